This is an optimization exercise on Yosys and OpenROAD, whose aim is small area and a short achievable clock period, not a production implementation. At most, simulation tests tie the RTL to the original design; equivalence was not proved. Order is by start time. A run may have started before the one above it ended, and the first run may already hold edits. Some runs may be left out. An edit can pass the tests and still lose a function that they never use. Function not checked in runs 2, 6, 10, 13, 16, 26 and 27: the RTL went through the layout flow alone. Power is estimated from default activity; no workload was simulated.

===== design/flow/run.sh =====
#!/bin/bash
# synth_recipe.tcl (not shown) runs the flow's synth.tcl, then flattens the netlist and writes it again
# the make line also repeats each setting of config.mk as NAME=value (left out here)
make -C /OpenROAD-flow-scripts/flow DESIGN_CONFIG=/design/flow/config.mk WORK_HOME=/design/flow/orfs CLKGATE_MAP_FILE= SYNTH_SCRIPT=/design/flow/synth_recipe.tcl finish

===== design/flow/config.mk =====
export PLATFORM = sky130hd
export DESIGN_NAME = lcm_32
export DESIGN_NICKNAME = lcm_32
export VERILOG_FILES = /design/flow/design.v
export SDC_FILE = /design/flow/constraint.sdc
export NUM_CORES = 4
export LEC_CHECK = 0
export CAP_MARGIN = 20
export CORE_MARGIN = 2
export CORE_UTILIZATION = 40
export SLEW_MARGIN = 20

===== design/flow/constraint.sdc =====
create_clock -name core_clock -period 10.0 [get_ports {clk}]
set_input_delay 2.0000 -clock core_clock [delete_from_list [all_inputs] [get_ports {clk}]]
set_output_delay 2.0000 -clock core_clock [all_outputs]
set_load 0.01 [all_outputs]

===== design/flow/design.v =====
module comp_64(
    input wire [64-1:0] ina,
    input wire clk,
    input wire rst_n,
    output wire [64-1:0] result,
    output reg ready_n);
    reg [64-1:0] rega;
    reg rst_n_add;
    wire ready_n_add;
    reg [2-1:0] status;
    add_64 add_64(~rega, 64'd1, clk, rst_n_add, result, ready_n_add);
    always @(posedge clk) begin
        if (!rst_n) begin
            rega <= ina;
            rst_n_add <= 0;
            ready_n <= 1;
            status <= 0;
        end else begin
            if (status == 0) begin
                if (!rst_n_add) begin
                    rst_n_add <= 1;
                    status <= 1;
                end
            end else if (status == 1) begin
                if (!ready_n_add) begin
                    status <= 2;
                end
            end else begin
                ready_n <= 0;
            end
        end
    end
endmodule
module add_64(
    input  wire [64-1:0] ina, inb,
    input  wire clk,
    input  wire rst_n,
    output reg [64-1:0] result,
    output reg ready_n);
    reg  [4-1:0] count;
    reg  status;
    reg [64-1:0] rega, regb;
    wire [9-1:0] res;
    reg  [8-1:0] a,b;
    reg carry;
    assign res = a + b + carry;
    always @(posedge clk) begin
        if (!rst_n) begin
            count  <= 0;
            status <= 0;
            result <= 0;
            carry  <= 0;
	        rega   <= ina;
	        regb   <= inb;
            a      <= ina[8-1:0];
            b      <= inb[8-1:0];
            ready_n <= 1;
        end else begin
            if (status >= 1'd1) begin
                ready_n <= 0;
            end else if (status >= 1'd0) begin
                if (count <= 4'd7) begin
                    a <= (rega >> (8*(count+1)));
                    b <= (regb >> (8*(count+1)));
                    carry <= res[9-1];
                    count <= count + 1;
                    case (count)
                        4'd0 : result[8-1:0]   <= res[8-1:0];
                        4'd1 : result[16-1:8]  <= res[8-1:0];
                        4'd2 : result[24-1:16] <= res[8-1:0];
                        4'd3 : result[32-1:24] <= res[8-1:0];
                        4'd4 : result[40-1:32] <= res[8-1:0];
                        4'd5 : result[48-1:40] <= res[8-1:0];
                        4'd6 : result[56-1:48] <= res[8-1:0];
                        4'd7 : begin 
                            result[64-1:56] <= res[8-1:0];
                            status <= status + 1;
                        end
                        default : begin end
                    endcase
                end else begin
                end
            end
        end
    end
endmodule
module sub_64(
    input  wire [64-1:0] ina, inb,
    input  wire clk,
    input  wire rst_n,
    output wire [64-1:0] result,
    output reg ready_n);
    reg  [2-1:0] status;
    reg [64-1:0] rega, regb;
    wire [64-1:0] compb;
    reg rst_n_comp, rst_n_add;
    wire ready_n_comp, ready_n_add;
    comp_64 comp_64(regb, clk, rst_n_comp, compb, ready_n_comp);
    add_64  add_64(rega, compb, clk, rst_n_add, result, ready_n_add);
    always @(posedge clk) begin
        if (!rst_n) begin 
            rst_n_comp <= 0;
            rst_n_add <= 0;
            status <= 0;
	        rega <= ina;
	        regb <= inb;
            ready_n <= 1;
        end else begin
            case (status)
                2'd0 : begin
                    if (!rst_n_comp) begin
                        rst_n_comp <= 1;
                        status <= status + 1;
                    end
                end
                2'd1 : begin
                    if (!ready_n_comp) begin
                        rst_n_add <= 1;
                        status <= status + 1;
                    end 
                end
                2'd2 : begin
                    if (!ready_n_add) begin
                        status <= status + 1;
                    end
                end
		        default : begin
                    ready_n <= 0;
                end
	        endcase
        end
    end
endmodule
module mul_648(
    input wire [64-1:0] ina,
    input wire [8-1:0]  inb,
    input wire clk,
    input wire rst_n,
    output reg [72-1:0] result,
    output reg ready_n);
    reg [64-1:0] rega;
    reg [8-1:0]  regb;
    reg [4-1:0]  count;
    reg [8-1:0]  calca;
    always @(posedge clk) begin
        if (!rst_n) begin
            result <= 0;
            count <= 0;
            rega <= ina;
            regb <= inb;
            ready_n <= 1;
            calca <= ina;
        end else begin
            if (count >= 4'd9) begin
                ready_n <= 0;
            end else begin
                calca <= (ina >> 8*(count+1));
                result <= result + ((calca*regb) << 8*count);
                count  <= count + 1;
            end
        end
    end
endmodule
module mul_328(
    input wire [32-1:0] ina,
    input wire [8-1:0]  inb,
    input wire clk,
    input wire rst_n,
    output reg [40-1:0] result,
    output reg ready_n);
    reg [32-1:0] rega;
    reg [8-1:0]  regb;
    reg [4-1:0]  count;
    reg [8-1:0]  calca;
    always @(posedge clk) begin
        if (!rst_n) begin
            result <= 0;
            count <= 0;
            rega <= ina;
            regb <= inb;
            ready_n <= 1;
            calca <= ina;
        end else begin
            if (count >= 4'd5) begin
                ready_n <= 0;
            end else begin
                calca <= (ina >> 8*(count+1));
                result <= result + ((calca*regb) << 8*count);
                count  <= count + 1;
            end
        end
    end
endmodule
module mul_3232(
    input wire [32-1:0] ina, inb,
    input wire clk,
    input wire rst_n,
    output reg [64-1:0] result,
    output reg ready_n);
    reg [32-1:0] rega, regb;
    reg [8-1:0]  calcb;
    reg [4-1:0]  count;
    wire ready_n_328; 
    reg  finish_328;  
    reg rst_n_328;
    wire [40-1:0] res_328;
    mul_328 mul_328(rega, calcb, clk, rst_n_328, res_328, ready_n_328);
    always @(posedge clk) begin
        if (!rst_n) begin
            result <= 0;
            rega <= ina;
            regb <= inb;
            calcb <= inb;
            ready_n <= 1;
            rst_n_328 <= 0;
            count <= 0;
            finish_328 <= 0;
        end else begin
            if (count >= 4'd4) begin
                ready_n <= 0;
            end else begin
                if (finish_328) begin  
                    result <= result + (res_328 << 8*(count));
                    count <= count + 1;
                    calcb <= (regb >> 8*(count+1));
                    rst_n_328 <= 0;
                    finish_328 <= 0;
                end else begin  
                    rst_n_328 <= 1;
                    if (!ready_n_328 & rst_n_328) begin
                        finish_328 <= 1;
                    end
                end
            end
        end
    end 
endmodule
module mul_6464(
    input wire [64-1:0] ina, inb,
    input wire clk,
    input wire rst_n,
    output reg [128-1:0] result,
    output reg ready_n);
    reg [64-1:0] rega, regb;
    reg [8-1:0]  calcb;
    reg [4-1:0]  count;
    wire ready_n_648; 
    reg  finish_648;  
    reg rst_n_648;
    wire [72-1:0] res_648;
    mul_648 mul_648(rega, calcb, clk, rst_n_648, res_648, ready_n_648);
    always @(posedge clk) begin
        if (!rst_n) begin
            result <= 0;
            rega <= ina;
            regb <= inb;
            calcb <= inb;
            ready_n <= 1;
            rst_n_648 <= 0;
            count <= 0;
            finish_648 <= 0;
        end else begin
            if (count >= 4'd8) begin
                ready_n <= 0;
            end else begin
                if (finish_648) begin  
                    result <= result + (res_648 << 8*(count));
                    count <= count + 1;
                    calcb <= (regb >> 8*(count+1));
                    rst_n_648 <= 0;
                    finish_648 <= 0;
                end else begin  
                    rst_n_648 <= 1;
                    if (!ready_n_648 & rst_n_648) begin
                        finish_648 <= 1;
                    end
                end
            end
        end
    end 
endmodule
module div_binary(
    input wire [64-1:0] a,b,
    input wire clk,
    input wire rst_n,
    output reg [64-1:0] q, r,
    output reg ready_n);
    reg [64-1:0] rega, regb;
    wire [8-1:0] sizea, sizeb;
    reg [2-1:0] status;
    reg rst_n_sizea, rst_n_sizeb, rst_n_sub;
    reg run_module;
    reg [8-1:0] i;
    wire [64-1:0] res_sub;
    wire ready_n_sizea, ready_n_sizeb, ready_n_sub;
    wire [64-1:0] regbshift;
    assign regbshift = regb << (i-sizeb);
    size_64 sizea_64(rega, clk, rst_n_sizea, sizea, ready_n_sizea);
    size_64 sizeb_64(regb, clk, rst_n_sizea, sizeb, ready_n_sizeb);
    sub_64  sub_64(rega, regbshift,clk, rst_n_sub, res_sub, ready_n_sub);
    always @(posedge clk) begin
        if (!rst_n) begin
            rega <= a;
            regb <= b;
            status <= 0;
            run_module <= 0;
            rst_n_sizea <= 0;
            rst_n_sizeb <= 0;
            rst_n_sub <= 0;
            ready_n <= 1;
            q <= 0;
            r <= 0;
            i <= 0;
        end else begin
            if (status == 0) begin
                if (run_module == 0) begin
                    rst_n_sizea <= 1;
                    rst_n_sizeb <= 1;
                    run_module <= 1;
                end else if (!ready_n_sizea & !ready_n_sizeb) begin
                    if (sizea >= sizeb) begin
                        status <= 1;
                        run_module <= 0;
                        i <= sizea;
                    end else begin
                        status <= 2;
                        q <= 0;
                        r <= rega;
                        run_module <= 0;
                    end
                end else begin end
            end else if (status == 1) begin
                if (run_module == 0) begin
                    rst_n_sub <= 1;
                    run_module <= 1;
                    q <= q << 1;
                end else if (!ready_n_sub) begin
                    run_module <= 0;
                    i <= i - 1;
                    if (i <= sizeb) begin
                        status <= 2;
                    end else begin 
                        status <= 1;
                        rst_n_sub <= 0;
                    end
                    if (res_sub[63] == 0) begin
                        rega <= res_sub;
                        q   <= q + 1;
                        r   <= res_sub;
                    end else begin end
                end else begin end
            end else begin
               ready_n <= 0;  
            end
        end
    end
endmodule
module size_64(
    input wire [64-1:0] a,
    input wire clk,
    input wire rst_n,
    output reg [8-1:0] size,  
    output reg ready_n);
    reg [2-1:0] status;
    always @(posedge clk) begin
        if (!rst_n) begin
            size <= 0;
            ready_n <= 1;
        end else begin
            if ((a >> size) != 0) begin 
                size <= size + 1;
            end else begin
                ready_n <= 0;
            end
        end
    end
endmodule
module gcd_32(
    input wire [32-1:0] ina, inb,
    input wire clk,
    input wire rst_n,
    output wire [32-1:0] result,
    output reg ready_n);
    reg [32-1:0] rega, regb, regg;
    reg [2-1:0]  status;
    reg rst_n_mul;
    wire ready_n_mul;
    wire [64-1:0] result_mul;
    assign result = result_mul[32-1:0];
    mul_3232 mul_3232(regb, regg, clk, rst_n_mul, result_mul, ready_n_mul);
    always @(posedge clk) begin
        if (!rst_n) begin
            regg <= 1;
            status <= 2'd0;
            rega   <= ina;
            regb   <= inb;
            ready_n <= 1;
            rst_n_mul <= 0;
        end else begin
            if (status >= 2'd2) begin
                ready_n <= 0;
            end else if (status >= 2'd1) begin
                if (!rst_n_mul) begin 
                    rst_n_mul <= 1;
                end else if (!ready_n_mul & rst_n_mul) begin
                    status <= status + 1;
                end
            end else begin
                if (rega == 32'd0) begin  
                    status <= status + 1;
                end else begin  
                    if (rega[0] == 1'b0 & regb[0] == 1'b0) begin
                        rega <= rega >> 1;
                        regb <= regb >> 1;
                        regg <= regg << 1;
                    end else if (rega[0] == 1'b0 & regb[0] == 1'b1) begin
                        rega <= rega >> 1;
                    end else if (rega[0] == 1'b1 & regb[0] == 1'b0) begin
                        regb <= regb >> 1;
                    end else begin
                        if (rega >= regb) begin
                            rega <= ((rega-regb) >> 1);
                        end else begin
                            regb <= ((regb-rega) >> 1);
                        end
                    end
                end
            end
        end
    end
endmodule 
module gcd_64(
    input wire [64-1:0] ina, inb,
    input wire clk,
    input wire rst_n,
    output wire [64-1:0] result,
    output reg ready_n);
    reg [64-1:0] rega, regb, regg;
    reg [2-1:0]  status;
    reg rst_n_mul;
    wire ready_n_mul;
    wire [128-1:0] result_mul;
    assign result = result_mul[64-1:0];
    mul_6464 mul_6464(regb, regg, clk, rst_n_mul, result_mul, ready_n_mul);
    always @(posedge clk) begin
        if (!rst_n) begin
            regg <= 1;
            status <= 2'd0;
            rega   <= ina;
            regb   <= inb;
            ready_n <= 1;
            rst_n_mul <= 0;
        end else begin
            if (status >= 2'd2) begin
                ready_n <= 0;
            end else if (status >= 2'd1) begin
                if (!rst_n_mul) begin 
                    rst_n_mul <= 1;
                end else if (!ready_n_mul & rst_n_mul) begin
                    status <= status + 1;
                end
            end else begin
                if (rega == 32'd0) begin  
                    status <= status + 1;
                end else begin  
                    if (rega[0] == 1'b0 & regb[0] == 1'b0) begin
                        rega <= rega >> 1;
                        regb <= regb >> 1;
                        regg <= regg << 1;
                    end else if (rega[0] == 1'b0 & regb[0] == 1'b1) begin
                        rega <= rega >> 1;
                    end else if (rega[0] == 1'b1 & regb[0] == 1'b0) begin
                        regb <= regb >> 1;
                    end else begin
                        if (rega >= regb) begin
                            rega <= ((rega-regb) >> 1);
                        end else begin
                            regb <= ((regb-rega) >> 1);
                        end
                    end
                end
            end
        end
    end
endmodule 
module lcm_32(
    input wire [32-1:0] ina, inb,
    input wire clk,
    input wire rst_n,
    output wire [64-1:0] result,
    output reg ready_n);
    reg [32-1:0] rega, regb;
    reg [2-1:0] status;
    reg rst_n_gcd, rst_n_div, rst_n_mul;
    wire [32-1:0] gcd;
    wire [64-1:0] q, r;
    wire ready_n_gcd, ready_n_div, ready_n_mul;
    gcd_32   gcd_32(rega, regb, clk, rst_n_gcd, gcd, ready_n_gcd);
    div_binary div_binary({32'd0, rega}, {32'd0, gcd}, clk, rst_n_div, q, r, ready_n_div);
    mul_3232 mul_3232(q[32-1:0], regb, clk, rst_n_mul, result, ready_n_mul);
    always @(posedge clk) begin
        if (!rst_n) begin
            status <= 0;
            ready_n <= 1;
            rega <= ina;
            regb <= inb;
            rst_n_gcd <= 0;
            rst_n_div <= 0;
            rst_n_mul <= 0;
        end else begin
            case(status)
               2'd0 : begin
                if (!rst_n_gcd) begin
                    rst_n_gcd <= 1;
                end else if (!ready_n_gcd) begin
                    status <= 1;
                end
               end
               2'd1 : begin
                if (!rst_n_div) begin
                    rst_n_div <= 1;
                end else if (!ready_n_div) begin
                    status <= 2;
                end
               end
               2'd2 : begin
                if (!rst_n_mul) begin
                    rst_n_mul <= 1;
                end else if (!ready_n_mul) begin
                    status <= 3;
                end
               end
               default : ready_n <= 0;
            endcase
        end
    end
endmodule 

==> results.toml, run 1 <==
[job]
maxCapViolCount = 0

[timing]
postLayoutSetupSlackWorst_ns = 2.063
tightest_slew_ns = 1.161
slew_violations = 0
finalSetupTns_ns = 0
fin_crit_sh_pct = 79.37
hold_viol_final = 0
setup_violations = 0
rsz0062_at_grt = "false"
min_period_ns = 7.937
slew_headroom_pct = 22.59
fin_worst_skew_ns = 0.05353
fmaxAchievable_mhz = 126.0

[clock_tree]
cts_max_level = 4
cts_tree = "built"
holdBufCountCts = 0
clk_pin_slew_worst_paths_ns = 0.06
post_cts_resized = 0
root_buffer = "clkbuf_16"
clk_latency_ns = 0.82
cts_sinks = 1215
cts_buffer_depth = 3
numCtsBuffers = 136
post_cts_buffers = 0

[setup_path]
cp_slowest_cell = "o41ai_1"
critPathKind = "flip-flop to flip-flop"
worst_path_most_repeated_cell = "fa_1"
slowest_delay_ns = 0.63
cp.required_ns = 10.71
worstPathMaxFanout = 8
start_kind = "flip-flop"
end_kind = "flip-flop"
worstPathArrival_ns = 8.65

[drt]
drt-total-wl_um = 200500
remaining_drc_errors = 0
vias = 54810
drt_iter0_markers = 4808
wl_per_cell_um = 20.68
vias_per_cell = 5.655
ant_nets = 0
drt_first_pass_iters = 8

[floorplanning]
core_um2 = 175500
die-area_um2 = 179500
initial_core_util_pct = 40.14
die_height_um = 423.7
ios = 131
dieWidth_um = 423.7
rows = 154

[yosys]
ys_async_sr_fraction_pct = 0
netlist_area_um2 = 70460
synth_top_area_cell = "edfxtp_1"
syn_area_per_cell_um2 = 9.654
synth.distinct_cells = 95
synth_edf_count = 734
synth_ff_type = "edfxtp_1"
synth_top_cell_area_share_pct = 31.28
seq_area_frac_synth_pct = 44.95
ys_top_cells_by_area = "edfxtp_1, dfxtp_1, ha_1, a21oi_1, nand2_1"
synth_seq_cells = 1215
yosys_warnings = 10
postSynthCellCount = 7298

[placed_design]
place_ws_ns = 2.195
dp_hpwl_um = 145000
port_buffers = 130
finalWeightedCongestion = 0.9416
placed_cells = 9444
placedInstanceArea_um2 = 73840

[grt]
grt_max_degree = 94
antenna_found_initial = 3
grt_pass1_wl_um = 310000
grt_usage_pct = 21.80
grt_pass1_vias = 51707
gr-total-overflow = 0

[finish]
drive_gt1_share_pct = 7.317
fin_nets = 7745
layout_commonest_cell = "nand2_1"
final_cell_mix = "nand2_1, edfxtp_1, nor2_1, a21oi_1, dfxtp_1"
final_cells = 9693
nFillCells = 16567
area_delta_synth_final_pct = 11.50
diodes = 0
design_area_um2 = 78560

[power_and_ir_drop]
vdd.ir_drop.worst_mv = 0.2555
pwr_density_cell_nw_per_um2 = 228.8
leakage_uw = 0.03011

[worst_hold_path]
hp-class = "flip-flop to flip-flop"

[outcome]
status = "no timing/DRC/antenna violations"
metal layers:
metal,GRT usage (%),up-vias,part of all wire (%)
met4,6.595,0,2.7
li1,-,26277,-
met2,34.01,1662,46
met1,31.16,26608,46
met5,0,-,0
met3,3.247,263,5.9
state kept, by name, indices dropped and copies added (netlist names), 55 cells and up:
| register | count |
|---|---|
| div_binary.sub_64.add_64.result | 64 |
| div_binary.sub_64.comp_64.add_64.result | 64 |
| div_binary.sub_64.comp_64.rega | 64 |
| div_binary.sub_64.regb | 64 |
| mul_3232.result | 64 |
| div_binary.rega | 63 |
| div_binary.sub_64.rega | 63 |
| div_binary.sub_64.add_64.regb | 56 |
| div_binary.sub_64.comp_64.add_64.rega | 56 |
| div_binary.sub_64.add_64.rega | 55 |
synthesized netlist by cell type (82+ instances only):
cell,count
nand2_1,782
edfxtp_1,734
nor2_1,727
a21oi_1,684
dfxtp_1,481
inv_1,371
ha_1,355
o21ai_0,334
clkbuf_1,326
mux2i_1,251
and2_1,163
xnor2_1,149
a211oi_1,143
a21o_1,142
nand3_1,142
nor3_1,111
nor2b_1,87
fa_1,82
worst paths after layout:
kind | startpoint | end | slack, ns | cells after the start
setup reg to reg | mul_3232.mul_328.calca[1] | mul_3232.mul_328.result[39] | 2.06 | 28
hold / removal | div_binary.sub_64.regb[55] | div_binary.sub_64.comp_64.rega[55] | 0.40 | 0
hold reg to reg | div_binary.sub_64.regb[55] | div_binary.sub_64.comp_64.rega[55] | 0.40 | 0
setup / recovery | mul_3232.mul_328.calca[1] | mul_3232.mul_328.result[39] | 2.06 | 28
worst max-delay path, delay by kind of cell, from the launching register on:
family / cells / cell delay [ns]
buffers and inverters: 3 / 0.18
AOI/OAI and AO/OA: 12 / 3.05
and+or+nand+nor: 4 / 0.95
muxes: 2 / 0.38
adders and majority gates: 6 / 2.57
xor gates and xnor gates: 1 / 0.25
DFF: 1 / 0.49
where the power goes:
part           leakage, uW  switching [uW]  total, uW  internal, uW
Clock              0.00227            2190       5210          3020
Sequential          0.0120             797       7060          6270
Combinational       0.0158            3560       5700          2150
Total               0.0301            6550      18000         11400
per-stage QoR:
| step | total power [uW] | util (%) | hold slack [ns] |
|---|---|---|---|
| floorplan | 10900 | - | 0.3689 |
| global placement | 12710 | 42.06 | 0.4005 |
| detailed placement | 12760 | 42.07 | 0.4045 |
| CTS | 18040 | 44.75 | 0.4008 |
| global route | 18910 | 44.75 | 0.4160 |
| finish | 17980 | 44.75 | 0.3997 |
kinds of logic (layout without fill, tap and decap cells):
kind of cell,after synthesis,in the layout,share of synthesized area [%]
AOI/OAI and AO/OA,1909,1909,17.19
muxes,398,398,7.066
and+or+nand+nor,2333,2333,15.07
xor gates and xnor gates,221,221,2.747
adders and majority gates,437,437,8.634
buffers and inverters,785,840,4.344
DFF,1215,1215,44.95
cell type report:
| class | count | area [um^2] | share of cell area (%) |
|---|---|---|---|
| Timing Repair Buffer | 213 | 1924 | 2.450 |
| Inverter | 378 | 1435 | 1.827 |
| Clock inverter | 60 | 880.8 | 1.121 |
| Tap cell | 2340 | 2928 | 3.727 |
| Sequential cell | 1215 | 31690 | 40.34 |
| Clock buffer | 189 | 3835 | 4.882 |
| Multi-Input combinational cell | 5298 | 35870 | 45.65 |
==> run 2, diff against run 1 <==
==> design/flow/design.v (replaced) <==
module lcm_32(
    input wire [32-1:0] ina, inb,
    input wire clk,
    input wire rst_n,
    output wire [64-1:0] result,
    output reg ready_n);
    localparam GCD = 2'd0, DIV = 2'd1, MUL = 2'd2, FIN = 2'd3;
    reg [1:0]  ph;
    reg [31:0] u, v;
    reg [5:0]  cnt;
    wire [32:0] duv = {1'b0, u} - {1'b0, v};
    wire [31:0] dvu = v - u;
    wire [32:0] s   = {1'b0, v} + {1'b0, inb};
    assign result = {v, u};
    always @(posedge clk) begin
        if (!rst_n) begin
            ph      <= GCD;
            u       <= ina;
            v       <= inb;
            cnt     <= 6'd0;
            ready_n <= 1'b1;
        end else begin
            case (ph)
            GCD: begin
                if (u == 32'd0) begin
                    u      <= ina;
                    cnt[5] <= 1'b1;
                    ph     <= DIV;
                end else if (!u[0] && !v[0]) begin
                    u   <= u >> 1;
                    v   <= v >> 1;
                    cnt <= cnt + 6'd1;
                end else if (!u[0]) begin
                    u <= u >> 1;
                end else if (!v[0]) begin
                    v <= v >> 1;
                end else if (!duv[32]) begin
                    u <= {1'b0, duv[31:1]};
                end else begin
                    v <= {1'b0, dvu[31:1]};
                end
            end
            DIV: begin
                if (u == 32'd0) begin  
                    v       <= 32'd0;
                    ph      <= FIN;
                    ready_n <= 1'b0;
                end else begin
                    u   <= u[0] ? {1'b1, duv[31:1]} : {1'b0, u[31:1]};
                    cnt <= cnt - 6'd1;
                    if (cnt == 6'd1) begin
                        v   <= 32'd0;
                        cnt <= 6'd32;
                        ph  <= MUL;
                    end
                end
            end
            MUL: begin
                {v, u} <= u[0] ? {s, u[31:1]} : {1'b0, v, u[31:1]};
                cnt    <= cnt - 6'd1;
                if (cnt == 6'd1) begin
                    ph      <= FIN;
                    ready_n <= 1'b0;
                end
            end
            default: ;
            endcase
        end
    end
endmodule
==> results.toml, run 2 <==
[job]
maxCapViolCount = 0

[yosys]
synth.most_common_cell = "a21oi_1"
netlist_area_um2 = 9540
synth_seq_cells = 73
synth_edf_count = 64
synthTopCellsByCount = "a21oi_1, ha_1, o21ai_0"
synth_ff_type = "edfxtp_1"
syn_area_per_cell_um2 = 7.957
ys_async_sr_fraction_pct = 0
yosys_warnings = 1
postSynthCellCount = 1199
synth.distinct_cells = 74
synth_top_area_cell = "edfxtp_1"
seq_area_frac_synth_pct = 22.03
synth_top_cell_area_share_pct = 20.14
ys_top_cells_by_area = "edfxtp_1, ha_1, a21oi_1, xnor2_1, a21o_1"

[setup_path]
end_kind = "flip-flop"
critPathKind = "primary input to flip-flop"
cp_slowest_cell = "o41ai_1"
cp_cell_sequence = "clkdlybuf4s50_1, ha_1, fa_1, a211oi_1, o21ai_0, o31ai_1, o21a_1, o21ai_0, o41ai_1, xor2_1, or3_1, o311ai_1"
cp.required_ns = 10.16
worstPathArrival_ns = 5.33
worstPathMaxFanout = 4
slowest_delay_ns = 0.48
start_kind = "primary input"
worst_path_most_repeated_cell = "o21ai_0"
startpoint = "inb[0]"
r2r_start = "u[17]"

[clock_tree]
cts_sinks = 73
post_cts_resized = 0
cts_tree = "built"
holdBufCountCts = 0
clk_latency_ns = 0.36
cts_buffer_depth = 2
clk_pin_slew_worst_paths_ns = 0.07
post_cts_buffers = 0
numCtsBuffers = 9
cts_max_level = 3
root_buffer = "clkbuf_16"

[finish]
area_delta_synth_final_pct = 18.99
fin_nets = 1457
design_area_um2 = 11350
drive_gt1_share_pct = 3.712
reg_top3 = "u x32, v x32, cnt x6"
final_cell_mix = "clkdlybuf4s50_1, a21oi_1, ha_1, o21ai_0, nor2_1"
layout_commonest_cell = "clkdlybuf4s50_1"
diodes = 0

[floorplanning]
die_height_um = 158.4
die-area_um2 = 25100
rows = 56
ios = 131
dieWidth_um = 158.4
initial_core_util_pct = 40.64
core_um2 = 23470

[outcome]
status = "no timing/DRC/antenna violations"

[timing]
fin_crit_sh_pct = 51.72
fmaxAchievable_mhz = 193.3
rsz0062_at_grt = "false"
setup_violations = 0
tightest_slew_ns = 1.193
hold_viol_final = 0
fin_worst_skew_ns = 0.009716
whs_ns = 0.4436
slew_headroom_pct = 20.18
finalSetupTns_ns = 0
min_period_ns = 5.172
slew_violations = 0

[grt]
antenna_found_initial = 0
grt_pass1_vias = 9172
grt_max_degree = 53
gr-total-overflow = 0
grt_usage_pct = 28.42
grt_pass1_wl_um = 53860

[drt]
dr_wl_met2_um = 16370
wl_per_cell_um = 21.97
ant_nets = 0
top_layer = "met4"
drt_iter0_markers = 903
drt-total-wl_um = 35420
vias = 9705
drt_first_pass_iters = 5
drt-met1-wl_um = 15650
remaining_drc_errors = 0
vias_per_cell = 6.020
wl_met3_um = 2255

[placed_design]
finalWeightedCongestion = 0.9351
placedInstanceArea_um2 = 11080
port_buffers = 130
dp_hpwl_um = 26460

[worst_hold_path]
hp-class = "flip-flop to flip-flop"
min_from = "ready_n"
-- run 2: cell count changes after synthesis, sizes merged, moves of 291 or more --
cell,change
a21oi,-577
dfxtp,-472
inv,-291
nor2,-638
edfxtp,-670
nand2,-698
-- run 2: logic make-up (layout without fill, tap and decap cells) --
group                      Yosys count  count (layout)  synth area share, %
buffers and inverters              145             239                5.862
xor gates and xnor gates            82              82                7.528
muxes                               28              28                2.964
adders and majority gates          103             103                13.74
DFF                                 73              73                22.03
AOI/OAI and AO/OA                  447             447                31.23
and+or+nand+nor                    321             321                16.64
-- run 2: final timing paths --
path / end / slack [ns] / cells past startpoint
worst max-delay path: v[27] / 4.83 / 12
worst min-delay path: ready_n / 0.44 / 2
worst max register to register: u[30] / 5.07 / 11
worst min register to register: ready_n / 0.44 / 2
-- run 2: per-stage QoR --
stage	setup slack [ns]	cells	utilization, %
6_report	4.828	1612	48.36
4_1_cts	4.892	1612	48.36
2_1_floorplan	5.405	1199	-
5_1_grt	4.657	1612	48.36
3_5_place_dp	4.565	1596	47.20
3_3_place_gp	4.596	1596	47.20
-- run 2: worst max-delay path, delay by kind of cell --
kind | cells | cell delay, ns
fa+ha+maj | 2 | 0.68
compound gates | 7 | 1.82
buf+inv | 1 | 0.43
simple gates | 1 | 0.31
xor+xnor | 1 | 0.11
-- run 2: final cells by class --
class                      instances  area [um^2]
fill                            2390        12120
multi-input combinational        981         6892
sequential                        73         2102
timing repair buffer             141         1379
tap                              319        399.1
inverter                          82        307.8
clock buffer                      11        242.7
clock inverter                     5        30.03
-- run 2: layer usage --
metal,vias to the layer above,track usage [%]
li1,4645,-
met5,-,0
met4,0,10.30
met3,53,3.756
met1,4645,37.76
met2,362,47.27
Power of run 2 is not shown: the default activity estimate is doubtful for this run.
==> run 3, diff against run 2 <==
==> design/flow/design.v (replaced) <==
module lcm_32(
    input wire [32-1:0] ina, inb,
    input wire clk,
    input wire rst_n,
    output wire [64-1:0] result,
    output reg ready_n);
    localparam GCD = 2'd0, DIV = 2'd1, MUL = 2'd2;
    reg [1:0]  ph;
    reg [31:0] u, v, w;
    reg [5:0]  cnt;
    wire        mul = (ph == MUL);
    wire        en  = mul ? w[0] : u[0];
    wire        sub = en & ~mul;
    wire [31:0] y   = {32{en}} & (v ^ {32{sub}});
    wire [32:0] a   = {1'b0, u} + {1'b0, y} + {32'd0, sub};
    wire [31:0] ash = {a[32] & mul, a[31:1]};
    assign result = {u, w};
    always @(posedge clk) begin
        if (!rst_n) begin
            ph      <= GCD;
            u       <= ina;
            v       <= inb;
            cnt     <= 6'd0;
            ready_n <= 1'b1;
        end else if (ready_n) begin
            case (ph)
            GCD: begin
                if (u == 32'd0) begin
                    u      <= ina;
                    cnt[5] <= 1'b1;
                    ph     <= DIV;
                end else if (!u[0]) begin
                    u <= ash;
                    if (!v[0]) begin
                        v   <= v >> 1;
                        cnt <= cnt + 6'd1;
                    end
                end else if (!v[0]) begin
                    v <= v >> 1;
                end else if (a[32]) begin  
                    u <= ash;
                end else begin
                    u <= v;
                    v <= u;
                end
            end
            DIV: begin
                u   <= ash;
                w   <= {u[0], w[31:1]};
                cnt <= cnt - 6'd1;
                if (cnt == 6'd1) begin
                    v   <= inb;
                    cnt <= 6'd32;
                    ph  <= MUL;
                end
            end
            default: begin  
                u   <= ash;
                w   <= {a[0], w[31:1]};
                cnt <= cnt - 6'd1;
                if (cnt == 6'd1) ready_n <= 1'b0;
            end
            endcase
        end
    end
endmodule
==> results.toml, run 3 <==
[setup_path]
cp.required_ns = 10.10
start_kind = "flip-flop"
critPathKind = "flip-flop to flip-flop"
end_kind = "flip-flop"
startpoint = "ph[1]"
r2r_start = "ph[1]"
worstPathMaxFanout = 33
worstPathArrival_ns = 5.18
r2r_slack_ns = 4.93

[drt]
drt-total-wl_um = 19600
vias = 6076
drt_first_pass_iters = 6
dr_wl_met2_um = 9302
top_layer = "met4"
drt-met1-wl_um = 8933
remaining_drc_errors = 0
wl_met3_um = 1116
drt_iter0_markers = 460
vias_per_cell = 5.668
ant_nets = 0
wl_per_cell_um = 18.28

[floorplanning]
die_height_um = 135.0
core_um2 = 16700
rows = 47
ios = 131
die-area_um2 = 18220
initial_core_util_pct = 41.09
dieWidth_um = 135.0

[clock_tree]
clk_latency_ns = 0.36
clk_pin_slew_worst_paths_ns = 0.08
post_cts_buffers = 0
post_cts_resized = 0
holdBufCountCts = 0
cts_sinks = 105
cts_buffer_depth = 2
root_buffer = "clkbuf_16"
cts_tree = "built"
numCtsBuffers = 9
cts_max_level = 3

[timing]
slew_headroom_pct = 37.63
fin_worst_skew_ns = 0.01044
hold_viol_final = 0
fmaxAchievable_mhz = 197.2
setup_violations = 0
finalSetupTns_ns = 0
postLayoutSetupSlackWorst_ns = 4.928
min_period_ns = 5.072
tightest_slew_ns = 0.9322
slew_violations = 0
rsz0062_at_grt = "false"
fin_crit_sh_pct = 50.72

[grt]
antenna_found_initial = 0
gr-total-overflow = 0
grt_pass1_vias = 5996
grt_max_degree = 41
grt_pass1_wl_um = 31710
grt_usage_pct = 21.79

[yosys]
postSynthCellCount = 740
syn_area_per_cell_um2 = 9.274
synth.most_common_cell = "nand2_1"
synth_top_cell_area_share_pct = 42.01
ys_top_cells_by_area = "edfxtp_1, o21ai_0, ha_1, nand2_1, a21oi_1"
synth_ff_type = "edfxtp_1"
yosys_warnings = 1
synthTopCellsByCount = "nand2_1, o21ai_0, edfxtp_1"
synth_edf_count = 96
synth.distinct_cells = 61
synth_top_area_cell = "edfxtp_1"
netlist_area_um2 = 6863
synth_seq_cells = 105
seq_area_frac_synth_pct = 44.63
ys_async_sr_fraction_pct = 0

[worst_hold_path]
min_from = "w[1]"
hp-class = "flip-flop to flip-flop"

[finish]
final_cells = 1072
fin_nets = 949
diodes = 0
reg_top3 = "u x32, v x32, w x32"
area_delta_synth_final_pct = 26.38
drive_gt1_share_pct = 5.986
final_cell_mix = "clkdlybuf4s50_1, nand2_1, o21ai_0, edfxtp_1, a21oi_1"
design_area_um2 = 8673
layout_commonest_cell = "clkdlybuf4s50_1"

[placed_design]
dp_hpwl_um = 13990
port_buffers = 130
placedInstanceArea_um2 = 8341
finalWeightedCongestion = 0.8680
place_ws_ns = 4.598
placed_cells = 1055

[outcome]
status = "no timing/DRC/antenna violations"

[power_and_ir_drop]
leakage_uw = 0.003265
vdd.ir_drop.worst_mv = 0.1278
pwr_density_cell_nw_per_um2 = 298.1

[job]
maxCapViolCount = 0
==> run 3: critical path: stages, from the launching register on <==
cell and delay (ns):
dfxtp_1 0.39, inv_1 0.16, o21ai_4 0.66, nor2_1 0.08, a21oi_1 0.19, fa_1 0.22, inv_1 0.06, fa_1 0.42
a211oi_2 0.30, o211ai_2 0.14, nand3_1 0.11, o211ai_2 0.14, a311o_1 0.36, a31o_2 0.31, a21o_1 0.20, a21boi_2 0.55
buf_4 0.38, o21ai_0 0.13
==> run 3: worst paths after layout <==
kind,to,cells after the start
setup / recovery,u[18],17
hold / removal,w[0],0
setup reg to reg,u[18],17
hold reg to reg,w[0],0
==> run 3: kinds of logic after synthesis <==
logic type	count (synthesis)	synth area share [%]
mux	1	0.1459
flops	105	44.63
xor+xnor	27	3.446
compound gates	277	25.07
buf+inv	59	3.701
fa+ha+maj	36	6.782
simple gates	235	16.23
==> run 3: stage by stage <==
stage	utilization (%)	hold WS [ns]	power [uW]
3_3_place_gp	49.94	0.4344	2189
4_1_cts	51.72	0.4530	2583
5_1_grt	51.93	0.4575	2789
3_5_place_dp	49.94	0.4336	2208
6_report	51.93	0.4522	2586
2_1_floorplan	-	0.4733	1760
==> run 3: final cells by class <==
| cell class | count | area [um^2] |
|---|---|---|
| sequential | 105 | 3063 |
| inverter | 15 | 56.30 |
| timing repair buffer | 140 | 1396 |
| multi-input combinational | 576 | 3585 |
| fill | 1535 | 8028 |
| clock buffer | 9 | 225.2 |
| clock inverter | 7 | 72.57 |
| tap | 220 | 275.3 |
==> run 3: power breakdown <==
part	leakage [uW]	switching, uW	internal [uW]
sequential	0.00105	159	642
combinational	0.00207	805	624
clock	0.000146	179	176
==> run 3: per-layer routing <==
layer,track usage (%),vias up
li1,-,2965
met1,30.08,2885
met2,35.05,206
met3,4.054,20
met4,6.424,0
met5,0,-
==> run 4, diff against run 3 <==
==> design/flow/flow/run.sh (new file) <==
#!/bin/bash
# The standard layout (standard.sh: the standard flow's synthesis and ORFS steps, unchanged
# constraints), with ORFS's timing repair asked to leave a larger setup margin
# so that it works the paths below the design's clock period as well.
set -euo pipefail
MARGIN=${MARGIN:-7}
bash standard.sh SETUP_SLACK_MARGIN=$MARGIN TNS_END_PERCENT=100 finish > standard_flow.log 2>&1
==> design/flow/standard.sh (new file) <==
#!/bin/bash
# synth_recipe.tcl (not shown) runs the flow's synth.tcl, then flattens the netlist and writes it again
# the make line also repeats each setting of config.mk as NAME=value (left out here)
make -C /OpenROAD-flow-scripts/flow DESIGN_CONFIG=/design/flow/config.mk WORK_HOME=/design/flow/orfs CLKGATE_MAP_FILE= SYNTH_SCRIPT=/design/flow/synth_recipe.tcl "${@:-finish}"
removed: design/flow/run.sh
==> results.toml, run 4 <==
[clock_tree]
cts_sinks = 105
clk_latency_ns = 0.37
clk_pin_slew_worst_paths_ns = 0.09
cts_max_level = 3
root_buffer = "clkbuf_16"
numCtsBuffers = 9
cts_tree = "built"
cts_buffer_depth = 2

[yosys]
synth_fa_ha_area_share_pct = 6.782
ys_async_sr_fraction_pct = 0
synthTopCellsByCount = "nand2_1, o21ai_0, edfxtp_1"
synth.distinct_cells = 61
synth_top_area_cell = "edfxtp_1"
ys_top_cells_by_area = "edfxtp_1, o21ai_0, ha_1, nand2_1, a21oi_1"
netlist_area_um2 = 6863
synth-xor-area-share_pct = 3.446
syn_area_per_cell_um2 = 9.274
yosys.area_share.simple_pct = 16.23
synth_top_family_by_area = "compound AO/OA/AOI/OAI gates"
postSynthCellCount = 740
synth_compound_area_share_pct = 25.07
synth_ff_type = "edfxtp_1"
synth.most_common_cell = "nand2_1"
seq_area_frac_synth_pct = 44.63
synth_top_cell_area_share_pct = 42.01
yosys_warnings = 1
synth_edf_count = 96
synthMuxAreaShare_pct = 0.1459
synth_seq_cells = 105

[grt]
gr-total-overflow = 0
met3_usage_pct = 4.354
use_met2_pct = 40.05
met1_usage_pct = 33.48
grt_usage_pct = 24.45
grt_max_degree = 41
grt_pass1_vias = 6510
busiest_layer = "met2"
grt_pass1_wl_um = 34620
antenna_found_initial = 0

[power_and_ir_drop]
vdd.ir_drop.worst_mv = 0.1438
pwr_density_cell_nw_per_um2 = 315.5
leakage_uw = 0.004027

[timing]
fmaxAchievable_mhz = 262.3
slew_headroom_pct = 40.91
setup_violations = 0
finalSetupTns_ns = 0
hold_viol_final = 0
min_period_ns = 3.812
fin_worst_skew_ns = 0.01308
slew_violations = 0
fin_crit_sh_pct = 38.12
rsz0062_at_grt = "true"
tightest_slew_ns = 0.8830

[drt]
remaining_drc_errors = 0
vias = 6677
drt-total-wl_um = 22730
drt_first_pass_iters = 7
drt_iter0_markers = 472
ant_nets = 0
vias_per_cell = 5.602
wl_per_cell_um = 19.07

[finish]
final_core_util_pct = 59.04
reg_top3 = "u x32, v x32, w x32"
area_delta_synth_final_pct = 43.66
final_cell_mix = "nand2_1, edfxtp_1, buf_4, o21ai_0, clkdlybuf4s50_1"
layout_commonest_cell = "nand2_1"
diodes = 0
drive_gt1_share_pct = 29.32
fin_nets = 1069

[placed_design]
dp_hpwl_um = 13950
port_buffers = 130
finalWeightedCongestion = 0.8879

[floorplanning]
die-area_um2 = 18220
dieWidth_um = 135.0
ios = 131
die_height_um = 135.0
rows = 47
initial_core_util_pct = 41.09
core_um2 = 16700

[job]
maxCapViolCount = 0

[worst_hold_path]
hp-class = "flip-flop to flip-flop"

[setup_path]
worstPathArrival_ns = 3.93
start_kind = "flip-flop"
critPathKind = "flip-flop to flip-flop"
cp.required_ns = 10.12
worstPathMaxFanout = 7
r2r_slack_ns = 6.19
end_kind = "flip-flop"

[outcome]
status = "no timing/DRC/antenna violations"
==> run 4: critical path, cell delays in order, from the launching register on <==
cell and delay (ns):
dfxtp_2 0.36, inv_4 0.06, nor3b_4 0.31, buf_12 0.16, buf_4 0.15, nand2_1 0.05, o21ai_0 0.08, ha_2 0.34
a21o_1 0.24, a221oi_2 0.29, a21boi_1 0.10, a311o_1 0.37, a31o_4 0.26, a21o_1 0.19, a21boi_4 0.17, buf_12 0.14
buf_6 0.10, buf_12 0.11, o21ai_1 0.05
==> run 4: final timing paths <==
path	cells after the start	to	from
worst max-delay path	18	u[18]	ph[1]
worst max register to register	18	u[18]	ph[1]
worst min register to register	0	w[28]	w[29]
worst min-delay path	0	w[28]	w[29]
==> run 4: per-stage QoR <==
step	area [um^2]	setup WS [ns]	total power [uW]	instances	hold slack, ns
global placement	8382	5.393	2215	1054	0.4340
floorplan	7007	6.278	1797	740	0.4848
detailed placement	8382	5.244	2225	1054	0.4344
global route	9859	6.031	3303	1192	0.4553
finish	9859	6.188	3110	1192	0.4471
CTS	9584	6.158	2914	1172	0.4496
==> run 4: repair_timing <==
item,CTS,global route
setup endpoints to repair,227,83
buffers inserted,96,20
hold buffers,0,0
gates cloned,6,0
resized for setup,338,43
pin swaps,15,29
==> run 4: kinds of logic (layout without fill, tap and decap cells) <==
logic type,Yosys count,count (layout)
AOI/OAI and AO/OA,277,278
muxes,1,1
and+or+nand+nor,235,236
DFF,105,105
adders and majority gates,36,36
buffers and inverters,59,289
xor gates and xnor gates,27,27
==> run 4: area by class of cell <==
type / instances / area, um^2
multi-input cells: 578 / 3844
well taps: 220 / 275.3
clock buffers: 9 / 225.2
fillers: 1464 / 6842
flip-flops and latches: 105 / 3072
inverters: 15 / 61.31
clock inverters: 7 / 70.07
repair buffers: 258 / 2312
==> run 4: routing by layer <==
metal | share of wire (%) | vias to the layer above
met1 | 45 | 3212
met3 | 5.7 | 35
met2 | 47 | 220
met4 | 1.8 | 0
met5 | 0 | -
li1 | - | 3210
==> run 4: where the power goes <==
group | leakage (uW) | internal, uW | switching (uW) | total [uW]
clock | 0.000147 | 177 | 192 | 369
sequential | 0.00105 | 639 | 101 | 741
combinational | 0.00283 | 956 | 1040 | 2000
==> run 5, diff against run 4 <==
==> design/flow/design.v (replaced) <==
module lcm_32(
    input wire [32-1:0] ina, inb,
    input wire clk,
    input wire rst_n,
    output wire [64-1:0] result,
    output reg ready_n);
    reg        gcd_ph, div_ph, mul_ph;    
    reg [31:0] u, v, w;
    reg [5:0]  cnt;
    wire [31:0] y   = mul_ph ? (v & {32{w[0]}}) : (~v & {32{u[0]}});
    wire        cin = ~mul_ph & u[0];
    wire [32:0] a   = {1'b0, u} + {1'b0, y} + {32'd0, cin};
    wire [31:0] ash = {a[32] & mul_ph, a[31:1]};
    assign result = {u, w};
    always @(posedge clk) begin
        if (!rst_n) begin
            gcd_ph  <= 1'b1;
            div_ph  <= 1'b0;
            mul_ph  <= 1'b0;
            u       <= ina;
            v       <= inb;
            cnt     <= 6'd0;
            ready_n <= 1'b1;
        end else if (gcd_ph) begin
            if (u == 32'd0) begin
                u      <= ina;
                cnt[5] <= 1'b1;
                gcd_ph <= 1'b0;
                div_ph <= 1'b1;
            end else if (!u[0]) begin
                u <= ash;
                if (!v[0]) begin
                    v   <= v >> 1;
                    cnt <= cnt + 6'd1;
                end
            end else if (!v[0]) begin
                v <= v >> 1;
            end else if (a[32]) begin  
                u <= ash;
            end else begin
                u <= v;
                v <= u;
            end
        end else if (div_ph) begin
            u   <= ash;
            w   <= {u[0], w[31:1]};
            cnt <= cnt - 6'd1;
            if (cnt == 6'd1) begin
                v      <= inb;
                cnt    <= 6'd32;
                div_ph <= 1'b0;
                mul_ph <= 1'b1;
            end
        end else if (mul_ph) begin
            u   <= ash;
            w   <= {a[0], w[31:1]};
            cnt <= cnt - 6'd1;
            if (cnt == 6'd1) begin
                mul_ph  <= 1'b0;
                ready_n <= 1'b0;
            end
        end
    end
endmodule
==> results.toml, run 5 <==
[placed_design]
finalWeightedCongestion = 0.9123
placed_cells = 1062
dp_hpwl_um = 14030
port_buffers = 130

[yosys]
synth_edf_count = 96
synth.distinct_cells = 56
ys_async_sr_fraction_pct = 0
netlist_area_um2 = 6922
syn_area_per_cell_um2 = 9.266
yosys.area_share.simple_pct = 14.43
synthTopCellsByCount = "edfxtp_1, o21ai_0, nand2_1"
synthMuxAreaShare_pct = 0.3073
synth_compound_area_share_pct = 26.37
postSynthCellCount = 747
synth_top_cell_area_share_pct = 41.65
ys_top_cells_by_area = "edfxtp_1, a22oi_1, ha_1, o21ai_0, a21oi_1"
synth.most_common_cell = "edfxtp_1"
synth_ff_type = "edfxtp_1"
synth_fa_ha_area_share_pct = 6.725
synth_top_area_cell = "edfxtp_1"
synth_top_family_by_area = "compound AO/OA/AOI/OAI gates"
seq_area_frac_synth_pct = 44.54
synth-xor-area-share_pct = 4.049
synth_seq_cells = 106
yosys_warnings = 1

[floorplanning]
ios = 131
rows = 48
initial_core_util_pct = 40.44
dieWidth_um = 135.5
core_um2 = 17120
die-area_um2 = 18370
die_height_um = 135.5

[power_and_ir_drop]
swShare_pct = 45.36
switching_power_uw = 1441
vdd.ir_drop.worst_mv = 0.1407
pwr_density_cell_nw_per_um2 = 317.4
leakage_uw = 0.003942
comb_power_share_pct = 65.3
p_int_uw = 1735
p_seq_share_pct = 23.6
clockPowerShare_pct = 11.1

[clock_tree]
clk_latency_ns = 0.37
cts_sinks = 106
cts_tree = "built"
numCtsBuffers = 9
clk_pin_slew_worst_paths_ns = 0.07
root_buffer = "clkbuf_16"
cts_buffer_depth = 2
cts_max_level = 3
holdBufCountCts = 0

[timing]
setup_violations = 0
min_period_ns = 3.591
hold_viol_final = 0
slew_headroom_pct = 50.66
finalSetupTns_ns = 0
fin_worst_skew_ns = 0.01688
tightest_slew_ns = 0.7390
rsz0062_at_grt = "true"
slew_violations = 0
fin_crit_sh_pct = 35.91
fmaxAchievable_mhz = 278.5

[setup_path]
cp_slowest_cell = "o31a_4"
cpLargestDelayFamily = "compound AO/OA/AOI/OAI gates"
worstPathMaxFanout = 6
worstPathArrival_ns = 3.81
slowest_delay_ns = 0.43
cp_cell_sequence = "bufinv_16, nand2_8, o21ai_2, fa_2, inv_2, fa_2, nand2b_4, a211o_1, a211o_1, o211a_1, nor3_4, nor2_4, o31a_4, buf_12, o21ai_4"
path_buf_inv = 3
start_kind = "flip-flop"
cp.required_ns = 10.22
critPathKind = "flip-flop to flip-flop"
end_kind = "flip-flop"

[grt]
met3_usage_pct = 4.190
busiest_layer = "met2"
gr-total-overflow = 0
grt_pass1_wl_um = 37400
antenna_found_initial = 0
grt_usage_pct = 26.70
use_met2_pct = 43.35
grt_pass1_vias = 6760
grt_max_degree = 35
met1_usage_pct = 35.82

[finish]
multi_input_area_um2 = 4043
drive_gt1_share_pct = 32.04
final_cells = 1208
nFillCells = 1518
reg_top3 = "u x32, v x32, w x32"
area_delta_synth_final_pct = 44.56
final_cell_mix = "buf_4, edfxtp_1, a21oi_1, nor2_1, nand2_1"
final_core_util_pct = 58.46
fin_nets = 1080
diodes = 0
layout_commonest_cell = "buf_4"
regArea_um2 = 3087

[drt]
drt_first_pass_iters = 5
remaining_drc_errors = 0
drt_iter0_markers = 590
vias_per_cell = 5.795
vias = 7000
drt-total-wl_um = 25110
ant_nets = 0
wl_per_cell_um = 20.79

[worst_hold_path]
hp-class = "flip-flop to flip-flop"

[job]
maxCapViolCount = 0

[outcome]
status = "no timing/DRC/antenna violations"
run 5: cell count changes in the layout (fill, tap and decap cells not counted), sizes merged, moves of 18 or more:
| cell | delta |
|---|---|
| a22oi | +23 |
| buf | -18 |
| clkbuf | +19 |
| nand2 | -31 |
| nor2 | +44 |
| nor2b | -32 |
| o21ai | -25 |
run 5: worst register-to-register path: cells and delay by family, from the launching register on:
family,cells,cell delay [ns]
simple gates,4,0.49
fa+ha+maj,2,0.57
flops,1,0.42
compound gates,6,1.51
buf+inv,3,0.44
run 5: final cells by class:
| cell class | instances | area share (%) |
|---|---|---|
| multi-input cells | 585 | 40.40 |
| clock inverters | 6 | 0.5127 |
| clock buffers | 10 | 2.288 |
| flip-flops and latches | 106 | 30.85 |
| inverters | 17 | 0.9379 |
| well taps | 225 | 2.814 |
| repair inverters | 1 | 0.08753 |
| repair buffers | 258 | 22.11 |
run 5: worst paths after layout:
kind | startpoint | to | slack (ns) | cells past startpoint
setup / recovery | v[0] | u[11] | 6.41 | 15
hold / removal | w[24] | w[23] | 0.45 | 0
setup reg to reg | v[0] | u[11] | 6.41 | 15
hold reg to reg | w[24] | w[23] | 0.45 | 0
run 5: repair_timing:
item / CTS / global route
pin swaps: 26 / 27
buffers inserted: 97 / 18
gates cloned: 11 / 4
endpoints found under the setup margin: 225 / 133
gates resized for setup: 293 / 85
run 5: power by group through the flow:
stage	clock network [uW]	logic, uW	registers, uW
final	353	2070	749
after global routing	375	2240	764
after CTS	361	1930	741
after detailed placement	0	1560	804
after global placement	0	1560	806
after floorplan	0	1130	778
run 5: logic make-up after synthesis:
family                     Yosys count
AOI/OAI and AO/OA                  290
and+or+nand+nor                    219
DFF                                106
buffers and inverters               62
adders and majority gates           36
xor gates and xnor gates            32
muxes                                2
run 5: per-stage QoR:
step	power, uW	cell area (um^2)	worst slack (ns)	hold slack [ns]
3_5_place_dp	2363	8419	4.995	0.4334
5_1_grt	3380	10010	6.272	0.4709
4_1_cts	3032	9759	6.477	0.4535
6_report	3176	10010	6.409	0.4521
2_1_floorplan	1904	7092	6.264	0.4666
3_3_place_gp	2363	8419	4.983	0.4391
run 5: routing by layer:
metal  up-vias  wire length (um)
met4         0               934
li1       3293                 -
met3        52              1934
met2       321             11730
met5         -                 0
met1      3334             10510
==> run 6, diff against run 5 <==
--- a/design/flow/design.v
+++ b/design/flow/design.v
@@ -1 +1,166 @@
+module lcm_prefix(input wire [32:0] g, input wire [32:0] p, output wire [32:0] c);
+    wire g0_1 = g[1] | (p[1] & g[0]);
+    wire p0_1 = p[1] & p[0];
+    wire g0_3 = g[3] | (p[3] & g[2]);
+    wire p0_3 = p[3] & p[2];
+    wire g0_5 = g[5] | (p[5] & g[4]);
+    wire p0_5 = p[5] & p[4];
+    wire g0_7 = g[7] | (p[7] & g[6]);
+    wire p0_7 = p[7] & p[6];
+    wire g0_9 = g[9] | (p[9] & g[8]);
+    wire p0_9 = p[9] & p[8];
+    wire g0_11 = g[11] | (p[11] & g[10]);
+    wire p0_11 = p[11] & p[10];
+    wire g0_13 = g[13] | (p[13] & g[12]);
+    wire p0_13 = p[13] & p[12];
+    wire g0_15 = g[15] | (p[15] & g[14]);
+    wire p0_15 = p[15] & p[14];
+    wire g0_17 = g[17] | (p[17] & g[16]);
+    wire p0_17 = p[17] & p[16];
+    wire g0_19 = g[19] | (p[19] & g[18]);
+    wire p0_19 = p[19] & p[18];
+    wire g0_21 = g[21] | (p[21] & g[20]);
+    wire p0_21 = p[21] & p[20];
+    wire g0_23 = g[23] | (p[23] & g[22]);
+    wire p0_23 = p[23] & p[22];
+    wire g0_25 = g[25] | (p[25] & g[24]);
+    wire p0_25 = p[25] & p[24];
+    wire g0_27 = g[27] | (p[27] & g[26]);
+    wire p0_27 = p[27] & p[26];
+    wire g0_29 = g[29] | (p[29] & g[28]);
+    wire p0_29 = p[29] & p[28];
+    wire g0_31 = g[31] | (p[31] & g[30]);
+    wire p0_31 = p[31] & p[30];
+    wire g1_2 = g[2] | (p[2] & g0_1);
+    wire p1_2 = p[2] & p0_1;
+    wire g1_3 = g0_3 | (p0_3 & g0_1);
+    wire p1_3 = p0_3 & p0_1;
+    wire g1_6 = g[6] | (p[6] & g0_5);
+    wire p1_6 = p[6] & p0_5;
+    wire g1_7 = g0_7 | (p0_7 & g0_5);
+    wire p1_7 = p0_7 & p0_5;
+    wire g1_10 = g[10] | (p[10] & g0_9);
+    wire p1_10 = p[10] & p0_9;
+    wire g1_11 = g0_11 | (p0_11 & g0_9);
+    wire p1_11 = p0_11 & p0_9;
+    wire g1_14 = g[14] | (p[14] & g0_13);
+    wire p1_14 = p[14] & p0_13;
+    wire g1_15 = g0_15 | (p0_15 & g0_13);
+    wire p1_15 = p0_15 & p0_13;
+    wire g1_18 = g[18] | (p[18] & g0_17);
+    wire p1_18 = p[18] & p0_17;
+    wire g1_19 = g0_19 | (p0_19 & g0_17);
+    wire p1_19 = p0_19 & p0_17;
+    wire g1_22 = g[22] | (p[22] & g0_21);
+    wire p1_22 = p[22] & p0_21;
+    wire g1_23 = g0_23 | (p0_23 & g0_21);
+    wire p1_23 = p0_23 & p0_21;
+    wire g1_26 = g[26] | (p[26] & g0_25);
+    wire p1_26 = p[26] & p0_25;
+    wire g1_27 = g0_27 | (p0_27 & g0_25);
+    wire p1_27 = p0_27 & p0_25;
+    wire g1_30 = g[30] | (p[30] & g0_29);
+    wire p1_30 = p[30] & p0_29;
+    wire g1_31 = g0_31 | (p0_31 & g0_29);
+    wire p1_31 = p0_31 & p0_29;
+    wire g2_4 = g[4] | (p[4] & g1_3);
+    wire p2_4 = p[4] & p1_3;
+    wire g2_5 = g0_5 | (p0_5 & g1_3);
+    wire p2_5 = p0_5 & p1_3;
+    wire g2_6 = g1_6 | (p1_6 & g1_3);
+    wire p2_6 = p1_6 & p1_3;
+    wire g2_7 = g1_7 | (p1_7 & g1_3);
+    wire p2_7 = p1_7 & p1_3;
+    wire g2_12 = g[12] | (p[12] & g1_11);
+    wire p2_12 = p[12] & p1_11;
+    wire g2_13 = g0_13 | (p0_13 & g1_11);
+    wire p2_13 = p0_13 & p1_11;
+    wire g2_14 = g1_14 | (p1_14 & g1_11);
+    wire p2_14 = p1_14 & p1_11;
+    wire g2_15 = g1_15 | (p1_15 & g1_11);
+    wire p2_15 = p1_15 & p1_11;
+    wire g2_20 = g[20] | (p[20] & g1_19);
+    wire p2_20 = p[20] & p1_19;
+    wire g2_21 = g0_21 | (p0_21 & g1_19);
+    wire p2_21 = p0_21 & p1_19;
+    wire g2_22 = g1_22 | (p1_22 & g1_19);
+    wire p2_22 = p1_22 & p1_19;
+    wire g2_23 = g1_23 | (p1_23 & g1_19);
+    wire p2_23 = p1_23 & p1_19;
+    wire g2_28 = g[28] | (p[28] & g1_27);
+    wire p2_28 = p[28] & p1_27;
+    wire g2_29 = g0_29 | (p0_29 & g1_27);
+    wire p2_29 = p0_29 & p1_27;
+    wire g2_30 = g1_30 | (p1_30 & g1_27);
+    wire p2_30 = p1_30 & p1_27;
+    wire g2_31 = g1_31 | (p1_31 & g1_27);
+    wire p2_31 = p1_31 & p1_27;
+    wire g3_8 = g[8] | (p[8] & g2_7);
+    wire p3_8 = p[8] & p2_7;
+    wire g3_9 = g0_9 | (p0_9 & g2_7);
+    wire p3_9 = p0_9 & p2_7;
+    wire g3_10 = g1_10 | (p1_10 & g2_7);
+    wire p3_10 = p1_10 & p2_7;
+    wire g3_11 = g1_11 | (p1_11 & g2_7);
+    wire p3_11 = p1_11 & p2_7;
+    wire g3_12 = g2_12 | (p2_12 & g2_7);
+    wire p3_12 = p2_12 & p2_7;
+    wire g3_13 = g2_13 | (p2_13 & g2_7);
+    wire p3_13 = p2_13 & p2_7;
+    wire g3_14 = g2_14 | (p2_14 & g2_7);
+    wire p3_14 = p2_14 & p2_7;
+    wire g3_15 = g2_15 | (p2_15 & g2_7);
+    wire p3_15 = p2_15 & p2_7;
+    wire g3_24 = g[24] | (p[24] & g2_23);
+    wire p3_24 = p[24] & p2_23;
+    wire g3_25 = g0_25 | (p0_25 & g2_23);
+    wire p3_25 = p0_25 & p2_23;
+    wire g3_26 = g1_26 | (p1_26 & g2_23);
+    wire p3_26 = p1_26 & p2_23;
+    wire g3_27 = g1_27 | (p1_27 & g2_23);
+    wire p3_27 = p1_27 & p2_23;
+    wire g3_28 = g2_28 | (p2_28 & g2_23);
+    wire p3_28 = p2_28 & p2_23;
+    wire g3_29 = g2_29 | (p2_29 & g2_23);
+    wire p3_29 = p2_29 & p2_23;
+    wire g3_30 = g2_30 | (p2_30 & g2_23);
+    wire p3_30 = p2_30 & p2_23;
+    wire g3_31 = g2_31 | (p2_31 & g2_23);
+    wire p3_31 = p2_31 & p2_23;
+    wire g4_16 = g[16] | (p[16] & g3_15);
+    wire p4_16 = p[16] & p3_15;
+    wire g4_17 = g0_17 | (p0_17 & g3_15);
+    wire p4_17 = p0_17 & p3_15;
+    wire g4_18 = g1_18 | (p1_18 & g3_15);
+    wire p4_18 = p1_18 & p3_15;
+    wire g4_19 = g1_19 | (p1_19 & g3_15);
+    wire p4_19 = p1_19 & p3_15;
+    wire g4_20 = g2_20 | (p2_20 & g3_15);
+    wire p4_20 = p2_20 & p3_15;
+    wire g4_21 = g2_21 | (p2_21 & g3_15);
+    wire p4_21 = p2_21 & p3_15;
+    wire g4_22 = g2_22 | (p2_22 & g3_15);
+    wire p4_22 = p2_22 & p3_15;
+    wire g4_23 = g2_23 | (p2_23 & g3_15);
+    wire p4_23 = p2_23 & p3_15;
+    wire g4_24 = g3_24 | (p3_24 & g3_15);
+    wire p4_24 = p3_24 & p3_15;
+    wire g4_25 = g3_25 | (p3_25 & g3_15);
+    wire p4_25 = p3_25 & p3_15;
+    wire g4_26 = g3_26 | (p3_26 & g3_15);
+    wire p4_26 = p3_26 & p3_15;
+    wire g4_27 = g3_27 | (p3_27 & g3_15);
+    wire p4_27 = p3_27 & p3_15;
+    wire g4_28 = g3_28 | (p3_28 & g3_15);
+    wire p4_28 = p3_28 & p3_15;
+    wire g4_29 = g3_29 | (p3_29 & g3_15);
+    wire p4_29 = p3_29 & p3_15;
+    wire g4_30 = g3_30 | (p3_30 & g3_15);
+    wire p4_30 = p3_30 & p3_15;
+    wire g4_31 = g3_31 | (p3_31 & g3_15);
+    wire p4_31 = p3_31 & p3_15;
+    wire g5_32 = g[32] | (p[32] & g4_31);
+    wire p5_32 = p[32] & p4_31;
+    assign c = {g5_32, g4_31, g4_30, g4_29, g4_28, g4_27, g4_26, g4_25, g4_24, g4_23, g4_22, g4_21, g4_20, g4_19, g4_18, g4_17, g4_16, g3_15, g3_14, g3_13, g3_12, g3_11, g3_10, g3_9, g3_8, g2_7, g2_6, g2_5, g2_4, g1_3, g1_2, g0_1, g[0]};
+endmodule
 module lcm_32(
@@ -11,3 +176,5 @@
     wire        cin = ~mul_ph & u[0];
-    wire [32:0] a   = {1'b0, u} + {1'b0, y} + {32'd0, cin};
+    wire [32:0] c;    
+    lcm_prefix pfx({u & y, cin}, {u ^ y, 1'b0}, c);
+    wire [32:0] a   = {c[32], u ^ y ^ c[31:0]};
     wire [31:0] ash = {a[32] & mul_ph, a[31:1]};
==> results.toml, run 6 <==
[drt]
vias_per_cell = 5.920
wl_per_cell_um = 21.84
vias = 7519
remaining_drc_errors = 0
ant_nets = 0
drt-total-wl_um = 27740
drt_iter0_markers = 697
drt_first_pass_iters = 6

[timing]
hold_viol_final = 0
setup_violations = 0
fin_worst_skew_ns = 0.01014
tightest_slew_ns = 1.083
finalSetupTns_ns = 0
min_period_ns = 4.297
slew_headroom_pct = 27.83
fmaxAchievable_mhz = 232.7
slew_violations = 0
postLayoutSetupSlackWorst_ns = 5.703
rsz0062_at_grt = "true"
fin_crit_sh_pct = 42.97

[clock_tree]
cts_buffer_depth = 2
cts_tree = "built"
clk_latency_ns = 0.37
numCtsBuffers = 9
cts_sinks = 106
holdBufCountCts = 0
cts_max_level = 3
clk_pin_slew_worst_paths_ns = 0.08
root_buffer = "clkbuf_16"

[placed_design]
dp_hpwl_um = 15510
finalWeightedCongestion = 0.8911
placed_cells = 1062
port_buffers = 130
place_ws_ns = 4.431

[floorplanning]
core_um2 = 16700
initial_core_util_pct = 41.17
ios = 131
rows = 47
die_height_um = 135.1
die-area_um2 = 18260
dieWidth_um = 135.1

[yosys]
ys_async_sr_fraction_pct = 0
syn_area_per_cell_um2 = 9.206
synth_top_cell_area_share_pct = 41.92
synth.most_common_cell = "a21oi_1"
synth_seq_cells = 106
synth.distinct_cells = 62
yosys_warnings = 1
synthTopCellsByCount = "a21oi_1, edfxtp_1, o21ai_0"
seq_area_frac_synth_pct = 44.83
netlist_area_um2 = 6877
ys_top_cells_by_area = "edfxtp_1, a21oi_1, o21ai_0, ha_1, nor2_1"
synth_ff_type = "edfxtp_1"
synth_edf_count = 96
synth_top_area_cell = "edfxtp_1"
postSynthCellCount = 747

[setup_path]
cp.required_ns = 10.13
start_kind = "flip-flop"
r2r_start = "w[0]"
worstPathArrival_ns = 4.42
end_kind = "flip-flop"
r2r_end = "u[13]"
reg2reg_depth = 25
worstPathMaxFanout = 7
r2r_slack_ns = 5.70
critPathKind = "flip-flop to flip-flop"
startpoint = "w[0]"

[finish]
reg_top3 = "u x32, v x32, w x32"
layout_commonest_cell = "buf_4"
drive_gt1_share_pct = 36.29
final_cells = 1270
final_cell_mix = "buf_4, edfxtp_1, a21oi_1, buf_6, nor2_1"
fin_nets = 1150
diodes = 0
final_core_util_pct = 65.87
area_delta_synth_final_pct = 59.97
nFillCells = 1327

[grt]
antenna_found_initial = 0
met1_usage_pct = 38.31
grt_max_degree = 53
gr-total-overflow = 0
met3_usage_pct = 5.893
busiest_layer = "met2"
grt_pass1_wl_um = 40630
use_met2_pct = 48.34
grt_pass1_vias = 7201
grt_usage_pct = 29.43

[power_and_ir_drop]
pwr_density_cell_nw_per_um2 = 329.5
vdd.ir_drop.worst_mv = 0.1478
leakage_uw = 0.004436
totalPowerFinal_uw = 3625

[worst_hold_path]
hp-class = "flip-flop to flip-flop"
min_from = "w[28]"
hold_path_depth = 0
hold_path_end = "w[27]"

[outcome]
status = "no timing/DRC/antenna violations"

[job]
maxCapViolCount = 0
[run 6: report_power, final]
part	leakage, uW	internal (uW)	switching, uW
Sequential	0.00104	656	145
Combinational	0.00324	1240	1190
Clock	0.000153	182	205
Total	0.00444	2080	1540
[run 6: how the worst max path moves through the flow]
| stage | to | slack (ns) | cells past startpoint |
|---|---|---|---|
| floorplan | u[9] | 5.85 | 20 |
| global placement | u[22] | 4.71 | 17 |
| detailed placement | u[22] | 4.43 | 17 |
| CTS | u[22] | 5.81 | 19 |
| global route | u[22] | 5.54 | 19 |
| finish | u[13] | 5.70 | 25 |
[run 6: layer usage]
| layer | routed length (um) | vias to the layer above |
|---|---|---|
| met5 | 0 | - |
| met4 | 1124 | 0 |
| met3 | 2289 | 80 |
| met2 | 13080 | 391 |
| met1 | 11250 | 3651 |
| li1 | - | 3397 |
[run 6: logic make-up (layout without fill, tap and decap cells)]
kind of cell | Yosys count | after routing | share of synthesized area [%]
adders and majority gates | 39 | 39 | 7.751
muxes | 3 | 3 | 0.4367
DFF | 106 | 106 | 44.83
and+or+nand+nor | 246 | 251 | 17.27
AOI/OAI and AO/OA | 274 | 274 | 23.84
buffers and inverters | 60 | 358 | 3.457
xor gates and xnor gates | 19 | 19 | 2.420
[run 6: repair_timing]
action | 4_1_cts | 5_1_grt
cloned | 11 | 2
gates resized for setup | 369 | 106
pin swaps | 34 | 57
endpoints found under the setup margin | 225 | 132
buffers inserted | 143 | 36
[run 6: worst max-delay path, stage by stage, from the launching register on]
cell and delay [ns]:
edfxtp_1 0.41, and2_4 0.21, buf_12 0.14, buf_16 0.14
buf_4 0.14, nand2_2 0.06, o21ai_2 0.07, ha_4 0.28
nor2_1 0.05, nor2_2 0.12, a41oi_2 0.15, or3_1 0.37
nand2_2 0.12, a221o_1 0.19, nor2_2 0.06, fa_2 0.45
buf_4 0.16, buf_6 0.10, buf_6 0.10, and3_4 0.16
o21ai_2 0.11, nand3_2 0.11, nand2_1 0.10, o211ai_1 0.11
o221ai_2 0.08, nor2b_1 0.07
[run 6: layout make-up]
cell class | instances | area (um^2) | area share, %
Multi-Input combinational cell | 586 | 4108 | 37.34
Timing Repair Buffer | 325 | 3129 | 28.45
Sequential cell | 106 | 3087 | 28.06
Tap cell | 220 | 275.3 | 2.502
Clock buffer | 9 | 225.2 | 2.047
Clock inverter | 7 | 88.84 | 0.8075
Inverter | 17 | 87.58 | 0.7962
[run 6: stage by stage]
step                hold slack [ns]  instance area [um^2]
CTS                          0.4568                 10420
floorplan                    0.4430                  7136
detailed placement           0.4311                  8472
finish                       0.4564                 11000
global route                 0.4658                 11000
global placement             0.4342                  8472
==> run 7, diff against run 6 <==
==> design/flow/design.v (replaced) <==
module lcm_32(
    input wire [32-1:0] ina, inb,
    input wire clk,
    input wire rst_n,
    output wire [64-1:0] result,
    output reg ready_n);
    reg        gcd_ph, div_ph, mul_ph;    
    reg [31:0] u, v, w;
    reg [5:0]  cnt;
    wire [31:0] y   = mul_ph ? (v & {32{w[0]}}) : (~v & {32{u[0]}});
    wire        cin = ~mul_ph & u[0];
    wire [32:0] a   = {1'b0, u} + {1'b0, y} + {32'd0, cin};
    wire [31:0] ash = {a[32] & mul_ph, a[31:1]};
    assign result = {u, w};
    always @(posedge clk) begin
        if (!rst_n) begin
            gcd_ph  <= 1'b1;
            div_ph  <= 1'b0;
            mul_ph  <= 1'b0;
            u       <= ina;
            v       <= inb;
            cnt     <= 6'd0;
            ready_n <= 1'b1;
        end else if (gcd_ph) begin
            if (u == 32'd0) begin
                u      <= ina;
                cnt[5] <= 1'b1;
                gcd_ph <= 1'b0;
                div_ph <= 1'b1;
            end else if (!u[0]) begin
                u <= ash;
                if (!v[0]) begin
                    v   <= v >> 1;
                    cnt <= cnt + 6'd1;
                end
            end else if (!v[0]) begin
                v <= v >> 1;
            end else if (a[32]) begin  
                u <= ash;
            end else begin
                u <= v;
                v <= u;
            end
        end else if (div_ph) begin
            u   <= ash;
            w   <= {u[0], w[31:1]};
            cnt <= cnt - 6'd1;
            if (cnt == 6'd1) begin
                v      <= inb;
                cnt    <= 6'd32;
                div_ph <= 1'b0;
                mul_ph <= 1'b1;
            end
        end else if (mul_ph) begin
            u   <= ash;
            w   <= {a[0], w[31:1]};
            cnt <= cnt - 6'd1;
            if (cnt == 6'd1) begin
                mul_ph  <= 1'b0;
                ready_n <= 1'b0;
            end
        end
    end
endmodule
==> design/flow/flow/run.sh (replaced) <==
#!/bin/bash
# The standard layout (standard.sh: the standard flow's synthesis and the ORFS steps, with
# the design's constraints unchanged), with two settings changed:
#  - ORFS's timing repair is asked to leave a setup margin, so that it also
#    works the paths that already meet the design's clock period;
#  - the buffer put on every input and output port is buf_1.
# standard.sh's full output goes to standard_flow.log.
set -euo pipefail
MARGIN=${MARGIN:-7}
bash standard.sh \
    SETUP_SLACK_MARGIN=$MARGIN \
    TNS_END_PERCENT=100 \
    "BUFFER_PORTS_ARGS=-buffer_cell sky130_fd_sc_hd__buf_1" \
    finish > standard_flow.log 2>&1
==> results.toml, run 7 <==
[setup_path]
end_kind = "flip-flop"
worstPathMaxFanout = 6
cp.required_ns = 10.20
r2r_end = "u[25]"
r2r_start = "w[0]"
start_kind = "flip-flop"
crit_end = "u[25]"
reg2reg_depth = 16
worstPathArrival_ns = 3.79
critPathKind = "flip-flop to flip-flop"
startpoint = "w[0]"
r2r_slack_ns = 6.41

[yosys]
synth_edf_count = 96
postSynthCellCount = 747
yosys_warnings = 1
ys_top_cells_by_area = "edfxtp_1, a22oi_1, ha_1, o21ai_0, a21oi_1"
synth_fa_ha_area_share_pct = 6.725
netlist_area_um2 = 6922
synth_compound_area_share_pct = 26.37
ys_async_sr_fraction_pct = 0
yosys.area_share.simple_pct = 14.43
synth_ff_type = "edfxtp_1"
seq_area_frac_synth_pct = 44.54
synth_top_cell_area_share_pct = 41.65
syn_area_per_cell_um2 = 9.266
synthTopCellsByCount = "edfxtp_1, o21ai_0, nand2_1"
synth.most_common_cell = "edfxtp_1"
synth_top_area_cell = "edfxtp_1"
synth-xor-area-share_pct = 4.049
synth_seq_cells = 106
synth_top_family_by_area = "compound AO/OA/AOI/OAI gates"
synthMuxAreaShare_pct = 0.3073
synth.distinct_cells = 56

[timing]
rsz0062_at_grt = "true"
hold_viol_final = 0
finalSetupTns_ns = 0
slew_violations = 0
slew_headroom_pct = 52.70
fmaxAchievable_mhz = 278.3
fin_worst_skew_ns = 0.01818
min_period_ns = 3.593
fin_crit_sh_pct = 35.93
tightest_slew_ns = 0.7085
setup_violations = 0
postLayoutSetupSlackWorst_ns = 6.407

[grt]
grt_pass1_vias = 6441
grt_max_degree = 35
grt_pass1_wl_um = 34730
antenna_found_initial = 0
grt_usage_pct = 24.64
gr-total-overflow = 0

[clock_tree]
cts_sinks = 106
cts_tree = "built"
root_buffer = "clkbuf_16"
cts_buffer_depth = 2
cts_max_level = 3
numCtsBuffers = 9
clk_pin_slew_worst_paths_ns = 0.07
clk_latency_ns = 0.37
holdBufCountCts = 0

[finish]
layout_commonest_cell = "buf_1"
fin_nets = 1058
reg_top3 = "u x32, v x32, w x32"
area_delta_synth_final_pct = 35.86
final_core_util_pct = 54.94
diodes = 0
final_cell_mix = "buf_1, edfxtp_1, buf_4, nor2_1"
nFillCells = 1530
final_cells = 1186
drive_gt1_share_pct = 25.70

[drt]
drt_iter0_markers = 534
vias_per_cell = 5.835
drt_first_pass_iters = 5
wl_per_cell_um = 19.46
remaining_drc_errors = 0
vias = 6920
drt-total-wl_um = 23070
ant_nets = 0

[outcome]
status = "no timing/DRC/antenna violations"

[power_and_ir_drop]
leakage_uw = 0.003509
pwr_density_cell_nw_per_um2 = 336.4
vdd.ir_drop.worst_mv = 0.1343

[floorplanning]
ios = 131
die-area_um2 = 18370
dieWidth_um = 135.5
rows = 48
initial_core_util_pct = 40.44
die_height_um = 135.5
core_um2 = 17120

[placed_design]
port_buffers = 130
place_ws_ns = 5.333
finalWeightedCongestion = 0.9177
placed_cells = 1064
dp_hpwl_um = 13980

[worst_hold_path]
hp-class = "flip-flop to flip-flop"

[job]
maxCapViolCount = 0
run 7: cell types whose count changed after synthesis, sizes merged, moves of 5 or more:
cell,change
nand2,+6
a21oi,-25
nor2b,-30
a22oi,+43
clkbuf,+8
buf,-6
nand3,+7
a21o,+5
xor2,+10
run 7: power by group:
part           switching, uW  total, uW  internal, uW
clock                    170        348           178
sequential               135        780           645
combinational           1110       2040           922
total                   1420       3160          1750
run 7: how the worst min path moves through the flow:
| stage | cells after the start | from | to | slack, ns |
|---|---|---|---|---|
| floorplan | 2 | ready_n | ready_n | 0.47 |
| global route | 0 | w[18] | w[17] | 0.47 |
| finish | 0 | w[11] | w[10] | 0.45 |
| global placement | 0 | w[18] | w[17] | 0.44 |
| detailed placement | 0 | w[11] | w[10] | 0.44 |
| CTS | 0 | w[11] | w[10] | 0.45 |
run 7: through the flow:
step	total power [uW]	cell area [um^2]	hold WS, ns
after floorplan	1904	7092	0.4666
after global placement	2267	7620	0.4364
after detailed placement	2263	7620	0.4361
after CTS	2913	8879	0.4519
after global routing	3367	9404	0.4690
final	3163	9404	0.4488
run 7: final cells by class:
type	count	area (um^2)	area share [%]
Timing Repair Buffer	238	1629	17.32
Tap cell	225	281.5	2.994
Multi-Input combinational cell	584	4066	43.24
Clock buffer	13	250.2	2.661
Sequential cell	106	3087	32.82
Clock inverter	3	22.52	0.2395
Inverter	17	67.56	0.7185
run 7: cell families after synthesis:
kind of cell	count (synthesis)
AO/OA/AOI/OAI	290
AND/OR/NAND/NOR	219
flip-flops	106
buffers and inverters	62
adder cells (fa/ha/maj)	36
XOR/XNOR	32
multiplexers	2
run 7: timing repair:
item,CTS,global route
buffers inserted,62,30
setup endpoints to repair,181,146
pin swaps,20,18
resized for setup,79,67
gates cloned,12,2
run 7: critical path: stages, from the launching register on:
cell	delay, ns
edfxtp_1	0.39
and2_4	0.18
buf_12	0.12
nand2_4	0.04
o21ai_2	0.06
fa_2	0.22
inv_2	0.04
fa_2	0.34
nand2b_4	0.15
a211o_1	0.32
a211o_1	0.29
o211a_1	0.26
nor3_4	0.19
nor2_4	0.08
o31a_4	0.42
buf_12	0.18
o31ai_2	0.16
run 7: routing by layer:
layer,global-route usage (%),vias to the layer above,part of all wire [%]
met2,40.57,322,46
met5,0,-,0
met4,8.275,0,3.4
met3,4.938,60,7.3
met1,32.49,3300,43
li1,-,3238,-
==> run 8, diff against run 7 <==
--- a/design/flow/flow/run.sh
+++ b/design/flow/flow/run.sh
@@ -8,3 +8,3 @@
 set -euo pipefail
-MARGIN=${MARGIN:-7}
+MARGIN=${MARGIN:-6.3}
 bash standard.sh \
==> results.toml, run 8 <==
[outcome]
status = "no timing/DRC/antenna violations"

[setup_path]
worstPathMaxFanout = 8
cp.required_ns = 10.21
slowest_delay_ns = 0.42
r2r_slack_ns = 6.28
end_kind = "flip-flop"
cp_slowest_cell = "edfxtp_1"
cpLargestDelayFamily = "compound AO/OA/AOI/OAI gates"
path_buf_inv = 4
cp_cell_sequence = "inv_2, buf_12, nand2_8, o21ai_4, fa_2, inv_2, fa_2, nand2b_4, a211o_1, a211o_1, o211a_1, nor3_4, nor2_4, o31a_4, buf_12, o31ai_2"
critPathKind = "flip-flop to flip-flop"
start_kind = "flip-flop"
worstPathArrival_ns = 3.93

[floorplanning]
die-area_um2 = 18370
ios = 131
core_um2 = 17120
die_height_um = 135.5
rows = 48
initial_core_util_pct = 40.44
dieWidth_um = 135.5

[yosys]
yosys_warnings = 1
seq_area_frac_synth_pct = 44.54
synth_edf_count = 96
synth_top_area_cell = "edfxtp_1"
netlist_area_um2 = 6922
synth_ff_type = "edfxtp_1"
synth_top_cell_area_share_pct = 41.65
ys_top_cells_by_area = "edfxtp_1, a22oi_1, ha_1, o21ai_0, a21oi_1"
postSynthCellCount = 747
synth_seq_cells = 106
syn_area_per_cell_um2 = 9.266
synth.most_common_cell = "edfxtp_1"
synth.distinct_cells = 56
ys_async_sr_fraction_pct = 0
synthTopCellsByCount = "edfxtp_1, o21ai_0, nand2_1"

[clock_tree]
numCtsBuffers = 9
cts_tree = "built"
cts_max_level = 3
clk_latency_ns = 0.37
holdBufCountCts = 0
clk_pin_slew_worst_paths_ns = 0.08
cts_buffer_depth = 2
cts_sinks = 106
root_buffer = "clkbuf_16"

[drt]
ant_nets = 0
vias_per_cell = 5.790
remaining_drc_errors = 0
drt_iter0_markers = 601
drt-total-wl_um = 21890
wl_per_cell_um = 19.74
drt_first_pass_iters = 6
vias = 6421

[worst_hold_path]
hp-class = "flip-flop to flip-flop"

[power_and_ir_drop]
vdd.ir_drop.worst_mv = 0.1331
pwr_density_cell_nw_per_um2 = 329.6
leakage_uw = 0.003051
totalPowerFinal_uw = 2814

[grt]
grt_usage_pct = 23.22
antenna_found_initial = 0
gr-total-overflow = 0
grt_pass1_wl_um = 33060
grt_pass1_vias = 6071
grt_max_degree = 35

[timing]
slew_violations = 0
setup_violations = 0
hold_viol_final = 0
min_period_ns = 3.722
rsz0062_at_grt = "true"
tightest_slew_ns = 0.8537
fin_crit_sh_pct = 37.22
finalSetupTns_ns = 0
fmaxAchievable_mhz = 268.7
slew_headroom_pct = 42.95
fin_worst_skew_ns = 0.009239

[finish]
final_cells = 1109
diodes = 0
area_delta_synth_final_pct = 23.36
layout_commonest_cell = "buf_1"
fin_nets = 981
final_cell_mix = "buf_1, edfxtp_1, nand2_1, a21oi_1, nor2_1"
nFillCells = 1643
drive_gt1_share_pct = 13.35
reg_top3 = "u x32, v x32, w x32"

[placed_design]
dp_hpwl_um = 14270
finalWeightedCongestion = 0.8821
placed_cells = 1066
port_buffers = 130

[job]
maxCapViolCount = 0
[run 8: kinds of logic after synthesis]
logic type               count (synthesis)  synth area share (%)
AO/OA/AOI/OAI                          290                 26.37
XOR/XNOR                                32                 4.049
adder cells (fa/ha/maj)                 36                 6.725
buffers and inverters                   62                 3.579
flip-flops                             106                 44.54
multiplexers                             2                0.3073
AND/OR/NAND/NOR                        219                 14.43
[run 8: stage by stage]
step / setup slack, ns / hold WS, ns / util (%) / instance area, um^2
after CTS: 6.253 / 0.4528 / 47.59 / 8145
after global routing: 6.127 / 0.4646 / 49.88 / 8538
after floorplan: 6.264 / 0.4666 / - / 7036
final: 6.278 / 0.4504 / 49.88 / 8538
after global placement: 5.196 / 0.4364 / 44.52 / 7620
after detailed placement: 5.040 / 0.4363 / 44.52 / 7620
[run 8: cell type report]
cell class / count / area (um^2) / share of cell area [%]
Sequential cell: 106 / 3087 / 36.15
Tap cell: 225 / 281.5 / 3.297
Multi-Input combinational cell: 580 / 3837 / 44.94
Inverter: 17 / 67.56 / 0.7913
Clock buffer: 11 / 232.7 / 2.726
Clock inverter: 5 / 62.56 / 0.7327
Timing Repair Buffer: 165 / 969.7 / 11.36
[run 8: power by group]
group | total [uW] | internal, uW | switching (uW)
registers | 804 | 645 | 159
logic | 1640 | 674 | 964
clock network | 372 | 197 | 175
total | 2810 | 1520 | 1300
[run 8: layer usage]
layer	vias to the layer above	part of all wire [%]	global-route usage, %
li1	3087	-	-
met1	3038	45	33.05
met2	263	45	36.20
met3	33	7.3	4.377
met4	0	1.9	6.481
met5	-	0	0
[run 8: what timing repair did]
action / 4_1_cts / 5_1_grt
resized for setup: 25 / 57
pin swaps: 7 / 30
setup buffers: 9 / 11
setup endpoints to repair: 94 / 61
gates cloned: 3 / 4
[run 8: path summary, 6_finish.rpt]
kind	startpoint	endpoint	depth (start not counted)
setup reg to reg	v[0]	u[25]	16
hold reg to reg	w[10]	w[9]	0
hold / removal	w[10]	w[9]	0
setup / recovery	v[0]	u[25]	16
==> run 9, diff against run 8 <==
--- a/design/flow/design.v
+++ b/design/flow/design.v
@@ -9,5 +9,4 @@
     reg [5:0]  cnt;
-    wire [31:0] y   = mul_ph ? (v & {32{w[0]}}) : (~v & {32{u[0]}});
-    wire        cin = ~mul_ph & u[0];
-    wire [32:0] a   = {1'b0, u} + {1'b0, y} + {32'd0, cin};
+    wire [31:0] y   = mul_ph ? (v & {32{w[0]}}) : ({~v[31:1], 1'b1} & {32{u[0]}});
+    wire [32:0] a   = {1'b0, u} + {1'b0, y};
     wire [31:0] ash = {a[32] & mul_ph, a[31:1]};
--- a/design/flow/flow/run.sh
+++ b/design/flow/flow/run.sh
@@ -8,3 +8,3 @@
 set -euo pipefail
-MARGIN=${MARGIN:-6.3}
+MARGIN=${MARGIN:-6.7}
 bash standard.sh \
==> results.toml, run 9 <==
[yosys]
ys_async_sr_fraction_pct = 0
yosys_warnings = 1
synth_top_cell_area_share_pct = 42.55
netlist_area_um2 = 6775
syn_area_per_cell_um2 = 9.805
synthTopCellsByCount = "edfxtp_1, nor2_1, nand2_1"
seq_area_frac_synth_pct = 45.50
synth_ff_type = "edfxtp_1"
synth.distinct_cells = 59
synth_seq_cells = 106
synth_top_area_cell = "edfxtp_1"
postSynthCellCount = 691
synth_edf_count = 96
synth.most_common_cell = "edfxtp_1"
ys_top_cells_by_area = "edfxtp_1, ha_1, nor2_1, o21ai_0, nand2_1"

[floorplanning]
rows = 47
die-area_um2 = 17990
die_height_um = 134.1
ios = 131
initial_core_util_pct = 40.86
core_um2 = 16580
dieWidth_um = 134.1

[setup_path]
start_kind = "flip-flop"
cp.required_ns = 10.12
worstPathMaxFanout = 28
critPathKind = "flip-flop to flip-flop"
end_kind = "flip-flop"
r2r_start = "w[0]"
startpoint = "w[0]"
worstPathArrival_ns = 3.52

[timing]
finalSetupTns_ns = 0
tightest_slew_ns = 0.8559
fin_worst_skew_ns = 0.01386
fin_crit_sh_pct = 33.97
slew_headroom_pct = 42.86
hold_viol_final = 0
rsz0062_at_grt = "true"
slew_violations = 0
setup_violations = 0
min_period_ns = 3.397
fmaxAchievable_mhz = 294.4

[clock_tree]
cts_max_level = 3
cts_buffer_depth = 2
cts_sinks = 106
cts_tree = "built"
root_buffer = "clkbuf_16"
clk_pin_slew_worst_paths_ns = 0.09
holdBufCountCts = 0
clk_latency_ns = 0.37
numCtsBuffers = 9

[finish]
final_cell_mix = "buf_1, edfxtp_1, nor2_1, nand2_1, buf_4"
design_area_um2 = 9112
layout_commonest_cell = "buf_1"
area_delta_synth_final_pct = 34.50
nFillCells = 1462
diodes = 0
drive_gt1_share_pct = 25.76
fin_nets = 989
reg_top3 = "u x32, v x32, w x32"

[drt]
drt-total-wl_um = 23440
wl_per_cell_um = 21.13
vias_per_cell = 6.028
drt_iter0_markers = 782
ant_nets = 0
remaining_drc_errors = 0
drt_first_pass_iters = 6
vias = 6685

[grt]
gr-total-overflow = 0
antenna_found_initial = 0
grt_pass1_vias = 6566
grt_pass1_wl_um = 35890
grt_max_degree = 37
grt_usage_pct = 25.37

[placed_design]
finalWeightedCongestion = 0.9507
placedInstanceArea_um2 = 7466
port_buffers = 130
dp_hpwl_um = 13600

[power_and_ir_drop]
pwr_density_cell_nw_per_um2 = 329.9
vdd.ir_drop.worst_mv = 0.1349
leakage_uw = 0.003355

[job]
maxCapViolCount = 0

[worst_hold_path]
hp-class = "flip-flop to flip-flop"
min_from = "w[21]"

[outcome]
status = "no timing/DRC/antenna violations"
==> run 9: where the power goes <==
group / switching, uW / leakage, uW / total, uW / internal (uW)
Combinational: 1000 / 0.00215 / 1800 / 803
Clock: 207 / 0.000157 / 392 / 186
Sequential: 172 / 0.00105 / 811 / 639
Total: 1380 / 0.00335 / 3010 / 1630
==> run 9: path summary, 6_finish.rpt <==
| kind | endpoint | slack [ns] | cells past startpoint |
|---|---|---|---|
| setup / recovery | u[8] | 6.60 | 15 |
| hold / removal | w[20] | 0.46 | 0 |
| setup reg to reg | u[8] | 6.60 | 15 |
| hold reg to reg | w[20] | 0.46 | 0 |
==> run 9: logic make-up (layout without fill, tap and decap cells) <==
group	after synthesis	after routing	share of synthesized area (%)
AO/OA/AOI/OAI	238	240	23.97
XOR/XNOR	32	32	4.137
adder cells (fa/ha/maj)	39	39	7.313
buffers and inverters	53	245	3.749
flip-flops	106	106	45.50
multiplexers	5	5	0.8125
AND/OR/NAND/NOR	218	222	14.52
==> run 9: cell type report <==
type | instances | area (um^2) | share of cell area (%)
timing repair buffer | 214 | 1374 | 15.08
clock inverter | 7 | 93.84 | 1.030
tap | 220 | 275.3 | 3.021
clock buffer | 9 | 225.2 | 2.472
sequential | 106 | 3087 | 33.87
inverter | 15 | 56.30 | 0.6179
multi-input combinational | 538 | 4001 | 43.91
==> run 9: metrics by stage <==
| stage | cells | total power, uW | hold WS, ns | utilization (%) | worst slack [ns] |
|---|---|---|---|---|---|
| 6_report | 1109 | 3006 | 0.4566 | 54.95 | 6.603 |
| 5_1_grt | 1109 | 3158 | 0.4769 | 54.95 | 6.435 |
| 4_1_cts | 1096 | 2760 | 0.4581 | 52.61 | 6.683 |
| 3_5_place_dp | 1009 | 2055 | 0.4348 | 45.02 | 5.536 |
| 3_3_place_gp | 1009 | 2027 | 0.4327 | 45.02 | 5.647 |
| 2_1_floorplan | 691 | 1741 | 0.4604 | - | 6.566 |
==> run 9: per-layer routing <==
layer	wire (um)	track usage [%]	vias to the layer above
li1	-	-	3014
met1	9317	32.50	3198
met2	11160	41.97	389
met3	2087	5.971	84
met4	875	9.415	0
met5	0	0	-
==> run 9: worst max-delay path: stages, from the launching register on <==
cell	delay (ns)
edfxtp_1	0.40
and2_4	0.20
buf_12	0.14
buf_16	0.14
buf_8	0.13
nand2_1	0.05
o21ai_1	0.07
ha_2	0.39
nand4_1	0.17
nor4_2	0.36
a31o_1	0.24
a31o_4	0.22
nor4_4	0.06
buf_12	0.18
a22oi_1	0.25
o21ai_2	0.08
==> run 9: what timing repair did <==
action	CTS	global route
pin swaps	24	25
buffers inserted	62	12
cloned	9	1
resized for setup	58	75
hold endpoints to repair	0	0
endpoints found under the setup margin	155	82
==> run 10, diff against run 9 <==
--- a/design/flow/design.v
+++ b/design/flow/design.v
@@ -9,2 +9,3 @@
     reg [5:0]  cnt;
+    reg        rst_q;
     wire [31:0] y   = mul_ph ? (v & {32{w[0]}}) : ({~v[31:1], 1'b1} & {32{u[0]}});
@@ -14,3 +15,10 @@
     always @(posedge clk) begin
-        if (!rst_n) begin
+        rst_q <= rst_n;
+        if (!rst_n || !rst_q)
+            ready_n <= 1'b1;
+        else if (mul_ph && cnt == 6'd1)
+            ready_n <= 1'b0;
+    end
+    always @(posedge clk) begin
+        if (!rst_q) begin
             gcd_ph  <= 1'b1;
@@ -21,3 +29,2 @@
             cnt     <= 6'd0;
-            ready_n <= 1'b1;
         end else if (gcd_ph) begin
@@ -56,6 +63,3 @@
             cnt <= cnt - 6'd1;
-            if (cnt == 6'd1) begin
-                mul_ph  <= 1'b0;
-                ready_n <= 1'b0;
-            end
+            if (cnt == 6'd1) mul_ph <= 1'b0;
         end
==> results.toml, run 10 <==
[drt]
drt_iter0_markers = 557
wl_per_cell_um = 19.49
vias_per_cell = 5.743
vias = 6576
remaining_drc_errors = 0
drt-total-wl_um = 22320
ant_nets = 0
drt_first_pass_iters = 7

[finish]
area_delta_synth_final_pct = 28.25
diodes = 0
nFillCells = 1604
layout_commonest_cell = "buf_1"
fin_nets = 1020
drive_gt1_share_pct = 16.74
final_cell_mix = "buf_1, edfxtp_1, a21oi_1, nand2_1, nor2_1"
reg_top3 = "u x32, v x32, w x32"
design_area_um2 = 9014

[power_and_ir_drop]
swShare_pct = 44.42
switching_power_uw = 1348
p_seq_share_pct = 26.3
vdd.ir_drop.worst_mv = 0.1679
totalPowerFinal_uw = 3035
clockPowerShare_pct = 12.3
leakage_uw = 0.003448
pwr_density_cell_nw_per_um2 = 336.7
comb_power_share_pct = 61.3
p_int_uw = 1687

[clock_tree]
cts_tree = "built"
clk_latency_ns = 0.37
numCtsBuffers = 9
cts_sinks = 107
clk_pin_slew_worst_paths_ns = 0.09
cts_buffer_depth = 2
root_buffer = "clkbuf_16"
holdBufCountCts = 0
cts_max_level = 3

[yosys]
netlist_area_um2 = 7028
synth_seq_cells = 107
seq_area_frac_synth_pct = 44.15
ys_async_sr_fraction_pct = 0
syn_area_per_cell_um2 = 9.484
synth_top_area_cell = "edfxtp_1"
yosys_warnings = 1
ys_top_cells_by_area = "edfxtp_1, a21oi_1, ha_1, a221o_1, o21ai_0"
synthTopCellsByCount = "a21oi_1, edfxtp_1, nand2_1"
synth_edf_count = 96
synth.most_common_cell = "a21oi_1"
synth_top_cell_area_share_pct = 41.02
synth_ff_type = "edfxtp_1"
synth.distinct_cells = 59
postSynthCellCount = 741

[floorplanning]
dieWidth_um = 136.6
core_um2 = 17240
initial_core_util_pct = 40.77
die_height_um = 136.6
die-area_um2 = 18650
ios = 131
rows = 48

[grt]
antenna_found_initial = 0
grt_max_degree = 67
grt_pass1_wl_um = 33920
grt_pass1_vias = 6401
gr-total-overflow = 0
grt_usage_pct = 23.78

[setup_path]
path_buf_inv = 6
worstPathMaxFanout = 13
worst_path_most_repeated_cell = "buf_12"
cpLargestDelayFamily = "compound AO/OA/AOI/OAI gates"
slowest_delay_ns = 0.42
cp_cell_sequence = "and2_4, buf_12, nand2_2, nand2_2, ha_4, inv_2, fa_2, nor2b_4, o211ai_2, a31oi_4, a211o_1, a21boi_4, a31o_4, buf_4, buf_6, nand2_4, a31oi_4, buf_12, buf_12"
r2r_slack_ns = 6.44
start_kind = "flip-flop"
critPathKind = "flip-flop to flip-flop"
cp_slowest_cell = "edfxtp_1"
cp.required_ns = 10.08
r2r_start = "w[0]"
startpoint = "w[0]"
end_kind = "flip-flop"
worstPathArrival_ns = 3.64

[placed_design]
dp_hpwl_um = 13650
placedInstanceArea_um2 = 7742
finalWeightedCongestion = 0.8908
port_buffers = 130
place_ws_ns = 5.450

[timing]
postLayoutSetupSlackWorst_ns = 6.436
slew_violations = 0
setup_violations = 0
fin_worst_skew_ns = 0.01037
finalSetupTns_ns = 0
fmaxAchievable_mhz = 280.6
min_period_ns = 3.564
whs_ns = 0.4574
fin_crit_sh_pct = 35.64
hold_viol_final = 0
slew_headroom_pct = 39.30
rsz0062_at_grt = "true"
tightest_slew_ns = 0.9093

[job]
maxCapViolCount = 0

[worst_hold_path]
min_from = "w[20]"
hp-class = "flip-flop to flip-flop"

[outcome]
status = "no timing/DRC/antenna violations"
[run 10: cell types whose count changed after synthesis, moves of 8 or more]
cell,change
nor2_1,-21
a221o_1,+30
a21oi_1,+60
and3_1,+31
nor2b_1,+28
o21ai_2,-20
a22oi_1,-26
nand4_1,-8
o21ai_1,-10
a31oi_1,+8
a221oi_1,-29
nand2_1,-8
[run 10: kinds of logic after synthesis]
group,count (synthesis),synth area share (%)
buffers and inverters,60,3.614
multiplexers,4,0.6231
XOR/XNOR,27,3.365
adder cells (fa/ha/maj),39,7.050
flip-flops,107,44.15
AO/OA/AOI/OAI,248,22.82
AND/OR/NAND/NOR,256,18.37
[run 10: path summary, 6_finish.rpt]
check,to,cells after the start
worst max-delay path,v[18],19
worst max register to register,v[18],19
worst min register to register,w[19],0
worst min-delay path,w[19],0
[run 10: area by class of cell]
type	instances	area [um^2]	share of cell area [%]
clock buffer	9	225.2	2.499
clock inverter	7	101.3	1.124
inverter	19	71.32	0.7912
multi-input combinational	577	4000	44.38
sequential	107	3107	34.47
tap	225	281.5	3.123
timing repair buffer	201	1227	13.62
[run 10: power groups by stage]
stage | clock network, uW | logic [uW] | registers [uW]
2_1_floorplan | 0 | 1070 | 774
5_1_grt | 399 | 2010 | 815
3_5_place_dp | 0 | 1380 | 811
3_3_place_gp | 0 | 1380 | 812
6_report | 374 | 1860 | 799
4_1_cts | 386 | 1700 | 795
[run 10: per-stage QoR]
step / std cells / utilization, %
global route: 1145 / 52.29
floorplan: 741 / -
detailed placement: 1064 / 44.92
CTS: 1128 / 50.83
finish: 1145 / 52.29
global placement: 1064 / 44.92
[run 10: timing repair]
action / 4_1_cts / 5_1_grt
gates resized for setup: 57 / 27
buffers inserted: 40 / 14
cloned: 8 / 3
setup endpoints to repair: 64 / 64
pin swaps: 53 / 32
[run 10: routing by layer]
layer	share of wire [%]	global-route usage [%]	vias to the layer above
met5	0	0	-
met4	3.6	9.606	0
met3	7.5	5.444	59
met2	46	38.47	256
met1	43	30.79	3122
li1	-	-	3139
==> run 11, diff against run 10 <==
--- a/design/flow/design.v
+++ b/design/flow/design.v
@@ -9,5 +9,5 @@
     reg [5:0]  cnt;
-    reg        rst_q;
-    wire [31:0] y   = mul_ph ? (v & {32{w[0]}}) : ({~v[31:1], 1'b1} & {32{u[0]}});
-    wire [32:0] a   = {1'b0, u} + {1'b0, y};
+    wire [31:0] y   = mul_ph ? (v & {32{w[0]}}) : (~v & {32{u[0]}});
+    wire        cin = ~mul_ph & u[0];
+    wire [32:0] a   = {1'b0, u} + {1'b0, y} + {32'd0, cin};
     wire [31:0] ash = {a[32] & mul_ph, a[31:1]};
@@ -15,10 +15,3 @@
     always @(posedge clk) begin
-        rst_q <= rst_n;
-        if (!rst_n || !rst_q)
-            ready_n <= 1'b1;
-        else if (mul_ph && cnt == 6'd1)
-            ready_n <= 1'b0;
-    end
-    always @(posedge clk) begin
-        if (!rst_q) begin
+        if (!rst_n) begin
             gcd_ph  <= 1'b1;
@@ -29,2 +22,3 @@
             cnt     <= 6'd0;
+            ready_n <= 1'b1;
         end else if (gcd_ph) begin
@@ -63,3 +57,6 @@
             cnt <= cnt - 6'd1;
-            if (cnt == 6'd1) mul_ph <= 1'b0;
+            if (cnt == 6'd1) begin
+                mul_ph  <= 1'b0;
+                ready_n <= 1'b0;
+            end
         end
==> results.toml, run 11 <==
[outcome]
status = "no timing/DRC/antenna violations"

[yosys]
synth_top_area_cell = "edfxtp_1"
synth.distinct_cells = 56
yosys_warnings = 1
netlist_area_um2 = 6922
synth.most_common_cell = "edfxtp_1"
ys_async_sr_fraction_pct = 0
syn_area_per_cell_um2 = 9.266
ys_top_cells_by_area = "edfxtp_1, a22oi_1, ha_1, o21ai_0, a21oi_1"
synthTopCellsByCount = "edfxtp_1, o21ai_0, nand2_1"
synth_ff_type = "edfxtp_1"
synth_edf_count = 96
postSynthCellCount = 747
synth_seq_cells = 106
seq_area_frac_synth_pct = 44.54
synth_top_cell_area_share_pct = 41.65

[clock_tree]
numCtsBuffers = 9
holdBufCountCts = 0
cts_tree = "built"
clk_pin_slew_worst_paths_ns = 0.07
root_buffer = "clkbuf_16"
clk_latency_ns = 0.36
cts_sinks = 106
cts_buffer_depth = 2
cts_max_level = 3

[drt]
drt_iter0_markers = 565
remaining_drc_errors = 0
vias = 6438
drt_first_pass_iters = 5
wl_per_cell_um = 19.45
drt-total-wl_um = 21780
vias_per_cell = 5.748
ant_nets = 0

[floorplanning]
die-area_um2 = 18370
ios = 131
dieWidth_um = 135.5
core_um2 = 17120
die_height_um = 135.5
rows = 48
initial_core_util_pct = 40.44

[timing]
tightest_slew_ns = 0.8073
fmaxAchievable_mhz = 279.2
slew_violations = 0
min_period_ns = 3.582
rsz0062_at_grt = "true"
slew_headroom_pct = 46.05
fin_worst_skew_ns = 0.01258
setup_violations = 0
postLayoutSetupSlackWorst_ns = 6.418
hold_viol_final = 0
finalSetupTns_ns = 0
fin_crit_sh_pct = 35.82

[setup_path]
start_kind = "flip-flop"
worstPathMaxFanout = 29
critPathKind = "flip-flop to flip-flop"
end_kind = "flip-flop"
cp.required_ns = 10.19
worstPathArrival_ns = 3.77
r2r_slack_ns = 6.42

[placed_design]
port_buffers = 130
placed_cells = 1064
place_ws_ns = 5.162
dp_hpwl_um = 14250
finalWeightedCongestion = 0.8522

[grt]
grt_usage_pct = 23.60
gr-total-overflow = 0
grt_pass1_vias = 6060
grt_pass1_wl_um = 33330
grt_max_degree = 35
antenna_found_initial = 0

[finish]
reg_top3 = "u x32, v x32, w x32"
final_core_util_pct = 50.56
final_cells = 1120
fin_nets = 992
drive_gt1_share_pct = 15.20
diodes = 0
layout_commonest_cell = "buf_1"
area_delta_synth_final_pct = 25.02
final_cell_mix = "buf_1, edfxtp_1, nand2_1, a21oi_1, nor2_1"

[power_and_ir_drop]
vdd.ir_drop.worst_mv = 0.1236
switching_power_uw = 1307
p_seq_share_pct = 28.3
clockPowerShare_pct = 12.4
comb_power_share_pct = 59.3
p_int_uw = 1553
pwr_density_cell_nw_per_um2 = 330.5
leakage_uw = 0.003107
totalPowerFinal_uw = 2860
swShare_pct = 45.71

[worst_hold_path]
hp-class = "flip-flop to flip-flop"

[job]
maxCapViolCount = 0
run 11: path summary, 6_finish.rpt:
path | endpoint | depth (start not counted) | start
hold / removal | w[1] | 0 | w[2]
hold reg to reg | w[1] | 0 | w[2]
setup / recovery | u[25] | 16 | mul_ph
setup reg to reg | u[25] | 16 | mul_ph
run 11: cells by family after synthesis:
| group | Yosys count | synth area share, % |
|---|---|---|
| AOI/OAI and AO/OA | 290 | 26.37 |
| muxes | 2 | 0.3073 |
| DFF | 106 | 44.54 |
| and+or+nand+nor | 219 | 14.43 |
| adders and majority gates | 36 | 6.725 |
| buffers and inverters | 62 | 3.579 |
| xor gates and xnor gates | 32 | 4.049 |
run 11: what timing repair did:
action,in CTS,in global routing
setup buffers,22,10
cloned,8,0
setup endpoints to repair,158,73
pin swaps,20,7
resized for setup,59,15
run 11: worst max-delay path, stage by stage (launching register included):
cell and delay [ns]:
dfxtp_4 0.38, and2_4 0.19, buf_12 0.13, nand2_4 0.05
o21ai_2 0.06, fa_2 0.24, inv_2 0.05, fa_2 0.36
nand2b_4 0.15, a211o_1 0.28, a211o_1 0.29, o211a_1 0.27
nor3_4 0.23, nor2_4 0.08, o31a_1 0.28, buf_12 0.19
o31ai_2 0.18
run 11: layer usage:
layer / vias up / wire length [um] / track usage, %
met5: - / 0 / 0
met2: 259 / 9879 / 37.57
met4: 0 / 520 / 7.350
met3: 34 / 1456 / 5.238
li1: 3103 / - / -
met1: 3042 / 9922 / 32.16
run 11: area by class of cell:
type                            instances  area (um^2)
Inverter                               17        67.56
Timing Repair Buffer                  175         1061
Clock inverter                          3        20.02
Tap cell                              225        281.5
Sequential cell                       106         3087
Fill cell                            1642         8463
Clock buffer                           13        270.3
Multi-Input combinational cell        581         3866
run 11: power by group through the flow:
stage	Combinational [uW]	Sequential, uW	Clock [uW]
CTS	1630	804	364
global placement	1460	817	0
finish	1700	809	354
floorplan	1130	778	0
global route	1860	824	379
detailed placement	1470	814	0
run 11: per-stage QoR:
| stage | hold slack, ns | instance area [um^2] |
|---|---|---|
| final | 0.4486 | 8653 |
| after global routing | 0.4598 | 8653 |
| after CTS | 0.4505 | 8518 |
| after detailed placement | 0.4317 | 7640 |
| after global placement | 0.4348 | 7612 |
| after floorplan | 0.4666 | 7081 |
==> run 12, diff against run 11 <==
--- a/design/flow/config.mk
+++ b/design/flow/config.mk
@@ -9,3 +9,4 @@
 export CORE_MARGIN = 2
-export CORE_UTILIZATION = 40
+export CORE_UTILIZATION = 60
+export CTS_BUF_LIST = sky130_fd_sc_hd__clkbuf_8
 export SLEW_MARGIN = 20
==> results.toml, run 12 <==
[finish]
final_cells = 1048
reg_top3 = "u x32, v x32, w x32"
layout_commonest_cell = "buf_1"
diodes = 0
final_cell_mix = "buf_1, edfxtp_1, nand2_1, a21oi_1, nor2_1"
drive_gt1_share_pct = 17.24
regArea_um2 = 3087
multi_input_area_um2 = 3939
area_delta_synth_final_pct = 23.63
fin_nets = 1002
nFillCells = 834
design_area_um2 = 8557

[grt]
grt_pass1_wl_um = 33380
grt_pass1_vias = 6597
antenna_found_initial = 0
grt_max_degree = 36
gr-total-overflow = 0
grt_usage_pct = 33.86

[yosys]
netlist_area_um2 = 6922
synth_ff_type = "edfxtp_1"
synth.most_common_cell = "edfxtp_1"
synth.distinct_cells = 56
synth_edf_count = 96
synth_top_cell_area_share_pct = 41.65
ys_top_cells_by_area = "edfxtp_1, a22oi_1, ha_1, o21ai_0, a21oi_1"
synthTopCellsByCount = "edfxtp_1, o21ai_0, nand2_1"
yosys_warnings = 1
syn_area_per_cell_um2 = 9.266
postSynthCellCount = 747
ys_async_sr_fraction_pct = 0
seq_area_frac_synth_pct = 44.54
synth_seq_cells = 106
synth_top_area_cell = "edfxtp_1"

[clock_tree]
clk_latency_ns = 0.41
clk_pin_slew_worst_paths_ns = 0.11
cts_tree = "built"
cts_max_level = 3
root_buffer = "clkbuf_8"
numCtsBuffers = 9
holdBufCountCts = 0
cts_sinks = 106
cts_buffer_depth = 2

[power_and_ir_drop]
vdd.ir_drop.worst_mv = 0.2288
totalPowerFinal_uw = 2852
p_seq_share_pct = 28.0
p_int_uw = 1504
swShare_pct = 47.28
pwr_density_cell_nw_per_um2 = 333.3
switching_power_uw = 1348
comb_power_share_pct = 62.7
clockPowerShare_pct = 9.3
leakage_uw = 0.003091

[drt]
wl_per_cell_um = 20.91
drt-total-wl_um = 21910
ant_nets = 0
remaining_drc_errors = 0
vias = 6869
drt_iter0_markers = 752
drt_first_pass_iters = 5
vias_per_cell = 6.554

[worst_hold_path]
hold_path_depth = 2
hp-class = "flip-flop to flip-flop"

[floorplanning]
dieWidth_um = 111.4
die_height_um = 111.4
ios = 131
core_um2 = 11320
rows = 39
initial_core_util_pct = 61.14
die-area_um2 = 12410

[timing]
finalSetupTns_ns = 0
hold_viol_final = 0
tightest_slew_ns = 1.013
setup_violations = 0
fmaxAchievable_mhz = 266.8
fin_worst_skew_ns = 0.01118
min_period_ns = 3.748
slew_violations = 0
fin_crit_sh_pct = 37.48
rsz0062_at_grt = "true"
slew_headroom_pct = 32.21

[setup_path]
cp.required_ns = 10.15
end_kind = "flip-flop"
r2r_end = "u[14]"
worstPathMaxFanout = 8
r2r_start = "v[0]"
critPathKind = "flip-flop to flip-flop"
r2r_slack_ns = 6.25
worstPathArrival_ns = 3.90
startpoint = "v[0]"
crit_end = "u[14]"
reg2reg_depth = 16
start_kind = "flip-flop"

[placed_design]
placed_cells = 979
placedInstanceArea_um2 = 7495
dp_hpwl_um = 13190
finalWeightedCongestion = 0.9278
port_buffers = 130

[job]
maxCapViolCount = 0

[outcome]
status = "no timing/DRC/antenna violations"
## run 12: layout make-up
class,instances,area share [%]
tap,143,2.091
clock buffer,9,1.448
inverter,17,0.8335
timing repair inverter,1,0.05849
sequential,106,36.07
clock inverter,7,0.7750
timing repair buffer,183,12.69
multi-input combinational,582,46.03
## run 12: power groups by stage
stage	clock network (uW)	registers, uW	logic [uW]
final	266	798	1790
after global routing	283	809	1930
after CTS	268	782	1650
after detailed placement	0	797	1450
after global placement	0	797	1420
after floorplan	0	778	1130
## run 12: metal layers
metal,track usage (%),vias up,routed length (um)
li1,-,3116,-
met1,43.83,3206,8564
met2,53.21,451,10040
met3,8.165,96,2307
met4,17.78,0,998
met5,0,-,0
## run 12: kinds of logic (layout without fill, tap and decap cells)
group	after synthesis	count (layout)	share of synthesized area [%]
mux	2	2	0.3073
fa+ha+maj	36	36	6.725
flops	106	106	44.54
buf+inv	62	217	3.579
compound gates	290	291	26.37
simple gates	219	221	14.43
xor+xnor	32	32	4.049
## run 12: critical path: stages (launching register included)
cell	delay, ns
edfxtp_1	0.47
clkinvlp_4	0.14
nand2_4	0.07
o21ai_4	0.16
fa_2	0.24
inv_2	0.04
fa_2	0.35
nand2b_4	0.15
a211o_1	0.32
a211o_1	0.32
o211a_1	0.28
nor3_4	0.28
buf_6	0.16
nor3_4	0.06
clkbuf_16	0.18
a22oi_2	0.17
o21ai_1	0.11
## run 12: worst min path at each step
stage                 start      end  slack, ns
global placement      w[18]    w[17]       0.43
CTS                 ready_n  ready_n       0.46
finish              ready_n  ready_n       0.46
global route          w[18]    w[17]       0.47
floorplan           ready_n  ready_n       0.47
detailed placement    w[18]    w[17]       0.43
## run 12: through the flow
stage | hold WS (ns) | setup slack, ns | util (%)
floorplan | 0.4666 | 6.264 | -
global placement | 0.4300 | 4.969 | 66.20
detailed placement | 0.4326 | 4.795 | 66.20
CTS | 0.4557 | 6.476 | 73.15
global route | 0.4678 | 6.146 | 75.59
finish | 0.4580 | 6.252 | 75.59
## run 12: timing repair
action	CTS	global route
buffers inserted	36	9
resized for setup	60	33
endpoints found under the hold margin	0	0
pin swaps	21	35
gates cloned	5	3
setup endpoints to repair	130	95
==> run 13, diff against run 12 <==
==> design/flow/design.v (replaced) <==
module lcm_32(
    input wire [32-1:0] ina, inb,
    input wire clk,
    input wire rst_n,
    output wire [64-1:0] result,
    output reg ready_n);
    reg        gcd_ph, div_ph, mul_ph;    
    reg [31:0] u, v, w;
    reg [5:0]  cnt;
    reg        add_q, sub_q;
    wire [31:0] y   = ({32{add_q}} & v) | ({32{sub_q}} & {~v[31:1], 1'b1});
    wire [32:0] a   = {1'b0, u} + {1'b0, y};
    wire [31:0] ash = {a[32] & mul_ph, a[31:1]};
    assign result = {u, w};
    reg [31:0] u_nx, v_nx, w_nx;
    reg [5:0]  cnt_nx;
    reg        gcd_nx, div_nx, mul_nx, ready_n_nx;
    always @* begin
        u_nx       = u;
        v_nx       = v;
        w_nx       = w;
        cnt_nx     = cnt;
        gcd_nx     = gcd_ph;
        div_nx     = div_ph;
        mul_nx     = mul_ph;
        ready_n_nx = ready_n;
        if (!rst_n) begin
            gcd_nx     = 1'b1;
            div_nx     = 1'b0;
            mul_nx     = 1'b0;
            u_nx       = ina;
            v_nx       = inb;
            cnt_nx     = 6'd0;
            ready_n_nx = 1'b1;
        end else if (gcd_ph) begin
            if (u == 32'd0) begin
                u_nx      = ina;
                cnt_nx[5] = 1'b1;
                gcd_nx    = 1'b0;
                div_nx    = 1'b1;
            end else if (!u[0]) begin
                u_nx = ash;
                if (!v[0]) begin
                    v_nx   = v >> 1;
                    cnt_nx = cnt + 6'd1;
                end
            end else if (!v[0]) begin
                v_nx = v >> 1;
            end else if (a[32]) begin  
                u_nx = ash;
            end else begin
                u_nx = v;
                v_nx = u;
            end
        end else if (div_ph) begin
            u_nx   = ash;
            w_nx   = {u[0], w[31:1]};
            cnt_nx = cnt - 6'd1;
            if (cnt == 6'd1) begin
                v_nx   = inb;
                cnt_nx = 6'd32;
                div_nx = 1'b0;
                mul_nx = 1'b1;
            end
        end else if (mul_ph) begin
            u_nx   = ash;
            w_nx   = {a[0], w[31:1]};
            cnt_nx = cnt - 6'd1;
            if (cnt == 6'd1) begin
                mul_nx     = 1'b0;
                ready_n_nx = 1'b0;
            end
        end
    end
    always @(posedge clk) begin
        u       <= u_nx;
        v       <= v_nx;
        w       <= w_nx;
        cnt     <= cnt_nx;
        gcd_ph  <= gcd_nx;
        div_ph  <= div_nx;
        mul_ph  <= mul_nx;
        ready_n <= ready_n_nx;
        add_q   <= mul_nx & w_nx[0];
        sub_q   <= ~mul_nx & u_nx[0];
    end
endmodule
--- a/design/flow/config.mk
+++ b/design/flow/config.mk
@@ -9,4 +9,3 @@
 export CORE_MARGIN = 2
-export CORE_UTILIZATION = 60
-export CTS_BUF_LIST = sky130_fd_sc_hd__clkbuf_8
+export CORE_UTILIZATION = 40
 export SLEW_MARGIN = 20
==> results.toml, run 13 <==
[worst_hold_path]
hold_path_end = "ready_n"
hp-class = "flip-flop to flip-flop"
min_from = "ready_n"
hold_path_depth = 2

[placed_design]
port_buffers = 130
place_ws_ns = 5.439
dp_hpwl_um = 13950
finalWeightedCongestion = 0.8720

[drt]
drt_first_pass_iters = 6
ant_nets = 0
remaining_drc_errors = 0
vias_per_cell = 5.813
drt-total-wl_um = 23180
drt_iter0_markers = 448
wl_per_cell_um = 20.40
vias = 6603

[clock_tree]
cts_sinks = 108
clk_pin_slew_worst_paths_ns = 0.08
root_buffer = "clkbuf_16"
clk_latency_ns = 0.37
numCtsBuffers = 9
cts_max_level = 3
cts_buffer_depth = 2
cts_tree = "built"

[timing]
hold_viol_final = 0
rsz0062_at_grt = "true"
fmaxAchievable_mhz = 292.5
tightest_slew_ns = 0.8071
fin_worst_skew_ns = 0.01048
slew_violations = 0
fin_crit_sh_pct = 34.19
min_period_ns = 3.419
postLayoutSetupSlackWorst_ns = 6.581
setup_violations = 0
finalSetupTns_ns = 0
slew_headroom_pct = 46.13

[floorplanning]
die_height_um = 140.6
core_um2 = 18150
ios = 131
die-area_um2 = 19760
dieWidth_um = 140.6
initial_core_util_pct = 41.11
rows = 49

[yosys]
synth_seq_cells = 108
synth.most_common_cell = "a21oi_1"
ys_async_sr_fraction_pct = 0
synth_top_cell_area_share_pct = 37.84
synth_top_area_cell = "edfxtp_1"
yosys_warnings = 1
postSynthCellCount = 755
ys_top_cells_by_area = "edfxtp_1, a21oi_1, ha_1, nor2b_1, mux2_2"
netlist_area_um2 = 7460
synth.distinct_cells = 71
synth_edf_count = 94
synth_ff_type = "edfxtp_1"
syn_area_per_cell_um2 = 9.880
synthTopCellsByCount = "a21oi_1, edfxtp_1, nor2b_1"
seq_area_frac_synth_pct = 41.60

[setup_path]
worstPathMaxFanout = 7
end_kind = "flip-flop"
r2r_end = "v[29]"
cp.required_ns = 10.08
critPathKind = "flip-flop to flip-flop"
r2r_slack_ns = 6.58
worstPathArrival_ns = 3.50
start_kind = "flip-flop"
reg2reg_depth = 15
r2r_start = "sub_q"

[finish]
fin_nets = 1004
multi_input_area_um2 = 4478
area_delta_synth_final_pct = 25.51
reg_top3 = "u x32, v x32, w x32"
drive_gt1_share_pct = 17.75
layout_commonest_cell = "buf_1"
diodes = 0
nFillCells = 1661
regArea_um2 = 3112
final_cell_mix = "buf_1, a21oi_1, edfxtp_1, nor2b_1, nor2_1"

[power_and_ir_drop]
pwr_density_cell_nw_per_um2 = 300.9
vdd.ir_drop.worst_mv = 0.1284
leakage_uw = 0.003476

[grt]
gr-total-overflow = 0
grt_max_degree = 40
grt_pass1_vias = 6393
grt_pass1_wl_um = 35420
grt_usage_pct = 22.86
antenna_found_initial = 0

[job]
maxCapViolCount = 0

[outcome]
status = "no timing/DRC/antenna violations"
run 13: changes by cell type in the layout (fill, tap and decap cells not counted), sizes merged, moves of 8 or more:
| cell | delta |
|---|---|
| o21ai | -55 |
| a21o | +13 |
| xor2 | -8 |
| mux2 | +31 |
| nor2 | -15 |
| a21oi | +28 |
| a221o | +33 |
| a22oi | -54 |
| a31oi | -8 |
| and2 | +29 |
| nor2b | +63 |
| nand2 | -48 |
run 13: final cells by class:
cell class / count / share of cell area (%)
multi-input cells: 586 / 47.83
flip-flops and latches: 108 / 33.24
clock inverters: 6 / 0.7484
repair buffers: 183 / 12.12
clock buffers: 10 / 2.446
inverters: 14 / 0.5613
well taps: 229 / 3.060
run 13: repair_timing:
item	CTS	global route
setup buffers	25	15
gates resized for setup	64	32
pin swaps	17	56
hold buffers	0	0
endpoints found under the setup margin	129	63
cloned	7	1
run 13: how the worst max path moves through the flow:
stage	start	to	slack, ns	depth (start not counted)
6_report	sub_q	v[29]	6.58	15
4_1_cts	add_q	u[28]	6.64	13
3_3_place_gp	rst_n	u[31]	5.49	6
2_1_floorplan	v[0]	v[10]	6.64	14
5_1_grt	sub_q	u[28]	6.49	14
3_5_place_dp	rst_n	u[28]	5.44	6
run 13: worst max-delay path, cell delays in order, from the launching register on:
cell and delay, ns:
dfxtp_4 0.39, buf_6 0.13, mux2_4 0.28, ha_4 0.26, a211oi_4 0.22, o211ai_1 0.19, o21ai_1 0.18, o2bb2a_4 0.16
nand3_4 0.08, o31ai_4 0.22, buf_6 0.14, a21boi_4 0.07, o311ai_4 0.31, buf_4 0.17, and2_4 0.17, buf_12 0.14
run 13: report_power, final:
group | total (uW) | internal [uW] | switching [uW] | leakage, uW
Clock | 377 | 198 | 180 | 0.000148
Sequential | 805 | 635 | 169 | 0.00107
Combinational | 1640 | 802 | 834 | 0.00226
Total | 2820 | 1630 | 1180 | 0.00348
run 13: metrics by stage:
| stage | utilization (%) | power (uW) | instances | hold WS (ns) | instance area [um^2] |
|---|---|---|---|---|---|
| floorplan | - | 1725 | 755 | 0.4241 | 7500 |
| detailed placement | 44.48 | 2034 | 1071 | 0.4416 | 8071 |
| CTS | 49.81 | 2654 | 1119 | 0.4516 | 9039 |
| global placement | 44.48 | 2042 | 1071 | 0.4359 | 8071 |
| global route | 51.59 | 2982 | 1136 | 0.4779 | 9363 |
| finish | 51.59 | 2817 | 1136 | 0.4501 | 9363 |
run 13: cells by family after synthesis:
kind of cell | after synthesis | synth area share (%)
mux | 32 | 4.831
simple gates | 249 | 18.42
fa+ha+maj | 36 | 6.139
xor+xnor | 30 | 3.522
flops | 108 | 41.60
buf+inv | 63 | 3.942
compound gates | 237 | 21.55
run 13: metal layers:
layer  up-vias  global-route usage, %  routed length [um]
li1       3126                      -                   -
met1      3203                  31.84               10520
met2       235                  36.58               10840
met3        39                  3.248                1282
met4         0                  8.000                 533
met5         -                      0                   0
==> run 14, diff against run 13 <==
==> design/flow/design.v (replaced) <==
module lcm_32(
    input wire [32-1:0] ina, inb,
    input wire clk,
    input wire rst_n,
    output wire [64-1:0] result,
    output reg ready_n);
    reg        gcd_ph, div_ph, mul_ph;    
    reg [31:0] u, v, w;
    reg [5:0]  cnt;
    wire [31:0] y   = mul_ph ? (v & {32{w[0]}}) : (~v & {32{u[0]}});
    wire        cin = ~mul_ph & u[0];
    wire [32:0] a   = {1'b0, u} + {1'b0, y} + {32'd0, cin};
    wire [31:0] ash = {a[32] & mul_ph, a[31:1]};
    assign result = {u, w};
    always @(posedge clk) begin
        if (!rst_n) begin
            gcd_ph  <= 1'b1;
            div_ph  <= 1'b0;
            mul_ph  <= 1'b0;
            u       <= ina;
            v       <= inb;
            cnt     <= 6'd0;
            ready_n <= 1'b1;
        end else if (gcd_ph) begin
            if (u == 32'd0) begin
                u      <= ina;
                cnt[5] <= 1'b1;
                gcd_ph <= 1'b0;
                div_ph <= 1'b1;
            end else if (!u[0]) begin
                u <= ash;
                if (!v[0]) begin
                    v   <= v >> 1;
                    cnt <= cnt + 6'd1;
                end
            end else if (!v[0]) begin
                v <= v >> 1;
            end else if (a[32]) begin  
                u <= ash;
            end else begin
                u <= v;
                v <= u;
            end
        end else if (div_ph) begin
            u   <= ash;
            w   <= {u[0], w[31:1]};
            cnt <= cnt - 6'd1;
            if (cnt == 6'd1) begin
                v      <= inb;
                cnt    <= 6'd32;
                div_ph <= 1'b0;
                mul_ph <= 1'b1;
            end
        end else if (mul_ph) begin
            u   <= ash;
            w   <= {a[0], w[31:1]};
            cnt <= cnt - 6'd1;
            if (cnt == 6'd1) begin
                mul_ph  <= 1'b0;
                ready_n <= 1'b0;
            end
        end
    end
endmodule
--- a/design/flow/flow/run.sh
+++ b/design/flow/flow/run.sh
@@ -8,3 +8,3 @@
 set -euo pipefail
-MARGIN=${MARGIN:-6.7}
+MARGIN=${MARGIN:-6.5}
 bash standard.sh \
==> results.toml, run 14 <==
[yosys]
seq_area_frac_synth_pct = 44.54
netlist_area_um2 = 6922
ys_async_sr_fraction_pct = 0
ys_top_cells_by_area = "edfxtp_1, a22oi_1, ha_1, o21ai_0, a21oi_1"
synth_top_cell_area_share_pct = 41.65
synth.distinct_cells = 56
syn_area_per_cell_um2 = 9.266
synth_ff_type = "edfxtp_1"
postSynthCellCount = 747
yosys_warnings = 1
synthTopCellsByCount = "edfxtp_1, o21ai_0, nand2_1"
synth.most_common_cell = "edfxtp_1"
synth_edf_count = 96
synth_seq_cells = 106
synth_top_area_cell = "edfxtp_1"

[clock_tree]
clk_pin_slew_worst_paths_ns = 0.07
cts_buffer_depth = 2
holdBufCountCts = 0
clk_latency_ns = 0.36
cts_tree = "built"
cts_max_level = 3
cts_sinks = 106
root_buffer = "clkbuf_16"
numCtsBuffers = 9

[setup_path]
cp.required_ns = 10.12
critPathKind = "flip-flop to flip-flop"
cp_slowest_cell = "edfxtp_1"
cp_cell_sequence = "and2_4, buf_12, nand2_4, o21ai_4, fa_2, buf_4, buf_4, a211oi_1, nor4_1, nor2_1, a211oi_2, a41o_1, a41oi_1, xor2_1, o21ai_2"
slowest_delay_ns = 0.43
worst_path_most_repeated_cell = "buf_4"
worstPathArrival_ns = 3.76
worstPathMaxFanout = 5
end_kind = "flip-flop"
start_kind = "flip-flop"

[drt]
drt_iter0_markers = 564
drt_first_pass_iters = 5
remaining_drc_errors = 0
vias = 6624
vias_per_cell = 5.862
drt-total-wl_um = 23150
wl_per_cell_um = 20.49
ant_nets = 0

[floorplanning]
die-area_um2 = 18370
initial_core_util_pct = 40.44
die_height_um = 135.5
dieWidth_um = 135.5
rows = 48
core_um2 = 17120
ios = 131

[power_and_ir_drop]
leakage_uw = 0.003187
clockPowerShare_pct = 12.6
p_seq_share_pct = 27.0
vdd.ir_drop.worst_mv = 0.1405
comb_power_share_pct = 60.5
swShare_pct = 45.98
pwr_density_cell_nw_per_um2 = 335.0
switching_power_uw = 1372
p_int_uw = 1612

[grt]
grt_max_degree = 35
antenna_found_initial = 0
grt_pass1_vias = 6143
gr-total-overflow = 0
grt_pass1_wl_um = 33780
grt_usage_pct = 24.07

[worst_hold_path]
hp-class = "flip-flop to flip-flop"

[placed_design]
port_buffers = 130
finalWeightedCongestion = 0.9391
placedInstanceArea_um2 = 7614
dp_hpwl_um = 14220

[timing]
fin_worst_skew_ns = 0.009488
slew_headroom_pct = 44.96
min_period_ns = 3.644
rsz0062_at_grt = "true"
slew_violations = 0
finalSetupTns_ns = 0
setup_violations = 0
fin_crit_sh_pct = 36.44
hold_viol_final = 0
tightest_slew_ns = 0.8237
fmaxAchievable_mhz = 274.4

[finish]
area_delta_synth_final_pct = 28.67
final_cell_mix = "buf_1, edfxtp_1, nand2_1, a21oi_1, nor2_1"
layout_commonest_cell = "buf_1"
reg_top3 = "u x32, v x32, w x32"
fin_nets = 1002
design_area_um2 = 8906
drive_gt1_share_pct = 18.67
diodes = 0

[outcome]
status = "no timing/DRC/antenna violations"

[job]
maxCapViolCount = 0
==> run 14: area by class of cell <==
class | count | area [um^2]
Fill cell | 1561 | 8210
Inverter | 17 | 67.56
Sequential cell | 106 | 3087
Clock buffer | 9 | 225.2
Clock inverter | 7 | 76.32
Multi-Input combinational cell | 581 | 3973
Timing Repair Buffer | 185 | 1196
Tap cell | 225 | 281.5
==> run 14: power groups by stage <==
| stage | sequential [uW] | combinational (uW) | clock [uW] |
|---|---|---|---|
| 2_1_floorplan | 778 | 1120 | 0 |
| 3_3_place_gp | 813 | 1460 | 0 |
| 3_5_place_dp | 808 | 1470 | 0 |
| 4_1_cts | 796 | 1620 | 378 |
| 5_1_grt | 818 | 1960 | 393 |
| 6_report | 805 | 1800 | 374 |
==> run 14: path summary, 6_finish.rpt <==
path	startpoint	slack, ns	cells past startpoint	to
worst max register to register	w[0]	6.36	15	u[28]
worst min register to register	w[4]	0.45	0	w[3]
worst min-delay path	w[4]	0.45	0	w[3]
worst max-delay path	w[0]	6.36	15	u[28]
==> run 14: stage by stage <==
step	total power [uW]	hold WS [ns]	utilization, %	std cells	setup WS, ns
final	2983	0.4459	52.03	1130	6.356
after global routing	3175	0.4581	52.03	1130	6.194
after CTS	2799	0.4493	49.85	1112	6.412
after detailed placement	2273	0.4318	44.48	1064	5.430
after global placement	2275	0.4295	44.48	1064	5.473
after floorplan	1902	0.4666	-	747	6.264
==> run 14: kinds of logic (layout without fill, tap and decap cells) <==
group | count (synthesis) | after routing | share of synthesized area [%]
AOI/OAI and AO/OA | 290 | 290 | 26.37
and+or+nand+nor | 219 | 221 | 14.43
DFF | 106 | 106 | 44.54
buffers and inverters | 62 | 218 | 3.579
adders and majority gates | 36 | 36 | 6.725
xor gates and xnor gates | 32 | 32 | 4.049
muxes | 2 | 2 | 0.3073
==> run 14: repair_timing <==
item	in CTS	in global routing
pin swaps	13	35
buffers inserted	24	14
endpoints found under the setup margin	94	94
resized for setup	55	51
hold endpoints to repair	0	0
cloned	8	4
==> run 14: per-layer routing <==
layer	GRT usage [%]	part of all wire, %	up-vias
met5	0	0	-
met2	37.77	46	289
li1	-	-	3130
met3	3.330	6.2	43
met1	33.53	45	3162
met4	9.954	2.6	0
==> run 14: worst max-delay path: cells and delay by family, from the launching register on <==
family                     cells  cell delay [ns]
AOI/OAI and AO/OA              6             1.34
and+or+nand+nor                4             0.62
DFF                            1             0.43
buffers and inverters          3             0.39
adders and majority gates      1             0.39
xor gates and xnor gates       1             0.23
==> run 15, diff against run 14 <==
--- a/design/flow/design.v
+++ b/design/flow/design.v
@@ -9,5 +9,4 @@
     reg [5:0]  cnt;
-    wire [31:0] y   = mul_ph ? (v & {32{w[0]}}) : (~v & {32{u[0]}});
-    wire        cin = ~mul_ph & u[0];
-    wire [32:0] a   = {1'b0, u} + {1'b0, y} + {32'd0, cin};
+    wire [31:0] y   = mul_ph ? (v & {32{w[0]}}) : ({~v[31:1], 1'b1} & {32{u[0]}});
+    wire [32:0] a   = {1'b0, u} + {1'b0, y};
     wire [31:0] ash = {a[32] & mul_ph, a[31:1]};
--- a/design/flow/flow/run.sh
+++ b/design/flow/flow/run.sh
@@ -8,3 +8,3 @@
 set -euo pipefail
-MARGIN=${MARGIN:-6.5}
+MARGIN=${MARGIN:-6.1}
 bash standard.sh \
==> results.toml, run 15 <==
[outcome]
status = "no timing/DRC/antenna violations"

[finish]
final_cell_mix = "buf_1, edfxtp_1, nor2_1, nand2_1, o21ai_0"
area_delta_synth_final_pct = 17.38
design_area_um2 = 7953
reg_top3 = "u x32, v x32, w x32"
drive_gt1_share_pct = 9.436
diodes = 0
layout_commonest_cell = "buf_1"
nFillCells = 1599
fin_nets = 916

[setup_path]
r2r_end = "u[16]"
worstPathArrival_ns = 3.92
cp.required_ns = 10.12
r2r_slack_ns = 6.21
end_kind = "flip-flop"
r2r_start = "w[0]"
path_buf_inv = 3
cpLargestDelayFamily = "buffers and inverters"
slowest_delay_ns = 0.66
cp_cell_sequence = "buf_1, nand2_1, buf_4, nor2_1, a21boi_4, buf_12"
reg2reg_depth = 15
cp_slowest_cell = "buf_1"
critPathKind = "primary input to flip-flop"
worstPathMaxFanout = 36
start_kind = "primary input"

[worst_hold_path]
hold_path_end = "w[14]"
hold_path_depth = 0
min_from = "w[15]"
hp-class = "flip-flop to flip-flop"

[timing]
fin_worst_skew_ns = 0.01897
slew_headroom_pct = 39.02
tightest_slew_ns = 0.9147
setup_violations = 0
fin_crit_sh_pct = 38.00
finalSetupTns_ns = 0
postLayoutSetupSlackWorst_ns = 6.200
min_period_ns = 3.800
fmaxAchievable_mhz = 263.2
hold_viol_final = 0
slew_violations = 0
rsz0062_at_grt = "false"

[yosys]
yosys_warnings = 1
synth_ff_type = "edfxtp_1"
ys_async_sr_fraction_pct = 0
synthTopCellsByCount = "edfxtp_1, nor2_1, nand2_1"
synth_edf_count = 96
synth.most_common_cell = "edfxtp_1"
postSynthCellCount = 691
syn_area_per_cell_um2 = 9.805
synth_seq_cells = 106
synth_top_area_cell = "edfxtp_1"
synth.distinct_cells = 59
synth_top_cell_area_share_pct = 42.55
seq_area_frac_synth_pct = 45.50
netlist_area_um2 = 6775
ys_top_cells_by_area = "edfxtp_1, ha_1, nor2_1, o21ai_0, nand2_1"

[drt]
drt-total-wl_um = 20520
vias = 6095
wl_per_cell_um = 19.81
ant_nets = 0
drt_iter0_markers = 738
vias_per_cell = 5.883
remaining_drc_errors = 0
drt_first_pass_iters = 5

[placed_design]
placedInstanceArea_um2 = 7411
finalWeightedCongestion = 0.9396
port_buffers = 130
place_ws_ns = 5.203
dp_hpwl_um = 13770

[floorplanning]
initial_core_util_pct = 40.86
ios = 131
core_um2 = 16580
die_height_um = 134.1
die-area_um2 = 17990
rows = 47
dieWidth_um = 134.1

[clock_tree]
cts_max_level = 3
clk_pin_slew_worst_paths_ns = 0.09
root_buffer = "clkbuf_16"
cts_sinks = 106
numCtsBuffers = 9
clk_latency_ns = 0.37
cts_tree = "built"
cts_buffer_depth = 2

[grt]
antenna_found_initial = 0
grt_pass1_vias = 5900
grt_max_degree = 37
gr-total-overflow = 0
grt_pass1_wl_um = 31600
grt_usage_pct = 22.10

[power_and_ir_drop]
leakage_uw = 0.002887
vdd.ir_drop.worst_mv = 0.1213
pwr_density_cell_nw_per_um2 = 316.3
totalPowerFinal_uw = 2516

[job]
maxCapViolCount = 0
-- run 15: per-stage QoR --
stage	hold slack [ns]	util (%)	std cells
global route	0.4709	47.96	1036
finish	0.4610	47.96	1036
CTS	0.4632	47.34	1031
floorplan	0.4604	-	691
global placement	0.4343	44.67	1009
detailed placement	0.4337	44.69	1009
-- run 15: where the power goes --
part	internal (uW)	switching, uW
clock network	185	206
logic	517	812
registers	639	158
-- run 15: area by class of cell --
type / count / area [um^2] / share of cell area (%)
clock buffers: 9 / 225.2 / 2.832
well taps: 220 / 275.3 / 3.461
inverters: 15 / 56.30 / 0.7080
flip-flops and latches: 106 / 3087 / 38.81
multi-input cells: 535 / 3547 / 44.60
clock inverters: 7 / 98.84 / 1.243
repair buffers: 144 / 663.1 / 8.339
-- run 15: worst max path at each step --
stage / slack, ns / from / depth (start not counted) / to
global route: 6.02 / w[0] / 15 / u[25]
CTS: 6.11 / rst_n / 3 / w[11]
global placement: 5.32 / u[0] / 13 / u[30]
detailed placement: 5.20 / u[0] / 13 / u[24]
finish: 6.20 / rst_n / 6 / u[24]
floorplan: 6.10 / rst_n / 4 / u[10]
-- run 15: per-layer routing --
layer	vias to the layer above	track usage, %	wire length (um)
li1	2853	-	-
met2	255	37.66	10100
met5	-	0	0
met1	2962	29.49	8895
met4	0	6.199	342
met3	25	3.175	1178
-- run 15: kinds of logic after synthesis --
family | share of synthesized area [%]
AOI/OAI and AO/OA | 23.97
and+or+nand+nor | 14.52
DFF | 45.50
buffers and inverters | 3.749
adders and majority gates | 7.313
xor gates and xnor gates | 4.137
muxes | 0.8125
-- run 15: repair_timing --
item                                    CTS  global route
endpoints found under the hold margin     0             0
endpoints found under the setup margin   94           123
setup buffers                             4             3
pin swaps                                 4             4
gates cloned                              2             2
hold buffers                              0             0
resized for setup                        12            10
-- run 15: worst reg2reg max path: stages (launching register included) --
cell and delay [ns]:
edfxtp_1 0.43, and2_4 0.18, buf_4 0.19, nand2_1 0.08
o21ai_0 0.08, ha_1 0.36, a21oi_1 0.30, o21ai_0 0.18
a21oi_1 0.19, o21ai_1 0.08, a31o_1 0.22, a31o_4 0.28
a21o_1 0.23, a31oi_4 0.34, bufbuf_16 0.35, o21ai_2 0.06
==> run 16, diff against run 15 <==
--- a/design/flow/design.v
+++ b/design/flow/design.v
@@ -10,3 +10,6 @@
     wire [31:0] y   = mul_ph ? (v & {32{w[0]}}) : ({~v[31:1], 1'b1} & {32{u[0]}});
-    wire [32:0] a   = {1'b0, u} + {1'b0, y};
+    wire [16:0] alo  = {1'b0, u[15:0]} + {1'b0, y[15:0]};
+    wire [16:0] ahi0 = {1'b0, u[31:16]} + {1'b0, y[31:16]};
+    wire [16:0] ahi1 = {1'b0, u[31:16]} + {1'b0, y[31:16]} + 17'd1;
+    wire [32:0] a    = {alo[16] ? ahi1 : ahi0, alo[15:0]};
     wire [31:0] ash = {a[32] & mul_ph, a[31:1]};
--- a/design/flow/flow/run.sh
+++ b/design/flow/flow/run.sh
@@ -8,3 +8,3 @@
 set -euo pipefail
-MARGIN=${MARGIN:-6.1}
+MARGIN=${MARGIN:-6.4}
 bash standard.sh \
==> results.toml, run 16 <==
[outcome]
status = "no timing/DRC/antenna violations"

[finish]
fin_nets = 1018
layout_commonest_cell = "buf_1"
reg_top3 = "u x32, v x32, w x32"
final_cell_mix = "buf_1, nand2_1, edfxtp_1, nor2_1, buf_4"
drive_gt1_share_pct = 18.97
final_core_util_pct = 52.77
nFillCells = 1638
diodes = 0
area_delta_synth_final_pct = 28.22

[yosys]
ys_async_sr_fraction_pct = 0
synth_seq_cells = 106
yosys_warnings = 1
synth_ff_type = "edfxtp_1"
synthTopCellsByCount = "nand2_1, edfxtp_1, nor2_1"
synth_top_cell_area_share_pct = 40.22
synth.most_common_cell = "nand2_1"
postSynthCellCount = 739
seq_area_frac_synth_pct = 43.01
ys_top_cells_by_area = "edfxtp_1, ha_1, nand2_1, nor2_1, a221oi_1"
synth.distinct_cells = 77
syn_area_per_cell_um2 = 9.700
synth_top_area_cell = "edfxtp_1"
netlist_area_um2 = 7168
synth_edf_count = 96

[power_and_ir_drop]
totalPowerFinal_uw = 3322
pwr_density_cell_nw_per_um2 = 361.4
vdd.ir_drop.worst_mv = 0.2505
leakage_uw = 0.003344

[clock_tree]
numCtsBuffers = 9
root_buffer = "clkbuf_16"
clk_pin_slew_worst_paths_ns = 0.08
cts_tree = "built"
cts_buffer_depth = 2
cts_max_level = 3
clk_latency_ns = 0.36
cts_sinks = 106

[timing]
finalSetupTns_ns = 0
slew_headroom_pct = 48.67
slew_violations = 0
rsz0062_at_grt = "true"
tightest_slew_ns = 0.7672
setup_violations = 0
fin_crit_sh_pct = 40.97
fmaxAchievable_mhz = 244.1
fin_worst_skew_ns = 0.01240
postLayoutSetupSlackWorst_ns = 5.903
min_period_ns = 4.097
hold_viol_final = 0

[setup_path]
end_kind = "flip-flop"
start_kind = "flip-flop"
worstPathMaxFanout = 7
critPathKind = "flip-flop to flip-flop"
cp.required_ns = 10.11
worstPathArrival_ns = 4.21

[drt]
vias_per_cell = 5.823
drt-total-wl_um = 22910
drt_first_pass_iters = 5
remaining_drc_errors = 0
drt_iter0_markers = 629
wl_per_cell_um = 20.06
ant_nets = 0
vias = 6650

[floorplanning]
rows = 48
ios = 131
initial_core_util_pct = 41.16
die_height_um = 137.9
die-area_um2 = 19010
core_um2 = 17420
dieWidth_um = 137.9

[worst_hold_path]
hp-class = "flip-flop to flip-flop"

[placed_design]
port_buffers = 130
finalWeightedCongestion = 0.8609
place_ws_ns = 4.525
dp_hpwl_um = 14880

[grt]
grt_usage_pct = 24.34
antenna_found_initial = 0
gr-total-overflow = 0
grt_pass1_wl_um = 35110
grt_max_degree = 35
grt_pass1_vias = 6270

[job]
maxCapViolCount = 0
==> run 16: changes by cell type after synthesis, sizes merged, moves of 7 or more <==
cell    change
nand2      +28
a21oi      -13
xnor2       +8
o21a        +7
nor2       +16
a221o      +14
a22oi      -27
o21ai      -36
o221ai     +12
and2       +16
==> run 16: worst paths after layout <==
check                           from    end  slack [ns]  depth (start not counted)
worst max-delay path            u[0]  u[30]        5.90                         17
worst min-delay path            w[1]   w[0]        0.43                          0
worst max register to register  u[0]  u[30]        5.90                         17
worst min register to register  w[1]   w[0]        0.43                          0
==> run 16: per-stage QoR <==
step	cell area [um^2]	hold slack, ns	instances
after floorplan	7361	0.4843	739
after global placement	7991	0.4298	1066
after detailed placement	7991	0.4318	1066
after CTS	9012	0.4347	1133
after global routing	9191	0.4457	1142
final	9191	0.4321	1142
==> run 16: layout make-up <==
| type | instances | area, um^2 | share of cell area (%) |
|---|---|---|---|
| Clock buffer | 9 | 225.2 | 2.450 |
| Inverter | 18 | 67.56 | 0.7351 |
| Timing Repair Buffer | 195 | 1134 | 12.33 |
| Clock inverter | 7 | 76.32 | 0.8304 |
| Multi-Input combinational cell | 582 | 4320 | 47.01 |
| Tap cell | 225 | 281.5 | 3.063 |
| Sequential cell | 106 | 3087 | 33.58 |
==> run 16: layer usage <==
layer / track usage, % / part of all wire (%) / routed length [um]
met3: 3.984 / 7.2 / 1647
met4: 7.086 / 1.9 / 430
met5: 0 / 0 / 0
met1: 34.81 / 45 / 10200
met2: 38.04 / 46 / 10630
==> run 16: power by group <==
group          internal [uW]  switching (uW)
registers                641             166
logic                    975            1170
clock network            180             187
total                   1790            1530
==> run 16: kinds of logic after synthesis <==
group,Yosys count,synth area share [%]
muxes,7,1.239
and+or+nand+nor,285,17.91
xor gates and xnor gates,46,6.092
AOI/OAI and AO/OA,200,21.36
DFF,106,43.01
adders and majority gates,40,7.192
buffers and inverters,55,3.194
==> run 16: repair_timing <==
item	CTS	global route
buffers inserted	45	9
pin swaps	38	26
gates cloned	6	0
hold buffers	0	0
setup endpoints to repair	127	63
resized for setup	61	22
==> run 16: worst max-delay path: stages, from the launching register on <==
cell	delay [ns]
edfxtp_1	0.52
nand2b_4	0.15
buf_4	0.16
o21ai_2	0.15
ha_1	0.29
a21o_1	0.20
a21oi_2	0.18
nand3_2	0.12
a221oi_4	0.23
buf_6	0.18
a21oi_4	0.08
a31oi_4	0.26
xnor2_2	0.17
and4_4	0.33
xnor2_4	0.21
o21ai_4	0.12
buf_6	0.18
a221o_1	0.31
==> run 17, diff against run 16 <==
--- a/design/flow/design.v
+++ b/design/flow/design.v
@@ -10,6 +10,3 @@
     wire [31:0] y   = mul_ph ? (v & {32{w[0]}}) : ({~v[31:1], 1'b1} & {32{u[0]}});
-    wire [16:0] alo  = {1'b0, u[15:0]} + {1'b0, y[15:0]};
-    wire [16:0] ahi0 = {1'b0, u[31:16]} + {1'b0, y[31:16]};
-    wire [16:0] ahi1 = {1'b0, u[31:16]} + {1'b0, y[31:16]} + 17'd1;
-    wire [32:0] a    = {alo[16] ? ahi1 : ahi0, alo[15:0]};
+    wire [32:0] a   = {1'b0, u} + {1'b0, y};
     wire [31:0] ash = {a[32] & mul_ph, a[31:1]};
==> results.toml, run 17 <==
[outcome]
status = "no timing/DRC/antenna violations"

[finish]
layout_commonest_cell = "buf_1"
final_core_util_pct = 49.62
drive_gt1_share_pct = 13.65
area_delta_synth_final_pct = 21.46
final_cell_mix = "buf_1, edfxtp_1, nor2_1, nand2_1, o21ai_0"
design_area_um2 = 8229
diodes = 0
reg_top3 = "u x32, v x32, w x32"
fin_nets = 935

[drt]
remaining_drc_errors = 0
wl_per_cell_um = 19.88
vias = 6111
vias_per_cell = 5.792
ant_nets = 0
drt_first_pass_iters = 6
drt-total-wl_um = 20970
drt_iter0_markers = 596

[job]
maxCapViolCount = 0

[grt]
grt_max_degree = 37
grt_usage_pct = 22.46
gr-total-overflow = 0
grt_pass1_wl_um = 32020
antenna_found_initial = 0
grt_pass1_vias = 5886

[floorplanning]
ios = 131
core_um2 = 16580
rows = 47
initial_core_util_pct = 40.86
dieWidth_um = 134.1
die-area_um2 = 17990
die_height_um = 134.1

[clock_tree]
numCtsBuffers = 9
holdBufCountCts = 0
cts_buffer_depth = 2
cts_max_level = 3
cts_tree = "built"
root_buffer = "clkbuf_16"
clk_pin_slew_worst_paths_ns = 0.08
cts_sinks = 106
clk_latency_ns = 0.37

[setup_path]
cp_cell_sequence = "buf_12, nand2b_2, o21ai_2, ha_1, a21oi_1, nand2_1, a211oi_2, nand3_2, a31o_1, a31o_4, a21o_1, a31oi_4, buf_12, buf_12, o21ai_0"
cp.required_ns = 10.11
worstPathMaxFanout = 11
critPathKind = "flip-flop to flip-flop"
cp_slowest_cell = "dfxtp_4"
worst_path_most_repeated_cell = "buf_12"
path_buf_inv = 3
start_kind = "flip-flop"
worstPathArrival_ns = 3.63
end_kind = "flip-flop"
cpLargestDelayFamily = "compound AO/OA/AOI/OAI gates"
slowest_delay_ns = 0.36

[placed_design]
finalWeightedCongestion = 0.8985
dp_hpwl_um = 13600
placedInstanceArea_um2 = 7432
port_buffers = 130

[power_and_ir_drop]
pwr_density_cell_nw_per_um2 = 317.3
totalPowerFinal_uw = 2611
vdd.ir_drop.worst_mv = 0.1242
leakage_uw = 0.002998

[yosys]
yosys_warnings = 1
synth.most_common_cell = "edfxtp_1"
ys_async_sr_fraction_pct = 0
synthTopCellsByCount = "edfxtp_1, nor2_1, nand2_1"
postSynthCellCount = 691
synth_top_cell_area_share_pct = 42.55
synth_edf_count = 96
synth_seq_cells = 106
synth_ff_type = "edfxtp_1"
ys_top_cells_by_area = "edfxtp_1, ha_1, nor2_1, o21ai_0, nand2_1"
synth.distinct_cells = 59
netlist_area_um2 = 6775
syn_area_per_cell_um2 = 9.805
seq_area_frac_synth_pct = 45.50
synth_top_area_cell = "edfxtp_1"

[timing]
setup_violations = 0
fin_worst_skew_ns = 0.008603
min_period_ns = 3.519
hold_viol_final = 0
fin_crit_sh_pct = 35.19
fmaxAchievable_mhz = 284.2
slew_violations = 0
slew_headroom_pct = 46.10
rsz0062_at_grt = "true"
tightest_slew_ns = 0.8077
finalSetupTns_ns = 0

[worst_hold_path]
hp-class = "flip-flop to flip-flop"
==> run 17: cell types whose count changed after synthesis, sizes merged, moves of 14 or more <==
| cell | previous run | this run |
|---|---|---|
| and2 | 20 | 4 |
| a221o | 14 | 0 |
| o21ai | 52 | 88 |
| nand2 | 104 | 76 |
| a22oi | 1 | 28 |
| nor2 | 96 | 80 |
==> run 17: timing repair <==
item,4_1_cts,5_1_grt
gates resized for setup,22,27
endpoints found under the setup margin,126,60
cloned,4,2
pin swaps,7,16
buffers inserted,10,14
==> run 17: through the flow <==
| stage | instances | hold slack, ns | worst slack [ns] |
|---|---|---|---|
| floorplan | 691 | 0.4604 | 6.415 |
| global placement | 1008 | 0.4339 | 5.072 |
| detailed placement | 1009 | 0.4315 | 5.245 |
| CTS | 1039 | 0.4492 | 6.412 |
| global route | 1055 | 0.4679 | 6.348 |
| finish | 1055 | 0.4480 | 6.481 |
==> run 17: logic make-up after synthesis <==
family	Yosys count	synth area share, %
AOI/OAI and AO/OA	238	23.97
and+or+nand+nor	218	14.52
adders and majority gates	39	7.313
buffers and inverters	53	3.749
xor gates and xnor gates	32	4.137
muxes	5	0.8125
DFF	106	45.50
==> run 17: path summary, 6_finish.rpt <==
kind	end	startpoint	slack, ns	depth (start not counted)
max	u[5]	mul_ph	6.48	15
min	w[27]	w[28]	0.45	0
max reg2reg	u[5]	mul_ph	6.48	15
min reg2reg	w[27]	w[28]	0.45	0
==> run 17: layout make-up <==
cell class | instances | area (um^2)
clock buffer | 9 | 225.2
sequential | 106 | 3087
inverter | 15 | 56.30
multi-input combinational | 536 | 3643
fill | 1556 | 8354
clock inverter | 7 | 70.07
tap | 220 | 275.3
timing repair buffer | 162 | 872.1
==> run 17: power by group <==
group | leakage, uW | switching (uW) | internal (uW) | total [uW]
Combinational | 0.00180 | 858 | 593 | 1450
Clock | 0.000147 | 188 | 177 | 365
Sequential | 0.00105 | 157 | 639 | 795
Total | 0.00300 | 1200 | 1410 | 2610
==> run 17: routing by layer <==
metal  part of all wire [%]  wire length, um  track usage, %
met5                      0                0               0
met1                     43             8941           29.93
met3                    7.0             1478           4.384
met2                     49            10180           37.83
met4                    1.8              378           5.497
==> run 18, diff against run 17 <==
--- a/design/flow/config.mk
+++ b/design/flow/config.mk
@@ -9,3 +9,3 @@
 export CORE_MARGIN = 2
-export CORE_UTILIZATION = 40
+export CORE_UTILIZATION = 55
 export SLEW_MARGIN = 20
==> results.toml, run 18 <==
[floorplanning]
rows = 40
core_um2 = 12010
die-area_um2 = 13220
initial_core_util_pct = 56.41
dieWidth_um = 115.0
die_height_um = 115.0
ios = 131

[placed_design]
finalWeightedCongestion = 0.8860
port_buffers = 130
dp_hpwl_um = 12730
place_ws_ns = 5.295

[job]
maxCapViolCount = 0

[setup_path]
end_kind = "flip-flop"
critPathKind = "flip-flop to flip-flop"
worstPathArrival_ns = 3.75
start_kind = "flip-flop"
cp.required_ns = 10.12
worstPathMaxFanout = 6

[finish]
final_cell_mix = "buf_1, edfxtp_1, nor2_1, nand2_1, o21ai_0"
diodes = 0
fin_nets = 951
reg_top3 = "u x32, v x32, w x32"
drive_gt1_share_pct = 16.10
layout_commonest_cell = "buf_1"
area_delta_synth_final_pct = 22.36
final_core_util_pct = 69.02

[yosys]
synth_seq_cells = 106
synth_edf_count = 96
seq_area_frac_synth_pct = 45.50
ys_async_sr_fraction_pct = 0
synth_top_area_cell = "edfxtp_1"
netlist_area_um2 = 6775
synth.distinct_cells = 59
synth_fa_ha_area_share_pct = 7.313
synthTopCellsByCount = "edfxtp_1, nor2_1, nand2_1"
ys_top_cells_by_area = "edfxtp_1, ha_1, nor2_1, o21ai_0, nand2_1"
synthMuxAreaShare_pct = 0.8126
yosys.area_share.simple_pct = 14.52
postSynthCellCount = 691
synth_top_cell_area_share_pct = 42.55
syn_area_per_cell_um2 = 9.805
yosys_warnings = 1
synth-xor-area-share_pct = 4.137
synth_compound_area_share_pct = 23.97
synth_ff_type = "edfxtp_1"
synth_top_family_by_area = "compound AO/OA/AOI/OAI gates"
synth.most_common_cell = "edfxtp_1"

[clock_tree]
root_buffer = "clkbuf_16"
clk_latency_ns = 0.37
holdBufCountCts = 0
numCtsBuffers = 9
cts_sinks = 106
cts_max_level = 3
cts_buffer_depth = 2
cts_tree = "built"
clk_pin_slew_worst_paths_ns = 0.08

[timing]
fin_crit_sh_pct = 36.35
postLayoutSetupSlackWorst_ns = 6.365
slew_violations = 0
rsz0062_at_grt = "false"
whs_ns = 0.4527
tightest_slew_ns = 0.8312
setup_violations = 0
fmaxAchievable_mhz = 275.1
hold_viol_final = 0
fin_worst_skew_ns = 0.01342
slew_headroom_pct = 44.47
min_period_ns = 3.635
finalSetupTns_ns = 0

[power_and_ir_drop]
vdd.ir_drop.worst_mv = 0.1750
pwr_density_cell_nw_per_um2 = 327.4
leakage_uw = 0.003082

[drt]
drt_iter0_markers = 612
wl_per_cell_um = 21.05
drt-total-wl_um = 21010
vias = 6403
ant_nets = 0
remaining_drc_errors = 0
vias_per_cell = 6.416
drt_first_pass_iters = 5

[grt]
grt_max_degree = 37
grt_pass1_vias = 5806
antenna_found_initial = 0
grt_pass1_wl_um = 30040
gr-total-overflow = 0
grt_usage_pct = 29.34

[outcome]
status = "no timing/DRC/antenna violations"

[worst_hold_path]
hp-class = "flip-flop to flip-flop"
run 18: worst max-delay path, stage by stage (launching register included):
cell,delay [ns]
edfxtp_1,0.51
and2_4,0.25
buf_6,0.13
nand2_1,0.06
o21ai_0,0.11
ha_1,0.43
a21oi_1,0.10
o21ai_0,0.31
nand2b_1,0.15
o21ai_1,0.09
a41oi_2,0.31
a221oi_2,0.13
o41ai_1,0.51
xnor2_1,0.21
o21ai_2,0.07
run 18: power breakdown:
group	total (uW)	switching, uW	internal, uW	leakage [uW]
clock network	381	197	185	0.000156
registers	800	162	639	0.00105
logic	1530	890	643	0.00188
run 18: area by class of cell:
cell class	count	area [um^2]
clock buffers	9	225.2
inverters	15	56.30
multi-input cells	538	3701
flip-flops and latches	106	3087
clock inverters	7	96.34
fillers	963	3721
repair buffers	176	940.9
well taps	147	183.9
run 18: cell families after synthesis:
group                    Yosys count
adder cells (fa/ha/maj)           39
XOR/XNOR                          32
AND/OR/NAND/NOR                  218
buffers and inverters             53
flip-flops                       106
AO/OA/AOI/OAI                    238
multiplexers                       5
run 18: stage by stage:
step / total power (uW) / cell area (um^2) / instances
after floorplan: 1706 / 6798 / 691
after global placement: 1988 / 7318 / 936
after detailed placement: 2016 / 7346 / 937
after CTS: 2431 / 7806 / 965
after global routing: 2864 / 8290 / 998
final: 2715 / 8290 / 998
run 18: repair_timing:
item,4_1_cts,5_1_grt
setup endpoints to repair,94,61
setup buffers,9,27
gates cloned,3,6
gates resized for setup,10,52
pin swaps,4,29
run 18: worst paths after layout:
path         startpoint  endpoint  slack (ns)  cells after the start
min               w[26]     w[25]        0.45                      0
min reg2reg       w[26]     w[25]        0.45                      0
max                w[0]     u[24]        6.36                     14
max reg2reg        w[0]     u[24]        6.36                     14
run 18: routing by layer:
| layer | track usage, % | share of wire [%] |
|---|---|---|
| met3 | 7.644 | 11 |
| met2 | 46.04 | 47 |
| met4 | 8.032 | 2.4 |
| met5 | 0 | 0 |
| met1 | 40.63 | 40 |
==> run 19, diff against run 18 <==
--- a/design/flow/flow/run.sh
+++ b/design/flow/flow/run.sh
@@ -8,3 +8,3 @@
 set -euo pipefail
-MARGIN=${MARGIN:-6.4}
+MARGIN=${MARGIN:-6.55}
 bash standard.sh \
--- a/design/flow/config.mk
+++ b/design/flow/config.mk
@@ -9,3 +9,3 @@
 export CORE_MARGIN = 2
-export CORE_UTILIZATION = 55
+export CORE_UTILIZATION = 40
 export SLEW_MARGIN = 20
==> results.toml, run 19 <==
[outcome]
status = "no timing/DRC/antenna violations"

[yosys]
synth_top_cell_area_share_pct = 42.55
postSynthCellCount = 691
synth-xor-area-share_pct = 4.137
netlist_area_um2 = 6775
synth_fa_ha_area_share_pct = 7.313
yosys_warnings = 1
ys_async_sr_fraction_pct = 0
synth.most_common_cell = "edfxtp_1"
syn_area_per_cell_um2 = 9.805
synth.distinct_cells = 59
synth_top_family_by_area = "compound AO/OA/AOI/OAI gates"
ys_top_cells_by_area = "edfxtp_1, ha_1, nor2_1, o21ai_0, nand2_1"
synthTopCellsByCount = "edfxtp_1, nor2_1, nand2_1"
synth_compound_area_share_pct = 23.97
synth_ff_type = "edfxtp_1"
synthMuxAreaShare_pct = 0.8126
synth_edf_count = 96
yosys.area_share.simple_pct = 14.52
synth_seq_cells = 106
seq_area_frac_synth_pct = 45.50
synth_top_area_cell = "edfxtp_1"

[power_and_ir_drop]
pwr_density_cell_nw_per_um2 = 324.3
leakage_uw = 0.003166
vdd.ir_drop.worst_mv = 0.1321
totalPowerFinal_uw = 2775

[grt]
antenna_found_initial = 0
gr-total-overflow = 0
grt_max_degree = 37
grt_pass1_wl_um = 33250
grt_pass1_vias = 6059
grt_usage_pct = 23.49

[setup_path]
worstPathArrival_ns = 3.60
start_kind = "flip-flop"
slowest_delay_ns = 0.39
worstPathMaxFanout = 8
cp_cell_sequence = "and2_4, buf_12, nand2_4, nand2_4, ha_4, inv_2, fa_2, nand2b_4, a211oi_4, o21ai_2, nand3_2, a31o_1, a31o_4, a21o_1, a31oi_4, buf_6, buf_16, o21ai_2"
critPathKind = "flip-flop to flip-flop"
r2r_slack_ns = 6.51
r2r_end = "u[23]"
reg2reg_depth = 18
cp.required_ns = 10.11
cp_slowest_cell = "edfxtp_1"
r2r_start = "w[0]"
end_kind = "flip-flop"

[timing]
hold_viol_final = 0
setup_violations = 0
fmaxAchievable_mhz = 286.5
finalSetupTns_ns = 0
slew_headroom_pct = 51.85
tightest_slew_ns = 0.7195
whs_ns = 0.4541
rsz0062_at_grt = "true"
fin_crit_sh_pct = 34.90
slew_violations = 0
min_period_ns = 3.490
fin_worst_skew_ns = 0.01038

[floorplanning]
rows = 47
dieWidth_um = 134.1
core_um2 = 16580
ios = 131
initial_core_util_pct = 40.86
die_height_um = 134.1
die-area_um2 = 17990

[clock_tree]
cts_max_level = 3
cts_buffer_depth = 2
cts_tree = "built"
numCtsBuffers = 9
holdBufCountCts = 0
root_buffer = "clkbuf_16"
clk_latency_ns = 0.37
cts_sinks = 106
clk_pin_slew_worst_paths_ns = 0.07

[worst_hold_path]
hp-class = "flip-flop to flip-flop"
hold_path_depth = 0
min_from = "w[27]"
hold_path_end = "w[26]"

[placed_design]
placed_cells = 1009
dp_hpwl_um = 13620
port_buffers = 130
placedInstanceArea_um2 = 7487
finalWeightedCongestion = 0.9352

[drt]
wl_per_cell_um = 20.32
drt_iter0_markers = 834
drt_first_pass_iters = 8
vias_per_cell = 5.891
ant_nets = 0
vias = 6351
remaining_drc_errors = 0
drt-total-wl_um = 21910

[finish]
diodes = 0
nFillCells = 1516
layout_commonest_cell = "buf_1"
final_cells = 1078
design_area_um2 = 8558
drive_gt1_share_pct = 17.25
final_cell_mix = "buf_1, edfxtp_1, nor2_1, nand2_1, o21ai_0"
area_delta_synth_final_pct = 26.32
fin_nets = 958
reg_top3 = "u x32, v x32, w x32"

[job]
maxCapViolCount = 0
==> run 19: metal layers <==
metal	global-route usage, %	share of wire, %	vias up
li1	-	-	2953
met1	31.87	41	3014
met4	7.778	3.1	0
met3	5.480	8.5	68
met5	0	0	-
met2	37.26	47	316
==> run 19: worst max path at each step <==
stage	startpoint	to	slack (ns)	cells after the start
finish	w[0]	u[23]	6.51	18
global route	w[0]	v[19]	6.35	15
CTS	w[0]	u[30]	6.55	16
detailed placement	rst_n	u[15]	5.17	6
global placement	rst_n	u[20]	5.23	6
floorplan	w[0]	u[10]	6.55	17
==> run 19: stage by stage <==
stage	setup slack (ns)	util, %
after global routing	6.346	51.61
after global placement	5.227	44.82
after CTS	6.547	50.01
final	6.510	51.61
after floorplan	6.551	-
after detailed placement	5.166	45.15
==> run 19: final cells by class <==
type | count | area [um^2] | area share, %
multi-input cells | 539 | 3755 | 43.87
flip-flops and latches | 106 | 3087 | 36.07
repair buffers | 182 | 1075 | 12.56
well taps | 220 | 275.3 | 3.216
clock buffers | 10 | 229.0 | 2.675
clock inverters | 6 | 81.33 | 0.9503
inverters | 15 | 56.30 | 0.6579
==> run 19: cells by family after synthesis <==
| kind of cell | Yosys count |
|---|---|
| muxes | 5 |
| xor gates and xnor gates | 32 |
| buffers and inverters | 53 |
| adders and majority gates | 39 |
| and+or+nand+nor | 218 |
| AOI/OAI and AO/OA | 238 |
| DFF | 106 |
==> run 19: critical path, delay by kind of cell (launching register included) <==
kind | cells | cell delay (ns)
adder cells (fa/ha/maj) | 2 | 0.38
flip-flops | 1 | 0.39
AO/OA/AOI/OAI | 7 | 1.34
buffers and inverters | 4 | 0.51
AND/OR/NAND/NOR | 5 | 0.62
==> run 19: where the power goes <==
part,internal (uW),leakage [uW],switching (uW)
logic,680,0.00196,915
registers,639,0.00105,158
clock network,201,0.000153,182
==> run 19: timing repair <==
action                                  4_1_cts  5_1_grt
endpoints found under the setup margin      157      109
setup buffers                                35        8
pin swaps                                    23       39
gates cloned                                  5        5
resized for setup                            29       33
==> run 20, diff against run 19 <==
--- a/design/flow/design.v
+++ b/design/flow/design.v
@@ -9,3 +9,4 @@
     reg [5:0]  cnt;
-    wire [31:0] y   = mul_ph ? (v & {32{w[0]}}) : ({~v[31:1], 1'b1} & {32{u[0]}});
+    reg         add_q, sub_q;
+    wire [31:0] y   = ({32{add_q}} & v) | ({32{sub_q}} & {~v[31:1], 1'b1});
     wire [32:0] a   = {1'b0, u} + {1'b0, y};
@@ -13,2 +14,11 @@
     assign result = {u, w};
+    wire u0_nx  = !rst_n ? ina[0] :
+                  gcd_ph ? ((u == 32'd0) ? ina[0] : (!u[0] || (v[0] && a[32])) ? a[1] : 1'b1) :
+                  (div_ph || mul_ph) ? a[1] : u[0];
+    wire w0_nx  = (div_ph || mul_ph) ? w[1] : w[0];
+    wire mul_nx = rst_n && ((div_ph && cnt == 6'd1) || (mul_ph && cnt != 6'd1));
+    always @(posedge clk) begin
+        add_q <= mul_nx & w0_nx;
+        sub_q <= ~mul_nx & u0_nx;
+    end
     always @(posedge clk) begin
--- a/design/flow/flow/run.sh
+++ b/design/flow/flow/run.sh
@@ -8,3 +8,3 @@
 set -euo pipefail
-MARGIN=${MARGIN:-6.55}
+MARGIN=${MARGIN:-6.4}
 bash standard.sh \
==> results.toml, run 20 <==
[setup_path]
r2r_start = "sub_q"
path_buf_inv = 1
cpLargestDelayFamily = "compound AO/OA/AOI/OAI gates"
worst_path_most_repeated_cell = "a21o_1"
worstPathArrival_ns = 3.57
end_kind = "flip-flop"
slowest_delay_ns = 0.35
worstPathMaxFanout = 32
start_kind = "flip-flop"
cp_cell_sequence = "buf_12, mux2_2, ha_1, a21o_1, a211o_1, o221a_1, a21o_1, a31oi_4, o211a_4, o21a_4"
critPathKind = "flip-flop to flip-flop"
startpoint = "sub_q"
cp.required_ns = 10.04
cp_slowest_cell = "o21a_4"

[power_and_ir_drop]
swShare_pct = 47.31
switching_power_uw = 1366
vdd.ir_drop.worst_mv = 0.1329
comb_power_share_pct = 59.0
clockPowerShare_pct = 12.8
pwr_density_cell_nw_per_um2 = 348.1
p_seq_share_pct = 28.3
leakage_uw = 0.003017
p_int_uw = 1522

[yosys]
netlist_area_um2 = 7104
syn_area_per_cell_um2 = 10.01
synthTopCellsByCount = "edfxtp_1, a21oi_1, nor2_1"
ys_async_sr_fraction_pct = 0
synth.distinct_cells = 60
synth_top_area_cell = "edfxtp_1"
yosys_warnings = 1
synth_edf_count = 96
ys_top_cells_by_area = "edfxtp_1, ha_1, mux2_2, a21oi_1, a32oi_1"
synth_top_cell_area_share_pct = 40.58
synth_seq_cells = 108
synth.most_common_cell = "edfxtp_1"
synth_ff_type = "edfxtp_1"
postSynthCellCount = 710
seq_area_frac_synth_pct = 43.96

[finish]
reg_top3 = "u x32, v x32, w x32"
final_core_util_pct = 47.79
area_delta_synth_final_pct = 16.77
final_cell_mix = "buf_1, edfxtp_1, a21oi_1, nor2_1, o21ai_0"
layout_commonest_cell = "buf_1"
final_cells = 1052
drive_gt1_share_pct = 11.37
diodes = 0
fin_nets = 924
nFillCells = 1683

[floorplanning]
dieWidth_um = 137.3
die-area_um2 = 18840
ios = 131
core_um2 = 17360
initial_core_util_pct = 40.93
die_height_um = 137.3
rows = 48

[placed_design]
placed_cells = 1022
port_buffers = 130
finalWeightedCongestion = 0.9138
dp_hpwl_um = 14150
place_ws_ns = 4.696

[outcome]
status = "no timing/DRC/antenna violations"

[drt]
wl_per_cell_um = 20.76
vias_per_cell = 6.149
drt_first_pass_iters = 5
drt_iter0_markers = 620
drt-total-wl_um = 21840
ant_nets = 0
remaining_drc_errors = 0
vias = 6469

[timing]
tightest_slew_ns = 0.9051
fin_crit_sh_pct = 35.25
hold_viol_final = 0
fin_worst_skew_ns = 0.01016
rsz0062_at_grt = "false"
setup_violations = 0
slew_violations = 0
min_period_ns = 3.525
postLayoutSetupSlackWorst_ns = 6.475
fmaxAchievable_mhz = 283.7
finalSetupTns_ns = 0
slew_headroom_pct = 39.58

[clock_tree]
cts_sinks = 108
holdBufCountCts = 0
clk_latency_ns = 0.37
cts_tree = "built"
cts_max_level = 3
numCtsBuffers = 9
clk_pin_slew_worst_paths_ns = 0.08
cts_buffer_depth = 2
root_buffer = "clkbuf_16"

[grt]
grt_pass1_vias = 6161
gr-total-overflow = 0
grt_max_degree = 35
antenna_found_initial = 0
grt_pass1_wl_um = 32820
grt_usage_pct = 22.40

[worst_hold_path]
hp-class = "flip-flop to flip-flop"
min_from = "w[4]"

[job]
maxCapViolCount = 0
## run 20: changes by cell type after synthesis, moves of 6 or more
cell,delta
a221oi_1,-30
nor2_1,-17
o211ai_1,+6
mux2_2,+27
a32oi_1,+29
o21ai_2,-11
o21ai_0,-14
and3_1,+6
a211oi_1,+6
o21ai_1,-6
buf_1,+8
nand2_1,-41
a21oi_1,+31
## run 20: final cells by class
class / count / area (um^2) / share of cell area, %
Multi-Input combinational cell: 544 / 3854 / 46.46
Sequential cell: 108 / 3127 / 37.69
Timing Repair Buffer: 147 / 689.4 / 8.311
Tap cell: 225 / 281.5 / 3.394
Clock buffer: 9 / 225.2 / 2.715
Clock inverter: 7 / 73.82 / 0.8899
Inverter: 12 / 45.04 / 0.5430
## run 20: timing repair
action	4_1_cts	5_1_grt
endpoints found under the hold margin	0	0
pin swaps	3	3
resized for setup	15	10
endpoints found under the setup margin	112	61
buffers inserted	3	6
gates cloned	3	2
## run 20: worst register-to-register path: stages (launching register included)
cell,delay (ns)
dfxtp_1,0.33
buf_12,0.17
mux2_2,0.28
ha_1,0.34
a21o_1,0.20
a211o_1,0.28
o221a_1,0.31
a21o_1,0.26
a31oi_4,0.32
o211a_4,0.35
o21a_4,0.35
## run 20: power by group through the flow
stage / combinational (uW) / sequential [uW] / clock, uW
6_report: 1700 / 817 / 368
5_1_grt: 1850 / 833 / 391
4_1_cts: 1610 / 813 / 377
3_5_place_dp: 1560 / 829 / 0
3_3_place_gp: 1540 / 830 / 0
2_1_floorplan: 1200 / 799 / 0
## run 20: layer usage
metal / GRT usage [%] / wire (um) / vias up
met4: 8.133 / 554 / 0
li1: - / - / 3000
met2: 36.98 / 10440 / 271
met5: 0 / 0 / -
met3: 3.385 / 1357 / 39
met1: 29.84 / 9492 / 3159
## run 20: metrics by stage
stage,power (uW),instance area [um^2],hold WS (ns)
2_1_floorplan,1995,7128,0.4843
3_3_place_gp,2372,7739,0.4376
3_5_place_dp,2391,7739,0.4312
4_1_cts,2802,8173,0.4532
5_1_grt,3075,8295,0.4706
6_report,2888,8295,0.4502
## run 20: cell families (layout without fill, tap and decap cells)
| group | count (synthesis) | after routing | share of synthesized area (%) |
|---|---|---|---|
| AND/OR/NAND/NOR | 177 | 177 | 11.98 |
| XOR/XNOR | 29 | 29 | 3.575 |
| buffers and inverters | 62 | 175 | 3.663 |
| AO/OA/AOI/OAI | 262 | 266 | 24.76 |
| adder cells (fa/ha/maj) | 36 | 36 | 6.446 |
| flip-flops | 108 | 108 | 43.96 |
| multiplexers | 36 | 36 | 5.618 |
## run 20: path summary, 6_finish.rpt
check	to	slack [ns]	cells after the start
max	v[16]	6.47	10
min	w[3]	0.45	0
max reg2reg	v[16]	6.47	10
min reg2reg	w[3]	0.45	0
==> run 21, diff against run 20 <==
--- a/design/flow/design.v
+++ b/design/flow/design.v
@@ -9,2 +9,3 @@
     reg [5:0]  cnt;
+    reg        rst_q;
     reg         add_q, sub_q;
@@ -14,3 +15,3 @@
     assign result = {u, w};
-    wire u0_nx  = !rst_n ? ina[0] :
+    wire u0_nx  = !rst_q ? ina[0] :
                   gcd_ph ? ((u == 32'd0) ? ina[0] : (!u[0] || (v[0] && a[32])) ? a[1] : 1'b1) :
@@ -18,3 +19,3 @@
     wire w0_nx  = (div_ph || mul_ph) ? w[1] : w[0];
-    wire mul_nx = rst_n && ((div_ph && cnt == 6'd1) || (mul_ph && cnt != 6'd1));
+    wire mul_nx = rst_q && ((div_ph && cnt == 6'd1) || (mul_ph && cnt != 6'd1));
     always @(posedge clk) begin
@@ -24,3 +25,10 @@
     always @(posedge clk) begin
-        if (!rst_n) begin
+        rst_q <= rst_n;
+        if (!rst_n || !rst_q)
+            ready_n <= 1'b1;
+        else if (mul_ph && cnt == 6'd1)
+            ready_n <= 1'b0;
+    end
+    always @(posedge clk) begin
+        if (!rst_q) begin
             gcd_ph  <= 1'b1;
@@ -31,3 +39,2 @@
             cnt     <= 6'd0;
-            ready_n <= 1'b1;
         end else if (gcd_ph) begin
@@ -66,6 +73,3 @@
             cnt <= cnt - 6'd1;
-            if (cnt == 6'd1) begin
-                mul_ph  <= 1'b0;
-                ready_n <= 1'b0;
-            end
+            if (cnt == 6'd1) mul_ph <= 1'b0;
         end
==> results.toml, run 21 <==
[yosys]
synthTopCellsByCount = "edfxtp_1, a21oi_1, nor2_1"
yosys_warnings = 1
synth.distinct_cells = 63
synth_ff_type = "edfxtp_1"
synth_edf_count = 96
netlist_area_um2 = 6955
seq_area_frac_synth_pct = 45.19
synth_seq_cells = 109
synth.most_common_cell = "edfxtp_1"
syn_area_per_cell_um2 = 10.02
ys_top_cells_by_area = "edfxtp_1, ha_1, a22oi_1, a21oi_1, mux2_2"
ys_async_sr_fraction_pct = 0
synth_top_area_cell = "edfxtp_1"
postSynthCellCount = 694
synth_top_cell_area_share_pct = 41.45

[setup_path]
cp_cell_sequence = "a21o_1, ha_1, inv_1, fa_1, nand2b_1, a21o_1, a211oi_2, o2111ai_2, a21oi_2, and4b_4, buf_4, a22o_1, a21o_1"
critPathKind = "flip-flop to flip-flop"
startpoint = "sub_q"
r2r_start = "sub_q"
slowest_delay_ns = 0.46
worst_path_most_repeated_cell = "a21o_1"
start_kind = "flip-flop"
path_buf_inv = 2
end_kind = "flip-flop"
worstPathArrival_ns = 3.54
cp_slowest_cell = "dfxtp_4"
cpLargestDelayFamily = "compound AO/OA/AOI/OAI gates"
worstPathMaxFanout = 18
cp.required_ns = 10.13

[placed_design]
dp_hpwl_um = 13480
port_buffers = 130
finalWeightedCongestion = 0.9152
placedInstanceArea_um2 = 7637
place_ws_ns = 5.358

[finish]
nFillCells = 1712
fin_nets = 920
final_cell_mix = "buf_1, edfxtp_1, a21oi_1, a22oi_1, nor2_1"
reg_top3 = "u x32, v x32, w x32"
design_area_um2 = 8197
layout_commonest_cell = "buf_1"
regArea_um2 = 3151
drive_gt1_share_pct = 11.66
diodes = 0
area_delta_synth_final_pct = 17.84
multi_input_area_um2 = 3684

[grt]
gr-total-overflow = 0
use_met2_pct = 33.22
antenna_found_initial = 0
grt_usage_pct = 21.23
busiest_layer = "met2"
met3_usage_pct = 4.325
grt_max_degree = 68
grt_pass1_wl_um = 30260
met1_usage_pct = 30.37
grt_pass1_vias = 5598

[power_and_ir_drop]
totalPowerFinal_uw = 2660
vdd.ir_drop.worst_mv = 0.1338
leakage_uw = 0.002949
pwr_density_cell_nw_per_um2 = 324.5

[worst_hold_path]
hp-class = "flip-flop to flip-flop"
min_from = "w[27]"

[timing]
setup_violations = 0
slew_violations = 0
postLayoutSetupSlackWorst_ns = 6.589
tightest_slew_ns = 0.7922
hold_viol_final = 0
fin_crit_sh_pct = 34.11
rsz0062_at_grt = "true"
slew_headroom_pct = 47.11
fmaxAchievable_mhz = 293.2
min_period_ns = 3.411
fin_worst_skew_ns = 0.01008
finalSetupTns_ns = 0

[floorplanning]
die-area_um2 = 18460
core_um2 = 17180
die_height_um = 135.9
ios = 131
dieWidth_um = 135.9
rows = 48
initial_core_util_pct = 40.49

[clock_tree]
cts_tree = "built"
holdBufCountCts = 0
clk_pin_slew_worst_paths_ns = 0.09
numCtsBuffers = 9
clk_latency_ns = 0.37
cts_max_level = 3
root_buffer = "clkbuf_16"
cts_buffer_depth = 2
cts_sinks = 109

[drt]
remaining_drc_errors = 0
vias = 6047
drt_first_pass_iters = 5
ant_nets = 0
wl_per_cell_um = 18.96
vias_per_cell = 5.770
drt-total-wl_um = 19870
drt_iter0_markers = 471

[outcome]
status = "no timing/DRC/antenna violations"

[job]
maxCapViolCount = 0
[run 21: where the power goes]
part	total (uW)	switching, uW	leakage (uW)	internal (uW)
sequential	815	156	0.00107	659
combinational	1460	848	0.00172	611
clock	386	202	0.000156	184
[run 21: final timing paths]
check	slack, ns	cells after the start	to
max	6.59	13	u[12]
min	0.45	0	w[26]
min reg2reg	0.45	0	w[26]
max reg2reg	6.59	13	u[12]
[run 21: cells by family after synthesis]
| logic type | share of synthesized area [%] |
|---|---|
| mux | 5.469 |
| buf+inv | 3.256 |
| fa+ha+maj | 6.584 |
| simple gates | 11.51 |
| flops | 45.19 |
| compound gates | 24.21 |
| xor+xnor | 3.778 |
[run 21: layout make-up]
type                            instances  share of cell area, %
Clock buffer                            9                  2.748
Clock inverter                          7                  1.236
Inverter                               15                 0.6869
Multi-Input combinational cell        532                  44.94
Sequential cell                       109                  38.44
Tap cell                              225                  3.435
Timing Repair Buffer                  151                  8.518
[run 21: routing by layer]
| layer | routed length, um | up-vias |
|---|---|---|
| met5 | 0 | - |
| met4 | 226 | 0 |
| met1 | 9193 | 2882 |
| met2 | 9003 | 228 |
| met3 | 1447 | 19 |
| li1 | - | 2918 |
[run 21: repair_timing]
item / 4_1_cts / 5_1_grt
setup endpoints to repair: 63 / 57
setup buffers: 8 / 5
gates resized for setup: 7 / 10
hold endpoints to repair: 0 / 0
pin swaps: 2 / 2
cloned: 1 / 0
[run 21: worst reg2reg max path: cells and delay by family, from the launching register on]
kind / cells / cell delay [ns]
AO/OA/AOI/OAI: 7 / 1.44
flip-flops: 1 / 0.46
AND/OR/NAND/NOR: 2 / 0.43
buffers and inverters: 2 / 0.27
adder cells (fa/ha/maj): 2 / 0.58
[run 21: through the flow]
stage               cells  utilization, %  hold slack [ns]
floorplan             694               -           0.4526
global placement     1017           44.46           0.4292
detailed placement   1017           44.46           0.4345
CTS                  1042           47.09           0.4557
global route         1048           47.72           0.4646
finish               1048           47.72           0.4548
==> run 22, diff against run 21 <==
--- a/design/flow/design.v
+++ b/design/flow/design.v
@@ -9,3 +9,2 @@
     reg [5:0]  cnt;
-    reg        rst_q;
     reg         add_q, sub_q;
@@ -15,3 +14,3 @@
     assign result = {u, w};
-    wire u0_nx  = !rst_q ? ina[0] :
+    wire u0_nx  = !rst_n ? ina[0] :
                   gcd_ph ? ((u == 32'd0) ? ina[0] : (!u[0] || (v[0] && a[32])) ? a[1] : 1'b1) :
@@ -19,3 +18,3 @@
     wire w0_nx  = (div_ph || mul_ph) ? w[1] : w[0];
-    wire mul_nx = rst_q && ((div_ph && cnt == 6'd1) || (mul_ph && cnt != 6'd1));
+    wire mul_nx = rst_n && ((div_ph && cnt == 6'd1) || (mul_ph && cnt != 6'd1));
     always @(posedge clk) begin
@@ -25,10 +24,3 @@
     always @(posedge clk) begin
-        rst_q <= rst_n;
-        if (!rst_n || !rst_q)
-            ready_n <= 1'b1;
-        else if (mul_ph && cnt == 6'd1)
-            ready_n <= 1'b0;
-    end
-    always @(posedge clk) begin
-        if (!rst_q) begin
+        if (!rst_n) begin
             gcd_ph  <= 1'b1;
@@ -39,2 +31,3 @@
             cnt     <= 6'd0;
+            ready_n <= 1'b1;
         end else if (gcd_ph) begin
@@ -73,3 +66,6 @@
             cnt <= cnt - 6'd1;
-            if (cnt == 6'd1) mul_ph <= 1'b0;
+            if (cnt == 6'd1) begin
+                mul_ph  <= 1'b0;
+                ready_n <= 1'b0;
+            end
         end
--- a/design/flow/flow/run.sh
+++ b/design/flow/flow/run.sh
@@ -8,3 +8,3 @@
 set -euo pipefail
-MARGIN=${MARGIN:-6.4}
+MARGIN=${MARGIN:-6.7}
 bash standard.sh \
==> results.toml, run 22 <==
[outcome]
status = "no timing/DRC/antenna violations"

[timing]
tightest_slew_ns = 1.021
min_period_ns = 3.265
fin_crit_sh_pct = 32.65
postLayoutSetupSlackWorst_ns = 6.735
slew_headroom_pct = 31.81
finalSetupTns_ns = 0
fin_worst_skew_ns = 0.01286
slew_violations = 0
hold_viol_final = 0
rsz0062_at_grt = "true"
fmaxAchievable_mhz = 306.3
setup_violations = 0

[setup_path]
reg2reg_depth = 11
worstPathMaxFanout = 12
r2r_end = "v[11]"
start_kind = "flip-flop"
end_kind = "flip-flop"
critPathKind = "flip-flop to flip-flop"
r2r_start = "add_q"
worstPathArrival_ns = 3.35
cp.required_ns = 10.08
r2r_slack_ns = 6.74

[drt]
remaining_drc_errors = 0
drt-total-wl_um = 22990
wl_per_cell_um = 21.51
vias = 6607
drt_iter0_markers = 839
drt_first_pass_iters = 5
vias_per_cell = 6.181
ant_nets = 0

[worst_hold_path]
hp-class = "flip-flop to flip-flop"
hold_path_end = "w[23]"
hold_path_depth = 0
min_from = "w[24]"

[grt]
gr-total-overflow = 0
antenna_found_initial = 1
grt_pass1_wl_um = 33730
grt_pass1_vias = 6300
grt_usage_pct = 23.24
grt_max_degree = 34

[power_and_ir_drop]
vdd.ir_drop.worst_mv = 0.1495
leakage_uw = 0.003151
pwr_density_cell_nw_per_um2 = 358.8

[finish]
drive_gt1_share_pct = 14.71
multi_input_area_um2 = 3936
reg_top3 = "u x32, v x32, w x32"
fin_nets = 940
area_delta_synth_final_pct = 21.49
regArea_um2 = 3131
final_cell_mix = "buf_1, edfxtp_1, a21oi_1, nor2_1, o21ai_0"
layout_commonest_cell = "buf_1"
nFillCells = 1576

[yosys]
synth_edf_count = 96
ys_async_sr_fraction_pct = 0
synth_ff_type = "edfxtp_1"
synth.most_common_cell = "edfxtp_1"
yosys_warnings = 1
syn_area_per_cell_um2 = 10.01
synth.distinct_cells = 60
synth_seq_cells = 108
seq_area_frac_synth_pct = 43.96
synth_top_area_cell = "edfxtp_1"
synth_top_cell_area_share_pct = 40.58
ys_top_cells_by_area = "edfxtp_1, ha_1, mux2_2, a21oi_1, a32oi_1"
postSynthCellCount = 710
netlist_area_um2 = 7104
synthTopCellsByCount = "edfxtp_1, a21oi_1, nor2_1"

[clock_tree]
clk_latency_ns = 0.37
holdBufCountCts = 0
cts_tree = "built"
cts_sinks = 108
root_buffer = "clkbuf_16"
numCtsBuffers = 9
clk_pin_slew_worst_paths_ns = 0.09
cts_buffer_depth = 2
cts_max_level = 3

[placed_design]
finalWeightedCongestion = 0.8966
place_ws_ns = 5.245
dp_hpwl_um = 14260
port_buffers = 130

[floorplanning]
die_height_um = 137.3
die-area_um2 = 18840
initial_core_util_pct = 40.93
ios = 131
rows = 48
core_um2 = 17360
dieWidth_um = 137.3

[job]
maxCapViolCount = 0
## run 22: cell types whose count changed after synthesis, sizes merged, moves of 5 or more
cell,before,now
a22oi,60,30
a32oi,0,30
buf,9,15
clkbuf,30,35
nand2,45,35
nand3,10,16
## run 22: worst max path at each step
stage                     start    end  slack, ns  cells past startpoint
after floorplan           rst_n   w[0]       6.58                      2
after global placement    add_q  v[15]       5.35                      9
after detailed placement  add_q  v[14]       5.25                      9
after CTS                 sub_q  u[31]       6.70                     14
after global routing      sub_q  u[26]       6.64                     11
final                     add_q  v[11]       6.74                     11
## run 22: final cells by class
class                   count  share of cell area (%)
flip-flops and latches    108                   36.27
well taps                 225                   3.262
clock inverters             7                   1.000
inverters                  12                  0.5219
repair buffers            162                   10.70
clock buffers               9                   2.609
multi-input cells         545                   45.61
diodes                      1                 0.02899
## run 22: layer usage
| layer | part of all wire (%) | GRT usage (%) | up-vias | wire [um] |
|---|---|---|---|---|
| li1 | - | - | 3026 | - |
| met1 | 42 | 30.50 | 3207 | 9585 |
| met2 | 48 | 38.17 | 327 | 10940 |
| met3 | 7.8 | 4.010 | 47 | 1791 |
| met4 | 2.9 | 9.221 | 0 | 669 |
| met5 | 0 | 0 | - | 0 |
## run 22: through the flow
step	hold WS, ns	area [um^2]	power [uW]	cells	util, %
after global routing	0.4721	8628	3274	1068	49.71
after detailed placement	0.4367	7766	2403	1022	44.74
after floorplan	0.4843	7177	1999	710	-
after CTS	0.4617	8362	2922	1057	48.18
final	0.4568	8631	3097	1069	49.73
after global placement	0.4356	7739	2380	1021	44.59
## run 22: logic make-up after synthesis
| group | after synthesis | share of synthesized area, % |
|---|---|---|
| mux | 36 | 5.618 |
| flops | 108 | 43.96 |
| fa+ha+maj | 36 | 6.446 |
| simple gates | 177 | 11.98 |
| xor+xnor | 29 | 3.575 |
| compound gates | 262 | 24.76 |
| buf+inv | 62 | 3.663 |
## run 22: critical path: stages (launching register included)
cell and delay (ns):
dfxtp_4 0.41, buf_12 0.15, mux2_4 0.27, ha_4 0.26
a21o_1 0.19, a211o_1 0.22, o221a_1 0.29, a21o_1 0.22
a31oi_4 0.29, o211a_4 0.34, o21a_4 0.19, buf_12 0.14
## run 22: where the power goes
| part | internal (uW) | leakage, uW | switching, uW | total (uW) |
|---|---|---|---|---|
| combinational | 799 | 0.00194 | 1100 | 1900 |
| sequential | 666 | 0.00106 | 161 | 826 |
| clock | 180 | 0.000151 | 194 | 374 |
## run 22: timing repair
item                       4_1_cts  5_1_grt
pin swaps                        7       12
setup endpoints to repair      127       64
buffers inserted                14        8
resized for setup               21       26
cloned                           5        3
==> run 23, diff against run 22 <==
--- a/design/flow/design.v
+++ b/design/flow/design.v
@@ -9,2 +9,3 @@
     reg [5:0]  cnt;
+    reg        rst_q;
     reg         add_q, sub_q;
@@ -14,3 +15,3 @@
     assign result = {u, w};
-    wire u0_nx  = !rst_n ? ina[0] :
+    wire u0_nx  = !rst_q ? ina[0] :
                   gcd_ph ? ((u == 32'd0) ? ina[0] : (!u[0] || (v[0] && a[32])) ? a[1] : 1'b1) :
@@ -18,3 +19,3 @@
     wire w0_nx  = (div_ph || mul_ph) ? w[1] : w[0];
-    wire mul_nx = rst_n && ((div_ph && cnt == 6'd1) || (mul_ph && cnt != 6'd1));
+    wire mul_nx = rst_q && ((div_ph && cnt == 6'd1) || (mul_ph && cnt != 6'd1));
     always @(posedge clk) begin
@@ -24,3 +25,10 @@
     always @(posedge clk) begin
-        if (!rst_n) begin
+        rst_q <= rst_n;
+        if (!rst_n || !rst_q)
+            ready_n <= 1'b1;
+        else if (mul_ph && cnt == 6'd1)
+            ready_n <= 1'b0;
+    end
+    always @(posedge clk) begin
+        if (!rst_q) begin
             gcd_ph  <= 1'b1;
@@ -31,3 +39,2 @@
             cnt     <= 6'd0;
-            ready_n <= 1'b1;
         end else if (gcd_ph) begin
@@ -66,6 +73,3 @@
             cnt <= cnt - 6'd1;
-            if (cnt == 6'd1) begin
-                mul_ph  <= 1'b0;
-                ready_n <= 1'b0;
-            end
+            if (cnt == 6'd1) mul_ph <= 1'b0;
         end
--- a/design/flow/flow/run.sh
+++ b/design/flow/flow/run.sh
@@ -8,3 +8,3 @@
 set -euo pipefail
-MARGIN=${MARGIN:-6.7}
+MARGIN=${MARGIN:-6.8}
 bash standard.sh \
==> results.toml, run 23 <==
[finish]
final_cell_mix = "buf_1, edfxtp_1, a21oi_1, nor2_1, a22oi_1"
reg_top3 = "u x32, v x32, w x32"
diodes = 0
fin_nets = 940
multi_input_area_um2 = 4194
design_area_um2 = 8922
nFillCells = 1597
regArea_um2 = 3151
drive_gt1_share_pct = 20.64
layout_commonest_cell = "buf_1"
area_delta_synth_final_pct = 28.28

[setup_path]
start_kind = "flip-flop"
r2r_start = "sub_q"
cp.required_ns = 10.08
worstPathArrival_ns = 3.33
startpoint = "sub_q"
critPathKind = "flip-flop to flip-flop"
end_kind = "flip-flop"
worstPathMaxFanout = 16

[power_and_ir_drop]
vdd.ir_drop.worst_mv = 0.1392
pwr_density_cell_nw_per_um2 = 342.6
leakage_uw = 0.003117
totalPowerFinal_uw = 3057

[clock_tree]
cts_tree = "built"
clk_latency_ns = 0.37
cts_max_level = 3
clk_pin_slew_worst_paths_ns = 0.08
numCtsBuffers = 9
holdBufCountCts = 0
root_buffer = "clkbuf_16"
cts_sinks = 109
cts_buffer_depth = 2

[yosys]
yosys.area_share.simple_pct = 11.51
synth_compound_area_share_pct = 24.21
postSynthCellCount = 694
ys_async_sr_fraction_pct = 0
synth_top_cell_area_share_pct = 41.45
netlist_area_um2 = 6955
synth_top_family_by_area = "compound AO/OA/AOI/OAI gates"
synthMuxAreaShare_pct = 5.469
yosys_warnings = 1
syn_area_per_cell_um2 = 10.02
synth-xor-area-share_pct = 3.778
seq_area_frac_synth_pct = 45.19
synth_fa_ha_area_share_pct = 6.584
ys_top_cells_by_area = "edfxtp_1, ha_1, a22oi_1, a21oi_1, mux2_2"
synth_seq_cells = 109
synth_ff_type = "edfxtp_1"
synth_top_area_cell = "edfxtp_1"
synthTopCellsByCount = "edfxtp_1, a21oi_1, nor2_1"
synth_edf_count = 96
synth.distinct_cells = 63
synth.most_common_cell = "edfxtp_1"

[floorplanning]
initial_core_util_pct = 40.49
die-area_um2 = 18460
core_um2 = 17180
rows = 48
ios = 131
die_height_um = 135.9
dieWidth_um = 135.9

[placed_design]
place_ws_ns = 5.619
port_buffers = 130
dp_hpwl_um = 13530
placedInstanceArea_um2 = 7652
finalWeightedCongestion = 0.8699

[grt]
grt_usage_pct = 22.15
grt_pass1_wl_um = 31100
antenna_found_initial = 0
busiest_layer = "met2"
grt_max_degree = 68
met3_usage_pct = 3.318
use_met2_pct = 33.87
met1_usage_pct = 32.13
grt_pass1_vias = 5666
gr-total-overflow = 0

[drt]
remaining_drc_errors = 0
drt_iter0_markers = 488
vias_per_cell = 5.770
drt-total-wl_um = 21240
drt_first_pass_iters = 5
ant_nets = 0
wl_per_cell_um = 19.88
vias = 6162

[timing]
slew_headroom_pct = 29.64
hold_viol_final = 0
fmaxAchievable_mhz = 307.4
fin_worst_skew_ns = 0.01059
tightest_slew_ns = 1.054
postLayoutSetupSlackWorst_ns = 6.747
min_period_ns = 3.253
slew_violations = 0
fin_crit_sh_pct = 32.53
setup_violations = 0
finalSetupTns_ns = 0
rsz0062_at_grt = "true"

[job]
maxCapViolCount = 0

[worst_hold_path]
min_from = "w[2]"
hp-class = "flip-flop to flip-flop"

[outcome]
status = "no timing/DRC/antenna violations"
==> run 23: stage by stage <==
step                      instances  utilization [%]  hold slack [ns]
final                          1068            51.94           0.4537
after detailed placement       1016            44.55           0.4350
after global routing           1068            51.94           0.4604
after CTS                      1053            49.05           0.4545
after global placement         1015            44.39           0.4306
after floorplan                 694                -           0.4526
==> run 23: what timing repair did <==
| item | 4_1_cts | 5_1_grt |
|---|---|---|
| pin swaps | 9 | 35 |
| resized for setup | 50 | 75 |
| cloned | 2 | 1 |
| setup endpoints to repair | 65 | 64 |
| setup buffers | 19 | 13 |
==> run 23: worst paths after layout <==
path | end | slack [ns] | cells past startpoint
worst max-delay path | v[17] | 6.75 | 13
worst min-delay path | w[1] | 0.45 | 0
worst max register to register | v[17] | 6.75 | 13
worst min register to register | w[1] | 0.45 | 0
==> run 23: critical path: stages (launching register included) <==
cell,delay [ns]
dfxtp_4,0.38
buf_4,0.15
mux2_2,0.28
ha_4,0.28
a21oi_4,0.13
o21ai_2,0.08
a221o_1,0.35
a311oi_2,0.38
a21oi_4,0.11
buf_4,0.16
nor2b_4,0.16
nand2_4,0.09
a31oi_4,0.21
buf_12,0.18
==> run 23: metal layers <==
layer | wire, um | share of wire, %
met2 | 9680 | 46
met4 | 343 | 1.6
met3 | 1179 | 5.6
met1 | 10030 | 47
met5 | 0 | 0
==> run 23: final cells by class <==
class	instances	area share, %
multi-input combinational	533	47.01
inverter	15	0.6310
clock inverter	7	1.192
clock buffer	9	2.524
timing repair buffer	170	10.18
tap	225	3.155
sequential	109	35.31
==> run 23: logic make-up (layout without fill, tap and decap cells) <==
family | Yosys count | in the layout
AO/OA/AOI/OAI | 262 | 263
XOR/XNOR | 30 | 30
adder cells (fa/ha/maj) | 36 | 36
buffers and inverters | 54 | 201
flip-flops | 109 | 109
multiplexers | 34 | 34
AND/OR/NAND/NOR | 169 | 170
==> run 23: report_power, final <==
part,internal [uW],total [uW],leakage [uW],switching (uW)
clock,224,402,0.000161,178
combinational,844,1820,0.00188,977
sequential,660,835,0.00107,174
==> run 24, diff against run 23 <==
--- a/design/flow/flow/run.sh
+++ b/design/flow/flow/run.sh
@@ -8,3 +8,3 @@
 set -euo pipefail
-MARGIN=${MARGIN:-6.8}
+MARGIN=${MARGIN:-6.6}
 bash standard.sh \
==> results.toml, run 24 <==
[yosys]
synthTopCellsByCount = "edfxtp_1, a21oi_1, nor2_1"
syn_area_per_cell_um2 = 10.02
netlist_area_um2 = 6955
synth_ff_type = "edfxtp_1"
ys_top_cells_by_area = "edfxtp_1, ha_1, a22oi_1, a21oi_1, mux2_2"
synth_edf_count = 96
postSynthCellCount = 694
seq_area_frac_synth_pct = 45.19
synth_seq_cells = 109
synth.most_common_cell = "edfxtp_1"
synth.distinct_cells = 63
ys_async_sr_fraction_pct = 0
synth_top_area_cell = "edfxtp_1"
synth_top_cell_area_share_pct = 41.45
yosys_warnings = 1

[power_and_ir_drop]
pwr_density_cell_nw_per_um2 = 323.9
vdd.ir_drop.worst_mv = 0.1377
leakage_uw = 0.002945

[worst_hold_path]
hp-class = "flip-flop to flip-flop"

[timing]
rsz0062_at_grt = "true"
fin_crit_sh_pct = 32.59
fin_worst_skew_ns = 0.01187
finalSetupTns_ns = 0
fmaxAchievable_mhz = 306.8
setup_violations = 0
hold_viol_final = 0
tightest_slew_ns = 0.8633
min_period_ns = 3.259
slew_headroom_pct = 42.37
slew_violations = 0

[grt]
antenna_found_initial = 0
met3_usage_pct = 3.691
grt_pass1_wl_um = 30480
busiest_layer = "met2"
met1_usage_pct = 29.65
grt_pass1_vias = 5730
grt_usage_pct = 20.99
grt_max_degree = 67
use_met2_pct = 33.95
gr-total-overflow = 0

[floorplanning]
core_um2 = 17180
initial_core_util_pct = 40.49
rows = 48
die_height_um = 135.9
dieWidth_um = 135.9
ios = 131
die-area_um2 = 18460

[setup_path]
end_kind = "flip-flop"
worstPathArrival_ns = 3.39
cp_cell_sequence = "buf_6, mux2_2, ha_2, nand2_1, nor4_1, o211ai_1, buf_4, o221a_2, a211oi_4, a221oi_1, xor2_1, o21ai_1"
worstPathMaxFanout = 16
r2r_slack_ns = 6.74
cp_slowest_cell = "ha_2"
start_kind = "flip-flop"
critPathKind = "flip-flop to flip-flop"
cp.required_ns = 10.13
slowest_delay_ns = 0.41

[finish]
reg_top3 = "u x32, v x32, w x32"
nFillCells = 1717
drive_gt1_share_pct = 12.93
fin_nets = 917
diodes = 0
final_cell_mix = "buf_1, edfxtp_1, a21oi_1, a22oi_1, nor2_1"
design_area_um2 = 8229
regArea_um2 = 3151
area_delta_synth_final_pct = 18.31
layout_commonest_cell = "buf_1"
multi_input_area_um2 = 3715

[drt]
drt_first_pass_iters = 4
drt_iter0_markers = 411
vias = 5961
vias_per_cell = 5.704
drt-total-wl_um = 19180
remaining_drc_errors = 0
ant_nets = 0
wl_per_cell_um = 18.35

[clock_tree]
numCtsBuffers = 9
clk_pin_slew_worst_paths_ns = 0.09
cts_sinks = 109
cts_tree = "built"
root_buffer = "clkbuf_16"
cts_buffer_depth = 2
cts_max_level = 3
clk_latency_ns = 0.37

[placed_design]
finalWeightedCongestion = 0.8784
dp_hpwl_um = 13240
port_buffers = 130
placedInstanceArea_um2 = 7652

[outcome]
status = "no timing/DRC/antenna violations"

[job]
maxCapViolCount = 0
==> run 24: cell counts after synthesis <==
Identical to the previous run, type by type.
==> run 24: per-layer routing <==
| layer | part of all wire (%) | wire length (um) | up-vias |
|---|---|---|---|
| met4 | 0.88 | 168 | 0 |
| met1 | 48 | 9160 | 2857 |
| li1 | - | - | 2914 |
| met3 | 5.9 | 1130 | 14 |
| met5 | 0 | 0 | - |
| met2 | 45 | 8718 | 176 |
==> run 24: cell type report <==
class                   instances  area share (%)
multi-input cells             531           45.14
flip-flops and latches        109           38.28
repair buffers                149           8.439
well taps                     225           3.421
clock buffers                   9           2.737
clock inverters                 7           1.292
inverters                      15          0.6842
==> run 24: worst paths after layout <==
| path | from | endpoint | cells after the start |
|---|---|---|---|
| max | add_q | u[28] | 12 |
| min | w[6] | w[5] | 0 |
| max reg2reg | add_q | u[28] | 12 |
| min reg2reg | w[6] | w[5] | 0 |
==> run 24: what timing repair did <==
item / CTS / global route
pin swaps: 1 / 7
hold buffers: 0 / 0
endpoints found under the setup margin: 64 / 61
buffers inserted: 9 / 3
gates resized for setup: 10 / 20
==> run 24: cells by family (layout without fill, tap and decap cells) <==
family	after synthesis	in the layout	synth area share [%]
xor+xnor	30	30	3.778
mux	34	34	5.469
simple gates	169	169	11.51
compound gates	262	262	24.21
fa+ha+maj	36	36	6.584
flops	109	109	45.19
buf+inv	54	180	3.256
==> run 24: worst max-delay path, delay by kind of cell, from the launching register on <==
| kind | cells | cell delay, ns |
|---|---|---|
| AO/OA/AOI/OAI | 5 | 0.97 |
| XOR/XNOR | 1 | 0.21 |
| adder cells (fa/ha/maj) | 1 | 0.41 |
| buffers and inverters | 2 | 0.33 |
| flip-flops | 1 | 0.39 |
| multiplexers | 1 | 0.27 |
| AND/OR/NAND/NOR | 2 | 0.41 |
==> run 24: through the flow <==
stage                     util (%)  power, uW  setup WS, ns  instances  hold slack, ns
after floorplan                  -       1828         6.612        694          0.4526
after CTS                    47.12       2613         6.631       1041          0.4554
after global routing         47.91       2875         6.590       1045          0.4605
final                        47.91       2666         6.741       1045          0.4549
after detailed placement     44.55       2190         5.622       1016          0.4342
after global placement       44.39       2185         5.660       1015          0.4317
==> run 24: report_power, final <==
group	total, uW	internal (uW)	switching, uW
sequential	807	659	148
combinational	1470	632	841
clock	385	184	201
==> run 25, diff against run 24 <==
--- a/design/flow/flow/run.sh
+++ b/design/flow/flow/run.sh
@@ -8,3 +8,3 @@
 set -euo pipefail
-MARGIN=${MARGIN:-6.6}
+MARGIN=${MARGIN:-6.7}
 bash standard.sh \
==> results.toml, run 25 <==
[setup_path]
r2r_end = "v[31]"
start_kind = "flip-flop"
reg2reg_depth = 15
r2r_slack_ns = 6.65
r2r_start = "add_q"
cp.required_ns = 10.09
worstPathArrival_ns = 3.44
critPathKind = "flip-flop to flip-flop"
end_kind = "flip-flop"
worstPathMaxFanout = 16

[placed_design]
placed_cells = 1016
port_buffers = 130
finalWeightedCongestion = 0.8893
place_ws_ns = 5.616
dp_hpwl_um = 13650

[floorplanning]
core_um2 = 17180
dieWidth_um = 135.9
ios = 131
rows = 48
die_height_um = 135.9
initial_core_util_pct = 40.49
die-area_um2 = 18460

[grt]
grt_max_degree = 47
grt_usage_pct = 21.70
grt_pass1_wl_um = 30860
antenna_found_initial = 0
grt_pass1_vias = 5641
gr-total-overflow = 0

[drt]
vias = 6157
remaining_drc_errors = 0
drt_first_pass_iters = 5
vias_per_cell = 5.787
ant_nets = 0
drt_iter0_markers = 571
wl_per_cell_um = 19.71
drt-total-wl_um = 20980

[clock_tree]
cts_buffer_depth = 2
root_buffer = "clkbuf_16"
cts_tree = "built"
clk_latency_ns = 0.36
cts_sinks = 109
clk_pin_slew_worst_paths_ns = 0.08
numCtsBuffers = 9
cts_max_level = 3

[job]
maxCapViolCount = 0

[yosys]
synth.most_common_cell = "edfxtp_1"
synth_ff_type = "edfxtp_1"
seq_area_frac_synth_pct = 45.19
synth.distinct_cells = 63
syn_area_per_cell_um2 = 10.02
ys_top_cells_by_area = "edfxtp_1, ha_1, a22oi_1, a21oi_1, mux2_2"
synth_seq_cells = 109
netlist_area_um2 = 6955
synth_top_cell_area_share_pct = 41.45
ys_async_sr_fraction_pct = 0
synth_edf_count = 96
synth_top_area_cell = "edfxtp_1"
synthTopCellsByCount = "edfxtp_1, a21oi_1, nor2_1"
postSynthCellCount = 694
yosys_warnings = 1

[finish]
area_delta_synth_final_pct = 24.27
final_core_util_pct = 50.32
fin_nets = 936
diodes = 0
final_cell_mix = "buf_1, edfxtp_1, a21oi_1, nor2_1, a22oi_1"
drive_gt1_share_pct = 17.28
layout_commonest_cell = "buf_1"
nFillCells = 1595
reg_top3 = "u x32, v x32, w x32"
final_cells = 1064

[worst_hold_path]
hp-class = "flip-flop to flip-flop"
hold_path_end = "w[15]"
min_from = "w[16]"
hold_path_depth = 0

[timing]
fin_worst_skew_ns = 0.009283
fmaxAchievable_mhz = 298.6
postLayoutSetupSlackWorst_ns = 6.651
fin_crit_sh_pct = 33.49
finalSetupTns_ns = 0
tightest_slew_ns = 0.9355
rsz0062_at_grt = "true"
slew_violations = 0
setup_violations = 0
slew_headroom_pct = 37.55
min_period_ns = 3.349
hold_viol_final = 0

[power_and_ir_drop]
leakage_uw = 0.003101
pwr_density_cell_nw_per_um2 = 337.2
vdd.ir_drop.worst_mv = 0.1387

[outcome]
status = "no timing/DRC/antenna violations"
run 25: cell counts after synthesis:
Identical to the previous run, type by type.
run 25: final cells by class:
| type | count | area [um^2] | share of cell area, % |
|---|---|---|---|
| clock inverters | 7 | 105.1 | 1.216 |
| multi-input cells | 531 | 3900 | 45.12 |
| repair buffers | 168 | 924.6 | 10.70 |
| clock buffers | 9 | 225.2 | 2.606 |
| inverters | 15 | 56.30 | 0.6514 |
| well taps | 225 | 281.5 | 3.257 |
| flip-flops and latches | 109 | 3151 | 36.45 |
run 25: cells by family after synthesis:
kind of cell	after synthesis	synth area share, %
compound gates	262	24.21
buf+inv	54	3.256
xor+xnor	30	3.778
simple gates	169	11.51
flops	109	45.19
mux	34	5.469
fa+ha+maj	36	6.584
run 25: where the power goes:
group | total [uW] | internal [uW] | leakage (uW) | switching [uW]
Combinational | 1690 | 772 | 0.00187 | 916
Sequential | 824 | 660 | 0.00107 | 164
Clock | 402 | 224 | 0.000164 | 178
run 25: through the flow:
step	instance area [um^2]	total power, uW	hold WS [ns]
after CTS	8100	2636	0.4495
after floorplan	6987	1834	0.4526
final	8643	2914	0.4505
after global routing	8643	3104	0.4554
after global placement	7632	2190	0.4267
after detailed placement	7632	2189	0.4332
run 25: timing repair:
item | 4_1_cts | 5_1_grt
hold buffers | 0 | 0
gates cloned | 0 | 3
setup buffers | 9 | 19
endpoints found under the setup margin | 64 | 63
pin swaps | 2 | 13
gates resized for setup | 20 | 64
run 25: worst max-delay path by stage:
stage	startpoint	endpoint	slack [ns]	cells past startpoint
finish	add_q	v[31]	6.65	15
floorplan	sub_q	v[10]	6.70	12
global route	add_q	v[31]	6.57	15
CTS	sub_q	v[16]	6.66	13
global placement	sub_q	v[30]	5.81	11
detailed placement	sub_q	v[16]	5.62	11
run 25: critical path, cell delays in order (launching register included):
cell,delay [ns]
dfxtp_4,0.39
buf_6,0.17
mux2_2,0.28
ha_2,0.20
a21oi_2,0.16
o21ai_2,0.09
a221o_1,0.31
a311oi_2,0.34
a21oi_2,0.12
buf_4,0.15
buf_6,0.12
nor2b_4,0.16
nand2_2,0.09
a31oi_4,0.17
buf_6,0.15
clkbuf_16,0.15
run 25: metal layers:
layer,part of all wire [%],vias up,track usage [%]
li1,-,2948,-
met1,47,2991,31.63
met2,46,196,33.05
met3,5.4,22,3.990
met4,1.7,0,6.134
met5,0,-,0
==> run 26, diff against run 25 <==
--- a/design/flow/design.v
+++ b/design/flow/design.v
@@ -1 +1,164 @@
+module lcm_prefix(input wire [31:0] g, input wire [31:0] p, output wire [31:0] c);
+    wire g0_1 = g[1] | (p[1] & g[0]);
+    wire p0_1 = p[1] & p[0];
+    wire g0_3 = g[3] | (p[3] & g[2]);
+    wire p0_3 = p[3] & p[2];
+    wire g0_5 = g[5] | (p[5] & g[4]);
+    wire p0_5 = p[5] & p[4];
+    wire g0_7 = g[7] | (p[7] & g[6]);
+    wire p0_7 = p[7] & p[6];
+    wire g0_9 = g[9] | (p[9] & g[8]);
+    wire p0_9 = p[9] & p[8];
+    wire g0_11 = g[11] | (p[11] & g[10]);
+    wire p0_11 = p[11] & p[10];
+    wire g0_13 = g[13] | (p[13] & g[12]);
+    wire p0_13 = p[13] & p[12];
+    wire g0_15 = g[15] | (p[15] & g[14]);
+    wire p0_15 = p[15] & p[14];
+    wire g0_17 = g[17] | (p[17] & g[16]);
+    wire p0_17 = p[17] & p[16];
+    wire g0_19 = g[19] | (p[19] & g[18]);
+    wire p0_19 = p[19] & p[18];
+    wire g0_21 = g[21] | (p[21] & g[20]);
+    wire p0_21 = p[21] & p[20];
+    wire g0_23 = g[23] | (p[23] & g[22]);
+    wire p0_23 = p[23] & p[22];
+    wire g0_25 = g[25] | (p[25] & g[24]);
+    wire p0_25 = p[25] & p[24];
+    wire g0_27 = g[27] | (p[27] & g[26]);
+    wire p0_27 = p[27] & p[26];
+    wire g0_29 = g[29] | (p[29] & g[28]);
+    wire p0_29 = p[29] & p[28];
+    wire g0_31 = g[31] | (p[31] & g[30]);
+    wire p0_31 = p[31] & p[30];
+    wire g1_2 = g[2] | (p[2] & g0_1);
+    wire p1_2 = p[2] & p0_1;
+    wire g1_3 = g0_3 | (p0_3 & g0_1);
+    wire p1_3 = p0_3 & p0_1;
+    wire g1_6 = g[6] | (p[6] & g0_5);
+    wire p1_6 = p[6] & p0_5;
+    wire g1_7 = g0_7 | (p0_7 & g0_5);
+    wire p1_7 = p0_7 & p0_5;
+    wire g1_10 = g[10] | (p[10] & g0_9);
+    wire p1_10 = p[10] & p0_9;
+    wire g1_11 = g0_11 | (p0_11 & g0_9);
+    wire p1_11 = p0_11 & p0_9;
+    wire g1_14 = g[14] | (p[14] & g0_13);
+    wire p1_14 = p[14] & p0_13;
+    wire g1_15 = g0_15 | (p0_15 & g0_13);
+    wire p1_15 = p0_15 & p0_13;
+    wire g1_18 = g[18] | (p[18] & g0_17);
+    wire p1_18 = p[18] & p0_17;
+    wire g1_19 = g0_19 | (p0_19 & g0_17);
+    wire p1_19 = p0_19 & p0_17;
+    wire g1_22 = g[22] | (p[22] & g0_21);
+    wire p1_22 = p[22] & p0_21;
+    wire g1_23 = g0_23 | (p0_23 & g0_21);
+    wire p1_23 = p0_23 & p0_21;
+    wire g1_26 = g[26] | (p[26] & g0_25);
+    wire p1_26 = p[26] & p0_25;
+    wire g1_27 = g0_27 | (p0_27 & g0_25);
+    wire p1_27 = p0_27 & p0_25;
+    wire g1_30 = g[30] | (p[30] & g0_29);
+    wire p1_30 = p[30] & p0_29;
+    wire g1_31 = g0_31 | (p0_31 & g0_29);
+    wire p1_31 = p0_31 & p0_29;
+    wire g2_4 = g[4] | (p[4] & g1_3);
+    wire p2_4 = p[4] & p1_3;
+    wire g2_5 = g0_5 | (p0_5 & g1_3);
+    wire p2_5 = p0_5 & p1_3;
+    wire g2_6 = g1_6 | (p1_6 & g1_3);
+    wire p2_6 = p1_6 & p1_3;
+    wire g2_7 = g1_7 | (p1_7 & g1_3);
+    wire p2_7 = p1_7 & p1_3;
+    wire g2_12 = g[12] | (p[12] & g1_11);
+    wire p2_12 = p[12] & p1_11;
+    wire g2_13 = g0_13 | (p0_13 & g1_11);
+    wire p2_13 = p0_13 & p1_11;
+    wire g2_14 = g1_14 | (p1_14 & g1_11);
+    wire p2_14 = p1_14 & p1_11;
+    wire g2_15 = g1_15 | (p1_15 & g1_11);
+    wire p2_15 = p1_15 & p1_11;
+    wire g2_20 = g[20] | (p[20] & g1_19);
+    wire p2_20 = p[20] & p1_19;
+    wire g2_21 = g0_21 | (p0_21 & g1_19);
+    wire p2_21 = p0_21 & p1_19;
+    wire g2_22 = g1_22 | (p1_22 & g1_19);
+    wire p2_22 = p1_22 & p1_19;
+    wire g2_23 = g1_23 | (p1_23 & g1_19);
+    wire p2_23 = p1_23 & p1_19;
+    wire g2_28 = g[28] | (p[28] & g1_27);
+    wire p2_28 = p[28] & p1_27;
+    wire g2_29 = g0_29 | (p0_29 & g1_27);
+    wire p2_29 = p0_29 & p1_27;
+    wire g2_30 = g1_30 | (p1_30 & g1_27);
+    wire p2_30 = p1_30 & p1_27;
+    wire g2_31 = g1_31 | (p1_31 & g1_27);
+    wire p2_31 = p1_31 & p1_27;
+    wire g3_8 = g[8] | (p[8] & g2_7);
+    wire p3_8 = p[8] & p2_7;
+    wire g3_9 = g0_9 | (p0_9 & g2_7);
+    wire p3_9 = p0_9 & p2_7;
+    wire g3_10 = g1_10 | (p1_10 & g2_7);
+    wire p3_10 = p1_10 & p2_7;
+    wire g3_11 = g1_11 | (p1_11 & g2_7);
+    wire p3_11 = p1_11 & p2_7;
+    wire g3_12 = g2_12 | (p2_12 & g2_7);
+    wire p3_12 = p2_12 & p2_7;
+    wire g3_13 = g2_13 | (p2_13 & g2_7);
+    wire p3_13 = p2_13 & p2_7;
+    wire g3_14 = g2_14 | (p2_14 & g2_7);
+    wire p3_14 = p2_14 & p2_7;
+    wire g3_15 = g2_15 | (p2_15 & g2_7);
+    wire p3_15 = p2_15 & p2_7;
+    wire g3_24 = g[24] | (p[24] & g2_23);
+    wire p3_24 = p[24] & p2_23;
+    wire g3_25 = g0_25 | (p0_25 & g2_23);
+    wire p3_25 = p0_25 & p2_23;
+    wire g3_26 = g1_26 | (p1_26 & g2_23);
+    wire p3_26 = p1_26 & p2_23;
+    wire g3_27 = g1_27 | (p1_27 & g2_23);
+    wire p3_27 = p1_27 & p2_23;
+    wire g3_28 = g2_28 | (p2_28 & g2_23);
+    wire p3_28 = p2_28 & p2_23;
+    wire g3_29 = g2_29 | (p2_29 & g2_23);
+    wire p3_29 = p2_29 & p2_23;
+    wire g3_30 = g2_30 | (p2_30 & g2_23);
+    wire p3_30 = p2_30 & p2_23;
+    wire g3_31 = g2_31 | (p2_31 & g2_23);
+    wire p3_31 = p2_31 & p2_23;
+    wire g4_16 = g[16] | (p[16] & g3_15);
+    wire p4_16 = p[16] & p3_15;
+    wire g4_17 = g0_17 | (p0_17 & g3_15);
+    wire p4_17 = p0_17 & p3_15;
+    wire g4_18 = g1_18 | (p1_18 & g3_15);
+    wire p4_18 = p1_18 & p3_15;
+    wire g4_19 = g1_19 | (p1_19 & g3_15);
+    wire p4_19 = p1_19 & p3_15;
+    wire g4_20 = g2_20 | (p2_20 & g3_15);
+    wire p4_20 = p2_20 & p3_15;
+    wire g4_21 = g2_21 | (p2_21 & g3_15);
+    wire p4_21 = p2_21 & p3_15;
+    wire g4_22 = g2_22 | (p2_22 & g3_15);
+    wire p4_22 = p2_22 & p3_15;
+    wire g4_23 = g2_23 | (p2_23 & g3_15);
+    wire p4_23 = p2_23 & p3_15;
+    wire g4_24 = g3_24 | (p3_24 & g3_15);
+    wire p4_24 = p3_24 & p3_15;
+    wire g4_25 = g3_25 | (p3_25 & g3_15);
+    wire p4_25 = p3_25 & p3_15;
+    wire g4_26 = g3_26 | (p3_26 & g3_15);
+    wire p4_26 = p3_26 & p3_15;
+    wire g4_27 = g3_27 | (p3_27 & g3_15);
+    wire p4_27 = p3_27 & p3_15;
+    wire g4_28 = g3_28 | (p3_28 & g3_15);
+    wire p4_28 = p3_28 & p3_15;
+    wire g4_29 = g3_29 | (p3_29 & g3_15);
+    wire p4_29 = p3_29 & p3_15;
+    wire g4_30 = g3_30 | (p3_30 & g3_15);
+    wire p4_30 = p3_30 & p3_15;
+    wire g4_31 = g3_31 | (p3_31 & g3_15);
+    wire p4_31 = p3_31 & p3_15;
+    assign c = {g4_31, g4_30, g4_29, g4_28, g4_27, g4_26, g4_25, g4_24, g4_23, g4_22, g4_21, g4_20, g4_19, g4_18, g4_17, g4_16, g3_15, g3_14, g3_13, g3_12, g3_11, g3_10, g3_9, g3_8, g2_7, g2_6, g2_5, g2_4, g1_3, g1_2, g0_1, g[0]};
+endmodule
 module lcm_32(
@@ -12,3 +175,5 @@
     wire [31:0] y   = ({32{add_q}} & v) | ({32{sub_q}} & {~v[31:1], 1'b1});
-    wire [32:0] a   = {1'b0, u} + {1'b0, y};
+    wire [31:0] c;
+    lcm_prefix pfx(u & y, u | y, c);
+    wire [32:0] a   = {c[31], u ^ y ^ {c[30:0], 1'b0}};
     wire [31:0] ash = {a[32] & mul_ph, a[31:1]};
--- a/design/flow/flow/run.sh
+++ b/design/flow/flow/run.sh
@@ -8,3 +8,3 @@
 set -euo pipefail
-MARGIN=${MARGIN:-6.7}
+MARGIN=${MARGIN:-6.8}
 bash standard.sh \
==> results.toml, run 26 <==
[outcome]
status = "no timing/DRC/antenna violations"

[floorplanning]
rows = 49
core_um2 = 18020
ios = 131
dieWidth_um = 139.7
die_height_um = 139.7
die-area_um2 = 19530
initial_core_util_pct = 40.89

[placed_design]
port_buffers = 130
placedInstanceArea_um2 = 8123
finalWeightedCongestion = 0.8452
dp_hpwl_um = 14560

[grt]
grt_pass1_wl_um = 33330
gr-total-overflow = 0
grt_max_degree = 65
grt_usage_pct = 21.79
antenna_found_initial = 0
grt_pass1_vias = 5953

[setup_path]
critPathKind = "flip-flop to flip-flop"
cp_cell_sequence = "a21o_1, ha_2, inv_2, fa_2, nor2_4, o311ai_4, a31oi_4, a22oi_4, a21oi_4, o21bai_4, nor3b_4, buf_12, buf_4, clkbuf_16, a221o_1"
cp_slowest_cell = "dfxtp_4"
slowest_delay_ns = 0.39
cp.required_ns = 10.12
r2r_start = "add_q"
cpLargestDelayFamily = "compound AO/OA/AOI/OAI gates"
worstPathArrival_ns = 3.38
startpoint = "add_q"
worstPathMaxFanout = 5
end_kind = "flip-flop"
path_buf_inv = 4
start_kind = "flip-flop"

[timing]
slew_violations = 0
fin_worst_skew_ns = 0.009343
tightest_slew_ns = 0.8816
slew_headroom_pct = 41.14
rsz0062_at_grt = "true"
whs_ns = 0.4541
fin_crit_sh_pct = 32.62
min_period_ns = 3.262
hold_viol_final = 0
fmaxAchievable_mhz = 306.6
setup_violations = 0
finalSetupTns_ns = 0

[yosys]
synth_seq_cells = 109
synth_edf_count = 96
synth.distinct_cells = 65
seq_area_frac_synth_pct = 42.65
synth_top_cell_area_share_pct = 39.12
yosys_warnings = 1
synthTopCellsByCount = "edfxtp_1, inv_1, nor2_1"
ys_top_cells_by_area = "edfxtp_1, ha_1, a21oi_1, inv_1, mux2i_1"
synth_top_area_cell = "edfxtp_1"
ys_async_sr_fraction_pct = 0
netlist_area_um2 = 7370
synth.most_common_cell = "edfxtp_1"
postSynthCellCount = 758
synth_ff_type = "edfxtp_1"
syn_area_per_cell_um2 = 9.722

[power_and_ir_drop]
totalPowerFinal_uw = 3002
vdd.ir_drop.worst_mv = 0.1417
leakage_uw = 0.003709
pwr_density_cell_nw_per_um2 = 327.2

[job]
maxCapViolCount = 0

[finish]
regArea_um2 = 3151
design_area_um2 = 9175
drive_gt1_share_pct = 13.65
final_cell_mix = "buf_1, edfxtp_1, inv_1, nor2_1, a21oi_1"
multi_input_area_um2 = 4031
area_delta_synth_final_pct = 24.50
fin_nets = 1053
reg_top3 = "u x32, v x32, w x32"
layout_commonest_cell = "buf_1"
diodes = 0
nFillCells = 1721

[clock_tree]
cts_buffer_depth = 2
clk_latency_ns = 0.36
root_buffer = "clkbuf_16"
cts_tree = "built"
numCtsBuffers = 9
cts_max_level = 3
cts_sinks = 109
clk_pin_slew_worst_paths_ns = 0.09
holdBufCountCts = 0

[drt]
wl_per_cell_um = 19.12
remaining_drc_errors = 0
drt-total-wl_um = 22030
drt_first_pass_iters = 5
vias_per_cell = 5.524
ant_nets = 0
vias = 6364
drt_iter0_markers = 452

[worst_hold_path]
hp-class = "flip-flop to flip-flop"
min_from = "w[10]"
-- run 26: cell type report --
cell class                 instances  area share (%)
inverter                          89           3.641
clock inverter                     7           1.132
sequential                       109           34.34
timing repair buffer             180           11.37
multi-input combinational        529           43.94
clock buffer                       9           2.455
tap                              229           3.123
-- run 26: cells by family after synthesis --
kind of cell	Yosys count	synth area share, %
AND/OR/NAND/NOR	204	13.00
adder cells (fa/ha/maj)	69	12.22
flip-flops	109	42.65
AO/OA/AOI/OAI	200	18.57
buffers and inverters	121	6.434
XOR/XNOR	22	2.615
multiplexers	33	4.499
-- run 26: repair_timing --
| action | CTS | global route |
|---|---|---|
| endpoints found under the setup margin | 63 | 61 |
| gates resized for setup | 12 | 64 |
| cloned | 1 | 4 |
| buffers inserted | 15 | 23 |
| pin swaps | 4 | 23 |
-- run 26: routing by layer --
| layer | GRT usage [%] | part of all wire [%] | vias to the layer above |
|---|---|---|---|
| met2 | 35.51 | 48 | 194 |
| li1 | - | - | 3044 |
| met4 | 4.737 | 1.5 | 0 |
| met3 | 3.785 | 5.3 | 21 |
| met1 | 30.56 | 45 | 3105 |
| met5 | 0 | 0 | - |
-- run 26: per-stage QoR --
stage / util [%] / worst slack [ns] / std cells
after global routing: 50.90 / 6.580 / 1152
after floorplan: - / 6.726 / 758
after global placement: 45.06 / 6.110 / 1093
after CTS: 48.07 / 6.763 / 1125
final: 50.90 / 6.738 / 1152
after detailed placement: 45.06 / 5.995 / 1093
-- run 26: power by group --
group / total (uW) / leakage, uW / internal, uW / switching, uW
clock: 391 / 0.000158 / 186 / 205
combinational: 1760 / 0.00248 / 786 / 971
sequential: 854 / 0.00107 / 669 / 185
total: 3000 / 0.00371 / 1640 / 1360
-- run 26: worst paths after layout --
check | depth (start not counted) | end | slack, ns
setup / recovery | 15 | u[19] | 6.74
hold / removal | 0 | w[9] | 0.45
setup reg to reg | 15 | u[19] | 6.74
hold reg to reg | 0 | w[9] | 0.45
==> run 27, diff against run 26 <==
==> design/flow/design.v (replaced) <==
module lcm_prefix(input wire [31:0] g, input wire [31:0] p, output wire [31:0] c);
    wire g0_1 = g[1] | (p[1] & g[0]);
    wire p0_1 = p[1] & p[0];
    wire g0_2 = g[2] | (p[2] & g[1]);
    wire p0_2 = p[2] & p[1];
    wire g0_3 = g[3] | (p[3] & g[2]);
    wire p0_3 = p[3] & p[2];
    wire g0_4 = g[4] | (p[4] & g[3]);
    wire p0_4 = p[4] & p[3];
    wire g0_5 = g[5] | (p[5] & g[4]);
    wire p0_5 = p[5] & p[4];
    wire g0_6 = g[6] | (p[6] & g[5]);
    wire p0_6 = p[6] & p[5];
    wire g0_7 = g[7] | (p[7] & g[6]);
    wire p0_7 = p[7] & p[6];
    wire g0_8 = g[8] | (p[8] & g[7]);
    wire p0_8 = p[8] & p[7];
    wire g0_9 = g[9] | (p[9] & g[8]);
    wire p0_9 = p[9] & p[8];
    wire g0_10 = g[10] | (p[10] & g[9]);
    wire p0_10 = p[10] & p[9];
    wire g0_11 = g[11] | (p[11] & g[10]);
    wire p0_11 = p[11] & p[10];
    wire g0_12 = g[12] | (p[12] & g[11]);
    wire p0_12 = p[12] & p[11];
    wire g0_13 = g[13] | (p[13] & g[12]);
    wire p0_13 = p[13] & p[12];
    wire g0_14 = g[14] | (p[14] & g[13]);
    wire p0_14 = p[14] & p[13];
    wire g0_15 = g[15] | (p[15] & g[14]);
    wire p0_15 = p[15] & p[14];
    wire g0_16 = g[16] | (p[16] & g[15]);
    wire p0_16 = p[16] & p[15];
    wire g0_17 = g[17] | (p[17] & g[16]);
    wire p0_17 = p[17] & p[16];
    wire g0_18 = g[18] | (p[18] & g[17]);
    wire p0_18 = p[18] & p[17];
    wire g0_19 = g[19] | (p[19] & g[18]);
    wire p0_19 = p[19] & p[18];
    wire g0_20 = g[20] | (p[20] & g[19]);
    wire p0_20 = p[20] & p[19];
    wire g0_21 = g[21] | (p[21] & g[20]);
    wire p0_21 = p[21] & p[20];
    wire g0_22 = g[22] | (p[22] & g[21]);
    wire p0_22 = p[22] & p[21];
    wire g0_23 = g[23] | (p[23] & g[22]);
    wire p0_23 = p[23] & p[22];
    wire g0_24 = g[24] | (p[24] & g[23]);
    wire p0_24 = p[24] & p[23];
    wire g0_25 = g[25] | (p[25] & g[24]);
    wire p0_25 = p[25] & p[24];
    wire g0_26 = g[26] | (p[26] & g[25]);
    wire p0_26 = p[26] & p[25];
    wire g0_27 = g[27] | (p[27] & g[26]);
    wire p0_27 = p[27] & p[26];
    wire g0_28 = g[28] | (p[28] & g[27]);
    wire p0_28 = p[28] & p[27];
    wire g0_29 = g[29] | (p[29] & g[28]);
    wire p0_29 = p[29] & p[28];
    wire g0_30 = g[30] | (p[30] & g[29]);
    wire p0_30 = p[30] & p[29];
    wire g0_31 = g[31] | (p[31] & g[30]);
    wire p0_31 = p[31] & p[30];
    wire g1_2 = g0_2 | (p0_2 & g[0]);
    wire p1_2 = p0_2 & p[0];
    wire g1_3 = g0_3 | (p0_3 & g0_1);
    wire p1_3 = p0_3 & p0_1;
    wire g1_4 = g0_4 | (p0_4 & g0_2);
    wire p1_4 = p0_4 & p0_2;
    wire g1_5 = g0_5 | (p0_5 & g0_3);
    wire p1_5 = p0_5 & p0_3;
    wire g1_6 = g0_6 | (p0_6 & g0_4);
    wire p1_6 = p0_6 & p0_4;
    wire g1_7 = g0_7 | (p0_7 & g0_5);
    wire p1_7 = p0_7 & p0_5;
    wire g1_8 = g0_8 | (p0_8 & g0_6);
    wire p1_8 = p0_8 & p0_6;
    wire g1_9 = g0_9 | (p0_9 & g0_7);
    wire p1_9 = p0_9 & p0_7;
    wire g1_10 = g0_10 | (p0_10 & g0_8);
    wire p1_10 = p0_10 & p0_8;
    wire g1_11 = g0_11 | (p0_11 & g0_9);
    wire p1_11 = p0_11 & p0_9;
    wire g1_12 = g0_12 | (p0_12 & g0_10);
    wire p1_12 = p0_12 & p0_10;
    wire g1_13 = g0_13 | (p0_13 & g0_11);
    wire p1_13 = p0_13 & p0_11;
    wire g1_14 = g0_14 | (p0_14 & g0_12);
    wire p1_14 = p0_14 & p0_12;
    wire g1_15 = g0_15 | (p0_15 & g0_13);
    wire p1_15 = p0_15 & p0_13;
    wire g1_16 = g0_16 | (p0_16 & g0_14);
    wire p1_16 = p0_16 & p0_14;
    wire g1_17 = g0_17 | (p0_17 & g0_15);
    wire p1_17 = p0_17 & p0_15;
    wire g1_18 = g0_18 | (p0_18 & g0_16);
    wire p1_18 = p0_18 & p0_16;
    wire g1_19 = g0_19 | (p0_19 & g0_17);
    wire p1_19 = p0_19 & p0_17;
    wire g1_20 = g0_20 | (p0_20 & g0_18);
    wire p1_20 = p0_20 & p0_18;
    wire g1_21 = g0_21 | (p0_21 & g0_19);
    wire p1_21 = p0_21 & p0_19;
    wire g1_22 = g0_22 | (p0_22 & g0_20);
    wire p1_22 = p0_22 & p0_20;
    wire g1_23 = g0_23 | (p0_23 & g0_21);
    wire p1_23 = p0_23 & p0_21;
    wire g1_24 = g0_24 | (p0_24 & g0_22);
    wire p1_24 = p0_24 & p0_22;
    wire g1_25 = g0_25 | (p0_25 & g0_23);
    wire p1_25 = p0_25 & p0_23;
    wire g1_26 = g0_26 | (p0_26 & g0_24);
    wire p1_26 = p0_26 & p0_24;
    wire g1_27 = g0_27 | (p0_27 & g0_25);
    wire p1_27 = p0_27 & p0_25;
    wire g1_28 = g0_28 | (p0_28 & g0_26);
    wire p1_28 = p0_28 & p0_26;
    wire g1_29 = g0_29 | (p0_29 & g0_27);
    wire p1_29 = p0_29 & p0_27;
    wire g1_30 = g0_30 | (p0_30 & g0_28);
    wire p1_30 = p0_30 & p0_28;
    wire g1_31 = g0_31 | (p0_31 & g0_29);
    wire p1_31 = p0_31 & p0_29;
    wire g2_4 = g1_4 | (p1_4 & g[0]);
    wire p2_4 = p1_4 & p[0];
    wire g2_5 = g1_5 | (p1_5 & g0_1);
    wire p2_5 = p1_5 & p0_1;
    wire g2_6 = g1_6 | (p1_6 & g1_2);
    wire p2_6 = p1_6 & p1_2;
    wire g2_7 = g1_7 | (p1_7 & g1_3);
    wire p2_7 = p1_7 & p1_3;
    wire g2_8 = g1_8 | (p1_8 & g1_4);
    wire p2_8 = p1_8 & p1_4;
    wire g2_9 = g1_9 | (p1_9 & g1_5);
    wire p2_9 = p1_9 & p1_5;
    wire g2_10 = g1_10 | (p1_10 & g1_6);
    wire p2_10 = p1_10 & p1_6;
    wire g2_11 = g1_11 | (p1_11 & g1_7);
    wire p2_11 = p1_11 & p1_7;
    wire g2_12 = g1_12 | (p1_12 & g1_8);
    wire p2_12 = p1_12 & p1_8;
    wire g2_13 = g1_13 | (p1_13 & g1_9);
    wire p2_13 = p1_13 & p1_9;
    wire g2_14 = g1_14 | (p1_14 & g1_10);
    wire p2_14 = p1_14 & p1_10;
    wire g2_15 = g1_15 | (p1_15 & g1_11);
    wire p2_15 = p1_15 & p1_11;
    wire g2_16 = g1_16 | (p1_16 & g1_12);
    wire p2_16 = p1_16 & p1_12;
    wire g2_17 = g1_17 | (p1_17 & g1_13);
    wire p2_17 = p1_17 & p1_13;
    wire g2_18 = g1_18 | (p1_18 & g1_14);
    wire p2_18 = p1_18 & p1_14;
    wire g2_19 = g1_19 | (p1_19 & g1_15);
    wire p2_19 = p1_19 & p1_15;
    wire g2_20 = g1_20 | (p1_20 & g1_16);
    wire p2_20 = p1_20 & p1_16;
    wire g2_21 = g1_21 | (p1_21 & g1_17);
    wire p2_21 = p1_21 & p1_17;
    wire g2_22 = g1_22 | (p1_22 & g1_18);
    wire p2_22 = p1_22 & p1_18;
    wire g2_23 = g1_23 | (p1_23 & g1_19);
    wire p2_23 = p1_23 & p1_19;
    wire g2_24 = g1_24 | (p1_24 & g1_20);
    wire p2_24 = p1_24 & p1_20;
    wire g2_25 = g1_25 | (p1_25 & g1_21);
    wire p2_25 = p1_25 & p1_21;
    wire g2_26 = g1_26 | (p1_26 & g1_22);
    wire p2_26 = p1_26 & p1_22;
    wire g2_27 = g1_27 | (p1_27 & g1_23);
    wire p2_27 = p1_27 & p1_23;
    wire g2_28 = g1_28 | (p1_28 & g1_24);
    wire p2_28 = p1_28 & p1_24;
    wire g2_29 = g1_29 | (p1_29 & g1_25);
    wire p2_29 = p1_29 & p1_25;
    wire g2_30 = g1_30 | (p1_30 & g1_26);
    wire p2_30 = p1_30 & p1_26;
    wire g2_31 = g1_31 | (p1_31 & g1_27);
    wire p2_31 = p1_31 & p1_27;
    wire g3_8 = g2_8 | (p2_8 & g[0]);
    wire p3_8 = p2_8 & p[0];
    wire g3_9 = g2_9 | (p2_9 & g0_1);
    wire p3_9 = p2_9 & p0_1;
    wire g3_10 = g2_10 | (p2_10 & g1_2);
    wire p3_10 = p2_10 & p1_2;
    wire g3_11 = g2_11 | (p2_11 & g1_3);
    wire p3_11 = p2_11 & p1_3;
    wire g3_12 = g2_12 | (p2_12 & g2_4);
    wire p3_12 = p2_12 & p2_4;
    wire g3_13 = g2_13 | (p2_13 & g2_5);
    wire p3_13 = p2_13 & p2_5;
    wire g3_14 = g2_14 | (p2_14 & g2_6);
    wire p3_14 = p2_14 & p2_6;
    wire g3_15 = g2_15 | (p2_15 & g2_7);
    wire p3_15 = p2_15 & p2_7;
    wire g3_16 = g2_16 | (p2_16 & g2_8);
    wire p3_16 = p2_16 & p2_8;
    wire g3_17 = g2_17 | (p2_17 & g2_9);
    wire p3_17 = p2_17 & p2_9;
    wire g3_18 = g2_18 | (p2_18 & g2_10);
    wire p3_18 = p2_18 & p2_10;
    wire g3_19 = g2_19 | (p2_19 & g2_11);
    wire p3_19 = p2_19 & p2_11;
    wire g3_20 = g2_20 | (p2_20 & g2_12);
    wire p3_20 = p2_20 & p2_12;
    wire g3_21 = g2_21 | (p2_21 & g2_13);
    wire p3_21 = p2_21 & p2_13;
    wire g3_22 = g2_22 | (p2_22 & g2_14);
    wire p3_22 = p2_22 & p2_14;
    wire g3_23 = g2_23 | (p2_23 & g2_15);
    wire p3_23 = p2_23 & p2_15;
    wire g3_24 = g2_24 | (p2_24 & g2_16);
    wire p3_24 = p2_24 & p2_16;
    wire g3_25 = g2_25 | (p2_25 & g2_17);
    wire p3_25 = p2_25 & p2_17;
    wire g3_26 = g2_26 | (p2_26 & g2_18);
    wire p3_26 = p2_26 & p2_18;
    wire g3_27 = g2_27 | (p2_27 & g2_19);
    wire p3_27 = p2_27 & p2_19;
    wire g3_28 = g2_28 | (p2_28 & g2_20);
    wire p3_28 = p2_28 & p2_20;
    wire g3_29 = g2_29 | (p2_29 & g2_21);
    wire p3_29 = p2_29 & p2_21;
    wire g3_30 = g2_30 | (p2_30 & g2_22);
    wire p3_30 = p2_30 & p2_22;
    wire g3_31 = g2_31 | (p2_31 & g2_23);
    wire p3_31 = p2_31 & p2_23;
    wire g4_16 = g3_16 | (p3_16 & g[0]);
    wire p4_16 = p3_16 & p[0];
    wire g4_17 = g3_17 | (p3_17 & g0_1);
    wire p4_17 = p3_17 & p0_1;
    wire g4_18 = g3_18 | (p3_18 & g1_2);
    wire p4_18 = p3_18 & p1_2;
    wire g4_19 = g3_19 | (p3_19 & g1_3);
    wire p4_19 = p3_19 & p1_3;
    wire g4_20 = g3_20 | (p3_20 & g2_4);
    wire p4_20 = p3_20 & p2_4;
    wire g4_21 = g3_21 | (p3_21 & g2_5);
    wire p4_21 = p3_21 & p2_5;
    wire g4_22 = g3_22 | (p3_22 & g2_6);
    wire p4_22 = p3_22 & p2_6;
    wire g4_23 = g3_23 | (p3_23 & g2_7);
    wire p4_23 = p3_23 & p2_7;
    wire g4_24 = g3_24 | (p3_24 & g3_8);
    wire p4_24 = p3_24 & p3_8;
    wire g4_25 = g3_25 | (p3_25 & g3_9);
    wire p4_25 = p3_25 & p3_9;
    wire g4_26 = g3_26 | (p3_26 & g3_10);
    wire p4_26 = p3_26 & p3_10;
    wire g4_27 = g3_27 | (p3_27 & g3_11);
    wire p4_27 = p3_27 & p3_11;
    wire g4_28 = g3_28 | (p3_28 & g3_12);
    wire p4_28 = p3_28 & p3_12;
    wire g4_29 = g3_29 | (p3_29 & g3_13);
    wire p4_29 = p3_29 & p3_13;
    wire g4_30 = g3_30 | (p3_30 & g3_14);
    wire p4_30 = p3_30 & p3_14;
    wire g4_31 = g3_31 | (p3_31 & g3_15);
    wire p4_31 = p3_31 & p3_15;
    assign c = {g4_31, g4_30, g4_29, g4_28, g4_27, g4_26, g4_25, g4_24, g4_23, g4_22, g4_21, g4_20, g4_19, g4_18, g4_17, g4_16, g3_15, g3_14, g3_13, g3_12, g3_11, g3_10, g3_9, g3_8, g2_7, g2_6, g2_5, g2_4, g1_3, g1_2, g0_1, g[0]};
endmodule
module lcm_32(
    input wire [32-1:0] ina, inb,
    input wire clk,
    input wire rst_n,
    output wire [64-1:0] result,
    output reg ready_n);
    reg        gcd_ph, div_ph, mul_ph;    
    reg [31:0] u, v, w;
    reg [5:0]  cnt;
    reg        rst_q;
    reg         add_q, sub_q;
    wire [31:0] y   = ({32{add_q}} & v) | ({32{sub_q}} & {~v[31:1], 1'b1});
    wire [31:0] c;
    lcm_prefix pfx(u & y, u | y, c);
    wire [32:0] a   = {c[31], u ^ y ^ {c[30:0], 1'b0}};
    wire [31:0] ash = {a[32] & mul_ph, a[31:1]};
    assign result = {u, w};
    wire u0_nx  = !rst_q ? ina[0] :
                  gcd_ph ? ((u == 32'd0) ? ina[0] : (!u[0] || (v[0] && a[32])) ? a[1] : 1'b1) :
                  (div_ph || mul_ph) ? a[1] : u[0];
    wire w0_nx  = (div_ph || mul_ph) ? w[1] : w[0];
    wire mul_nx = rst_q && ((div_ph && cnt == 6'd1) || (mul_ph && cnt != 6'd1));
    always @(posedge clk) begin
        add_q <= mul_nx & w0_nx;
        sub_q <= ~mul_nx & u0_nx;
    end
    always @(posedge clk) begin
        rst_q <= rst_n;
        if (!rst_n || !rst_q)
            ready_n <= 1'b1;
        else if (mul_ph && cnt == 6'd1)
            ready_n <= 1'b0;
    end
    always @(posedge clk) begin
        if (!rst_q) begin
            gcd_ph  <= 1'b1;
            div_ph  <= 1'b0;
            mul_ph  <= 1'b0;
            u       <= ina;
            v       <= inb;
            cnt     <= 6'd0;
        end else if (gcd_ph) begin
            if (u == 32'd0) begin
                u      <= ina;
                cnt[5] <= 1'b1;
                gcd_ph <= 1'b0;
                div_ph <= 1'b1;
            end else if (!u[0]) begin
                u <= ash;
                if (!v[0]) begin
                    v   <= v >> 1;
                    cnt <= cnt + 6'd1;
                end
            end else if (!v[0]) begin
                v <= v >> 1;
            end else if (a[32]) begin  
                u <= ash;
            end else begin
                u <= v;
                v <= u;
            end
        end else if (div_ph) begin
            u   <= ash;
            w   <= {u[0], w[31:1]};
            cnt <= cnt - 6'd1;
            if (cnt == 6'd1) begin
                v      <= inb;
                cnt    <= 6'd32;
                div_ph <= 1'b0;
                mul_ph <= 1'b1;
            end
        end else if (mul_ph) begin
            u   <= ash;
            w   <= {a[0], w[31:1]};
            cnt <= cnt - 6'd1;
            if (cnt == 6'd1) mul_ph <= 1'b0;
        end
    end
endmodule
==> results.toml, run 27 <==
[setup_path]
slowest_delay_ns = 0.37
cp_cell_sequence = "buf_12, buf_4, mux2i_1, inv_1, ha_1, nor2_1, a221oi_2, a211oi_1, o21bai_1, a21o_1, a31oi_4, a21oi_2, a31oi_4, buf_12, clkbuf_16"
cp_slowest_cell = "dfxtp_4"
start_kind = "flip-flop"
critPathKind = "flip-flop to flip-flop"
r2r_slack_ns = 6.75
cpLargestDelayFamily = "compound AO/OA/AOI/OAI gates"
cp.required_ns = 10.09
worstPathMaxFanout = 16
worstPathArrival_ns = 3.34
path_buf_inv = 5
end_kind = "flip-flop"

[clock_tree]
root_buffer = "clkbuf_16"
cts_tree = "built"
cts_max_level = 3
clk_latency_ns = 0.37
numCtsBuffers = 9
cts_buffer_depth = 2
holdBufCountCts = 0
clk_pin_slew_worst_paths_ns = 0.09
cts_sinks = 109

[grt]
grt_pass1_wl_um = 35900
grt_max_degree = 69
met1_usage_pct = 31.10
met3_usage_pct = 2.985
use_met2_pct = 38.01
grt_usage_pct = 22.72
antenna_found_initial = 0
gr-total-overflow = 0
busiest_layer = "met2"
grt_pass1_vias = 6563

[drt]
vias_per_cell = 5.668
vias = 6739
wl_per_cell_um = 20.23
drt_first_pass_iters = 5
drt_iter0_markers = 675
drt-total-wl_um = 24050
ant_nets = 0
remaining_drc_errors = 0

[yosys]
synth_top_cell_area_share_pct = 37.48
netlist_area_um2 = 7692
synthTopCellsByCount = "inv_1, edfxtp_1, a21oi_1"
synth_seq_cells = 109
synth_ff_type = "edfxtp_1"
synth.most_common_cell = "inv_1"
ys_top_cells_by_area = "edfxtp_1, ha_1, a21oi_1, inv_1, a22oi_1"
synth_top_area_cell = "edfxtp_1"
syn_area_per_cell_um2 = 9.485
postSynthCellCount = 811
yosys_warnings = 1
synth_edf_count = 96
synth.distinct_cells = 72
seq_area_frac_synth_pct = 40.86
ys_async_sr_fraction_pct = 0

[finish]
area_delta_synth_final_pct = 21.08
diodes = 0
final_cell_mix = "buf_1, inv_1, edfxtp_1, a21oi_1, nor2_1"
layout_commonest_cell = "buf_1"
reg_top3 = "u x32, v x32, w x32"
nFillCells = 1809
fin_nets = 1083
drive_gt1_share_pct = 11.41

[timing]
min_period_ns = 3.254
slew_violations = 0
finalSetupTns_ns = 0
fin_crit_sh_pct = 32.54
tightest_slew_ns = 1.039
rsz0062_at_grt = "true"
setup_violations = 0
fin_worst_skew_ns = 0.01213
fmaxAchievable_mhz = 307.3
postLayoutSetupSlackWorst_ns = 6.746
slew_headroom_pct = 30.73
hold_viol_final = 0

[power_and_ir_drop]
leakage_uw = 0.003814
pwr_density_cell_nw_per_um2 = 339.6
vdd.ir_drop.worst_mv = 0.1348

[floorplanning]
die_height_um = 142.7
die-area_um2 = 20360
rows = 50
ios = 131
initial_core_util_pct = 40.99
dieWidth_um = 142.7
core_um2 = 18770

[placed_design]
dp_hpwl_um = 15630
port_buffers = 130
place_ws_ns = 6.083
finalWeightedCongestion = 0.8971

[job]
maxCapViolCount = 0

[outcome]
status = "no timing/DRC/antenna violations"

[worst_hold_path]
hp-class = "flip-flop to flip-flop"
## run 27: worst reg2reg max path: stages, from the launching register on
cell       delay, ns
dfxtp_4         0.37
buf_12          0.15
buf_4           0.14
mux2i_1         0.18
inv_1           0.06
ha_1            0.26
nor2_1          0.22
a221oi_2        0.10
a211oi_1        0.26
o21bai_1        0.09
a21o_1          0.24
a31oi_4         0.23
a21oi_2         0.11
a31oi_4         0.21
buf_12          0.17
clkbuf_16       0.16
## run 27: routing by layer
| metal | vias to the layer above | routed length [um] |
|---|---|---|
| li1 | 3221 | - |
| met2 | 170 | 11650 |
| met4 | 0 | 435 |
| met3 | 33 | 1025 |
| met5 | - | 0 |
| met1 | 3315 | 10950 |
## run 27: logic make-up after synthesis
logic type      after synthesis  synth area share (%)
compound gates              244                 21.15
buf+inv                     137                 7.027
flops                       109                 40.86
simple gates                188                 11.79
mux                          35                 4.652
fa+ha+maj                    67                 11.00
xor+xnor                     31                 3.530
## run 27: worst paths after layout
kind / from / endpoint / depth (start not counted)
max reg2reg: add_q / v[2] / 15
max: add_q / v[2] / 15
min: w[23] / w[22] / 0
min reg2reg: w[23] / w[22] / 0
## run 27: cell type report
cell class / count / area (um^2) / share of cell area [%]
Tap cell: 234 / 292.8 / 3.143
Clock inverter: 7 / 101.3 / 1.088
Sequential cell: 109 / 3151 / 33.83
Timing Repair Buffer: 161 / 889.6 / 9.551
Clock buffer: 9 / 225.2 / 2.418
Multi-Input combinational cell: 569 / 4279 / 45.94
Inverter: 100 / 375.4 / 4.030
## run 27: power by group
part           switching [uW]  leakage (uW)  internal, uW  total (uW)
clock network             202      0.000157           185         388
registers                 198       0.00107           674         872
logic                    1100       0.00259           803        1900
total                    1500       0.00381          1660        3160
## run 27: stage by stage
stage	cell area (um^2)	power [uW]	hold WS (ns)	util, %	instances
after floorplan	7749	2048	0.4556	-	811
after global placement	8416	2472	0.4292	44.84	1146
after detailed placement	8417	2483	0.4319	44.85	1146
after CTS	8886	2952	0.4541	47.35	1169
after global routing	9314	3380	0.4695	49.63	1189
final	9314	3163	0.4529	49.63	1189
## run 27: what timing repair did
action / 4_1_cts / 5_1_grt
resized for setup: 17 / 36
endpoints found under the hold margin: 0 / 0
buffers inserted: 5 / 12
cloned: 2 / 7
pin swaps: 1 / 8
setup endpoints to repair: 65 / 65
==> run 28, diff against run 27 <==
==> design/flow/design.v (replaced) <==
module lcm_32(
    input wire [32-1:0] ina, inb,
    input wire clk,
    input wire rst_n,
    output wire [64-1:0] result,
    output reg ready_n);
    reg        gcd_ph, div_ph, mul_ph;    
    reg [31:0] u, v, w;
    reg [5:0]  cnt;
    reg        rst_q;
    reg         add_q, sub_q;
    wire [31:0] y   = ({32{add_q}} & v) | ({32{sub_q}} & {~v[31:1], 1'b1});
    wire [32:0] a   = {1'b0, u} + {1'b0, y};
    wire [31:0] ash = {a[32] & mul_ph, a[31:1]};
    assign result = {u, w};
    wire u0_nx  = !rst_q ? ina[0] :
                  gcd_ph ? ((u == 32'd0) ? ina[0] : (!u[0] || (v[0] && a[32])) ? a[1] : 1'b1) :
                  (div_ph || mul_ph) ? a[1] : u[0];
    wire w0_nx  = (div_ph || mul_ph) ? w[1] : w[0];
    wire mul_nx = rst_q && ((div_ph && cnt == 6'd1) || (mul_ph && cnt != 6'd1));
    always @(posedge clk) begin
        add_q <= mul_nx & w0_nx;
        sub_q <= ~mul_nx & u0_nx;
    end
    always @(posedge clk) begin
        rst_q <= rst_n;
        if (!rst_n || !rst_q)
            ready_n <= 1'b1;
        else if (mul_ph && cnt == 6'd1)
            ready_n <= 1'b0;
    end
    always @(posedge clk) begin
        if (!rst_q) begin
            gcd_ph  <= 1'b1;
            div_ph  <= 1'b0;
            mul_ph  <= 1'b0;
            u       <= ina;
            v       <= inb;
            cnt     <= 6'd0;
        end else if (gcd_ph) begin
            if (u == 32'd0) begin
                u      <= ina;
                cnt[5] <= 1'b1;
                gcd_ph <= 1'b0;
                div_ph <= 1'b1;
            end else if (!u[0]) begin
                u <= ash;
                if (!v[0]) begin
                    v   <= v >> 1;
                    cnt <= cnt + 6'd1;
                end
            end else if (!v[0]) begin
                v <= v >> 1;
            end else if (a[32]) begin  
                u <= ash;
            end else begin
                u <= v;
                v <= u;
            end
        end else if (div_ph) begin
            u   <= ash;
            w   <= {u[0], w[31:1]};
            cnt <= cnt - 6'd1;
            if (cnt == 6'd1) begin
                v      <= inb;
                cnt    <= 6'd32;
                div_ph <= 1'b0;
                mul_ph <= 1'b1;
            end
        end else if (mul_ph) begin
            u   <= ash;
            w   <= {a[0], w[31:1]};
            cnt <= cnt - 6'd1;
            if (cnt == 6'd1) mul_ph <= 1'b0;
        end
    end
endmodule
--- a/design/flow/flow/run.sh
+++ b/design/flow/flow/run.sh
@@ -8,3 +8,3 @@
 set -euo pipefail
-MARGIN=${MARGIN:-6.8}
+MARGIN=${MARGIN:-6.6}
 bash standard.sh \
--- a/design/flow/config.mk
+++ b/design/flow/config.mk
@@ -9,3 +9,3 @@
 export CORE_MARGIN = 2
-export CORE_UTILIZATION = 40
+export CORE_UTILIZATION = 50
 export SLEW_MARGIN = 20
==> results.toml, run 28 <==
[clock_tree]
cts_sinks = 109
cts_buffer_depth = 2
cts_tree = "built"
root_buffer = "clkbuf_16"
holdBufCountCts = 0
numCtsBuffers = 9
cts_max_level = 3
clk_latency_ns = 0.37
clk_pin_slew_worst_paths_ns = 0.08

[floorplanning]
ios = 131
initial_core_util_pct = 50.70
core_um2 = 13720
die-area_um2 = 14870
die_height_um = 121.9
dieWidth_um = 121.9
rows = 43

[yosys]
ys_top_cells_by_area = "edfxtp_1, ha_1, a22oi_1, a21oi_1, mux2_2"
yosys_warnings = 1
syn_area_per_cell_um2 = 10.02
ys_async_sr_fraction_pct = 0
synthTopCellsByCount = "edfxtp_1, a21oi_1, nor2_1"
synth_ff_type = "edfxtp_1"
netlist_area_um2 = 6955
synth_top_area_cell = "edfxtp_1"
seq_area_frac_synth_pct = 45.19
postSynthCellCount = 694
synth_top_cell_area_share_pct = 41.45
synth_seq_cells = 109
synth_edf_count = 96
synth.most_common_cell = "edfxtp_1"
synth.distinct_cells = 63

[timing]
finalSetupTns_ns = 0
slew_violations = 0
slew_headroom_pct = 39.91
fin_worst_skew_ns = 0.01505
whs_ns = 0.4518
fin_crit_sh_pct = 33.77
rsz0062_at_grt = "true"
min_period_ns = 3.377
fmaxAchievable_mhz = 296.1
setup_violations = 0
hold_viol_final = 0
tightest_slew_ns = 0.9001

[placed_design]
port_buffers = 130
finalWeightedCongestion = 0.9737
placed_cells = 972
placedInstanceArea_um2 = 7624
dp_hpwl_um = 13760

[grt]
grt_pass1_wl_um = 30670
grt_usage_pct = 26.70
grt_max_degree = 43
antenna_found_initial = 0
grt_pass1_vias = 5821
gr-total-overflow = 0

[outcome]
status = "no timing/DRC/antenna violations"

[setup_path]
cpLargestDelayFamily = "compound AO/OA/AOI/OAI gates"
start_kind = "flip-flop"
worstPathArrival_ns = 3.48
cp.required_ns = 10.10
worst_path_most_repeated_cell = "o21ai_0"
path_buf_inv = 1
cp_slowest_cell = "dfxtp_4"
cp_cell_sequence = "clkbuf_4, mux2_2, ha_1, a21oi_1, o21ai_0, a221o_1, a21oi_2, nand3_1, o21a_1, nand2_8, o21ai_0"
worstPathMaxFanout = 23
slowest_delay_ns = 0.38
critPathKind = "flip-flop to flip-flop"
end_kind = "flip-flop"

[finish]
drive_gt1_share_pct = 13.99
diodes = 0
layout_commonest_cell = "buf_1"
nFillCells = 1237
fin_nets = 926
final_cell_mix = "buf_1, edfxtp_1, a21oi_1, nor2_1, a22oi_1"
reg_top3 = "u x32, v x32, w x32"
final_cells = 1009
multi_input_area_um2 = 3707
design_area_um2 = 8219
area_delta_synth_final_pct = 18.17
regArea_um2 = 3151

[power_and_ir_drop]
pwr_density_cell_nw_per_um2 = 325.5
totalPowerFinal_uw = 2675
leakage_uw = 0.002973
vdd.ir_drop.worst_mv = 0.1770

[drt]
drt-total-wl_um = 20460
vias_per_cell = 6.115
wl_per_cell_um = 20.28
vias = 6170
ant_nets = 0
drt_first_pass_iters = 7
remaining_drc_errors = 0
drt_iter0_markers = 535

[job]
maxCapViolCount = 0

[worst_hold_path]
hp-class = "flip-flop to flip-flop"
==> run 28: changes by cell type after synthesis, moves of 9 or more <==
cell,before,now
a21o_1,4,15
a21oi_1,88,72
a22oi_1,48,58
and3_1,13,4
ha_1,66,35
inv_1,99,14
mux2_2,2,32
mux2i_1,32,2
nand2_1,26,44
nor2_1,82,59
o21ai_0,13,51
o21ai_1,30,10
==> run 28: logic make-up after synthesis <==
family	after synthesis	synth area share [%]
muxes	34	5.469
adders and majority gates	36	6.584
DFF	109	45.19
AOI/OAI and AO/OA	262	24.21
xor gates and xnor gates	30	3.778
and+or+nand+nor	169	11.51
buffers and inverters	54	3.256
==> run 28: worst register-to-register path: stages (launching register included) <==
cell      delay, ns
dfxtp_4        0.38
clkbuf_4       0.19
mux2_2         0.28
ha_1           0.36
a21oi_1        0.24
o21ai_0        0.18
a221o_1        0.38
a21oi_2        0.25
nand3_1        0.17
o21a_1         0.34
nand2_8        0.20
o21ai_0        0.14
==> run 28: path summary, 6_finish.rpt <==
kind / endpoint / startpoint / slack [ns] / cells after the start
worst max-delay path: u[8] / add_q / 6.62 / 11
worst min-delay path: w[16] / w[17] / 0.45 / 0
worst max register to register: u[8] / add_q / 6.62 / 11
worst min register to register: w[16] / w[17] / 0.45 / 0
==> run 28: stage by stage <==
stage | setup WS [ns] | util, %
2_1_floorplan | 6.612 | -
3_3_place_gp | 5.687 | 55.17
3_5_place_dp | 5.685 | 55.57
4_1_cts | 6.574 | 58.42
5_1_grt | 6.498 | 59.91
6_report | 6.623 | 59.91
==> run 28: routing by layer <==
| layer | track usage, % | part of all wire [%] |
|---|---|---|
| met3 | 5.384 | 5.5 |
| met4 | 7.615 | 1.5 |
| met2 | 41.97 | 48 |
| met1 | 37.59 | 45 |
| met5 | 0 | 0 |
==> run 28: power breakdown <==
group	switching, uW	total (uW)	internal (uW)
clock	177	350	173
combinational	864	1510	651
sequential	151	810	660
total	1190	2680	1480
==> run 28: repair_timing <==
action | CTS | global route
pin swaps | 2 | 7
buffers inserted | 10 | 9
gates resized for setup | 10 | 23
gates cloned | 0 | 2
setup endpoints to repair | 64 | 62
==> run 28: cell type report <==
| type | count | share of cell area [%] |
|---|---|---|
| multi-input cells | 531 | 45.11 |
| flip-flops and latches | 109 | 38.33 |
| repair buffers | 158 | 9.788 |
| clock inverters | 5 | 0.5176 |
| clock buffers | 11 | 2.831 |
| inverters | 15 | 0.6850 |
| well taps | 180 | 2.740 |
==> run 29, diff against run 28 <==
--- a/design/flow/config.mk
+++ b/design/flow/config.mk
@@ -9,3 +9,4 @@
 export CORE_MARGIN = 2
-export CORE_UTILIZATION = 50
+export CORE_UTILIZATION = 40
+export PLACE_DENSITY = 0.75
 export SLEW_MARGIN = 20
==> results.toml, run 29 <==
[outcome]
status = "no timing/DRC/antenna violations"

[yosys]
synth-xor-area-share_pct = 3.778
synth_top_cell_area_share_pct = 41.45
synth_seq_cells = 109
synth_top_area_cell = "edfxtp_1"
yosys_warnings = 1
netlist_area_um2 = 6955
seq_area_frac_synth_pct = 45.19
yosys.area_share.simple_pct = 11.51
synthMuxAreaShare_pct = 5.469
synth.distinct_cells = 63
synth_ff_type = "edfxtp_1"
synth.most_common_cell = "edfxtp_1"
synth_edf_count = 96
ys_top_cells_by_area = "edfxtp_1, ha_1, a22oi_1, a21oi_1, mux2_2"
postSynthCellCount = 694
syn_area_per_cell_um2 = 10.02
synthTopCellsByCount = "edfxtp_1, a21oi_1, nor2_1"
synth_compound_area_share_pct = 24.21
synth_fa_ha_area_share_pct = 6.584
ys_async_sr_fraction_pct = 0
synth_top_family_by_area = "compound AO/OA/AOI/OAI gates"

[finish]
reg_top3 = "u x32, v x32, w x32"
final_core_util_pct = 48.89
area_delta_synth_final_pct = 20.74
fin_nets = 925
diodes = 0
drive_gt1_share_pct = 14.37
design_area_um2 = 8398
layout_commonest_cell = "buf_1"
final_cell_mix = "buf_1, edfxtp_1, a21oi_1, a22oi_1, nor2_1"

[timing]
slew_headroom_pct = 41.25
rsz0062_at_grt = "true"
fmaxAchievable_mhz = 297.6
fin_crit_sh_pct = 33.60
whs_ns = 0.4524
slew_violations = 0
min_period_ns = 3.360
setup_violations = 0
hold_viol_final = 0
fin_worst_skew_ns = 0.01237
tightest_slew_ns = 0.8800
finalSetupTns_ns = 0

[grt]
busiest_layer = "met2"
grt_max_degree = 68
grt_usage_pct = 21.46
antenna_found_initial = 1
use_met2_pct = 33.95
grt_pass1_wl_um = 30880
grt_pass1_vias = 5833
gr-total-overflow = 0
met1_usage_pct = 29.83
met3_usage_pct = 2.796

[drt]
ant_nets = 0
drt-total-wl_um = 20600
drt_first_pass_iters = 5
vias = 6276
vias_per_cell = 5.960
drt_iter0_markers = 745
wl_per_cell_um = 19.57
remaining_drc_errors = 0

[placed_design]
dp_hpwl_um = 13510
finalWeightedCongestion = 0.9432
port_buffers = 130
placedInstanceArea_um2 = 7620

[power_and_ir_drop]
pwr_density_cell_nw_per_um2 = 332.4
leakage_uw = 0.002990
totalPowerFinal_uw = 2791
vdd.ir_drop.worst_mv = 0.1275

[setup_path]
r2r_slack_ns = 6.64
start_kind = "flip-flop"
reg2reg_depth = 13
worstPathArrival_ns = 3.48
worstPathMaxFanout = 15
critPathKind = "flip-flop to flip-flop"
end_kind = "flip-flop"
cp.required_ns = 10.12

[floorplanning]
die_height_um = 135.9
rows = 48
core_um2 = 17180
dieWidth_um = 135.9
ios = 131
die-area_um2 = 18460
initial_core_util_pct = 40.49

[clock_tree]
cts_sinks = 109
cts_tree = "built"
numCtsBuffers = 9
clk_pin_slew_worst_paths_ns = 0.08
root_buffer = "clkbuf_16"
holdBufCountCts = 0
cts_buffer_depth = 2
clk_latency_ns = 0.36
cts_max_level = 3

[worst_hold_path]
hp-class = "flip-flop to flip-flop"
hold_path_depth = 0

[job]
maxCapViolCount = 0
-- run 29: critical path, stage by stage, from the launching register on --
cell	delay, ns
dfxtp_4	0.41
a21o_1	0.14
ha_2	0.20
inv_1	0.07
fa_2	0.36
nand2b_1	0.17
a21o_1	0.20
a211oi_2	0.30
o2111ai_2	0.16
a21oi_2	0.26
and4b_4	0.28
buf_8	0.17
a22o_1	0.24
a21o_1	0.14
-- run 29: final timing paths --
check,end,startpoint
max,u[12],add_q
min,w[1],w[2]
max reg2reg,u[12],add_q
min reg2reg,w[1],w[2]
-- run 29: layout make-up --
type | instances | area, um^2
repair buffers | 156 | 778.2
clock buffers | 10 | 239.0
clock inverters | 6 | 67.56
well taps | 225 | 281.5
flip-flops and latches | 109 | 3151
inverters | 15 | 56.30
fillers | 1597 | 8778
multi-input cells | 532 | 3825
-- run 29: what timing repair did --
action	4_1_cts	5_1_grt
setup buffers	10	9
resized for setup	8	44
endpoints found under the setup margin	64	63
pin swaps	3	7
gates cloned	1	1
-- run 29: cells by family (layout without fill, tap and decap cells) --
group | count (synthesis) | in the layout
fa+ha+maj | 36 | 36
flops | 109 | 109
compound gates | 262 | 263
mux | 34 | 34
buf+inv | 54 | 187
xor+xnor | 30 | 30
simple gates | 169 | 169
-- run 29: per-stage QoR --
step	worst slack, ns	instances
finish	6.640	1053
global placement	5.733	1014
floorplan	6.612	694
CTS	6.513	1041
global route	6.506	1053
detailed placement	5.584	1014
-- run 29: per-layer routing --
layer	wire length (um)	vias up
met4	562	2
met3	1446	40
li1	-	2931
met2	9489	287
met5	14	-
met1	9089	3016
-- run 29: where the power goes --
part	internal (uW)	total, uW	switching (uW)
registers	660	823	163
clock network	203	376	173
logic	699	1590	892
total	1560	2790	1230
==> run 30, diff against run 29 <==
--- a/design/flow/flow/run.sh
+++ b/design/flow/flow/run.sh
@@ -8,3 +8,3 @@
 set -euo pipefail
-MARGIN=${MARGIN:-6.6}
+MARGIN=${MARGIN:-6.5}
 bash standard.sh \
--- a/design/flow/config.mk
+++ b/design/flow/config.mk
@@ -10,3 +10,2 @@
 export CORE_UTILIZATION = 40
-export PLACE_DENSITY = 0.75
 export SLEW_MARGIN = 20
==> results.toml, run 30 <==
[outcome]
status = "no timing/DRC/antenna violations"

[yosys]
synth_ff_type = "edfxtp_1"
synth.most_common_cell = "edfxtp_1"
ys_async_sr_fraction_pct = 0
synth_compound_area_share_pct = 24.21
syn_area_per_cell_um2 = 10.02
synth_top_cell_area_share_pct = 41.45
seq_area_frac_synth_pct = 45.19
synth_edf_count = 96
synth_top_family_by_area = "compound AO/OA/AOI/OAI gates"
synth_seq_cells = 109
yosys.area_share.simple_pct = 11.51
synth-xor-area-share_pct = 3.778
synthTopCellsByCount = "edfxtp_1, a21oi_1, nor2_1"
postSynthCellCount = 694
synth_fa_ha_area_share_pct = 6.584
synth_top_area_cell = "edfxtp_1"
netlist_area_um2 = 6955
synth.distinct_cells = 63
synthMuxAreaShare_pct = 5.469
yosys_warnings = 1
ys_top_cells_by_area = "edfxtp_1, ha_1, a22oi_1, a21oi_1, mux2_2"

[timing]
finalSetupTns_ns = 0
slew_violations = 0
fin_crit_sh_pct = 33.33
fmaxAchievable_mhz = 300.0
setup_violations = 0
min_period_ns = 3.333
slew_headroom_pct = 40.21
hold_viol_final = 0
tightest_slew_ns = 0.8957
fin_worst_skew_ns = 0.01012
rsz0062_at_grt = "false"

[finish]
final_core_util_pct = 47.60
fin_nets = 915
layout_commonest_cell = "buf_1"
drive_gt1_share_pct = 11.86
reg_top3 = "u x32, v x32, w x32"
diodes = 0
final_cell_mix = "buf_1, edfxtp_1, a21oi_1, nor2_1, a22oi_1"
area_delta_synth_final_pct = 17.56

[job]
maxCapViolCount = 0

[drt]
drt_first_pass_iters = 5
vias = 5972
remaining_drc_errors = 0
vias_per_cell = 5.726
drt-total-wl_um = 19740
wl_per_cell_um = 18.92
drt_iter0_markers = 461
ant_nets = 0

[clock_tree]
cts_buffer_depth = 2
cts_max_level = 3
cts_sinks = 109
clk_latency_ns = 0.37
root_buffer = "clkbuf_16"
numCtsBuffers = 9
clk_pin_slew_worst_paths_ns = 0.09
cts_tree = "built"

[placed_design]
finalWeightedCongestion = 0.9059
port_buffers = 130
dp_hpwl_um = 13560

[setup_path]
worstPathArrival_ns = 3.41
startpoint = "v[15]"
slowest_delay_ns = 0.40
start_kind = "flip-flop"
end_kind = "flip-flop"
cp.required_ns = 10.08
cp_slowest_cell = "edfxtp_1"
worstPathMaxFanout = 17
cp_cell_sequence = "mux2_2, ha_1, a21oi_1, o21ai_1, a221o_1, a311oi_2, a21oi_4, nor2b_4, nand2_1, a31oi_4, buf_16"
critPathKind = "flip-flop to flip-flop"
r2r_start = "v[15]"

[floorplanning]
ios = 131
rows = 48
die-area_um2 = 18460
core_um2 = 17180
initial_core_util_pct = 40.49
dieWidth_um = 135.9
die_height_um = 135.9

[grt]
gr-total-overflow = 0
grt_pass1_wl_um = 30360
antenna_found_initial = 0
grt_max_degree = 67
grt_usage_pct = 21.13
grt_pass1_vias = 5802

[power_and_ir_drop]
comb_power_share_pct = 55.1
vdd.ir_drop.worst_mv = 0.1362
p_seq_share_pct = 30.2
swShare_pct = 45.26
clockPowerShare_pct = 14.6
p_int_uw = 1460
switching_power_uw = 1207
pwr_density_cell_nw_per_um2 = 326.1
leakage_uw = 0.002929

[worst_hold_path]
min_from = "w[3]"
hp-class = "flip-flop to flip-flop"
-- run 30: cells by family after synthesis --
family / Yosys count
xor+xnor: 30
simple gates: 169
compound gates: 262
fa+ha+maj: 36
mux: 34
flops: 109
buf+inv: 54
-- run 30: area by class of cell --
type | instances | area, um^2
Timing Repair Buffer | 147 | 675.6
Inverter | 15 | 56.30
Tap cell | 225 | 281.5
Sequential cell | 109 | 3151
Clock buffer | 9 | 225.2
Multi-Input combinational cell | 531 | 3686
Clock inverter | 7 | 101.3
Fill cell | 1705 | 9000
-- run 30: timing repair --
item	CTS	global route
setup endpoints to repair	64	56
hold buffers	0	0
endpoints found under the hold margin	0	0
gates resized for setup	8	15
pin swaps	1	5
buffers inserted	7	3
-- run 30: per-layer routing --
metal	share of wire, %	GRT usage (%)
met1	46	29.15
met2	46	34.12
met3	6.4	4.064
met4	1.2	5.613
met5	0	0
-- run 30: worst paths after layout --
check / end / slack (ns) / cells past startpoint
min: w[2] / 0.45 / 0
max: v[15] / 6.67 / 11
min reg2reg: w[2] / 0.45 / 0
max reg2reg: v[15] / 6.67 / 11
-- run 30: critical path: cells and delay by family, from the launching register on --
kind	cells	cell delay [ns]
flops	1	0.40
buf+inv	1	0.20
simple gates	2	0.30
fa+ha+maj	1	0.36
mux	1	0.35
compound gates	6	1.42
-- run 30: power groups by stage --
stage | Sequential (uW) | Combinational [uW] | Clock, uW
6_report | 806 | 1470 | 390
5_1_grt | 824 | 1620 | 412
4_1_cts | 809 | 1410 | 396
3_5_place_dp | 829 | 1370 | 0
3_3_place_gp | 837 | 1350 | 0
2_1_floorplan | 790 | 1040 | 0
-- run 30: stage by stage --
step / area [um^2] / worst slack, ns / std cells / total power, uW / hold slack [ns]
after floorplan: 6970 / 6.536 / 694 / 1827 / 0.4526
after detailed placement: 7665 / 5.618 / 1017 / 2195 / 0.4340
after CTS: 8087 / 6.501 / 1040 / 2617 / 0.4577
after global routing: 8177 / 6.490 / 1043 / 2853 / 0.4659
after global placement: 7622 / 5.567 / 1015 / 2187 / 0.4305
final: 8177 / 6.667 / 1043 / 2667 / 0.4539
==> run 31, diff against run 30 <==
--- a/design/flow/design.v
+++ b/design/flow/design.v
@@ -9,3 +9,2 @@
     reg [5:0]  cnt;
-    reg        rst_q;
     reg         add_q, sub_q;
@@ -15,3 +14,3 @@
     assign result = {u, w};
-    wire u0_nx  = !rst_q ? ina[0] :
+    wire u0_nx  = !rst_n ? ina[0] :
                   gcd_ph ? ((u == 32'd0) ? ina[0] : (!u[0] || (v[0] && a[32])) ? a[1] : 1'b1) :
@@ -19,3 +18,3 @@
     wire w0_nx  = (div_ph || mul_ph) ? w[1] : w[0];
-    wire mul_nx = rst_q && ((div_ph && cnt == 6'd1) || (mul_ph && cnt != 6'd1));
+    wire mul_nx = rst_n && ((div_ph && cnt == 6'd1) || (mul_ph && cnt != 6'd1));
     always @(posedge clk) begin
@@ -25,10 +24,3 @@
     always @(posedge clk) begin
-        rst_q <= rst_n;
-        if (!rst_n || !rst_q)
-            ready_n <= 1'b1;
-        else if (mul_ph && cnt == 6'd1)
-            ready_n <= 1'b0;
-    end
-    always @(posedge clk) begin
-        if (!rst_q) begin
+        if (!rst_n) begin
             gcd_ph  <= 1'b1;
@@ -39,2 +31,3 @@
             cnt     <= 6'd0;
+            ready_n <= 1'b1;
         end else if (gcd_ph) begin
@@ -73,3 +66,6 @@
             cnt <= cnt - 6'd1;
-            if (cnt == 6'd1) mul_ph <= 1'b0;
+            if (cnt == 6'd1) begin
+                mul_ph  <= 1'b0;
+                ready_n <= 1'b0;
+            end
         end
--- a/design/flow/flow/run.sh
+++ b/design/flow/flow/run.sh
@@ -8,3 +8,3 @@
 set -euo pipefail
-MARGIN=${MARGIN:-6.5}
+MARGIN=${MARGIN:-6.6}
 bash standard.sh \
==> results.toml, run 31 <==
[outcome]
status = "no timing/DRC/antenna violations"

[finish]
multi_input_area_um2 = 3949
final_cell_mix = "buf_1, edfxtp_1, a21oi_1, nor2_1, o21ai_0"
nFillCells = 1584
layout_commonest_cell = "buf_1"
drive_gt1_share_pct = 13.95
regArea_um2 = 3131
area_delta_synth_final_pct = 20.22
reg_top3 = "u x32, v x32, w x32"
diodes = 0
fin_nets = 936

[clock_tree]
cts_buffer_depth = 2
numCtsBuffers = 9
root_buffer = "clkbuf_16"
holdBufCountCts = 0
cts_max_level = 3
clk_pin_slew_worst_paths_ns = 0.09
cts_sinks = 108
cts_tree = "built"
clk_latency_ns = 0.37

[yosys]
synth_top_cell_area_share_pct = 40.58
ys_top_cells_by_area = "edfxtp_1, ha_1, mux2_2, a21oi_1, a32oi_1"
synth.distinct_cells = 60
netlist_area_um2 = 7104
synthTopCellsByCount = "edfxtp_1, a21oi_1, nor2_1"
synth_top_area_cell = "edfxtp_1"
syn_area_per_cell_um2 = 10.01
yosys_warnings = 1
synth.most_common_cell = "edfxtp_1"
synth_ff_type = "edfxtp_1"
synth_edf_count = 96
ys_async_sr_fraction_pct = 0
seq_area_frac_synth_pct = 43.96
postSynthCellCount = 710
synth_seq_cells = 108

[placed_design]
port_buffers = 130
finalWeightedCongestion = 0.8949
dp_hpwl_um = 14410

[floorplanning]
initial_core_util_pct = 40.93
ios = 131
dieWidth_um = 137.3
die_height_um = 137.3
rows = 48
core_um2 = 17360
die-area_um2 = 18840

[timing]
min_period_ns = 3.361
finalSetupTns_ns = 0
fin_crit_sh_pct = 33.61
setup_violations = 0
tightest_slew_ns = 1.043
rsz0062_at_grt = "true"
hold_viol_final = 0
slew_headroom_pct = 30.35
slew_violations = 0
fin_worst_skew_ns = 0.01118
fmaxAchievable_mhz = 297.5

[power_and_ir_drop]
pwr_density_cell_nw_per_um2 = 356.1
clockPowerShare_pct = 12.3
swShare_pct = 47.11
totalPowerFinal_uw = 3041
vdd.ir_drop.worst_mv = 0.1568
p_int_uw = 1608
comb_power_share_pct = 60.5
p_seq_share_pct = 27.2
switching_power_uw = 1433
leakage_uw = 0.003109

[grt]
grt_max_degree = 34
grt_usage_pct = 23.40
grt_pass1_vias = 6208
antenna_found_initial = 0
gr-total-overflow = 0
grt_pass1_wl_um = 33880

[drt]
drt-total-wl_um = 22790
wl_per_cell_um = 21.42
vias = 6463
drt_first_pass_iters = 7
drt_iter0_markers = 683
remaining_drc_errors = 0
vias_per_cell = 6.074
ant_nets = 0

[worst_hold_path]
hp-class = "flip-flop to flip-flop"
hold_path_depth = 0

[setup_path]
start_kind = "flip-flop"
cp.required_ns = 10.08
critPathKind = "flip-flop to flip-flop"
reg2reg_depth = 11
worstPathMaxFanout = 16
worstPathArrival_ns = 3.44
end_kind = "flip-flop"

[job]
maxCapViolCount = 0
-- run 31: changes by cell type after synthesis, moves of 7 or more --
cell	change
nand2_1	-9
o21ai_2	+9
a22oi_1	-28
o21ai_0	-7
a32oi_1	+30
-- run 31: routing by layer --
layer / vias to the layer above / global-route usage [%] / share of wire (%)
met1: 3103 / 31.24 / 43
met5: - / 0 / 0
li1: 3021 / - / -
met2: 290 / 37.73 / 47
met4: 0 / 9.794 / 3.0
met3: 49 / 3.790 / 7.3
-- run 31: logic make-up after synthesis --
| logic type | after synthesis | share of synthesized area (%) |
|---|---|---|
| buffers and inverters | 62 | 3.663 |
| AOI/OAI and AO/OA | 262 | 24.76 |
| DFF | 108 | 43.96 |
| and+or+nand+nor | 177 | 11.98 |
| muxes | 36 | 5.618 |
| xor gates and xnor gates | 29 | 3.575 |
| adders and majority gates | 36 | 6.446 |
-- run 31: per-stage QoR --
step	instances	cell area [um^2]	hold WS, ns	worst slack (ns)	util [%]
2_1_floorplan	710	7176	0.4843	6.584	-
3_3_place_gp	1021	7739	0.4364	5.348	44.59
3_5_place_dp	1023	7781	0.4304	5.252	44.83
4_1_cts	1052	8283	0.4560	6.570	47.72
5_1_grt	1064	8541	0.4713	6.575	49.21
6_report	1064	8541	0.4515	6.639	49.21
-- run 31: final timing paths --
kind / startpoint / to / slack, ns
max reg2reg: sub_q / v[9] / 6.64
max: sub_q / v[9] / 6.64
min: w[21] / w[20] / 0.45
min reg2reg: w[21] / w[20] / 0.45
-- run 31: layout make-up --
type	count	share of cell area, %
flip-flops and latches	108	36.65
multi-input cells	546	46.24
clock inverters	7	1.011
clock buffers	9	2.637
repair buffers	157	9.640
well taps	225	3.296
inverters	12	0.5274
-- run 31: worst max-delay path, stage by stage (launching register included) --
cell	delay (ns)
dfxtp_4	0.38
buf_12	0.15
mux2_4	0.28
ha_4	0.24
a21o_1	0.17
a211o_1	0.26
o221a_1	0.31
a21o_1	0.25
a31oi_4	0.35
o211a_4	0.34
o21a_4	0.18
buf_12	0.14
-- run 31: timing repair --
action / 4_1_cts / 5_1_grt
endpoints found under the hold margin: 0 / 0
endpoints found under the setup margin: 102 / 64
resized for setup: 17 / 26
cloned: 5 / 2
setup buffers: 8 / 10
pin swaps: 4 / 9
-- run 31: power by group through the flow --
stage	combinational, uW	clock, uW	sequential, uW
5_1_grt	2000	399	842
3_3_place_gp	1550	0	832
2_1_floorplan	1200	0	798
4_1_cts	1680	380	817
3_5_place_dp	1580	0	831
6_report	1840	373	828
==> run 32, diff against run 31 <==
--- a/design/flow/design.v
+++ b/design/flow/design.v
@@ -9,2 +9,3 @@
     reg [5:0]  cnt;
+    reg        rst_q;
     reg         add_q, sub_q;
@@ -14,3 +15,3 @@
     assign result = {u, w};
-    wire u0_nx  = !rst_n ? ina[0] :
+    wire u0_nx  = !rst_q ? ina[0] :
                   gcd_ph ? ((u == 32'd0) ? ina[0] : (!u[0] || (v[0] && a[32])) ? a[1] : 1'b1) :
@@ -18,3 +19,3 @@
     wire w0_nx  = (div_ph || mul_ph) ? w[1] : w[0];
-    wire mul_nx = rst_n && ((div_ph && cnt == 6'd1) || (mul_ph && cnt != 6'd1));
+    wire mul_nx = rst_q && ((div_ph && cnt == 6'd1) || (mul_ph && cnt != 6'd1));
     always @(posedge clk) begin
@@ -24,3 +25,10 @@
     always @(posedge clk) begin
-        if (!rst_n) begin
+        rst_q <= rst_n;
+        if (!rst_n || !rst_q)
+            ready_n <= 1'b1;
+        else if (mul_ph && cnt == 6'd1)
+            ready_n <= 1'b0;
+    end
+    always @(posedge clk) begin
+        if (!rst_q) begin
             gcd_ph  <= 1'b1;
@@ -31,3 +39,2 @@
             cnt     <= 6'd0;
-            ready_n <= 1'b1;
         end else if (gcd_ph) begin
@@ -66,6 +73,3 @@
             cnt <= cnt - 6'd1;
-            if (cnt == 6'd1) begin
-                mul_ph  <= 1'b0;
-                ready_n <= 1'b0;
-            end
+            if (cnt == 6'd1) mul_ph <= 1'b0;
         end
--- a/design/flow/flow/run.sh
+++ b/design/flow/flow/run.sh
@@ -11,3 +11,3 @@
     SETUP_SLACK_MARGIN=$MARGIN \
-    TNS_END_PERCENT=100 \
+    TNS_END_PERCENT=30 \
     "BUFFER_PORTS_ARGS=-buffer_cell sky130_fd_sc_hd__buf_1" \
==> results.toml, run 32 <==
[finish]
final_cell_mix = "buf_1, edfxtp_1, a21oi_1, a22oi_1, nor2_1"
nFillCells = 1717
regArea_um2 = 3151
layout_commonest_cell = "buf_1"
reg_top3 = "u x32, v x32, w x32"
area_delta_synth_final_pct = 18.31
diodes = 0
drive_gt1_share_pct = 12.93
multi_input_area_um2 = 3715
fin_nets = 917

[yosys]
synthMuxAreaShare_pct = 5.469
synth.distinct_cells = 63
synth_top_family_by_area = "compound AO/OA/AOI/OAI gates"
synth_ff_type = "edfxtp_1"
seq_area_frac_synth_pct = 45.19
synth_seq_cells = 109
postSynthCellCount = 694
syn_area_per_cell_um2 = 10.02
synth_compound_area_share_pct = 24.21
yosys_warnings = 1
synth_top_area_cell = "edfxtp_1"
synth_top_cell_area_share_pct = 41.45
synth_fa_ha_area_share_pct = 6.584
synth.most_common_cell = "edfxtp_1"
synthTopCellsByCount = "edfxtp_1, a21oi_1, nor2_1"
synth_edf_count = 96
netlist_area_um2 = 6955
synth-xor-area-share_pct = 3.778
yosys.area_share.simple_pct = 11.51
ys_top_cells_by_area = "edfxtp_1, ha_1, a22oi_1, a21oi_1, mux2_2"
ys_async_sr_fraction_pct = 0

[power_and_ir_drop]
comb_power_share_pct = 55.3
swShare_pct = 44.64
p_seq_share_pct = 30.3
p_int_uw = 1476
leakage_uw = 0.002945
pwr_density_cell_nw_per_um2 = 323.9
totalPowerFinal_uw = 2666
switching_power_uw = 1190
clockPowerShare_pct = 14.4
vdd.ir_drop.worst_mv = 0.1377

[setup_path]
cp.required_ns = 10.13
end_kind = "flip-flop"
critPathKind = "flip-flop to flip-flop"
worstPathMaxFanout = 16
r2r_start = "add_q"
reg2reg_depth = 12
startpoint = "add_q"
start_kind = "flip-flop"
worstPathArrival_ns = 3.39

[grt]
grt_usage_pct = 20.99
grt_max_degree = 67
grt_pass1_vias = 5730
gr-total-overflow = 0
antenna_found_initial = 0
grt_pass1_wl_um = 30480

[drt]
remaining_drc_errors = 0
vias = 5961
vias_per_cell = 5.704
wl_per_cell_um = 18.35
drt-total-wl_um = 19180
ant_nets = 0
drt_iter0_markers = 411
drt_first_pass_iters = 4

[timing]
rsz0062_at_grt = "true"
finalSetupTns_ns = 0
fin_worst_skew_ns = 0.01187
tightest_slew_ns = 0.8633
min_period_ns = 3.259
fin_crit_sh_pct = 32.59
fmaxAchievable_mhz = 306.8
slew_headroom_pct = 42.37
hold_viol_final = 0
slew_violations = 0
setup_violations = 0

[clock_tree]
cts_sinks = 109
clk_latency_ns = 0.37
root_buffer = "clkbuf_16"
numCtsBuffers = 9
holdBufCountCts = 0
clk_pin_slew_worst_paths_ns = 0.09
cts_buffer_depth = 2
cts_tree = "built"
cts_max_level = 3

[floorplanning]
core_um2 = 17180
die_height_um = 135.9
dieWidth_um = 135.9
ios = 131
die-area_um2 = 18460
rows = 48
initial_core_util_pct = 40.49

[job]
maxCapViolCount = 0

[worst_hold_path]
min_from = "w[6]"
hold_path_depth = 0
hp-class = "flip-flop to flip-flop"

[placed_design]
dp_hpwl_um = 13240
port_buffers = 130
finalWeightedCongestion = 0.8784

[outcome]
status = "no timing/DRC/antenna violations"
==> run 32: cell count changes after synthesis, moves of 7 or more <==
cell,before,now
a22oi_1,30,58
a32oi_1,30,0
nand2_1,35,44
o21ai_0,44,51
o21ai_2,9,0
==> run 32: power by group through the flow <==
stage | clock, uW | combinational (uW) | sequential [uW]
2_1_floorplan | 0 | 1040 | 790
3_3_place_gp | 0 | 1350 | 834
3_5_place_dp | 0 | 1360 | 831
4_1_cts | 391 | 1420 | 806
5_1_grt | 409 | 1640 | 825
6_report | 385 | 1470 | 807
==> run 32: cells by family after synthesis <==
kind of cell    after synthesis
flops                       109
buf+inv                      54
mux                          34
xor+xnor                     30
fa+ha+maj                    36
compound gates              262
simple gates                169
==> run 32: per-stage QoR <==
stage / setup slack [ns] / instance area, um^2 / std cells / util [%] / hold WS (ns)
CTS: 6.631 / 8094 / 1041 / 47.12 / 0.4554
detailed placement: 5.622 / 7652 / 1016 / 44.55 / 0.4342
global placement: 5.660 / 7625 / 1015 / 44.39 / 0.4317
global route: 6.590 / 8229 / 1045 / 47.91 / 0.4605
floorplan: 6.612 / 6973 / 694 / - / 0.4526
finish: 6.741 / 8229 / 1045 / 47.91 / 0.4549
==> run 32: final timing paths <==
check,end,slack [ns]
max reg2reg,u[28],6.74
min reg2reg,w[5],0.45
max,u[28],6.74
min,w[5],0.45
==> run 32: layer usage <==
| layer | global-route usage [%] | vias to the layer above | wire length [um] |
|---|---|---|---|
| met5 | 0 | - | 0 |
| met4 | 4.398 | 0 | 168 |
| met3 | 3.691 | 14 | 1130 |
| met2 | 33.95 | 176 | 8718 |
| met1 | 29.65 | 2857 | 9160 |
| li1 | - | 2914 | - |
==> run 32: what timing repair did <==
action,CTS,global route
setup endpoints to repair,64,61
buffers inserted,9,3
gates resized for setup,10,20
pin swaps,1,7
==> run 32: final cells by class <==
cell class | count | share of cell area, %
Clock inverter | 7 | 1.292
Inverter | 15 | 0.6842
Tap cell | 225 | 3.421
Sequential cell | 109 | 38.28
Clock buffer | 9 | 2.737
Timing Repair Buffer | 149 | 8.439
Multi-Input combinational cell | 531 | 45.14
==> run 32: critical path, stage by stage, from the launching register on <==
cell,delay (ns)
dfxtp_4,0.39
buf_6,0.16
mux2_2,0.27
ha_2,0.41
nand2_1,0.13
nor4_1,0.28
o211ai_1,0.13
buf_4,0.17
o221a_2,0.26
a211oi_4,0.34
a221oi_1,0.16
xor2_1,0.21
o21ai_1,0.08
==> run 33, diff against run 32 <==
--- a/design/flow/flow/run.sh
+++ b/design/flow/flow/run.sh
@@ -11,3 +11,3 @@
     SETUP_SLACK_MARGIN=$MARGIN \
-    TNS_END_PERCENT=30 \
+    TNS_END_PERCENT=60 \
     "BUFFER_PORTS_ARGS=-buffer_cell sky130_fd_sc_hd__buf_1" \
==> results.toml, run 33 <==
[grt]
grt_max_degree = 67
grt_pass1_wl_um = 30480
antenna_found_initial = 0
grt_usage_pct = 20.99
grt_pass1_vias = 5730
gr-total-overflow = 0

[timing]
tightest_slew_ns = 0.8633
finalSetupTns_ns = 0
fmaxAchievable_mhz = 306.8
min_period_ns = 3.259
setup_violations = 0
fin_worst_skew_ns = 0.01187
hold_viol_final = 0
fin_crit_sh_pct = 32.59
slew_headroom_pct = 42.37
slew_violations = 0
rsz0062_at_grt = "true"

[yosys]
yosys_warnings = 1
netlist_area_um2 = 6955
synth.distinct_cells = 63
postSynthCellCount = 694
seq_area_frac_synth_pct = 45.19
synth-xor-area-share_pct = 3.778
synth_seq_cells = 109
synth_edf_count = 96
synthTopCellsByCount = "edfxtp_1, a21oi_1, nor2_1"
synth_top_area_cell = "edfxtp_1"
synthMuxAreaShare_pct = 5.469
synth_top_family_by_area = "compound AO/OA/AOI/OAI gates"
ys_top_cells_by_area = "edfxtp_1, ha_1, a22oi_1, a21oi_1, mux2_2"
yosys.area_share.simple_pct = 11.51
synth_fa_ha_area_share_pct = 6.584
synth.most_common_cell = "edfxtp_1"
syn_area_per_cell_um2 = 10.02
synth_ff_type = "edfxtp_1"
ys_async_sr_fraction_pct = 0
synth_top_cell_area_share_pct = 41.45
synth_compound_area_share_pct = 24.21

[power_and_ir_drop]
pwr_density_cell_nw_per_um2 = 323.9
p_int_uw = 1476
switching_power_uw = 1190
leakage_uw = 0.002945
comb_power_share_pct = 55.3
swShare_pct = 44.64
vdd.ir_drop.worst_mv = 0.1377
clockPowerShare_pct = 14.4
p_seq_share_pct = 30.3

[setup_path]
worstPathArrival_ns = 3.39
cp.required_ns = 10.13
worstPathMaxFanout = 16
critPathKind = "flip-flop to flip-flop"
start_kind = "flip-flop"
end_kind = "flip-flop"

[drt]
vias = 5961
ant_nets = 0
drt-total-wl_um = 19180
drt_first_pass_iters = 4
drt_iter0_markers = 411
vias_per_cell = 5.704
remaining_drc_errors = 0
wl_per_cell_um = 18.35

[clock_tree]
numCtsBuffers = 9
cts_max_level = 3
root_buffer = "clkbuf_16"
clk_latency_ns = 0.37
holdBufCountCts = 0
cts_sinks = 109
clk_pin_slew_worst_paths_ns = 0.09
cts_tree = "built"
cts_buffer_depth = 2

[finish]
final_cell_mix = "buf_1, edfxtp_1, a21oi_1, a22oi_1, nor2_1"
reg_top3 = "u x32, v x32, w x32"
drive_gt1_share_pct = 12.93
area_delta_synth_final_pct = 18.31
diodes = 0
final_cells = 1045
layout_commonest_cell = "buf_1"
fin_nets = 917

[placed_design]
placed_cells = 1016
dp_hpwl_um = 13240
port_buffers = 130
finalWeightedCongestion = 0.8784

[floorplanning]
core_um2 = 17180
initial_core_util_pct = 40.49
die-area_um2 = 18460
rows = 48
ios = 131
die_height_um = 135.9
dieWidth_um = 135.9

[outcome]
status = "no timing/DRC/antenna violations"

[worst_hold_path]
hp-class = "flip-flop to flip-flop"

[job]
maxCapViolCount = 0
-- run 33: cell counts after synthesis --
Identical to the previous run, type by type.
-- run 33: layout make-up --
class,count,area [um^2]
clock buffers,9,225.2
clock inverters,7,106.4
fillers,1717,8947
inverters,15,56.30
multi-input cells,531,3715
flip-flops and latches,109,3151
well taps,225,281.5
repair buffers,149,694.4
-- run 33: worst paths after layout --
check,start,to,slack (ns),cells past startpoint
setup / recovery,add_q,u[28],6.74,12
hold / removal,w[6],w[5],0.45,0
setup reg to reg,add_q,u[28],6.74,12
hold reg to reg,w[6],w[5],0.45,0
-- run 33: stage by stage --
stage	setup slack [ns]	power (uW)	hold slack (ns)	area, um^2	utilization, %
5_1_grt	6.590	2875	0.4605	8229	47.91
6_report	6.741	2666	0.4549	8229	47.91
2_1_floorplan	6.612	1828	0.4526	6973	-
3_5_place_dp	5.622	2190	0.4342	7652	44.55
4_1_cts	6.631	2613	0.4554	8094	47.12
3_3_place_gp	5.660	2185	0.4317	7625	44.39
-- run 33: repair_timing --
item                       4_1_cts  5_1_grt
setup endpoints to repair       64       61
gates resized for setup         10       20
pin swaps                        1        7
buffers inserted                 9        3
-- run 33: power groups by stage --
stage | combinational [uW] | clock [uW] | sequential, uW
2_1_floorplan | 1040 | 0 | 790
3_3_place_gp | 1350 | 0 | 834
3_5_place_dp | 1360 | 0 | 831
4_1_cts | 1420 | 391 | 806
5_1_grt | 1640 | 409 | 825
6_report | 1470 | 385 | 807
-- run 33: logic make-up (layout without fill, tap and decap cells) --
group,Yosys count,in the layout
AO/OA/AOI/OAI,262,262
adder cells (fa/ha/maj),36,36
multiplexers,34,34
AND/OR/NAND/NOR,169,169
XOR/XNOR,30,30
flip-flops,109,109
buffers and inverters,54,180
-- run 33: routing by layer --
metal,share of wire (%),up-vias,GRT usage (%)
met5,0,-,0
met4,0.88,0,4.398
met1,48,2857,29.65
met3,5.9,14,3.691
met2,45,176,33.95
li1,-,2914,-
-- run 33: critical path: stages, from the launching register on --
cell and delay, ns:
dfxtp_4 0.39, buf_6 0.16, mux2_2 0.27, ha_2 0.41, nand2_1 0.13, nor4_1 0.28, o211ai_1 0.13, buf_4 0.17
o221a_2 0.26, a211oi_4 0.34, a221oi_1 0.16, xor2_1 0.21, o21ai_1 0.08
==> run 34, diff against run 33 <==
--- a/design/flow/flow/run.sh
+++ b/design/flow/flow/run.sh
@@ -11,3 +11,3 @@
     SETUP_SLACK_MARGIN=$MARGIN \
-    TNS_END_PERCENT=60 \
+    TNS_END_PERCENT=100 \
     "BUFFER_PORTS_ARGS=-buffer_cell sky130_fd_sc_hd__buf_1" \
--- a/design/flow/config.mk
+++ b/design/flow/config.mk
@@ -10,2 +10,3 @@
 export CORE_UTILIZATION = 40
+export CTS_CLUSTER_SIZE = 30
 export SLEW_MARGIN = 20
==> results.toml, run 34 <==
[finish]
final_core_util_pct = 47.91
layout_commonest_cell = "buf_1"
reg_top3 = "u x32, v x32, w x32"
area_delta_synth_final_pct = 18.31
diodes = 0
nFillCells = 1717
design_area_um2 = 8229
drive_gt1_share_pct = 12.93
final_cell_mix = "buf_1, edfxtp_1, a21oi_1, a22oi_1, nor2_1"
fin_nets = 917

[yosys]
synth_edf_count = 96
synth.most_common_cell = "edfxtp_1"
ys_top_cells_by_area = "edfxtp_1, ha_1, a22oi_1, a21oi_1, mux2_2"
syn_area_per_cell_um2 = 10.02
synth_top_cell_area_share_pct = 41.45
yosys_warnings = 1
synth_seq_cells = 109
synthTopCellsByCount = "edfxtp_1, a21oi_1, nor2_1"
synth.distinct_cells = 63
netlist_area_um2 = 6955
postSynthCellCount = 694
seq_area_frac_synth_pct = 45.19
synth_ff_type = "edfxtp_1"
ys_async_sr_fraction_pct = 0
synth_top_area_cell = "edfxtp_1"

[drt]
vias_per_cell = 5.704
ant_nets = 0
wl_per_cell_um = 18.35
drt-total-wl_um = 19180
remaining_drc_errors = 0
drt_iter0_markers = 411
drt_first_pass_iters = 4
vias = 5961

[power_and_ir_drop]
switching_power_uw = 1190
p_seq_share_pct = 30.3
pwr_density_cell_nw_per_um2 = 323.9
vdd.ir_drop.worst_mv = 0.1377
clockPowerShare_pct = 14.4
swShare_pct = 44.64
comb_power_share_pct = 55.3
leakage_uw = 0.002945
p_int_uw = 1476

[timing]
slew_violations = 0
rsz0062_at_grt = "true"
hold_viol_final = 0
setup_violations = 0
fin_worst_skew_ns = 0.01187
finalSetupTns_ns = 0
whs_ns = 0.4549
min_period_ns = 3.259
slew_headroom_pct = 42.37
fin_crit_sh_pct = 32.59
fmaxAchievable_mhz = 306.8
tightest_slew_ns = 0.8633

[clock_tree]
cts_tree = "built"
holdBufCountCts = 0
clk_pin_slew_worst_paths_ns = 0.09
cts_sinks = 109
cts_max_level = 3
clk_latency_ns = 0.37
root_buffer = "clkbuf_16"
numCtsBuffers = 9
cts_buffer_depth = 2

[floorplanning]
die_height_um = 135.9
rows = 48
initial_core_util_pct = 40.49
dieWidth_um = 135.9
core_um2 = 17180
die-area_um2 = 18460
ios = 131

[grt]
antenna_found_initial = 0
grt_pass1_vias = 5730
grt_usage_pct = 20.99
gr-total-overflow = 0
grt_pass1_wl_um = 30480
grt_max_degree = 67

[job]
maxCapViolCount = 0

[setup_path]
reg2reg_depth = 12
start_kind = "flip-flop"
cp.required_ns = 10.13
worstPathArrival_ns = 3.39
worstPathMaxFanout = 16
critPathKind = "flip-flop to flip-flop"
end_kind = "flip-flop"

[placed_design]
finalWeightedCongestion = 0.8784
dp_hpwl_um = 13240
port_buffers = 130
placedInstanceArea_um2 = 7652

[outcome]
status = "no timing/DRC/antenna violations"

[worst_hold_path]
hold_path_depth = 0
hp-class = "flip-flop to flip-flop"
## run 34: cell counts in the layout (fill, tap and decap cells not counted)
No cell type changed its count.
## run 34: critical path: stages (launching register included)
cell and delay (ns):
dfxtp_4 0.39, buf_6 0.16, mux2_2 0.27, ha_2 0.41, nand2_1 0.13, nor4_1 0.28
o211ai_1 0.13, buf_4 0.17, o221a_2 0.26, a211oi_4 0.34, a221oi_1 0.16, xor2_1 0.21
o21ai_1 0.08
## run 34: layout make-up
cell class	count	area (um^2)	area share, %
sequential	109	3151	38.28
multi-input combinational	531	3715	45.14
clock buffer	9	225.2	2.737
tap	225	281.5	3.421
inverter	15	56.30	0.6842
timing repair buffer	149	694.4	8.439
clock inverter	7	106.4	1.292
## run 34: path summary, 6_finish.rpt
path	start	endpoint	slack (ns)
max	add_q	u[28]	6.74
min	w[6]	w[5]	0.45
max reg2reg	add_q	u[28]	6.74
min reg2reg	w[6]	w[5]	0.45
## run 34: logic make-up after synthesis
family          Yosys count  share of synthesized area [%]
xor+xnor                 30                          3.778
mux                      34                          5.469
compound gates          262                          24.21
flops                   109                          45.19
buf+inv                  54                          3.256
fa+ha+maj                36                          6.584
simple gates            169                          11.51
## run 34: metal layers
| layer | routed length [um] | share of wire (%) | GRT usage (%) | vias to the layer above |
|---|---|---|---|---|
| met3 | 1130 | 5.9 | 3.691 | 14 |
| met2 | 8718 | 45 | 33.95 | 176 |
| met1 | 9160 | 48 | 29.65 | 2857 |
| met4 | 168 | 0.88 | 4.398 | 0 |
| met5 | 0 | 0 | 0 | - |
| li1 | - | - | - | 2914 |
## run 34: repair_timing
item                                    4_1_cts  5_1_grt
gates resized for setup                      10       20
endpoints found under the hold margin         0        0
cloned                                        0        0
endpoints found under the setup margin       64       61
buffers inserted                              9        3
pin swaps                                     1        7
## run 34: power groups by stage
| stage | Combinational [uW] | Sequential (uW) | Clock, uW |
|---|---|---|---|
| 4_1_cts | 1420 | 806 | 391 |
| 5_1_grt | 1640 | 825 | 409 |
| 3_3_place_gp | 1350 | 834 | 0 |
| 6_report | 1470 | 807 | 385 |
| 2_1_floorplan | 1040 | 790 | 0 |
| 3_5_place_dp | 1360 | 831 | 0 |
## run 34: through the flow
step                instances  setup WS, ns  power [uW]
finish                   1045         6.741        2666
global route             1045         6.590        2875
CTS                      1041         6.631        2613
detailed placement       1016         5.622        2190
global placement         1015         5.660        2185
floorplan                 694         6.612        1828
==> run 35, diff against run 34 <==
--- a/design/flow/flow/run.sh
+++ b/design/flow/flow/run.sh
@@ -8,3 +8,3 @@
 set -euo pipefail
-MARGIN=${MARGIN:-6.6}
+MARGIN=${MARGIN:-6.65}
 bash standard.sh \
--- a/design/flow/config.mk
+++ b/design/flow/config.mk
@@ -10,3 +10,2 @@
 export CORE_UTILIZATION = 40
-export CTS_CLUSTER_SIZE = 30
 export SLEW_MARGIN = 20
==> results.toml, run 35 <==
[clock_tree]
cts_tree = "built"
root_buffer = "clkbuf_16"
cts_buffer_depth = 2
cts_max_level = 3
clk_pin_slew_worst_paths_ns = 0.08
clk_latency_ns = 0.37
cts_sinks = 109
holdBufCountCts = 0
numCtsBuffers = 9

[outcome]
status = "no timing/DRC/antenna violations"

[drt]
drt_first_pass_iters = 5
ant_nets = 0
wl_per_cell_um = 19.48
drt-met1-wl_um = 9780
top_layer = "met4"
drt-total-wl_um = 20530
vias = 6183
remaining_drc_errors = 0
vias_per_cell = 5.866
drt_iter0_markers = 536
wl_met3_um = 1325
dr_wl_met2_um = 9154

[yosys]
yosys_warnings = 1
netlist_area_um2 = 6955
synth_top_area_cell = "edfxtp_1"
synth_seq_cells = 109
synth.distinct_cells = 63
synth_fa_ha_area_share_pct = 6.584
postSynthCellCount = 694
synth-xor-area-share_pct = 3.778
synth_top_cell_area_share_pct = 41.45
synth_compound_area_share_pct = 24.21
synth_top_family_by_area = "compound AO/OA/AOI/OAI gates"
synth_edf_count = 96
syn_area_per_cell_um2 = 10.02
synth_ff_type = "edfxtp_1"
seq_area_frac_synth_pct = 45.19
synthMuxAreaShare_pct = 5.469
synthTopCellsByCount = "edfxtp_1, a21oi_1, nor2_1"
ys_top_cells_by_area = "edfxtp_1, ha_1, a22oi_1, a21oi_1, mux2_2"
synth.most_common_cell = "edfxtp_1"
yosys.area_share.simple_pct = 11.51
ys_async_sr_fraction_pct = 0

[power_and_ir_drop]
vdd.ir_drop.worst_mv = 0.1551
pwr_density_cell_nw_per_um2 = 330.0
leakage_uw = 0.003022

[finish]
diodes = 0
area_delta_synth_final_pct = 22.65
nFillCells = 1628
final_cell_mix = "buf_1, edfxtp_1, a21oi_1, nor2_1, a22oi_1"
multi_input_area_um2 = 3876
regArea_um2 = 3151
fin_nets = 926
layout_commonest_cell = "buf_1"
reg_top3 = "u x32, v x32, w x32"
drive_gt1_share_pct = 15.08

[setup_path]
start_kind = "flip-flop"
r2r_slack_ns = 6.72
critPathKind = "flip-flop to flip-flop"
startpoint = "v[12]"
end_kind = "flip-flop"
reg2reg_depth = 11
r2r_start = "v[12]"
worstPathArrival_ns = 3.38
worstPathMaxFanout = 7
cp.required_ns = 10.11
r2r_end = "u[30]"
crit_end = "u[30]"

[floorplanning]
rows = 48
die-area_um2 = 18460
ios = 131
dieWidth_um = 135.9
core_um2 = 17180
die_height_um = 135.9
initial_core_util_pct = 40.49

[timing]
slew_violations = 0
fin_worst_skew_ns = 0.009395
hold_viol_final = 0
rsz0062_at_grt = "true"
whs_ns = 0.4529
fmaxAchievable_mhz = 305.3
slew_headroom_pct = 41.91
setup_violations = 0
finalSetupTns_ns = 0
tightest_slew_ns = 0.8701
fin_crit_sh_pct = 32.76
min_period_ns = 3.276

[placed_design]
port_buffers = 130
dp_hpwl_um = 13730
finalWeightedCongestion = 1.005

[grt]
antenna_found_initial = 0
gr-total-overflow = 0
grt_pass1_wl_um = 30660
grt_pass1_vias = 5699
grt_max_degree = 48
grt_usage_pct = 21.43

[job]
maxCapViolCount = 0

[worst_hold_path]
hp-class = "flip-flop to flip-flop"
## run 35: cell types whose count changed in the layout (fill, tap and decap cells not counted), moves of 3 or more
cell       change
ha_2           -4
buf_12         +3
ha_4          +11
o21ai_0        -4
a22oi_2        +5
clkbuf_16      +3
a22oi_1        -5
ha_1           -7
o21ai_1        +4
## run 35: repair_timing
action                                  4_1_cts  5_1_grt
gates cloned                                  0        4
buffers inserted                             10        6
endpoints found under the setup margin       64       61
gates resized for setup                      12       49
pin swaps                                     2        9
hold endpoints to repair                      0        0
## run 35: kinds of logic after synthesis
logic type	count (synthesis)
and+or+nand+nor	169
xor gates and xnor gates	30
DFF	109
AOI/OAI and AO/OA	262
muxes	34
adders and majority gates	36
buffers and inverters	54
## run 35: area by class of cell
| type | instances | area share (%) |
|---|---|---|
| Timing Repair Buffer | 158 | 10.08 |
| Tap cell | 225 | 3.300 |
| Inverter | 15 | 0.6600 |
| Clock inverter | 7 | 0.9534 |
| Multi-Input combinational cell | 531 | 45.44 |
| Clock buffer | 9 | 2.640 |
| Sequential cell | 109 | 36.93 |
## run 35: per-layer routing
layer,vias up,GRT usage [%]
li1,2933,-
met1,3002,31.26
met4,0,6.134
met3,16,3.915
met5,-,0
met2,232,32.60
## run 35: metrics by stage
| step | instance area, um^2 | setup WS [ns] | instances | utilization [%] | total power, uW |
|---|---|---|---|---|---|
| after floorplan | 6974 | 6.684 | 694 | - | 1828 |
| after global placement | 7632 | 5.884 | 1016 | 44.43 | 2201 |
| after detailed placement | 7660 | 5.670 | 1017 | 44.60 | 2195 |
| after CTS | 8100 | 6.657 | 1043 | 47.16 | 2602 |
| after global routing | 8531 | 6.636 | 1054 | 49.66 | 3002 |
| final | 8531 | 6.724 | 1054 | 49.66 | 2815 |
## run 35: where the power goes
group          switching (uW)  leakage, uW  internal [uW]
registers                 168      0.00107            660
clock network             189     0.000148            178
logic                     894      0.00180            727
total                    1250      0.00302           1560
## run 35: critical path, stage by stage (launching register included)
cell	delay, ns
edfxtp_1	0.48
mux2_2	0.37
ha_2	0.42
nand2_1	0.14
nor4_1	0.27
o211ai_1	0.13
buf_4	0.17
o221a_2	0.26
a211oi_4	0.30
o21ai_0	0.18
xor2_1	0.22
o21ai_1	0.08
## run 35: how the worst min path moves through the flow
stage | startpoint | end | slack, ns | depth (start not counted)
6_report | w[20] | w[19] | 0.45 | 0
3_3_place_gp | w[30] | w[29] | 0.43 | 0
2_1_floorplan | cnt[4] | cnt[4] | 0.45 | 1
5_1_grt | w[23] | w[22] | 0.47 | 0
4_1_cts | w[20] | w[19] | 0.46 | 0
3_5_place_dp | w[20] | w[19] | 0.43 | 0
==> run 36, diff against run 35 <==
--- a/design/flow/flow/run.sh
+++ b/design/flow/flow/run.sh
@@ -8,3 +8,3 @@
 set -euo pipefail
-MARGIN=${MARGIN:-6.65}
+MARGIN=${MARGIN:-6.6}
 bash standard.sh \
--- a/design/flow/config.mk
+++ b/design/flow/config.mk
@@ -9,3 +9,3 @@
 export CORE_MARGIN = 2
-export CORE_UTILIZATION = 40
+export CORE_UTILIZATION = 45
 export SLEW_MARGIN = 20
==> results.toml, run 36 <==
[floorplanning]
initial_core_util_pct = 45.92
die-area_um2 = 16470
dieWidth_um = 128.3
rows = 45
core_um2 = 15150
die_height_um = 128.3
ios = 131

[drt]
drt-met1-wl_um = 9592
vias = 6309
vias_per_cell = 6.179
top_layer = "met4"
wl_per_cell_um = 20.49
remaining_drc_errors = 0
ant_nets = 0
dr_wl_met2_um = 9537
drt_iter0_markers = 552
drt_first_pass_iters = 5
wl_met3_um = 1306
drt-total-wl_um = 20920

[power_and_ir_drop]
vdd.ir_drop.worst_mv = 0.1560
clockPowerShare_pct = 12.8
swShare_pct = 44.45
pwr_density_cell_nw_per_um2 = 330.0
leakage_uw = 0.003021
p_int_uw = 1540
p_seq_share_pct = 29.6
comb_power_share_pct = 57.6
switching_power_uw = 1232

[yosys]
ys_top_cells_by_area = "edfxtp_1, ha_1, a22oi_1, a21oi_1, mux2_2"
synth_top_cell_area_share_pct = 41.45
synth.most_common_cell = "edfxtp_1"
synth_top_area_cell = "edfxtp_1"
ys_async_sr_fraction_pct = 0
synth_edf_count = 96
synthTopCellsByCount = "edfxtp_1, a21oi_1, nor2_1"
synth.distinct_cells = 63
netlist_area_um2 = 6955
syn_area_per_cell_um2 = 10.02
postSynthCellCount = 694
yosys_warnings = 1
synth_seq_cells = 109
seq_area_frac_synth_pct = 45.19
synth_ff_type = "edfxtp_1"

[setup_path]
cp.required_ns = 10.08
worstPathArrival_ns = 3.45
worstPathMaxFanout = 16
start_kind = "flip-flop"
end_kind = "flip-flop"
critPathKind = "flip-flop to flip-flop"

[clock_tree]
cts_buffer_depth = 2
holdBufCountCts = 0
root_buffer = "clkbuf_16"
cts_tree = "built"
numCtsBuffers = 9
clk_pin_slew_worst_paths_ns = 0.08
clk_latency_ns = 0.37
cts_max_level = 3
cts_sinks = 109

[outcome]
status = "no timing/DRC/antenna violations"

[timing]
fin_worst_skew_ns = 0.009780
fin_crit_sh_pct = 33.67
rsz0062_at_grt = "true"
slew_headroom_pct = 38.02
postLayoutSetupSlackWorst_ns = 6.633
slew_violations = 0
fmaxAchievable_mhz = 297.0
tightest_slew_ns = 0.9284
min_period_ns = 3.367
hold_viol_final = 0
setup_violations = 0
finalSetupTns_ns = 0

[placed_design]
finalWeightedCongestion = 0.8978
dp_hpwl_um = 13750
port_buffers = 130
placedInstanceArea_um2 = 7634
place_ws_ns = 5.696

[finish]
drive_gt1_share_pct = 14.65
fin_nets = 930
final_cell_mix = "buf_1, edfxtp_1, a21oi_1, a22oi_1, nor2_1"
diodes = 0
design_area_um2 = 8402
area_delta_synth_final_pct = 20.80
reg_top3 = "u x32, v x32, w x32"
layout_commonest_cell = "buf_1"

[worst_hold_path]
hp-class = "flip-flop to flip-flop"

[grt]
grt_max_degree = 67
grt_pass1_wl_um = 31820
antenna_found_initial = 0
grt_pass1_vias = 5950
grt_usage_pct = 24.45
gr-total-overflow = 0

[job]
maxCapViolCount = 0
run 36: cell types whose count changed in the layout (fill, tap and decap cells not counted), sizes merged:
cell / previous run / this run
buf: 155 / 159
clkinv: 6 / 5
inv: 16 / 17
run 36: critical path, stage by stage (launching register included):
cell and delay (ns):
dfxtp_4 0.39, buf_6 0.17, mux2_2 0.27, ha_1 0.36, o21a_1 0.21, o211ai_1 0.27, a211oi_2 0.10, o2111ai_2 0.28
a21oi_4 0.12, buf_12 0.15, nor2b_4 0.14, nand2_1 0.13, a31oi_4 0.18, buf_12 0.16, clkbuf_16 0.16
run 36: final cells by class:
type | instances | area [um^2]
clock inverters | 7 | 57.56
clock buffers | 9 | 225.2
multi-input cells | 531 | 3815
inverters | 15 | 56.30
repair buffers | 162 | 862.1
fillers | 1358 | 6744
flip-flops and latches | 109 | 3151
well taps | 188 | 235.2
run 36: logic make-up after synthesis:
group                    count (synthesis)  share of synthesized area [%]
AO/OA/AOI/OAI                          262                          24.21
AND/OR/NAND/NOR                        169                          11.51
flip-flops                             109                          45.19
buffers and inverters                   54                          3.256
adder cells (fa/ha/maj)                 36                          6.584
multiplexers                            34                          5.469
XOR/XNOR                                30                          3.778
run 36: metrics by stage:
stage	utilization, %	cells	hold slack, ns	power (uW)
CTS	53.09	1006	0.4569	2593
global placement	50.04	978	0.4281	2165
detailed placement	50.40	980	0.4385	2197
global route	55.47	1021	0.4625	2967
floorplan	-	694	0.4526	1828
finish	55.47	1021	0.4535	2773
run 36: path summary, 6_finish.rpt:
kind,from,to,slack (ns),cells past startpoint
setup reg to reg,sub_q,v[2],6.63,14
hold / removal,w[5],w[4],0.45,0
hold reg to reg,w[5],w[4],0.45,0
setup / recovery,sub_q,v[2],6.63,14
run 36: repair_timing:
action	in CTS	in global routing
cloned	0	2
setup buffers	10	13
gates resized for setup	9	33
pin swaps	2	4
setup endpoints to repair	64	62
run 36: power by group through the flow:
stage	registers, uW	logic [uW]	clock network, uW
floorplan	790	1040	0
global placement	829	1340	0
detailed placement	831	1370	0
CTS	811	1420	360
global route	836	1760	376
finish	821	1600	354
run 36: routing by layer:
metal / global-route usage (%) / up-vias
met3: 4.382 / 52
met1: 35.15 / 3056
li1: - / 2931
met2: 37.80 / 270
met4: 7.498 / 0
met5: 0 / -
==> run 37, diff against run 36 <==
--- a/design/flow/flow/run.sh
+++ b/design/flow/flow/run.sh
@@ -5,3 +5,6 @@
 #    works the paths that already meet the design's clock period;
-#  - the buffer put on every input and output port is buf_1.
+#  - the buffer put on every input and output port is buf_1;
+#  - the buffers that synthesis (ABC) put in are removed at the floorplan
+#    step instead of being repaired there (the later repair steps buffer the
+#    nets they need).
 # standard.sh's full output goes to standard_flow.log.
@@ -12,2 +15,3 @@
     TNS_END_PERCENT=100 \
+    REMOVE_ABC_BUFFERS=1 \
     "BUFFER_PORTS_ARGS=-buffer_cell sky130_fd_sc_hd__buf_1" \
--- a/design/flow/config.mk
+++ b/design/flow/config.mk
@@ -9,3 +9,3 @@
 export CORE_MARGIN = 2
-export CORE_UTILIZATION = 45
+export CORE_UTILIZATION = 40
 export SLEW_MARGIN = 20
==> results.toml, run 37 <==
[clock_tree]
clk_latency_ns = 0.38
root_buffer = "clkbuf_16"
clk_pin_slew_worst_paths_ns = 0.09
numCtsBuffers = 9
cts_tree = "built"
cts_buffer_depth = 2
cts_max_level = 3
cts_sinks = 109
holdBufCountCts = 0

[yosys]
synth_ff_type = "edfxtp_1"
seq_area_frac_synth_pct = 45.19
syn_area_per_cell_um2 = 10.02
synthTopCellsByCount = "edfxtp_1, a21oi_1, nor2_1"
synth_seq_cells = 109
ys_top_cells_by_area = "edfxtp_1, ha_1, a22oi_1, a21oi_1, mux2_2"
synth_top_area_cell = "edfxtp_1"
yosys_warnings = 1
postSynthCellCount = 694
synth.most_common_cell = "edfxtp_1"
synth.distinct_cells = 63
netlist_area_um2 = 6955
synth_edf_count = 96
synth_top_cell_area_share_pct = 41.45
ys_async_sr_fraction_pct = 0

[setup_path]
cp_slowest_cell = "or3_4"
worstPathArrival_ns = 3.46
worstPathMaxFanout = 7
r2r_end = "u[12]"
end_kind = "flip-flop"
r2r_slack_ns = 6.68
start_kind = "flip-flop"
slowest_delay_ns = 0.41
path_buf_inv = 2
r2r_start = "add_q"
critPathKind = "flip-flop to flip-flop"
cp_cell_sequence = "clkbuf_4, mux2_2, ha_2, nand2_2, or3_4, nor2_2, o2111ai_2, a21oi_4, and4b_4, buf_4, a22o_1, a21o_1"
cp.required_ns = 10.14
cpLargestDelayFamily = "simple AND/OR/NAND/NOR gates"
reg2reg_depth = 12

[timing]
whs_ns = 0.4537
slew_violations = 0
fmaxAchievable_mhz = 301.2
min_period_ns = 3.320
fin_crit_sh_pct = 33.20
setup_violations = 0
tightest_slew_ns = 0.8467
finalSetupTns_ns = 0
rsz0062_at_grt = "true"
fin_worst_skew_ns = 0.01122
hold_viol_final = 0
slew_headroom_pct = 43.48

[power_and_ir_drop]
vdd.ir_drop.worst_mv = 0.1526
clockPowerShare_pct = 14.5
p_seq_share_pct = 29.9
swShare_pct = 45.08
leakage_uw = 0.003019
comb_power_share_pct = 55.6
switching_power_uw = 1228
pwr_density_cell_nw_per_um2 = 326.6
p_int_uw = 1495

[finish]
design_area_um2 = 8337
reg_top3 = "u x32, v x32, w x32"
layout_commonest_cell = "buf_1"
fin_nets = 928
diodes = 0
final_cells = 1056
area_delta_synth_final_pct = 19.86
final_core_util_pct = 48.54
drive_gt1_share_pct = 13.60
final_cell_mix = "buf_1, edfxtp_1, a21oi_1, a22oi_1, nor2_1"

[drt]
drt_iter0_markers = 477
drt_first_pass_iters = 5
remaining_drc_errors = 0
vias = 6161
vias_per_cell = 5.834
wl_per_cell_um = 19.13
drt-total-wl_um = 20200
ant_nets = 0

[grt]
grt_max_degree = 67
antenna_found_initial = 0
grt_usage_pct = 21.54
grt_pass1_wl_um = 30930
grt_pass1_vias = 5702
gr-total-overflow = 0

[placed_design]
dp_hpwl_um = 13370
placed_cells = 1016
placedInstanceArea_um2 = 7630
finalWeightedCongestion = 0.8466
port_buffers = 130

[floorplanning]
die-area_um2 = 18460
die_height_um = 135.9
core_um2 = 17180
rows = 48
dieWidth_um = 135.9
initial_core_util_pct = 40.49
ios = 131

[worst_hold_path]
hold_path_end = "w[7]"
hold_path_depth = 0
hp-class = "flip-flop to flip-flop"
min_from = "w[8]"

[outcome]
status = "no timing/DRC/antenna violations"

[job]
maxCapViolCount = 0
run 37: cell types whose count changed in the layout (fill, tap and decap cells not counted), sizes merged:
cell	before	now
buf	159	157
inv	17	19
clkinv	5	3
run 37: power by group through the flow:
| stage | Sequential, uW | Clock (uW) | Combinational [uW] |
|---|---|---|---|
| after floorplan | 803 | 0 | 1000 |
| after global placement | 836 | 0 | 1360 |
| after detailed placement | 833 | 0 | 1360 |
| after CTS | 815 | 402 | 1400 |
| after global routing | 831 | 415 | 1670 |
| final | 815 | 394 | 1510 |
run 37: worst register-to-register path: cells and delay by family (launching register included):
family	cells	cell delay [ns]
and+or+nand+nor	4	0.90
AOI/OAI and AO/OA	4	0.77
DFF	1	0.39
adders and majority gates	1	0.39
buffers and inverters	2	0.35
muxes	1	0.28
run 37: through the flow:
step,total power (uW),setup WS (ns)
2_1_floorplan,1805,4.956
3_5_place_dp,2190,5.670
5_1_grt,2913,6.579
3_3_place_gp,2201,5.871
4_1_cts,2619,6.605
6_report,2723,6.680
run 37: how the worst max path moves through the flow:
stage / startpoint / endpoint / slack (ns) / cells after the start
finish: add_q / u[12] / 6.68 / 12
global route: sub_q / u[12] / 6.58 / 12
CTS: v[13] / v[18] / 6.60 / 11
detailed placement: add_q / u[24] / 5.67 / 12
global placement: add_q / u[24] / 5.87 / 12
floorplan: gcd_ph / u[10] / 4.96 / 2
run 37: cell type report:
type / count / area [um^2]
multi-input combinational: 531 / 3706
clock buffer: 9 / 225.2
tap: 225 / 281.5
timing repair buffer: 160 / 820.8
sequential: 109 / 3151
fill: 1678 / 8840
inverter: 15 / 56.30
clock inverter: 7 / 96.34
run 37: logic make-up after synthesis:
kind of cell | after synthesis | synth area share, %
xor+xnor | 30 | 3.778
simple gates | 169 | 11.51
buf+inv | 54 | 3.256
compound gates | 262 | 24.21
fa+ha+maj | 36 | 6.584
flops | 109 | 45.19
mux | 34 | 5.469
run 37: repair_timing:
item                       4_1_cts  5_1_grt
gates resized for setup         14       17
gates cloned                     0        3
pin swaps                        0        5
setup endpoints to repair       64       61
buffers inserted                 7       13
run 37: metal layers:
metal	vias up	track usage [%]	part of all wire (%)
li1	2936	-	-
met1	2990	30.45	46
met2	219	34.09	47
met3	16	3.840	5.8
met4	0	5.845	1.2
met5	-	0	0

port drivers added, routing unchanged:
In the flow no input, the clock included, has a driving cell. The finished layouts below were timed again as built, in two steps.
Step 1 sets driving cells, clkbuf_16 on the clock port and buf_2 on the other inputs (assumed; they add their load-dependent delay and slew).
Step 2 times the ports against the registers' clock, not the clock port: input delays grow and output delays shrink by t, the midpoint of the rising clock arrivals with the driver on.
Slacks: no drivers / after step 1 / after step 2; pairs: no drivers / after step 1.
run	shift t [ns]	setup slack, ns	hold WS [ns]	clock arrival spread, ns	slew at the worst register clock pin (ns)
run 1	0.875	2.063 / 2.063 / 2.063	0.400 / 0.400 / 0.400	0.057 / 0.057	0.07 / 0.07
run 2	0.399	4.828 / 4.854 / 4.455	0.444 / 0.444 / 0.444	0.009 / 0.009	0.07 / 0.07
run 3	0.398	4.928 / 4.928 / 4.928	0.452 / 0.452 / 0.452	0.011 / 0.011	0.08 / 0.08
run 4	0.410	6.188 / 6.188 / 6.188	0.447 / 0.447 / 0.447	0.013 / 0.013	0.09 / 0.09
run 5	0.408	6.409 / 6.409 / 6.357	0.452 / 0.452 / 0.452	0.017 / 0.017	0.08 / 0.08
run 6	0.410	5.703 / 5.703 / 5.703	0.456 / 0.456 / 0.456	0.011 / 0.011	0.09 / 0.09
run 7	0.397	6.407 / 6.407 / 6.407	0.449 / 0.449 / 0.449	0.019 / 0.018	0.08 / 0.08
run 8	0.404	6.278 / 6.278 / 6.025	0.450 / 0.450 / 0.450	0.013 / 0.013	0.08 / 0.08
run 9	0.411	6.603 / 6.603 / 6.427	0.457 / 0.457 / 0.457	0.014 / 0.013	0.10 / 0.10
run 10	0.406	6.436 / 6.436 / 6.436	0.457 / 0.457 / 0.457	0.014 / 0.013	0.09 / 0.09
run 11	0.394	6.418 / 6.418 / 6.318	0.449 / 0.449 / 0.449	0.012 / 0.013	0.07 / 0.07
run 12	0.442	6.252 / 6.252 / 6.054	0.458 / 0.458 / 0.458	0.011 / 0.012	0.11 / 0.11
run 13	0.403	6.581 / 6.581 / 6.258	0.450 / 0.450 / 0.450	0.010 / 0.010	0.08 / 0.08
run 14	0.401	6.356 / 6.356 / 6.022	0.446 / 0.446 / 0.446	0.010 / 0.010	0.08 / 0.08
run 15	0.409	6.200 / 6.206 / 5.809	0.461 / 0.461 / 0.461	0.019 / 0.019	0.09 / 0.09
run 16	0.398	5.903 / 5.903 / 5.806	0.432 / 0.432 / 0.432	0.013 / 0.013	0.08 / 0.08
run 17	0.407	6.481 / 6.481 / 6.186	0.448 / 0.448 / 0.448	0.009 / 0.008	0.08 / 0.08
run 18	0.411	6.365 / 6.365 / 6.130	0.453 / 0.453 / 0.453	0.014 / 0.013	0.09 / 0.09
run 19	0.401	6.510 / 6.510 / 6.170	0.454 / 0.454 / 0.454	0.010 / 0.011	0.08 / 0.08
run 20	0.405	6.475 / 6.475 / 6.139	0.450 / 0.450 / 0.450	0.010 / 0.010	0.08 / 0.08
run 21	0.409	6.589 / 6.589 / 6.589	0.455 / 0.455 / 0.455	0.011 / 0.010	0.09 / 0.09
run 22	0.408	6.735 / 6.731 / 6.365	0.457 / 0.457 / 0.457	0.013 / 0.014	0.09 / 0.09
run 23	0.412	6.747 / 6.747 / 6.747	0.454 / 0.454 / 0.454	0.010 / 0.010	0.08 / 0.08
run 24	0.405	6.741 / 6.741 / 6.741	0.455 / 0.455 / 0.455	0.012 / 0.012	0.09 / 0.09
run 25	0.404	6.651 / 6.651 / 6.651	0.451 / 0.451 / 0.451	0.010 / 0.010	0.08 / 0.08
run 26	0.405	6.738 / 6.738 / 6.738	0.454 / 0.454 / 0.454	0.009 / 0.010	0.09 / 0.09
run 27	0.406	6.746 / 6.746 / 6.746	0.453 / 0.453 / 0.453	0.013 / 0.012	0.09 / 0.09
run 28	0.408	6.623 / 6.623 / 6.623	0.452 / 0.452 / 0.452	0.015 / 0.015	0.08 / 0.08
run 29	0.399	6.640 / 6.640 / 6.640	0.452 / 0.452 / 0.452	0.012 / 0.012	0.08 / 0.08
run 30	0.409	6.667 / 6.667 / 6.667	0.454 / 0.454 / 0.454	0.011 / 0.010	0.09 / 0.09
run 31	0.401	6.639 / 6.639 / 6.282	0.451 / 0.451 / 0.451	0.011 / 0.011	0.09 / 0.09
run 32	0.405	6.741 / 6.741 / 6.741	0.455 / 0.455 / 0.455	0.012 / 0.012	0.09 / 0.09
run 33	0.405	6.741 / 6.741 / 6.741	0.455 / 0.455 / 0.455	0.012 / 0.012	0.09 / 0.09
run 34	0.405	6.741 / 6.741 / 6.741	0.455 / 0.455 / 0.455	0.012 / 0.012	0.09 / 0.09
run 35	0.404	6.724 / 6.724 / 6.724	0.453 / 0.453 / 0.453	0.011 / 0.011	0.08 / 0.08
run 36	0.404	6.633 / 6.633 / 6.633	0.453 / 0.453 / 0.453	0.010 / 0.010	0.08 / 0.08
run 37	0.419	6.680 / 6.680 / 6.680	0.454 / 0.454 / 0.454	0.011 / 0.012	0.09 / 0.09
After both steps setup and hold are still met in every run listed. For run 15, which loses most, drivers alone change the setup slack by +0.006 ns; drivers and shift together by -0.391 ns.
